This is an optimization exercise on Yosys and OpenROAD, whose aim is small area, a short achievable clock period and few clock cycles per item, not a production implementation. RTL that was checked went through simulation tests only; none was proved equivalent to the original. The runs stand in the order in which they began. Some may have run side by side, so a run need not build on the results above it, and the first need not be the original design. The series may have gaps, and a smaller design here may also do less where the tests do not look. No functional check of the RTL was part of runs 10 to 17, 24, 28 to 30 and 37 to 39. No activity file was given, so power comes from the tool's default toggle rates.

## flow/constraint.sdc

```tcl
create_clock -name core_clock -period 12.0 [get_ports {clk}]
set_input_delay 2.4000 -clock core_clock [delete_from_list [all_inputs] [get_ports {clk}]]
set_output_delay 2.4000 -clock core_clock [all_outputs]
set_load 0.01 [all_outputs]
```

## flow/run.sh

```bash
#!/bin/bash
# synth_recipe.tcl (not shown) runs the flow's synth.tcl, then flattens the netlist and writes it again
# the make line also repeats each setting of config.mk as NAME=value (left out here)
make -C /OpenROAD-flow-scripts/flow DESIGN_CONFIG=/design/flow/config.mk WORK_HOME=/design/flow/orfs CLKGATE_MAP_FILE= SYNTH_SCRIPT=/design/flow/synth_recipe.tcl finish
```

## flow/design.v

```verilog
module Accumulator
#(
	parameter NBits=16
)
(
	input clk,
	input reset,
	input sys_reset,
	input [NBits-1:0]in,
	input ready,	
	output [NBits-1:0]acc,
	output readBit
);
logic [NBits-1:0]acc_logic;	 
bit readyLogic;					 
always @ (posedge clk, negedge reset) begin
	if(reset == 1'b0) begin
		acc_logic = 16'b0000000000000000;
		readyLogic <= 1'b0;
	end
	else if(sys_reset == 1'b1)
		acc_logic = 16'b0000000000000000;
	else
	begin
		if(!ready)
			acc_logic = acc_logic + in;
		readyLogic <= ready;
	end
end
assign acc = acc_logic;
assign readBit = readyLogic;
endmodule
module BCD_16Bit
(
	input [15:0]bits_in,
	output [3:0]uni,
	output [3:0]dec,
	output [3:0]cen,
	output [3:0]thou,
	output [3:0]thou2
);
genvar i;			 
genvar j;			 
genvar k;			 
genvar l;			 
wire [56:0]For0_wire;		 
wire [56:0]For1_wire;		 
wire [56:0]For2_wire;		 
wire [56:0]For3_wire;		 
wire [19:0]bits_out;
Binary_shift_three_adder
C1
(
	.In_Bits({1'b0,bits_in[15:13]}),
	.Out_Bits({For0_wire[3:0]})
);
Binary_shift_three_adder
C14
(
	.In_Bits({1'b0,For0_wire[3],For0_wire[7],For0_wire[11]}),
	.Out_Bits({For1_wire[3:0]})
);
Binary_shift_three_adder
C24
(
	.In_Bits({1'b0,For1_wire[3],For1_wire[7],For1_wire[11]}),
	.Out_Bits({For2_wire[3:0]})
);
Binary_shift_three_adder
C31
(
	.In_Bits({1'b0,For2_wire[3],For2_wire[7],For2_wire[11]}),
	.Out_Bits({bits_out[19],For3_wire[2:0]})
);
generate
	for(i = 0; i < 48; i = i + 4) begin:Binaries
	if(i == 44) begin
		Binary_shift_three_adder
		C_Stage1
		(
			.In_Bits({For0_wire[i+2:i+0],bits_in[12-(i/4)]}),
			.Out_Bits({bits_out[4:1]})
		);
	end
	else
	begin
		Binary_shift_three_adder
		C_Stage1
		(
			.In_Bits({For0_wire[i+2:i+0],bits_in[12-(i/4)]}),
			.Out_Bits({For0_wire[i+7:i+4]})
		);
	end
	end:Binaries
	for(j = 0; j < 36; j = j + 4) begin:Binaries_2
	if(j == 32) begin
		Binary_shift_three_adder
		C_Stage2
		(
			.In_Bits({For1_wire[j+2:j+0],For0_wire[15+j]}),
			.Out_Bits({bits_out[8:5]})
		);
	end
	else
	begin
		Binary_shift_three_adder
		C_Stage2
		(
			.In_Bits({For1_wire[j+2:j+0],For0_wire[15+j]}),
			.Out_Bits({For1_wire[j+7:j+4]})
		);
	end
	end:Binaries_2
	for(k = 0; k < 24; k = k + 4) begin:Binaries_3
	if(k == 20) begin
		Binary_shift_three_adder
		C_Stage3
		(
			.In_Bits({For2_wire[k+2:k+0],For1_wire[15+k]}),
			.Out_Bits({bits_out[12:9]})
		);
	end
	else
	begin
		Binary_shift_three_adder
		C_Stage3
		(
			.In_Bits({For2_wire[k+2:k+0],For1_wire[15+k]}),
			.Out_Bits({For2_wire[k+7:k+4]})
		);
	end
	end:Binaries_3
	for(l = 0; l < 12; l = l + 4) begin:Binaries_4
	if(l == 0)
	begin
		Binary_shift_three_adder
		C_Stage4
		(
			.In_Bits({For3_wire[l+2:l+0],For2_wire[15+l]}),
			.Out_Bits({bits_out[18-l],For3_wire[l+6:l+4]})
		);
	end
	if(l == 4)
	begin
	Binary_shift_three_adder
	C_Stage4
	(
		.In_Bits({For3_wire[l+2:l+0],For2_wire[15+l]}),
		.Out_Bits({bits_out[17],For3_wire[l+6:l+4]})
	);
	end
	if(l == 8) begin
		Binary_shift_three_adder
		C_Stage4
		(
			.In_Bits({For3_wire[l+2:l+0],For2_wire[15+l]}),
			.Out_Bits({bits_out[16:13]})
		);
	end
	end:Binaries_4
endgenerate
assign bits_out[0] = bits_in[0];
assign uni = bits_out[3:0];
assign dec = bits_out[7:4];
assign cen = bits_out[11:8];
assign thou = bits_out[15:12];
assign thou2 = bits_out[19:16];
endmodule
module Binary_a2_complement_converter
(
	input [7:0] In_Bits,
	output [7:0] Out_Bits,
	output Sign
);
	logic [7:0] Out_Bits_Logic;
	logic Sign_Logic;
	always_comb
	begin	
		if((In_Bits[7]))
		begin
			Out_Bits_Logic = ~In_Bits+8'b00000001;
			Sign_Logic = 1'b1;
		end
		else
		begin
			Out_Bits_Logic = In_Bits;
			Sign_Logic = 1'b0;
		end
	end
	assign Out_Bits = Out_Bits_Logic;
	assign Sign = Sign_Logic;
endmodule
module Binary_shift_three_adder
(
	input [3:0] In_Bits,
	output [3:0] Out_Bits
);
	logic [3:0] Out_Bits_Logic;
always_comb
	begin	
		if(~(In_Bits[3])&~(In_Bits[2])&~(In_Bits[1])&~(In_Bits[0]))
			Out_Bits_Logic = 4'b0000;
		else if(~(In_Bits[3])&~(In_Bits[2])&~(In_Bits[1])&(In_Bits[0]))    
			Out_Bits_Logic = 4'b0001;
		else if(~(In_Bits[3])&~(In_Bits[2])&(In_Bits[1])&~(In_Bits[0]))
			Out_Bits_Logic = 4'b0010;
		else if(~(In_Bits[3])&~(In_Bits[2])&(In_Bits[1])&(In_Bits[0]))
			Out_Bits_Logic = 4'b0011;
		else if(~(In_Bits[3])&(In_Bits[2])&~(In_Bits[1])&~(In_Bits[0]))
			Out_Bits_Logic = 4'b0100;
		else if(~(In_Bits[3])&(In_Bits[2])&~(In_Bits[1])&(In_Bits[0]))
			Out_Bits_Logic = 4'b1000;
		else if(~(In_Bits[3])&(In_Bits[2])&(In_Bits[1])&~(In_Bits[0]))
			Out_Bits_Logic = 4'b1001;
		else if(~(In_Bits[3])&(In_Bits[2])&(In_Bits[1])&(In_Bits[0]))
			Out_Bits_Logic = 4'b1010;
		else if((In_Bits[3])&~(In_Bits[2])&~(In_Bits[1])&~(In_Bits[0]))
			Out_Bits_Logic = 4'b1011;
		else if((In_Bits[3])&~(In_Bits[2])&~(In_Bits[1])&(In_Bits[0]))
			Out_Bits_Logic = 4'b1100;
		else
			Out_Bits_Logic = 4'b0000;
	 end
	 assign Out_Bits = Out_Bits_Logic;
endmodule
module Ctl_Unit
(
	input start,
	input reset,
	input clk,
	output one_shot,
	output first,
	output ready
);
enum logic [3:0] {IDLE, ONE_SHOT, FIRST, SECOND, THIRD, FOURTH, FIFTH, SIXTH, SEVENTH, EIGHTH, READY} state; 
bit one_shot_bit;		 
bit first_bit;			 
bit ready_bit;			 
always_ff@(posedge clk, negedge reset) begin
	if(reset == 1'b0)
		state <= IDLE;
	else
	begin
		case(state)
			IDLE:				if(start == 1'b1) 	state <= ONE_SHOT;
			ONE_SHOT:									state <= FIRST;
			FIRST:									 	state <= SECOND;
			SECOND:										state <= THIRD;
			THIRD:										state <= FOURTH;
			FOURTH:										state <= FIFTH;
			FIFTH:										state <= SIXTH;
			SIXTH:										state <= SEVENTH;
			SEVENTH:									 	state <= EIGHTH;
			EIGHTH:										state <= READY;
			READY:			if(start == 1'b0) 	state <= IDLE;
			default:		state <= IDLE;
		endcase
	end
end
always_comb begin
	one_shot_bit = 1'b0;
	first_bit = 	1'b0;
	ready_bit =	   1'b0;
	case(state) 		
			ONE_SHOT:	one_shot_bit = 1'b1;									
			FIRST:		first_bit = 	1'b1;							 									
			READY:		ready_bit =	   1'b1;	
			default:	;
	endcase
end
assign one_shot = one_shot_bit;
assign first = first_bit;
assign ready = ready_bit;
endmodule
module Multiplexer2to1
#(
	parameter NBits=32
)
(
	input Selector,
	input [NBits-1:0] MUX_Data0,
	input [NBits-1:0] MUX_Data1,
	output [NBits-1:0] MUX_Output
);
	logic [NBits-1:0] Mux_Output_Logic;
	always_comb
	begin
		if(Selector)
			Mux_Output_Logic = MUX_Data1;
		else
			Mux_Output_Logic = MUX_Data0;
	end
	assign MUX_Output = Mux_Output_Logic;
endmodule
module Nor_M
(
	input A,
	input B,
	output C
);
assign C = ~(A|B);
endmodule
module Xor_M
(
	input A,
	input B,
	output C
);
assign C = A^B;
endmodule
module SegmentDisplay
(
	input [3:0]value,
	output [6:0]Seg_Result
);
logic Seg0_log;
logic Seg1_log;
logic Seg2_log;
logic Seg3_log;
logic Seg4_log;
logic Seg5_log;
logic Seg6_log;
always_comb begin: SegDis
	if (value == 4'b0000)
		begin
			Seg0_log = 1'b0;
			Seg1_log = 1'b0;
			Seg2_log = 1'b0;
			Seg3_log = 1'b0;
			Seg4_log = 1'b0;
			Seg5_log = 1'b0;
			Seg6_log = 1'b1;
		end
	else
	if (value == 4'b0001)
		begin
			Seg0_log = 1'b1;
			Seg1_log = 1'b0;
			Seg2_log = 1'b0;
			Seg3_log = 1'b1;
			Seg4_log = 1'b1;
			Seg5_log = 1'b1;
			Seg6_log = 1'b1;
		end
	else
	if (value == 4'b0010)
		begin
			Seg0_log = 1'b0;
			Seg1_log = 1'b0;
			Seg2_log = 1'b1;
			Seg3_log = 1'b0;
			Seg4_log = 1'b0;
			Seg5_log = 1'b1;
			Seg6_log = 1'b0;
		end
	else
	if (value == 4'b0011)
		begin
			Seg0_log = 1'b0;
			Seg1_log = 1'b0;
			Seg2_log = 1'b0;
			Seg3_log = 1'b0;
			Seg4_log = 1'b1;
			Seg5_log = 1'b1;
			Seg6_log = 1'b0;
		end
	else	
	if (value == 4'b0100)
		begin
			Seg0_log = 1'b1;
			Seg1_log = 1'b0;
			Seg2_log = 1'b0;
			Seg3_log = 1'b1;
			Seg4_log = 1'b1;
			Seg5_log = 1'b0;
			Seg6_log = 1'b0;
		end
	else
	if (value == 4'b0101)
		begin
			Seg0_log = 1'b0;
			Seg1_log = 1'b1;
			Seg2_log = 1'b0;
			Seg3_log = 1'b0;
			Seg4_log = 1'b1;
			Seg5_log = 1'b0;
			Seg6_log = 1'b0;
		end
	else
	if (value == 4'b0110)
		begin
			Seg0_log = 1'b0;
			Seg1_log = 1'b1;
			Seg2_log = 1'b0;
			Seg3_log = 1'b0;
			Seg4_log = 1'b0;
			Seg5_log = 1'b0;
			Seg6_log = 1'b0;
		end
	else
	if (value == 4'b0111)
		begin
			Seg0_log = 1'b0;
			Seg1_log = 1'b0;
			Seg2_log = 1'b0;
			Seg3_log = 1'b1;
			Seg4_log = 1'b1;
			Seg5_log = 1'b1;
			Seg6_log = 1'b1;
		end
	else
	if (value == 4'b1000)
		begin
			Seg0_log = 1'b0;
			Seg1_log = 1'b0;
			Seg2_log = 1'b0;
			Seg3_log = 1'b0;
			Seg4_log = 1'b0;
			Seg5_log = 1'b0;
			Seg6_log = 1'b0;
		end
	else	
	if (value == 4'b1001)
		begin
			Seg0_log = 1'b0;
			Seg1_log = 1'b0;
			Seg2_log = 1'b0;
			Seg3_log = 1'b0;
			Seg4_log = 1'b1;
			Seg5_log = 1'b0;
			Seg6_log = 1'b0;
		end
	else
		begin
			Seg0_log = 1'b1;
			Seg1_log = 1'b1;
			Seg2_log = 1'b1;
			Seg3_log = 1'b1;
			Seg4_log = 1'b1;
			Seg5_log = 1'b1;
			Seg6_log = 1'b1;
		end
end
assign Seg_Result = {Seg6_log, Seg5_log, Seg4_log, Seg3_log, Seg2_log, Seg1_log, Seg0_log};
endmodule 
module SegmentSign
(
	input SignValue,
	input [15:0] Value,
	output [6:0]Seg_Result
);
logic Seg0_log;
logic Seg1_log;
logic Seg2_log;
logic Seg3_log;
logic Seg4_log;
logic Seg5_log;
logic Seg6_log;
always_comb begin: SegDis
	if (Value==16'b0)
		begin
			Seg0_log = 1'b1;
			Seg1_log = 1'b1;
			Seg2_log = 1'b1;
			Seg3_log = 1'b1;
			Seg4_log = 1'b1;
			Seg5_log = 1'b1;
			Seg6_log = 1'b1;
		end
	else 
		begin
		if (SignValue == 1'b1)
			begin
				Seg0_log = 1'b1;
				Seg1_log = 1'b1;
				Seg2_log = 1'b1;
				Seg3_log = 1'b1;
				Seg4_log = 1'b1;
				Seg5_log = 1'b1;
				Seg6_log = 1'b0;
			end
		else
			begin
				Seg0_log = 1'b1;
				Seg1_log = 1'b1;
				Seg2_log = 1'b1;
				Seg3_log = 1'b1;
				Seg4_log = 1'b1;
				Seg5_log = 1'b1;
				Seg6_log = 1'b1;
			end
		end
end
assign Seg_Result = {Seg6_log, Seg5_log, Seg4_log, Seg3_log, Seg2_log, Seg1_log, Seg0_log};
endmodule 
module ShiftRegisterLoR
#(
	parameter WORD_LENGTH = 8
)
(
	input clk,
	input reset,
	input load,
	input shift,
	input [WORD_LENGTH - 1 : 0] parallelInput,
	input LoR,
	input ready,
	output serialOutput,
	output [WORD_LENGTH - 1 : 0] parallelOutput,
	output readyFlag
);
logic [WORD_LENGTH - 1 : 0] shiftRegister_logic;	 
bit LoR_bit;		 
bit readyBit;		 
always @ (posedge clk, negedge reset) begin
	if(reset == 1'b0) begin
		shiftRegister_logic <= {WORD_LENGTH{1'b0}};
		LoR_bit = 1'b0;
		readyBit <= 1'b0;
	end
	else
	begin
		case ({load, shift})
			2'b01:
				if(LoR == 1'b0)
					begin
						LoR_bit = shiftRegister_logic[WORD_LENGTH - 1]; 
						shiftRegister_logic <= {shiftRegister_logic[WORD_LENGTH - 2 : 0], 1'b0};
					end
				else
					begin
						LoR_bit = shiftRegister_logic[0]; 
						shiftRegister_logic <= {1'b0, shiftRegister_logic[WORD_LENGTH - 1 : 1]};
					end
			2'b10:
				shiftRegister_logic <= parallelInput;
			default:
				shiftRegister_logic <= shiftRegister_logic;
		endcase
		readyBit <= ready;
	end
end
assign serialOutput = LoR_bit;
assign parallelOutput = shiftRegister_logic;
assign readyFlag = readyBit;
endmodule
 module Seq_Multiplier
#(
	parameter NBits = 8 , 
	parameter N2Bits = 2*NBits
)
(
	input clk,
	input reset,
	input start,
	input [NBits-1:0] multiplier,
	input [NBits-1:0] multiplicand,
	output [N2Bits-1:0] product,
	output readyBit,
	output signBit
);
wire one_shot;
wire first;
wire ready;
wire shift_ctl;
wire [NBits-1:0] parallel_output_multiplier;
wire serial_output_multiplier;
wire shift_ctl_multiplicand;
wire [N2Bits-1:0] parallel_output_multiplicand;
wire serial_output_multiplicand;
wire [N2Bits-1:0] acc_input;
wire [N2Bits-1:0] acc_output;
wire [NBits-1:0] multiplier_a2;
wire [NBits-1:0] multiplicand_a2;
wire sign_multiplier;
wire sign_multiplicand;
wire out_sign;
wire readyBitmultiplier;
wire readyBitmultiplicand;
wire readyBitAcc;
Ctl_Unit CU1 (
	.start(start),
	.reset(reset),
	.clk(clk),
	.one_shot(one_shot),
	.first(first),
	.ready(ready)
);
Nor_M NG1(
	.A(one_shot),
	.B(ready),
	.C(shift_ctl)
);
ShiftRegisterLoR #(NBits) Multiplier
(
	.clk(clk),
	.reset(reset),
	.load(one_shot),
	.shift(shift_ctl),
	.parallelInput(multiplier_a2),
	.LoR(1'b1),	
	.ready(ready),
	.serialOutput(serial_output_multiplier),
	.parallelOutput(parallel_output_multiplier),
	.readyFlag(readyBitmultiplier)
);
Multiplexer2to1 #(1) MUX_Nor
(
	.Selector(first),
	.MUX_Data0(shift_ctl),
	.MUX_Data1(1'b0),
	.MUX_Output(shift_ctl_multiplicand)
);
ShiftRegisterLoR #(N2Bits) Multiplicand
(
	.clk(clk),
	.reset(reset),
	.load(one_shot),
	.shift(shift_ctl_multiplicand),
	.parallelInput({8'b0, multiplicand_a2}),
	.LoR(1'b0),	
	.ready(ready),
	.serialOutput(serial_output_multiplicand),
	.parallelOutput(parallel_output_multiplicand),
	.readyFlag(readyBitmultiplicand)
);
Multiplexer2to1 #(N2Bits) MUX_Multiplier
(
	.Selector(serial_output_multiplier),
	.MUX_Data0(16'b0),
	.MUX_Data1(parallel_output_multiplicand),
	.MUX_Output(acc_input)
);
Accumulator #(N2Bits) acc1
(
	.clk(clk),
	.reset(reset),
	.sys_reset(one_shot),
	.in(acc_input),
	.ready(readyBitmultiplier),
	.acc(acc_output),
	.readBit(readyBitAcc)
);
Binary_a2_complement_converter A2C1
(
	.In_Bits(multiplier),
   .Out_Bits(multiplier_a2),
	.Sign(sign_multiplier)
);
Binary_a2_complement_converter A2C2
(
	.In_Bits(multiplicand),
   .Out_Bits(multiplicand_a2),
	.Sign(sign_multiplicand)
);
Xor_M XG1(
	.A(sign_multiplier),
	.B(sign_multiplicand),
	.C(out_sign)
);
assign product = acc_output;
assign readyBit = readyBitAcc;
assign signBit = out_sign;
endmodule
module Practica_1
#(
	parameter NBits = 8,
	parameter N2Bits = NBits*2
)
(
	input clk,
	input reset,
	input start,
	input [NBits-1:0] multiplier,
	input [NBits-1:0] multiplicand,
	output [6:0]uni_Seg_out,
	output [6:0]dec_Seg_out,
	output [6:0]cen_Seg_out,
	output [6:0]thou_Seg_out,
	output [6:0]thou2_Seg_out,
	output [6:0]sign_Seg_out,
	output ready
);
wire [15:0] product;
wire [15:0] product_mux;
wire readyBit;
wire signBit;
wire  [3:0] uni;
wire  [3:0] dec;
wire  [3:0] cen;
wire  [3:0] thou;
wire  [3:0] thou2;
wire [19:0] seg_In;
wire [34:0] seg_Out;
wire [6:0] sign_Seg;
assign seg_In = {thou2, thou, cen, dec, uni};
genvar i;	
 Seq_Multiplier SM1
(
	.clk(clk),
	.reset(reset),
	.start(start),
	.multiplier(multiplier),
	.multiplicand(multiplicand),
	.product(product),
	.readyBit(readyBit),
	.signBit(signBit)
);
Multiplexer2to1 #(N2Bits) MUX_Seq_Out
(
	.Selector(readyBit),
	.MUX_Data0(16'b0),
	.MUX_Data1(product),
	.MUX_Output(product_mux)
);
 BCD_16Bit BCD1
(
	.bits_in(product_mux),
	.uni(uni),
	.dec(dec),
	.cen(cen),
	.thou(thou),
	.thou2(thou2)
);
 SegmentSign SS1
(
	.SignValue(signBit),
	.Value(product_mux),
	.Seg_Result(sign_Seg)
);
generate
	for(i = 4; i < 21; i = i + 4) begin :Seg7
			SegmentDisplay SD
			(
				.value(seg_In[(i-1):(i-4)]),
				.Seg_Result(seg_Out[((7*(i/4))-1):((7*(i/4))-7)])
			);
	end: Seg7
endgenerate
assign uni_Seg_out = seg_Out[6:0];
assign dec_Seg_out = seg_Out[13:7];
assign cen_Seg_out = seg_Out[20:14];
assign thou_Seg_out = seg_Out[27:21];
assign thou2_Seg_out = seg_Out[34:28];
assign sign_Seg_out = sign_Seg;
assign ready = readyBit;
endmodule
```

## flow/config.mk

```make
export PLATFORM = sky130hd
export DESIGN_NAME = Practica_1
export DESIGN_NICKNAME = Practica_1
export VERILOG_FILES = /design/flow/design.v
export SDC_FILE = /design/flow/constraint.sdc
export NUM_CORES = 4
export LEC_CHECK = 0
export CAP_MARGIN = 20
export CORE_MARGIN = 2
export CORE_UTILIZATION = 40
export SLEW_MARGIN = 20
```

==> PnR_summary.wiki, run 1 <==
{| class="wikitable"
! Metric !! Value
|-
| Fill count || 2267
|-
| Transition time of the tightest slew-check pin || around 1.2 ns
|-
| Number of synthesized flops with an enable pin || 0
|-
| Fmax || 94.04 MHz
|-
| Via count of the first global-routing pass || 8487
|-
| Final Total Pwr || about 0.0022 W
|-
| Reported leakage power || 3.438 nW
|-
| Dominant synthesized flop cell || dfrtp_1
|-
| CTS hold repair buffers || 0
|-
| Port bufs || 55
|-
| Endpoint required time on the critical path || 9.60 ns
|-
| Iter 0 DRT Violations || 1062
|-
| Fin Clk Skew || 0.005451 ns
|-
| Number of inserted diodes || 0
|-
| DPL Wire Length || 18530 um
|-
| Congestion Overflow GR || 0
|-
| Hold Crit Class || reg2reg
|-
| I/O pin cnt || 62
|-
| Final setup TNS || 0 ns
|-
| Unrepaired setup endpoints after global routing || false
|-
| Kind of capture point of the worst setup path || output port
|-
| Total standard cell area after synthesis || 8884 um2
|-
| Router iterations before antenna repair || 5
|-
| Count of pins over their slew limit || 0
|-
| Worst setup slack after layout || 1.366 ns
|-
| Worst Path Class, Setup || reg2out
|-
| Most common cell after layout, fill and taps aside || nor2_1
|-
| Minimum period implied by the final worst setup slack || 10.63 ns
|-
| H-tree Lvls || 2
|-
| Number of distinct standard cells referenced by the synthesized netlist || 116
|-
| Die height || between 150 and 200 um
|-
| Most frequent cells in the layout || nor2_1 (140), nand2_1 (135), a21oi_1 (100)
|-
| Average footprint of a synthesized cell || 6.833 um2
|-
| Hold Violations, Final || 0
|-
| Category of the worst setup path launch point || register
|-
| Sequential cell area fraction in the yosys report || 0.1324
|-
| Cell chosen for the clock root || clkbuf_16
|-
| Layout overhead on the synthesized area || 5.127%
|-
| Worst IR drop on VDD || 0.1087 mV
|-
| Wire length per cell after detailed routing || ~17 um
|-
| Die width || between 150 and 200 um
|-
| Insertion delay to the later sink of the worst-skew pair || around 0.29 ns
|-
| Max capacitance violation total || 0
|-
| Slew headroom || 0.2166
|-
| Clock Path Buffers || 2
|-
| DRC violation count after routing || 0
|-
| Maximum number of pins on one net before global-route repair || 48
|-
| Core utilization of the finished layout || 0.4279
|-
| Outcome || timing/DRC/antenna clean
|-
| Tightest hold margin || roughly 0.48 ns
|-
| Post-placement setup slack || approximately 1.9 ns
|-
| Critical path peak fanout || 34
|-
| Fin crit share || 0.8862
|-
| Total global routing track utilization || 0.2098
|-
| YS warnings || 10
|-
| Number of clock sinks || 47
|-
| Number of instances resized during post-cts repair || 0
|-
| Post-CTS Repair Setup Buffers || 0
|-
| Initial cell density of the core || 0.4071
|-
| WL final || 25620 um
|-
| Via count of the routed design || roughly 9500
|-
| Number of antenna-violating nets in the routed design || 0
|-
| Share of layout cells above drive strength 1 || 0.06275
|-
| Final setup violating endpoints || 0
|-
| Clock tree from TritonCTS || done
|-
| Antenna violations before repair || 0
|-
| Number of synthesized register bits || 47
|-
| Full die area || 23420 um2
|-
| Clock edge transition at the registers on the reported setup and hold paths || ~0.060 ns
|-
| Post-synthesis cell count || 1300
|-
| Pwr dens || 235.7 nW/um2
|-
| Mean number of vias per cell || roughly 6.3
|-
| Final Net Count || 1279
|-
| Number of buffers added by the clock tree synthesis step || 5
|-
| Final weighted congestion in routability-driven placement || 0.9353
|-
| First-pass GRT wire length || 42590 um
|-
| Floorplan core area || roughly 22000 um2
|-
| Fraction of registers with async set/reset || 1.000
|-
| Crit path arrival time || 8.23 ns
|-
| Number of rows created at floorplan || 54
|}
-- state kept, by name (all words and copies together) (netlist names) --
register / cells
SM1.Multiplier.readyBit: 1
SM1.Multiplicand.shiftRegister_logic: 16
SM1.acc1.acc_logic: 16
SM1.Multiplier.LoR_bit: 1
SM1.acc1.readyLogic: 1
SM1.CU1.state: 4
SM1.Multiplier.shiftRegister_logic: 8
-- path summary, 6_finish.rpt --
check                      cells past startpoint                                         startpoint  slack, ns                                                end
min in group asynchronous                      1                                              reset       2.10  SM1.Multiplier.shiftRegister_logic[3]$_DFFE_PN0P_
hold reg to reg                                2  SM1.Multiplier.shiftRegister_logic[3]$_DFFE_PN0P_       0.48  SM1.Multiplier.shiftRegister_logic[3]$_DFFE_PN0P_
hold / removal                                 2  SM1.Multiplier.shiftRegister_logic[3]$_DFFE_PN0P_       0.48  SM1.Multiplier.shiftRegister_logic[3]$_DFFE_PN0P_
setup reg to reg                              19                 SM1.Multiplier.LoR_bit$_DFFE_PN0N_       7.83                 SM1.acc1.acc_logic[15]$_DFFE_PN0P_
setup / recovery                              21                 SM1.acc1.acc_logic[11]$_DFFE_PN0P_       1.37                                    thou_Seg_out[5]
max in group asynchronous                      1                                              reset       9.45                 SM1.acc1.acc_logic[13]$_DFFE_PN0P_
-- critical path: stages (launching register included) --
cell	delay, ns
dfrtp_1	1.00
nor2b_1	0.46
mux2i_1	0.41
o221ai_2	0.28
xnor2_1	0.49
nand2_1	0.32
nand3_1	0.26
and3b_1	0.20
a2111oi_1	0.51
or3_1	0.21
o211a_1	0.57
o21a_4	0.34
nor3_1	0.09
o211a_1	0.30
o31ai_4	0.35
nor3b_1	0.40
nor4_4	0.11
o21ai_4	0.38
a21oi_1	0.06
or3_1	0.35
o311ai_1	0.22
clkdlybuf4s50_1	0.58
-- metrics by stage --
step           instances  area, um2
6_report            1523       9339
5_1_grt             1523       9339
4_1_cts             1523       9330
3_5_place_dp        1515       9185
3_3_place_gp        1515       9185
2_1_floorplan       1305       8902
-- layout make-up --
| class | instances | area, um2 | share of cell area |
|---|---|---|---|
| well taps | 280 | 350.3 | 0.03751 |
| clock inverters | 2 | 16.27 | 0.001742 |
| repair buffers | 70 | 660.6 | 0.07074 |
| multi-input cells | 1083 | 6874 | 0.7361 |
| clock buffers | 6 | 128.9 | 0.01380 |
| inverters | 35 | 131.4 | 0.01407 |
| flip-flops and latches | 47 | 1177 | 0.1261 |
-- Yosys cell counts, types with 12 or more instances --
| cell type | n | area, um2 |
|---|---|---|
| mux2i_1 | 23 | 230.2 |
| clkbuf_1 | 67 | 251.5 |
| a21o_1 | 12 | 90.09 |
| nor4_1 | 12 | 75.07 |
| nor3_1 | 29 | 145.1 |
| and3_1 | 15 | 93.84 |
| nand3_1 | 48 | 240.2 |
| o21bai_1 | 14 | 105.1 |
| nand4_1 | 17 | 106.4 |
| o21ai_0 | 84 | 420.4 |
| dfrtp_1 | 47 | 1176 |
| nor2_1 | 140 | 525.5 |
| nand2b_1 | 13 | 81.33 |
| o22ai_1 | 20 | 125.1 |
| o211ai_1 | 27 | 202.7 |
| a21oi_1 | 100 | 500.5 |
| inv_1 | 33 | 123.9 |
| buf_2 | 19 | 95.09 |
| and2_1 | 29 | 181.4 |
| a211oi_1 | 17 | 127.6 |
| buf_4 | 48 | 360.4 |
| ha_1 | 17 | 212.7 |
| o31ai_1 | 15 | 112.6 |
| nand2_1 | 135 | 506.7 |
| xnor2_1 | 29 | 254.0 |
| xor2_1 | 18 | 157.7 |
-- logic make-up after synthesis --
group	Yosys count	share of synthesized area
AO/OA/AOI/OAI	469	0.3711
adder cells (fa/ha/maj)	21	0.02972
AND/OR/NAND/NOR	508	0.2849
other	1	0.0004221
flip-flops	47	0.1324
buffers and inverters	175	0.09775
multiplexers	32	0.03732
XOR/XNOR	47	0.04634
-- per-layer routing --
| layer | vias to the layer above | part of all wire | track usage |
|---|---|---|---|
| met4 | 0 | 0.011 | 0.03924 |
| met2 | 396 | 0.43 | 0.3155 |
| met5 | - | 0 | 0 |
| li1 | 4707 | - | - |
| met1 | 4406 | 0.48 | 0.3132 |
| met3 | 27 | 0.080 | 0.03941 |
-- where the power goes --
group	total, W	internal [W]	switching [W]
Sequential	0.000363	0.000218	0.000144
Combinational	0.00170	0.000750	0.000951
Clock	0.000138	0.0000780	0.0000602
Total	0.00220	0.00105	0.00116
Testbench counts, summed over its fixed seeds: cycles 120,000, items 8,000.
==> run 2: changes to the inputs <==
==> flow/design.v (replaced) <==
module BCD_16Bit
(
	input [15:0]bits_in,
	output [3:0]uni,
	output [3:0]dec,
	output [3:0]cen,
	output [3:0]thou,
	output [3:0]thou2
);
genvar i;			 
genvar j;			 
genvar k;			 
genvar l;			 
wire [56:0]For0_wire;		 
wire [56:0]For1_wire;		 
wire [56:0]For2_wire;		 
wire [56:0]For3_wire;		 
wire [19:0]bits_out;
Binary_shift_three_adder
C1
(
	.In_Bits({1'b0,bits_in[15:13]}),
	.Out_Bits({For0_wire[3:0]})
);
Binary_shift_three_adder
C14
(
	.In_Bits({1'b0,For0_wire[3],For0_wire[7],For0_wire[11]}),
	.Out_Bits({For1_wire[3:0]})
);
Binary_shift_three_adder
C24
(
	.In_Bits({1'b0,For1_wire[3],For1_wire[7],For1_wire[11]}),
	.Out_Bits({For2_wire[3:0]})
);
Binary_shift_three_adder
C31
(
	.In_Bits({1'b0,For2_wire[3],For2_wire[7],For2_wire[11]}),
	.Out_Bits({bits_out[19],For3_wire[2:0]})
);
generate
	for(i = 0; i < 48; i = i + 4) begin:Binaries
	if(i == 44) begin
		Binary_shift_three_adder
		C_Stage1
		(
			.In_Bits({For0_wire[i+2:i+0],bits_in[12-(i/4)]}),
			.Out_Bits({bits_out[4:1]})
		);
	end
	else
	begin
		Binary_shift_three_adder
		C_Stage1
		(
			.In_Bits({For0_wire[i+2:i+0],bits_in[12-(i/4)]}),
			.Out_Bits({For0_wire[i+7:i+4]})
		);
	end
	end:Binaries
	for(j = 0; j < 36; j = j + 4) begin:Binaries_2
	if(j == 32) begin
		Binary_shift_three_adder
		C_Stage2
		(
			.In_Bits({For1_wire[j+2:j+0],For0_wire[15+j]}),
			.Out_Bits({bits_out[8:5]})
		);
	end
	else
	begin
		Binary_shift_three_adder
		C_Stage2
		(
			.In_Bits({For1_wire[j+2:j+0],For0_wire[15+j]}),
			.Out_Bits({For1_wire[j+7:j+4]})
		);
	end
	end:Binaries_2
	for(k = 0; k < 24; k = k + 4) begin:Binaries_3
	if(k == 20) begin
		Binary_shift_three_adder
		C_Stage3
		(
			.In_Bits({For2_wire[k+2:k+0],For1_wire[15+k]}),
			.Out_Bits({bits_out[12:9]})
		);
	end
	else
	begin
		Binary_shift_three_adder
		C_Stage3
		(
			.In_Bits({For2_wire[k+2:k+0],For1_wire[15+k]}),
			.Out_Bits({For2_wire[k+7:k+4]})
		);
	end
	end:Binaries_3
	for(l = 0; l < 12; l = l + 4) begin:Binaries_4
	if(l == 0)
	begin
		Binary_shift_three_adder
		C_Stage4
		(
			.In_Bits({For3_wire[l+2:l+0],For2_wire[15+l]}),
			.Out_Bits({bits_out[18-l],For3_wire[l+6:l+4]})
		);
	end
	if(l == 4)
	begin
	Binary_shift_three_adder
	C_Stage4
	(
		.In_Bits({For3_wire[l+2:l+0],For2_wire[15+l]}),
		.Out_Bits({bits_out[17],For3_wire[l+6:l+4]})
	);
	end
	if(l == 8) begin
		Binary_shift_three_adder
		C_Stage4
		(
			.In_Bits({For3_wire[l+2:l+0],For2_wire[15+l]}),
			.Out_Bits({bits_out[16:13]})
		);
	end
	end:Binaries_4
endgenerate
assign bits_out[0] = bits_in[0];
assign uni = bits_out[3:0];
assign dec = bits_out[7:4];
assign cen = bits_out[11:8];
assign thou = bits_out[15:12];
assign thou2 = bits_out[19:16];
endmodule
module Binary_shift_three_adder
(
	input [3:0] In_Bits,
	output [3:0] Out_Bits
);
	logic [3:0] Out_Bits_Logic;
always_comb
	begin	
		if(~(In_Bits[3])&~(In_Bits[2])&~(In_Bits[1])&~(In_Bits[0]))
			Out_Bits_Logic = 4'b0000;
		else if(~(In_Bits[3])&~(In_Bits[2])&~(In_Bits[1])&(In_Bits[0]))    
			Out_Bits_Logic = 4'b0001;
		else if(~(In_Bits[3])&~(In_Bits[2])&(In_Bits[1])&~(In_Bits[0]))
			Out_Bits_Logic = 4'b0010;
		else if(~(In_Bits[3])&~(In_Bits[2])&(In_Bits[1])&(In_Bits[0]))
			Out_Bits_Logic = 4'b0011;
		else if(~(In_Bits[3])&(In_Bits[2])&~(In_Bits[1])&~(In_Bits[0]))
			Out_Bits_Logic = 4'b0100;
		else if(~(In_Bits[3])&(In_Bits[2])&~(In_Bits[1])&(In_Bits[0]))
			Out_Bits_Logic = 4'b1000;
		else if(~(In_Bits[3])&(In_Bits[2])&(In_Bits[1])&~(In_Bits[0]))
			Out_Bits_Logic = 4'b1001;
		else if(~(In_Bits[3])&(In_Bits[2])&(In_Bits[1])&(In_Bits[0]))
			Out_Bits_Logic = 4'b1010;
		else if((In_Bits[3])&~(In_Bits[2])&~(In_Bits[1])&~(In_Bits[0]))
			Out_Bits_Logic = 4'b1011;
		else if((In_Bits[3])&~(In_Bits[2])&~(In_Bits[1])&(In_Bits[0]))
			Out_Bits_Logic = 4'b1100;
		else
			Out_Bits_Logic = 4'b0000;
	 end
	 assign Out_Bits = Out_Bits_Logic;
endmodule
module SegmentDisplay
(
	input [3:0]value,
	output [6:0]Seg_Result
);
logic Seg0_log;
logic Seg1_log;
logic Seg2_log;
logic Seg3_log;
logic Seg4_log;
logic Seg5_log;
logic Seg6_log;
always_comb begin: SegDis
	if (value == 4'b0000)
		begin
			Seg0_log = 1'b0;
			Seg1_log = 1'b0;
			Seg2_log = 1'b0;
			Seg3_log = 1'b0;
			Seg4_log = 1'b0;
			Seg5_log = 1'b0;
			Seg6_log = 1'b1;
		end
	else
	if (value == 4'b0001)
		begin
			Seg0_log = 1'b1;
			Seg1_log = 1'b0;
			Seg2_log = 1'b0;
			Seg3_log = 1'b1;
			Seg4_log = 1'b1;
			Seg5_log = 1'b1;
			Seg6_log = 1'b1;
		end
	else
	if (value == 4'b0010)
		begin
			Seg0_log = 1'b0;
			Seg1_log = 1'b0;
			Seg2_log = 1'b1;
			Seg3_log = 1'b0;
			Seg4_log = 1'b0;
			Seg5_log = 1'b1;
			Seg6_log = 1'b0;
		end
	else
	if (value == 4'b0011)
		begin
			Seg0_log = 1'b0;
			Seg1_log = 1'b0;
			Seg2_log = 1'b0;
			Seg3_log = 1'b0;
			Seg4_log = 1'b1;
			Seg5_log = 1'b1;
			Seg6_log = 1'b0;
		end
	else	
	if (value == 4'b0100)
		begin
			Seg0_log = 1'b1;
			Seg1_log = 1'b0;
			Seg2_log = 1'b0;
			Seg3_log = 1'b1;
			Seg4_log = 1'b1;
			Seg5_log = 1'b0;
			Seg6_log = 1'b0;
		end
	else
	if (value == 4'b0101)
		begin
			Seg0_log = 1'b0;
			Seg1_log = 1'b1;
			Seg2_log = 1'b0;
			Seg3_log = 1'b0;
			Seg4_log = 1'b1;
			Seg5_log = 1'b0;
			Seg6_log = 1'b0;
		end
	else
	if (value == 4'b0110)
		begin
			Seg0_log = 1'b0;
			Seg1_log = 1'b1;
			Seg2_log = 1'b0;
			Seg3_log = 1'b0;
			Seg4_log = 1'b0;
			Seg5_log = 1'b0;
			Seg6_log = 1'b0;
		end
	else
	if (value == 4'b0111)
		begin
			Seg0_log = 1'b0;
			Seg1_log = 1'b0;
			Seg2_log = 1'b0;
			Seg3_log = 1'b1;
			Seg4_log = 1'b1;
			Seg5_log = 1'b1;
			Seg6_log = 1'b1;
		end
	else
	if (value == 4'b1000)
		begin
			Seg0_log = 1'b0;
			Seg1_log = 1'b0;
			Seg2_log = 1'b0;
			Seg3_log = 1'b0;
			Seg4_log = 1'b0;
			Seg5_log = 1'b0;
			Seg6_log = 1'b0;
		end
	else	
	if (value == 4'b1001)
		begin
			Seg0_log = 1'b0;
			Seg1_log = 1'b0;
			Seg2_log = 1'b0;
			Seg3_log = 1'b0;
			Seg4_log = 1'b1;
			Seg5_log = 1'b0;
			Seg6_log = 1'b0;
		end
	else
		begin
			Seg0_log = 1'b1;
			Seg1_log = 1'b1;
			Seg2_log = 1'b1;
			Seg3_log = 1'b1;
			Seg4_log = 1'b1;
			Seg5_log = 1'b1;
			Seg6_log = 1'b1;
		end
end
assign Seg_Result = {Seg6_log, Seg5_log, Seg4_log, Seg3_log, Seg2_log, Seg1_log, Seg0_log};
endmodule 
module Practica_1
#(
	parameter NBits = 8,
	parameter N2Bits = NBits*2
)
(
	input clk,
	input reset,
	input start,
	input [NBits-1:0] multiplier,
	input [NBits-1:0] multiplicand,
	output [6:0]uni_Seg_out,
	output [6:0]dec_Seg_out,
	output [6:0]cen_Seg_out,
	output [6:0]thou_Seg_out,
	output [6:0]thou2_Seg_out,
	output [6:0]sign_Seg_out,
	output ready
);
wire [7:0] mag_a = multiplier[7] ? -multiplier : multiplier;
wire [7:0] mag_b = multiplicand[7] ? -multiplicand : multiplicand;
wire [14:0] prod = mag_a * mag_b;
wire minus = (multiplier[7] & ~multiplicand[7] & |multiplicand) |
             (multiplicand[7] & ~multiplier[7] & |multiplier);
logic [14:0] prod_q;
logic minus_q;
logic ready_q;
always_ff @(posedge clk) begin
	prod_q <= prod;
	minus_q <= minus;
end
always_ff @(posedge clk, negedge reset) begin
	if (!reset) ready_q <= 1'b0;
	else ready_q <= start;
end
wire [3:0] uni, dec, cen, thou, thou2;
BCD_16Bit BCD1 (.bits_in({1'b0, prod_q}), .uni(uni), .dec(dec), .cen(cen), .thou(thou), .thou2(thou2));
SegmentDisplay SD0 (.value(uni),   .Seg_Result(uni_Seg_out));
SegmentDisplay SD1 (.value(dec),   .Seg_Result(dec_Seg_out));
SegmentDisplay SD2 (.value(cen),   .Seg_Result(cen_Seg_out));
SegmentDisplay SD3 (.value(thou),  .Seg_Result(thou_Seg_out));
SegmentDisplay SD4 (.value(thou2), .Seg_Result(thou2_Seg_out));
assign sign_Seg_out = minus_q ? 7'h3F : 7'h7F;
assign ready = ready_q;
endmodule
==> PnR_summary.wiki, run 2 <==
{| class="wikitable"
! Metric !! Value
|-
| Buf/Inv on CP || 1 (unchanged)
|-
| Worst Path Class, Setup || reg2out (unchanged)
|-
| Count leader, synth || nor2_1 (unchanged)
|-
| Crit-path slowest cell || dfxtp_1 (was dfrtp_1)
|-
| Flip-flop count of the largest register after layout || 15
|-
| GR peak layer || met2 (unchanged)
|-
| I/O pin cnt || 62 (unchanged)
|-
| Kind of capture point of the worst setup path || output port (unchanged)
|-
| Layout overhead on the synthesized area || 4.408% (was 5.127%)
|-
| Congestion Overflow GR || 0 (unchanged)
|-
| Post-synthesis compound-gate area fraction || 0.2963 (was 0.3711)
|-
| Die width || 139.3 um (was 153.0 um)
|-
| Critical path peak fanout || 32 (was 34)
|-
| Port bufs || 54 (was 55)
|-
| Cell chosen for the clock root || clkbuf_16 (unchanged)
|-
| First-pass GRT wire length || 30430 um (was 42590 um)
|-
| Average footprint of a synthesized cell || 7.180 um2 (was 6.833 um2)
|-
| Post-CTS Repair Setup Buffers || 0 (unchanged)
|-
| DRC violation count after routing || 0 (unchanged)
|-
| DPL Wire Length || 13390 um (was 18530 um)
|-
| Met2 track demand over resource || 0.2933 (was 0.3155)
|-
| Top post-synthesis cells by count || nor2_1 (96), nand2_1 (95), inv_1 (66) (was nor2_1 (140), nand2_1 (135), a21oi_1 (100))
|-
| CTS hold repair buffers || 0 (unchanged)
|-
| Number of inserted diodes || 0 (unchanged)
|-
| Transition time of the tightest slew-check pin || 1.072 ns (was 1.163 ns)
|-
| Number of antenna-violating nets in the routed design || 0 (unchanged)
|-
| Hold Violations, Final || 0 (unchanged)
|-
| Mean number of vias per cell || 5.989 (was 6.261)
|-
| Number of instances resized during post-cts repair || 0 (unchanged)
|-
| WL final || 17500 um (was 25620 um)
|-
| Share of cell area taken by muxes after synthesis || 0.03144 (was 0.03732)
|-
| Number of clock sinks || 17 (was 47)
|-
| Adder and majority cell fraction of the synthesized area || 0.1654 (was 0.02972)
|-
| Category of the worst setup path launch point || register (unchanged)
|-
| Total standard cell area after synthesis || 7323 um2 (was 8884 um2)
|-
| Antenna violations before repair || 0 (unchanged)
|-
| Router iterations before antenna repair || 5 (unchanged)
|-
| Share of Yosys cell area claimed by the top area cell type || 0.09568 (was 0.1324)
|-
| Die height || 139.3 um (was 153.0 um)
|-
| Dominant synthesized flop cell || dfxtp_1 (was dfrtp_1)
|-
| Xor/xnor share of the synthesized area || 0.05501 (was 0.04634)
|-
| Hold Crit Class || in2async (was reg2reg)
|-
| Post-synth top area cell || fa_1 (was dfrtp_1)
|-
| Slowest stage delay, CP || 0.96 ns (was 1.00 ns)
|-
| Post-synthesis cell count || 1020 (was 1300)
|-
| Maximum number of pins on one net before global-route repair || 33 (was 48)
|-
| Worst setup path start || prod_q[11]$_DFF_P_ (was SM1.acc1.acc_logic[11]$_DFFE_PN0P_)
|-
| Final Net Count || 1074 (was 1279)
|-
| Top area cells in the synthesized netlist || fa_1 (9.6%), ha_1 (6.2%), nor2_1 (4.9%) (was dfrtp_1 (13%), nor2_1 (5.9%), nand2_1 (5.7%))
|-
| Via count of the first global-routing pass || 6530 (was 8487)
|-
| Largest Register || prod_q
|-
| Count of pins over their slew limit || 0 (unchanged)
|-
| Number of synthesized flops with an enable pin || 0 (unchanged)
|-
| Share of layout cells above drive strength 1 || 0.06205 (was 0.06275)
|-
| Floorplan core area || 17960 um2 (was 21820 um2)
|-
| Number of distinct standard cells referenced by the synthesized netlist || 104 (was 116)
|-
| Iter 0 DRT Violations || 504 (was 1062)
|-
| Outcome || timing/DRC/antenna clean (unchanged)
|-
| Final setup violating endpoints || 0 (unchanged)
|-
| WP depth || 17 (was 21)
|-
| M1 GR Usage || 0.2435 (was 0.3132)
|-
| Most common cell after layout, fill and taps aside || nor2_1 (unchanged)
|-
| Most frequent cells in the layout || nor2_1 (96), nand2_1 (95), inv_1 (66) (was nor2_1 (140), nand2_1 (135), a21oi_1 (100))
|-
| Full die area || 19410 um2 (was 23420 um2)
|-
| Clock Path Buffers || 2 (unchanged)
|-
| H-tree Lvls || 1 (was 2)
|-
| Sequential cell area fraction in the yosys report || 0.04716 (was 0.1324)
|-
| Number of synthesized register bits || 17 (was 47)
|-
| Simple logic cell fraction of the synthesized area || 0.2775 (was 0.2849)
|-
| Met3 track demand over resource || 0.01617 (was 0.03941)
|-
| Final setup TNS || 0 ns (unchanged)
|-
| Initial cell density of the core || 0.4077 (was 0.4071)
|-
| Clock edge transition at the registers on the reported setup and hold paths || 0.05 ns (was 0.06 ns)
|-
| YS warnings || 3 (was 10)
|-
| Unrepaired setup endpoints after global routing || false (unchanged)
|-
| Endpoint required time on the critical path || 9.60 ns (about the same)
|-
| Minimum period implied by the final worst setup slack || 9.705 ns (was 10.63 ns)
|-
| Fraction of registers with async set/reset || 0.05882 (was 1.000)
|-
| Slew headroom || 0.2845 (was 0.2166)
|-
| Number of buffers added by the clock tree synthesis step || 3 (was 5)
|-
| Final weighted congestion in routability-driven placement || 0.8719 (was 0.9353)
|-
| Main combinational cell family by area after synthesis || compound AO/OA/AOI/OAI gates (unchanged)
|-
| Crit path arrival time || 7.31 ns (was 8.23 ns)
|-
| Family with the most delay on the worst path || compound AO/OA/AOI/OAI gates (unchanged)
|-
| Via count of the routed design || 7259 (was 9536)
|-
| Wire length per cell after detailed routing || 14.44 um (was 16.82 um)
|-
| Fin crit share || 0.8088 (was 0.8862)
|-
| Cell Chain, Critical Path || nor4bb_1 > a211oi_1 > a31oi_2 > a211o_4 > a32oi_1 > o2111ai_2 > o211ai_1 > a22oi_2 > o221ai_1 > a21o_1 > mux2_2 > o21ai_1 > nor3_1 > nor4b_2 > nor4_1 > or3_1 > clkdlybuf4s50_1 (was nor2b_1 > mux2i_1 > o221ai_2 > xnor2_1 > nand2_1 > nand3_1 > and3b_1 > a2111oi_1 > or3_1 > o211a_1 > o21a_4 > nor3_1 > o211a_1 > o31ai_4 > nor3b_1 > nor4_4 > o21ai_4 > a21oi_1 > or3_1 > o311ai_1 > clkdlybuf4s50_1)
|-
| Number of rows created at floorplan || 49 (was 54)
|-
| Total global routing track utilization || 0.1759 (was 0.2098)
|-
| Clock tree from TritonCTS || done (unchanged)
|-
| Max capacitance violation total || 0 (unchanged)
|-
| Fmax || 103.0 MHz (was 94.04 MHz)
|}
==> run 2: cell count changes after synthesis, moves of 19 or more <==
| cell | previous run | this run |
|---|---|---|
| o21ai_0 | 84 | 45 |
| inv_1 | 33 | 66 |
| nand2_1 | 135 | 95 |
| fa_1 | 1 | 35 |
| nor2_1 | 140 | 96 |
| ha_1 | 17 | 36 |
| a21oi_1 | 100 | 53 |
| nand3_1 | 48 | 23 |
| clkbuf_1 | 67 | 34 |
| dfrtp_1 | 47 | 1 |
==> run 2: area by class of cell <==
class / count / area (um2)
clock buffer: 4 / 78.83
tap: 229 / 286.5
fill: 1881 / 10320
inverter: 70 / 262.8
sequential: 17 / 345.3
multi-input combinational: 831 / 6080
timing repair buffer: 61 / 593.1
==> run 2: worst max-delay path by stage <==
stage                            endpoint
after floorplan           thou_Seg_out[1]
after global placement    thou_Seg_out[6]
after detailed placement  thou_Seg_out[6]
after CTS                 thou_Seg_out[6]
after global routing      thou_Seg_out[6]
final                     thou_Seg_out[6]
==> run 2: layer usage <==
layer / part of all wire / routed length [um]
met2: 0.47 / 8252
met5: 0 / 0
met1: 0.47 / 8263
met3: 0.040 / 692
met4: 0.017 / 295
==> run 2: cells by family (layout without fill, tap and decap cells) <==
kind of cell	Yosys count	after routing
buf+inv	177	135
compound gates	289	289
simple gates	391	391
xor+xnor	46	46
mux	21	21
other cells	2	7
flops	17	17
fa+ha+maj	77	77
==> run 2: through the flow <==
stage	worst slack, ns	std cells	util	area, um2	hold WS, ns
finish	2.295	1212	0.4256	7646	2.284
global route	1.722	1212	0.4256	7646	2.283
CTS	2.355	1212	0.4252	7639	2.280
detailed placement	2.656	1208	0.4208	7560	2.553
global placement	2.717	1208	0.4208	7560	2.549
floorplan	4.654	1025	-	7342	2.104
Testbench counts for the RTL of run 2, summed over its fixed seeds: cycles 16,000, items 8,000.
Power of run 2 is left out: the tool's default activity adds up to more than one toggle a clock period on the data nets, which glitch-free logic cannot reach.
==> run 3: changes to the inputs <==
==> flow/design.v (replaced) <==
module BCD_16Bit
(
	input [15:0]bits_in,
	output [3:0]uni,
	output [3:0]dec,
	output [3:0]cen,
	output [3:0]thou,
	output [3:0]thou2
);
	function automatic [3:0] add3(input [3:0] i);
		add3[3] = i[3] | (i[2] & (i[1] | i[0]));
		add3[2] = (i[3] & i[0]) | (i[2] & ~i[1] & ~i[0]);
		add3[1] = (i[3] & ~i[0]) | (~i[2] & i[1]) | (i[1] & i[0]);
		add3[0] = (i[3] & ~i[0]) | (~i[3] & ~i[2] & i[0]) | (i[2] & i[1] & ~i[0]);
	endfunction
	logic [19:0] s;
	integer k;
	always_comb begin
		s = 20'd0;
		for (k = 14; k >= 0; k = k - 1) begin
			if (s[3:0]   >= 0) s[3:0]   = add3(s[3:0]);
			if (s[7:4]   >= 0) s[7:4]   = add3(s[7:4]);
			if (s[11:8]  >= 0) s[11:8]  = add3(s[11:8]);
			if (s[15:12] >= 0) s[15:12] = add3(s[15:12]);
			s = {s[18:0], bits_in[k]};
		end
	end
	assign uni = s[3:0];
	assign dec = s[7:4];
	assign cen = s[11:8];
	assign thou = s[15:12];
	assign thou2 = s[19:16];
endmodule
module SegmentDisplay
(
	input [3:0]value,
	output [6:0]Seg_Result
);
	logic [6:0] seg;
	always_comb begin
		case (value)
			4'd0: seg = 7'h40;
			4'd1: seg = 7'h79;
			4'd2: seg = 7'h24;
			4'd3: seg = 7'h30;
			4'd4: seg = 7'h19;
			4'd5: seg = 7'h12;
			4'd6: seg = 7'h02;
			4'd7: seg = 7'h78;
			4'd8: seg = 7'h00;
			default: seg = 7'h10;
		endcase
	end
	assign Seg_Result = seg;
endmodule
module Seq_Multiplier
(
	input [7:0] multiplier,
	input [7:0] multiplicand,
	output [14:0] product,
	output signBit
);
	wire sa = multiplier[7];
	wire sb = multiplicand[7];
	wire [6:0] a1 = multiplier[6:0] ^ {7{sa}};
	wire [6:0] b1 = multiplicand[6:0] ^ {7{sb}};
	wire pp_0_0 = a1[0] & b1[0];
	wire pp_0_1 = a1[0] & b1[1];
	wire pp_0_2 = a1[0] & b1[2];
	wire pp_0_3 = a1[0] & b1[3];
	wire pp_0_4 = a1[0] & b1[4];
	wire pp_0_5 = a1[0] & b1[5];
	wire pp_0_6 = a1[0] & b1[6];
	wire pp_1_0 = a1[1] & b1[0];
	wire pp_1_1 = a1[1] & b1[1];
	wire pp_1_2 = a1[1] & b1[2];
	wire pp_1_3 = a1[1] & b1[3];
	wire pp_1_4 = a1[1] & b1[4];
	wire pp_1_5 = a1[1] & b1[5];
	wire pp_1_6 = a1[1] & b1[6];
	wire pp_2_0 = a1[2] & b1[0];
	wire pp_2_1 = a1[2] & b1[1];
	wire pp_2_2 = a1[2] & b1[2];
	wire pp_2_3 = a1[2] & b1[3];
	wire pp_2_4 = a1[2] & b1[4];
	wire pp_2_5 = a1[2] & b1[5];
	wire pp_2_6 = a1[2] & b1[6];
	wire pp_3_0 = a1[3] & b1[0];
	wire pp_3_1 = a1[3] & b1[1];
	wire pp_3_2 = a1[3] & b1[2];
	wire pp_3_3 = a1[3] & b1[3];
	wire pp_3_4 = a1[3] & b1[4];
	wire pp_3_5 = a1[3] & b1[5];
	wire pp_3_6 = a1[3] & b1[6];
	wire pp_4_0 = a1[4] & b1[0];
	wire pp_4_1 = a1[4] & b1[1];
	wire pp_4_2 = a1[4] & b1[2];
	wire pp_4_3 = a1[4] & b1[3];
	wire pp_4_4 = a1[4] & b1[4];
	wire pp_4_5 = a1[4] & b1[5];
	wire pp_4_6 = a1[4] & b1[6];
	wire pp_5_0 = a1[5] & b1[0];
	wire pp_5_1 = a1[5] & b1[1];
	wire pp_5_2 = a1[5] & b1[2];
	wire pp_5_3 = a1[5] & b1[3];
	wire pp_5_4 = a1[5] & b1[4];
	wire pp_5_5 = a1[5] & b1[5];
	wire pp_5_6 = a1[5] & b1[6];
	wire pp_6_0 = a1[6] & b1[0];
	wire pp_6_1 = a1[6] & b1[1];
	wire pp_6_2 = a1[6] & b1[2];
	wire pp_6_3 = a1[6] & b1[3];
	wire pp_6_4 = a1[6] & b1[4];
	wire pp_6_5 = a1[6] & b1[5];
	wire pp_6_6 = a1[6] & b1[6];
	wire sb1_0 = sa & b1[0];
	wire sa1_0 = sb & a1[0];
	wire sb1_1 = sa & b1[1];
	wire sa1_1 = sb & a1[1];
	wire sb1_2 = sa & b1[2];
	wire sa1_2 = sb & a1[2];
	wire sb1_3 = sa & b1[3];
	wire sa1_3 = sb & a1[3];
	wire sb1_4 = sa & b1[4];
	wire sa1_4 = sb & a1[4];
	wire sb1_5 = sa & b1[5];
	wire sa1_5 = sb & a1[5];
	wire sb1_6 = sa & b1[6];
	wire sa1_6 = sb & a1[6];
	wire ss = sa & sb;
	wire hs0 = pp_0_4 ^ pp_1_3;
	wire hc0 = pp_0_4 & pp_1_3;
	wire fs1 = pp_0_5 ^ pp_1_4 ^ pp_2_3;
	wire fc1 = (pp_0_5 & pp_1_4) | (pp_0_5 & pp_2_3) | (pp_1_4 & pp_2_3);
	wire hs2 = pp_3_2 ^ pp_4_1;
	wire hc2 = pp_3_2 & pp_4_1;
	wire fs3 = pp_0_6 ^ pp_1_5 ^ pp_2_4;
	wire fc3 = (pp_0_6 & pp_1_5) | (pp_0_6 & pp_2_4) | (pp_1_5 & pp_2_4);
	wire fs4 = pp_3_3 ^ pp_4_2 ^ pp_5_1;
	wire fc4 = (pp_3_3 & pp_4_2) | (pp_3_3 & pp_5_1) | (pp_4_2 & pp_5_1);
	wire hs5 = pp_6_0 ^ sb1_6;
	wire hc5 = pp_6_0 & sb1_6;
	wire fs6 = pp_1_6 ^ pp_2_5 ^ pp_3_4;
	wire fc6 = (pp_1_6 & pp_2_5) | (pp_1_6 & pp_3_4) | (pp_2_5 & pp_3_4);
	wire hs7 = pp_4_3 ^ pp_5_2;
	wire hc7 = pp_4_3 & pp_5_2;
	wire hs8 = pp_2_6 ^ pp_3_5;
	wire hc8 = pp_2_6 & pp_3_5;
	wire hs9 = pp_0_2 ^ pp_1_1;
	wire hc9 = pp_0_2 & pp_1_1;
	wire fs10 = pp_0_3 ^ pp_1_2 ^ pp_2_1;
	wire fc10 = (pp_0_3 & pp_1_2) | (pp_0_3 & pp_2_1) | (pp_1_2 & pp_2_1);
	wire hs11 = pp_3_0 ^ sb1_3;
	wire hc11 = pp_3_0 & sb1_3;
	wire fs12 = hs0 ^ pp_2_2 ^ pp_3_1;
	wire fc12 = (hs0 & pp_2_2) | (hs0 & pp_3_1) | (pp_2_2 & pp_3_1);
	wire fs13 = pp_4_0 ^ sb1_4 ^ sa1_4;
	wire fc13 = (pp_4_0 & sb1_4) | (pp_4_0 & sa1_4) | (sb1_4 & sa1_4);
	wire fs14 = hc0 ^ fs1 ^ hs2;
	wire fc14 = (hc0 & fs1) | (hc0 & hs2) | (fs1 & hs2);
	wire fs15 = pp_5_0 ^ sb1_5 ^ sa1_5;
	wire fc15 = (pp_5_0 & sb1_5) | (pp_5_0 & sa1_5) | (sb1_5 & sa1_5);
	wire fs16 = fc1 ^ hc2 ^ fs3;
	wire fc16 = (fc1 & hc2) | (fc1 & fs3) | (hc2 & fs3);
	wire fs17 = fs4 ^ hs5 ^ sa1_6;
	wire fc17 = (fs4 & hs5) | (fs4 & sa1_6) | (hs5 & sa1_6);
	wire fs18 = fc3 ^ fc4 ^ hc5;
	wire fc18 = (fc3 & fc4) | (fc3 & hc5) | (fc4 & hc5);
	wire fs19 = fs6 ^ hs7 ^ pp_6_1;
	wire fc19 = (fs6 & hs7) | (fs6 & pp_6_1) | (hs7 & pp_6_1);
	wire fs20 = fc6 ^ hc7 ^ hs8;
	wire fc20 = (fc6 & hc7) | (fc6 & hs8) | (hc7 & hs8);
	wire fs21 = pp_4_4 ^ pp_5_3 ^ pp_6_2;
	wire fc21 = (pp_4_4 & pp_5_3) | (pp_4_4 & pp_6_2) | (pp_5_3 & pp_6_2);
	wire fs22 = hc8 ^ pp_3_6 ^ pp_4_5;
	wire fc22 = (hc8 & pp_3_6) | (hc8 & pp_4_5) | (pp_3_6 & pp_4_5);
	wire hs23 = pp_5_4 ^ pp_6_3;
	wire hc23 = pp_5_4 & pp_6_3;
	wire hs24 = pp_4_6 ^ pp_5_5;
	wire hc24 = pp_4_6 & pp_5_5;
	wire hs25 = pp_0_0 ^ sb1_0;
	wire hc25 = pp_0_0 & sb1_0;
	wire fs26 = pp_0_1 ^ pp_1_0 ^ sb1_1;
	wire fc26 = (pp_0_1 & pp_1_0) | (pp_0_1 & sb1_1) | (pp_1_0 & sb1_1);
	wire fs27 = hs9 ^ pp_2_0 ^ sb1_2;
	wire fc27 = (hs9 & pp_2_0) | (hs9 & sb1_2) | (pp_2_0 & sb1_2);
	wire fs28 = hc9 ^ fs10 ^ hs11;
	wire fc28 = (hc9 & fs10) | (hc9 & hs11) | (fs10 & hs11);
	wire fs29 = fc10 ^ hc11 ^ fs12;
	wire fc29 = (fc10 & hc11) | (fc10 & fs12) | (hc11 & fs12);
	wire fs30 = fc12 ^ fc13 ^ fs14;
	wire fc30 = (fc12 & fc13) | (fc12 & fs14) | (fc13 & fs14);
	wire fs31 = fc14 ^ fc15 ^ fs16;
	wire fc31 = (fc14 & fc15) | (fc14 & fs16) | (fc15 & fs16);
	wire fs32 = fc16 ^ fc17 ^ fs18;
	wire fc32 = (fc16 & fc17) | (fc16 & fs18) | (fc17 & fs18);
	wire fs33 = fc18 ^ fc19 ^ fs20;
	wire fc33 = (fc18 & fc19) | (fc18 & fs20) | (fc19 & fs20);
	wire fs34 = fc20 ^ fc21 ^ fs22;
	wire fc34 = (fc20 & fc21) | (fc20 & fs22) | (fc21 & fs22);
	wire fs35 = fc22 ^ hc23 ^ hs24;
	wire fc35 = (fc22 & hc23) | (fc22 & hs24) | (hc23 & hs24);
	wire hs36 = hc24 ^ pp_5_6;
	wire hc36 = hc24 & pp_5_6;
	wire hs37 = hs25 ^ sa1_0;
	wire hc37 = hs25 & sa1_0;
	wire fs38 = hc25 ^ fs26 ^ sa1_1;
	wire fc38 = (hc25 & fs26) | (hc25 & sa1_1) | (fs26 & sa1_1);
	wire fs39 = fc26 ^ fs27 ^ sa1_2;
	wire fc39 = (fc26 & fs27) | (fc26 & sa1_2) | (fs27 & sa1_2);
	wire fs40 = fc27 ^ fs28 ^ sa1_3;
	wire fc40 = (fc27 & fs28) | (fc27 & sa1_3) | (fs28 & sa1_3);
	wire fs41 = fc28 ^ fs29 ^ fs13;
	wire fc41 = (fc28 & fs29) | (fc28 & fs13) | (fs29 & fs13);
	wire fs42 = fc29 ^ fs30 ^ fs15;
	wire fc42 = (fc29 & fs30) | (fc29 & fs15) | (fs30 & fs15);
	wire fs43 = fc30 ^ fs31 ^ fs17;
	wire fc43 = (fc30 & fs31) | (fc30 & fs17) | (fs31 & fs17);
	wire fs44 = fc31 ^ fs32 ^ fs19;
	wire fc44 = (fc31 & fs32) | (fc31 & fs19) | (fs32 & fs19);
	wire fs45 = fc32 ^ fs33 ^ fs21;
	wire fc45 = (fc32 & fs33) | (fc32 & fs21) | (fs33 & fs21);
	wire fs46 = fc33 ^ fs34 ^ hs23;
	wire fc46 = (fc33 & fs34) | (fc33 & hs23) | (fs34 & hs23);
	wire fs47 = fc34 ^ fs35 ^ pp_6_4;
	wire fc47 = (fc34 & fs35) | (fc34 & pp_6_4) | (fs35 & pp_6_4);
	wire fs48 = fc35 ^ hs36 ^ pp_6_5;
	wire fc48 = (fc35 & hs36) | (fc35 & pp_6_5) | (hs36 & pp_6_5);
	wire hs49 = hc36 ^ pp_6_6;
	wire hc49 = hc36 & pp_6_6;
	wire [14:0] rx = {1'b0, hc49, fc48, fc47, fc46, fc45, fc44, fc43, fc42, fc41, fc40, fc39, fc38, hc37, hs37};
	wire [14:0] ry = {1'b0, 1'b0, hs49, fs48, fs47, fs46, fs45, fs44, fs43, fs42, fs41, fs40, fs39, fs38, ss};
	assign product = rx + ry;
	assign signBit = (sa & ~sb & |multiplicand) | (sb & ~sa & |multiplier);
endmodule
module Practica_1
#(
	parameter NBits = 8,
	parameter N2Bits = NBits*2
)
(
	input clk,
	input reset,
	input start,
	input [NBits-1:0] multiplier,
	input [NBits-1:0] multiplicand,
	output [6:0]uni_Seg_out,
	output [6:0]dec_Seg_out,
	output [6:0]cen_Seg_out,
	output [6:0]thou_Seg_out,
	output [6:0]thou2_Seg_out,
	output [6:0]sign_Seg_out,
	output ready
);
wire [14:0] prod;
wire minus;
Seq_Multiplier SM1 (.multiplier(multiplier), .multiplicand(multiplicand), .product(prod), .signBit(minus));
logic [14:0] prod_q;
logic minus_q;
logic ready_q;
always_ff @(posedge clk) begin
	prod_q <= prod;
	minus_q <= minus;
end
always_ff @(posedge clk, negedge reset) begin
	if (!reset) ready_q <= 1'b0;
	else ready_q <= start;
end
wire [3:0] uni, dec, cen, thou, thou2;
BCD_16Bit BCD1 (.bits_in({1'b0, prod_q}), .uni(uni), .dec(dec), .cen(cen), .thou(thou), .thou2(thou2));
SegmentDisplay SD0 (.value(uni),   .Seg_Result(uni_Seg_out));
SegmentDisplay SD1 (.value(dec),   .Seg_Result(dec_Seg_out));
SegmentDisplay SD2 (.value(cen),   .Seg_Result(cen_Seg_out));
SegmentDisplay SD3 (.value(thou),  .Seg_Result(thou_Seg_out));
SegmentDisplay SD4 (.value(thou2), .Seg_Result(thou2_Seg_out));
assign sign_Seg_out = minus_q ? 7'h3F : 7'h7F;
assign ready = ready_q;
endmodule
--- a/flow/config.mk
+++ b/flow/config.mk
@@ -6,6 +6,8 @@
 export NUM_CORES = 4
 export LEC_CHECK = 0
+export ABC_AREA = 1
 export CAP_MARGIN = 20
 export CORE_MARGIN = 2
 export CORE_UTILIZATION = 40
+export SETUP_SLACK_MARGIN = 5
 export SLEW_MARGIN = 20
==> PnR_summary.wiki, run 3 <==
{| class="wikitable"
! Metric !! Value
|-
| Wire length per cell after detailed routing || 9.845 um (was 14.44 um)
|-
| DPL Wire Length || 9703 um (was 13390 um)
|-
| Slowest stage delay, CP || 0.37 ns (was 0.96 ns)
|-
| Number of rows created at floorplan || 43 (was 49)
|-
| Cell chosen for the clock root || clkbuf_16 (unchanged)
|-
| Share of layout cells above drive strength 1 || 0.3286 (was 0.06205)
|-
| Layout overhead on the synthesized area || 29.14% (was 4.408%)
|-
| Number of synthesized flops with an enable pin || 0 (unchanged)
|-
| Total global routing track utilization || 0.1543 (was 0.1759)
|-
| Count leader, synth || nand2_1 (was nor2_1)
|-
| Via count of the first global-routing pass || 5110 (was 6530)
|-
| WL final || 12200 um (was 17500 um)
|-
| Full die area || 15390 um2 (was 19410 um2)
|-
| Top area cells in the synthesized netlist || nand2_1 (20%), fa_1 (13%), ha_1 (11%) (was fa_1 (9.6%), ha_1 (6.2%), nor2_1 (4.9%))
|-
| Post-synthesis cell count || 983 (was 1020)
|-
| Filler-free cell count of the finished design || 1239 (was 1212)
|-
| Number of synthesized register bits || 17 (unchanged)
|-
| Floorplan core area || 13990 um2 (was 17960 um2)
|-
| Max capacitance violation total || 0 (unchanged)
|-
| Minimum period implied by the final worst setup slack || 6.775 ns (was 9.705 ns)
|-
| Flip-flop count of the largest register after layout || 15 (unchanged)
|-
| Slew headroom || 0.5453 (was 0.2845)
|-
| Final Net Count || 1168 (was 1074)
|-
| Hold Crit Class || in2async (unchanged)
|-
| YS warnings || 3 (unchanged)
|-
| Category of the worst setup path launch point || register (unchanged)
|-
| Via count of the routed design || 5754 (was 7259)
|-
| Final weighted congestion in routability-driven placement || 0.8210 (was 0.8719)
|-
| Clock tree from TritonCTS || done (unchanged)
|-
| Die height || 124.1 um (was 139.3 um)
|-
| Number of clock sinks || 17 (unchanged)
|-
| Transition time of the tightest slew-check pin || 0.6771 ns (was 1.072 ns)
|-
| Number of distinct standard cells referenced by the synthesized netlist || 35 (was 104)
|-
| Worst Path Class, Setup || reg2out (unchanged)
|-
| Crit-path slowest cell || dfxtp_4 (was dfxtp_1)
|-
| Endpoint required time on the critical path || 9.60 ns (about the same)
|-
| Maximum number of pins on one net before global-route repair || 12 (was 33)
|-
| Most prevalent standard cell on the critical path || nand2_2
|-
| Fin crit share || 0.5646 (was 0.8088)
|-
| Mean number of vias per cell || 4.644 (was 5.989)
|-
| Most frequent cells in the layout || nand2_1 (229), inv_1 (125), nand2_2 (123) (was nor2_1 (96), nand2_1 (95), inv_1 (66))
|-
| Crit path arrival time || 4.38 ns (was 7.31 ns)
|-
| Hold Violations, Final || 0 (unchanged)
|-
| Top post-synthesis cells by count || nand2_1 (313), inv_1 (132), nor2_1 (123) (was nor2_1 (96), nand2_1 (95), inv_1 (66))
|-
| Largest Register || prod_q (unchanged)
|-
| Post-synth top area cell || nand2_1 (was fa_1)
|-
| CTS hold repair buffers || 0 (unchanged)
|-
| Number of buffers added by the clock tree synthesis step || 3 (unchanged)
|-
| First-pass GRT wire length || 20400 um (was 30430 um)
|-
| Clock edge transition at the registers on the reported setup and hold paths || 0.06 ns (was 0.05 ns)
|-
| Initial cell density of the core || 0.4122 (was 0.4077)
|-
| Area used by multi-input combinational logic || 5446 um2 (was 6080 um2)
|-
| Register area || 360.3 um2 (was 345.3 um2)
|-
| H-tree Lvls || 1 (unchanged)
|-
| Congestion Overflow GR || 0 (unchanged)
|-
| Unrepaired setup endpoints after global routing || true (was false)
|-
| Count of pins over their slew limit || 0 (unchanged)
|-
| Die width || 124.1 um (was 139.3 um)
|-
| Share of Yosys cell area claimed by the top area cell type || 0.2038 (was 0.09568)
|-
| Port bufs || 54 (unchanged)
|-
| I/O pin cnt || 62 (unchanged)
|-
| Number of inserted diodes || 0 (unchanged)
|-
| Clock Path Buffers || 2 (unchanged)
|-
| Final setup TNS || 0 ns (unchanged)
|-
| Iter 0 DRT Violations || 145 (was 504)
|-
| Average footprint of a synthesized cell || 5.865 um2 (was 7.180 um2)
|-
| Kind of capture point of the worst setup path || output port (unchanged)
|-
| Outcome || timing/DRC/antenna clean (unchanged)
|-
| DRC violation count after routing || 0 (unchanged)
|-
| Placed Cells incl. Taps || 1210 (was 1208)
|-
| Critical path peak fanout || 5 (was 32)
|-
| Antenna violations before repair || 0 (unchanged)
|-
| Fmax || 147.6 MHz (was 103.0 MHz)
|-
| Router iterations before antenna repair || 4 (was 5)
|-
| Number of antenna-violating nets in the routed design || 0 (unchanged)
|-
| Most common cell after layout, fill and taps aside || nand2_1 (was nor2_1)
|-
| Final setup violating endpoints || 0 (unchanged)
|-
| Fraction of registers with async set/reset || 0.05882 (unchanged)
|-
| Total standard cell area after synthesis || 5766 um2 (was 7323 um2)
|-
| Sequential cell area fraction in the yosys report || 0.05990 (was 0.04716)
|-
| Fill count || 1477 (was 1881)
|-
| Dominant synthesized flop cell || dfxtp_1 (unchanged)
|}
==> run 3: layout make-up <==
class	instances	share of cell area
flip-flops and latches	17	0.04840
clock buffers	3	0.01008
well taps	180	0.03025
repair buffers	79	0.08973
multi-input cells	786	0.7315
clock inverters	1	0.0006722
inverters	173	0.08940
==> run 3: what timing repair did <==
action,4_1_cts,5_1_grt
buffers inserted,1,24
resized for setup,46,233
hold endpoints to repair,0,0
endpoints found under the setup margin,34,38
pin swaps,4,66
==> run 3: cells by family (layout without fill, tap and decap cells) <==
group,Yosys count,in the layout,synth area share
AO/OA/AOI/OAI,59,59,0.06011
XOR/XNOR,23,23,0.03494
adder cells (fa/ha/maj),89,89,0.2426
buffers and inverters,185,256,0.1254
flip-flops,17,17,0.05990
other,2,7,0.001303
AND/OR/NAND/NOR,608,608,0.4757
==> run 3: metrics by stage <==
step | cell area, um2 | utilization | hold WS (ns) | setup slack [ns]
6_report | 7446 | 0.5323 | 2.281 | 5.225
5_1_grt | 7446 | 0.5323 | 2.280 | 4.798
4_1_cts | 6629 | 0.4739 | 2.277 | 4.773
3_5_place_dp | 6479 | 0.4631 | 2.551 | 4.115
3_3_place_gp | 6479 | 0.4631 | 2.549 | 4.251
2_1_floorplan | 5786 | - | 2.104 | 5.064
==> run 3: worst paths after layout <==
path                               startpoint                end
worst max-delay path       prod_q[12]$_DFF_P_     dec_Seg_out[0]
worst min-delay path                    reset  ready_q$_DFF_PN0_
max in group asynchronous               reset  ready_q$_DFF_PN0_
min in group core_clock                 start  ready_q$_DFF_PN0_
==> run 3: layer usage <==
metal | wire length (um) | track usage | up-vias
li1 | - | - | 3122
met1 | 5664 | 0.2011 | 2554
met2 | 6136 | 0.2824 | 68
met3 | 265 | 0.008242 | 10
met4 | 131 | 0.02949 | 0
met5 | 0 | 0 | -
==> run 3: worst max-delay path: cells and delay by family (launching register included) <==
kind            cells  cell delay, ns
fa+ha+maj           1            0.20
flops               1            0.37
compound gates      2            0.20
simple gates       28            2.50
buf+inv             8            0.84
Testbench counts for the RTL of run 3, summed over its fixed seeds: cycles 16,000, items 8,000.
Power of run 3 is left out for the same reason.
==> run 4: changes to the inputs <==
--- a/flow/config.mk
+++ b/flow/config.mk
@@ -6,5 +6,6 @@
 export NUM_CORES = 4
 export LEC_CHECK = 0
-export ABC_AREA = 1
+export ABC_AREA = 0
+export ABC_CLOCK_PERIOD_IN_PS = 5000
 export CAP_MARGIN = 20
 export CORE_MARGIN = 2
==> PnR_summary.wiki, run 4 <==
{| class="wikitable"
! Metric !! Value
|-
| Outcome || timing/DRC/antenna clean (unchanged)
|-
| Minimum period implied by the final worst setup slack || 7.953 ns (was 6.775 ns)
|-
| Unrepaired setup endpoints after global routing || true (unchanged)
|-
| Share of Yosys cell area claimed by the top area cell type || 0.1005 (was 0.2038)
|-
| Average footprint of a synthesized cell || 7.316 um2 (was 5.865 um2)
|-
| Wire length per cell after detailed routing || 17.16 um (was 9.845 um)
|-
| Endpoint required time on the critical path || 9.60 ns (about the same)
|-
| Top post-synthesis cells by count || nor2_1 (126), nand2_1 (75), inv_1 (74) (was nand2_1 (313), inv_1 (132), nor2_1 (123))
|-
| Mean number of vias per cell || 6.072 (was 4.644)
|-
| YS warnings || 3 (unchanged)
|-
| Fmax || 125.7 MHz (was 147.6 MHz)
|-
| Flip-flop count of the largest register after layout || 15 (unchanged)
|-
| Number of distinct standard cells referenced by the synthesized netlist || 123 (was 35)
|-
| DRC violation count after routing || 0 (unchanged)
|-
| Core utilization of the finished layout || 0.5903 (was 0.5323)
|-
| First-pass GRT wire length || 39610 um (was 20400 um)
|-
| Clock tree from TritonCTS || done (unchanged)
|-
| Total standard cell area after synthesis || 7572 um2 (was 5766 um2)
|-
| Number of synthesized flops with an enable pin || 0 (unchanged)
|-
| Tightest hold margin || 2.295 ns (was 2.281 ns)
|-
| Post-synthesis compound-gate area fraction || 0.3457 (was 0.06011)
|-
| Worst Path Class, Setup || reg2out (unchanged)
|-
| Number of buffers added by the clock tree synthesis step || 3 (unchanged)
|-
| Slowest stage delay, CP || 0.54 ns (was 0.37 ns)
|-
| WL final || 24630 um (was 12200 um)
|-
| Kind of capture point of the worst setup path || output port (unchanged)
|-
| Share of cell area taken by muxes after synthesis || 0.02594 (was 0)
|-
| Top area cells in the synthesized netlist || fa_1 (10%), ha_1 (8.4%), nor2_1 (6.2%) (was nand2_1 (20%), fa_1 (13%), ha_1 (11%))
|-
| Total global routing track utilization || 0.2297 (was 0.1543)
|-
| Via count of the first global-routing pass || 8318 (was 5110)
|-
| Port bufs || 54 (unchanged)
|-
| Crit-path slowest cell || or4b_4 (was dfxtp_4)
|-
| Count leader, synth || nor2_1 (was nand2_1)
|-
| Initial cell density of the core || 0.4062 (was 0.4122)
|-
| Full die area || 20050 um2 (was 15390 um2)
|-
| Fill count || 1590 (was 1477)
|-
| Number of rows created at floorplan || 50 (was 43)
|-
| Number of inserted diodes || 0 (unchanged)
|-
| DPL Wire Length || 14570 um (was 9703 um)
|-
| Router iterations before antenna repair || 5 (was 4)
|-
| Main combinational cell family by area after synthesis || compound AO/OA/AOI/OAI gates (was simple AND/OR/NAND/NOR gates)
|-
| Most common cell after layout, fill and taps aside || buf_4 (was nand2_1)
|-
| Number of synthesized register bits || 17 (unchanged)
|-
| Slew headroom || 0.4514 (was 0.5453)
|-
| Sequential cell area fraction in the yosys report || 0.04560 (was 0.05990)
|-
| Cell chosen for the clock root || clkbuf_16 (unchanged)
|-
| Largest Register || prod_q (unchanged)
|-
| I/O pin cnt || 62 (unchanged)
|-
| Floorplan core area || 18640 um2 (was 13990 um2)
|-
| Maximum number of pins on one net before global-route repair || 39 (was 12)
|-
| Adder and majority cell fraction of the synthesized area || 0.1900 (was 0.2426)
|-
| Category of the worst setup path launch point || register (unchanged)
|-
| Most prevalent standard cell on the critical path || and2_4 (was nand2_2)
|-
| Fraction of registers with async set/reset || 0.05882 (unchanged)
|-
| Die height || 141.6 um (was 124.1 um)
|-
| Layout overhead on the synthesized area || 45.34% (was 29.14%)
|-
| Clock Path Buffers || 2 (unchanged)
|-
| Xor/xnor share of the synthesized area || 0.04280 (was 0.03494)
|-
| Transition time of the tightest slew-check pin || 0.8229 ns (was 0.6771 ns)
|-
| Most frequent cells in the layout || buf_4 (132), nor2_1 (108), nand2_1 (67) (was nand2_1 (229), inv_1 (125), nand2_2 (123))
|-
| Simple logic cell fraction of the synthesized area || 0.2601 (was 0.4757)
|-
| Congestion Overflow GR || 0 (unchanged)
|-
| Final Net Count || 1310 (was 1168)
|-
| Hold Violations, Final || 0 (unchanged)
|-
| Antenna violations before repair || 0 (unchanged)
|-
| Iter 0 DRT Violations || 754 (was 145)
|-
| Critical path peak fanout || 11 (was 5)
|-
| Hold Crit Class || in2async (unchanged)
|-
| Fin crit share || 0.6627 (was 0.5646)
|-
| Post-synthesis cell count || 1035 (was 983)
|-
| H-tree Lvls || 1 (unchanged)
|-
| Cell Chain, Critical Path || buf_12 > buf_16 > and4bb_2 > a211oi_4 > and2_4 > o211ai_1 > buf_4 > buf_4 > o21a_1 > o211a_1 > and2_4 > a211o_4 > a41oi_2 > nor2_1 > or4b_4 > and2_4 > nand2_4 > and4_1 > a21oi_2 > o21a_1 > ha_1 > or4_4 > a21oi_2 > buf_2
|-
| Dominant synthesized flop cell || dfxtp_1 (unchanged)
|-
| Final weighted congestion in routability-driven placement || 0.8984 (was 0.8210)
|-
| Via count of the routed design || 8714 (was 5754)
|-
| Final setup TNS || 0 ns (unchanged)
|-
| Buf/Inv on CP || 5 (was 8)
|-
| Number of antenna-violating nets in the routed design || 0 (unchanged)
|-
| Family with the most delay on the worst path || simple AND/OR/NAND/NOR gates (unchanged)
|-
| Post-synth top area cell || fa_1 (was nand2_1)
|-
| Clock edge transition at the registers on the reported setup and hold paths || 0.05 ns (was 0.06 ns)
|-
| CTS hold repair buffers || 0 (unchanged)
|-
| Max capacitance violation total || 0 (unchanged)
|-
| Die width || 141.6 um (was 124.1 um)
|-
| Share of layout cells above drive strength 1 || 0.3963 (was 0.3286)
|-
| Count of pins over their slew limit || 0 (unchanged)
|-
| Number of clock sinks || 17 (unchanged)
|-
| Crit path arrival time || 5.55 ns (was 4.38 ns)
|-
| Final setup violating endpoints || 0 (unchanged)
|}
==> run 4: final cells by class <==
type	instances	area [um2]	area share
Multi-Input combinational cell	878	7976	0.7248
Clock buffer	4	78.83	0.007162
Inverter	76	296.5	0.02694
Timing Repair Buffer	226	1992	0.1810
Sequential cell	17	369.1	0.03354
Tap cell	234	292.8	0.02660
==> run 4: worst paths after layout <==
| kind | startpoint | to | cells after the start | slack (ns) |
|---|---|---|---|---|
| max in group asynchronous | reset | ready_q$_DFF_PN0_ | 1 | 9.61 |
| setup / recovery | prod_q[14]$_DFF_P_ | cen_Seg_out[3] | 24 | 4.05 |
| min in group core_clock | multiplicand[7] | minus_q$_DFF_P_ | 3 | 2.51 |
| hold / removal | reset | ready_q$_DFF_PN0_ | 1 | 2.29 |
==> run 4: logic make-up after synthesis <==
kind of cell	count (synthesis)
multiplexers	19
buffers and inverters	148
AND/OR/NAND/NOR	376
other	2
flip-flops	17
XOR/XNOR	37
AO/OA/AOI/OAI	343
adder cells (fa/ha/maj)	93
==> run 4: stage by stage <==
stage / instance area [um2] / setup WS [ns] / std cells
5_1_grt: 11010 / 3.875 / 1435
3_5_place_dp: 8127 / 2.875 / 1262
3_3_place_gp: 8127 / 2.941 / 1262
2_1_floorplan: 7642 / 4.646 / 1040
6_report: 11010 / 4.047 / 1435
4_1_cts: 10100 / 4.181 / 1387
==> run 4: timing repair <==
action,4_1_cts,5_1_grt
resized for setup,327,141
pin swaps,93,50
endpoints found under the setup margin,40,37
setup buffers,115,47
gates cloned,6,1
==> run 4: metal layers <==
metal	GRT usage	up-vias	part of all wire	wire length, um
met1	0.2968	4159	0.42	10410
met3	0.01384	69	0.043	1054
met4	0.07737	0	0.028	692
met2	0.4083	362	0.51	12470
li1	-	4124	-	-
met5	0	-	0	0
Power of run 4 is left out for the same reason.
==> run 5: changes to the inputs <==
==> flow/flow/run.sh (new file) <==
#!/bin/bash
set -euo pipefail
bash standard.sh SETUP_SLACK_MARGIN=6.0 finish > flow_make.log 2>&1
==> flow/standard.sh (new file) <==
#!/bin/bash
# synth_recipe.tcl (not shown) runs the flow's synth.tcl, then flattens the netlist and writes it again
# the make line also repeats each setting of config.mk as NAME=value (left out here)
make -C /OpenROAD-flow-scripts/flow DESIGN_CONFIG=/design/flow/config.mk WORK_HOME=/design/flow/orfs CLKGATE_MAP_FILE= SYNTH_SCRIPT=/design/flow/synth_recipe.tcl "${@:-finish}"
--- a/flow/config.mk
+++ b/flow/config.mk
@@ -6,6 +6,5 @@
 export NUM_CORES = 4
 export LEC_CHECK = 0
-export ABC_AREA = 0
-export ABC_CLOCK_PERIOD_IN_PS = 5000
+export ABC_AREA = 1
 export CAP_MARGIN = 20
 export CORE_MARGIN = 2
removed: flow/run.sh
==> PnR_summary.wiki, run 5 <==
{| class="wikitable"
! Metric !! Value
|-
| Outcome || timing/DRC/antenna clean (unchanged)
|-
| Fmax || 146.3 MHz (was 125.7 MHz)
|-
| Die height || 124.1 um (was 141.6 um)
|-
| Max capacitance violation total || 0 (unchanged)
|-
| Die width || 124.1 um (was 141.6 um)
|-
| Maximum number of pins on one net before global-route repair || 10 (was 39)
|-
| Via count of the routed design || 6398 (was 8714)
|-
| Average footprint of a synthesized cell || 5.865 um2 (was 7.316 um2)
|-
| Most common cell after layout, fill and taps aside || nand2_1 (was buf_4)
|-
| Clock edge transition at the registers on the reported setup and hold paths || 0.05 ns (about the same)
|-
| Layout overhead on the synthesized area || 65.28% (was 45.34%)
|-
| Most frequent cells in the layout || nand2_1 (156), nand2_2 (132), inv_1 (102) (was buf_4 (132), nor2_1 (108), nand2_1 (67))
|-
| Unrepaired setup endpoints after global routing || true (unchanged)
|-
| CTS hold repair buffers || 0 (unchanged)
|-
| Worst Path Class, Setup || reg2out (unchanged)
|-
| Fin crit share || 0.5698 (was 0.6627)
|-
| Worst setup slack after layout || 5.163 ns (was 4.047 ns)
|-
| Most prevalent standard cell on the critical path || nand2_4 (was and2_4)
|-
| Share of layout cells above drive strength 1 || 0.5567 (was 0.3963)
|-
| Endpoint required time on the critical path || 9.60 ns (about the same)
|-
| Full die area || 15390 um2 (was 20050 um2)
|-
| Critical path peak fanout || 8 (was 11)
|-
| Slowest stage delay, CP || 0.39 ns (was 0.54 ns)
|-
| Sequential cell area fraction in the yosys report || 0.05990 (was 0.04560)
|-
| Number of clock sinks || 17 (unchanged)
|-
| Count of pins over their slew limit || 0 (unchanged)
|-
| Kind of capture point of the worst setup path || output port (unchanged)
|-
| Dominant synthesized flop cell || dfxtp_1 (unchanged)
|-
| YS warnings || 3 (unchanged)
|-
| Port bufs || 54 (unchanged)
|-
| Router iterations before antenna repair || 6 (was 5)
|-
| Number of synthesized register bits || 17 (unchanged)
|-
| Total global routing track utilization || 0.1781 (was 0.2297)
|-
| Share of Yosys cell area claimed by the top area cell type || 0.2038 (was 0.1005)
|-
| H-tree Lvls || 1 (unchanged)
|-
| Fraction of registers with async set/reset || 0.05882 (unchanged)
|-
| Minimum period implied by the final worst setup slack || 6.837 ns (was 7.953 ns)
|-
| Congestion Overflow GR || 0 (unchanged)
|-
| Iter 0 DRT Violations || 182 (was 754)
|-
| Number of synthesized flops with an enable pin || 0 (unchanged)
|-
| Post-synth top area cell || nand2_1 (was fa_1)
|-
| Crit path arrival time || 4.44 ns (was 5.55 ns)
|-
| Number of inserted diodes || 0 (unchanged)
|-
| Number of buffers added by the clock tree synthesis step || 3 (unchanged)
|-
| Post-synthesis cell count || 983 (was 1035)
|-
| Post-placement setup slack || 4.035 ns (was 2.875 ns)
|-
| Antenna violations before repair || 0 (unchanged)
|-
| Final weighted congestion in routability-driven placement || 0.8098 (was 0.8984)
|-
| Wire length per cell after detailed routing || 11.68 um (was 17.16 um)
|-
| First-pass GRT wire length || 23340 um (was 39610 um)
|-
| Count leader, synth || nand2_1 (was nor2_1)
|-
| Number of distinct standard cells referenced by the synthesized netlist || 35 (was 123)
|-
| Final setup TNS || 0 ns (unchanged)
|-
| Hold Violations, Final || 0 (unchanged)
|-
| Via count of the first global-routing pass || 5717 (was 8318)
|-
| Total standard cell area after synthesis || 5766 um2 (was 7572 um2)
|-
| Flip-flop count of the largest register after layout || 15 (unchanged)
|-
| Clock Path Buffers || 2 (unchanged)
|-
| Number of antenna-violating nets in the routed design || 0 (unchanged)
|-
| Cell chosen for the clock root || clkbuf_16 (unchanged)
|-
| Top post-synthesis cells by count || nand2_1 (313), inv_1 (132), nor2_1 (123) (was nor2_1 (126), nand2_1 (75), inv_1 (74))
|-
| Crit-path slowest cell || dfxtp_4 (was or4b_4)
|-
| Fill count || 1161 (was 1590)
|-
| Final setup violating endpoints || 0 (unchanged)
|-
| Mean number of vias per cell || 4.825 (was 6.072)
|-
| Initial cell density of the core || 0.4122 (was 0.4062)
|-
| DRC violation count after routing || 0 (unchanged)
|-
| Post-route cell area || 9529 um2 (was 11010 um2)
|-
| I/O pin cnt || 62 (unchanged)
|-
| Clock tree from TritonCTS || done (unchanged)
|-
| Category of the worst setup path launch point || register (unchanged)
|-
| DPL Wire Length || 9881 um (was 14570 um)
|-
| Hold Crit Class || in2async (unchanged)
|-
| Final Net Count || 1255 (was 1310)
|-
| Area post-placement || 6638 um2 (was 8127 um2)
|-
| Floorplan core area || 13990 um2 (was 18640 um2)
|-
| Largest Register || prod_q (unchanged)
|-
| Number of rows created at floorplan || 43 (was 50)
|-
| WL final || 15490 um (was 24630 um)
|-
| Top area cells in the synthesized netlist || nand2_1 (20%), fa_1 (13%), ha_1 (11%) (was fa_1 (10%), ha_1 (8.4%), nor2_1 (6.2%))
|}
==> run 5: area by class of cell <==
class	instances	area, um2	area share
Clock buffer	4	78.83	0.008272
Sequential cell	17	360.3	0.03782
Timing Repair Buffer	166	1439	0.1510
Multi-Input combinational cell	786	6719	0.7051
Tap cell	180	225.2	0.02363
Inverter	173	706.9	0.07419
==> run 5: layer usage <==
metal | up-vias | global-route usage | routed length, um
met5 | - | 0 | 0
li1 | 3297 | - | -
met2 | 95 | 0.3381 | 8580
met4 | 0 | 0.03652 | 166
met3 | 15 | 0.01053 | 338
met1 | 2991 | 0.2205 | 6399
==> run 5: worst paths after layout <==
check,from,to,slack [ns]
setup / recovery,prod_q[14]$_DFF_P_,thou_Seg_out[6],5.16
hold / removal,reset,ready_q$_DFF_PN0_,2.28
min in group core_clock,multiplier[1],minus_q$_DFF_P_,2.57
max in group asynchronous,reset,ready_q$_DFF_PN0_,9.62
==> run 5: worst max-delay path, delay by kind of cell (launching register included) <==
kind | cells | cell delay, ns
simple gates | 28 | 2.54
buf+inv | 11 | 1.03
flops | 1 | 0.39
compound gates | 1 | 0.24
==> run 5: logic make-up after synthesis <==
kind of cell,share of synthesized area
simple gates,0.4757
xor+xnor,0.03494
fa+ha+maj,0.2426
buf+inv,0.1254
flops,0.05990
other cells,0.001303
compound gates,0.06011
==> run 5: timing repair <==
action                     CTS  global route
resized for setup          397           325
pin swaps                  141           198
setup endpoints to repair   46            39
setup buffers               70            42
==> run 5: metrics by stage <==
step | utilization | cells | hold WS [ns]
after floorplan | - | 988 | 2.104
after global placement | 0.4745 | 1210 | 2.549
after detailed placement | 0.4745 | 1210 | 2.551
after CTS | 0.5721 | 1284 | 2.282
after global routing | 0.6812 | 1326 | 2.291
final | 0.6812 | 1326 | 2.285
Power of run 5 is left out for the same reason.
==> run 6: changes to the inputs <==
==> flow/flow/run.sh (replaced) <==
#!/bin/bash
set -euo pipefail
bash standard.sh SETUP_SLACK_MARGIN=6.5 finish > flow_make.log 2>&1
==> PnR_summary.wiki, run 6 <==
{| class="wikitable"
! Metric !! Value
|-
| Outcome || timing/DRC/antenna clean (unchanged)
|-
| Clock edge transition at the registers on the reported setup and hold paths || 0.05 ns (about the same)
|-
| Share of Yosys cell area claimed by the top area cell type || 0.2038 (unchanged)
|-
| Number of rows created at floorplan || 43 (unchanged)
|-
| Number of synthesized flops with an enable pin || 0 (unchanged)
|-
| Fill count || 1185 (was 1161)
|-
| Count leader, synth || nand2_1 (unchanged)
|-
| Via count of the first global-routing pass || 5704 (was 5717)
|-
| Number of distinct standard cells referenced by the synthesized netlist || 35 (unchanged)
|-
| Die width || 124.1 um (unchanged)
|-
| Buf/Inv on CP || 10 (was 11)
|-
| Most frequent cells in the layout || nand2_1 (158), nand2_2 (135), inv_1 (110) (was nand2_1 (156), nand2_2 (132), inv_1 (102))
|-
| Initial cell density of the core || 0.4122 (unchanged)
|-
| Hold Violations, Final || 0 (unchanged)
|-
| WL final || 15090 um (was 15490 um)
|-
| Kind of capture point of the worst setup path || output port (unchanged)
|-
| Iter 0 DRT Violations || 214 (was 182)
|-
| H-tree Lvls || 1 (unchanged)
|-
| Most prevalent standard cell on the critical path || nand2_4 (unchanged)
|-
| Total global routing track utilization || 0.1762 (was 0.1781)
|-
| Clock Path Buffers || 2 (unchanged)
|-
| Crit-path slowest cell || dfxtp_4 (unchanged)
|-
| Fmax || 146.0 MHz (was 146.3 MHz)
|-
| Endpoint required time on the critical path || 9.60 ns (about the same)
|-
| Via count of the routed design || 6237 (was 6398)
|-
| Sequential cell area fraction in the yosys report || 0.05990 (unchanged)
|-
| Total standard cell area after synthesis || 5766 um2 (unchanged)
|-
| Final setup violating endpoints || 0 (unchanged)
|-
| Area post-placement || 6675 um2 (was 6638 um2)
|-
| Area used by multi-input combinational logic || 6564 um2 (was 6719 um2)
|-
| Number of antenna-violating nets in the routed design || 0 (unchanged)
|-
| Fin crit share || 0.5708 (was 0.5698)
|-
| Top area cells in the synthesized netlist || nand2_1 (20%), fa_1 (13%), ha_1 (11%) (unchanged)
|-
| Post-synth top area cell || nand2_1 (unchanged)
|-
| DPL Wire Length || 9791 um (was 9881 um)
|-
| Unrepaired setup endpoints after global routing || true (unchanged)
|-
| Full die area || 15390 um2 (unchanged)
|-
| Die height || 124.1 um (unchanged)
|-
| Fraction of registers with async set/reset || 0.05882 (unchanged)
|-
| Flip-flop count of the largest register after layout || 15 (unchanged)
|-
| Maximum number of pins on one net before global-route repair || 12 (was 10)
|-
| Worst Path Class, Setup || reg2out (unchanged)
|-
| Average footprint of a synthesized cell || 5.865 um2 (unchanged)
|-
| Router iterations before antenna repair || 4 (was 6)
|-
| Register area || 360.3 um2 (unchanged)
|-
| Crit path arrival time || 4.45 ns (was 4.44 ns)
|-
| Final weighted congestion in routability-driven placement || 0.8110 (was 0.8098)
|-
| Most common cell after layout, fill and taps aside || nand2_1 (unchanged)
|-
| Category of the worst setup path launch point || register (unchanged)
|-
| Minimum period implied by the final worst setup slack || 6.849 ns (was 6.837 ns)
|-
| I/O pin cnt || 62 (unchanged)
|-
| Clock tree from TritonCTS || done (unchanged)
|-
| Final Net Count || 1238 (was 1255)
|-
| Number of synthesized register bits || 17 (unchanged)
|-
| Number of inserted diodes || 0 (unchanged)
|-
| Port bufs || 54 (unchanged)
|-
| YS warnings || 3 (unchanged)
|-
| Wire length per cell after detailed routing || 11.53 um (was 11.68 um)
|-
| CTS hold repair buffers || 0 (unchanged)
|-
| Number of clock sinks || 17 (unchanged)
|-
| Final setup TNS || 0 ns (unchanged)
|-
| Post-route cell area || 9186 um2 (was 9529 um2)
|-
| Family with the most delay on the worst path || simple AND/OR/NAND/NOR gates (unchanged)
|-
| Share of layout cells above drive strength 1 || 0.5376 (was 0.5567)
|-
| Floorplan core area || 13990 um2 (unchanged)
|-
| Max capacitance violation total || 0 (unchanged)
|-
| Antenna violations before repair || 0 (unchanged)
|-
| Post-synthesis cell count || 983 (unchanged)
|-
| Largest Register || prod_q (unchanged)
|-
| Cell chosen for the clock root || clkbuf_16 (unchanged)
|-
| First-pass GRT wire length || 23180 um (was 23340 um)
|-
| Top post-synthesis cells by count || nand2_1 (313), inv_1 (132), nor2_1 (123) (unchanged)
|-
| Hold Crit Class || in2async (unchanged)
|-
| Layout overhead on the synthesized area || 59.33% (was 65.28%)
|-
| Number of buffers added by the clock tree synthesis step || 3 (unchanged)
|-
| DRC violation count after routing || 0 (unchanged)
|-
| Slowest stage delay, CP || 0.40 ns (was 0.39 ns)
|-
| Dominant synthesized flop cell || dfxtp_1 (unchanged)
|-
| Count of pins over their slew limit || 0 (unchanged)
|-
| Congestion Overflow GR || 0 (unchanged)
|-
| Critical path peak fanout || 8 (unchanged)
|-
| Mean number of vias per cell || 4.765 (was 4.825)
|}
-- run 6: cell count changes in the layout (fill, tap and decap cells not counted), moves of 3 or more --
| cell | change |
|---|---|
| nand2_2 | +3 |
| ha_4 | -5 |
| buf_6 | -10 |
| ha_1 | +6 |
| inv_2 | -7 |
| nand3_4 | -5 |
| nand2_8 | -3 |
| inv_1 | +8 |
| clkbuf_2 | +7 |
| nand3_2 | +4 |
| buf_4 | -11 |
| inv_4 | -3 |
-- run 6: cells by family after synthesis --
kind of cell    synth area share
compound gates           0.06011
other cells             0.001303
fa+ha+maj                 0.2426
xor+xnor                 0.03494
simple gates              0.4757
buf+inv                   0.1254
flops                    0.05990
-- run 6: metrics by stage --
step,std cells,setup WS [ns],utilization,hold WS [ns]
floorplan,988,5.512,-,2.104
global route,1309,4.851,0.6567,2.283
CTS,1274,5.257,0.5516,2.281
finish,1309,5.151,0.6567,2.285
global placement,1210,4.192,0.4772,2.549
detailed placement,1210,4.145,0.4772,2.550
-- run 6: path summary, 6_finish.rpt --
kind,slack [ns],from,end,depth (start not counted)
worst min-delay path,2.29,reset,ready_q$_DFF_PN0_,1
min in group core_clock,2.50,multiplier[7],minus_q$_DFF_P_,3
worst max-delay path,5.15,prod_q[12]$_DFF_P_,thou_Seg_out[6],41
max in group asynchronous,9.62,reset,ready_q$_DFF_PN0_,1
-- run 6: final cells by class --
class | instances | area share
multi-input combinational | 786 | 0.7145
timing repair buffer | 149 | 0.1354
inverter | 173 | 0.07777
sequential | 17 | 0.03923
tap | 180 | 0.02452
clock buffer | 4 | 0.008581
-- run 6: metal layers --
layer  track usage  up-vias  wire [um]  share of wire
met5             0        -          0              0
met4       0.03933        0        156          0.010
met3      0.008242       12        293          0.019
met2        0.3408       85       8380           0.56
met1        0.2128     2876       6263           0.41
li1              -     3264          -              -
-- run 6: timing repair --
| action | CTS | global route |
|---|---|---|
| setup endpoints to repair | 48 | 45 |
| cloned | 0 | 1 |
| hold endpoints to repair | 0 | 0 |
| setup buffers | 60 | 34 |
| gates resized for setup | 281 | 377 |
| pin swaps | 124 | 168 |
Power of run 6 is left out for the same reason.
==> run 7: changes to the inputs <==
==> flow/flow/run.sh (replaced) <==
#!/bin/bash
# The standard layout (standard.sh), with two changes:
#  - synthesis maps logic with flow/abc_custom.script (see flow/my_synth.tcl);
#  - port buffers are sky130_fd_sc_hd__buf_2 cells.
# make's output goes to flow_make.log here; each tool's full log is under orfs/logs.
set -euo pipefail
bash standard.sh "SYNTH_SCRIPT=$PWD/flow/my_synth.tcl" \
  "BUFFER_PORTS_ARGS=-buffer_cell sky130_fd_sc_hd__buf_2" finish > flow_make.log 2>&1
==> flow/flow/abc_custom.script (new file) <==
strash
dch
map -a
topo
stime -c
buffer -c
upsize -c
dnsize -c
==> flow/flow/my_synth.tcl (new file) <==
# The standard synthesis (synth_recipe.tcl), with one change: the ABC
# technology-mapping call uses the script named by abc_custom.script next to
# this file instead of ORFS's abc_area/abc_speed script.  Registers, their
# names and cell types come from the same steps as the standard synthesis.
set ::custom_abc_script [file join [file dirname [file normalize [info script]]] abc_custom.script]
proc abc {args} {
  set i [lsearch -exact $args -script]
  if {$i >= 0} { lset args [expr {$i + 1}] $::custom_abc_script }
  puts "custom abc: $args"
  yosys abc {*}$args
}
proc synth {args} { yosys synth -nofsm -noshare {*}$args }
source $::env(SCRIPTS_DIR)/synth.tcl
# left out here: clear keep_hierarchy, flatten, clean up, hide names made inside functions, write 1_2_yosys.v
==> PnR_summary.wiki, run 7 <==
{| class="wikitable"
! Metric !! Value
|-
| Number of antenna-violating nets in the routed design || 0 (unchanged)
|-
| I/O pin cnt || 62 (unchanged)
|-
| Count leader, synth || nor2_1 (was nand2_1)
|-
| Flip-flop count of the largest register after layout || 15 (unchanged)
|-
| Top post-synthesis cells by count || nor2_1 (143), inv_1 (119), nand2_1 (72) (was nand2_1 (313), inv_1 (132), nor2_1 (123))
|-
| Category of the worst setup path launch point || register (unchanged)
|-
| Fin crit share || 0.6339 (was 0.5708)
|-
| CTS hold repair buffers || 0 (unchanged)
|-
| Top area cells in the synthesized netlist || fa_1 (15%), ha_1 (13%), nor2_1 (11%) (was nand2_1 (20%), fa_1 (13%), ha_1 (11%))
|-
| Fraction of registers with async set/reset || 0.05882 (unchanged)
|-
| Worst setup slack after layout || 4.393 ns (was 5.151 ns)
|-
| Minimum period implied by the final worst setup slack || 7.607 ns (was 6.849 ns)
|-
| Cell chosen for the clock root || clkbuf_16 (unchanged)
|-
| Maximum number of pins on one net before global-route repair || 11 (was 12)
|-
| Iter 0 DRT Violations || 137 (was 214)
|-
| Slew headroom || 0.4908
|-
| H-tree Lvls || 1 (unchanged)
|-
| Unrepaired setup endpoints after global routing || true (unchanged)
|-
| Number of distinct standard cells referenced by the synthesized netlist || 47 (was 35)
|-
| Critical path peak fanout || 5 (was 8)
|-
| Port bufs || 54 (unchanged)
|-
| Slowest stage delay, CP || 0.33 ns (was 0.40 ns)
|-
| Total global routing track utilization || 0.1674 (was 0.1762)
|-
| DRC violation count after routing || 0 (unchanged)
|-
| Most prevalent standard cell on the critical path || inv_2 (was nand2_4)
|-
| Number of synthesized register bits || 17 (unchanged)
|-
| DPL Wire Length || 7796 um (was 9791 um)
|-
| Via count of the first global-routing pass || 4597 (was 5704)
|-
| Final setup TNS || 0 ns (unchanged)
|-
| Endpoint required time on the critical path || 9.60 ns (about the same)
|-
| Initial cell density of the core || 0.4134 (was 0.4122)
|-
| Share of Yosys cell area claimed by the top area cell type || 0.1519 (was 0.2038)
|-
| Largest Register || prod_q (unchanged)
|-
| Count of pins over their slew limit || 0 (unchanged)
|-
| Post-synth top area cell || fa_1 (was nand2_1)
|-
| Clock edge transition at the registers on the reported setup and hold paths || 0.05 ns (about the same)
|-
| Post-synthesis cell count || 753 (was 983)
|-
| Die height || 115.9 um (was 124.1 um)
|-
| Average footprint of a synthesized cell || 6.650 um2 (was 5.865 um2)
|-
| Crit path arrival time || 5.21 ns (was 4.45 ns)
|-
| Post-placement setup slack || 4.542 ns (was 4.145 ns)
|-
| Final Net Count || 970 (was 1238)
|-
| First-pass GRT wire length || 19110 um (was 23180 um)
|-
| Clock Path Buffers || 2 (unchanged)
|-
| Share of layout cells above drive strength 1 || 0.4774 (was 0.5376)
|-
| Mean number of vias per cell || 4.717 (was 4.765)
|-
| Hold Violations, Final || 0 (unchanged)
|-
| Family with the most delay on the worst path || compound AO/OA/AOI/OAI gates (was simple AND/OR/NAND/NOR gates)
|-
| Congestion Overflow GR || 0 (unchanged)
|-
| Wire length per cell after detailed routing || 11.20 um (was 11.53 um)
|-
| Most frequent cells in the layout || nor2_1 (104), inv_1 (101), inv_2 (78) (was nand2_1 (158), nand2_2 (135), inv_1 (110))
|-
| Number of buffers added by the clock tree synthesis step || 3 (unchanged)
|-
| Via count of the routed design || 4854 (was 6237)
|-
| Max capacitance violation total || 0 (unchanged)
|-
| Outcome || timing/DRC/antenna clean (unchanged)
|-
| WL final || 11520 um (was 15090 um)
|-
| Full die area || 13430 um2 (was 15390 um2)
|-
| Kind of capture point of the worst setup path || output port (unchanged)
|-
| Crit-path slowest cell || dfxtp_2 (was dfxtp_4)
|-
| Fmax || 131.5 MHz (was 146.0 MHz)
|-
| Layout overhead on the synthesized area || 41.48% (was 59.33%)
|-
| Number of synthesized flops with an enable pin || 0 (unchanged)
|-
| Clock tree from TritonCTS || done (unchanged)
|-
| Number of clock sinks || 17 (unchanged)
|-
| Sequential cell area fraction in the yosys report || 0.06897 (was 0.05990)
|-
| Final weighted congestion in routability-driven placement || 0.7658 (was 0.8110)
|-
| Buf/Inv on CP || 15 (was 10)
|-
| Router iterations before antenna repair || 4 (unchanged)
|-
| Floorplan core area || 12110 um2 (was 13990 um2)
|-
| Number of inserted diodes || 0 (unchanged)
|-
| Fill count || 1064 (was 1185)
|-
| Die width || 115.9 um (was 124.1 um)
|-
| Antenna violations before repair || 0 (unchanged)
|-
| Hold Crit Class || in2async (unchanged)
|-
| YS warnings || 3 (unchanged)
|-
| Total standard cell area after synthesis || 5007 um2 (was 5766 um2)
|-
| Final setup violating endpoints || 0 (unchanged)
|-
| Dominant synthesized flop cell || dfxtp_1 (unchanged)
|-
| Most common cell after layout, fill and taps aside || nor2_1 (was nand2_1)
|-
| Worst Path Class, Setup || reg2out (unchanged)
|-
| Transition time of the tightest slew-check pin || 0.7584 ns
|-
| Number of rows created at floorplan || 40 (was 43)
|}
==> run 7: changes by cell type in the layout (fill, tap and decap cells not counted), sizes merged, moves of 8 or more <==
cell	delta
a21oi	+20
a22oi	+8
buf	-11
clkbuf	-8
inv	+8
nand2	-295
nand3	-46
nor2	+10
o21ai	+22
o22ai	+21
==> run 7: metal layers <==
metal  vias up  share of wire  global-route usage
met1      2234           0.44              0.2019
li1       2556              -                   -
met5         -              0                   0
met4         0          0.011             0.04444
met2        58           0.53              0.3240
met3         6          0.016            0.005753
==> run 7: kinds of logic after synthesis <==
kind of cell,count (synthesis),synth area share
other,2,0.001500
buffers and inverters,204,0.1582
xor gates and xnor gates,21,0.03673
and+or+nand+nor,271,0.2309
AOI/OAI and AO/OA,149,0.2244
adders and majority gates,89,0.2794
DFF,17,0.06897
==> run 7: layout make-up <==
class / count / area [um2] / area share
clock buffer: 4 / 78.83 / 0.01113
inverter: 184 / 704.4 / 0.09943
multi-input combinational: 538 / 4930 / 0.6959
sequential: 17 / 347.8 / 0.04910
tap: 168 / 210.2 / 0.02967
timing repair buffer: 118 / 813.3 / 0.1148
==> run 7: repair_timing <==
action                     in CTS  in global routing
resized for setup             163                 81
setup endpoints to repair      35                 38
pin swaps                      46                 42
cloned                          1                  0
buffers inserted               46                 18
==> run 7: path summary, 6_finish.rpt <==
kind | from | to | slack [ns] | depth (start not counted)
worst max-delay path | prod_q[14]$_DFF_P_ | dec_Seg_out[4] | 4.39 | 40
worst min-delay path | reset | ready_q$_DFF_PN0_ | 1.91 | 1
max in group asynchronous | reset | ready_q$_DFF_PN0_ | 10.00 | 1
min in group core_clock | start | ready_q$_DFF_PN0_ | 2.25 | 1
==> run 7: through the flow <==
stage | util | hold WS, ns | instances | instance area [um2]
global placement | 0.4464 | 2.174 | 960 | 5406
finish | 0.5849 | 1.914 | 1029 | 7084
floorplan | - | 2.104 | 758 | 5029
CTS | 0.5405 | 1.908 | 1011 | 6546
global route | 0.5849 | 1.905 | 1029 | 7084
detailed placement | 0.4464 | 2.176 | 960 | 5406
Power of run 7 is left out for the same reason.
==> run 8: changes to the inputs <==
--- a/flow/config.mk
+++ b/flow/config.mk
@@ -10,4 +10,3 @@
 export CORE_MARGIN = 2
 export CORE_UTILIZATION = 40
-export SETUP_SLACK_MARGIN = 5
 export SLEW_MARGIN = 20
==> PnR_summary.wiki, run 8 <==
{| class="wikitable"
! Metric !! Value
|-
| Most prevalent standard cell on the critical path || nor2_1 (was inv_2)
|-
| Via count of the routed design || 4401 (was 4854)
|-
| Core utilization of the finished layout || 0.4528 (was 0.5849)
|-
| Die height || 115.9 um (unchanged)
|-
| Fin crit share || 0.6411 (was 0.6339)
|-
| Hold Violations, Final || 0 (unchanged)
|-
| Transition time of the tightest slew-check pin || 0.7894 ns (was 0.7584 ns)
|-
| Slowest stage delay, CP || 0.35 ns (was 0.33 ns)
|-
| Layout overhead on the synthesized area || 9.520% (was 41.48%)
|-
| Number of instances resized during post-cts repair || 0 (was 163)
|-
| Minimum period implied by the final worst setup slack || 7.693 ns (was 7.607 ns)
|-
| DRC violation count after routing || 0 (unchanged)
|-
| WL final || 8678 um (was 11520 um)
|-
| Final setup violating endpoints || 0 (unchanged)
|-
| Share of layout cells above drive strength 1 || 0.2399 (was 0.4774)
|-
| Post-synthesis cell count || 753 (unchanged)
|-
| Kind of capture point of the worst setup path || output port (unchanged)
|-
| YS warnings || 3 (unchanged)
|-
| Full die area || 13430 um2 (unchanged)
|-
| Maximum number of pins on one net before global-route repair || 11 (unchanged)
|-
| Via count of the first global-routing pass || 4101 (was 4597)
|-
| Unrepaired setup endpoints after global routing || false (was true)
|-
| Number of inserted diodes || 0 (unchanged)
|-
| Top post-synthesis cells by count || nor2_1 (143), inv_1 (119), nand2_1 (72) (unchanged)
|-
| Category of the worst setup path launch point || register (unchanged)
|-
| Number of distinct standard cells referenced by the synthesized netlist || 47 (unchanged)
|-
| Tightest hold margin || 1.918 ns (was 1.914 ns)
|-
| Die width || 115.9 um (unchanged)
|-
| Cell chosen for the clock root || clkbuf_16 (unchanged)
|-
| Clock edge transition at the registers on the reported setup and hold paths || 0.05 ns (about the same)
|-
| DPL Wire Length || 7692 um (was 7796 um)
|-
| Endpoint required time on the critical path || 9.60 ns (about the same)
|-
| Largest Register || prod_q (unchanged)
|-
| Share of Yosys cell area claimed by the top area cell type || 0.1519 (unchanged)
|-
| Slew headroom || 0.4700 (was 0.4908)
|-
| Congestion Overflow GR || 0 (unchanged)
|-
| Hold Crit Class || in2async (unchanged)
|-
| Total global routing track utilization || 0.1366 (was 0.1674)
|-
| Average footprint of a synthesized cell || 6.650 um2 (unchanged)
|-
| Critical path peak fanout || 5 (unchanged)
|-
| Clock Path Buffers || 2 (unchanged)
|-
| Post-CTS Repair Setup Buffers || 0 (was 46)
|-
| Count of pins over their slew limit || 0 (unchanged)
|-
| Number of buffers added by the clock tree synthesis step || 3 (unchanged)
|-
| Total standard cell area after synthesis || 5007 um2 (unchanged)
|-
| Number of antenna-violating nets in the routed design || 0 (unchanged)
|-
| Antenna violations before repair || 0 (unchanged)
|-
| Final weighted congestion in routability-driven placement || 0.7847 (was 0.7658)
|-
| Initial cell density of the core || 0.4134 (unchanged)
|-
| Worst Path Class, Setup || reg2out (unchanged)
|-
| Number of synthesized register bits || 17 (unchanged)
|-
| Most common cell after layout, fill and taps aside || nor2_1 (unchanged)
|-
| First-pass GRT wire length || 15990 um (was 19110 um)
|-
| Fraction of registers with async set/reset || 0.05882 (unchanged)
|-
| Final Net Count || 905 (was 970)
|-
| Iter 0 DRT Violations || 112 (was 137)
|-
| Clock tree from TritonCTS || done (unchanged)
|-
| Most frequent cells in the layout || nor2_1 (143), inv_1 (119), nand2_1 (72) (was nor2_1 (104), inv_1 (101), inv_2 (78))
|-
| I/O pin cnt || 62 (unchanged)
|-
| Number of rows created at floorplan || 40 (unchanged)
|-
| Floorplan core area || 12110 um2 (unchanged)
|-
| Number of clock sinks || 17 (unchanged)
|-
| Number of synthesized flops with an enable pin || 0 (unchanged)
|-
| Router iterations before antenna repair || 4 (unchanged)
|-
| Final setup TNS || 0 ns (unchanged)
|-
| Count leader, synth || nor2_1 (unchanged)
|-
| Outcome || timing/DRC/antenna clean (unchanged)
|-
| Max capacitance violation total || 0 (unchanged)
|-
| Post-synth top area cell || fa_1 (unchanged)
|-
| Crit-path slowest cell || dfxtp_1 (was dfxtp_2)
|-
| Port bufs || 54 (unchanged)
|-
| Mean number of vias per cell || 4.565 (was 4.717)
|-
| CTS hold repair buffers || 0 (unchanged)
|-
| Dominant synthesized flop cell || dfxtp_1 (unchanged)
|-
| Crit path arrival time || 5.29 ns (was 5.21 ns)
|-
| H-tree Lvls || 1 (unchanged)
|-
| Sequential cell area fraction in the yosys report || 0.06897 (unchanged)
|-
| Flip-flop count of the largest register after layout || 15 (unchanged)
|-
| Fmax || 130.0 MHz (was 131.5 MHz)
|-
| Top area cells in the synthesized netlist || fa_1 (15%), ha_1 (13%), nor2_1 (11%) (unchanged)
|-
| Wire length per cell after detailed routing || 9.002 um (was 11.20 um)
|}
==> run 8: cell counts after synthesis <==
Identical to the previous run, type by type.
==> run 8: worst max-delay path, delay by kind of cell, from the launching register on <==
family                     cells  cell delay (ns)
buffers and inverters          9             0.74
AOI/OAI and AO/OA             12             1.87
adders and majority gates      1             0.20
DFF                            1             0.35
and+or+nand+nor               15             1.88
==> run 8: cell type report <==
type                            count  area (um2)
Multi-Input combinational cell    537        3889
Tap cell                          168       210.2
Sequential cell                    17       345.3
Inverter                          184       690.7
Clock buffer                        4       78.83
Fill cell                        1286        6628
Timing Repair Buffer               54       270.3
==> run 8: layer usage <==
metal | global-route usage | vias to the layer above | wire length (um)
met2 | 0.2491 | 51 | 4016
met1 | 0.1795 | 1919 | 4419
met5 | 0 | - | 0
met4 | 0.03016 | 0 | 70
met3 | 0.005230 | 4 | 172
li1 | - | 2427 | -
==> run 8: cells by family (layout without fill, tap and decap cells) <==
family                     Yosys count  in the layout  synth area share
DFF                                 17             17           0.06897
adders and majority gates           89             89            0.2794
xor gates and xnor gates            21             21           0.03673
buffers and inverters              204            242            0.1582
other                                2              7          0.001500
AOI/OAI and AO/OA                  149            149            0.2244
and+or+nand+nor                    271            271            0.2309
==> run 8: how the worst max path moves through the flow <==
stage,from,to,slack (ns),depth (start not counted)
CTS,prod_q[14]$_DFF_P_,cen_Seg_out[4],4.27,39
detailed placement,multiplicand[7],prod_q[13]$_DFF_P_,4.51,24
global placement,multiplicand[7],prod_q[13]$_DFF_P_,4.54,24
finish,prod_q[14]$_DFF_P_,cen_Seg_out[6],4.31,37
global route,prod_q[14]$_DFF_P_,cen_Seg_out[4],3.49,38
floorplan,multiplicand[7],prod_q[13]$_DFF_P_,4.76,24
==> run 8: through the flow <==
stage / std cells / instance area (um2) / worst slack [ns]
2_1_floorplan: 758 / 5026 / 4.760
3_3_place_gp: 960 / 5405 / 4.543
3_5_place_dp: 960 / 5405 / 4.510
4_1_cts: 964 / 5484 / 4.269
5_1_grt: 964 / 5484 / 3.487
6_report: 964 / 5484 / 4.307
Power of run 8 is left out for the same reason.
==> run 9: changes to the inputs <==
--- a/flow/config.mk
+++ b/flow/config.mk
@@ -9,4 +9,6 @@
 export CAP_MARGIN = 20
 export CORE_MARGIN = 2
-export CORE_UTILIZATION = 40
+export CORE_UTILIZATION = 70
+export CTS_BUF_LIST = sky130_fd_sc_hd__clkbuf_4
+export PLACE_DENSITY = 0.8
 export SLEW_MARGIN = 20
==> PnR_summary.wiki, run 9 <==
{| class="wikitable"
! Metric !! Value
|-
| Fin crit share || 0.6573 (was 0.6411)
|-
| Number of synthesized register bits || 17 (unchanged)
|-
| Area used by multi-input combinational logic || 3889 um2 (unchanged)
|-
| H-tree Lvls || 1 (unchanged)
|-
| Iter 0 DRT Violations || 127 (was 112)
|-
| DPL Wire Length || 8526 um (was 7692 um)
|-
| Register area || 345.3 um2 (unchanged)
|-
| Share of cell area taken by muxes after synthesis || 0 (unchanged)
|-
| Fraction of registers with async set/reset || 0.05882 (unchanged)
|-
| Share of Yosys cell area claimed by the top area cell type || 0.1519 (unchanged)
|-
| Fmax || 126.8 MHz (was 130.0 MHz)
|-
| Clock Path Buffers || 2 (unchanged)
|-
| Cell chosen for the clock root || clkbuf_4 (was clkbuf_16)
|-
| Total global routing track utilization || 0.2590 (was 0.1366)
|-
| Crit-path slowest cell || dfxtp_1 (unchanged)
|-
| Unrepaired setup endpoints after global routing || false (unchanged)
|-
| Simple logic cell fraction of the synthesized area || 0.2309 (unchanged)
|-
| YS warnings || 3 (unchanged)
|-
| Outcome || timing/DRC/antenna clean (unchanged)
|-
| Transition time of the tightest slew-check pin || 0.7919 ns (was 0.7894 ns)
|-
| Total standard cell area after synthesis || 5007 um2 (unchanged)
|-
| Final setup TNS || 0 ns (unchanged)
|-
| Slew headroom || 0.4683 (was 0.4700)
|-
| Max capacitance violation total || 0 (unchanged)
|-
| Via count of the routed design || 4687 (was 4401)
|-
| Layout overhead on the synthesized area || 6.747% (was 9.520%)
|-
| Via count of the first global-routing pass || 4325 (was 4101)
|-
| Die height || 88.58 um (was 115.9 um)
|-
| Fill count || 544 (was 1286)
|-
| Clock edge transition at the registers on the reported setup and hold paths || 0.09 ns (was 0.05 ns)
|-
| Final Net Count || 905 (unchanged)
|-
| Average footprint of a synthesized cell || 6.650 um2 (unchanged)
|-
| Main combinational cell family by area after synthesis || adder cells (unchanged)
|-
| Largest Register || prod_q (unchanged)
|-
| Category of the worst setup path launch point || register (unchanged)
|-
| Congestion Overflow GR || 0 (unchanged)
|-
| Worst Path Class, Setup || reg2out (unchanged)
|-
| Worst setup slack after layout || 4.112 ns (was 4.307 ns)
|-
| Post-synthesis cell count || 753 (unchanged)
|-
| Family with the most delay on the worst path || simple AND/OR/NAND/NOR gates (unchanged)
|-
| Initial cell density of the core || 0.7290 (was 0.4134)
|-
| Number of buffers added by the clock tree synthesis step || 3 (unchanged)
|-
| Buf/Inv on CP || 9 (unchanged)
|-
| Hold Violations, Final || 0 (unchanged)
|-
| DRC violation count after routing || 0 (unchanged)
|-
| Most frequent cells in the layout || nor2_1 (143), inv_1 (119), nand2_1 (72) (unchanged)
|-
| I/O pin cnt || 62 (unchanged)
|-
| Share of layout cells above drive strength 1 || 0.2412 (was 0.2399)
|-
| Post-synth top area cell || fa_1 (unchanged)
|-
| Most common cell after layout, fill and taps aside || nor2_1 (unchanged)
|-
| Final weighted congestion in routability-driven placement || 0.9196 (was 0.7847)
|-
| Floorplan core area || 6869 um2 (was 12110 um2)
|-
| Hold Crit Class || in2async (unchanged)
|-
| Top post-synthesis cells by count || nor2_1 (143), inv_1 (119), nand2_1 (72) (unchanged)
|-
| Port bufs || 54 (unchanged)
|-
| Post-synthesis compound-gate area fraction || 0.2244 (unchanged)
|-
| Xor/xnor share of the synthesized area || 0.03673 (unchanged)
|-
| Number of instances resized during post-cts repair || 0 (unchanged)
|-
| Maximum number of pins on one net before global-route repair || 11 (unchanged)
|-
| Kind of capture point of the worst setup path || output port (unchanged)
|-
| Number of clock sinks || 17 (unchanged)
|-
| Number of inserted diodes || 0 (unchanged)
|-
| Count of pins over their slew limit || 0 (unchanged)
|-
| Wire length per cell after detailed routing || 11.02 um (was 9.002 um)
|-
| Router iterations before antenna repair || 4 (unchanged)
|-
| Critical path peak fanout || 5 (unchanged)
|-
| Number of synthesized flops with an enable pin || 0 (unchanged)
|-
| Slowest stage delay, CP || 0.36 ns (was 0.35 ns)
|-
| Adder and majority cell fraction of the synthesized area || 0.2794 (unchanged)
|-
| Full die area || 7846 um2 (was 13430 um2)
|-
| Clock tree from TritonCTS || done (unchanged)
|-
| Number of distinct standard cells referenced by the synthesized netlist || 47 (unchanged)
|-
| Count leader, synth || nor2_1 (unchanged)
|-
| Final setup violating endpoints || 0 (unchanged)
|-
| Minimum period implied by the final worst setup slack || 7.888 ns (was 7.693 ns)
|-
| Number of rows created at floorplan || 30 (was 40)
|-
| Antenna violations before repair || 0 (unchanged)
|-
| Post-CTS Repair Setup Buffers || 0 (unchanged)
|-
| Post-placement setup slack || 4.432 ns (was 4.510 ns)
|-
| Top area cells in the synthesized netlist || fa_1 (15%), ha_1 (13%), nor2_1 (11%) (unchanged)
|-
| Crit path arrival time || 5.49 ns (was 5.29 ns)
|-
| Dominant synthesized flop cell || dfxtp_1 (unchanged)
|-
| CTS hold repair buffers || 0 (unchanged)
|-
| Core utilization of the finished layout || 0.7781 (was 0.4528)
|-
| Endpoint required time on the critical path || 9.60 ns (about the same)
|-
| Number of antenna-violating nets in the routed design || 0 (unchanged)
|-
| First-pass GRT wire length || 16790 um (was 15990 um)
|-
| Mean number of vias per cell || 5.254 (was 4.565)
|-
| WL final || 9828 um (was 8678 um)
|-
| Most prevalent standard cell on the critical path || nor2_1 (unchanged)
|-
| Die width || 88.58 um (was 115.9 um)
|-
| Sequential cell area fraction in the yosys report || 0.06897 (unchanged)
|-
| Flip-flop count of the largest register after layout || 15 (unchanged)
|}
## run 9: per-layer routing
metal	up-vias	routed length [um]	track usage	share of wire
li1	2417	-	-	-
met1	2161	4107	0.2774	0.42
met2	99	5317	0.5400	0.54
met3	10	289	0.01493	0.029
met4	0	113	0.06474	0.011
met5	-	0	0	0
## run 9: cell families after synthesis
family                   Yosys count
other                              2
AO/OA/AOI/OAI                    149
XOR/XNOR                          21
adder cells (fa/ha/maj)           89
AND/OR/NAND/NOR                  271
flip-flops                        17
buffers and inverters            204
## run 9: how the worst max path moves through the flow
stage | startpoint | to | cells past startpoint
after floorplan | multiplicand[7] | prod_q[13]$_DFF_P_ | 24
after global placement | multiplicand[7] | prod_q[13]$_DFF_P_ | 24
after detailed placement | multiplicand[7] | prod_q[14]$_DFF_P_ | 20
after CTS | prod_q[14]$_DFF_P_ | cen_Seg_out[6] | 38
after global routing | prod_q[14]$_DFF_P_ | cen_Seg_out[5] | 38
final | prod_q[14]$_DFF_P_ | cen_Seg_out[5] | 37
## run 9: layout make-up
type	count	share of cell area
Multi-Input combinational cell	537	0.7275
Timing Repair Buffer	54	0.05056
Sequential cell	17	0.06461
Tap cell	96	0.02247
Inverter	184	0.1292
Clock buffer	4	0.005618
## run 9: per-stage QoR
stage	instance area (um2)	cells	hold slack, ns
CTS	5345	892	1.847
global placement	5315	888	2.174
global route	5345	892	1.845
detailed placement	5315	888	2.176
finish	5345	892	1.856
floorplan	5026	758	2.104
Power of run 9 is left out for the same reason.
==> run 10: changes to the inputs <==
--- a/flow/design.v
+++ b/flow/design.v
@@ -1,16 +1,15 @@
-module BCD_16Bit
-(
-	input [15:0]bits_in,
-	output [3:0]uni,
-	output [3:0]dec,
-	output [3:0]cen,
-	output [3:0]thou,
-	output [3:0]thou2
-);
-	function automatic [3:0] add3(input [3:0] i);
-		add3[3] = i[3] | (i[2] & (i[1] | i[0]));
-		add3[2] = (i[3] & i[0]) | (i[2] & ~i[1] & ~i[0]);
-		add3[1] = (i[3] & ~i[0]) | (~i[2] & i[1]) | (i[1] & i[0]);
-		add3[0] = (i[3] & ~i[0]) | (~i[3] & ~i[2] & i[0]) | (i[2] & i[1] & ~i[0]);
+module BCD_Head
+#(
+	parameter K = 7
+)
+(
+	input [14:0] bits_in,
+	output [14:0] state
+);
+	function automatic [3:0] bcd_add3(input [3:0] i);
+		bcd_add3[3] = i[3] | (i[2] & (i[1] | i[0]));
+		bcd_add3[2] = (i[3] & i[0]) | (i[2] & ~i[1] & ~i[0]);
+		bcd_add3[1] = (i[3] & ~i[0]) | (~i[2] & i[1]) | (i[1] & i[0]);
+		bcd_add3[0] = (i[3] & ~i[0]) | (~i[3] & ~i[2] & i[0]) | (i[2] & i[1] & ~i[0]);
 	endfunction
 	logic [19:0] s;
@@ -18,10 +17,47 @@
 	always_comb begin
 		s = 20'd0;
-		for (k = 14; k >= 0; k = k - 1) begin
-			if (s[3:0]   >= 0) s[3:0]   = add3(s[3:0]);
-			if (s[7:4]   >= 0) s[7:4]   = add3(s[7:4]);
-			if (s[11:8]  >= 0) s[11:8]  = add3(s[11:8]);
-			if (s[15:12] >= 0) s[15:12] = add3(s[15:12]);
+		for (k = 14; k > 14 - K; k = k - 1) begin
+			s[3:0]   = bcd_add3(s[3:0]);
+			s[7:4]   = bcd_add3(s[7:4]);
 			s = {s[18:0], bits_in[k]};
+		end
+	end
+	generate
+		if (K < 15) begin : rest
+			assign state = {s[K-1:0], bits_in[14-K:0]};
+		end else begin : all
+			assign state = s[14:0];
+		end
+	endgenerate
+endmodule
+module BCD_16Bit
+#(
+	parameter K = 7
+)
+(
+	input [14:0] state,
+	output [3:0] uni,
+	output [3:0] dec,
+	output [3:0] cen,
+	output [3:0] thou,
+	output [3:0] thou2
+);
+	function automatic [3:0] bcd_add3(input [3:0] i);
+		bcd_add3[3] = i[3] | (i[2] & (i[1] | i[0]));
+		bcd_add3[2] = (i[3] & i[0]) | (i[2] & ~i[1] & ~i[0]);
+		bcd_add3[1] = (i[3] & ~i[0]) | (~i[2] & i[1]) | (i[1] & i[0]);
+		bcd_add3[0] = (i[3] & ~i[0]) | (~i[3] & ~i[2] & i[0]) | (i[2] & i[1] & ~i[0]);
+	endfunction
+	logic [19:0] s;
+	integer k;
+	always_comb begin
+		s = 20'd0;
+		s[K-1:0] = state[14:15-K];
+		for (k = 14 - K; k >= 0; k = k - 1) begin
+			s[3:0]   = bcd_add3(s[3:0]);
+			s[7:4]   = bcd_add3(s[7:4]);
+			s[11:8]  = bcd_add3(s[11:8]);
+			s[15:12] = bcd_add3(s[15:12]);
+			s = {s[18:0], state[k]};
 		end
 	end
@@ -237,5 +273,6 @@
 #(
 	parameter NBits = 8,
-	parameter N2Bits = NBits*2
+	parameter N2Bits = NBits*2,
+	parameter K = 5		 
 )
 (
@@ -254,11 +291,13 @@
 );
 wire [14:0] prod;
+wire [14:0] bcd_state;
 wire minus;
 Seq_Multiplier SM1 (.multiplier(multiplier), .multiplicand(multiplicand), .product(prod), .signBit(minus));
-logic [14:0] prod_q;
+BCD_Head #(K) BH1 (.bits_in(prod), .state(bcd_state));
+logic [14:0] state_q;
 logic minus_q;
 logic ready_q;
 always_ff @(posedge clk) begin
-	prod_q <= prod;
+	state_q <= bcd_state;
 	minus_q <= minus;
 end
@@ -268,5 +307,5 @@
 end
 wire [3:0] uni, dec, cen, thou, thou2;
-BCD_16Bit BCD1 (.bits_in({1'b0, prod_q}), .uni(uni), .dec(dec), .cen(cen), .thou(thou), .thou2(thou2));
+BCD_16Bit #(K) BCD1 (.state(state_q), .uni(uni), .dec(dec), .cen(cen), .thou(thou), .thou2(thou2));
 SegmentDisplay SD0 (.value(uni),   .Seg_Result(uni_Seg_out));
 SegmentDisplay SD1 (.value(dec),   .Seg_Result(dec_Seg_out));
==> flow/flow/abc_custom.script (replaced) <==
strash
dch
map -D 3500
topo
stime -c
buffer -c
upsize -c
dnsize -c
==> flow/flow/my_synth.tcl (replaced) <==
# The standard synthesis (synth_recipe.tcl) with two changes to how the
# combinational logic is mapped; registers, their names and cell types come
# from the same steps as the standard synthesis:
#  - the ABC call uses abc_custom.script (next to this file) instead of ORFS's
#    abc_area/abc_speed script;
#  - extract_fa only extracts full adders (no half adders), so that XOR/AND
#    pairs are left to ABC.
set ::custom_dir [file dirname [file normalize [info script]]]
set ::custom_abc_script [file join $::custom_dir abc_custom.script]
set ::custom_fa_mode -fa
if {[file exists [file join $::custom_dir fa_mode]]} {
  set f [open [file join $::custom_dir fa_mode]]; set ::custom_fa_mode [string trim [read $f]]; close $f
}
proc abc {args} {
  set i [lsearch -exact $args -script]
  if {$i >= 0} { lset args [expr {$i + 1}] $::custom_abc_script }
  puts "custom abc: $args"
  yosys abc {*}$args
}
proc extract_fa {args} {
  puts "custom extract_fa: $::custom_fa_mode $args"
  if {$::custom_fa_mode ne "none"} { yosys extract_fa {*}$::custom_fa_mode {*}$args }
}
proc synth {args} { yosys synth -nofsm -noshare {*}$args }
source $::env(SCRIPTS_DIR)/synth.tcl
# left out here: clear keep_hierarchy, flatten, clean up, hide names made inside functions, write 1_2_yosys.v
--- a/flow/config.mk
+++ b/flow/config.mk
@@ -9,6 +9,4 @@
 export CAP_MARGIN = 20
 export CORE_MARGIN = 2
-export CORE_UTILIZATION = 70
-export CTS_BUF_LIST = sky130_fd_sc_hd__clkbuf_4
-export PLACE_DENSITY = 0.8
+export CORE_UTILIZATION = 40
 export SLEW_MARGIN = 20
==> PnR_summary.wiki, run 10 <==
{| class="wikitable"
! Metric !! Value
|-
| Core utilization of the finished layout || 0.4499 (was 0.7781)
|-
| Critical path peak fanout || 16 (was 5)
|-
| Maximum number of pins on one net before global-route repair || 20 (was 11)
|-
| Wire length per cell after detailed routing || 11.14 um (was 11.02 um)
|-
| Total standard cell area after synthesis || 4474 um2 (was 5007 um2)
|-
| Clock edge transition at the registers on the reported setup and hold paths || 0.07 ns (was 0.09 ns)
|-
| Iter 0 DRT Violations || 216 (was 127)
|-
| GR peak layer || met2 (unchanged)
|-
| Die height || 109.8 um (was 88.58 um)
|-
| Dominant synthesized flop cell || dfxtp_1 (unchanged)
|-
| Number of inserted diodes || 0 (unchanged)
|-
| Minimum period implied by the final worst setup slack || 7.510 ns (was 7.888 ns)
|-
| Post-synth top area cell || fa_1 (unchanged)
|-
| Hold Violations, Final || 0 (unchanged)
|-
| YS warnings || 4 (was 3)
|-
| Endpoint required time on the critical path || 12.19 ns (was 9.60 ns)
|-
| Kind of capture point of the worst setup path || register (was output port)
|-
| CTS hold repair buffers || 0 (unchanged)
|-
| Sequential cell area fraction in the yosys report || 0.07718 (was 0.06897)
|-
| Count of pins over their slew limit || 0 (unchanged)
|-
| Top post-synthesis cells by count || inv_1 (149), nor2_1 (142), nand2_1 (139) (was nor2_1 (143), inv_1 (119), nand2_1 (72))
|-
| Congestion Overflow GR || 0 (unchanged)
|-
| Floorplan core area || 10890 um2 (was 6869 um2)
|-
| Full die area || 12050 um2 (was 7846 um2)
|-
| Slew headroom || 0.4924 (was 0.4683)
|-
| Average footprint of a synthesized cell || 6.006 um2 (was 6.650 um2)
|-
| First-pass GRT wire length || 18310 um (was 16790 um)
|-
| Filler-free cell count of the finished design || 935 (was 892)
|-
| Most frequent cells in the layout || inv_1 (149), nor2_1 (142), nand2_1 (139) (was nor2_1 (143), inv_1 (119), nand2_1 (72))
|-
| Placed Cells incl. Taps || 931 (was 888)
|-
| DPL Wire Length || 9236 um (was 8526 um)
|-
| Die width || 109.8 um (was 88.58 um)
|-
| Number of distinct standard cells referenced by the synthesized netlist || 53 (was 47)
|-
| I/O pin cnt || 62 (unchanged)
|-
| H-tree Lvls || 1 (unchanged)
|-
| Mean number of vias per cell || 4.863 (was 5.254)
|-
| Via count of the routed design || 4547 (was 4687)
|-
| Number of synthesized flops with an enable pin || 0 (unchanged)
|-
| Share of layout cells above drive strength 1 || 0.1761 (was 0.2412)
|-
| Clock Path Buffers || 2 (unchanged)
|-
| Router iterations before antenna repair || 4 (unchanged)
|-
| Crit path arrival time || 7.70 ns (was 5.49 ns)
|-
| Unrepaired setup endpoints after global routing || false (unchanged)
|-
| Count leader, synth || inv_1 (was nor2_1)
|-
| Flip-flop count of the largest register after layout || 15 (unchanged)
|-
| DRC violation count after routing || 0 (unchanged)
|-
| Number of buffers added by the clock tree synthesis step || 3 (unchanged)
|-
| Port bufs || 54 (unchanged)
|-
| Number of instances resized during post-cts repair || 0 (unchanged)
|-
| Antenna violations before repair || 0 (unchanged)
|-
| Met2 track demand over resource || 0.3563 (was 0.5400)
|-
| Hold Crit Class || in2async (unchanged)
|-
| Final setup violating endpoints || 0 (unchanged)
|-
| Met3 track demand over resource || 0.01600 (was 0.01493)
|-
| Outcome || timing/DRC/antenna clean (unchanged)
|-
| Largest Register || state_q (was prod_q)
|-
| Fraction of registers with async set/reset || 0.05882 (unchanged)
|-
| Top area cells in the synthesized netlist || fa_1 (17%), inv_1 (13%), nor2_1 (12%) (was fa_1 (15%), ha_1 (13%), nor2_1 (11%))
|-
| Initial cell density of the core || 0.4109 (was 0.7290)
|-
| Final Net Count || 853 (was 905)
|-
| Category of the worst setup path launch point || input pin (was register)
|-
| Transition time of the tightest slew-check pin || 0.7559 ns (was 0.7919 ns)
|-
| Share of Yosys cell area claimed by the top area cell type || 0.1700 (was 0.1519)
|-
| Layout overhead on the synthesized area || 9.480% (was 6.747%)
|-
| Crit-path slowest cell || fa_1 (was dfxtp_1)
|-
| Number of clock sinks || 17 (unchanged)
|-
| Cell chosen for the clock root || clkbuf_8 (was clkbuf_4)
|-
| Post-synthesis cell count || 745 (was 753)
|-
| Slowest stage delay, CP || 0.51 ns (was 0.36 ns)
|-
| Most common cell after layout, fill and taps aside || inv_1 (was nor2_1)
|-
| M1 GR Usage || 0.2313 (was 0.2774)
|-
| Final setup TNS || 0 ns (unchanged)
|-
| WL final || 10420 um (was 9828 um)
|-
| Number of antenna-violating nets in the routed design || 0 (unchanged)
|-
| Number of synthesized register bits || 17 (unchanged)
|-
| Worst Path Class, Setup || in2reg (was reg2out)
|-
| Post-CTS Repair Setup Buffers || 0 (unchanged)
|-
| Final weighted congestion in routability-driven placement || 0.8494 (was 0.9196)
|-
| Fmax || 133.2 MHz (was 126.8 MHz)
|-
| Max capacitance violation total || 0 (unchanged)
|-
| Most prevalent standard cell on the critical path || nand2_1 (was nor2_1)
|-
| Fin crit share || 0.6258 (was 0.6573)
|-
| Clock tree from TritonCTS || done (unchanged)
|-
| Total global routing track utilization || 0.1842 (was 0.2590)
|-
| Number of rows created at floorplan || 38 (was 30)
|-
| Via count of the first global-routing pass || 4373 (was 4325)
|}
[run 10: cell types whose count changed after synthesis, sizes merged, moves of 5 or more]
cell,previous run,this run
a21oi,50,24
a22oi,8,13
a31oi,4,9
clkbuf,13,3
ha,51,0
inv,181,169
nand2,77,145
nand3,23,34
nand4,0,5
nor3,2,14
o22ai,21,12
[run 10: worst max-delay path, delay by kind of cell]
kind / cells / cell delay (ns)
AOI/OAI and AO/OA: 5 / 0.88
buffers and inverters: 5 / 0.83
adders and majority gates: 4 / 1.94
and+or+nand+nor: 12 / 1.61
[run 10: stage by stage]
step	setup WS [ns]	hold slack [ns]	cell area, um2
5_1_grt	4.034	1.886	4898
6_report	4.490	1.902	4898
3_5_place_dp	4.260	2.177	4852
2_1_floorplan	4.885	2.104	4493
3_3_place_gp	4.363	2.176	4852
4_1_cts	4.520	1.893	4898
[run 10: metal layers]
metal	wire, um	vias to the layer above	share of wire
li1	-	2393	-
met1	4890	2092	0.47
met2	5237	58	0.50
met3	252	4	0.024
met4	37	0	0.0036
met5	0	-	0
[run 10: cell families (layout without fill, tap and decap cells)]
family                     count (synthesis)  in the layout  synth area share
AOI/OAI and AO/OA                        117            117            0.1980
xor gates and xnor gates                  20             20           0.03915
adders and majority gates                 38             38            0.1700
buffers and inverters                    183            228            0.1619
DFF                                       17             17           0.07718
other                                      2              7          0.001678
and+or+nand+nor                          368            368            0.3521
[run 10: layout make-up]
| cell class | instances | area, um2 |
|---|---|---|
| Multi-Input combinational cell | 550 | 3423 |
| Clock buffer | 3 | 41.29 |
| Sequential cell | 17 | 345.3 |
| Timing Repair Buffer | 54 | 270.3 |
| Inverter | 170 | 638.1 |
| Tap cell | 140 | 175.2 |
| Clock inverter | 1 | 5.005 |
| Fill cell | 1175 | 5989 |
[run 10: worst paths after layout]
path | slack [ns] | to | from | cells after the start
max in group asynchronous | 10.02 | ready_q$_DFF_PN0_ | reset | 1
setup / recovery | 4.49 | state_q[13]$_DFF_P_ | multiplicand[7] | 26
hold / removal | 1.90 | ready_q$_DFF_PN0_ | reset | 1
min in group core_clock | 2.25 | ready_q$_DFF_PN0_ | start | 1
Power of run 10 is left out for the same reason.
==> run 11: changes to the inputs <==
--- a/flow/design.v
+++ b/flow/design.v
@@ -274,5 +274,5 @@
 	parameter NBits = 8,
 	parameter N2Bits = NBits*2,
-	parameter K = 5		 
+	parameter K = 7		 
 )
 (
==> PnR_summary.wiki, run 11 <==
{| class="wikitable"
! Metric !! Value
|-
| Number of clock sinks || 17 (unchanged)
|-
| Worst setup path start || multiplier[7] (was multiplicand[7])
|-
| Share of Yosys cell area claimed by the top area cell type || 0.1639 (was 0.1700)
|-
| Final setup violating endpoints || 0 (unchanged)
|-
| Number of synthesized flops with an enable pin || 0 (unchanged)
|-
| Die width || 111.7 um (was 109.8 um)
|-
| Worst Path Class, Setup || in2reg (unchanged)
|-
| Final setup TNS || 0 ns (unchanged)
|-
| Crit-path slowest cell || fa_1 (unchanged)
|-
| I/O pin cnt || 62 (unchanged)
|-
| Average footprint of a synthesized cell || 5.897 um2 (was 6.006 um2)
|-
| Count of pins over their slew limit || 0 (unchanged)
|-
| GR peak layer || met2 (unchanged)
|-
| Full die area || 12480 um2 (was 12050 um2)
|-
| Family with the most delay on the worst path || simple AND/OR/NAND/NOR gates (was adder cells)
|-
| Maximum number of pins on one net before global-route repair || 21 (was 20)
|-
| Final Net Count || 895 (was 853)
|-
| Critical path peak fanout || 20 (was 16)
|-
| Post-synthesis compound-gate area fraction || 0.1874 (was 0.1980)
|-
| Most prevalent standard cell on the critical path || inv_1 (was nand2_1)
|-
| Most common cell after layout, fill and taps aside || inv_1 (unchanged)
|-
| Post-synthesis cell count || 787 (was 745)
|-
| Tightest hold margin || 1.912 ns (was 1.902 ns)
|-
| Antenna violations before repair || 0 (unchanged)
|-
| Layout overhead on the synthesized area || 9.841% (was 9.480%)
|-
| Met3 track demand over resource || 0.008710 (was 0.01600)
|-
| Congestion Overflow GR || 0 (unchanged)
|-
| First-pass GRT wire length || 16660 um (was 18310 um)
|-
| Flip-flop count of the largest register after layout || 15 (unchanged)
|-
| Area post-placement || 5019 um2 (was 4852 um2)
|-
| Number of synthesized register bits || 17 (unchanged)
|-
| Transition time of the tightest slew-check pin || 0.4998 ns (was 0.7559 ns)
|-
| Share of cell area taken by muxes after synthesis || 0 (unchanged)
|-
| Wire length per cell after detailed routing || 9.187 um (was 11.14 um)
|-
| DRC violation count after routing || 0 (unchanged)
|-
| Via count of the first global-routing pass || 4024 (was 4373)
|-
| Crit path arrival time || 8.23 ns (was 7.70 ns)
|-
| M1 GR Usage || 0.2175 (was 0.2313)
|-
| Unrepaired setup endpoints after global routing || false (unchanged)
|-
| Sequential cell area fraction in the yosys report || 0.07441 (was 0.07718)
|-
| Largest Register || state_q (unchanged)
|-
| WP depth || 33 (was 26)
|-
| Final weighted congestion in routability-driven placement || 0.8926 (was 0.8494)
|-
| Initial cell density of the core || 0.4082 (was 0.4109)
|-
| Buf/Inv on CP || 10 (was 5)
|-
| Number of inserted diodes || 0 (unchanged)
|-
| Number of rows created at floorplan || 39 (was 38)
|-
| Floorplan core area || 11370 um2 (was 10890 um2)
|-
| Critical Path Sink || state_q[9]$_DFF_P_ (was state_q[13]$_DFF_P_)
|-
| Fin crit share || 0.6729 (was 0.6258)
|-
| Number of instances resized during post-cts repair || 0 (unchanged)
|-
| Clock tree from TritonCTS || done (unchanged)
|-
| Main combinational cell family by area after synthesis || simple AND/OR/NAND/NOR gates (unchanged)
|-
| Xor/xnor share of the synthesized area || 0.03020 (was 0.03915)
|-
| DPL Wire Length || 7966 um (was 9236 um)
|-
| Hold Violations, Final || 0 (unchanged)
|-
| Number of buffers added by the clock tree synthesis step || 3 (unchanged)
|-
| Simple logic cell fraction of the synthesized area || 0.3629 (was 0.3521)
|-
| Clock edge transition at the registers on the reported setup and hold paths || 0.05 ns (was 0.07 ns)
|-
| CTS hold repair buffers || 0 (unchanged)
|-
| Slowest stage delay, CP || 0.54 ns (was 0.51 ns)
|-
| Hold Crit Class || in2async (unchanged)
|-
| Adder and majority cell fraction of the synthesized area || 0.1639 (was 0.1700)
|-
| Met2 track demand over resource || 0.2574 (was 0.3563)
|-
| Number of antenna-violating nets in the routed design || 0 (unchanged)
|-
| Minimum period implied by the final worst setup slack || 8.075 ns (was 7.510 ns)
|-
| Via count of the routed design || 4535 (was 4547)
|-
| Post-synth top area cell || fa_1 (unchanged)
|-
| Total global routing track utilization || 0.1524 (was 0.1842)
|-
| Top area cells in the synthesized netlist || fa_1 (16%), inv_1 (13%), nor2_1 (13%) (was fa_1 (17%), inv_1 (13%), nor2_1 (12%))
|-
| Outcome || timing/DRC/antenna clean (unchanged)
|-
| Category of the worst setup path launch point || input pin (unchanged)
|-
| Max capacitance violation total || 0 (unchanged)
|-
| H-tree Lvls || 1 (unchanged)
|-
| YS warnings || 4 (unchanged)
|-
| Worst setup slack after layout || 3.925 ns (was 4.490 ns)
|-
| Port bufs || 54 (unchanged)
|-
| Most frequent cells in the layout || inv_1 (159), nor2_1 (155), nand2_1 (138) (was inv_1 (149), nor2_1 (142), nand2_1 (139))
|-
| Top post-synthesis cells by count || inv_1 (159), nor2_1 (155), nand2_1 (138) (was inv_1 (149), nor2_1 (142), nand2_1 (139))
|-
| Kind of capture point of the worst setup path || register (unchanged)
|-
| Number of distinct standard cells referenced by the synthesized netlist || 45 (was 53)
|-
| Endpoint required time on the critical path || 12.15 ns (was 12.19 ns)
|-
| Clock Path Buffers || 2 (unchanged)
|-
| Share of layout cells above drive strength 1 || 0.2043 (was 0.1761)
|-
| Cell chosen for the clock root || clkbuf_16 (was clkbuf_8)
|-
| Die height || 111.7 um (was 109.8 um)
|-
| Dominant synthesized flop cell || dfxtp_1 (unchanged)
|-
| Slew headroom || 0.6656 (was 0.4924)
|-
| WL final || 9003 um (was 10420 um)
|-
| Total standard cell area after synthesis || 4641 um2 (was 4474 um2)
|-
| Fmax || 123.8 MHz (was 133.2 MHz)
|-
| Post-CTS Repair Setup Buffers || 0 (unchanged)
|-
| Count leader, synth || inv_1 (unchanged)
|-
| Iter 0 DRT Violations || 175 (was 216)
|-
| Router iterations before antenna repair || 4 (unchanged)
|-
| Mean number of vias per cell || 4.628 (was 4.863)
|-
| Fraction of registers with async set/reset || 0.05882 (unchanged)
|-
| Post-route cell area || 5097 um2 (was 4898 um2)
|-
| Post-placement setup slack || 3.701 ns (was 4.260 ns)
|}
## run 11: worst min-delay path by stage
| stage | end | cells after the start |
|---|---|---|
| floorplan | ready_q$_DFF_PN0_ | 0 |
| global placement | ready_q$_DFF_PN0_ | 1 |
| detailed placement | ready_q$_DFF_PN0_ | 1 |
| CTS | ready_q$_DFF_PN0_ | 1 |
| global route | ready_q$_DFF_PN0_ | 1 |
| finish | ready_q$_DFF_PN0_ | 1 |
## run 11: routing by layer
| metal | share of wire | routed length [um] |
|---|---|---|
| met5 | 0 | 0 |
| met4 | 0.0086 | 77 |
| met3 | 0.036 | 321 |
| met2 | 0.44 | 3994 |
| met1 | 0.51 | 4610 |
## run 11: kinds of logic (layout without fill, tap and decap cells)
kind of cell | after synthesis | count (layout)
other | 2 | 7
adders and majority gates | 38 | 38
and+or+nand+nor | 384 | 384
xor gates and xnor gates | 16 | 16
buffers and inverters | 211 | 256
AOI/OAI and AO/OA | 119 | 119
DFF | 17 | 17
## run 11: through the flow
| step | instances | util |
|---|---|---|
| 2_1_floorplan | 792 | - |
| 3_3_place_gp | 976 | 0.4414 |
| 3_5_place_dp | 976 | 0.4414 |
| 4_1_cts | 980 | 0.4483 |
| 5_1_grt | 980 | 0.4483 |
| 6_report | 980 | 0.4483 |
## run 11: layout make-up
cell class,count,area [um2]
Clock buffer,4,78.83
Fill cell,1239,6272
Inverter,198,743.2
Multi-Input combinational cell,564,3481
Sequential cell,17,345.3
Tap cell,143,178.9
Timing Repair Buffer,54,270.3
Power of run 11 is left out for the same reason.
==> run 12: changes to the inputs <==
--- a/flow/design.v
+++ b/flow/design.v
@@ -18,6 +18,6 @@
 		s = 20'd0;
 		for (k = 14; k > 14 - K; k = k - 1) begin
-			s[3:0]   = bcd_add3(s[3:0]);
-			s[7:4]   = bcd_add3(s[7:4]);
+			if (k <= 10) s[3:0] = bcd_add3(s[3:0]);
+			if (k <= 7)  s[7:4] = bcd_add3(s[7:4]);
 			s = {s[18:0], bits_in[k]};
 		end
@@ -55,8 +55,8 @@
 		s[K-1:0] = state[14:15-K];
 		for (k = 14 - K; k >= 0; k = k - 1) begin
-			s[3:0]   = bcd_add3(s[3:0]);
-			s[7:4]   = bcd_add3(s[7:4]);
-			s[11:8]  = bcd_add3(s[11:8]);
-			s[15:12] = bcd_add3(s[15:12]);
+			if (k <= 10) s[3:0]   = bcd_add3(s[3:0]);
+			if (k <= 7)  s[7:4]   = bcd_add3(s[7:4]);
+			if (k <= 4)  s[11:8]  = bcd_add3(s[11:8]);
+			if (k <= 0)  s[15:12] = bcd_add3(s[15:12]);
 			s = {s[18:0], state[k]};
 		end
@@ -274,5 +274,5 @@
 	parameter NBits = 8,
 	parameter N2Bits = NBits*2,
-	parameter K = 7		 
+	parameter K = 5		 
 )
 (
==> flow/flow/fa_mode (new file) <==
none
==> PnR_summary.wiki, run 12 <==
{| class="wikitable"
! Metric !! Value
|-
| Endpoint required time on the critical path || 9.60 ns (was 12.15 ns)
|-
| Post-synth top area cell || nand2_1 (was fa_1)
|-
| Layout overhead on the synthesized area || 8.790% (was 9.841%)
|-
| Top post-synthesis cells by count || nand2_1 (218), nor2_1 (141), inv_1 (115) (was inv_1 (159), nor2_1 (155), nand2_1 (138))
|-
| Share of Yosys cell area claimed by the top area cell type || 0.1706 (was 0.1639)
|-
| Area post-placement || 5140 um2 (was 5019 um2)
|-
| Clock Path Buffers || 2 (unchanged)
|-
| Dominant synthesized flop cell || dfxtp_1 (unchanged)
|-
| Fraction of registers with async set/reset || 0.05882 (unchanged)
|-
| Fin crit share || 0.5807 (was 0.6729)
|-
| Critical path peak fanout || 7 (was 20)
|-
| Core utilization of the finished layout || 0.4513 (was 0.4483)
|-
| Floorplan core area || 11560 um2 (was 11370 um2)
|-
| I/O pin cnt || 62 (unchanged)
|-
| Most common cell after layout, fill and taps aside || nand2_1 (was inv_1)
|-
| Antenna violations before repair || 0 (unchanged)
|-
| Number of distinct standard cells referenced by the synthesized netlist || 60 (was 45)
|-
| YS warnings || 4 (unchanged)
|-
| Congestion Overflow GR || 0 (unchanged)
|-
| Transition time of the tightest slew-check pin || 0.5336 ns (was 0.4998 ns)
|-
| Post-synthesis cell count || 875 (was 787)
|-
| Count of pins over their slew limit || 0 (unchanged)
|-
| Outcome || timing/DRC/antenna clean (unchanged)
|-
| Via count of the routed design || 5051 (was 4535)
|-
| Hold Violations, Final || 0 (unchanged)
|-
| Initial cell density of the core || 0.4148 (was 0.4082)
|-
| Kind of capture point of the worst setup path || output port (was register)
|-
| Via count of the first global-routing pass || 4576 (was 4024)
|-
| Final setup TNS || 0 ns (unchanged)
|-
| Number of synthesized register bits || 17 (unchanged)
|-
| Post-CTS Repair Setup Buffers || 0 (unchanged)
|-
| Most prevalent standard cell on the critical path || nor2_1 (was inv_1)
|-
| Unrepaired setup endpoints after global routing || false (unchanged)
|-
| Sequential cell area fraction in the yosys report || 0.07199 (was 0.07441)
|-
| Worst setup slack after layout || 5.032 ns (was 3.925 ns)
|-
| Count leader, synth || nand2_1 (was inv_1)
|-
| Die height || 113.5 um (was 111.7 um)
|-
| Fmax || 143.5 MHz (was 123.8 MHz)
|-
| H-tree Lvls || 1 (unchanged)
|-
| Wire length per cell after detailed routing || 9.384 um (was 9.187 um)
|-
| Hold Crit Class || in2async (unchanged)
|-
| Final weighted congestion in routability-driven placement || 0.8300 (was 0.8926)
|-
| Die width || 113.5 um (was 111.7 um)
|-
| Max capacitance violation total || 0 (unchanged)
|-
| Cell chosen for the clock root || clkbuf_16 (unchanged)
|-
| Final setup violating endpoints || 0 (unchanged)
|-
| DPL Wire Length || 8545 um (was 7966 um)
|-
| Category of the worst setup path launch point || register (was input pin)
|-
| Port bufs || 52 (was 54)
|-
| Final Net Count || 941 (was 895)
|-
| Full die area || 12880 um2 (was 12480 um2)
|-
| Maximum number of pins on one net before global-route repair || 16 (was 21)
|-
| Clock tree from TritonCTS || done (unchanged)
|-
| Number of antenna-violating nets in the routed design || 0 (unchanged)
|-
| Crit path arrival time || 4.57 ns (was 8.23 ns)
|-
| Minimum period implied by the final worst setup slack || 6.968 ns (was 8.075 ns)
|-
| First-pass GRT wire length || 18700 um (was 16660 um)
|-
| Post-placement setup slack || 5.298 ns (was 3.701 ns)
|-
| Router iterations before antenna repair || 5 (was 4)
|-
| Worst Path Class, Setup || reg2out (was in2reg)
|-
| CTS hold repair buffers || 0 (unchanged)
|-
| Mean number of vias per cell || 4.747 (was 4.628)
|-
| Number of inserted diodes || 0 (unchanged)
|-
| Post-route cell area || 5219 um2 (was 5097 um2)
|-
| Clock edge transition at the registers on the reported setup and hold paths || 0.05 ns (about the same)
|-
| Flip-flop count of the largest register after layout || 15 (unchanged)
|-
| Crit-path slowest cell || nor3_1 (was fa_1)
|-
| Total standard cell area after synthesis || 4797 um2 (was 4641 um2)
|-
| Largest Register || state_q (unchanged)
|-
| Share of layout cells above drive strength 1 || 0.1954 (was 0.2043)
|-
| Number of clock sinks || 17 (unchanged)
|-
| Number of instances resized during post-cts repair || 0 (unchanged)
|-
| Slowest stage delay, CP || 0.43 ns (was 0.54 ns)
|-
| Slew headroom || 0.6415 (was 0.6656)
|-
| Average footprint of a synthesized cell || 5.482 um2 (was 5.897 um2)
|-
| Number of synthesized flops with an enable pin || 0 (unchanged)
|-
| DRC violation count after routing || 0 (unchanged)
|-
| Top area cells in the synthesized netlist || nand2_1 (17%), nor2_1 (11%), inv_1 (9.0%) (was fa_1 (16%), inv_1 (13%), nor2_1 (13%))
|-
| Number of rows created at floorplan || 39 (unchanged)
|-
| WL final || 9985 um (was 9003 um)
|-
| Total global routing track utilization || 0.1650 (was 0.1524)
|-
| Most frequent cells in the layout || nand2_1 (218), nor2_1 (141), inv_1 (115) (was inv_1 (159), nor2_1 (155), nand2_1 (138))
|-
| Iter 0 DRT Violations || 150 (was 175)
|-
| Number of buffers added by the clock tree synthesis step || 3 (unchanged)
|}
run 12: changes by cell type in the layout (fill, tap and decap cells not counted), sizes merged, moves of 5 or more:
cell,before,now
inv,195,145
o22ai,12,20
xnor2,6,19
a21oi,46,32
nand3,29,38
or2,9,24
a21o,0,5
nand2,141,228
xor2,10,35
nor2,173,162
fa,38,0
o21ai,40,58
run 12: worst paths after layout:
check	startpoint	end	slack, ns	depth (start not counted)
hold / removal	reset	ready_q$_DFF_PN0_	1.91	1
max in group asynchronous	reset	ready_q$_DFF_PN0_	10.00	1
min in group core_clock	start	ready_q$_DFF_PN0_	2.25	1
setup / recovery	state_q[10]$_DFF_P_	uni_Seg_out[3]	5.03	29
run 12: per-stage QoR:
stage | instances | hold WS, ns
floorplan | 882 | 2.104
global placement | 1060 | 2.176
detailed placement | 1060 | 2.178
CTS | 1064 | 1.911
global route | 1064 | 1.904
finish | 1064 | 1.912
run 12: logic make-up (layout without fill, tap and decap cells):
kind of cell | after synthesis | count (layout) | synth area share
compound gates | 146 | 146 | 0.2327
xor+xnor | 54 | 54 | 0.1017
buf+inv | 168 | 207 | 0.1437
flops | 17 | 17 | 0.07199
other cells | 2 | 9 | 0.001566
simple gates | 488 | 488 | 0.4484
run 12: final cells by class:
cell class	count	area [um2]
clock buffers	4	78.83
fillers	1265	6346
inverters	151	566.8
multi-input cells	697	3789
flip-flops and latches	17	345.3
well taps	143	178.9
repair buffers	52	260.3
run 12: worst max-delay path: cells and delay by family, from the launching register on:
kind,cells,cell delay (ns)
buffers and inverters,6,0.52
AOI/OAI and AO/OA,11,1.80
DFF,1,0.42
and+or+nand+nor,12,1.57
run 12: routing by layer:
layer  global-route usage  part of all wire  vias up
met3              0.01435             0.025        6
met2               0.2954              0.45       57
met4              0.02764            0.0065        0
met5                    0                 0        -
met1               0.2193              0.52     2136
li1                     -                 -     2852
Power of run 12 is left out for the same reason.
==> run 13: changes to the inputs <==
--- a/flow/design.v
+++ b/flow/design.v
@@ -274,5 +274,5 @@
 	parameter NBits = 8,
 	parameter N2Bits = NBits*2,
-	parameter K = 5		 
+	parameter K = 7		 
 )
 (
==> PnR_summary.wiki, run 13 <==
{| class="wikitable"
! Metric !! Value
|-
| DPL Wire Length || 9553 um (was 8545 um)
|-
| I/O pin cnt || 62 (unchanged)
|-
| Crit path arrival time || 4.54 ns (was 4.57 ns)
|-
| Layout overhead on the synthesized area || 8.407% (was 8.790%)
|-
| Kind of capture point of the worst setup path || output port (unchanged)
|-
| Via count of the routed design || 5366 (was 5051)
|-
| First-pass GRT wire length || 19750 um (was 18700 um)
|-
| Total standard cell area after synthesis || 4941 um2 (was 4797 um2)
|-
| Transition time of the tightest slew-check pin || 0.6973 ns (was 0.5336 ns)
|-
| Clock Path Buffers || 2 (unchanged)
|-
| Maximum number of pins on one net before global-route repair || 15 (was 16)
|-
| Die width || 115.1 um (was 113.5 um)
|-
| Fill count || 1318 (was 1265)
|-
| Fraction of registers with async set/reset || 0.05882 (unchanged)
|-
| WL final || 11230 um (was 9985 um)
|-
| Number of rows created at floorplan || 40 (was 39)
|-
| Share of Yosys cell area claimed by the top area cell type || 0.1421 (was 0.1706)
|-
| Number of antenna-violating nets in the routed design || 0 (unchanged)
|-
| Die height || 115.1 um (was 113.5 um)
|-
| Flip-flop count of the largest register after layout || 15 (unchanged)
|-
| Congestion Overflow GR || 0 (unchanged)
|-
| Post-synth top area cell || nand2_1 (unchanged)
|-
| Initial cell density of the core || 0.4114 (was 0.4148)
|-
| Number of instances resized during post-cts repair || 0 (unchanged)
|-
| Hold Violations, Final || 0 (unchanged)
|-
| Category of the worst setup path launch point || register (unchanged)
|-
| Post-CTS Repair Setup Buffers || 0 (unchanged)
|-
| Number of inserted diodes || 0 (unchanged)
|-
| Family with the most delay on the worst path || compound AO/OA/AOI/OAI gates (unchanged)
|-
| Unrepaired setup endpoints after global routing || false (unchanged)
|-
| Final setup violating endpoints || 0 (unchanged)
|-
| Minimum period implied by the final worst setup slack || 6.936 ns (was 6.968 ns)
|-
| Top area cells in the synthesized netlist || nand2_1 (14%), inv_1 (13%), nor2_1 (12%) (was nand2_1 (17%), nor2_1 (11%), inv_1 (9.0%))
|-
| Iter 0 DRT Violations || 158 (was 150)
|-
| CTS hold repair buffers || 0 (unchanged)
|-
| M1 GR Usage || 0.2201 (was 0.2193)
|-
| Port bufs || 52 (unchanged)
|-
| Buf/Inv on CP || 9 (was 6)
|-
| Crit-path slowest cell || o21ai_0 (was nor3_1)
|-
| Met3 track demand over resource || 0.008434 (was 0.01435)
|-
| Wire length per cell after detailed routing || 10.08 um (was 9.384 um)
|-
| Total global routing track utilization || 0.1753 (was 0.1650)
|-
| Number of synthesized flops with an enable pin || 0 (unchanged)
|-
| Full die area || 13260 um2 (was 12880 um2)
|-
| Number of buffers added by the clock tree synthesis step || 3 (unchanged)
|-
| Dominant synthesized flop cell || dfxtp_1 (unchanged)
|-
| H-tree Lvls || 1 (unchanged)
|-
| Fmax || 144.2 MHz (was 143.5 MHz)
|-
| GR peak layer || met2 (unchanged)
|-
| Slew headroom || 0.5309 (was 0.6415)
|-
| Worst setup path start || state_q[8]$_DFF_P_ (was state_q[10]$_DFF_P_)
|-
| Share of layout cells above drive strength 1 || 0.1406 (was 0.1954)
|-
| Largest Register || state_q (unchanged)
|-
| Outcome || timing/DRC/antenna clean (unchanged)
|-
| Router iterations before antenna repair || 5 (unchanged)
|-
| Mean number of vias per cell || 4.817 (was 4.747)
|-
| YS warnings || 4 (unchanged)
|-
| Number of distinct standard cells referenced by the synthesized netlist || 62 (was 60)
|-
| Fin crit share || 0.5780 (was 0.5807)
|-
| Final weighted congestion in routability-driven placement || 0.8994 (was 0.8300)
|-
| Antenna violations before repair || 0 (unchanged)
|-
| Number of clock sinks || 17 (unchanged)
|-
| Hold Crit Class || in2async (unchanged)
|-
| Most common cell after layout, fill and taps aside || nand2_1 (unchanged)
|-
| Final setup TNS || 0 ns (unchanged)
|-
| DRC violation count after routing || 0 (unchanged)
|-
| Final Net Count || 987 (was 941)
|-
| Number of synthesized register bits || 17 (unchanged)
|-
| Average footprint of a synthesized cell || 5.365 um2 (was 5.482 um2)
|-
| Post-synthesis cell count || 921 (was 875)
|-
| Max capacitance violation total || 0 (unchanged)
|-
| Top post-synthesis cells by count || nand2_1 (187), inv_1 (168), nor2_1 (161) (was nand2_1 (218), nor2_1 (141), inv_1 (115))
|-
| Endpoint required time on the critical path || 9.60 ns (about the same)
|-
| Cell chosen for the clock root || clkbuf_16 (unchanged)
|-
| Most frequent cells in the layout || nand2_1 (187), inv_1 (168), nor2_1 (161) (was nand2_1 (218), nor2_1 (141), inv_1 (115))
|-
| Floorplan core area || 12010 um2 (was 11560 um2)
|-
| Via count of the first global-routing pass || 4813 (was 4576)
|-
| Sequential cell area fraction in the yosys report || 0.06989 (was 0.07199)
|-
| Clock tree from TritonCTS || done (unchanged)
|-
| Worst Path Class, Setup || reg2out (unchanged)
|-
| Critical path peak fanout || 5 (was 7)
|-
| Count leader, synth || nand2_1 (unchanged)
|-
| Count of pins over their slew limit || 0 (unchanged)
|-
| Met2 track demand over resource || 0.3255 (was 0.2954)
|-
| Clock edge transition at the registers on the reported setup and hold paths || 0.05 ns (about the same)
|-
| Slowest stage delay, CP || 0.41 ns (was 0.43 ns)
|}
==> run 13: cell count changes after synthesis, sizes merged, moves of 6 or more <==
cell and delta:
inv +36, xnor2 +6, nor3 -7, nand2 -20, nor2 +11, nand3 -6, a21oi +36, o21ai -6
==> run 13: worst max path at each step <==
stage,endpoint,slack [ns],depth (start not counted)
6_report,thou_Seg_out[6],5.06,30
2_1_floorplan,thou_Seg_out[3],5.89,30
3_5_place_dp,state_q[11]$_DFF_P_,5.27,30
4_1_cts,dec_Seg_out[0],5.11,23
3_3_place_gp,state_q[11]$_DFF_P_,5.25,30
5_1_grt,thou_Seg_out[6],4.40,32
==> run 13: cells by family (layout without fill, tap and decap cells) <==
logic type / Yosys count / after routing / share of synthesized area
AO/OA/AOI/OAI: 180 / 180 / 0.2259
XOR/XNOR: 64 / 64 / 0.1302
adder cells (fa/ha/maj): 1 / 1 / 0.002026
buffers and inverters: 199 / 238 / 0.1661
flip-flops: 17 / 17 / 0.06989
other: 2 / 9 / 0.001520
AND/OR/NAND/NOR: 458 / 458 / 0.4044
==> run 13: area by class of cell <==
class / instances / area [um2] / area share
sequential: 17 / 345.3 / 0.06447
timing repair buffer: 52 / 260.3 / 0.04859
tap: 147 / 183.9 / 0.03434
clock buffer: 3 / 75.07 / 0.01402
clock inverter: 1 / 5.005 / 0.0009344
inverter: 182 / 685.7 / 0.1280
multi-input combinational: 712 / 3801 / 0.7096
==> run 13: per-stage QoR <==
step	cell area [um2]	worst slack (ns)	hold WS (ns)	cells	util
after floorplan	4967	5.885	2.104	928	-
after global placement	5276	5.247	2.174	1110	0.4393
after detailed placement	5276	5.275	2.177	1110	0.4393
after CTS	5356	5.106	1.904	1114	0.4459
after global routing	5356	4.402	1.904	1114	0.4459
final	5356	5.064	1.909	1114	0.4459
==> run 13: per-layer routing <==
layer,vias to the layer above,part of all wire
met2,78,0.47
met4,0,0.019
met3,17,0.022
li1,2966,-
met1,2305,0.48
met5,-,0
Power of run 13 is left out for the same reason.
==> run 14: changes to the inputs <==
--- a/flow/flow/run.sh
+++ b/flow/flow/run.sh
@@ -5,4 +5,4 @@
 # make's output goes to flow_make.log here; each tool's full log is under orfs/logs.
 set -euo pipefail
-bash standard.sh "SYNTH_SCRIPT=$PWD/flow/my_synth.tcl" \
+bash standard.sh SETUP_SLACK_MARGIN=6.0 TNS_END_PERCENT=0 "SYNTH_SCRIPT=$PWD/flow/my_synth.tcl" \
   "BUFFER_PORTS_ARGS=-buffer_cell sky130_fd_sc_hd__buf_2" finish > flow_make.log 2>&1
==> PnR_summary.wiki, run 14 <==
{| class="wikitable"
! Metric !! Value
|-
| Dominant synthesized flop cell || dfxtp_1 (unchanged)
|-
| Hold Violations, Final || 0 (unchanged)
|-
| Slew headroom || 0.5204 (was 0.5309)
|-
| Kind of capture point of the worst setup path || output port (unchanged)
|-
| YS warnings || 4 (unchanged)
|-
| Router iterations before antenna repair || 4 (was 5)
|-
| Clock edge transition at the registers on the reported setup and hold paths || 0.05 ns (about the same)
|-
| Fin crit share || 0.5443 (was 0.5780)
|-
| Number of buffers added by the clock tree synthesis step || 3 (unchanged)
|-
| Final setup violating endpoints || 0 (unchanged)
|-
| Fraction of registers with async set/reset || 0.05882 (unchanged)
|-
| Share of layout cells above drive strength 1 || 0.3396 (was 0.1406)
|-
| Category of the worst setup path launch point || register (unchanged)
|-
| Via count of the routed design || 5588 (was 5366)
|-
| Full die area || 13260 um2 (unchanged)
|-
| Antenna violations before repair || 0 (unchanged)
|-
| Minimum period implied by the final worst setup slack || 6.531 ns (was 6.936 ns)
|-
| Number of distinct standard cells referenced by the synthesized netlist || 62 (unchanged)
|-
| First-pass GRT wire length || 20640 um (was 19750 um)
|-
| Clock tree from TritonCTS || done (unchanged)
|-
| Final Net Count || 1024 (was 987)
|-
| Crit-path slowest cell || a221o_1 (was o21ai_0)
|-
| Via count of the first global-routing pass || 4998 (was 4813)
|-
| Core utilization of the finished layout || 0.5368 (was 0.4459)
|-
| Worst Path Class, Setup || reg2out (unchanged)
|-
| Tightest hold margin || 1.911 ns (was 1.909 ns)
|-
| Floorplan core area || 12010 um2 (unchanged)
|-
| Endpoint required time on the critical path || 9.60 ns (about the same)
|-
| Die width || 115.1 um (unchanged)
|-
| Share of Yosys cell area claimed by the top area cell type || 0.1421 (unchanged)
|-
| Number of clock sinks || 17 (unchanged)
|-
| Outcome || timing/DRC/antenna clean (unchanged)
|-
| Layout overhead on the synthesized area || 30.49% (was 8.407%)
|-
| WL final || 12900 um (was 11230 um)
|-
| Number of rows created at floorplan || 40 (unchanged)
|-
| Clock Path Buffers || 2 (unchanged)
|-
| Number of inserted diodes || 0 (unchanged)
|-
| Fmax || 153.1 MHz (was 144.2 MHz)
|-
| Die height || 115.1 um (unchanged)
|-
| Hold Crit Class || in2async (unchanged)
|-
| Cell chosen for the clock root || clkbuf_16 (unchanged)
|-
| H-tree Lvls || 1 (unchanged)
|-
| Largest Register || state_q (unchanged)
|-
| Wire length per cell after detailed routing || 11.20 um (was 10.08 um)
|-
| Iter 0 DRT Violations || 171 (was 158)
|-
| Maximum number of pins on one net before global-route repair || 15 (unchanged)
|-
| Number of synthesized flops with an enable pin || 0 (unchanged)
|-
| Most frequent cells in the layout || nand2_1 (177), inv_1 (135), nor2_1 (118) (was nand2_1 (187), inv_1 (168), nor2_1 (161))
|-
| Top post-synthesis cells by count || nand2_1 (187), inv_1 (168), nor2_1 (161) (unchanged)
|-
| Fill count || 1219 (was 1318)
|-
| DRC violation count after routing || 0 (unchanged)
|-
| Register area || 355.3 um2 (was 345.3 um2)
|-
| Most common cell after layout, fill and taps aside || nand2_1 (unchanged)
|-
| Area used by multi-input combinational logic || 4596 um2 (was 3801 um2)
|-
| DPL Wire Length || 9584 um (was 9553 um)
|-
| Mean number of vias per cell || 4.855 (was 4.817)
|-
| Initial cell density of the core || 0.4114 (unchanged)
|-
| Transition time of the tightest slew-check pin || 0.7128 ns (was 0.6973 ns)
|-
| Post-synth top area cell || nand2_1 (unchanged)
|-
| Total global routing track utilization || 0.1818 (was 0.1753)
|-
| Count leader, synth || nand2_1 (unchanged)
|-
| Critical path peak fanout || 4 (was 5)
|-
| Count of pins over their slew limit || 0 (unchanged)
|-
| Flip-flop count of the largest register after layout || 15 (unchanged)
|-
| Sequential cell area fraction in the yosys report || 0.06989 (unchanged)
|-
| Top area cells in the synthesized netlist || nand2_1 (14%), inv_1 (13%), nor2_1 (12%) (unchanged)
|-
| Unrepaired setup endpoints after global routing || true (was false)
|-
| Slowest stage delay, CP || 0.37 ns (was 0.41 ns)
|-
| Number of antenna-violating nets in the routed design || 0 (unchanged)
|-
| Final setup TNS || 0 ns (unchanged)
|-
| Number of synthesized register bits || 17 (unchanged)
|-
| Average footprint of a synthesized cell || 5.365 um2 (unchanged)
|-
| Final weighted congestion in routability-driven placement || 0.9432 (was 0.8994)
|-
| Most prevalent standard cell on the critical path || inv_2
|-
| Post-synthesis cell count || 921 (unchanged)
|-
| Crit path arrival time || 4.13 ns (was 4.54 ns)
|-
| I/O pin cnt || 62 (unchanged)
|-
| Total standard cell area after synthesis || 4941 um2 (unchanged)
|-
| Port bufs || 52 (unchanged)
|-
| Max capacitance violation total || 0 (unchanged)
|-
| Congestion Overflow GR || 0 (unchanged)
|}
-- run 14: layout make-up --
| cell class | count | share of cell area |
|---|---|---|
| Timing Repair Buffer | 89 | 0.08422 |
| Sequential cell | 17 | 0.05511 |
| Clock buffer | 4 | 0.01223 |
| Inverter | 182 | 0.1071 |
| Multi-Input combinational cell | 712 | 0.7128 |
| Tap cell | 147 | 0.02853 |
-- run 14: kinds of logic (layout without fill, tap and decap cells) --
logic type / Yosys count / count (layout) / synth area share
other: 2 / 9 / 0.001520
buffers and inverters: 199 / 275 / 0.1661
flip-flops: 17 / 17 / 0.06989
XOR/XNOR: 64 / 64 / 0.1302
AND/OR/NAND/NOR: 458 / 458 / 0.4044
adder cells (fa/ha/maj): 1 / 1 / 0.002026
AO/OA/AOI/OAI: 180 / 180 / 0.2259
-- run 14: timing repair --
item	4_1_cts	5_1_grt
hold buffers	0	0
endpoints found under the setup margin	37	38
buffers inserted	12	25
pin swaps	18	54
resized for setup	72	162
-- run 14: worst max path at each step --
stage / from / to / depth (start not counted)
floorplan: state_q[10]$_DFF_P_ / dec_Seg_out[3] / 26
detailed placement: state_q[8]$_DFF_P_ / thou_Seg_out[0] / 29
finish: state_q[8]$_DFF_P_ / thou_Seg_out[6] / 28
CTS: state_q[9]$_DFF_P_ / cen_Seg_out[0] / 33
global route: state_q[8]$_DFF_P_ / cen_Seg_out[6] / 26
global placement: state_q[8]$_DFF_P_ / thou_Seg_out[0] / 29
-- run 14: routing by layer --
layer  share of wire  vias up  track usage
met5               0        -            0
met4           0.013        0      0.04498
met3           0.021       12     0.006326
met2            0.52       92       0.3424
met1            0.44     2441       0.2275
li1                -     3043            -
-- run 14: through the flow --
stage	instance area, um2	instances	setup WS, ns
after floorplan	4972	928	5.963
after CTS	5705	1126	5.545
after global placement	5281	1110	5.209
after global routing	6447	1151	5.156
final	6447	1151	5.469
after detailed placement	5281	1110	5.262
-- run 14: worst max-delay path: cells and delay by family, from the launching register on --
kind / cells / cell delay [ns]
AOI/OAI and AO/OA: 8 / 1.42
and+or+nand+nor: 11 / 1.10
buffers and inverters: 9 / 1.01
DFF: 1 / 0.33
Power of run 14 is left out for the same reason.
==> run 15: changes to the inputs <==
--- a/flow/flow/run.sh
+++ b/flow/flow/run.sh
@@ -5,4 +5,4 @@
 # make's output goes to flow_make.log here; each tool's full log is under orfs/logs.
 set -euo pipefail
-bash standard.sh SETUP_SLACK_MARGIN=6.0 TNS_END_PERCENT=0 "SYNTH_SCRIPT=$PWD/flow/my_synth.tcl" \
+bash standard.sh SETUP_SLACK_MARGIN=6.5 TNS_END_PERCENT=0 "SYNTH_SCRIPT=$PWD/flow/my_synth.tcl" \
   "BUFFER_PORTS_ARGS=-buffer_cell sky130_fd_sc_hd__buf_2" finish > flow_make.log 2>&1
==> PnR_summary.wiki, run 15 <==
{| class="wikitable"
! Metric !! Value
|-
| Fraction of registers with async set/reset || 0.05882 (unchanged)
|-
| Share of layout cells above drive strength 1 || 0.2910 (was 0.3396)
|-
| Initial cell density of the core || 0.4114 (unchanged)
|-
| DRC violation count after routing || 0 (unchanged)
|-
| Count of pins over their slew limit || 0 (unchanged)
|-
| Post-synthesis cell count || 921 (unchanged)
|-
| Dominant synthesized flop cell || dfxtp_1 (unchanged)
|-
| Clock edge transition at the registers on the reported setup and hold paths || 0.06 ns (was 0.05 ns)
|-
| Post-synth top area cell || nand2_1 (unchanged)
|-
| DPL Wire Length || 9751 um (was 9584 um)
|-
| Outcome || timing/DRC/antenna clean (unchanged)
|-
| First-pass GRT wire length || 20090 um (was 20640 um)
|-
| Most common cell after layout, fill and taps aside || nand2_1 (unchanged)
|-
| Fmax || 154.1 MHz (was 153.1 MHz)
|-
| Cell chosen for the clock root || clkbuf_16 (unchanged)
|-
| Layout overhead on the synthesized area || 23.73% (was 30.49%)
|-
| Iter 0 DRT Violations || 226 (was 171)
|-
| Transition time of the tightest slew-check pin || 0.6534 ns (was 0.7128 ns)
|-
| Hold Violations, Final || 0 (unchanged)
|-
| Number of buffers added by the clock tree synthesis step || 3 (unchanged)
|-
| Kind of capture point of the worst setup path || output port (unchanged)
|-
| Final setup violating endpoints || 0 (unchanged)
|-
| Number of distinct standard cells referenced by the synthesized netlist || 62 (unchanged)
|-
| Full die area || 13260 um2 (unchanged)
|-
| Largest Register || state_q (unchanged)
|-
| Critical path peak fanout || 6 (was 4)
|-
| Endpoint required time on the critical path || 9.60 ns (about the same)
|-
| Area used by multi-input combinational logic || 4352 um2 (was 4596 um2)
|-
| Most frequent cells in the layout || nand2_1 (181), inv_1 (151), nor2_1 (132) (was nand2_1 (177), inv_1 (135), nor2_1 (118))
|-
| Crit-path slowest cell || dfxtp_2 (was a221o_1)
|-
| Worst setup slack after layout || 5.510 ns (was 5.469 ns)
|-
| Final weighted congestion in routability-driven placement || 0.8788 (was 0.9432)
|-
| Fill count || 1251 (was 1219)
|-
| Total standard cell area after synthesis || 4941 um2 (unchanged)
|-
| Hold Crit Class || in2async (unchanged)
|-
| Unrepaired setup endpoints after global routing || true (unchanged)
|-
| Flip-flop count of the largest register after layout || 15 (unchanged)
|-
| Average footprint of a synthesized cell || 5.365 um2 (unchanged)
|-
| Number of inserted diodes || 0 (unchanged)
|-
| Via count of the first global-routing pass || 4900 (was 4998)
|-
| Via count of the routed design || 5554 (was 5588)
|-
| Die width || 115.1 um (unchanged)
|-
| Slew headroom || 0.5598 (was 0.5204)
|-
| I/O pin cnt || 62 (unchanged)
|-
| Number of synthesized flops with an enable pin || 0 (unchanged)
|-
| Port bufs || 52 (unchanged)
|-
| WL final || 12100 um (was 12900 um)
|-
| Wire length per cell after detailed routing || 10.62 um (was 11.20 um)
|-
| Worst Path Class, Setup || reg2out (unchanged)
|-
| Sequential cell area fraction in the yosys report || 0.06989 (unchanged)
|-
| Share of Yosys cell area claimed by the top area cell type || 0.1421 (unchanged)
|-
| Slowest stage delay, CP || 0.33 ns (was 0.37 ns)
|-
| Number of antenna-violating nets in the routed design || 0 (unchanged)
|-
| Final setup TNS || 0 ns (unchanged)
|-
| Top area cells in the synthesized netlist || nand2_1 (14%), inv_1 (13%), nor2_1 (12%) (unchanged)
|-
| Count leader, synth || nand2_1 (unchanged)
|-
| Number of synthesized register bits || 17 (unchanged)
|-
| Total global routing track utilization || 0.1791 (was 0.1818)
|-
| Antenna violations before repair || 0 (unchanged)
|-
| Max capacitance violation total || 0 (unchanged)
|-
| CTS hold repair buffers || 0 (unchanged)
|-
| Router iterations before antenna repair || 4 (unchanged)
|-
| Maximum number of pins on one net before global-route repair || 15 (unchanged)
|-
| YS warnings || 4 (unchanged)
|-
| Register area || 351.6 um2 (was 355.3 um2)
|-
| Mean number of vias per cell || 4.872 (was 4.855)
|-
| H-tree Lvls || 1 (unchanged)
|-
| Clock Path Buffers || 2 (unchanged)
|-
| Minimum period implied by the final worst setup slack || 6.490 ns (was 6.531 ns)
|-
| Final Net Count || 1013 (was 1024)
|-
| Post-placement setup slack || 5.419 ns (was 5.262 ns)
|-
| Number of clock sinks || 17 (unchanged)
|-
| Die height || 115.1 um (unchanged)
|-
| Congestion Overflow GR || 0 (unchanged)
|-
| Category of the worst setup path launch point || register (unchanged)
|-
| Fin crit share || 0.5408 (was 0.5443)
|-
| Clock tree from TritonCTS || done (unchanged)
|-
| Crit path arrival time || 4.09 ns (was 4.13 ns)
|-
| Floorplan core area || 12010 um2 (unchanged)
|-
| Top post-synthesis cells by count || nand2_1 (187), inv_1 (168), nor2_1 (161) (unchanged)
|-
| Number of rows created at floorplan || 40 (unchanged)
|}
## run 15: critical path, delay by kind of cell (launching register included)
| family | cells | cell delay (ns) |
|---|---|---|
| AO/OA/AOI/OAI | 9 | 1.40 |
| buffers and inverters | 11 | 0.85 |
| flip-flops | 1 | 0.33 |
| AND/OR/NAND/NOR | 13 | 1.24 |
## run 15: final timing paths
kind | startpoint | endpoint | slack, ns | depth (start not counted)
min in group core_clock | start | ready_q$_DFF_PN0_ | 2.24 | 1
setup / recovery | state_q[8]$_DFF_P_ | cen_Seg_out[0] | 5.51 | 33
max in group asynchronous | reset | ready_q$_DFF_PN0_ | 10.02 | 1
hold / removal | reset | ready_q$_DFF_PN0_ | 1.90 | 1
## run 15: final cells by class
type | instances | share of cell area
Clock buffer | 3 | 0.01228
Clock inverter | 1 | 0.0008187
Inverter | 182 | 0.1126
Multi-Input combinational cell | 712 | 0.7118
Sequential cell | 17 | 0.05751
Tap cell | 147 | 0.03009
Timing Repair Buffer | 78 | 0.07491
## run 15: cells by family (layout without fill, tap and decap cells)
| family | Yosys count | count (layout) | synth area share |
|---|---|---|---|
| adders and majority gates | 1 | 1 | 0.002026 |
| DFF | 17 | 17 | 0.06989 |
| other | 2 | 9 | 0.001520 |
| and+or+nand+nor | 458 | 458 | 0.4044 |
| xor gates and xnor gates | 64 | 64 | 0.1302 |
| buffers and inverters | 199 | 264 | 0.1661 |
| AOI/OAI and AO/OA | 180 | 180 | 0.2259 |
## run 15: through the flow
stage / cell area (um2) / std cells / util / hold slack (ns)
floorplan: 5080 / 928 / - / 2.104
global placement: 5389 / 1110 / 0.4486 / 2.174
detailed placement: 5389 / 1110 / 0.4486 / 2.175
CTS: 5705 / 1127 / 0.4750 / 1.900
global route: 6113 / 1140 / 0.5090 / 1.897
finish: 6113 / 1140 / 0.5090 / 1.900
## run 15: routing by layer
metal | global-route usage | up-vias | routed length [um]
met1 | 0.2114 | 2446 | 5427
met3 | 0.01845 | 12 | 301
met2 | 0.3455 | 67 | 6149
li1 | - | 3029 | -
met4 | 0.04016 | 0 | 223
met5 | 0 | - | 0
## run 15: what timing repair did
action | CTS | global route
buffers inserted | 13 | 13
resized for setup | 42 | 95
setup endpoints to repair | 38 | 41
pin swaps | 15 | 32
Power of run 15 is left out for the same reason.
==> run 16: changes to the inputs <==
--- a/flow/design.v
+++ b/flow/design.v
@@ -1,9 +1,10 @@
 module BCD_Head
 #(
-	parameter K = 7
+	parameter K = 7,
+	parameter SW = (K <= 7) ? 15 : 16
 )
 (
 	input [14:0] bits_in,
-	output [14:0] state
+	output [SW-1:0] state
 );
 	function automatic [3:0] bcd_add3(input [3:0] i);
@@ -23,18 +24,13 @@
 		end
 	end
-	generate
-		if (K < 15) begin : rest
-			assign state = {s[K-1:0], bits_in[14-K:0]};
-		end else begin : all
-			assign state = s[14:0];
-		end
-	endgenerate
+	assign state = {s[SW-16+K:0], bits_in[14-K:0]};
 endmodule
 module BCD_16Bit
 #(
-	parameter K = 7
+	parameter K = 7,
+	parameter SW = (K <= 7) ? 15 : 16
 )
 (
-	input [14:0] state,
+	input [SW-1:0] state,
 	output [3:0] uni,
 	output [3:0] dec,
@@ -53,5 +49,5 @@
 	always_comb begin
 		s = 20'd0;
-		s[K-1:0] = state[14:15-K];
+		s[SW-16+K:0] = state[SW-1:15-K];
 		for (k = 14 - K; k >= 0; k = k - 1) begin
 			if (k <= 10) s[3:0]   = bcd_add3(s[3:0]);
@@ -274,5 +270,6 @@
 	parameter NBits = 8,
 	parameter N2Bits = NBits*2,
-	parameter K = 7		 
+	parameter K = 9,	 
+	parameter SW = (K <= 7) ? 15 : 16	 
 )
 (
@@ -291,9 +288,9 @@
 );
 wire [14:0] prod;
-wire [14:0] bcd_state;
+wire [SW-1:0] bcd_state;
 wire minus;
 Seq_Multiplier SM1 (.multiplier(multiplier), .multiplicand(multiplicand), .product(prod), .signBit(minus));
 BCD_Head #(K) BH1 (.bits_in(prod), .state(bcd_state));
-logic [14:0] state_q;
+logic [SW-1:0] state_q;
 logic minus_q;
 logic ready_q;
--- a/flow/flow/run.sh
+++ b/flow/flow/run.sh
@@ -5,4 +5,4 @@
 # make's output goes to flow_make.log here; each tool's full log is under orfs/logs.
 set -euo pipefail
-bash standard.sh SETUP_SLACK_MARGIN=6.5 TNS_END_PERCENT=0 "SYNTH_SCRIPT=$PWD/flow/my_synth.tcl" \
+bash standard.sh "SYNTH_SCRIPT=$PWD/flow/my_synth.tcl" \
   "BUFFER_PORTS_ARGS=-buffer_cell sky130_fd_sc_hd__buf_2" finish > flow_make.log 2>&1
==> PnR_summary.wiki, run 16 <==
{| class="wikitable"
! Metric !! Value
|-
| Outcome || timing/DRC/antenna clean (unchanged)
|-
| Worst Path Class, Setup || in2reg (was reg2out)
|-
| Clock edge transition at the registers on the reported setup and hold paths || 0.05 ns (was 0.06 ns)
|-
| Hold Crit Class || in2async (unchanged)
|-
| Hold Violations, Final || 0 (unchanged)
|-
| Slew headroom || 0.5647 (was 0.5598)
|-
| YS warnings || 4 (unchanged)
|-
| Adder and majority cell fraction of the synthesized area || 0.001969 (was 0.002026)
|-
| Slowest stage delay, CP || 0.38 ns (was 0.33 ns)
|-
| I/O pin cnt || 62 (unchanged)
|-
| Congestion Overflow GR || 0 (unchanged)
|-
| Number of synthesized register bits || 18 (was 17)
|-
| Family with the most delay on the worst path || simple AND/OR/NAND/NOR gates (was compound AO/OA/AOI/OAI gates)
|-
| CTS hold repair buffers || 0 (unchanged)
|-
| Clock tree from TritonCTS || done (unchanged)
|-
| Via count of the first global-routing pass || 5030 (was 4900)
|-
| Crit-path slowest cell || xor2_1 (was dfxtp_2)
|-
| Number of rows created at floorplan || 41 (was 40)
|-
| Number of antenna-violating nets in the routed design || 0 (unchanged)
|-
| Critical Path Sink || state_q[7]$_DFF_P_ (was cen_Seg_out[0])
|-
| Tightest hold margin || 1.905 ns (was 1.900 ns)
|-
| Max capacitance violation total || 0 (unchanged)
|-
| Placed Cells incl. Taps || 1165 (was 1110)
|-
| Floorplan core area || 12520 um2 (was 12010 um2)
|-
| Simple logic cell fraction of the synthesized area || 0.4381 (was 0.4044)
|-
| Unrepaired setup endpoints after global routing || false (was true)
|-
| Post-synth top area cell || nand2_1 (unchanged)
|-
| Buf/Inv on CP || 5 (was 11)
|-
| WL final || 11400 um (was 12100 um)
|-
| Share of cell area taken by muxes after synthesis || 0 (unchanged)
|-
| Via count of the routed design || 5690 (was 5554)
|-
| Worst setup slack after layout || 4.829 ns (was 5.510 ns)
|-
| Maximum number of pins on one net before global-route repair || 16 (was 15)
|-
| Post-synthesis compound-gate area fraction || 0.2171 (was 0.2259)
|-
| DRC violation count after routing || 0 (unchanged)
|-
| Antenna violations before repair || 0 (unchanged)
|-
| Dominant synthesized flop cell || dfxtp_1 (unchanged)
|-
| Port bufs || 52 (unchanged)
|-
| Fill count || 1405 (was 1251)
|-
| Count leader, synth || nand2_1 (unchanged)
|-
| Number of instances resized during post-cts repair || 0 (was 42)
|-
| Crit path arrival time || 7.30 ns (was 4.09 ns)
|-
| Average footprint of a synthesized cell || 5.346 um2 (was 5.365 um2)
|-
| Layout overhead on the synthesized area || 9.082% (was 23.73%)
|-
| WP depth || 32 (was 33)
|-
| Share of Yosys cell area claimed by the top area cell type || 0.1528 (was 0.1421)
|-
| Count of pins over their slew limit || 0 (unchanged)
|-
| Initial cell density of the core || 0.4061 (was 0.4114)
|-
| Sequential cell area fraction in the yosys report || 0.07187 (was 0.06989)
|-
| Fraction of registers with async set/reset || 0.05556 (was 0.05882)
|-
| Final setup violating endpoints || 0 (unchanged)
|-
| Share of layout cells above drive strength 1 || 0.1174 (was 0.2910)
|-
| Number of clock sinks || 18 (was 17)
|-
| Number of inserted diodes || 0 (unchanged)
|-
| Most frequent cells in the layout || nand2_1 (207), nor2_1 (163), inv_1 (159) (was nand2_1 (181), inv_1 (151), nor2_1 (132))
|-
| Flip-flop count of the largest register after layout || 16 (was 15)
|-
| Transition time of the tightest slew-check pin || 0.6470 ns (was 0.6534 ns)
|-
| Post-placement setup slack || 4.619 ns (was 5.419 ns)
|-
| Main combinational cell family by area after synthesis || simple AND/OR/NAND/NOR gates (unchanged)
|-
| Die height || 116.7 um (was 115.1 um)
|-
| Top post-synthesis cells by count || nand2_1 (207), nor2_1 (163), inv_1 (159) (was nand2_1 (187), inv_1 (168), nor2_1 (161))
|-
| Worst setup path start || multiplicand[7] (was state_q[8]$_DFF_P_)
|-
| Post-synthesis cell count || 951 (was 921)
|-
| Die width || 116.7 um (was 115.1 um)
|-
| Full die area || 13630 um2 (was 13260 um2)
|-
| Number of distinct standard cells referenced by the synthesized netlist || 55 (was 62)
|-
| Top area cells in the synthesized netlist || nand2_1 (15%), nor2_1 (12%), inv_1 (12%) (was nand2_1 (14%), inv_1 (13%), nor2_1 (12%))
|-
| Xor/xnor share of the synthesized area || 0.1245 (was 0.1302)
|-
| Router iterations before antenna repair || 7 (was 4)
|-
| Final setup TNS || 0 ns (unchanged)
|-
| Kind of capture point of the worst setup path || register (was output port)
|-
| Total standard cell area after synthesis || 5084 um2 (was 4941 um2)
|-
| First-pass GRT wire length || 20670 um (was 20090 um)
|-
| Post-CTS Repair Setup Buffers || 0 (was 13)
|-
| Mean number of vias per cell || 4.867 (was 4.872)
|-
| Iter 0 DRT Violations || 298 (was 226)
|-
| Fmax || 139.5 MHz (was 154.1 MHz)
|-
| Clock Path Buffers || 2 (unchanged)
|-
| Critical path peak fanout || 14 (was 6)
|-
| Final weighted congestion in routability-driven placement || 0.8536 (was 0.8788)
|-
| Final Net Count || 1017 (was 1013)
|-
| Minimum period implied by the final worst setup slack || 7.171 ns (was 6.490 ns)
|-
| DPL Wire Length || 9648 um (was 9751 um)
|-
| Wire length per cell after detailed routing || 9.752 um (was 10.62 um)
|-
| Endpoint required time on the critical path || 12.13 ns (was 9.60 ns)
|-
| Largest Register || state_q (unchanged)
|-
| Fin crit share || 0.5976 (was 0.5408)
|-
| Cell chosen for the clock root || clkbuf_16 (unchanged)
|-
| Total global routing track utilization || 0.1769 (was 0.1791)
|-
| Most prevalent standard cell on the critical path || nand2_1
|-
| Category of the worst setup path launch point || input pin (was register)
|-
| Most common cell after layout, fill and taps aside || nand2_1 (unchanged)
|-
| H-tree Lvls || 1 (unchanged)
|-
| Number of buffers added by the clock tree synthesis step || 3 (unchanged)
|-
| Filler-free cell count of the finished design || 1169 (was 1140)
|-
| Number of synthesized flops with an enable pin || 0 (unchanged)
|}
[run 16: cell types whose count changed after synthesis, moves of 9 or more]
cell     change
inv_2        -9
nand3_1     +26
inv_1        -9
nand2_1     +20
xnor2_1      -9
nand4_1     +10
a21oi_1     -11
[run 16: worst min path at each step]
stage / from / endpoint / slack [ns] / cells past startpoint
3_5_place_dp: reset / ready_q$_DFF_PN0_ / 2.18 / 1
3_3_place_gp: reset / ready_q$_DFF_PN0_ / 2.17 / 1
2_1_floorplan: reset / ready_q$_DFF_PN0_ / 2.10 / 0
6_report: reset / ready_q$_DFF_PN0_ / 1.91 / 1
5_1_grt: reset / ready_q$_DFF_PN0_ / 1.90 / 1
4_1_cts: reset / ready_q$_DFF_PN0_ / 1.90 / 1
[run 16: stage by stage]
stage / utilization / cell area [um2]
floorplan: - / 5110
global placement: 0.4359 / 5456
detailed placement: 0.4359 / 5456
CTS: 0.4430 / 5545
global route: 0.4430 / 5545
finish: 0.4430 / 5545
[run 16: per-layer routing]
| metal | share of wire | wire length, um | track usage | up-vias |
|---|---|---|---|---|
| met2 | 0.45 | 5172 | 0.3133 | 84 |
| met3 | 0.028 | 314 | 0.007265 | 7 |
| met1 | 0.51 | 5799 | 0.2359 | 2474 |
| met4 | 0.010 | 114 | 0.04549 | 0 |
| li1 | - | - | - | 3125 |
| met5 | 0 | 0 | 0 | - |
[run 16: final cells by class]
class / count / area, um2 / share of cell area
clock buffer: 4 / 88.84 / 0.01602
inverter: 162 / 608.1 / 0.1097
multi-input combinational: 761 / 4008 / 0.7227
sequential: 18 / 365.4 / 0.06588
tap: 172 / 215.2 / 0.03881
timing repair buffer: 52 / 260.3 / 0.04693
[run 16: cells by family (layout without fill, tap and decap cells)]
logic type | count (synthesis) | count (layout)
other | 2 | 9
xor gates and xnor gates | 62 | 62
buffers and inverters | 179 | 218
AOI/OAI and AO/OA | 173 | 173
DFF | 18 | 18
adders and majority gates | 1 | 1
and+or+nand+nor | 516 | 516
Power of run 16 is left out for the same reason.
==> run 17: changes to the inputs <==
==> flow/flow/abc_custom.script (replaced) <==
strash
&get -n
&dch -f
&nf -D 3500 -R 1000
&put
topo
stime -c
buffer -c
upsize -c
dnsize -c
==> PnR_summary.wiki, run 17 <==
{| class="wikitable"
! Metric !! Value
|-
| Outcome || timing/DRC/antenna clean (unchanged)
|-
| Antenna violations before repair || 0 (unchanged)
|-
| Clock tree from TritonCTS || done (unchanged)
|-
| Sequential cell area fraction in the yosys report || 0.08095 (was 0.07187)
|-
| Initial cell density of the core || 0.4127 (was 0.4061)
|-
| Mean number of vias per cell || 5.184 (was 4.867)
|-
| Via count of the routed design || 4738 (was 5690)
|-
| Cell chosen for the clock root || clkbuf_16 (unchanged)
|-
| Number of rows created at floorplan || 38 (was 41)
|-
| Unrepaired setup endpoints after global routing || false (unchanged)
|-
| Area post-placement || 4832 um2 (was 5456 um2)
|-
| Fraction of registers with async set/reset || 0.05556 (unchanged)
|-
| Number of synthesized register bits || 18 (unchanged)
|-
| Transition time of the tightest slew-check pin || 0.7347 ns (was 0.6470 ns)
|-
| Most frequent cells in the layout || nor2_1 (136), nand2_1 (123), buf_2 (52) (was nand2_1 (207), nor2_1 (163), inv_1 (159))
|-
| Maximum number of pins on one net before global-route repair || 21 (was 16)
|-
| H-tree Lvls || 1 (unchanged)
|-
| Router iterations before antenna repair || 4 (was 7)
|-
| Post-synthesis cell count || 730 (was 951)
|-
| WL final || 9865 um (was 11400 um)
|-
| Core utilization of the finished layout || 0.4500 (was 0.4430)
|-
| Top post-synthesis cells by count || nor2_1 (136), nand2_1 (123), xnor2_1 (51) (was nand2_1 (207), nor2_1 (163), inv_1 (159))
|-
| YS warnings || 4 (unchanged)
|-
| Via count of the first global-routing pass || 4343 (was 5030)
|-
| Final Net Count || 794 (was 1017)
|-
| Hold Crit Class || in2async (unchanged)
|-
| Post-synth top area cell || nor2_1 (was nand2_1)
|-
| Worst setup slack after layout || 3.608 ns (was 4.829 ns)
|-
| DPL Wire Length || 8270 um (was 9648 um)
|-
| Floorplan core area || 10940 um2 (was 12520 um2)
|-
| Clock Path Buffers || 2 (unchanged)
|-
| Most common cell after layout, fill and taps aside || nor2_1 (was nand2_1)
|-
| Iter 0 DRT Violations || 205 (was 298)
|-
| Most prevalent standard cell on the critical path || nand2_1 (unchanged)
|-
| Layout overhead on the synthesized area || 9.038% (was 9.082%)
|-
| Post-CTS Repair Setup Buffers || 0 (unchanged)
|-
| Post-route cell area || 4921 um2 (was 5545 um2)
|-
| Number of synthesized flops with an enable pin || 0 (unchanged)
|-
| Crit path arrival time || 8.53 ns (was 7.30 ns)
|-
| Category of the worst setup path launch point || input pin (unchanged)
|-
| Crit-path slowest cell || xor2_1 (unchanged)
|-
| Slowest stage delay, CP || 0.66 ns (was 0.38 ns)
|-
| Number of clock sinks || 18 (unchanged)
|-
| Fin crit share || 0.6993 (was 0.5976)
|-
| Number of distinct standard cells referenced by the synthesized netlist || 59 (was 55)
|-
| Number of antenna-violating nets in the routed design || 0 (unchanged)
|-
| I/O pin cnt || 62 (unchanged)
|-
| Slew headroom || 0.5086 (was 0.5647)
|-
| Final setup violating endpoints || 0 (unchanged)
|-
| Fmax || 119.2 MHz (was 139.5 MHz)
|-
| Endpoint required time on the critical path || 12.14 ns (was 12.13 ns)
|-
| Wire length per cell after detailed routing || 10.79 um (was 9.752 um)
|-
| Minimum period implied by the final worst setup slack || 8.392 ns (was 7.171 ns)
|-
| Largest Register || state_q (unchanged)
|-
| Flip-flop count of the largest register after layout || 16 (unchanged)
|-
| Post-placement setup slack || 3.417 ns (was 4.619 ns)
|-
| DRC violation count after routing || 0 (unchanged)
|-
| Total global routing track utilization || 0.1683 (was 0.1769)
|-
| Final weighted congestion in routability-driven placement || 0.8468 (was 0.8536)
|-
| Share of layout cells above drive strength 1 || 0.1176 (was 0.1174)
|-
| Full die area || 12150 um2 (was 13630 um2)
|-
| Number of inserted diodes || 0 (unchanged)
|-
| Final setup TNS || 0 ns (unchanged)
|-
| Average footprint of a synthesized cell || 6.182 um2 (was 5.346 um2)
|-
| Congestion Overflow GR || 0 (unchanged)
|-
| Top area cells in the synthesized netlist || nor2_1 (11%), nand2_1 (10%), xnor2_1 (9.9%) (was nand2_1 (15%), nor2_1 (12%), inv_1 (12%))
|-
| Worst Path Class, Setup || in2reg (unchanged)
|-
| Die width || 110.2 um (was 116.7 um)
|-
| Share of Yosys cell area claimed by the top area cell type || 0.1131 (was 0.1528)
|-
| Max capacitance violation total || 0 (unchanged)
|-
| Hold Violations, Final || 0 (unchanged)
|-
| Count leader, synth || nor2_1 (was nand2_1)
|-
| Count of pins over their slew limit || 0 (unchanged)
|-
| Number of buffers added by the clock tree synthesis step || 3 (unchanged)
|-
| Number of instances resized during post-cts repair || 0 (unchanged)
|-
| Die height || 110.2 um (was 116.7 um)
|-
| CTS hold repair buffers || 0 (unchanged)
|-
| Kind of capture point of the worst setup path || register (unchanged)
|-
| Dominant synthesized flop cell || dfxtp_1 (unchanged)
|-
| Clock edge transition at the registers on the reported setup and hold paths || 0.05 ns (about the same)
|-
| Port bufs || 52 (unchanged)
|-
| First-pass GRT wire length || 17370 um (was 20670 um)
|-
| Critical path peak fanout || 20 (was 14)
|-
| Total standard cell area after synthesis || 4513 um2 (was 5084 um2)
|}
[run 17: cell types whose count changed in the layout (fill, tap and decap cells not counted), moves of 14 or more]
cell	before	now
nand2b_1	0	19
nand3_1	57	14
nand2_1	207	123
xor2_1	40	18
nor2_1	163	136
xnor2_1	10	51
and2_1	7	23
o22ai_1	24	10
inv_1	159	32
[run 17: kinds of logic (layout without fill, tap and decap cells)]
kind of cell               after synthesis  in the layout  share of synthesized area
AOI/OAI and AO/OA                      176            176                     0.2429
xor gates and xnor gates                86             86                     0.2068
adders and majority gates               10             10                    0.02301
buffers and inverters                   51             88                    0.05822
DFF                                     18             18                    0.08095
muxes                                    1              1                   0.002218
other                                    2              9                   0.001664
and+or+nand+nor                        386            386                     0.3843
[run 17: area by class of cell]
class	count	area, um2
tap	140	175.2
clock buffer	4	88.84
inverter	32	120.1
timing repair buffer	52	260.3
multi-input combinational	668	3911
fill	1169	6015
sequential	18	365.4
[run 17: worst max-delay path: cells and delay by family]
| kind | cells | cell delay [ns] |
|---|---|---|
| fa+ha+maj | 1 | 0.39 |
| compound gates | 7 | 1.19 |
| simple gates | 19 | 2.21 |
| buf+inv | 2 | 0.61 |
| xor+xnor | 5 | 1.72 |
[run 17: layer usage]
metal | wire length, um | vias to the layer above | track usage
met1 | 4796 | 2132 | 0.2066
met2 | 4699 | 62 | 0.3216
met3 | 303 | 5 | 0.01235
met4 | 65 | 0 | 0.03036
li1 | - | 2539 | -
met5 | 0 | - | 0
[run 17: path summary, 6_finish.rpt]
kind	cells after the start	from	slack, ns	to
worst max-delay path	34	multiplicand[7]	3.61	state_q[7]$_DFF_P_
worst min-delay path	1	reset	1.91	ready_q$_DFF_PN0_
max in group asynchronous	1	reset	10.00	ready_q$_DFF_PN0_
min in group core_clock	1	start	2.25	ready_q$_DFF_PN0_
[run 17: stage by stage]
stage	std cells	hold WS, ns
finish	914	1.911
global route	914	1.912
CTS	914	1.906
detailed placement	910	2.176
global placement	910	2.174
floorplan	737	2.104
Power of run 17 is left out for the same reason.
==> run 18: changes to the inputs <==
--- a/flow/design.v
+++ b/flow/design.v
@@ -270,5 +270,5 @@
 	parameter NBits = 8,
 	parameter N2Bits = NBits*2,
-	parameter K = 9,	 
+	parameter K = 8,	 
 	parameter SW = (K <= 7) ? 15 : 16	 
 )
==> flow/flow/abc_custom.script (replaced) <==
strash
dch
map -D 3500
topo
stime -c
buffer -c
upsize -c
dnsize -c
--- a/flow/config.mk
+++ b/flow/config.mk
@@ -9,4 +9,6 @@
 export CAP_MARGIN = 20
 export CORE_MARGIN = 2
-export CORE_UTILIZATION = 40
+export CORE_UTILIZATION = 65
+export CTS_BUF_LIST = sky130_fd_sc_hd__clkbuf_8
+export PLACE_DENSITY = 0.75
 export SLEW_MARGIN = 20
==> PnR_summary.wiki, run 18 <==
{| class="wikitable"
! Metric !! Value
|-
| Number of clock sinks || 18 (unchanged)
|-
| Number of instances resized during post-cts repair || 0 (unchanged)
|-
| Post-route cell area || 5231 um2 (was 4921 um2)
|-
| Number of synthesized register bits || 18 (unchanged)
|-
| Sequential cell area fraction in the yosys report || 0.07447 (was 0.08095)
|-
| Flip-flop count of the largest register after layout || 16 (unchanged)
|-
| Clock edge transition at the registers on the reported setup and hold paths || 0.07 ns (was 0.05 ns)
|-
| Iter 0 DRT Violations || 285 (was 205)
|-
| Full die area || 8258 um2 (was 12150 um2)
|-
| Cell chosen for the clock root || clkbuf_8 (was clkbuf_16)
|-
| Number of buffers added by the clock tree synthesis step || 3 (unchanged)
|-
| Floorplan core area || 7292 um2 (was 10940 um2)
|-
| Port bufs || 52 (unchanged)
|-
| Largest Register || state_q (unchanged)
|-
| WL final || 12850 um (was 9865 um)
|-
| Total standard cell area after synthesis || 4906 um2 (was 4513 um2)
|-
| Die width || 90.88 um (was 110.2 um)
|-
| DRC violation count after routing || 0 (unchanged)
|-
| Count of pins over their slew limit || 0 (unchanged)
|-
| Post-synth top area cell || nand2_1 (was nor2_1)
|-
| Number of antenna-violating nets in the routed design || 0 (unchanged)
|-
| Fmax || 144.3 MHz (was 119.2 MHz)
|-
| Crit path arrival time || 7.07 ns (was 8.53 ns)
|-
| Number of synthesized flops with an enable pin || 0 (unchanged)
|-
| Clock Path Buffers || 2 (unchanged)
|-
| Final setup TNS || 0 ns (unchanged)
|-
| Hold Crit Class || in2async (unchanged)
|-
| Router iterations before antenna repair || 7 (was 4)
|-
| Endpoint required time on the critical path || 12.14 ns (about the same)
|-
| Share of layout cells above drive strength 1 || 0.1160 (was 0.1176)
|-
| Most common cell after layout, fill and taps aside || nand2_1 (was nor2_1)
|-
| Minimum period implied by the final worst setup slack || 6.928 ns (was 8.392 ns)
|-
| Clock tree from TritonCTS || done (unchanged)
|-
| Post-CTS Repair Setup Buffers || 0 (unchanged)
|-
| Transition time of the tightest slew-check pin || 0.5727 ns (was 0.7347 ns)
|-
| Wire length per cell after detailed routing || 11.88 um (was 10.79 um)
|-
| Layout overhead on the synthesized area || 6.631% (was 9.038%)
|-
| Slew headroom || 0.6142 (was 0.5086)
|-
| Via count of the first global-routing pass || 5600 (was 4343)
|-
| CTS hold repair buffers || 0 (unchanged)
|-
| Fin crit share || 0.5773 (was 0.6993)
|-
| Number of distinct standard cells referenced by the synthesized netlist || 57 (was 59)
|-
| Fraction of registers with async set/reset || 0.05556 (unchanged)
|-
| Number of rows created at floorplan || 31 (was 38)
|-
| Final weighted congestion in routability-driven placement || 0.9698 (was 0.8468)
|-
| Worst Path Class, Setup || in2reg (unchanged)
|-
| Dominant synthesized flop cell || dfxtp_1 (unchanged)
|-
| Maximum number of pins on one net before global-route repair || 18 (was 21)
|-
| YS warnings || 4 (unchanged)
|-
| Final Net Count || 1003 (was 794)
|-
| I/O pin cnt || 62 (unchanged)
|-
| DPL Wire Length || 10770 um (was 8270 um)
|-
| Kind of capture point of the worst setup path || register (unchanged)
|-
| Congestion Overflow GR || 0 (unchanged)
|-
| Outcome || timing/DRC/antenna clean (unchanged)
|-
| Critical path peak fanout || 17 (was 20)
|-
| Max capacitance violation total || 0 (unchanged)
|-
| Tightest hold margin || 1.905 ns (was 1.911 ns)
|-
| Post-placement setup slack || 4.903 ns (was 3.417 ns)
|-
| Mean number of vias per cell || 5.416 (was 5.184)
|-
| Most frequent cells in the layout || nand2_1 (211), nor2_1 (174), inv_1 (157) (was nor2_1 (136), nand2_1 (123), buf_2 (52))
|-
| Fill count || 694 (was 1169)
|-
| First-pass GRT wire length || 22710 um (was 17370 um)
|-
| Unrepaired setup endpoints after global routing || false (unchanged)
|-
| Category of the worst setup path launch point || input pin (unchanged)
|-
| Top area cells in the synthesized netlist || nand2_1 (16%), nor2_1 (13%), inv_1 (12%) (was nor2_1 (11%), nand2_1 (10%), xnor2_1 (9.9%))
|-
| Count leader, synth || nand2_1 (was nor2_1)
|-
| H-tree Lvls || 1 (unchanged)
|-
| Post-synthesis cell count || 938 (was 730)
|-
| Number of inserted diodes || 0 (unchanged)
|-
| Hold Violations, Final || 0 (unchanged)
|-
| Final setup violating endpoints || 0 (unchanged)
|-
| Worst setup slack after layout || 5.072 ns (was 3.608 ns)
|-
| Share of Yosys cell area claimed by the top area cell type || 0.1614 (was 0.1131)
|-
| Initial cell density of the core || 0.6728 (was 0.4127)
|-
| Total global routing track utilization || 0.3165 (was 0.1683)
|-
| Top post-synthesis cells by count || nand2_1 (211), nor2_1 (174), inv_1 (157) (was nor2_1 (136), nand2_1 (123), xnor2_1 (51))
|-
| Antenna violations before repair || 0 (unchanged)
|-
| Average footprint of a synthesized cell || 5.230 um2 (was 6.182 um2)
|-
| Via count of the routed design || 5860 (was 4738)
|-
| Area post-placement || 5176 um2 (was 4832 um2)
|-
| Die height || 90.88 um (was 110.2 um)
|}
-- run 18: cell count changes in the layout (fill, tap and decap cells not counted), moves of 11 or more --
| cell | previous run | this run |
|---|---|---|
| a21oi_1 | 42 | 53 |
| a22oi_1 | 17 | 5 |
| and2_1 | 23 | 5 |
| inv_1 | 32 | 157 |
| nand2_1 | 123 | 211 |
| nand2_2 | 1 | 12 |
| nand2b_1 | 19 | 0 |
| nand3_1 | 14 | 42 |
| nor2_1 | 136 | 174 |
| nor2b_1 | 13 | 0 |
| xnor2_1 | 51 | 19 |
| xor2_1 | 18 | 40 |
-- run 18: how the worst max path moves through the flow --
stage                          end           from  slack (ns)  cells past startpoint
2_1_floorplan  state_q[11]$_DFF_P_  multiplier[7]        5.75                     32
3_3_place_gp   state_q[11]$_DFF_P_  multiplier[7]        5.10                     30
3_5_place_dp   state_q[11]$_DFF_P_  multiplier[7]        4.90                     29
4_1_cts        state_q[11]$_DFF_P_  multiplier[7]        5.17                     27
5_1_grt         state_q[8]$_DFF_P_  multiplier[7]        4.53                     29
6_report       state_q[11]$_DFF_P_  multiplier[7]        5.07                     27
-- run 18: through the flow --
stage / cells / util
2_1_floorplan: 945 / -
3_3_place_gp: 1078 / 0.7098
3_5_place_dp: 1078 / 0.7098
4_1_cts: 1082 / 0.7174
5_1_grt: 1082 / 0.7174
6_report: 1082 / 0.7174
-- run 18: layer usage --
| layer | up-vias | GRT usage | routed length (um) |
|---|---|---|---|
| met5 | - | 0 | 0 |
| met4 | 0 | 0.1376 | 541 |
| met3 | 41 | 0.01669 | 535 |
| met2 | 189 | 0.6455 | 6722 |
| met1 | 2599 | 0.3271 | 5050 |
| li1 | 3031 | - | - |
-- run 18: cell type report --
class,instances,area [um2],share of cell area
multi-input cells,744,3805,0.7273
inverters,165,621.8,0.1189
flip-flops and latches,18,365.4,0.06984
repair buffers,52,260.3,0.04975
well taps,99,123.9,0.02368
clock buffers,4,55.05,0.01052
-- run 18: cells by family (layout without fill, tap and decap cells) --
logic type               count (synthesis)  after routing  share of synthesized area
AND/OR/NAND/NOR                        508            508                     0.4430
adder cells (fa/ha/maj)                  1              1                   0.002040
other                                    2              9                   0.001531
XOR/XNOR                                65             65                     0.1252
flip-flops                              18             18                    0.07447
buffers and inverters                  183            221                     0.1553
AO/OA/AOI/OAI                          161            161                     0.1984
-- run 18: critical path: stages --
cell and delay [ns]:
buf_2 0.35, nor2_1 0.14, nor2_2 0.32, inv_2 0.11, nor2_1 0.16, inv_1 0.08, nor2_1 0.12, xor2_1 0.31
inv_1 0.07, nand2_1 0.06, nand2_1 0.08, xor2_1 0.20, xor2_1 0.16, inv_1 0.06, or2_2 0.29, nand2_1 0.15
o21ai_1 0.16, a221oi_1 0.39, o21ai_2 0.16, xnor2_1 0.28, nand2_1 0.11, nand2_2 0.13, nand2_2 0.08, a21oi_2 0.22
nand3_1 0.16, a31oi_1 0.21, o21bai_1 0.07
Testbench counts for the RTL of run 18, summed over its fixed seeds: cycles 16,000, items 8,000.
Power of run 18 is left out for the same reason.
==> run 19: changes to the inputs <==
--- a/flow/config.mk
+++ b/flow/config.mk
@@ -9,6 +9,4 @@
 export CAP_MARGIN = 20
 export CORE_MARGIN = 2
-export CORE_UTILIZATION = 65
-export CTS_BUF_LIST = sky130_fd_sc_hd__clkbuf_8
-export PLACE_DENSITY = 0.75
+export CORE_UTILIZATION = 40
 export SLEW_MARGIN = 20
==> PnR_summary.wiki, run 19 <==
{| class="wikitable"
! Metric !! Value
|-
| Number of distinct standard cells referenced by the synthesized netlist || 57 (unchanged)
|-
| First-pass GRT wire length || 20140 um (was 22710 um)
|-
| I/O pin cnt || 62 (unchanged)
|-
| Dominant synthesized flop cell || dfxtp_1 (unchanged)
|-
| Top area cells in the synthesized netlist || nand2_1 (16%), nor2_1 (13%), inv_1 (12%) (unchanged)
|-
| Most prevalent standard cell on the critical path || nand2_1 (unchanged)
|-
| Count leader, synth || nand2_1 (unchanged)
|-
| Number of inserted diodes || 0 (unchanged)
|-
| Average footprint of a synthesized cell || 5.230 um2 (unchanged)
|-
| Number of rows created at floorplan || 40 (was 31)
|-
| Hold Crit Class || in2async (unchanged)
|-
| Total global routing track utilization || 0.1811 (was 0.3165)
|-
| Worst setup path start || multiplier[7] (unchanged)
|-
| Max capacitance violation total || 0 (unchanged)
|-
| CTS hold repair buffers || 0 (unchanged)
|-
| Final Net Count || 1003 (unchanged)
|-
| Largest Register || state_q (unchanged)
|-
| Share of Yosys cell area claimed by the top area cell type || 0.1614 (unchanged)
|-
| Most frequent cells in the layout || nand2_1 (211), nor2_1 (174), inv_1 (157) (unchanged)
|-
| Slew headroom || 0.6334 (was 0.6142)
|-
| Transition time of the tightest slew-check pin || 0.5442 ns (was 0.5727 ns)
|-
| Maximum number of pins on one net before global-route repair || 18 (unchanged)
|-
| Number of antenna-violating nets in the routed design || 0 (unchanged)
|-
| Kind of capture point of the worst setup path || register (unchanged)
|-
| DPL Wire Length || 9990 um (was 10770 um)
|-
| Final setup violating endpoints || 0 (unchanged)
|-
| Post-CTS Repair Setup Buffers || 0 (unchanged)
|-
| Hold Violations, Final || 0 (unchanged)
|-
| Total standard cell area after synthesis || 4906 um2 (unchanged)
|-
| Number of clock sinks || 18 (unchanged)
|-
| Crit path arrival time || 6.97 ns (was 7.07 ns)
|-
| Clock edge transition at the registers on the reported setup and hold paths || 0.05 ns (was 0.07 ns)
|-
| Number of synthesized register bits || 18 (unchanged)
|-
| Met3 track demand over resource || 0.02109 (was 0.01669)
|-
| WL final || 11500 um (was 12850 um)
|-
| Post-synth top area cell || nand2_1 (unchanged)
|-
| Via count of the routed design || 5425 (was 5860)
|-
| YS warnings || 4 (unchanged)
|-
| Slowest stage delay, CP || 0.34 ns (was 0.39 ns)
|-
| GR peak layer || met2 (unchanged)
|-
| Crit-path slowest cell || buf_2 (was a221oi_1)
|-
| Full die area || 13170 um2 (was 8258 um2)
|-
| Unrepaired setup endpoints after global routing || false (unchanged)
|-
| Mean number of vias per cell || 4.801 (was 5.416)
|-
| Clock Path Buffers || 2 (unchanged)
|-
| Post-synthesis cell count || 938 (unchanged)
|-
| Final setup TNS || 0 ns (unchanged)
|-
| M1 GR Usage || 0.2518 (was 0.3271)
|-
| Endpoint required time on the critical path || 12.20 ns (was 12.14 ns)
|-
| Die height || 114.7 um (was 90.88 um)
|-
| Most common cell after layout, fill and taps aside || nand2_1 (unchanged)
|-
| Fraction of registers with async set/reset || 0.05556 (unchanged)
|-
| Initial cell density of the core || 0.4084 (was 0.6728)
|-
| Cell chosen for the clock root || clkbuf_16 (was clkbuf_8)
|-
| Clock tree from TritonCTS || done (unchanged)
|-
| Wire length per cell after detailed routing || 10.18 um (was 11.88 um)
|-
| Fmax || 147.6 MHz (was 144.3 MHz)
|-
| Layout overhead on the synthesized area || 8.544% (was 6.631%)
|-
| Die width || 114.7 um (was 90.88 um)
|-
| Flip-flop count of the largest register after layout || 16 (unchanged)
|-
| Count of pins over their slew limit || 0 (unchanged)
|-
| Router iterations before antenna repair || 5 (was 7)
|-
| Iter 0 DRT Violations || 244 (was 285)
|-
| Fin crit share || 0.5647 (was 0.5773)
|-
| Worst Path Class, Setup || in2reg (unchanged)
|-
| Floorplan core area || 12010 um2 (was 7292 um2)
|-
| Category of the worst setup path launch point || input pin (unchanged)
|-
| Number of synthesized flops with an enable pin || 0 (unchanged)
|-
| DRC violation count after routing || 0 (unchanged)
|-
| Congestion Overflow GR || 0 (unchanged)
|-
| Critical path peak fanout || 17 (unchanged)
|-
| Via count of the first global-routing pass || 4734 (was 5600)
|-
| Met2 track demand over resource || 0.3077 (was 0.6455)
|-
| Antenna violations before repair || 0 (unchanged)
|-
| Minimum period implied by the final worst setup slack || 6.776 ns (was 6.928 ns)
|-
| Final weighted congestion in routability-driven placement || 0.8852 (was 0.9698)
|-
| H-tree Lvls || 1 (unchanged)
|-
| Number of buffers added by the clock tree synthesis step || 3 (unchanged)
|-
| Number of instances resized during post-cts repair || 0 (unchanged)
|-
| Port bufs || 52 (unchanged)
|-
| Outcome || timing/DRC/antenna clean (unchanged)
|-
| Sequential cell area fraction in the yosys report || 0.07447 (unchanged)
|-
| Top post-synthesis cells by count || nand2_1 (211), nor2_1 (174), inv_1 (157) (unchanged)
|-
| Share of layout cells above drive strength 1 || 0.1160 (unchanged)
|}
-- run 19: cell types whose count changed in the layout (fill, tap and decap cells not counted) --
cell / change
clkbuf_8: -3
clkbuf_16: +3
-- run 19: area by class of cell --
| class | instances | area [um2] |
|---|---|---|
| Fill cell | 1369 | 6686 |
| Multi-Input combinational cell | 744 | 3805 |
| Inverter | 165 | 621.8 |
| Sequential cell | 18 | 365.4 |
| Timing Repair Buffer | 52 | 260.3 |
| Tap cell | 147 | 183.9 |
| Clock buffer | 4 | 88.84 |
-- run 19: logic make-up (layout without fill, tap and decap cells) --
logic type,count (synthesis),count (layout),synth area share
AND/OR/NAND/NOR,508,508,0.4430
adder cells (fa/ha/maj),1,1,0.002040
XOR/XNOR,65,65,0.1252
AO/OA/AOI/OAI,161,161,0.1984
other,2,9,0.001531
flip-flops,18,18,0.07447
buffers and inverters,183,221,0.1553
-- run 19: worst max-delay path, delay by kind of cell --
| family | cells | cell delay, ns |
|---|---|---|
| XOR/XNOR | 4 | 0.88 |
| AND/OR/NAND/NOR | 17 | 2.22 |
| buffers and inverters | 3 | 0.53 |
| AO/OA/AOI/OAI | 6 | 0.93 |
-- run 19: layer usage --
metal / routed length (um) / vias to the layer above
met3: 559 / 8
li1: - / 3016
met2: 4891 / 110
met5: 0 / -
met4: 122 / 0
met1: 5928 / 2291
-- run 19: worst max path at each step --
| stage | end | slack, ns |
|---|---|---|
| 2_1_floorplan | state_q[11]$_DFF_P_ | 5.75 |
| 3_3_place_gp | state_q[11]$_DFF_P_ | 5.02 |
| 3_5_place_dp | state_q[8]$_DFF_P_ | 5.03 |
| 4_1_cts | state_q[8]$_DFF_P_ | 5.28 |
| 5_1_grt | state_q[8]$_DFF_P_ | 4.61 |
| 6_report | state_q[8]$_DFF_P_ | 5.22 |
-- run 19: stage by stage --
step | instance area, um2 | worst slack [ns] | hold WS, ns | std cells | utilization
finish | 5325 | 5.224 | 1.907 | 1130 | 0.4433
global route | 5325 | 4.612 | 1.902 | 1130 | 0.4433
CTS | 5325 | 5.275 | 1.900 | 1130 | 0.4433
detailed placement | 5236 | 5.029 | 2.176 | 1126 | 0.4359
global placement | 5236 | 5.022 | 2.176 | 1126 | 0.4359
floorplan | 4932 | 5.745 | 2.104 | 945 | -
Power of run 19 is left out for the same reason.
==> run 20: changes to the inputs <==
==> flow/flow/run.sh (replaced) <==
#!/bin/bash
# The standard layout (standard.sh) with two changes:
#  - synthesis runs flow/my_synth.tcl: the standard flow's synthesis script, except that
#    ABC maps the logic with flow/abc_custom.script and extract_fa is set by
#    flow/fa_mode ("none": adders are left to ABC as plain logic);
#  - port buffers are sky130_fd_sc_hd__buf_2 cells.
# make's output goes to flow_make.log here; each tool's full log is in orfs/logs.
set -euo pipefail
bash standard.sh "SYNTH_SCRIPT=$PWD/flow/my_synth.tcl" \
  "BUFFER_PORTS_ARGS=-buffer_cell sky130_fd_sc_hd__buf_2" finish > flow_make.log 2>&1
--- a/flow/flow/my_synth.tcl
+++ b/flow/flow/my_synth.tcl
@@ -4,6 +4,6 @@
 #  - the ABC call uses abc_custom.script (next to this file) instead of ORFS's
 #    abc_area/abc_speed script;
-#  - extract_fa only extracts full adders (no half adders), so that XOR/AND
-#    pairs are left to ABC.
+#  - extract_fa runs with the options in fa_mode next to this file (default
+#    -fa, full adders only); "none" skips it, leaving adders to ABC.
 set ::custom_dir [file dirname [file normalize [info script]]]
 set ::custom_abc_script [file join $::custom_dir abc_custom.script]
==> PnR_summary.wiki, run 20 <==
{| class="wikitable"
! Metric !! Value
|-
| Die width || 114.7 um (unchanged)
|-
| DRC violation count after routing || 0 (unchanged)
|-
| Worst Path Class, Setup || in2reg (unchanged)
|-
| Share of layout cells above drive strength 1 || 0.1160 (unchanged)
|-
| Category of the worst setup path launch point || input pin (unchanged)
|-
| Final Net Count || 1003 (unchanged)
|-
| Via count of the routed design || 5425 (unchanged)
|-
| Number of synthesized flops with an enable pin || 0 (unchanged)
|-
| Crit-path slowest cell || buf_2 (unchanged)
|-
| Post-synthesis cell count || 938 (unchanged)
|-
| Number of synthesized register bits || 18 (unchanged)
|-
| H-tree Lvls || 1 (unchanged)
|-
| Layout overhead on the synthesized area || 8.544% (unchanged)
|-
| Most prevalent standard cell on the critical path || nand2_1 (unchanged)
|-
| Hold Violations, Final || 0 (unchanged)
|-
| Share of Yosys cell area claimed by the top area cell type || 0.1614 (unchanged)
|-
| Crit path arrival time || 6.97 ns (about the same)
|-
| Total global routing track utilization || 0.1811 (unchanged)
|-
| Clock edge transition at the registers on the reported setup and hold paths || 0.05 ns (about the same)
|-
| Minimum period implied by the final worst setup slack || 6.776 ns (unchanged)
|-
| Count of pins over their slew limit || 0 (unchanged)
|-
| Clock tree from TritonCTS || done (unchanged)
|-
| Router iterations before antenna repair || 5 (unchanged)
|-
| Top area cells in the synthesized netlist || nand2_1 (16%), nor2_1 (13%), inv_1 (12%) (unchanged)
|-
| Final setup TNS || 0 ns (unchanged)
|-
| Antenna violations before repair || 0 (unchanged)
|-
| Endpoint required time on the critical path || 12.20 ns (about the same)
|-
| DPL Wire Length || 9990 um (unchanged)
|-
| First-pass GRT wire length || 20140 um (unchanged)
|-
| Top post-synthesis cells by count || nand2_1 (211), nor2_1 (174), inv_1 (157) (unchanged)
|-
| Iter 0 DRT Violations || 244 (unchanged)
|-
| Via count of the first global-routing pass || 4734 (unchanged)
|-
| I/O pin cnt || 62 (unchanged)
|-
| Number of buffers added by the clock tree synthesis step || 3 (unchanged)
|-
| Total standard cell area after synthesis || 4906 um2 (unchanged)
|-
| Dominant synthesized flop cell || dfxtp_1 (unchanged)
|-
| Largest Register || state_q (unchanged)
|-
| Outcome || timing/DRC/antenna clean (unchanged)
|-
| Congestion Overflow GR || 0 (unchanged)
|-
| Cell chosen for the clock root || clkbuf_16 (unchanged)
|-
| Average footprint of a synthesized cell || 5.230 um2 (unchanged)
|-
| Clock Path Buffers || 2 (unchanged)
|-
| Final setup violating endpoints || 0 (unchanged)
|-
| Fmax || 147.6 MHz (unchanged)
|-
| Number of antenna-violating nets in the routed design || 0 (unchanged)
|-
| Number of distinct standard cells referenced by the synthesized netlist || 57 (unchanged)
|-
| CTS hold repair buffers || 0 (unchanged)
|-
| Post-CTS Repair Setup Buffers || 0 (unchanged)
|-
| Unrepaired setup endpoints after global routing || false (unchanged)
|-
| Port bufs || 52 (unchanged)
|-
| Post-synth top area cell || nand2_1 (unchanged)
|-
| YS warnings || 4 (unchanged)
|-
| Flip-flop count of the largest register after layout || 16 (unchanged)
|-
| WL final || 11500 um (unchanged)
|-
| Die height || 114.7 um (unchanged)
|-
| Wire length per cell after detailed routing || 10.18 um (unchanged)
|-
| Maximum number of pins on one net before global-route repair || 18 (unchanged)
|-
| Final weighted congestion in routability-driven placement || 0.8852 (unchanged)
|-
| Max capacitance violation total || 0 (unchanged)
|-
| Hold Crit Class || in2async (unchanged)
|-
| Number of clock sinks || 18 (unchanged)
|-
| Transition time of the tightest slew-check pin || 0.5442 ns (unchanged)
|-
| Mean number of vias per cell || 4.801 (unchanged)
|-
| Fin crit share || 0.5647 (unchanged)
|-
| Slowest stage delay, CP || 0.34 ns (about the same)
|-
| Slew headroom || 0.6334 (unchanged)
|-
| Most frequent cells in the layout || nand2_1 (211), nor2_1 (174), inv_1 (157) (unchanged)
|-
| Floorplan core area || 12010 um2 (unchanged)
|-
| Number of rows created at floorplan || 40 (unchanged)
|-
| Count leader, synth || nand2_1 (unchanged)
|-
| Most common cell after layout, fill and taps aside || nand2_1 (unchanged)
|-
| Sequential cell area fraction in the yosys report || 0.07447 (unchanged)
|-
| Full die area || 13170 um2 (unchanged)
|-
| Kind of capture point of the worst setup path || register (unchanged)
|-
| Number of inserted diodes || 0 (unchanged)
|-
| Critical path peak fanout || 17 (unchanged)
|-
| Number of instances resized during post-cts repair || 0 (unchanged)
|-
| Fraction of registers with async set/reset || 0.05556 (unchanged)
|-
| Initial cell density of the core || 0.4084 (unchanged)
|}
## run 20: cell counts in the layout (fill, tap and decap cells not counted)
No cell type changed its count.
## run 20: per-layer routing
layer	wire (um)	global-route usage	vias to the layer above	share of wire
li1	-	-	3016	-
met3	559	0.02109	8	0.049
met1	5928	0.2518	2291	0.52
met2	4891	0.3077	110	0.43
met4	122	0.02892	0	0.011
met5	0	0	-	0
## run 20: final cells by class
class	count	area, um2
Multi-Input combinational cell	744	3805
Sequential cell	18	365.4
Clock buffer	4	88.84
Inverter	165	621.8
Tap cell	147	183.9
Timing Repair Buffer	52	260.3
Fill cell	1369	6686
## run 20: how the worst max path moves through the flow
stage                    startpoint                  end  slack (ns)  cells past startpoint
finish                multiplier[7]   state_q[8]$_DFF_P_        5.22                     30
global route          multiplier[7]   state_q[8]$_DFF_P_        4.61                     29
CTS                   multiplier[7]   state_q[8]$_DFF_P_        5.28                     30
detailed placement  multiplicand[7]   state_q[8]$_DFF_P_        5.03                     32
global placement      multiplier[7]  state_q[11]$_DFF_P_        5.02                     32
floorplan             multiplier[7]  state_q[11]$_DFF_P_        5.75                     32
## run 20: kinds of logic after synthesis
group           count (synthesis)  share of synthesized area
simple gates                  508                     0.4430
buf+inv                       183                     0.1553
compound gates                161                     0.1984
xor+xnor                       65                     0.1252
flops                          18                    0.07447
other cells                     2                   0.001531
fa+ha+maj                       1                   0.002040
## run 20: per-stage QoR
step	hold slack [ns]	setup slack, ns	cell area, um2	util	instances
after global placement	2.176	5.022	5236	0.4359	1126
final	1.907	5.224	5325	0.4433	1130
after detailed placement	2.176	5.029	5236	0.4359	1126
after CTS	1.900	5.275	5325	0.4433	1130
after floorplan	2.104	5.745	4932	-	945
after global routing	1.902	4.612	5325	0.4433	1130
## run 20: worst max-delay path: cells and delay by family
family | cells | cell delay, ns
buffers and inverters | 3 | 0.53
xor gates and xnor gates | 4 | 0.88
AOI/OAI and AO/OA | 6 | 0.93
and+or+nand+nor | 17 | 2.22
Power of run 20 is left out for the same reason.
==> run 21: changes to the inputs <==
==> flow/flow/run.sh (replaced) <==
#!/bin/bash
# The standard layout (standard.sh) with two changes:
#  - synthesis runs flow/my_synth.tcl: the standard flow's synthesis script, except that
#    ABC maps the logic with flow/abc_custom.script and extract_fa is set by
#    flow/fa_mode ("none": adders are left to ABC as plain logic);
#  - port buffers are sky130_fd_sc_hd__buf_1 cells.
# make's output goes to flow_make.log here; each tool's full log is in orfs/logs.
set -euo pipefail
bash standard.sh "SYNTH_SCRIPT=$PWD/flow/my_synth.tcl" \
  "BUFFER_PORTS_ARGS=-buffer_cell sky130_fd_sc_hd__buf_1" finish > flow_make.log 2>&1
==> PnR_summary.wiki, run 21 <==
{| class="wikitable"
! Metric !! Value
|-
| Number of inserted diodes || 0 (unchanged)
|-
| Iter 0 DRT Violations || 323 (was 244)
|-
| Average footprint of a synthesized cell || 5.230 um2 (unchanged)
|-
| Crit-path slowest cell || buf_1 (was buf_2)
|-
| Outcome || timing/DRC/antenna clean (unchanged)
|-
| Final setup TNS || 0 ns (unchanged)
|-
| I/O pin cnt || 62 (unchanged)
|-
| Antenna violations before repair || 0 (unchanged)
|-
| Congestion Overflow GR || 0 (unchanged)
|-
| Number of synthesized register bits || 18 (unchanged)
|-
| Max capacitance violation total || 0 (unchanged)
|-
| Minimum period implied by the final worst setup slack || 7.141 ns (was 6.776 ns)
|-
| Count of pins over their slew limit || 0 (unchanged)
|-
| Unrepaired setup endpoints after global routing || false (unchanged)
|-
| Core utilization of the finished layout || 0.4379 (was 0.4433)
|-
| Clock Path Buffers || 2 (unchanged)
|-
| Full die area || 13170 um2 (unchanged)
|-
| Largest Register || state_q (unchanged)
|-
| Sequential cell area fraction in the yosys report || 0.07447 (unchanged)
|-
| Count leader, synth || nand2_1 (unchanged)
|-
| Crit path arrival time || 7.28 ns (was 6.97 ns)
|-
| Initial cell density of the core || 0.4084 (unchanged)
|-
| Clock edge transition at the registers on the reported setup and hold paths || 0.05 ns (about the same)
|-
| Fraction of registers with async set/reset || 0.05556 (unchanged)
|-
| Worst Path Class, Setup || in2reg (unchanged)
|-
| Number of distinct standard cells referenced by the synthesized netlist || 57 (unchanged)
|-
| First-pass GRT wire length || 20210 um (was 20140 um)
|-
| YS warnings || 4 (unchanged)
|-
| Floorplan core area || 12010 um2 (unchanged)
|-
| Endpoint required time on the critical path || 12.14 ns (was 12.20 ns)
|-
| Slowest stage delay, CP || 0.66 ns (was 0.34 ns)
|-
| Total global routing track utilization || 0.1795 (was 0.1811)
|-
| Wire length per cell after detailed routing || 10.09 um (was 10.18 um)
|-
| Hold Violations, Final || 0 (unchanged)
|-
| Share of Yosys cell area claimed by the top area cell type || 0.1614 (unchanged)
|-
| Number of instances resized during post-cts repair || 0 (unchanged)
|-
| CTS hold repair buffers || 0 (unchanged)
|-
| Fin crit share || 0.5951 (was 0.5647)
|-
| Maximum number of pins on one net before global-route repair || 18 (unchanged)
|-
| Number of synthesized flops with an enable pin || 0 (unchanged)
|-
| Number of rows created at floorplan || 40 (unchanged)
|-
| Number of antenna-violating nets in the routed design || 0 (unchanged)
|-
| Clock tree from TritonCTS || done (unchanged)
|-
| Via count of the first global-routing pass || 4815 (was 4734)
|-
| Post-synth top area cell || nand2_1 (unchanged)
|-
| Number of clock sinks || 18 (unchanged)
|-
| Total standard cell area after synthesis || 4906 um2 (unchanged)
|-
| Critical path peak fanout || 17 (unchanged)
|-
| Slew headroom || 0.3932 (was 0.6334)
|-
| Router iterations before antenna repair || 5 (unchanged)
|-
| Category of the worst setup path launch point || input pin (unchanged)
|-
| Top post-synthesis cells by count || nand2_1 (211), nor2_1 (174), inv_1 (157) (unchanged)
|-
| Via count of the routed design || 5425 (unchanged)
|-
| Most frequent cells in the layout || nand2_1 (211), nor2_1 (174), inv_1 (157) (unchanged)
|-
| Final weighted congestion in routability-driven placement || 0.9293 (was 0.8852)
|-
| Dominant synthesized flop cell || dfxtp_1 (unchanged)
|-
| Post-synthesis cell count || 938 (unchanged)
|-
| Layout overhead on the synthesized area || 7.217% (was 8.544%)
|-
| Flip-flop count of the largest register after layout || 16 (unchanged)
|-
| WL final || 11400 um (was 11500 um)
|-
| Die width || 114.7 um (unchanged)
|-
| Share of layout cells above drive strength 1 || 0.06307 (was 0.1160)
|-
| Post-CTS Repair Setup Buffers || 0 (unchanged)
|-
| Port bufs || 52 (unchanged)
|-
| Final Net Count || 1003 (unchanged)
|-
| Top area cells in the synthesized netlist || nand2_1 (16%), nor2_1 (13%), inv_1 (12%) (unchanged)
|-
| Cell chosen for the clock root || clkbuf_16 (unchanged)
|-
| Kind of capture point of the worst setup path || register (unchanged)
|-
| Final setup violating endpoints || 0 (unchanged)
|-
| Transition time of the tightest slew-check pin || 0.9102 ns (was 0.5442 ns)
|-
| Hold Crit Class || in2async (unchanged)
|-
| Mean number of vias per cell || 4.801 (unchanged)
|-
| DPL Wire Length || 9812 um (was 9990 um)
|-
| Number of buffers added by the clock tree synthesis step || 3 (unchanged)
|-
| Most common cell after layout, fill and taps aside || nand2_1 (unchanged)
|-
| H-tree Lvls || 1 (unchanged)
|-
| Most prevalent standard cell on the critical path || nand2_1 (unchanged)
|-
| Die height || 114.7 um (unchanged)
|-
| Fmax || 140.0 MHz (was 147.6 MHz)
|-
| DRC violation count after routing || 0 (unchanged)
|}
[run 21: kinds of logic (layout without fill, tap and decap cells)]
logic type / after synthesis / in the layout / share of synthesized area
compound gates: 161 / 161 / 0.1984
xor+xnor: 65 / 65 / 0.1252
fa+ha+maj: 1 / 1 / 0.002040
buf+inv: 183 / 221 / 0.1553
flops: 18 / 18 / 0.07447
other cells: 2 / 9 / 0.001531
simple gates: 508 / 508 / 0.4430
[run 21: layout make-up]
cell class | count | area (um2)
timing repair buffer | 52 | 195.2
tap | 147 | 183.9
fill | 1346 | 6751
clock buffer | 4 | 88.84
multi-input combinational | 744 | 3805
inverter | 165 | 621.8
sequential | 18 | 365.4
[run 21: metal layers]
metal / global-route usage / vias up / share of wire / wire length [um]
met5: 0 / - / 0 / 0
met2: 0.3030 / 105 / 0.43 / 4857
met3: 0.02109 / 6 / 0.050 / 565
met4: 0.02892 / 0 / 0.0096 / 110
li1: - / 3017 / - / -
met1: 0.2510 / 2297 / 0.51 / 5867
[run 21: worst max-delay path, delay by kind of cell]
| family | cells | cell delay, ns |
|---|---|---|
| buffers and inverters | 4 | 0.91 |
| XOR/XNOR | 2 | 0.38 |
| AO/OA/AOI/OAI | 4 | 0.49 |
| AND/OR/NAND/NOR | 23 | 3.10 |
[run 21: worst paths after layout]
check,endpoint,startpoint
max,state_q[8]$_DFF_P_,multiplier[7]
max in group asynchronous,ready_q$_DFF_PN0_,reset
min in group core_clock,ready_q$_DFF_PN0_,start
min,ready_q$_DFF_PN0_,reset
[run 21: metrics by stage]
step           cells  hold slack, ns  setup WS (ns)  cell area (um2)
6_report        1130           1.899          4.859             5260
5_1_grt         1130           1.898          4.099             5260
4_1_cts         1130           1.899          4.894             5260
3_5_place_dp    1126           2.165          4.641             5171
3_3_place_gp    1126           2.166          4.654             5171
2_1_floorplan    945           2.104          5.745             4932
Power of run 21 is left out for the same reason.
==> run 22: changes to the inputs <==
==> flow/flow/run.sh (replaced) <==
#!/bin/bash
# The standard layout (standard.sh) with two changes:
#  - synthesis runs flow/my_synth.tcl: the standard flow's synthesis script, except that
#    ABC maps the logic with flow/abc_custom.script and extract_fa is set by
#    flow/fa_mode ("none": adders are left to ABC as plain logic);
#  - port buffers are sky130_fd_sc_hd__buf_2 cells.
# make's output goes to flow_make.log here; each tool's full log is in orfs/logs.
set -euo pipefail
bash standard.sh "SYNTH_SCRIPT=$PWD/flow/my_synth.tcl" \
  "BUFFER_PORTS_ARGS=-buffer_cell sky130_fd_sc_hd__buf_2" finish > flow_make.log 2>&1
==> flow/flow/abc_custom.script (replaced) <==
strash
dch
map -D 4000
topo
stime -c
buffer -c
upsize -c
dnsize -c
==> PnR_summary.wiki, run 22 <==
{| class="wikitable"
! Metric !! Value
|-
| Router iterations before antenna repair || 5 (unchanged)
|-
| Most common cell after layout, fill and taps aside || nand2_1 (unchanged)
|-
| Final Net Count || 1002 (was 1003)
|-
| Sequential cell area fraction in the yosys report || 0.07557 (was 0.07447)
|-
| Total standard cell area after synthesis || 4835 um2 (was 4906 um2)
|-
| Initial cell density of the core || 0.4059 (was 0.4084)
|-
| Tightest hold margin || 1.909 ns (was 1.899 ns)
|-
| Hold Violations, Final || 0 (unchanged)
|-
| Post-synth top area cell || nand2_1 (unchanged)
|-
| DRC violation count after routing || 0 (unchanged)
|-
| Layout overhead on the synthesized area || 8.696% (was 7.217%)
|-
| Slowest stage delay, CP || 0.29 ns (was 0.66 ns)
|-
| Number of antenna-violating nets in the routed design || 0 (unchanged)
|-
| Crit path arrival time || 6.97 ns (was 7.28 ns)
|-
| Fin crit share || 0.5707 (was 0.5951)
|-
| Flip-flop count of the largest register after layout || 16 (unchanged)
|-
| Clock edge transition at the registers on the reported setup and hold paths || 0.06 ns (was 0.05 ns)
|-
| Minimum period implied by the final worst setup slack || 6.849 ns (was 7.141 ns)
|-
| Outcome || timing/DRC/antenna clean (unchanged)
|-
| Worst Path Class, Setup || in2reg (unchanged)
|-
| Endpoint required time on the critical path || 12.13 ns (was 12.14 ns)
|-
| H-tree Lvls || 1 (unchanged)
|-
| Number of buffers added by the clock tree synthesis step || 3 (unchanged)
|-
| Maximum number of pins on one net before global-route repair || 18 (unchanged)
|-
| Share of layout cells above drive strength 1 || 0.1253 (was 0.06307)
|-
| Full die area || 12980 um2 (was 13170 um2)
|-
| Family with the most delay on the worst path || simple AND/OR/NAND/NOR gates (unchanged)
|-
| Count leader, synth || nand2_1 (unchanged)
|-
| Wire length per cell after detailed routing || 10.20 um (was 10.09 um)
|-
| Via count of the routed design || 5318 (was 5425)
|-
| Number of distinct standard cells referenced by the synthesized netlist || 54 (was 57)
|-
| Max capacitance violation total || 0 (unchanged)
|-
| Core utilization of the finished layout || 0.4412 (was 0.4379)
|-
| Largest Register || state_q (unchanged)
|-
| Most prevalent standard cell on the critical path || nand2_1 (unchanged)
|-
| Die width || 113.9 um (was 114.7 um)
|-
| Unrepaired setup endpoints after global routing || false (unchanged)
|-
| Clock Path Buffers || 2 (unchanged)
|-
| Antenna violations before repair || 0 (unchanged)
|-
| Category of the worst setup path launch point || input pin (unchanged)
|-
| Transition time of the tightest slew-check pin || 0.7336 ns (was 0.9102 ns)
|-
| Via count of the first global-routing pass || 4728 (was 4815)
|-
| Number of clock sinks || 18 (unchanged)
|-
| Post-CTS Repair Setup Buffers || 0 (unchanged)
|-
| Cell chosen for the clock root || clkbuf_16 (unchanged)
|-
| Buf/Inv on CP || 5 (was 4)
|-
| DPL Wire Length || 10140 um (was 9812 um)
|-
| I/O pin cnt || 62 (unchanged)
|-
| Final setup TNS || 0 ns (unchanged)
|-
| YS warnings || 4 (unchanged)
|-
| Port bufs || 52 (unchanged)
|-
| Floorplan core area || 11910 um2 (was 12010 um2)
|-
| Number of rows created at floorplan || 40 (unchanged)
|-
| Crit-path slowest cell || buf_2 (was buf_1)
|-
| Mean number of vias per cell || 4.710 (was 4.801)
|-
| Final weighted congestion in routability-driven placement || 0.8801 (was 0.9293)
|-
| CTS hold repair buffers || 0 (unchanged)
|-
| Number of inserted diodes || 0 (unchanged)
|-
| Count of pins over their slew limit || 0 (unchanged)
|-
| Final setup violating endpoints || 0 (unchanged)
|-
| Share of Yosys cell area claimed by the top area cell type || 0.1514 (was 0.1614)
|-
| Kind of capture point of the worst setup path || register (unchanged)
|-
| Critical path peak fanout || 17 (unchanged)
|-
| Fmax || 146.0 MHz (was 140.0 MHz)
|-
| Congestion Overflow GR || 0 (unchanged)
|-
| Total global routing track utilization || 0.1838 (was 0.1795)
|-
| Most frequent cells in the layout || nand2_1 (195), nor2_1 (182), inv_1 (176) (was nand2_1 (211), nor2_1 (174), inv_1 (157))
|-
| Fraction of registers with async set/reset || 0.05556 (unchanged)
|-
| Die height || 113.9 um (was 114.7 um)
|-
| WL final || 11510 um (was 11400 um)
|-
| Iter 0 DRT Violations || 237 (was 323)
|-
| Top post-synthesis cells by count || nand2_1 (195), nor2_1 (182), inv_1 (176) (was nand2_1 (211), nor2_1 (174), inv_1 (157))
|-
| Top area cells in the synthesized netlist || nand2_1 (15%), nor2_1 (14%), inv_1 (14%) (was nand2_1 (16%), nor2_1 (13%), inv_1 (12%))
|-
| Dominant synthesized flop cell || dfxtp_1 (unchanged)
|-
| Number of synthesized flops with an enable pin || 0 (unchanged)
|-
| Post-synthesis cell count || 936 (was 938)
|-
| Number of instances resized during post-cts repair || 0 (unchanged)
|-
| Hold Crit Class || in2async (unchanged)
|-
| Clock tree from TritonCTS || done (unchanged)
|-
| Average footprint of a synthesized cell || 5.165 um2 (was 5.230 um2)
|-
| Slew headroom || 0.5065 (was 0.3932)
|-
| Number of synthesized register bits || 18 (unchanged)
|-
| First-pass GRT wire length || 20240 um (was 20210 um)
|}
run 22: cell types whose count changed in the layout (fill, tap and decap cells not counted), moves of 4 or more:
cell and delta:
o21ai_1 -4, nand4_1 -4, a21oi_1 +9, nand2_1 -16, buf_1 -52, inv_1 +19
buf_2 +52, inv_2 +9, nand3_1 -11, nor2_1 +8, a21boi_1 -4, xnor2_1 -8
run 22: layer usage:
| layer | GRT usage | wire [um] |
|---|---|---|
| met4 | 0.03252 | 124 |
| met1 | 0.2417 | 5644 |
| met2 | 0.3357 | 5441 |
| met5 | 0 | 0 |
| met3 | 0.009033 | 303 |
run 22: path summary, 6_finish.rpt:
| kind | cells past startpoint | end | startpoint | slack [ns] |
|---|---|---|---|---|
| setup / recovery | 35 | state_q[8]$_DFF_P_ | multiplier[7] | 5.15 |
| hold / removal | 1 | ready_q$_DFF_PN0_ | reset | 1.91 |
| max in group asynchronous | 1 | ready_q$_DFF_PN0_ | reset | 10.01 |
| min in group core_clock | 1 | ready_q$_DFF_PN0_ | start | 2.26 |
run 22: metrics by stage:
stage	instances	area [um2]	setup WS [ns]
2_1_floorplan	943	4861	5.623
3_3_place_gp	1125	5166	4.930
3_5_place_dp	1125	5166	4.900
4_1_cts	1129	5255	5.159
5_1_grt	1129	5255	4.480
6_report	1129	5255	5.151
run 22: cell type report:
class / instances / area, um2
Clock buffer: 4 / 88.84
Fill cell: 1350 / 6656
Inverter: 193 / 724.4
Multi-Input combinational cell: 715 / 3632
Sequential cell: 18 / 365.4
Tap cell: 147 / 183.9
Timing Repair Buffer: 52 / 260.3
run 22: cells by family after synthesis:
logic type / Yosys count / synth area share
xor+xnor: 59 / 0.1146
buf+inv: 210 / 0.1786
compound gates: 158 / 0.1957
other cells: 2 / 0.001553
simple gates: 488 / 0.4319
flops: 18 / 0.07557
fa+ha+maj: 1 / 0.002070
Power of run 22 is left out for the same reason.
==> run 23: changes to the inputs <==
==> flow/flow/abc_custom.script (replaced) <==
strash
dch
map -D 3500
topo
stime -c
buffer -c
upsize -c
dnsize -c
--- a/flow/config.mk
+++ b/flow/config.mk
@@ -9,4 +9,4 @@
 export CAP_MARGIN = 20
 export CORE_MARGIN = 2
-export CORE_UTILIZATION = 40
+export CORE_UTILIZATION = 55
 export SLEW_MARGIN = 20
==> PnR_summary.wiki, run 23 <==
{| class="wikitable"
! Metric !! Value
|-
| Crit-path slowest cell || a21oi_1 (was buf_2)
|-
| Clock edge transition at the registers on the reported setup and hold paths || 0.08 ns (was 0.06 ns)
|-
| Congestion Overflow GR || 0 (unchanged)
|-
| Top area cells in the synthesized netlist || nand2_1 (16%), nor2_1 (13%), inv_1 (12%) (was nand2_1 (15%), nor2_1 (14%), inv_1 (14%))
|-
| Hold Crit Class || in2async (unchanged)
|-
| Fmax || 146.8 MHz (was 146.0 MHz)
|-
| Die width || 98.45 um (was 113.9 um)
|-
| Kind of capture point of the worst setup path || output port (was register)
|-
| Layout overhead on the synthesized area || 6.861% (was 8.696%)
|-
| Count of pins over their slew limit || 0 (unchanged)
|-
| Post-CTS Repair Setup Buffers || 0 (unchanged)
|-
| YS warnings || 4 (unchanged)
|-
| Number of synthesized flops with an enable pin || 0 (unchanged)
|-
| Number of instances resized during post-cts repair || 0 (unchanged)
|-
| Port bufs || 52 (unchanged)
|-
| Unrepaired setup endpoints after global routing || false (unchanged)
|-
| Transition time of the tightest slew-check pin || 0.5840 ns (was 0.7336 ns)
|-
| Largest Register || state_q (unchanged)
|-
| Post-synth top area cell || nand2_1 (unchanged)
|-
| Critical path peak fanout || 6 (was 17)
|-
| Fin crit share || 0.5675 (was 0.5707)
|-
| Count leader, synth || nand2_1 (unchanged)
|-
| Endpoint required time on the critical path || 9.60 ns (was 12.13 ns)
|-
| DRC violation count after routing || 0 (unchanged)
|-
| Final setup TNS || 0 ns (unchanged)
|-
| Slowest stage delay, CP || 0.40 ns (was 0.29 ns)
|-
| Antenna violations before repair || 0 (unchanged)
|-
| First-pass GRT wire length || 21570 um (was 20240 um)
|-
| Number of synthesized register bits || 18 (unchanged)
|-
| Via count of the routed design || 5619 (was 5318)
|-
| Worst Path Class, Setup || reg2out (was in2reg)
|-
| Number of antenna-violating nets in the routed design || 0 (unchanged)
|-
| Sequential cell area fraction in the yosys report || 0.07447 (was 0.07557)
|-
| Mean number of vias per cell || 5.150 (was 4.710)
|-
| Flip-flop count of the largest register after layout || 16 (unchanged)
|-
| Average footprint of a synthesized cell || 5.230 um2 (was 5.165 um2)
|-
| Top post-synthesis cells by count || nand2_1 (211), nor2_1 (174), inv_1 (157) (was nand2_1 (195), nor2_1 (182), inv_1 (176))
|-
| Initial cell density of the core || 0.5653 (was 0.4059)
|-
| Fill count || 884 (was 1350)
|-
| Xor/xnor share of the synthesized area || 0.1252 (was 0.1146)
|-
| Post-synthesis compound-gate area fraction || 0.1984 (was 0.1957)
|-
| Simple logic cell fraction of the synthesized area || 0.4430 (was 0.4319)
|-
| Die height || 98.45 um (was 113.9 um)
|-
| Worst setup slack after layout || 5.189 ns (was 5.151 ns)
|-
| Tightest hold margin || 1.885 ns (was 1.909 ns)
|-
| Share of cell area taken by muxes after synthesis || 0 (unchanged)
|-
| Crit path arrival time || 4.41 ns (was 6.97 ns)
|-
| Final Net Count || 1003 (was 1002)
|-
| Register area || 365.4 um2 (unchanged)
|-
| Minimum period implied by the final worst setup slack || 6.811 ns (was 6.849 ns)
|-
| Most frequent cells in the layout || nand2_1 (211), nor2_1 (174), inv_1 (157) (was nand2_1 (195), nor2_1 (182), inv_1 (176))
|-
| Cell chosen for the clock root || clkbuf_8 (was clkbuf_16)
|-
| Clock tree from TritonCTS || done (unchanged)
|-
| Outcome || timing/DRC/antenna clean (unchanged)
|-
| Iter 0 DRT Violations || 195 (was 237)
|-
| Number of inserted diodes || 0 (unchanged)
|-
| Adder and majority cell fraction of the synthesized area || 0.002040 (was 0.002070)
|-
| Maximum number of pins on one net before global-route repair || 18 (unchanged)
|-
| Number of distinct standard cells referenced by the synthesized netlist || 57 (was 54)
|-
| Share of layout cells above drive strength 1 || 0.1160 (was 0.1253)
|-
| Full die area || 9691 um2 (was 12980 um2)
|-
| Fraction of registers with async set/reset || 0.05556 (unchanged)
|-
| I/O pin cnt || 62 (unchanged)
|-
| Hold Violations, Final || 0 (unchanged)
|-
| H-tree Lvls || 1 (unchanged)
|-
| Total standard cell area after synthesis || 4906 um2 (was 4835 um2)
|-
| Clock Path Buffers || 2 (unchanged)
|-
| Router iterations before antenna repair || 7 (was 5)
|-
| Most prevalent standard cell on the critical path || inv_1 (was nand2_1)
|-
| Dominant synthesized flop cell || dfxtp_1 (unchanged)
|-
| Core utilization of the finished layout || 0.6041 (was 0.4412)
|-
| Final weighted congestion in routability-driven placement || 0.9138 (was 0.8801)
|-
| Floorplan core area || 8678 um2 (was 11910 um2)
|-
| Number of clock sinks || 18 (unchanged)
|-
| Post-placement setup slack || 4.887 ns (was 4.900 ns)
|-
| WL final || 12120 um (was 11510 um)
|-
| DPL Wire Length || 10440 um (was 10140 um)
|-
| CTS hold repair buffers || 0 (unchanged)
|-
| Via count of the first global-routing pass || 5280 (was 4728)
|-
| Post-synthesis cell count || 938 (was 936)
|-
| Share of Yosys cell area claimed by the top area cell type || 0.1614 (was 0.1514)
|-
| Total global routing track utilization || 0.2582 (was 0.1838)
|-
| Number of buffers added by the clock tree synthesis step || 3 (unchanged)
|-
| Wire length per cell after detailed routing || 11.11 um (was 10.20 um)
|-
| Category of the worst setup path launch point || register (was input pin)
|-
| Area used by multi-input combinational logic || 3805 um2 (was 3632 um2)
|-
| Number of rows created at floorplan || 34 (was 40)
|-
| Max capacitance violation total || 0 (unchanged)
|-
| Final setup violating endpoints || 0 (unchanged)
|-
| Main combinational cell family by area after synthesis || simple AND/OR/NAND/NOR gates (unchanged)
|-
| Slew headroom || 0.6087 (was 0.5065)
|-
| Most common cell after layout, fill and taps aside || nand2_1 (unchanged)
|}
==> run 23: cell count changes after synthesis, sizes merged, moves of 3 or more <==
cell	before	now
nand3	34	43
a21boi	3	9
nand2	209	224
xnor2	14	24
nand4	3	7
nor2	191	183
a21oi	65	55
xor2	45	41
inv	190	163
o21a	1	5
or2	25	22
==> run 23: metrics by stage <==
step | instance area (um2) | cells
6_report | 5243 | 1091
5_1_grt | 5243 | 1091
4_1_cts | 5243 | 1091
3_5_place_dp | 5187 | 1087
3_3_place_gp | 5187 | 1087
2_1_floorplan | 4932 | 945
==> run 23: per-layer routing <==
metal,vias to the layer above,global-route usage,share of wire
met4,0,0.05585,0.013
li1,3026,-,-
met5,-,0,0
met2,91,0.5306,0.53
met3,13,0.01348,0.029
met1,2489,0.2871,0.43
==> run 23: final timing paths <==
kind	start	endpoint	slack (ns)
min in group core_clock	start	ready_q$_DFF_PN0_	2.23
max in group asynchronous	reset	ready_q$_DFF_PN0_	10.03
hold / removal	reset	ready_q$_DFF_PN0_	1.89
setup / recovery	state_q[7]$_DFF_P_	thou_Seg_out[3]	5.19
==> run 23: final cells by class <==
class | instances | share of cell area
flip-flops and latches | 18 | 0.06969
inverters | 165 | 0.1186
multi-input cells | 744 | 0.7258
well taps | 108 | 0.02578
repair buffers | 52 | 0.04964
clock buffers | 4 | 0.01050
==> run 23: cell families after synthesis <==
group | Yosys count
simple gates | 508
xor+xnor | 65
compound gates | 161
buf+inv | 183
flops | 18
fa+ha+maj | 1
other cells | 2
==> run 23: critical path, delay by kind of cell (launching register included) <==
family	cells	cell delay, ns
simple gates	11	1.23
flops	1	0.34
compound gates	7	1.76
buf+inv	8	0.81
Power of run 23 is left out for the same reason.
==> run 24: changes to the inputs <==
--- a/flow/design.v
+++ b/flow/design.v
@@ -293,9 +293,7 @@
 BCD_Head #(K) BH1 (.bits_in(prod), .state(bcd_state));
 logic [SW-1:0] state_q;
-logic minus_q;
 logic ready_q;
 always_ff @(posedge clk) begin
 	state_q <= bcd_state;
-	minus_q <= minus;
 end
 always_ff @(posedge clk, negedge reset) begin
@@ -310,5 +308,5 @@
 SegmentDisplay SD3 (.value(thou),  .Seg_Result(thou_Seg_out));
 SegmentDisplay SD4 (.value(thou2), .Seg_Result(thou2_Seg_out));
-assign sign_Seg_out = minus_q ? 7'h3F : 7'h7F;
+assign sign_Seg_out = minus ? 7'h3F : 7'h7F;
 assign ready = ready_q;
 endmodule
--- a/flow/config.mk
+++ b/flow/config.mk
@@ -9,4 +9,4 @@
 export CAP_MARGIN = 20
 export CORE_MARGIN = 2
-export CORE_UTILIZATION = 55
+export CORE_UTILIZATION = 40
 export SLEW_MARGIN = 20
==> PnR_summary.wiki, run 24 <==
{| class="wikitable"
! Metric !! Value
|-
| Top post-synthesis cells by count || nand2_1 (193), nor2_1 (170), inv_1 (149) (was nand2_1 (211), nor2_1 (174), inv_1 (157))
|-
| Worst Path Class, Setup || in2reg (was reg2out)
|-
| H-tree Lvls || 1 (unchanged)
|-
| Category of the worst setup path launch point || input pin (was register)
|-
| Cell chosen for the clock root || clkbuf_16 (was clkbuf_8)
|-
| Full die area || 13150 um2 (was 9691 um2)
|-
| Mean number of vias per cell || 4.844 (was 5.150)
|-
| Final weighted congestion in routability-driven placement || 0.8300 (was 0.9138)
|-
| Maximum number of pins on one net before global-route repair || 18 (unchanged)
|-
| GR peak layer || met2 (unchanged)
|-
| Count of pins over their slew limit || 0 (unchanged)
|-
| Final Net Count || 987 (was 1003)
|-
| Outcome || timing/DRC/antenna clean (unchanged)
|-
| YS warnings || 4 (unchanged)
|-
| Family with the most delay on the worst path || simple AND/OR/NAND/NOR gates (was compound AO/OA/AOI/OAI gates)
|-
| Crit path arrival time || 6.96 ns (was 4.41 ns)
|-
| Transition time of the tightest slew-check pin || 0.7346 ns (was 0.5840 ns)
|-
| Fmax || 146.3 MHz (was 146.8 MHz)
|-
| Flip-flop count of the largest register after layout || 16 (unchanged)
|-
| I/O pin cnt || 62 (unchanged)
|-
| Minimum period implied by the final worst setup slack || 6.837 ns (was 6.811 ns)
|-
| Fraction of registers with async set/reset || 0.05882 (was 0.05556)
|-
| Dominant synthesized flop cell || dfxtp_1 (unchanged)
|-
| Clock tree from TritonCTS || done (unchanged)
|-
| Share of layout cells above drive strength 1 || 0.1324 (was 0.1160)
|-
| Congestion Overflow GR || 0 (unchanged)
|-
| Top area cells in the synthesized netlist || nand2_1 (15%), nor2_1 (13%), inv_1 (11%) (was nand2_1 (16%), nor2_1 (13%), inv_1 (12%))
|-
| Met2 track demand over resource || 0.2935 (was 0.5306)
|-
| Placed Cells incl. Taps || 1110 (was 1087)
|-
| CTS hold repair buffers || 0 (unchanged)
|-
| Slowest stage delay, CP || 0.43 ns (was 0.40 ns)
|-
| Hold Crit Class || in2async (unchanged)
|-
| Number of inserted diodes || 0 (unchanged)
|-
| DRC violation count after routing || 0 (unchanged)
|-
| Number of clock sinks || 17 (was 18)
|-
| Number of buffers added by the clock tree synthesis step || 3 (unchanged)
|-
| Initial cell density of the core || 0.4095 (was 0.5653)
|-
| Count leader, synth || nand2_1 (unchanged)
|-
| Kind of capture point of the worst setup path || register (was output port)
|-
| Wire length per cell after detailed routing || 9.505 um (was 11.11 um)
|-
| Die width || 114.7 um (was 98.45 um)
|-
| Final setup TNS || 0 ns (unchanged)
|-
| Number of distinct standard cells referenced by the synthesized netlist || 56 (was 57)
|-
| Via count of the first global-routing pass || 4609 (was 5280)
|-
| Final setup violating endpoints || 0 (unchanged)
|-
| Buf/Inv on CP || 4 (was 8)
|-
| Number of synthesized register bits || 17 (was 18)
|-
| Post-synthesis cell count || 921 (was 938)
|-
| Iter 0 DRT Violations || 239 (was 195)
|-
| Number of antenna-violating nets in the routed design || 0 (unchanged)
|-
| Fin crit share || 0.5697 (was 0.5675)
|-
| Port bufs || 52 (unchanged)
|-
| Post-synth top area cell || nand2_1 (unchanged)
|-
| Critical path peak fanout || 17 (was 6)
|-
| Max capacitance violation total || 0 (unchanged)
|-
| Floorplan core area || 11960 um2 (was 8678 um2)
|-
| Number of instances resized during post-cts repair || 0 (unchanged)
|-
| Share of Yosys cell area claimed by the top area cell type || 0.1479 (was 0.1614)
|-
| Most frequent cells in the layout || nand2_1 (193), nor2_1 (170), inv_1 (149) (was nand2_1 (211), nor2_1 (174), inv_1 (157))
|-
| M1 GR Usage || 0.2168 (was 0.2871)
|-
| Most prevalent standard cell on the critical path || nor2_1 (was inv_1)
|-
| Most common cell after layout, fill and taps aside || nand2_1 (unchanged)
|-
| Clock edge transition at the registers on the reported setup and hold paths || 0.05 ns (was 0.08 ns)
|-
| Via count of the routed design || 5396 (was 5619)
|-
| WP depth || 31 (was 26)
|-
| Clock Path Buffers || 2 (unchanged)
|-
| Post-CTS Repair Setup Buffers || 0 (unchanged)
|-
| Total global routing track utilization || 0.1636 (was 0.2582)
|-
| Sequential cell area fraction in the yosys report || 0.07050 (was 0.07447)
|-
| Total standard cell area after synthesis || 4898 um2 (was 4906 um2)
|-
| Antenna violations before repair || 0 (unchanged)
|-
| Layout overhead on the synthesized area || 8.557% (was 6.861%)
|-
| Endpoint required time on the critical path || 12.12 ns (was 9.60 ns)
|-
| Crit-path slowest cell || a221oi_1 (was a21oi_1)
|-
| Largest Register || state_q (unchanged)
|-
| First-pass GRT wire length || 18690 um (was 21570 um)
|-
| Hold Violations, Final || 0 (unchanged)
|-
| Unrepaired setup endpoints after global routing || false (unchanged)
|-
| Die height || 114.7 um (was 98.45 um)
|-
| Met3 track demand over resource || 0.004764 (was 0.01348)
|-
| Router iterations before antenna repair || 5 (was 7)
|-
| Number of synthesized flops with an enable pin || 0 (unchanged)
|-
| DPL Wire Length || 9064 um (was 10440 um)
|-
| Filler-free cell count of the finished design || 1114 (was 1091)
|-
| Average footprint of a synthesized cell || 5.319 um2 (was 5.230 um2)
|-
| WL final || 10590 um (was 12120 um)
|-
| Slew headroom || 0.5079 (was 0.6087)
|-
| Number of rows created at floorplan || 40 (was 34)
|}
run 24: cell types whose count changed in the layout (fill, tap and decap cells not counted), moves of 4 or more:
| cell | change |
|---|---|
| nand2_2 | +9 |
| a31oi_1 | +5 |
| xor2_1 | -4 |
| nor2_1 | -4 |
| nand2_1 | -18 |
| inv_2 | +5 |
| clkbuf_8 | -4 |
| inv_1 | -8 |
| or2_1 | +4 |
run 24: worst paths after layout:
check	from	to	slack [ns]
max in group asynchronous	reset	ready_q$_DFF_PN0_	10.00
setup / recovery	multiplier[7]	state_q[11]$_DFF_P_	5.16
min in group core_clock	start	ready_q$_DFF_PN0_	2.26
hold / removal	reset	ready_q$_DFF_PN0_	1.92
run 24: cell families after synthesis:
kind of cell / count (synthesis) / share of synthesized area
compound gates: 171 / 0.2179
xor+xnor: 59 / 0.1155
flops: 17 / 0.07050
simple gates: 496 / 0.4444
buf+inv: 176 / 0.1502
other cells: 2 / 0.001533
run 24: stage by stage:
| stage | setup slack, ns | area, um2 | hold slack [ns] | util |
|---|---|---|---|---|
| finish | 5.163 | 5318 | 1.917 | 0.4446 |
| detailed placement | 4.781 | 5230 | 2.175 | 0.4372 |
| CTS | 5.028 | 5310 | 1.913 | 0.4439 |
| global route | 4.481 | 5318 | 1.916 | 0.4446 |
| floorplan | 5.803 | 4925 | 2.104 | - |
| global placement | 4.883 | 5230 | 2.174 | 0.4372 |
run 24: layer usage:
metal	share of wire	vias to the layer above
met5	0	-
met4	0.012	0
met3	0.032	12
met2	0.46	86
met1	0.50	2288
li1	-	3010
run 24: area by class of cell:
| type | count | area [um2] |
|---|---|---|
| fillers | 1355 | 6644 |
| multi-input cells | 735 | 3851 |
| inverters | 159 | 596.8 |
| flip-flops and latches | 17 | 345.3 |
| repair buffers | 52 | 260.3 |
| well taps | 147 | 183.9 |
| clock buffers | 3 | 75.07 |
| clock inverters | 1 | 5.005 |
Power of run 24 is left out for the same reason.
==> run 25: changes to the inputs <==
==> flow/design.v (replaced) <==
module BCD_Head
#(
	parameter K = 7,
	parameter SW = (K <= 7) ? 15 : 16
)
(
	input [14:0] bits_in,
	output [SW-1:0] state
);
	function automatic [3:0] bcd_add3(input [3:0] i);
		bcd_add3[3] = i[3] | (i[2] & (i[1] | i[0]));
		bcd_add3[2] = (i[3] & i[0]) | (i[2] & ~i[1] & ~i[0]);
		bcd_add3[1] = (i[3] & ~i[0]) | (~i[2] & i[1]) | (i[1] & i[0]);
		bcd_add3[0] = (i[3] & ~i[0]) | (~i[3] & ~i[2] & i[0]) | (i[2] & i[1] & ~i[0]);
	endfunction
	logic [19:0] s;
	integer k;
	always_comb begin
		s = 20'd0;
		for (k = 14; k > 14 - K; k = k - 1) begin
			if (k <= 10) s[3:0] = bcd_add3(s[3:0]);
			if (k <= 7)  s[7:4] = bcd_add3(s[7:4]);
			s = {s[18:0], bits_in[k]};
		end
	end
	assign state = {s[SW-16+K:0], bits_in[14-K:0]};
endmodule
module BCD_16Bit
#(
	parameter K = 7,
	parameter SW = (K <= 7) ? 15 : 16
)
(
	input [SW-1:0] state,
	output [3:0] uni,
	output [3:0] dec,
	output [3:0] cen,
	output [3:0] thou,
	output [3:0] thou2
);
	function automatic [3:0] bcd_add3(input [3:0] i);
		bcd_add3[3] = i[3] | (i[2] & (i[1] | i[0]));
		bcd_add3[2] = (i[3] & i[0]) | (i[2] & ~i[1] & ~i[0]);
		bcd_add3[1] = (i[3] & ~i[0]) | (~i[2] & i[1]) | (i[1] & i[0]);
		bcd_add3[0] = (i[3] & ~i[0]) | (~i[3] & ~i[2] & i[0]) | (i[2] & i[1] & ~i[0]);
	endfunction
	logic [19:0] s;
	integer k;
	always_comb begin
		s = 20'd0;
		s[SW-16+K:0] = state[SW-1:15-K];
		for (k = 14 - K; k >= 0; k = k - 1) begin
			if (k <= 10) s[3:0]   = bcd_add3(s[3:0]);
			if (k <= 7)  s[7:4]   = bcd_add3(s[7:4]);
			if (k <= 4)  s[11:8]  = bcd_add3(s[11:8]);
			if (k <= 0)  s[15:12] = bcd_add3(s[15:12]);
			s = {s[18:0], state[k]};
		end
	end
	assign uni = s[3:0];
	assign dec = s[7:4];
	assign cen = s[11:8];
	assign thou = s[15:12];
	assign thou2 = s[19:16];
endmodule
module SegmentDisplay
(
	input [3:0]value,
	output [6:0]Seg_Result
);
	logic [6:0] seg;
	always_comb begin
		case (value)
			4'd0: seg = 7'h40;
			4'd1: seg = 7'h79;
			4'd2: seg = 7'h24;
			4'd3: seg = 7'h30;
			4'd4: seg = 7'h19;
			4'd5: seg = 7'h12;
			4'd6: seg = 7'h02;
			4'd7: seg = 7'h78;
			4'd8: seg = 7'h00;
			default: seg = 7'h10;
		endcase
	end
	assign Seg_Result = seg;
endmodule
module Seq_Multiplier
(
	input [7:0] multiplier,
	input [7:0] multiplicand,
	output [14:0] product,
	output signBit
);
	wire sa = multiplier[7];
	wire sb = multiplicand[7];
	function automatic [7:0] magnitude(input [7:0] x);
		integer i;
		magnitude[0] = x[0];
		for (i = 1; i < 8; i = i + 1)
			magnitude[i] = x[i] ^ (x[7] & |(x & ((8'd1 << i) - 8'd1)));
	endfunction
	wire [7:0] ma = magnitude(multiplier);
	wire [7:0] mb = magnitude(multiplicand);
	wire pp_0_0 = (ma[0] & mb[0]);
	wire pp_0_1 = (ma[0] & mb[1]);
	wire pp_0_2 = (ma[0] & mb[2]);
	wire pp_0_3 = (ma[0] & mb[3]);
	wire pp_0_4 = (ma[0] & mb[4]);
	wire pp_0_5 = (ma[0] & mb[5]);
	wire pp_0_6 = (ma[0] & mb[6]);
	wire pp_1_0 = (ma[1] & mb[0]);
	wire pp_1_1 = (ma[1] & mb[1]);
	wire pp_1_2 = (ma[1] & mb[2]);
	wire pp_1_3 = (ma[1] & mb[3]);
	wire pp_1_4 = (ma[1] & mb[4]);
	wire pp_1_5 = (ma[1] & mb[5]);
	wire pp_1_6 = (ma[1] & mb[6]);
	wire pp_2_0 = (ma[2] & mb[0]);
	wire pp_2_1 = (ma[2] & mb[1]);
	wire pp_2_2 = (ma[2] & mb[2]);
	wire pp_2_3 = (ma[2] & mb[3]);
	wire pp_2_4 = (ma[2] & mb[4]);
	wire pp_2_5 = (ma[2] & mb[5]);
	wire pp_2_6 = (ma[2] & mb[6]);
	wire pp_3_0 = (ma[3] & mb[0]);
	wire pp_3_1 = (ma[3] & mb[1]);
	wire pp_3_2 = (ma[3] & mb[2]);
	wire pp_3_3 = (ma[3] & mb[3]);
	wire pp_3_4 = (ma[3] & mb[4]);
	wire pp_3_5 = (ma[3] & mb[5]);
	wire pp_3_6 = (ma[3] & mb[6]);
	wire pp_4_0 = (ma[4] & mb[0]);
	wire pp_4_1 = (ma[4] & mb[1]);
	wire pp_4_2 = (ma[4] & mb[2]);
	wire pp_4_3 = (ma[4] & mb[3]);
	wire pp_4_4 = (ma[4] & mb[4]);
	wire pp_4_5 = (ma[4] & mb[5]);
	wire pp_4_6 = (ma[4] & mb[6]);
	wire pp_5_0 = (ma[5] & mb[0]);
	wire pp_5_1 = (ma[5] & mb[1]);
	wire pp_5_2 = (ma[5] & mb[2]);
	wire pp_5_3 = (ma[5] & mb[3]);
	wire pp_5_4 = (ma[5] & mb[4]);
	wire pp_5_5 = (ma[5] & mb[5]);
	wire pp_5_6 = (ma[5] & mb[6]);
	wire pp_6_0 = (ma[6] & mb[0]);
	wire pp_6_1 = (ma[6] & mb[1]) | (ma[7] & mb[0]) | (mb[7] & ma[0]);
	wire pp_6_2 = (ma[6] & mb[2]) | (ma[7] & mb[1]) | (mb[7] & ma[1]);
	wire pp_6_3 = (ma[6] & mb[3]) | (ma[7] & mb[2]) | (mb[7] & ma[2]);
	wire pp_6_4 = (ma[6] & mb[4]) | (ma[7] & mb[3]) | (mb[7] & ma[3]);
	wire pp_6_5 = (ma[6] & mb[5]) | (ma[7] & mb[4]) | (mb[7] & ma[4]);
	wire pp_6_6 = (ma[6] & mb[6]) | (ma[7] & mb[5]) | (mb[7] & ma[5]);
	wire px_13 = (ma[7] & mb[6]) | (mb[7] & ma[6]);
	wire px_14 = (ma[7] & mb[7]);
	wire hs0 = pp_0_6 ^ pp_1_5;
	wire hc0 = pp_0_6 & pp_1_5;
	wire hs1 = pp_1_6 ^ pp_2_5;
	wire hc1 = pp_1_6 & pp_2_5;
	wire hs2 = pp_0_4 ^ pp_1_3;
	wire hc2 = pp_0_4 & pp_1_3;
	wire fs3 = pp_0_5 ^ pp_1_4 ^ pp_2_3;
	wire fc3 = (pp_0_5 & pp_1_4) | (pp_0_5 & pp_2_3) | (pp_1_4 & pp_2_3);
	wire hs4 = pp_3_2 ^ pp_4_1;
	wire hc4 = pp_3_2 & pp_4_1;
	wire fs5 = hs0 ^ pp_2_4 ^ pp_3_3;
	wire fc5 = (hs0 & pp_2_4) | (hs0 & pp_3_3) | (pp_2_4 & pp_3_3);
	wire fs6 = pp_4_2 ^ pp_5_1 ^ pp_6_0;
	wire fc6 = (pp_4_2 & pp_5_1) | (pp_4_2 & pp_6_0) | (pp_5_1 & pp_6_0);
	wire fs7 = hc0 ^ hs1 ^ pp_3_4;
	wire fc7 = (hc0 & hs1) | (hc0 & pp_3_4) | (hs1 & pp_3_4);
	wire fs8 = pp_4_3 ^ pp_5_2 ^ pp_6_1;
	wire fc8 = (pp_4_3 & pp_5_2) | (pp_4_3 & pp_6_1) | (pp_5_2 & pp_6_1);
	wire fs9 = hc1 ^ pp_2_6 ^ pp_3_5;
	wire fc9 = (hc1 & pp_2_6) | (hc1 & pp_3_5) | (pp_2_6 & pp_3_5);
	wire fs10 = pp_4_4 ^ pp_5_3 ^ pp_6_2;
	wire fc10 = (pp_4_4 & pp_5_3) | (pp_4_4 & pp_6_2) | (pp_5_3 & pp_6_2);
	wire fs11 = pp_3_6 ^ pp_4_5 ^ pp_5_4;
	wire fc11 = (pp_3_6 & pp_4_5) | (pp_3_6 & pp_5_4) | (pp_4_5 & pp_5_4);
	wire hs12 = pp_0_3 ^ pp_1_2;
	wire hc12 = pp_0_3 & pp_1_2;
	wire fs13 = hs2 ^ pp_2_2 ^ pp_3_1;
	wire fc13 = (hs2 & pp_2_2) | (hs2 & pp_3_1) | (pp_2_2 & pp_3_1);
	wire fs14 = hc2 ^ fs3 ^ hs4;
	wire fc14 = (hc2 & fs3) | (hc2 & hs4) | (fs3 & hs4);
	wire fs15 = fc3 ^ hc4 ^ fs5;
	wire fc15 = (fc3 & hc4) | (fc3 & fs5) | (hc4 & fs5);
	wire fs16 = fc5 ^ fc6 ^ fs7;
	wire fc16 = (fc5 & fc6) | (fc5 & fs7) | (fc6 & fs7);
	wire fs17 = fc7 ^ fc8 ^ fs9;
	wire fc17 = (fc7 & fc8) | (fc7 & fs9) | (fc8 & fs9);
	wire fs18 = fc9 ^ fc10 ^ fs11;
	wire fc18 = (fc9 & fc10) | (fc9 & fs11) | (fc10 & fs11);
	wire fs19 = fc11 ^ pp_4_6 ^ pp_5_5;
	wire fc19 = (fc11 & pp_4_6) | (fc11 & pp_5_5) | (pp_4_6 & pp_5_5);
	wire hs20 = pp_0_2 ^ pp_1_1;
	wire hc20 = pp_0_2 & pp_1_1;
	wire fs21 = hs12 ^ pp_2_1 ^ pp_3_0;
	wire fc21 = (hs12 & pp_2_1) | (hs12 & pp_3_0) | (pp_2_1 & pp_3_0);
	wire fs22 = hc12 ^ fs13 ^ pp_4_0;
	wire fc22 = (hc12 & fs13) | (hc12 & pp_4_0) | (fs13 & pp_4_0);
	wire fs23 = fc13 ^ fs14 ^ pp_5_0;
	wire fc23 = (fc13 & fs14) | (fc13 & pp_5_0) | (fs14 & pp_5_0);
	wire fs24 = fc14 ^ fs15 ^ fs6;
	wire fc24 = (fc14 & fs15) | (fc14 & fs6) | (fs15 & fs6);
	wire fs25 = fc15 ^ fs16 ^ fs8;
	wire fc25 = (fc15 & fs16) | (fc15 & fs8) | (fs16 & fs8);
	wire fs26 = fc16 ^ fs17 ^ fs10;
	wire fc26 = (fc16 & fs17) | (fc16 & fs10) | (fs17 & fs10);
	wire fs27 = fc17 ^ fs18 ^ pp_6_3;
	wire fc27 = (fc17 & fs18) | (fc17 & pp_6_3) | (fs18 & pp_6_3);
	wire fs28 = fc18 ^ fs19 ^ pp_6_4;
	wire fc28 = (fc18 & fs19) | (fc18 & pp_6_4) | (fs19 & pp_6_4);
	wire fs29 = fc19 ^ pp_5_6 ^ pp_6_5;
	wire fc29 = (fc19 & pp_5_6) | (fc19 & pp_6_5) | (pp_5_6 & pp_6_5);
	wire [14:0] rx = {px_14, px_13, fc29, fc28, fc27, fc26, fc25, fc24, fc23, fc22, fc21, hc20, hs20, pp_0_1, pp_0_0};
	wire [14:0] ry = {1'b0, 1'b0, pp_6_6, fs29, fs28, fs27, fs26, fs25, fs24, fs23, fs22, fs21, pp_2_0, pp_1_0, 1'b0};
	assign product = rx + ry;
	assign signBit = (sa & ~sb & |multiplicand) | (sb & ~sa & |multiplier);
endmodule
module Practica_1
#(
	parameter NBits = 8,
	parameter N2Bits = NBits*2,
	parameter K = 8,	 
	parameter SW = (K <= 7) ? 15 : 16	 
)
(
	input clk,
	input reset,
	input start,
	input [NBits-1:0] multiplier,
	input [NBits-1:0] multiplicand,
	output [6:0]uni_Seg_out,
	output [6:0]dec_Seg_out,
	output [6:0]cen_Seg_out,
	output [6:0]thou_Seg_out,
	output [6:0]thou2_Seg_out,
	output [6:0]sign_Seg_out,
	output ready
);
wire [14:0] prod;
wire [SW-1:0] bcd_state;
wire minus;
Seq_Multiplier SM1 (.multiplier(multiplier), .multiplicand(multiplicand), .product(prod), .signBit(minus));
BCD_Head #(K) BH1 (.bits_in(prod), .state(bcd_state));
logic [SW-1:0] state_q;
logic minus_q;
logic ready_q;
always_ff @(posedge clk) begin
	state_q <= bcd_state;
	minus_q <= minus;
end
always_ff @(posedge clk, negedge reset) begin
	if (!reset) ready_q <= 1'b0;
	else ready_q <= start;
end
wire [3:0] uni, dec, cen, thou, thou2;
BCD_16Bit #(K) BCD1 (.state(state_q), .uni(uni), .dec(dec), .cen(cen), .thou(thou), .thou2(thou2));
SegmentDisplay SD0 (.value(uni),   .Seg_Result(uni_Seg_out));
SegmentDisplay SD1 (.value(dec),   .Seg_Result(dec_Seg_out));
SegmentDisplay SD2 (.value(cen),   .Seg_Result(cen_Seg_out));
SegmentDisplay SD3 (.value(thou),  .Seg_Result(thou_Seg_out));
SegmentDisplay SD4 (.value(thou2), .Seg_Result(thou2_Seg_out));
assign sign_Seg_out = minus_q ? 7'h3F : 7'h7F;
assign ready = ready_q;
endmodule
==> PnR_summary.wiki, run 25 <==
{| class="wikitable"
! Metric !! Value
|-
| Largest Register || state_q (unchanged)
|-
| Mean number of vias per cell || 4.845 (was 4.844)
|-
| Number of inserted diodes || 0 (unchanged)
|-
| Sequential cell area fraction in the yosys report || 0.08265 (was 0.07050)
|-
| Hold Crit Class || in2async (unchanged)
|-
| Fmax || 150.5 MHz (was 146.3 MHz)
|-
| Slew headroom || 0.6634 (was 0.5079)
|-
| Clock Path Buffers || 2 (unchanged)
|-
| Top area cells in the synthesized netlist || nand2_1 (15%), inv_1 (12%), nor2_1 (12%) (was nand2_1 (15%), nor2_1 (13%), inv_1 (11%))
|-
| Max capacitance violation total || 0 (unchanged)
|-
| DRC violation count after routing || 0 (unchanged)
|-
| Via count of the first global-routing pass || 4115 (was 4609)
|-
| Total standard cell area after synthesis || 4420 um2 (was 4898 um2)
|-
| Final Net Count || 894 (was 987)
|-
| Post-synthesis cell count || 826 (was 921)
|-
| Full die area || 11910 um2 (was 13150 um2)
|-
| Number of antenna-violating nets in the routed design || 0 (unchanged)
|-
| Final setup TNS || 0 ns (unchanged)
|-
| Number of clock sinks || 18 (was 17)
|-
| Via count of the routed design || 4913 (was 5396)
|-
| Wire length per cell after detailed routing || 9.179 um (was 9.505 um)
|-
| DPL Wire Length || 8022 um (was 9064 um)
|-
| Floorplan core area || 10790 um2 (was 11960 um2)
|-
| Number of instances resized during post-cts repair || 0 (unchanged)
|-
| Most frequent cells in the layout || nand2_1 (171), inv_1 (145), nor2_1 (144) (was nand2_1 (193), nor2_1 (170), inv_1 (149))
|-
| Router iterations before antenna repair || 5 (unchanged)
|-
| Transition time of the tightest slew-check pin || 0.4997 ns (was 0.7346 ns)
|-
| Final weighted congestion in routability-driven placement || 0.8667 (was 0.8300)
|-
| Post-route cell area || 4827 um2 (was 5318 um2)
|-
| Clock tree from TritonCTS || done (unchanged)
|-
| Unrepaired setup endpoints after global routing || false (unchanged)
|-
| Number of distinct standard cells referenced by the synthesized netlist || 56 (unchanged)
|-
| Number of buffers added by the clock tree synthesis step || 3 (unchanged)
|-
| Initial cell density of the core || 0.4096 (was 0.4095)
|-
| Die height || 109.1 um (was 114.7 um)
|-
| Kind of capture point of the worst setup path || output port (was register)
|-
| WL final || 9307 um (was 10590 um)
|-
| Crit path arrival time || 4.24 ns (was 6.96 ns)
|-
| Fin crit share || 0.5535 (was 0.5697)
|-
| Fill count || 1192 (was 1355)
|-
| Critical path peak fanout || 5 (was 17)
|-
| Number of synthesized flops with an enable pin || 0 (unchanged)
|-
| Category of the worst setup path launch point || register (was input pin)
|-
| Count leader, synth || nand2_1 (unchanged)
|-
| Total global routing track utilization || 0.1585 (was 0.1636)
|-
| Area post-placement || 4772 um2 (was 5230 um2)
|-
| Number of synthesized register bits || 18 (was 17)
|-
| Post-CTS Repair Setup Buffers || 0 (unchanged)
|-
| Clock edge transition at the registers on the reported setup and hold paths || 0.07 ns (was 0.05 ns)
|-
| Count of pins over their slew limit || 0 (unchanged)
|-
| Number of rows created at floorplan || 38 (was 40)
|-
| YS warnings || 5 (was 4)
|-
| Most common cell after layout, fill and taps aside || nand2_1 (unchanged)
|-
| Top post-synthesis cells by count || nand2_1 (171), inv_1 (145), nor2_1 (144) (was nand2_1 (193), nor2_1 (170), inv_1 (149))
|-
| Maximum number of pins on one net before global-route repair || 11 (was 18)
|-
| Flip-flop count of the largest register after layout || 16 (unchanged)
|-
| H-tree Lvls || 1 (unchanged)
|-
| Average footprint of a synthesized cell || 5.352 um2 (was 5.319 um2)
|-
| Antenna violations before repair || 0 (unchanged)
|-
| Minimum period implied by the final worst setup slack || 6.642 ns (was 6.837 ns)
|-
| I/O pin cnt || 62 (unchanged)
|-
| Endpoint required time on the critical path || 9.60 ns (was 12.12 ns)
|-
| Share of layout cells above drive strength 1 || 0.1430 (was 0.1324)
|-
| Hold Violations, Final || 0 (unchanged)
|-
| Worst Path Class, Setup || reg2out (was in2reg)
|-
| Congestion Overflow GR || 0 (unchanged)
|-
| Share of Yosys cell area claimed by the top area cell type || 0.1452 (was 0.1479)
|-
| First-pass GRT wire length || 16330 um (was 18690 um)
|-
| Dominant synthesized flop cell || dfxtp_1 (unchanged)
|-
| Fraction of registers with async set/reset || 0.05556 (was 0.05882)
|-
| Die width || 109.1 um (was 114.7 um)
|-
| Port bufs || 52 (unchanged)
|-
| Post-synth top area cell || nand2_1 (unchanged)
|-
| Outcome || timing/DRC/antenna clean (unchanged)
|-
| Final setup violating endpoints || 0 (unchanged)
|-
| Cell chosen for the clock root || clkbuf_8 (was clkbuf_16)
|-
| CTS hold repair buffers || 0 (unchanged)
|-
| Layout overhead on the synthesized area || 9.199% (was 8.557%)
|-
| Iter 0 DRT Violations || 273 (was 239)
|}
## run 25: cell count changes in the layout (fill, tap and decap cells not counted), sizes merged, moves of 5 or more
cell	delta
nor2	-27
nand4	-6
or2	-9
nand2	-29
xnor2	-7
a31oi	-5
nand3	+6
xor2	-9
## run 25: cell families after synthesis
| logic type | count (synthesis) | synth area share |
|---|---|---|
| xor gates and xnor gates | 43 | 0.1056 |
| DFF | 18 | 0.08265 |
| other | 2 | 0.001699 |
| AOI/OAI and AO/OA | 161 | 0.2281 |
| buffers and inverters | 176 | 0.1622 |
| and+or+nand+nor | 426 | 0.4198 |
## run 25: worst max path at each step
stage | start | end | slack, ns | cells past startpoint
floorplan | multiplicand[7] | state_q[8]$_DFF_P_ | 5.90 | 31
global placement | multiplicand[1] | state_q[8]$_DFF_P_ | 5.33 | 32
detailed placement | multiplicand[1] | state_q[8]$_DFF_P_ | 5.35 | 32
CTS | state_q[7]$_DFF_P_ | thou_Seg_out[1] | 5.32 | 24
global route | state_q[7]$_DFF_P_ | cen_Seg_out[0] | 4.61 | 27
finish | state_q[7]$_DFF_P_ | thou_Seg_out[1] | 5.36 | 24
## run 25: layout make-up
| cell class | instances | area, um2 | area share |
|---|---|---|---|
| Multi-Input combinational cell | 639 | 3364 | 0.6970 |
| Inverter | 161 | 606.8 | 0.1257 |
| Sequential cell | 18 | 365.4 | 0.07569 |
| Timing Repair Buffer | 52 | 260.3 | 0.05391 |
| Tap cell | 140 | 175.2 | 0.03629 |
| Clock buffer | 4 | 55.05 | 0.01140 |
## run 25: per-layer routing
layer,share of wire,vias to the layer above,global-route usage
met5,0,-,0
met4,0.010,0,0.02930
met3,0.031,6,0.005380
met2,0.46,74,0.2941
met1,0.50,2125,0.2043
li1,-,2708,-
## run 25: through the flow
step | hold WS [ns] | worst slack [ns] | utilization | std cells
after floorplan | 2.104 | 5.902 | - | 833
after global placement | 2.176 | 5.327 | 0.4422 | 1010
after detailed placement | 2.175 | 5.345 | 0.4422 | 1010
after CTS | 1.901 | 5.318 | 0.4473 | 1014
after global routing | 1.895 | 4.609 | 0.4473 | 1014
final | 1.907 | 5.358 | 0.4473 | 1014
## run 25: worst max-delay path, stage by stage (launching register included)
cell	delay, ns
dfxtp_1	0.32
inv_1	0.09
nand2_1	0.07
a21oi_1	0.26
inv_1	0.10
nor2_1	0.16
inv_1	0.07
a21oi_1	0.26
inv_1	0.09
a21oi_1	0.24
inv_1	0.10
nor2_1	0.10
inv_1	0.05
a21oi_1	0.25
nor2_1	0.08
o21ai_0	0.21
inv_1	0.10
nor2_1	0.12
nand2_1	0.06
nand3_1	0.12
nor2_1	0.07
o21ai_0	0.41
nor2_1	0.18
nor4_1	0.29
buf_2	0.17
Testbench counts for the RTL of run 25, summed over its fixed seeds: cycles 16,000, items 8,000.
Power of run 25 is left out for the same reason.
==> run 26: changes to the inputs <==
==> flow/flow/abc_custom.script (replaced) <==
strash
dch
map -D 3000
topo
stime -c
buffer -c
upsize -c
dnsize -c
==> PnR_summary.wiki, run 26 <==
{| class="wikitable"
! Metric !! Value
|-
| Wire length per cell after detailed routing || 9.701 um (was 9.179 um)
|-
| DRC violation count after routing || 0 (unchanged)
|-
| Crit path arrival time || 4.16 ns (was 4.24 ns)
|-
| Number of synthesized flops with an enable pin || 0 (unchanged)
|-
| Slowest stage delay, CP || 0.35 ns (was 0.41 ns)
|-
| Fraction of registers with async set/reset || 0.05556 (unchanged)
|-
| Number of clock sinks || 18 (unchanged)
|-
| Most common cell after layout, fill and taps aside || nand2_1 (unchanged)
|-
| Critical path peak fanout || 4 (was 5)
|-
| First-pass GRT wire length || 18830 um (was 16330 um)
|-
| Die height || 111.8 um (was 109.1 um)
|-
| Mean number of vias per cell || 4.946 (was 4.845)
|-
| Iter 0 DRT Violations || 251 (was 273)
|-
| Number of antenna-violating nets in the routed design || 0 (unchanged)
|-
| Count of pins over their slew limit || 0 (unchanged)
|-
| Minimum period implied by the final worst setup slack || 6.558 ns (was 6.642 ns)
|-
| H-tree Lvls || 1 (unchanged)
|-
| Full die area || 12500 um2 (was 11910 um2)
|-
| Outcome || timing/DRC/antenna clean (unchanged)
|-
| Most frequent cells in the layout || nand2_1 (216), inv_1 (146), nor2_1 (139) (was nand2_1 (171), inv_1 (145), nor2_1 (144))
|-
| Hold Crit Class || in2async (unchanged)
|-
| WL final || 10430 um (was 9307 um)
|-
| Final setup violating endpoints || 0 (unchanged)
|-
| Number of inserted diodes || 0 (unchanged)
|-
| Total standard cell area after synthesis || 4648 um2 (was 4420 um2)
|-
| Share of layout cells above drive strength 1 || 0.1094 (was 0.1430)
|-
| Sequential cell area fraction in the yosys report || 0.07860 (was 0.08265)
|-
| DPL Wire Length || 8896 um (was 8022 um)
|-
| Share of Yosys cell area claimed by the top area cell type || 0.1744 (was 0.1452)
|-
| Die width || 111.8 um (was 109.1 um)
|-
| Maximum number of pins on one net before global-route repair || 12 (was 11)
|-
| CTS hold repair buffers || 0 (unchanged)
|-
| Top post-synthesis cells by count || nand2_1 (216), inv_1 (146), nor2_1 (139) (was nand2_1 (171), inv_1 (145), nor2_1 (144))
|-
| Total global routing track utilization || 0.1686 (was 0.1585)
|-
| Post-CTS Repair Setup Buffers || 0 (unchanged)
|-
| Congestion Overflow GR || 0 (unchanged)
|-
| Dominant synthesized flop cell || dfxtp_1 (unchanged)
|-
| Hold Violations, Final || 0 (unchanged)
|-
| Post-synth top area cell || nand2_1 (unchanged)
|-
| Number of buffers added by the clock tree synthesis step || 3 (unchanged)
|-
| Largest Register || state_q (unchanged)
|-
| Antenna violations before repair || 0 (unchanged)
|-
| Via count of the routed design || 5317 (was 4913)
|-
| Fin crit share || 0.5465 (was 0.5535)
|-
| Endpoint required time on the critical path || 9.60 ns (about the same)
|-
| Final Net Count || 952 (was 894)
|-
| Average footprint of a synthesized cell || 5.246 um2 (was 5.352 um2)
|-
| Worst Path Class, Setup || reg2out (unchanged)
|-
| Router iterations before antenna repair || 5 (unchanged)
|-
| Layout overhead on the synthesized area || 9.233% (was 9.199%)
|-
| Category of the worst setup path launch point || register (unchanged)
|-
| Final weighted congestion in routability-driven placement || 0.8339 (was 0.8667)
|-
| Number of synthesized register bits || 18 (unchanged)
|-
| Clock tree from TritonCTS || done (unchanged)
|-
| Count leader, synth || nand2_1 (unchanged)
|-
| YS warnings || 5 (unchanged)
|-
| Clock edge transition at the registers on the reported setup and hold paths || 0.06 ns (was 0.07 ns)
|-
| Clock Path Buffers || 2 (unchanged)
|-
| Via count of the first global-routing pass || 4614 (was 4115)
|-
| Cell chosen for the clock root || clkbuf_16 (was clkbuf_8)
|-
| Number of rows created at floorplan || 39 (was 38)
|-
| Most prevalent standard cell on the critical path || inv_1 (unchanged)
|-
| Buf/Inv on CP || 10 (was 8)
|-
| Family with the most delay on the worst path || compound AO/OA/AOI/OAI gates (unchanged)
|-
| Port bufs || 52 (unchanged)
|-
| Flip-flop count of the largest register after layout || 16 (unchanged)
|-
| Initial cell density of the core || 0.4088 (was 0.4096)
|-
| Crit-path slowest cell || o21ai_0 (unchanged)
|-
| Unrepaired setup endpoints after global routing || false (unchanged)
|-
| Top area cells in the synthesized netlist || nand2_1 (17%), inv_1 (12%), nor2_1 (11%) (was nand2_1 (15%), inv_1 (12%), nor2_1 (12%))
|-
| Max capacitance violation total || 0 (unchanged)
|-
| Floorplan core area || 11370 um2 (was 10790 um2)
|-
| Cell Chain, Critical Path || inv_1 > nand2_1 > a21oi_1 > inv_1 > nor2_1 > inv_1 > a21oi_1 > inv_1 > a21oi_1 > inv_1 > nor2_1 > inv_1 > a21oi_1 > nor2_1 > o21ai_0 > inv_1 > o22ai_1 > inv_1 > o21ai_0 > inv_1 > nor3_1 > nor2_1 > buf_2 (was inv_1 > nand2_1 > a21oi_1 > inv_1 > nor2_1 > inv_1 > a21oi_1 > inv_1 > a21oi_1 > inv_1 > nor2_1 > inv_1 > a21oi_1 > nor2_1 > o21ai_0 > inv_1 > nor2_1 > nand2_1 > nand3_1 > nor2_1 > o21ai_0 > nor2_1 > nor4_1 > buf_2)
|-
| Transition time of the tightest slew-check pin || 0.7393 ns (was 0.4997 ns)
|-
| Kind of capture point of the worst setup path || output port (unchanged)
|-
| Slew headroom || 0.5055 (was 0.6634)
|-
| Number of distinct standard cells referenced by the synthesized netlist || 56 (unchanged)
|-
| Fmax || 152.5 MHz (was 150.5 MHz)
|-
| Number of instances resized during post-cts repair || 0 (unchanged)
|-
| Post-synthesis cell count || 886 (was 826)
|-
| I/O pin cnt || 62 (unchanged)
|-
| Final setup TNS || 0 ns (unchanged)
|}
run 26: cell types whose count changed in the layout (fill, tap and decap cells not counted), sizes merged, moves of 4 or more:
cell,delta
nand2,+39
or2,-7
nor4,-4
nand4,+12
o21ai,+6
xor2,-5
nand3,+14
inv,-9
run 26: per-stage QoR:
stage | std cells | hold slack [ns] | cell area (um2) | utilization | worst slack (ns)
after floorplan | 893 | 2.104 | 4674 | - | 6.131
final | 1075 | 1.907 | 5077 | 0.4466 | 5.442
after global routing | 1075 | 1.901 | 5077 | 0.4466 | 4.757
after CTS | 1075 | 1.903 | 5077 | 0.4466 | 5.421
after detailed placement | 1071 | 2.175 | 4989 | 0.4388 | 5.427
after global placement | 1071 | 2.174 | 4989 | 0.4388 | 5.462
run 26: cells by family (layout without fill, tap and decap cells):
logic type / count (synthesis) / in the layout / synth area share
buffers and inverters: 170 / 209 / 0.1505
AO/OA/AOI/OAI: 177 / 177 / 0.2393
other: 2 / 9 / 0.001616
flip-flops: 18 / 18 / 0.07860
XOR/XNOR: 39 / 39 / 0.08479
AND/OR/NAND/NOR: 480 / 480 / 0.4452
run 26: layer usage:
layer	part of all wire	up-vias	GRT usage
met5	0	-	0
met4	0.014	0	0.03868
met3	0.032	11	0.008165
met2	0.46	86	0.2966
met1	0.50	2283	0.2277
li1	-	2937	-
run 26: worst paths after layout:
path                                      to  cells after the start               start  slack [ns]
max                           cen_Seg_out[3]                     23  state_q[7]$_DFF_P_        5.44
min                        ready_q$_DFF_PN0_                      1               reset        1.91
max in group asynchronous  ready_q$_DFF_PN0_                      1               reset       10.01
min in group core_clock    ready_q$_DFF_PN0_                      1               start        2.25
run 26: area by class of cell:
type	instances	area, um2
Sequential cell	18	365.4
Multi-Input combinational cell	705	3610
Timing Repair Buffer	52	260.3
Inverter	153	574.3
Tap cell	143	178.9
Clock buffer	4	88.84
Fill cell	1285	6292
Power of run 26 is left out for the same reason.
==> run 27: changes to the inputs <==
--- a/flow/design.v
+++ b/flow/design.v
@@ -69,20 +69,13 @@
 	output [6:0]Seg_Result
 );
-	logic [6:0] seg;
-	always_comb begin
-		case (value)
-			4'd0: seg = 7'h40;
-			4'd1: seg = 7'h79;
-			4'd2: seg = 7'h24;
-			4'd3: seg = 7'h30;
-			4'd4: seg = 7'h19;
-			4'd5: seg = 7'h12;
-			4'd6: seg = 7'h02;
-			4'd7: seg = 7'h78;
-			4'd8: seg = 7'h00;
-			default: seg = 7'h10;
-		endcase
-	end
-	assign Seg_Result = seg;
+	wire d3 = value[3], d2 = value[2], d1 = value[1], d0 = value[0];
+	wire a = d3 | d1 | ~(d2 ^ d0);
+	wire b = ~d2 | ~(d1 ^ d0);
+	wire c = d2 | ~d1 | d0;
+	wire d = d3 | (~d2 & ~d0) | (~d2 & d1) | (d1 & ~d0) | (d2 & ~d1 & d0);
+	wire e = ~d0 & (~d2 | d1);
+	wire f = d3 | (~d1 & ~d0) | (d2 & ~d1) | (d2 & ~d0);
+	wire g = d3 | (d2 ^ d1) | (d1 & ~d0);
+	assign Seg_Result = ~{g, f, e, d, c, b, a};
 endmodule
 module Seq_Multiplier
==> flow/flow/abc_custom.script (replaced) <==
strash
dch
map -D 3500
topo
stime -c
buffer -c
upsize -c
dnsize -c
--- a/flow/config.mk
+++ b/flow/config.mk
@@ -9,4 +9,5 @@
 export CAP_MARGIN = 20
 export CORE_MARGIN = 2
-export CORE_UTILIZATION = 40
+export CORE_UTILIZATION = 55
+export PLACE_DENSITY = 0.75
 export SLEW_MARGIN = 20
==> PnR_summary.wiki, run 27 <==
{| class="wikitable"
! Metric !! Value
|-
| Fraction of registers with async set/reset || 0.05556 (unchanged)
|-
| Clock edge transition at the registers on the reported setup and hold paths || 0.08 ns (was 0.06 ns)
|-
| Iter 0 DRT Violations || 175 (was 251)
|-
| Unrepaired setup endpoints after global routing || false (unchanged)
|-
| Top post-synthesis cells by count || nand2_1 (195), inv_1 (146), nor2_1 (128) (was nand2_1 (216), inv_1 (146), nor2_1 (139))
|-
| DPL Wire Length || 8776 um (was 8896 um)
|-
| Dominant synthesized flop cell || dfxtp_1 (unchanged)
|-
| Critical path peak fanout || 5 (was 4)
|-
| Final weighted congestion in routability-driven placement || 0.8988 (was 0.8339)
|-
| WL final || 10290 um (was 10430 um)
|-
| Full die area || 8737 um2 (was 12500 um2)
|-
| Flip-flop count of the largest register after layout || 16 (unchanged)
|-
| Most frequent cells in the layout || nand2_1 (195), inv_1 (146), nor2_1 (128) (was nand2_1 (216), inv_1 (146), nor2_1 (139))
|-
| Number of buffers added by the clock tree synthesis step || 3 (unchanged)
|-
| Number of inserted diodes || 0 (unchanged)
|-
| Via count of the routed design || 4994 (was 5317)
|-
| Sequential cell area fraction in the yosys report || 0.08298 (was 0.07860)
|-
| Max capacitance violation total || 0 (unchanged)
|-
| Number of synthesized flops with an enable pin || 0 (unchanged)
|-
| Router iterations before antenna repair || 5 (unchanged)
|-
| Congestion Overflow GR || 0 (unchanged)
|-
| Via count of the first global-routing pass || 4772 (was 4614)
|-
| Final setup violating endpoints || 0 (unchanged)
|-
| Number of antenna-violating nets in the routed design || 0 (unchanged)
|-
| Number of instances resized during post-cts repair || 0 (unchanged)
|-
| Mean number of vias per cell || 5.127 (was 4.946)
|-
| Total standard cell area after synthesis || 4403 um2 (was 4648 um2)
|-
| YS warnings || 4 (was 5)
|-
| Category of the worst setup path launch point || register (unchanged)
|-
| Cell chosen for the clock root || clkbuf_8 (was clkbuf_16)
|-
| Post-CTS Repair Setup Buffers || 0 (unchanged)
|-
| Antenna violations before repair || 0 (unchanged)
|-
| Clock Path Buffers || 2 (unchanged)
|-
| Average footprint of a synthesized cell || 5.343 um2 (was 5.246 um2)
|-
| Die width || 93.47 um (was 111.8 um)
|-
| I/O pin cnt || 62 (unchanged)
|-
| H-tree Lvls || 1 (unchanged)
|-
| Clock tree from TritonCTS || done (unchanged)
|-
| Die height || 93.47 um (was 111.8 um)
|-
| Layout overhead on the synthesized area || 8.156% (was 9.233%)
|-
| Slew headroom || 0.6646 (was 0.5055)
|-
| Floorplan core area || 7727 um2 (was 11370 um2)
|-
| Number of clock sinks || 18 (unchanged)
|-
| Total global routing track utilization || 0.2470 (was 0.1686)
|-
| Final Net Count || 892 (was 952)
|-
| Fin crit share || 0.5720 (was 0.5465)
|-
| Transition time of the tightest slew-check pin || 0.4978 ns (was 0.7393 ns)
|-
| Endpoint required time on the critical path || 9.60 ns (about the same)
|-
| Minimum period implied by the final worst setup slack || 6.864 ns (was 6.558 ns)
|-
| Fmax || 145.7 MHz (was 152.5 MHz)
|-
| Initial cell density of the core || 0.5698 (was 0.4088)
|-
| Number of distinct standard cells referenced by the synthesized netlist || 58 (was 56)
|-
| Hold Violations, Final || 0 (unchanged)
|-
| Hold Crit Class || in2async (unchanged)
|-
| First-pass GRT wire length || 18710 um (was 18830 um)
|-
| Wire length per cell after detailed routing || 10.56 um (was 9.701 um)
|-
| Port bufs || 52 (unchanged)
|-
| Crit path arrival time || 4.46 ns (was 4.16 ns)
|-
| Count of pins over their slew limit || 0 (unchanged)
|-
| DRC violation count after routing || 0 (unchanged)
|-
| CTS hold repair buffers || 0 (unchanged)
|-
| Top area cells in the synthesized netlist || nand2_1 (17%), inv_1 (12%), nor2_1 (11%) (unchanged)
|-
| Maximum number of pins on one net before global-route repair || 11 (was 12)
|-
| Count leader, synth || nand2_1 (unchanged)
|-
| Largest Register || state_q (unchanged)
|-
| Worst Path Class, Setup || reg2out (unchanged)
|-
| Number of synthesized register bits || 18 (unchanged)
|-
| Most common cell after layout, fill and taps aside || nand2_1 (unchanged)
|-
| Post-synthesis cell count || 824 (was 886)
|-
| Number of rows created at floorplan || 32 (was 39)
|-
| Share of Yosys cell area claimed by the top area cell type || 0.1662 (was 0.1744)
|-
| Final setup TNS || 0 ns (unchanged)
|-
| Share of layout cells above drive strength 1 || 0.1365 (was 0.1094)
|-
| Post-synth top area cell || nand2_1 (unchanged)
|-
| Placed Cells incl. Taps || 970 (was 1071)
|-
| Kind of capture point of the worst setup path || output port (unchanged)
|-
| Outcome || timing/DRC/antenna clean (unchanged)
|-
| Filler-free cell count of the finished design || 974 (was 1075)
|}
run 27: cell type report:
| type | count | area, um2 |
|---|---|---|
| inverters | 154 | 578.1 |
| flip-flops and latches | 18 | 365.4 |
| well taps | 102 | 127.6 |
| fillers | 776 | 2965 |
| repair buffers | 52 | 260.3 |
| clock buffers | 4 | 55.05 |
| multi-input cells | 644 | 3376 |
run 27: per-stage QoR:
| stage | cell area (um2) | hold WS, ns | setup WS, ns | utilization |
|---|---|---|---|---|
| final | 4762 | 1.902 | 5.137 | 0.6163 |
| after global routing | 4762 | 1.887 | 4.396 | 0.6163 |
| after CTS | 4762 | 1.897 | 5.161 | 0.6163 |
| after detailed placement | 4707 | 2.176 | 5.175 | 0.6091 |
| after global placement | 4707 | 2.175 | 5.347 | 0.6091 |
| after floorplan | 4429 | 2.104 | 5.926 | - |
run 27: final timing paths:
| path | end | slack (ns) | startpoint |
|---|---|---|---|
| worst max-delay path | cen_Seg_out[3] | 5.14 | state_q[9]$_DFF_P_ |
| max in group asynchronous | ready_q$_DFF_PN0_ | 10.02 | reset |
| worst min-delay path | ready_q$_DFF_PN0_ | 1.90 | reset |
| min in group core_clock | ready_q$_DFF_PN0_ | 2.25 | start |
run 27: kinds of logic (layout without fill, tap and decap cells):
| kind of cell | after synthesis | count (layout) | share of synthesized area |
|---|---|---|---|
| AOI/OAI and AO/OA | 165 | 165 | 0.2324 |
| xor gates and xnor gates | 44 | 44 | 0.1037 |
| buffers and inverters | 169 | 210 | 0.1563 |
| DFF | 18 | 18 | 0.08298 |
| other | 2 | 9 | 0.001706 |
| and+or+nand+nor | 426 | 426 | 0.4228 |
run 27: worst max-delay path: stages (launching register included):
cell and delay, ns:
dfxtp_1 0.31, inv_1 0.09, nor2_1 0.06, o21ai_0 0.25, inv_1 0.09, nor2_1 0.14
inv_1 0.07, o21ai_0 0.38, nor2_1 0.10, o21ai_0 0.14, nand2_1 0.14, a21oi_1 0.34
nor2_1 0.08, o21ai_0 0.42, nor2_1 0.12, inv_1 0.09, o21ai_0 0.10, inv_1 0.12
nor2_1 0.06, a21oi_1 0.15, o21ai_0 0.22, nor4_1 0.47, a21o_1 0.13, buf_2 0.12
run 27: routing by layer:
metal / vias up / track usage / routed length (um)
met3: 10 / 0.02659 / 360
met5: - / 0 / 0
li1: 2694 / - / -
met2: 101 / 0.4688 / 5090
met4: 0 / 0.04657 / 68
met1: 2189 / 0.2988 / 4768
Testbench counts for the RTL of run 27, summed over its fixed seeds: cycles 16,000, items 8,000.
Power of run 27 is left out for the same reason.
==> run 28: changes to the inputs <==
--- a/flow/design.v
+++ b/flow/design.v
@@ -216,5 +216,5 @@
 	parameter NBits = 8,
 	parameter N2Bits = NBits*2,
-	parameter K = 8,	 
+	parameter K = 7,	 
 	parameter SW = (K <= 7) ? 15 : 16	 
 )
--- a/flow/config.mk
+++ b/flow/config.mk
@@ -9,5 +9,4 @@
 export CAP_MARGIN = 20
 export CORE_MARGIN = 2
-export CORE_UTILIZATION = 55
-export PLACE_DENSITY = 0.75
+export CORE_UTILIZATION = 40
 export SLEW_MARGIN = 20
==> PnR_summary.wiki, run 28 <==
{| class="wikitable"
! Metric !! Value
|-
| Outcome || timing/DRC/antenna clean (unchanged)
|-
| Total standard cell area after synthesis || 4333 um2 (was 4403 um2)
|-
| Clock Path Buffers || 2 (unchanged)
|-
| Iter 0 DRT Violations || 250 (was 175)
|-
| Number of clock sinks || 17 (was 18)
|-
| Initial cell density of the core || 0.4050 (was 0.5698)
|-
| YS warnings || 4 (unchanged)
|-
| Transition time of the tightest slew-check pin || 0.6594 ns (was 0.4978 ns)
|-
| Number of synthesized flops with an enable pin || 0 (unchanged)
|-
| WL final || 8907 um (was 10290 um)
|-
| Hold Violations, Final || 0 (unchanged)
|-
| DRC violation count after routing || 0 (unchanged)
|-
| Top area cells in the synthesized netlist || nand2_1 (15%), inv_1 (14%), nor2_1 (13%) (was nand2_1 (17%), inv_1 (12%), nor2_1 (11%))
|-
| Largest Register || state_q (unchanged)
|-
| Fmax || 138.9 MHz (was 145.7 MHz)
|-
| Post-synthesis cell count || 825 (was 824)
|-
| Share of Yosys cell area claimed by the top area cell type || 0.1533 (was 0.1662)
|-
| Most common cell after layout, fill and taps aside || nand2_1 (unchanged)
|-
| Final weighted congestion in routability-driven placement || 0.8115 (was 0.8988)
|-
| WP depth || 26 (was 23)
|-
| Port bufs || 52 (unchanged)
|-
| Unrepaired setup endpoints after global routing || false (unchanged)
|-
| Wire length per cell after detailed routing || 8.784 um (was 10.56 um)
|-
| Critical path peak fanout || 5 (unchanged)
|-
| Final setup violating endpoints || 0 (unchanged)
|-
| Maximum number of pins on one net before global-route repair || 11 (unchanged)
|-
| Number of inserted diodes || 0 (unchanged)
|-
| Sequential cell area fraction in the yosys report || 0.07970 (was 0.08298)
|-
| Number of synthesized register bits || 17 (was 18)
|-
| Floorplan core area || 10700 um2 (was 7727 um2)
|-
| Mean number of vias per cell || 4.617 (was 5.127)
|-
| Total global routing track utilization || 0.1557 (was 0.2470)
|-
| Layout overhead on the synthesized area || 9.356% (was 8.156%)
|-
| Full die area || 11680 um2 (was 8737 um2)
|-
| Slew headroom || 0.5589 (was 0.6646)
|-
| Family with the most delay on the worst path || compound AO/OA/AOI/OAI gates (unchanged)
|-
| Number of instances resized during post-cts repair || 0 (unchanged)
|-
| Count leader, synth || nand2_1 (unchanged)
|-
| Number of rows created at floorplan || 38 (was 32)
|-
| Flip-flop count of the largest register after layout || 15 (was 16)
|-
| DPL Wire Length || 7623 um (was 8776 um)
|-
| Worst Path Class, Setup || reg2out (unchanged)
|-
| Die width || 108.1 um (was 93.47 um)
|-
| Via count of the first global-routing pass || 3918 (was 4772)
|-
| Via count of the routed design || 4682 (was 4994)
|-
| Minimum period implied by the final worst setup slack || 7.201 ns (was 6.864 ns)
|-
| Clock tree from TritonCTS || done (unchanged)
|-
| Count of pins over their slew limit || 0 (unchanged)
|-
| Crit path arrival time || 4.80 ns (was 4.46 ns)
|-
| CTS hold repair buffers || 0 (unchanged)
|-
| Post-CTS Repair Setup Buffers || 0 (unchanged)
|-
| Buf/Inv on CP || 9 (was 6)
|-
| Congestion Overflow GR || 0 (unchanged)
|-
| Worst setup path start || state_q[10]$_DFF_P_ (was state_q[9]$_DFF_P_)
|-
| Top post-synthesis cells by count || nand2_1 (177), inv_1 (156), nor2_1 (154) (was nand2_1 (195), inv_1 (146), nor2_1 (128))
|-
| Final setup TNS || 0 ns (unchanged)
|-
| Cell chosen for the clock root || clkbuf_8 (unchanged)
|-
| Number of buffers added by the clock tree synthesis step || 3 (unchanged)
|-
| Fraction of registers with async set/reset || 0.05882 (was 0.05556)
|-
| Max capacitance violation total || 0 (unchanged)
|-
| Post-synth top area cell || nand2_1 (unchanged)
|-
| H-tree Lvls || 1 (unchanged)
|-
| Critical Path Sink || dec_Seg_out[3] (was cen_Seg_out[3])
|-
| First-pass GRT wire length || 15860 um (was 18710 um)
|-
| Kind of capture point of the worst setup path || output port (unchanged)
|-
| Antenna violations before repair || 0 (unchanged)
|-
| Slowest stage delay, CP || 0.40 ns (was 0.47 ns)
|-
| Most frequent cells in the layout || nand2_1 (177), inv_1 (156), nor2_1 (154) (was nand2_1 (195), inv_1 (146), nor2_1 (128))
|-
| Hold Crit Class || in2async (unchanged)
|-
| Crit-path slowest cell || o21ai_0 (was nor4_1)
|-
| Die height || 108.1 um (was 93.47 um)
|-
| Fin crit share || 0.6000 (was 0.5720)
|-
| Tightest hold margin || 1.909 ns (was 1.902 ns)
|-
| Dominant synthesized flop cell || dfxtp_1 (unchanged)
|-
| Share of layout cells above drive strength 1 || 0.1293 (was 0.1365)
|-
| Average footprint of a synthesized cell || 5.252 um2 (was 5.343 um2)
|-
| Final Net Count || 894 (was 892)
|-
| Number of antenna-violating nets in the routed design || 0 (unchanged)
|-
| Category of the worst setup path launch point || register (unchanged)
|-
| Most prevalent standard cell on the critical path || inv_1
|-
| Clock edge transition at the registers on the reported setup and hold paths || 0.07 ns (was 0.08 ns)
|-
| Fill count || 1213 (was 776)
|-
| I/O pin cnt || 62 (unchanged)
|-
| Router iterations before antenna repair || 4 (was 5)
|-
| Endpoint required time on the critical path || 9.60 ns (about the same)
|-
| Number of distinct standard cells referenced by the synthesized netlist || 61 (was 58)
|}
run 28: area by class of cell:
type | instances | area (um2) | share of cell area
Tap cell | 140 | 175.2 | 0.03697
Clock buffer | 3 | 41.29 | 0.008714
Clock inverter | 1 | 5.005 | 0.001056
Sequential cell | 17 | 345.3 | 0.07288
Multi-Input combinational cell | 633 | 3281 | 0.6924
Inverter | 168 | 630.6 | 0.1331
Timing Repair Buffer | 52 | 260.3 | 0.05492
run 28: per-layer routing:
layer  global-route usage  vias to the layer above  wire length, um
li1                     -                     2669                -
met1               0.2145                     1958             4677
met2               0.2713                       53             3974
met3              0.01748                        2              238
met4              0.01282                        0               16
met5                    0                        -                0
run 28: per-stage QoR:
stage,cell area [um2],util,std cells,setup slack (ns)
2_1_floorplan,4359,-,832,5.815
3_3_place_gp,4692,0.4386,1010,5.164
3_5_place_dp,4692,0.4386,1010,5.143
4_1_cts,4738,0.4429,1014,4.840
5_1_grt,4738,0.4429,1014,4.101
6_report,4738,0.4429,1014,4.799
run 28: worst min path at each step:
stage | from | cells after the start | to
2_1_floorplan | reset | 0 | ready_q$_DFF_PN0_
3_3_place_gp | reset | 1 | ready_q$_DFF_PN0_
3_5_place_dp | reset | 1 | ready_q$_DFF_PN0_
4_1_cts | reset | 1 | ready_q$_DFF_PN0_
5_1_grt | reset | 1 | ready_q$_DFF_PN0_
6_report | reset | 1 | ready_q$_DFF_PN0_
run 28: logic make-up (layout without fill, tap and decap cells):
kind of cell,after synthesis,count (layout),synth area share
xor+xnor,40,40,0.09472
other cells,2,9,0.001733
fa+ha+maj,1,1,0.002310
buf+inv,182,224,0.1692
compound gates,155,155,0.2252
simple gates,428,428,0.4271
flops,17,17,0.07970
Power of run 28 is left out for the same reason.
==> run 29: changes to the inputs <==
--- a/flow/design.v
+++ b/flow/design.v
@@ -239,9 +239,7 @@
 BCD_Head #(K) BH1 (.bits_in(prod), .state(bcd_state));
 logic [SW-1:0] state_q;
-logic minus_q;
 logic ready_q;
 always_ff @(posedge clk) begin
 	state_q <= bcd_state;
-	minus_q <= minus;
 end
 always_ff @(posedge clk, negedge reset) begin
@@ -256,5 +254,5 @@
 SegmentDisplay SD3 (.value(thou),  .Seg_Result(thou_Seg_out));
 SegmentDisplay SD4 (.value(thou2), .Seg_Result(thou2_Seg_out));
-assign sign_Seg_out = minus_q ? 7'h3F : 7'h7F;
+assign sign_Seg_out = minus ? 7'h3F : 7'h7F;
 assign ready = ready_q;
 endmodule
==> PnR_summary.wiki, run 29 <==
{| class="wikitable"
! Metric !! Value
|-
| Initial cell density of the core || 0.4121 (was 0.4050)
|-
| Clock edge transition at the registers on the reported setup and hold paths || 0.06 ns (was 0.07 ns)
|-
| H-tree Lvls || 1 (unchanged)
|-
| Full die area || 11480 um2 (was 11680 um2)
|-
| Top post-synthesis cells by count || nand2_1 (172), inv_1 (148), nor2_1 (143) (was nand2_1 (177), inv_1 (156), nor2_1 (154))
|-
| Final weighted congestion in routability-driven placement || 0.7966 (was 0.8115)
|-
| Worst Path Class, Setup || reg2out (unchanged)
|-
| DRC violation count after routing || 0 (unchanged)
|-
| Average footprint of a synthesized cell || 5.291 um2 (was 5.252 um2)
|-
| Fraction of registers with async set/reset || 0.06250 (was 0.05882)
|-
| Share of Yosys cell area claimed by the top area cell type || 0.1518 (was 0.1533)
|-
| Crit-path slowest cell || o21ai_0 (unchanged)
|-
| Most frequent cells in the layout || nand2_1 (172), inv_1 (148), nor2_1 (143) (was nand2_1 (177), inv_1 (156), nor2_1 (154))
|-
| Final setup TNS || 0 ns (unchanged)
|-
| Congestion Overflow GR || 0 (unchanged)
|-
| Mean number of vias per cell || 4.675 (was 4.617)
|-
| Hold Crit Class || in2async (unchanged)
|-
| Number of synthesized flops with an enable pin || 0 (unchanged)
|-
| Wire length per cell after detailed routing || 8.995 um (was 8.784 um)
|-
| Hold Violations, Final || 0 (unchanged)
|-
| Floorplan core area || 10320 um2 (was 10700 um2)
|-
| Total standard cell area after synthesis || 4254 um2 (was 4333 um2)
|-
| Kind of capture point of the worst setup path || output port (unchanged)
|-
| Outcome || timing/DRC/antenna clean (unchanged)
|-
| Category of the worst setup path launch point || register (unchanged)
|-
| Final setup violating endpoints || 0 (unchanged)
|-
| Router iterations before antenna repair || 4 (unchanged)
|-
| Post-synthesis cell count || 804 (was 825)
|-
| DPL Wire Length || 7653 um (was 7623 um)
|-
| Post-synth top area cell || nand2_1 (unchanged)
|-
| Cell chosen for the clock root || clkbuf_8 (unchanged)
|-
| Unrepaired setup endpoints after global routing || false (unchanged)
|-
| Post-CTS Repair Setup Buffers || 0 (unchanged)
|-
| Count leader, synth || nand2_1 (unchanged)
|-
| Number of inserted diodes || 0 (unchanged)
|-
| Dominant synthesized flop cell || dfxtp_1 (unchanged)
|-
| Number of clock sinks || 16 (was 17)
|-
| Maximum number of pins on one net before global-route repair || 11 (unchanged)
|-
| Iter 0 DRT Violations || 228 (was 250)
|-
| Post-placement setup slack || 5.172 ns (was 5.143 ns)
|-
| Antenna violations before repair || 0 (unchanged)
|-
| Number of buffers added by the clock tree synthesis step || 3 (unchanged)
|-
| Port bufs || 52 (unchanged)
|-
| Buf/Inv on CP || 8 (was 9)
|-
| WL final || 8896 um (was 8907 um)
|-
| Fin crit share || 0.5930 (was 0.6000)
|-
| Final Net Count || 873 (was 894)
|-
| Slowest stage delay, CP || 0.38 ns (was 0.40 ns)
|-
| Clock tree from TritonCTS || done (unchanged)
|-
| YS warnings || 4 (unchanged)
|-
| Most common cell after layout, fill and taps aside || nand2_1 (unchanged)
|-
| First-pass GRT wire length || 16140 um (was 15860 um)
|-
| Sequential cell area fraction in the yosys report || 0.07647 (was 0.07970)
|-
| Number of rows created at floorplan || 37 (was 38)
|-
| I/O pin cnt || 62 (unchanged)
|-
| Number of antenna-violating nets in the routed design || 0 (unchanged)
|-
| Worst setup slack after layout || 4.884 ns (was 4.799 ns)
|-
| Number of synthesized register bits || 16 (was 17)
|-
| Total global routing track utilization || 0.1602 (was 0.1557)
|-
| Die width || 107.1 um (was 108.1 um)
|-
| Layout overhead on the synthesized area || 9.618% (was 9.356%)
|-
| Number of distinct standard cells referenced by the synthesized netlist || 56 (was 61)
|-
| Share of layout cells above drive strength 1 || 0.1301 (was 0.1293)
|-
| Number of instances resized during post-cts repair || 0 (unchanged)
|-
| Top area cells in the synthesized netlist || nand2_1 (15%), inv_1 (13%), nor2_1 (13%) (was nand2_1 (15%), inv_1 (14%), nor2_1 (13%))
|-
| Endpoint required time on the critical path || 9.60 ns (about the same)
|-
| Crit path arrival time || 4.72 ns (was 4.80 ns)
|-
| Critical path peak fanout || 5 (unchanged)
|-
| CTS hold repair buffers || 0 (unchanged)
|-
| Largest Register || state_q (unchanged)
|-
| Clock Path Buffers || 2 (unchanged)
|-
| Fmax || 140.5 MHz (was 138.9 MHz)
|-
| Max capacitance violation total || 0 (unchanged)
|-
| Flip-flop count of the largest register after layout || 15 (unchanged)
|-
| Die height || 107.1 um (was 108.1 um)
|-
| Count of pins over their slew limit || 0 (unchanged)
|-
| Family with the most delay on the worst path || compound AO/OA/AOI/OAI gates (unchanged)
|-
| Via count of the first global-routing pass || 4043 (was 3918)
|-
| Tightest hold margin || 1.906 ns (was 1.909 ns)
|-
| Via count of the routed design || 4624 (was 4682)
|-
| Minimum period implied by the final worst setup slack || 7.116 ns (was 7.201 ns)
|-
| Core utilization of the finished layout || 0.4517 (was 0.4429)
|-
| Most prevalent standard cell on the critical path || inv_1 (unchanged)
|}
[run 29: cell type report]
class | instances | area (um2)
Multi-Input combinational cell | 626 | 3271
Inverter | 155 | 581.8
Sequential cell | 16 | 325.3
Timing Repair Buffer | 52 | 260.3
Fill cell | 1144 | 5660
Clock buffer | 4 | 55.05
Tap cell | 136 | 170.2
[run 29: worst max-delay path by stage]
| stage | startpoint | endpoint | depth (start not counted) |
|---|---|---|---|
| 2_1_floorplan | state_q[8]$_DFF_P_ | dec_Seg_out[3] | 24 |
| 3_3_place_gp | state_q[8]$_DFF_P_ | dec_Seg_out[3] | 25 |
| 3_5_place_dp | state_q[8]$_DFF_P_ | dec_Seg_out[3] | 25 |
| 4_1_cts | state_q[8]$_DFF_P_ | dec_Seg_out[3] | 25 |
| 5_1_grt | state_q[10]$_DFF_P_ | dec_Seg_out[3] | 27 |
| 6_report | state_q[8]$_DFF_P_ | dec_Seg_out[3] | 25 |
[run 29: per-layer routing]
layer,routed length [um],global-route usage,vias to the layer above
met2,4000,0.2880,51
li1,-,-,2641
met3,203,0.01277,5
met4,44,0.02226,0
met1,4647,0.2125,1927
met5,0,0,-
[run 29: cells by family (layout without fill, tap and decap cells)]
family          after synthesis  after routing  share of synthesized area
simple gates                415            415                     0.4215
buf+inv                     169            211                     0.1609
compound gates              160            160                     0.2397
xor+xnor                     42             42                    0.09971
flops                        16             16                    0.07647
other cells                   2              9                   0.001765
[run 29: stage by stage]
| step | area (um2) | std cells |
|---|---|---|
| after floorplan | 4280 | 811 |
| after global placement | 4608 | 985 |
| after detailed placement | 4608 | 985 |
| after CTS | 4663 | 989 |
| after global routing | 4663 | 989 |
| final | 4663 | 989 |
Power of run 29 is left out for the same reason.
==> run 30: changes to the inputs <==
--- a/flow/design.v
+++ b/flow/design.v
@@ -216,5 +216,5 @@
 	parameter NBits = 8,
 	parameter N2Bits = NBits*2,
-	parameter K = 7,	 
+	parameter K = 8,	 
 	parameter SW = (K <= 7) ? 15 : 16	 
 )
==> PnR_summary.wiki, run 30 <==
{| class="wikitable"
! Metric !! Value
|-
| Outcome || timing/DRC/antenna clean (unchanged)
|-
| Post-CTS Repair Setup Buffers || 0 (unchanged)
|-
| Clock Path Buffers || 2 (unchanged)
|-
| Count of pins over their slew limit || 0 (unchanged)
|-
| Number of synthesized flops with an enable pin || 0 (unchanged)
|-
| Initial cell density of the core || 0.4058 (was 0.4121)
|-
| Critical path peak fanout || 5 (unchanged)
|-
| Max capacitance violation total || 0 (unchanged)
|-
| Dominant synthesized flop cell || dfxtp_1 (unchanged)
|-
| Hold Crit Class || in2async (unchanged)
|-
| Crit path arrival time || 4.52 ns (was 4.72 ns)
|-
| WL final || 8880 um (was 8896 um)
|-
| YS warnings || 4 (unchanged)
|-
| Wire length per cell after detailed routing || 8.916 um (was 8.995 um)
|-
| Via count of the routed design || 4740 (was 4624)
|-
| Number of rows created at floorplan || 38 (was 37)
|-
| Number of antenna-violating nets in the routed design || 0 (unchanged)
|-
| Total standard cell area after synthesis || 4360 um2 (was 4254 um2)
|-
| Kind of capture point of the worst setup path || output port (unchanged)
|-
| Via count of the first global-routing pass || 4077 (was 4043)
|-
| Fin crit share || 0.5767 (was 0.5930)
|-
| Number of distinct standard cells referenced by the synthesized netlist || 54 (was 56)
|-
| Core utilization of the finished layout || 0.4421 (was 0.4517)
|-
| Minimum period implied by the final worst setup slack || 6.921 ns (was 7.116 ns)
|-
| Placed Cells incl. Taps || 992 (was 985)
|-
| Share of Yosys cell area claimed by the top area cell type || 0.1773 (was 0.1518)
|-
| CTS hold repair buffers || 0 (unchanged)
|-
| M1 GR Usage || 0.2058 (was 0.2125)
|-
| Met3 track demand over resource || 0.007836 (was 0.01277)
|-
| Fmax || 144.5 MHz (was 140.5 MHz)
|-
| Maximum number of pins on one net before global-route repair || 12 (was 11)
|-
| I/O pin cnt || 62 (unchanged)
|-
| Worst Path Class, Setup || reg2out (unchanged)
|-
| Category of the worst setup path launch point || register (unchanged)
|-
| Layout overhead on the synthesized area || 8.953% (was 9.618%)
|-
| Worst setup path start || state_q[9]$_DFF_P_ (was state_q[8]$_DFF_P_)
|-
| DPL Wire Length || 7618 um (was 7653 um)
|-
| Share of layout cells above drive strength 1 || 0.1495 (was 0.1301)
|-
| Average footprint of a synthesized cell || 5.390 um2 (was 5.291 um2)
|-
| Transition time of the tightest slew-check pin || 0.4973 ns
|-
| Unrepaired setup endpoints after global routing || false (unchanged)
|-
| Final setup violating endpoints || 0 (unchanged)
|-
| Area post-placement || 4705 um2 (was 4608 um2)
|-
| Mean number of vias per cell || 4.759 (was 4.675)
|-
| Largest Register || state_q (unchanged)
|-
| Final weighted congestion in routability-driven placement || 0.8199 (was 0.7966)
|-
| First-pass GRT wire length || 16260 um (was 16140 um)
|-
| DRC violation count after routing || 0 (unchanged)
|-
| Final setup TNS || 0 ns (unchanged)
|-
| Number of clock sinks || 17 (was 16)
|-
| Port bufs || 52 (unchanged)
|-
| Number of buffers added by the clock tree synthesis step || 3 (unchanged)
|-
| Fraction of registers with async set/reset || 0.05882 (was 0.06250)
|-
| Cell chosen for the clock root || clkbuf_8 (unchanged)
|-
| Router iterations before antenna repair || 5 (was 4)
|-
| Sequential cell area fraction in the yosys report || 0.07920 (was 0.07647)
|-
| Number of synthesized register bits || 17 (was 16)
|-
| GR peak layer || met2 (unchanged)
|-
| Number of instances resized during post-cts repair || 0 (unchanged)
|-
| Die height || 108.4 um (was 107.1 um)
|-
| Iter 0 DRT Violations || 226 (was 228)
|-
| Die width || 108.4 um (was 107.1 um)
|-
| Filler-free cell count of the finished design || 996 (was 989)
|-
| Flip-flop count of the largest register after layout || 16 (was 15)
|-
| Final Net Count || 876 (was 873)
|-
| Floorplan core area || 10750 um2 (was 10320 um2)
|-
| Hold Violations, Final || 0 (unchanged)
|-
| Most frequent cells in the layout || nand2_1 (206), inv_1 (127), nor2_1 (125) (was nand2_1 (172), inv_1 (148), nor2_1 (143))
|-
| Endpoint required time on the critical path || 9.60 ns (about the same)
|-
| Congestion Overflow GR || 0 (unchanged)
|-
| Slew headroom || 0.6649
|-
| Total global routing track utilization || 0.1585 (was 0.1602)
|-
| Clock tree from TritonCTS || done (unchanged)
|-
| Antenna violations before repair || 0 (unchanged)
|-
| Most common cell after layout, fill and taps aside || nand2_1 (unchanged)
|-
| Count leader, synth || nand2_1 (unchanged)
|-
| Post-synth top area cell || nand2_1 (unchanged)
|-
| Post-synthesis cell count || 809 (was 804)
|-
| Met2 track demand over resource || 0.2929 (was 0.2880)
|-
| Full die area || 11750 um2 (was 11480 um2)
|-
| H-tree Lvls || 1 (unchanged)
|-
| Post-route cell area || 4751 um2 (was 4663 um2)
|-
| Top post-synthesis cells by count || nand2_1 (206), inv_1 (127), nor2_1 (125) (was nand2_1 (172), inv_1 (148), nor2_1 (143))
|-
| Clock edge transition at the registers on the reported setup and hold paths || 0.07 ns (was 0.06 ns)
|-
| Number of inserted diodes || 0 (unchanged)
|-
| Top area cells in the synthesized netlist || nand2_1 (18%), inv_1 (11%), nor2_1 (11%) (was nand2_1 (15%), inv_1 (13%), nor2_1 (13%))
|}
-- run 30: kinds of logic (layout without fill, tap and decap cells) --
logic type / count (synthesis) / in the layout / share of synthesized area
AOI/OAI and AO/OA: 164 / 164 / 0.2485
xor gates and xnor gates: 39 / 39 / 0.09555
buffers and inverters: 151 / 191 / 0.1432
DFF: 17 / 17 / 0.07920
other: 2 / 9 / 0.001722
and+or+nand+nor: 436 / 436 / 0.4318
-- run 30: final timing paths --
path                                endpoint  slack (ns)
max in group asynchronous  ready_q$_DFF_PN0_       10.01
hold / removal             ready_q$_DFF_PN0_        1.91
setup / recovery              dec_Seg_out[3]        5.08
min in group core_clock    ready_q$_DFF_PN0_        2.25
-- run 30: final cells by class --
| class | instances | area (um2) |
|---|---|---|
| Fill cell | 1233 | 5995 |
| Sequential cell | 17 | 345.3 |
| Clock inverter | 1 | 5.005 |
| Inverter | 135 | 506.7 |
| Timing Repair Buffer | 52 | 260.3 |
| Clock buffer | 3 | 41.29 |
| Multi-Input combinational cell | 648 | 3417 |
| Tap cell | 140 | 175.2 |
-- run 30: metal layers --
metal  routed length (um)  vias up
li1                     -     2668
met1                 4458     2006
met2                 4146       64
met3                  232        2
met4                   42        0
met5                    0        -
-- run 30: worst max-delay path, cell delays in order (launching register included) --
cell     delay (ns)
dfxtp_1        0.32
inv_1          0.06
nor2_1         0.09
inv_1          0.06
a22oi_1        0.22
nor2_1         0.07
inv_1          0.10
o22ai_1        0.07
or2_2          0.31
nand2_1        0.07
nand2_1        0.04
or2_2          0.29
or2_2          0.27
a21oi_1        0.25
inv_1          0.09
o21ai_0        0.42
nor2_1         0.11
a21oi_1        0.23
nor2_1         0.10
o21ai_0        0.35
inv_1          0.10
nor2_1         0.16
inv_1          0.07
nand2_1        0.06
nor2_1         0.04
a31o_2         0.20
buf_2          0.13
-- run 30: metrics by stage --
step	hold slack, ns	setup WS, ns
finish	1.911	5.079
global route	1.897	4.446
CTS	1.906	5.091
detailed placement	2.176	5.359
global placement	2.174	5.353
floorplan	2.104	5.862
Power of run 30 is left out for the same reason.
==> run 31: changes to the inputs <==
--- a/flow/design.v
+++ b/flow/design.v
@@ -239,7 +239,9 @@
 BCD_Head #(K) BH1 (.bits_in(prod), .state(bcd_state));
 logic [SW-1:0] state_q;
+logic minus_q;
 logic ready_q;
 always_ff @(posedge clk) begin
 	state_q <= bcd_state;
+	minus_q <= minus;
 end
 always_ff @(posedge clk, negedge reset) begin
@@ -254,5 +256,5 @@
 SegmentDisplay SD3 (.value(thou),  .Seg_Result(thou_Seg_out));
 SegmentDisplay SD4 (.value(thou2), .Seg_Result(thou2_Seg_out));
-assign sign_Seg_out = minus ? 7'h3F : 7'h7F;
+assign sign_Seg_out = minus_q ? 7'h3F : 7'h7F;
 assign ready = ready_q;
 endmodule
--- a/flow/config.mk
+++ b/flow/config.mk
@@ -10,3 +10,4 @@
 export CORE_MARGIN = 2
 export CORE_UTILIZATION = 40
+export CTS_BUF_LIST = sky130_fd_sc_hd__clkbuf_4 sky130_fd_sc_hd__clkbuf_8
 export SLEW_MARGIN = 20
==> PnR_summary.wiki, run 31 <==
{| class="wikitable"
! Metric !! Value
|-
| Final weighted congestion in routability-driven placement || 0.8430 (was 0.8199)
|-
| Number of distinct standard cells referenced by the synthesized netlist || 58 (was 54)
|-
| Clock Path Buffers || 2 (unchanged)
|-
| Number of antenna-violating nets in the routed design || 0 (unchanged)
|-
| Sequential cell area fraction in the yosys report || 0.08298 (was 0.07920)
|-
| Port bufs || 52 (unchanged)
|-
| Most common cell after layout, fill and taps aside || nand2_1 (unchanged)
|-
| Most frequent cells in the layout || nand2_1 (195), inv_1 (146), nor2_1 (128) (was nand2_1 (206), inv_1 (127), nor2_1 (125))
|-
| Total standard cell area after synthesis || 4403 um2 (was 4360 um2)
|-
| Total global routing track utilization || 0.1629 (was 0.1585)
|-
| Post-CTS Repair Setup Buffers || 0 (unchanged)
|-
| Iter 0 DRT Violations || 192 (was 226)
|-
| Post-synth top area cell || nand2_1 (unchanged)
|-
| H-tree Lvls || 1 (unchanged)
|-
| Number of synthesized flops with an enable pin || 0 (unchanged)
|-
| Register area || 365.4 um2 (was 345.3 um2)
|-
| I/O pin cnt || 62 (unchanged)
|-
| Fmax || 150.5 MHz (was 144.5 MHz)
|-
| CTS hold repair buffers || 0 (unchanged)
|-
| Fraction of registers with async set/reset || 0.05556 (was 0.05882)
|-
| Number of synthesized register bits || 18 (was 17)
|-
| Final Net Count || 892 (was 876)
|-
| Count of pins over their slew limit || 0 (unchanged)
|-
| Most prevalent standard cell on the critical path || nor2_1
|-
| Worst Path Class, Setup || reg2out (unchanged)
|-
| Final setup TNS || 0 ns (unchanged)
|-
| YS warnings || 4 (unchanged)
|-
| Critical Path Sink || cen_Seg_out[3] (was dec_Seg_out[3])
|-
| Wire length per cell after detailed routing || 9.088 um (was 8.916 um)
|-
| Final setup violating endpoints || 0 (unchanged)
|-
| Router iterations before antenna repair || 5 (unchanged)
|-
| Post-synthesis cell count || 824 (was 809)
|-
| Top post-synthesis cells by count || nand2_1 (195), inv_1 (146), nor2_1 (128) (was nand2_1 (206), inv_1 (127), nor2_1 (125))
|-
| Clock edge transition at the registers on the reported setup and hold paths || 0.06 ns (was 0.07 ns)
|-
| Max capacitance violation total || 0 (unchanged)
|-
| Number of clock sinks || 18 (was 17)
|-
| Category of the worst setup path launch point || register (unchanged)
|-
| Maximum number of pins on one net before global-route repair || 11 (was 12)
|-
| WL final || 9197 um (was 8880 um)
|-
| Fin crit share || 0.5538 (was 0.5767)
|-
| Slew headroom || 0.6631 (was 0.6649)
|-
| Unrepaired setup endpoints after global routing || false (unchanged)
|-
| Floorplan core area || 10790 um2 (was 10750 um2)
|-
| Clock tree from TritonCTS || done (unchanged)
|-
| Fill count || 1194 (was 1233)
|-
| Top area cells in the synthesized netlist || nand2_1 (17%), inv_1 (12%), nor2_1 (11%) (was nand2_1 (18%), inv_1 (11%), nor2_1 (11%))
|-
| Share of layout cells above drive strength 1 || 0.1365 (was 0.1495)
|-
| Kind of capture point of the worst setup path || output port (unchanged)
|-
| Die height || 108.9 um (was 108.4 um)
|-
| Cell chosen for the clock root || clkbuf_8 (unchanged)
|-
| Dominant synthesized flop cell || dfxtp_1 (unchanged)
|-
| Endpoint required time on the critical path || 9.60 ns (about the same)
|-
| Layout overhead on the synthesized area || 9.236% (was 8.953%)
|-
| Post-placement setup slack || 5.262 ns (was 5.359 ns)
|-
| DRC violation count after routing || 0 (unchanged)
|-
| Number of buffers added by the clock tree synthesis step || 3 (unchanged)
|-
| Transition time of the tightest slew-check pin || 0.5001 ns (was 0.4973 ns)
|-
| Flip-flop count of the largest register after layout || 16 (unchanged)
|-
| Number of rows created at floorplan || 38 (unchanged)
|-
| Share of Yosys cell area claimed by the top area cell type || 0.1662 (was 0.1773)
|-
| Full die area || 11860 um2 (was 11750 um2)
|-
| Slowest stage delay, CP || 0.41 ns (was 0.42 ns)
|-
| Initial cell density of the core || 0.4080 (was 0.4058)
|-
| Average footprint of a synthesized cell || 5.343 um2 (was 5.390 um2)
|-
| Largest Register || state_q (unchanged)
|-
| Via count of the first global-routing pass || 4082 (was 4077)
|-
| DPL Wire Length || 7941 um (was 7618 um)
|-
| Worst setup path start || state_q[9]$_DFF_P_ (unchanged)
|-
| Hold Crit Class || in2async (unchanged)
|-
| Minimum period implied by the final worst setup slack || 6.646 ns (was 6.921 ns)
|-
| Congestion Overflow GR || 0 (unchanged)
|-
| Mean number of vias per cell || 4.728 (was 4.759)
|-
| Hold Violations, Final || 0 (unchanged)
|-
| Crit-path slowest cell || o21ai_0 (unchanged)
|-
| Worst setup slack after layout || 5.354 ns (was 5.079 ns)
|-
| Number of inserted diodes || 0 (unchanged)
|-
| Via count of the routed design || 4785 (was 4740)
|-
| Crit path arrival time || 4.25 ns (was 4.52 ns)
|-
| Critical path peak fanout || 5 (unchanged)
|-
| Area used by multi-input combinational logic || 3376 um2 (was 3417 um2)
|-
| Cell Chain, Critical Path || inv_1 > nor2_1 > o21ai_0 > inv_1 > nor2_1 > inv_1 > o21ai_0 > nor2_1 > a21oi_1 > nor2_1 > a21oi_1 > o21ai_0 > nor2_1 > o21ai_0 > nor2_1 > inv_1 > o21ai_0 > nor2_1 > a21oi_1 > o21ai_0 > nor4_1 > a21o_1 > buf_2
|-
| Number of instances resized during post-cts repair || 0 (unchanged)
|-
| Count leader, synth || nand2_1 (unchanged)
|-
| Die width || 108.9 um (was 108.4 um)
|-
| First-pass GRT wire length || 16600 um (was 16260 um)
|-
| Antenna violations before repair || 0 (unchanged)
|-
| Outcome || timing/DRC/antenna clean (unchanged)
|}
## run 31: how the worst min path moves through the flow
| stage | cells after the start | from | slack (ns) | to |
|---|---|---|---|---|
| after floorplan | 0 | reset | 2.10 | ready_q$_DFF_PN0_ |
| after detailed placement | 1 | reset | 2.18 | ready_q$_DFF_PN0_ |
| after global routing | 1 | reset | 1.89 | ready_q$_DFF_PN0_ |
| final | 1 | reset | 1.91 | ready_q$_DFF_PN0_ |
| after global placement | 1 | reset | 2.17 | ready_q$_DFF_PN0_ |
| after CTS | 1 | reset | 1.91 | ready_q$_DFF_PN0_ |
## run 31: area by class of cell
class / count / share of cell area
multi-input cells: 644 / 0.7019
inverters: 154 / 0.1202
flip-flops and latches: 18 / 0.07596
clock buffers: 4 / 0.01145
well taps: 140 / 0.03642
repair buffers: 52 / 0.05411
## run 31: kinds of logic (layout without fill, tap and decap cells)
kind of cell | count (synthesis) | in the layout | synth area share
compound gates | 165 | 165 | 0.2324
xor+xnor | 44 | 44 | 0.1037
buf+inv | 169 | 210 | 0.1563
flops | 18 | 18 | 0.08298
other cells | 2 | 9 | 0.001706
simple gates | 426 | 426 | 0.4228
## run 31: through the flow
| step | instance area, um2 | util | hold slack [ns] | cells |
|---|---|---|---|---|
| after CTS | 4810 | 0.4456 | 1.905 | 1012 |
| after global routing | 4810 | 0.4456 | 1.893 | 1012 |
| after global placement | 4755 | 0.4405 | 2.175 | 1008 |
| after floorplan | 4429 | - | 2.104 | 831 |
| final | 4810 | 0.4456 | 1.910 | 1012 |
| after detailed placement | 4755 | 0.4405 | 2.175 | 1008 |
## run 31: metal layers
metal | vias to the layer above | share of wire | track usage
met2 | 104 | 0.43 | 0.2733
li1 | 2695 | - | -
met3 | 8 | 0.044 | 0.01913
met5 | - | 0 | 0
met4 | 0 | 0.010 | 0.02839
met1 | 1978 | 0.52 | 0.2260
## run 31: critical path, delay by kind of cell (launching register included)
kind	cells	cell delay, ns
compound gates	10	2.10
buf+inv	5	0.40
flops	1	0.31
simple gates	8	1.17
Testbench counts for the RTL of run 31, summed over its fixed seeds: cycles 16,000, items 8,000.
Power of run 31 is left out for the same reason.
==> run 32: changes to the inputs <==
--- a/flow/config.mk
+++ b/flow/config.mk
@@ -10,4 +10,3 @@
 export CORE_MARGIN = 2
 export CORE_UTILIZATION = 40
-export CTS_BUF_LIST = sky130_fd_sc_hd__clkbuf_4 sky130_fd_sc_hd__clkbuf_8
 export SLEW_MARGIN = 20
==> PnR_summary.wiki, run 32 <==
{| class="wikitable"
! Metric !! Value
|-
| Outcome || timing/DRC/antenna clean (unchanged)
|-
| Clock edge transition at the registers on the reported setup and hold paths || 0.06 ns (about the same)
|-
| Unrepaired setup endpoints after global routing || false (unchanged)
|-
| Clock tree from TritonCTS || done (unchanged)
|-
| Most prevalent standard cell on the critical path || nor2_1 (unchanged)
|-
| Initial cell density of the core || 0.4080 (unchanged)
|-
| Antenna violations before repair || 0 (unchanged)
|-
| Final weighted congestion in routability-driven placement || 0.8430 (unchanged)
|-
| Endpoint required time on the critical path || 9.60 ns (about the same)
|-
| DRC violation count after routing || 0 (unchanged)
|-
| GR peak layer || met2 (unchanged)
|-
| Transition time of the tightest slew-check pin || 0.5001 ns (unchanged)
|-
| Worst setup slack after layout || 5.354 ns (unchanged)
|-
| Most frequent cells in the layout || nand2_1 (195), inv_1 (146), nor2_1 (128) (unchanged)
|-
| Full die area || 11860 um2 (unchanged)
|-
| Hold Violations, Final || 0 (unchanged)
|-
| Die width || 108.9 um (unchanged)
|-
| Share of layout cells above drive strength 1 || 0.1365 (unchanged)
|-
| Critical path peak fanout || 5 (unchanged)
|-
| Top area cells in the synthesized netlist || nand2_1 (17%), inv_1 (12%), nor2_1 (11%) (unchanged)
|-
| Floorplan core area || 10790 um2 (unchanged)
|-
| Number of rows created at floorplan || 38 (unchanged)
|-
| Count of pins over their slew limit || 0 (unchanged)
|-
| Number of clock sinks || 18 (unchanged)
|-
| Hold Crit Class || in2async (unchanged)
|-
| Crit path arrival time || 4.25 ns (about the same)
|-
| Post-synth top area cell || nand2_1 (unchanged)
|-
| Fmax || 150.5 MHz (unchanged)
|-
| Maximum number of pins on one net before global-route repair || 11 (unchanged)
|-
| Congestion Overflow GR || 0 (unchanged)
|-
| WL final || 9197 um (unchanged)
|-
| Post-synthesis cell count || 824 (unchanged)
|-
| Clock Path Buffers || 2 (unchanged)
|-
| Slowest stage delay, CP || 0.41 ns (about the same)
|-
| Cell Chain, Critical Path || inv_1 > nor2_1 > o21ai_0 > inv_1 > nor2_1 > inv_1 > o21ai_0 > nor2_1 > a21oi_1 > nor2_1 > a21oi_1 > o21ai_0 > nor2_1 > o21ai_0 > nor2_1 > inv_1 > o21ai_0 > nor2_1 > a21oi_1 > o21ai_0 > nor4_1 > a21o_1 > buf_2 (unchanged)
|-
| Port bufs || 52 (unchanged)
|-
| Number of inserted diodes || 0 (unchanged)
|-
| Crit-path slowest cell || o21ai_0 (unchanged)
|-
| DPL Wire Length || 7941 um (unchanged)
|-
| Sequential cell area fraction in the yosys report || 0.08298 (unchanged)
|-
| YS warnings || 4 (unchanged)
|-
| Mean number of vias per cell || 4.728 (unchanged)
|-
| Die height || 108.9 um (unchanged)
|-
| Max capacitance violation total || 0 (unchanged)
|-
| Category of the worst setup path launch point || register (unchanged)
|-
| CTS hold repair buffers || 0 (unchanged)
|-
| Met3 track demand over resource || 0.01913 (unchanged)
|-
| Number of distinct standard cells referenced by the synthesized netlist || 58 (unchanged)
|-
| Number of instances resized during post-cts repair || 0 (unchanged)
|-
| Post-placement setup slack || 5.262 ns (unchanged)
|-
| Number of buffers added by the clock tree synthesis step || 3 (unchanged)
|-
| Average footprint of a synthesized cell || 5.343 um2 (unchanged)
|-
| Final Net Count || 892 (unchanged)
|-
| Router iterations before antenna repair || 5 (unchanged)
|-
| Fill count || 1194 (unchanged)
|-
| Kind of capture point of the worst setup path || output port (unchanged)
|-
| Number of synthesized register bits || 18 (unchanged)
|-
| Fraction of registers with async set/reset || 0.05556 (unchanged)
|-
| Worst Path Class, Setup || reg2out (unchanged)
|-
| I/O pin cnt || 62 (unchanged)
|-
| Fin crit share || 0.5538 (unchanged)
|-
| Via count of the first global-routing pass || 4082 (unchanged)
|-
| H-tree Lvls || 1 (unchanged)
|-
| M1 GR Usage || 0.2260 (unchanged)
|-
| Number of synthesized flops with an enable pin || 0 (unchanged)
|-
| Most common cell after layout, fill and taps aside || nand2_1 (unchanged)
|-
| Iter 0 DRT Violations || 192 (unchanged)
|-
| Cell chosen for the clock root || clkbuf_8 (unchanged)
|-
| Share of Yosys cell area claimed by the top area cell type || 0.1662 (unchanged)
|-
| Post-CTS Repair Setup Buffers || 0 (unchanged)
|-
| First-pass GRT wire length || 16600 um (unchanged)
|-
| Slew headroom || 0.6631 (unchanged)
|-
| Top post-synthesis cells by count || nand2_1 (195), inv_1 (146), nor2_1 (128) (unchanged)
|-
| Final setup TNS || 0 ns (unchanged)
|-
| Final setup violating endpoints || 0 (unchanged)
|-
| Count leader, synth || nand2_1 (unchanged)
|-
| Largest Register || state_q (unchanged)
|-
| Dominant synthesized flop cell || dfxtp_1 (unchanged)
|-
| Wire length per cell after detailed routing || 9.088 um (unchanged)
|-
| Via count of the routed design || 4785 (unchanged)
|-
| Met2 track demand over resource || 0.2733 (unchanged)
|-
| Layout overhead on the synthesized area || 9.236% (unchanged)
|-
| Number of antenna-violating nets in the routed design || 0 (unchanged)
|-
| Minimum period implied by the final worst setup slack || 6.646 ns (unchanged)
|-
| Total global routing track utilization || 0.1629 (unchanged)
|-
| Flip-flop count of the largest register after layout || 16 (unchanged)
|-
| Total standard cell area after synthesis || 4403 um2 (unchanged)
|}
-- run 32: area by class of cell --
class | count | area [um2] | share of cell area
timing repair buffer | 52 | 260.3 | 0.05411
clock buffer | 4 | 55.05 | 0.01145
multi-input combinational | 644 | 3376 | 0.7019
tap | 140 | 175.2 | 0.03642
sequential | 18 | 365.4 | 0.07596
inverter | 154 | 578.1 | 0.1202
-- run 32: worst max-delay path by stage --
stage,startpoint,to,cells after the start
after global placement,multiplicand[0],state_q[8]$_DFF_P_,29
after global routing,state_q[9]$_DFF_P_,cen_Seg_out[3],23
after CTS,state_q[9]$_DFF_P_,cen_Seg_out[3],23
after detailed placement,multiplicand[0],state_q[8]$_DFF_P_,30
after floorplan,multiplicand[7],state_q[8]$_DFF_P_,29
final,state_q[9]$_DFF_P_,cen_Seg_out[3],23
-- run 32: logic make-up (layout without fill, tap and decap cells) --
| group | count (synthesis) | after routing | synth area share |
|---|---|---|---|
| xor+xnor | 44 | 44 | 0.1037 |
| flops | 18 | 18 | 0.08298 |
| other cells | 2 | 9 | 0.001706 |
| compound gates | 165 | 165 | 0.2324 |
| buf+inv | 169 | 210 | 0.1563 |
| simple gates | 426 | 426 | 0.4228 |
-- run 32: metrics by stage --
step                      cells    util  hold WS, ns  area, um2
final                      1012  0.4456        1.910       4810
after global routing       1012  0.4456        1.893       4810
after CTS                  1012  0.4456        1.905       4810
after floorplan             831       -        2.104       4429
after detailed placement   1008  0.4405        2.175       4755
after global placement     1008  0.4405        2.175       4755
-- run 32: metal layers --
metal,wire (um),part of all wire,vias to the layer above
li1,-,-,2695
met1,4739,0.52,1978
met2,3957,0.43,104
met3,405,0.044,8
met4,94,0.010,0
met5,0,0,-
-- run 32: worst max-delay path, delay by kind of cell (launching register included) --
family,cells,cell delay (ns)
buffers and inverters,5,0.40
AO/OA/AOI/OAI,10,2.10
AND/OR/NAND/NOR,8,1.17
flip-flops,1,0.31
Power of run 32 is left out for the same reason.
==> run 33: changes to the inputs <==
==> flow/run.sh (new file) <==
#!/bin/bash
# synth_recipe.tcl (not shown) runs the flow's synth.tcl, then flattens the netlist and writes it again
# the make line also repeats each setting of config.mk as NAME=value (left out here)
make -C /OpenROAD-flow-scripts/flow DESIGN_CONFIG=/design/flow/config.mk WORK_HOME=/design/flow/orfs CLKGATE_MAP_FILE= SYNTH_SCRIPT=/design/flow/synth_recipe.tcl finish
removed: flow/flow/run.sh
removed: flow/flow/abc_custom.script
removed: flow/flow/fa_mode
removed: flow/flow/my_synth.tcl
removed: flow/standard.sh
==> PnR_summary.wiki, run 33 <==
{| class="wikitable"
! Metric !! Value
|-
| Outcome || timing/DRC/antenna clean (unchanged)
|-
| Via count of the first global-routing pass || 4373 (was 4082)
|-
| Count leader, synth || nand2_1 (unchanged)
|-
| Xor/xnor share of the synthesized area || 0.03658 (was 0.1037)
|-
| Endpoint required time on the critical path || 12.14 ns (was 9.60 ns)
|-
| Worst setup slack after layout || 3.688 ns (was 5.354 ns)
|-
| Minimum period implied by the final worst setup slack || 8.312 ns (was 6.646 ns)
|-
| Hold Violations, Final || 0 (unchanged)
|-
| Iter 0 DRT Violations || 173 (was 192)
|-
| Most prevalent standard cell on the critical path || nand2_1 (was nor2_1)
|-
| Fill count || 1249 (was 1194)
|-
| Worst setup path start || multiplicand[0] (was state_q[9]$_DFF_P_)
|-
| Sequential cell area fraction in the yosys report || 0.07630 (was 0.08298)
|-
| Final Net Count || 959 (was 892)
|-
| Clock tree from TritonCTS || done (unchanged)
|-
| Main combinational cell family by area after synthesis || simple AND/OR/NAND/NOR gates (unchanged)
|-
| Full die area || 12860 um2 (was 11860 um2)
|-
| Crit path arrival time || 8.45 ns (was 4.25 ns)
|-
| Final weighted congestion in routability-driven placement || 0.8462 (was 0.8430)
|-
| DRC violation count after routing || 0 (unchanged)
|-
| Critical path peak fanout || 7 (was 5)
|-
| Dominant synthesized flop cell || dfxtp_1 (unchanged)
|-
| Clock Path Buffers || 2 (unchanged)
|-
| Post-synthesis cell count || 822 (was 824)
|-
| Total standard cell area after synthesis || 4788 um2 (was 4403 um2)
|-
| Fmax || 120.3 MHz (was 150.5 MHz)
|-
| Number of instances resized during post-cts repair || 0 (unchanged)
|-
| Hold Crit Class || in2async (unchanged)
|-
| Number of distinct standard cells referenced by the synthesized netlist || 43 (was 58)
|-
| Fraction of registers with async set/reset || 0.05556 (unchanged)
|-
| CTS hold repair buffers || 0 (unchanged)
|-
| Post-synthesis compound-gate area fraction || 0.09041 (was 0.2325)
|-
| Top area cells in the synthesized netlist || nand2_1 (18%), ha_1 (11%), inv_1 (11%) (was nand2_1 (17%), inv_1 (12%), nor2_1 (11%))
|-
| Via count of the routed design || 4888 (was 4785)
|-
| Antenna violations before repair || 0 (unchanged)
|-
| Floorplan core area || 11560 um2 (was 10790 um2)
|-
| Transition time of the tightest slew-check pin || 0.6722 ns (was 0.5001 ns)
|-
| Router iterations before antenna repair || 4 (was 5)
|-
| Die height || 113.4 um (was 108.9 um)
|-
| Post-CTS Repair Setup Buffers || 0 (unchanged)
|-
| Slew headroom || 0.5503 (was 0.6631)
|-
| Wire length per cell after detailed routing || 9.934 um (was 9.088 um)
|-
| Number of inserted diodes || 0 (unchanged)
|-
| Final setup TNS || 0 ns (unchanged)
|-
| YS warnings || 4 (unchanged)
|-
| Maximum number of pins on one net before global-route repair || 11 (unchanged)
|-
| Category of the worst setup path launch point || input pin (was register)
|-
| Most common cell after layout, fill and taps aside || nand2_1 (unchanged)
|-
| First-pass GRT wire length || 18060 um (was 16600 um)
|-
| Post-placement setup slack || 3.498 ns (was 5.262 ns)
|-
| Number of antenna-violating nets in the routed design || 0 (unchanged)
|-
| Number of rows created at floorplan || 39 (was 38)
|-
| Top post-synthesis cells by count || nand2_1 (234), inv_1 (134), nor2_1 (102) (was nand2_1 (195), inv_1 (146), nor2_1 (128))
|-
| Most frequent cells in the layout || nand2_1 (234), inv_1 (134), nor2_1 (102) (was nand2_1 (195), inv_1 (146), nor2_1 (128))
|-
| Flip-flop count of the largest register after layout || 16 (unchanged)
|-
| Average footprint of a synthesized cell || 5.825 um2 (was 5.343 um2)
|-
| H-tree Lvls || 1 (unchanged)
|-
| Cell chosen for the clock root || clkbuf_16 (was clkbuf_8)
|-
| DPL Wire Length || 8946 um (was 7941 um)
|-
| Layout overhead on the synthesized area || 14.97% (was 9.236%)
|-
| Family with the most delay on the worst path || adder cells (was compound AO/OA/AOI/OAI gates)
|-
| Worst Path Class, Setup || in2reg (was reg2out)
|-
| Filler-free cell count of the finished design || 1015 (was 1012)
|-
| Placed Cells incl. Taps || 1011 (was 1008)
|-
| Largest Register || state_q (unchanged)
|-
| Number of synthesized register bits || 18 (unchanged)
|-
| WL final || 10080 um (was 9197 um)
|-
| Mean number of vias per cell || 4.816 (was 4.728)
|-
| Crit-path slowest cell || fa_1 (was o21ai_0)
|-
| Port bufs || 52 (unchanged)
|-
| Unrepaired setup endpoints after global routing || false (unchanged)
|-
| Initial cell density of the core || 0.4140 (was 0.4080)
|-
| Clock edge transition at the registers on the reported setup and hold paths || 0.05 ns (was 0.06 ns)
|-
| Die width || 113.4 um (was 108.9 um)
|-
| Share of layout cells above drive strength 1 || 0.08945 (was 0.1365)
|-
| Max capacitance violation total || 0 (unchanged)
|-
| Simple logic cell fraction of the synthesized area || 0.4421 (was 0.4228)
|-
| Kind of capture point of the worst setup path || register (was output port)
|-
| Final setup violating endpoints || 0 (unchanged)
|-
| Share of cell area taken by muxes after synthesis || 0 (unchanged)
|-
| Fin crit share || 0.6927 (was 0.5538)
|-
| Share of Yosys cell area claimed by the top area cell type || 0.1834 (was 0.1662)
|-
| Count of pins over their slew limit || 0 (unchanged)
|-
| Number of buffers added by the clock tree synthesis step || 3 (unchanged)
|-
| Buf/Inv on CP || 5 (unchanged)
|-
| Number of synthesized flops with an enable pin || 0 (unchanged)
|-
| Adder and majority cell fraction of the synthesized area || 0.2143 (was 0)
|-
| Total global routing track utilization || 0.1585 (was 0.1629)
|-
| I/O pin cnt || 62 (unchanged)
|-
| Congestion Overflow GR || 0 (unchanged)
|-
| Post-synth top area cell || nand2_1 (unchanged)
|-
| Slowest stage delay, CP || 0.54 ns (was 0.41 ns)
|-
| Number of clock sinks || 18 (unchanged)
|}
[run 33: stage by stage]
stage,utilization,hold WS [ns],instance area [um2]
floorplan,-,2.104,4815
global placement,0.4684,2.549,5416
detailed placement,0.4684,2.554,5416
CTS,0.4760,2.287,5505
global route,0.4760,2.293,5505
finish,0.4760,2.293,5505
[run 33: routing by layer]
metal / part of all wire / track usage
met1: 0.47 / 0.2106
met2: 0.50 / 0.2950
met3: 0.024 / 0.004782
met4: 0.0044 / 0.01951
met5: 0 / 0
[run 33: worst paths after layout]
| path | cells after the start | slack, ns | to |
|---|---|---|---|
| setup / recovery | 31 | 3.69 | state_q[9]$_DFF_P_ |
| hold / removal | 1 | 2.29 | ready_q$_DFF_PN0_ |
| max in group asynchronous | 1 | 9.61 | ready_q$_DFF_PN0_ |
| min in group core_clock | 1 | 2.59 | ready_q$_DFF_PN0_ |
[run 33: area by class of cell]
type | count | area, um2 | area share
multi-input combinational | 647 | 3785 | 0.6875
inverter | 151 | 566.8 | 0.1030
timing repair buffer | 52 | 520.5 | 0.09455
sequential | 18 | 365.4 | 0.06636
tap | 143 | 178.9 | 0.03250
clock buffer | 4 | 88.84 | 0.01614
[run 33: logic make-up (layout without fill, tap and decap cells)]
logic type,after synthesis,count (layout)
compound gates,72,72
xor+xnor,20,20
fa+ha+maj,67,67
buf+inv,164,207
flops,18,18
other cells,2,9
simple gates,479,479
Power of run 33 is left out for the same reason.
==> run 34: changes to the inputs <==
==> flow/flow/run.sh (new file) <==
#!/bin/bash
# The standard layout (standard.sh) with two changes:
#  - synthesis runs flow/my_synth.tcl: the standard flow's synthesis script, except that
#    ABC maps the logic with flow/abc_custom.script and extract_fa is set by
#    flow/fa_mode ("none": adders are left to ABC as plain logic);
#  - port buffers are sky130_fd_sc_hd__buf_2 cells.
# make's output goes to flow_make.log here; each tool's full log is in orfs/logs.
set -euo pipefail
bash standard.sh "SYNTH_SCRIPT=$PWD/flow/my_synth.tcl" \
  "BUFFER_PORTS_ARGS=-buffer_cell sky130_fd_sc_hd__buf_2" finish > flow_make.log 2>&1
==> flow/flow/abc_custom.script (new file) <==
strash
dch
map -D 3500
topo
stime -c
buffer -c
upsize -c
dnsize -c
==> flow/flow/fa_mode (new file) <==
none
==> flow/flow/my_synth.tcl (new file) <==
# The standard synthesis (synth_recipe.tcl) with two changes to how the
# combinational logic is mapped; registers, their names and cell types come
# from the same steps as the standard synthesis:
#  - the ABC call uses abc_custom.script (next to this file) instead of ORFS's
#    abc_area/abc_speed script;
#  - extract_fa runs with the options in fa_mode next to this file (default
#    -fa, full adders only); "none" skips it, leaving adders to ABC.
set ::custom_dir [file dirname [file normalize [info script]]]
set ::custom_abc_script [file join $::custom_dir abc_custom.script]
set ::custom_fa_mode -fa
if {[file exists [file join $::custom_dir fa_mode]]} {
  set f [open [file join $::custom_dir fa_mode]]; set ::custom_fa_mode [string trim [read $f]]; close $f
}
proc abc {args} {
  set i [lsearch -exact $args -script]
  if {$i >= 0} { lset args [expr {$i + 1}] $::custom_abc_script }
  puts "custom abc: $args"
  yosys abc {*}$args
}
proc extract_fa {args} {
  puts "custom extract_fa: $::custom_fa_mode $args"
  if {$::custom_fa_mode ne "none"} { yosys extract_fa {*}$::custom_fa_mode {*}$args }
}
proc synth {args} { yosys synth -nofsm -noshare {*}$args }
source $::env(SCRIPTS_DIR)/synth.tcl
# left out here: clear keep_hierarchy, flatten, clean up, hide names made inside functions, write 1_2_yosys.v
==> flow/standard.sh (new file) <==
#!/bin/bash
# synth_recipe.tcl (not shown) runs the flow's synth.tcl, then flattens the netlist and writes it again
# the make line also repeats each setting of config.mk as NAME=value (left out here)
make -C /OpenROAD-flow-scripts/flow DESIGN_CONFIG=/design/flow/config.mk WORK_HOME=/design/flow/orfs CLKGATE_MAP_FILE= SYNTH_SCRIPT=/design/flow/synth_recipe.tcl "${@:-finish}"
--- a/flow/config.mk
+++ b/flow/config.mk
@@ -10,3 +10,5 @@
 export CORE_MARGIN = 2
 export CORE_UTILIZATION = 40
+export CTS_CLUSTER_DIAMETER = 200
+export CTS_CLUSTER_SIZE = 40
 export SLEW_MARGIN = 20
removed: flow/run.sh
==> PnR_summary.wiki, run 34 <==
{| class="wikitable"
! Metric !! Value
|-
| Outcome || timing/DRC/antenna clean (unchanged)
|-
| Number of synthesized flops with an enable pin || 0 (unchanged)
|-
| Final setup violating endpoints || 0 (unchanged)
|-
| Top area cells in the synthesized netlist || nand2_1 (17%), inv_1 (12%), nor2_1 (11%) (was nand2_1 (18%), ha_1 (11%), inv_1 (11%))
|-
| Port bufs || 52 (unchanged)
|-
| Top post-synthesis cells by count || nand2_1 (195), inv_1 (146), nor2_1 (128) (was nand2_1 (234), inv_1 (134), nor2_1 (102))
|-
| Post-placement setup slack || 5.262 ns (was 3.498 ns)
|-
| Count of pins over their slew limit || 0 (unchanged)
|-
| Met3 track demand over resource || 0.01913 (was 0.004782)
|-
| Post-CTS Repair Setup Buffers || 0 (unchanged)
|-
| Crit path arrival time || 4.25 ns (was 8.45 ns)
|-
| Kind of capture point of the worst setup path || output port (was register)
|-
| Clock edge transition at the registers on the reported setup and hold paths || 0.06 ns (was 0.05 ns)
|-
| Most frequent cells in the layout || nand2_1 (195), inv_1 (146), nor2_1 (128) (was nand2_1 (234), inv_1 (134), nor2_1 (102))
|-
| Fmax || 150.5 MHz (was 120.3 MHz)
|-
| Final setup TNS || 0 ns (unchanged)
|-
| Layout overhead on the synthesized area || 9.236% (was 14.97%)
|-
| Fill count || 1194 (was 1249)
|-
| Total standard cell area after synthesis || 4403 um2 (was 4788 um2)
|-
| Via count of the routed design || 4785 (was 4888)
|-
| Full die area || 11860 um2 (was 12860 um2)
|-
| I/O pin cnt || 62 (unchanged)
|-
| Post-synth top area cell || nand2_1 (unchanged)
|-
| DRC violation count after routing || 0 (unchanged)
|-
| Share of Yosys cell area claimed by the top area cell type || 0.1662 (was 0.1834)
|-
| Max capacitance violation total || 0 (unchanged)
|-
| Number of buffers added by the clock tree synthesis step || 3 (unchanged)
|-
| Number of distinct standard cells referenced by the synthesized netlist || 58 (was 43)
|-
| Mean number of vias per cell || 4.728 (was 4.816)
|-
| Slew headroom || 0.6631 (was 0.5503)
|-
| Final weighted congestion in routability-driven placement || 0.8430 (was 0.8462)
|-
| Worst Path Class, Setup || reg2out (was in2reg)
|-
| Wire length per cell after detailed routing || 9.088 um (was 9.934 um)
|-
| Number of rows created at floorplan || 38 (was 39)
|-
| Flip-flop count of the largest register after layout || 16 (unchanged)
|-
| Unrepaired setup endpoints after global routing || false (unchanged)
|-
| Met2 track demand over resource || 0.2733 (was 0.2950)
|-
| Hold Crit Class || in2async (unchanged)
|-
| Iter 0 DRT Violations || 192 (was 173)
|-
| Floorplan core area || 10790 um2 (was 11560 um2)
|-
| Most common cell after layout, fill and taps aside || nand2_1 (unchanged)
|-
| Share of layout cells above drive strength 1 || 0.1365 (was 0.08945)
|-
| Antenna violations before repair || 0 (unchanged)
|-
| Average footprint of a synthesized cell || 5.343 um2 (was 5.825 um2)
|-
| Sequential cell area fraction in the yosys report || 0.08298 (was 0.07630)
|-
| Count leader, synth || nand2_1 (unchanged)
|-
| Category of the worst setup path launch point || register (was input pin)
|-
| Endpoint required time on the critical path || 9.60 ns (was 12.14 ns)
|-
| WL final || 9197 um (was 10080 um)
|-
| Number of instances resized during post-cts repair || 0 (unchanged)
|-
| Cell chosen for the clock root || clkbuf_8 (was clkbuf_16)
|-
| Die height || 108.9 um (was 113.4 um)
|-
| M1 GR Usage || 0.2260 (was 0.2106)
|-
| Worst setup path start || state_q[9]$_DFF_P_ (was multiplicand[0])
|-
| Hold Violations, Final || 0 (unchanged)
|-
| Maximum number of pins on one net before global-route repair || 11 (unchanged)
|-
| Number of antenna-violating nets in the routed design || 0 (unchanged)
|-
| Placed Cells incl. Taps || 1008 (was 1011)
|-
| Fin crit share || 0.5538 (was 0.6927)
|-
| Number of clock sinks || 18 (unchanged)
|-
| Clock tree from TritonCTS || done (unchanged)
|-
| Post-synthesis cell count || 824 (was 822)
|-
| Critical path peak fanout || 5 (was 7)
|-
| Number of synthesized register bits || 18 (unchanged)
|-
| Die width || 108.9 um (was 113.4 um)
|-
| Tightest hold margin || 1.910 ns (was 2.293 ns)
|-
| Initial cell density of the core || 0.4080 (was 0.4140)
|-
| GR peak layer || met2 (unchanged)
|-
| Transition time of the tightest slew-check pin || 0.5001 ns (was 0.6722 ns)
|-
| Worst setup slack after layout || 5.354 ns (was 3.688 ns)
|-
| Clock Path Buffers || 2 (unchanged)
|-
| H-tree Lvls || 1 (unchanged)
|-
| Via count of the first global-routing pass || 4082 (was 4373)
|-
| Minimum period implied by the final worst setup slack || 6.646 ns (was 8.312 ns)
|-
| Final Net Count || 892 (was 959)
|-
| Congestion Overflow GR || 0 (unchanged)
|-
| Fraction of registers with async set/reset || 0.05556 (unchanged)
|-
| Total global routing track utilization || 0.1629 (was 0.1585)
|-
| Router iterations before antenna repair || 5 (was 4)
|-
| First-pass GRT wire length || 16600 um (was 18060 um)
|-
| Filler-free cell count of the finished design || 1012 (was 1015)
|-
| CTS hold repair buffers || 0 (unchanged)
|-
| Largest Register || state_q (unchanged)
|-
| YS warnings || 4 (unchanged)
|-
| Number of inserted diodes || 0 (unchanged)
|-
| DPL Wire Length || 7941 um (was 8946 um)
|-
| Dominant synthesized flop cell || dfxtp_1 (unchanged)
|}
-- run 34: cell types whose count changed after synthesis, sizes merged, moves of 11 or more --
cell and change:
nand2 -49, ha -42, nand3 -31, fa -25, nor2 +24, a21oi +23, o21ai +21, xnor2 +12
xor2 +12, o22ai +11
-- run 34: per-layer routing --
layer  part of all wire  routed length, um
met5                  0                  0
met1               0.52               4739
met3              0.044                405
met4              0.010                 94
met2               0.43               3957
-- run 34: how the worst max path moves through the flow --
stage / to / slack [ns] / cells after the start
2_1_floorplan: state_q[8]$_DFF_P_ / 5.93 / 29
6_report: cen_Seg_out[3] / 5.35 / 23
4_1_cts: cen_Seg_out[3] / 5.34 / 23
3_3_place_gp: state_q[8]$_DFF_P_ / 5.27 / 29
5_1_grt: cen_Seg_out[3] / 4.65 / 23
3_5_place_dp: state_q[8]$_DFF_P_ / 5.26 / 30
-- run 34: final cells by class --
type	instances	area (um2)	area share
sequential	18	365.4	0.07596
clock buffer	4	55.05	0.01145
timing repair buffer	52	260.3	0.05411
tap	140	175.2	0.03642
multi-input combinational	644	3376	0.7019
inverter	154	578.1	0.1202
-- run 34: cell families after synthesis --
| group | Yosys count | share of synthesized area |
|---|---|---|
| and+or+nand+nor | 426 | 0.4228 |
| buffers and inverters | 169 | 0.1563 |
| AOI/OAI and AO/OA | 165 | 0.2324 |
| DFF | 18 | 0.08298 |
| other | 2 | 0.001706 |
| xor gates and xnor gates | 44 | 0.1037 |
-- run 34: through the flow --
stage / utilization / area [um2]
final: 0.4456 / 4810
after global placement: 0.4405 / 4755
after floorplan: - / 4429
after CTS: 0.4456 / 4810
after global routing: 0.4456 / 4810
after detailed placement: 0.4405 / 4755
-- run 34: critical path, stage by stage (launching register included) --
cell and delay [ns]:
dfxtp_1 0.31, inv_1 0.08, nor2_1 0.06, o21ai_0 0.19, inv_1 0.08, nor2_1 0.12, inv_1 0.06, o21ai_0 0.41
nor2_1 0.10, a21oi_1 0.34, nor2_1 0.11, a21oi_1 0.11, o21ai_0 0.18, nor2_1 0.12, o21ai_0 0.17, nor2_1 0.18
inv_1 0.06, o21ai_0 0.21, nor2_1 0.10, a21oi_1 0.15, o21ai_0 0.22, nor4_1 0.38, a21o_1 0.12, buf_2 0.12
Power of run 34 is left out for the same reason.
==> run 35: changes to the inputs <==
==> flow/flow/abc_custom.script (replaced) <==
strash
dch
map -D 3250
topo
stime -c
buffer -c
upsize -c
dnsize -c
--- a/flow/config.mk
+++ b/flow/config.mk
@@ -10,5 +10,3 @@
 export CORE_MARGIN = 2
 export CORE_UTILIZATION = 40
-export CTS_CLUSTER_DIAMETER = 200
-export CTS_CLUSTER_SIZE = 40
 export SLEW_MARGIN = 20
==> PnR_summary.wiki, run 35 <==
{| class="wikitable"
! Metric !! Value
|-
| Count of pins over their slew limit || 0 (unchanged)
|-
| Transition time of the tightest slew-check pin || 0.5121 ns (was 0.5001 ns)
|-
| Area post-placement || 4842 um2 (was 4755 um2)
|-
| Full die area || 12080 um2 (was 11860 um2)
|-
| Cell Chain, Critical Path || nor2_1 > o21ai_0 > inv_1 > nor2_1 > inv_1 > o21ai_0 > nor2_1 > a21oi_1 > nor2_1 > a21oi_1 > o21ai_0 > nor2_1 > o21ai_0 > nor2_1 > inv_1 > o21ai_0 > nor2_1 > a21oi_1 > o21ai_0 > nor4_1 > a21o_1 > buf_2 (was inv_1 > nor2_1 > o21ai_0 > inv_1 > nor2_1 > inv_1 > o21ai_0 > nor2_1 > a21oi_1 > nor2_1 > a21oi_1 > o21ai_0 > nor2_1 > o21ai_0 > nor2_1 > inv_1 > o21ai_0 > nor2_1 > a21oi_1 > o21ai_0 > nor4_1 > a21o_1 > buf_2)
|-
| Number of rows created at floorplan || 38 (unchanged)
|-
| Post-synth top area cell || nand2_1 (unchanged)
|-
| Number of instances resized during post-cts repair || 0 (unchanged)
|-
| Number of inserted diodes || 0 (unchanged)
|-
| Family with the most delay on the worst path || compound AO/OA/AOI/OAI gates (unchanged)
|-
| Final weighted congestion in routability-driven placement || 0.8866 (was 0.8430)
|-
| Category of the worst setup path launch point || register (unchanged)
|-
| Number of buffers added by the clock tree synthesis step || 3 (unchanged)
|-
| Die width || 109.9 um (was 108.9 um)
|-
| Top area cells in the synthesized netlist || nand2_1 (17%), inv_1 (11%), nor2_1 (10%) (was nand2_1 (17%), inv_1 (12%), nor2_1 (11%))
|-
| H-tree Lvls || 1 (unchanged)
|-
| Wire length per cell after detailed routing || 9.502 um (was 9.088 um)
|-
| Fmax || 150.2 MHz (was 150.5 MHz)
|-
| Post-route cell area || 4897 um2 (was 4810 um2)
|-
| Share of layout cells above drive strength 1 || 0.1440 (was 0.1365)
|-
| Cell chosen for the clock root || clkbuf_8 (unchanged)
|-
| Final Net Count || 902 (was 892)
|-
| Slew headroom || 0.6550 (was 0.6631)
|-
| Floorplan core area || 10890 um2 (was 10790 um2)
|-
| Critical path peak fanout || 5 (unchanged)
|-
| Tightest hold margin || 1.911 ns (was 1.910 ns)
|-
| Most common cell after layout, fill and taps aside || nand2_1 (unchanged)
|-
| Via count of the first global-routing pass || 4240 (was 4082)
|-
| Final setup violating endpoints || 0 (unchanged)
|-
| Clock edge transition at the registers on the reported setup and hold paths || 0.06 ns (about the same)
|-
| Post-synthesis cell count || 833 (was 824)
|-
| YS warnings || 4 (unchanged)
|-
| Crit path arrival time || 4.26 ns (was 4.25 ns)
|-
| First-pass GRT wire length || 17570 um (was 16600 um)
|-
| Post-placement setup slack || 5.462 ns (was 5.262 ns)
|-
| Clock tree from TritonCTS || done (unchanged)
|-
| Number of clock sinks || 18 (unchanged)
|-
| Endpoint required time on the critical path || 9.60 ns (about the same)
|-
| Sequential cell area fraction in the yosys report || 0.08145 (was 0.08298)
|-
| Hold Crit Class || in2async (unchanged)
|-
| Mean number of vias per cell || 4.789 (was 4.728)
|-
| I/O pin cnt || 62 (unchanged)
|-
| CTS hold repair buffers || 0 (unchanged)
|-
| Buf/Inv on CP || 4 (was 5)
|-
| Share of Yosys cell area claimed by the top area cell type || 0.1674 (was 0.1662)
|-
| DRC violation count after routing || 0 (unchanged)
|-
| Most prevalent standard cell on the critical path || nor2_1 (unchanged)
|-
| Most frequent cells in the layout || nand2_1 (200), inv_1 (131), nor2_1 (119) (was nand2_1 (195), inv_1 (146), nor2_1 (128))
|-
| Iter 0 DRT Violations || 228 (was 192)
|-
| Count leader, synth || nand2_1 (unchanged)
|-
| Post-CTS Repair Setup Buffers || 0 (unchanged)
|-
| Dominant synthesized flop cell || dfxtp_1 (unchanged)
|-
| Congestion Overflow GR || 0 (unchanged)
|-
| Number of synthesized register bits || 18 (unchanged)
|-
| Top post-synthesis cells by count || nand2_1 (200), inv_1 (131), nor2_1 (119) (was nand2_1 (195), inv_1 (146), nor2_1 (128))
|-
| Final setup TNS || 0 ns (unchanged)
|-
| Die height || 109.9 um (was 108.9 um)
|-
| Router iterations before antenna repair || 4 (was 5)
|-
| Worst setup slack after layout || 5.341 ns (was 5.354 ns)
|-
| Average footprint of a synthesized cell || 5.385 um2 (was 5.343 um2)
|-
| Flip-flop count of the largest register after layout || 16 (unchanged)
|-
| Fraction of registers with async set/reset || 0.05556 (unchanged)
|-
| Fill count || 1195 (was 1194)
|-
| DPL Wire Length || 8393 um (was 7941 um)
|-
| Number of distinct standard cells referenced by the synthesized netlist || 58 (unchanged)
|-
| Layout overhead on the synthesized area || 9.177% (was 9.236%)
|-
| Max capacitance violation total || 0 (unchanged)
|-
| Number of synthesized flops with an enable pin || 0 (unchanged)
|-
| Via count of the routed design || 4894 (was 4785)
|-
| Total global routing track utilization || 0.1700 (was 0.1629)
|-
| Number of antenna-violating nets in the routed design || 0 (unchanged)
|-
| Fin crit share || 0.5549 (was 0.5538)
|-
| Maximum number of pins on one net before global-route repair || 11 (unchanged)
|-
| Crit-path slowest cell || o21ai_0 (unchanged)
|-
| WL final || 9711 um (was 9197 um)
|-
| Clock Path Buffers || 2 (unchanged)
|-
| Largest Register || state_q (unchanged)
|-
| Initial cell density of the core || 0.4120 (was 0.4080)
|-
| Hold Violations, Final || 0 (unchanged)
|-
| Minimum period implied by the final worst setup slack || 6.659 ns (was 6.646 ns)
|-
| Slowest stage delay, CP || 0.39 ns (was 0.41 ns)
|-
| Kind of capture point of the worst setup path || output port (unchanged)
|-
| Antenna violations before repair || 0 (unchanged)
|-
| Unrepaired setup endpoints after global routing || false (unchanged)
|-
| Worst Path Class, Setup || reg2out (unchanged)
|-
| Outcome || timing/DRC/antenna clean (unchanged)
|-
| Port bufs || 52 (unchanged)
|-
| Total standard cell area after synthesis || 4486 um2 (was 4403 um2)
|}
## run 35: changes by cell type after synthesis, moves of 4 or more
| cell | delta |
|---|---|
| xor2_1 | -6 |
| o211ai_1 | +4 |
| nand2_1 | +5 |
| inv_2 | +7 |
| inv_1 | -15 |
| o21ai_1 | +4 |
| nor2_1 | -9 |
## run 35: cell families (layout without fill, tap and decap cells)
family	count (synthesis)	in the layout	share of synthesized area
AND/OR/NAND/NOR	426	426	0.4139
AO/OA/AOI/OAI	185	185	0.2636
buffers and inverters	163	205	0.1481
XOR/XNOR	39	39	0.09121
flip-flops	18	18	0.08145
other	2	9	0.001674
## run 35: metal layers
metal | vias up | share of wire | GRT usage
met1 | 2054 | 0.52 | 0.2343
li1 | 2772 | - | -
met2 | 61 | 0.45 | 0.2940
met3 | 7 | 0.027 | 0.01838
met4 | 0 | 0.0072 | 0.01627
met5 | - | 0 | 0
## run 35: stage by stage
stage,utilization,cells
after floorplan,-,840
after global placement,0.4447,1018
after detailed placement,0.4447,1018
after CTS,0.4498,1022
after global routing,0.4498,1022
final,0.4498,1022
## run 35: area by class of cell
| type | count | area [um2] | area share |
|---|---|---|---|
| flip-flops and latches | 18 | 365.4 | 0.07460 |
| multi-input cells | 659 | 3482 | 0.7110 |
| well taps | 140 | 175.2 | 0.03577 |
| clock buffers | 4 | 55.05 | 0.01124 |
| inverters | 149 | 559.3 | 0.1142 |
| repair buffers | 52 | 260.3 | 0.05314 |
## run 35: path summary, 6_finish.rpt
path	startpoint	end	slack [ns]	cells past startpoint
setup / recovery	state_q[7]$_DFF_P_	cen_Seg_out[3]	5.34	22
hold / removal	reset	ready_q$_DFF_PN0_	1.91	1
min in group core_clock	start	ready_q$_DFF_PN0_	2.25	1
max in group asynchronous	reset	ready_q$_DFF_PN0_	10.01	1
Power of run 35 is left out for the same reason.
==> run 36: changes to the inputs <==
==> flow/flow/abc_custom.script (replaced) <==
strash
dch -f
map -D 3500
topo
stime -c
buffer -c
upsize -c
dnsize -c
==> PnR_summary.wiki, run 36 <==
{| class="wikitable"
! Metric !! Value
|-
| Average footprint of a synthesized cell || 5.191 um2 (was 5.385 um2)
|-
| Sequential cell area fraction in the yosys report || 0.08398 (was 0.08145)
|-
| Post-route cell area || 4757 um2 (was 4897 um2)
|-
| Die width || 108.3 um (was 109.9 um)
|-
| Port bufs || 52 (unchanged)
|-
| Share of layout cells above drive strength 1 || 0.1208 (was 0.1440)
|-
| Fmax || 154.2 MHz (was 150.2 MHz)
|-
| Final Net Count || 906 (was 902)
|-
| Post-synth top area cell || nand2_1 (unchanged)
|-
| Floorplan core area || 10750 um2 (was 10890 um2)
|-
| Dominant synthesized flop cell || dfxtp_1 (unchanged)
|-
| Crit path arrival time || 4.09 ns (was 4.26 ns)
|-
| Most common cell after layout, fill and taps aside || nand2_1 (unchanged)
|-
| Final weighted congestion in routability-driven placement || 0.9909 (was 0.8866)
|-
| Layout overhead on the synthesized area || 9.347% (was 9.177%)
|-
| Cell chosen for the clock root || clkbuf_8 (unchanged)
|-
| Number of clock sinks || 18 (unchanged)
|-
| Clock tree from TritonCTS || done (unchanged)
|-
| Slew headroom || 0.6427 (was 0.6550)
|-
| Clock edge transition at the registers on the reported setup and hold paths || 0.06 ns (about the same)
|-
| YS warnings || 4 (unchanged)
|-
| Total standard cell area after synthesis || 4350 um2 (was 4486 um2)
|-
| DRC violation count after routing || 0 (unchanged)
|-
| Number of synthesized register bits || 18 (unchanged)
|-
| Via count of the first global-routing pass || 4119 (was 4240)
|-
| Wire length per cell after detailed routing || 8.999 um (was 9.502 um)
|-
| Most frequent cells in the layout || nand2_1 (207), inv_1 (159), nor2_1 (134) (was nand2_1 (200), inv_1 (131), nor2_1 (119))
|-
| Category of the worst setup path launch point || register (unchanged)
|-
| Number of buffers added by the clock tree synthesis step || 3 (unchanged)
|-
| Hold Violations, Final || 0 (unchanged)
|-
| Count leader, synth || nand2_1 (unchanged)
|-
| Total global routing track utilization || 0.1633 (was 0.1700)
|-
| Top area cells in the synthesized netlist || nand2_1 (18%), inv_1 (14%), nor2_1 (12%) (was nand2_1 (17%), inv_1 (11%), nor2_1 (10%))
|-
| Number of distinct standard cells referenced by the synthesized netlist || 61 (was 58)
|-
| Endpoint required time on the critical path || 9.60 ns (about the same)
|-
| Share of Yosys cell area claimed by the top area cell type || 0.1786 (was 0.1674)
|-
| Router iterations before antenna repair || 5 (was 4)
|-
| Count of pins over their slew limit || 0 (unchanged)
|-
| Number of rows created at floorplan || 38 (unchanged)
|-
| H-tree Lvls || 1 (unchanged)
|-
| I/O pin cnt || 62 (unchanged)
|-
| Outcome || timing/DRC/antenna clean (unchanged)
|-
| Minimum period implied by the final worst setup slack || 6.485 ns (was 6.659 ns)
|-
| Final setup TNS || 0 ns (unchanged)
|-
| Fraction of registers with async set/reset || 0.05556 (unchanged)
|-
| DPL Wire Length || 7916 um (was 8393 um)
|-
| Max capacitance violation total || 0 (unchanged)
|-
| Number of inserted diodes || 0 (unchanged)
|-
| Number of synthesized flops with an enable pin || 0 (unchanged)
|-
| Antenna violations before repair || 0 (unchanged)
|-
| Unrepaired setup endpoints after global routing || false (unchanged)
|-
| CTS hold repair buffers || 0 (unchanged)
|-
| Mean number of vias per cell || 4.663 (was 4.789)
|-
| Hold Crit Class || in2async (unchanged)
|-
| Top post-synthesis cells by count || nand2_1 (207), inv_1 (159), nor2_1 (134) (was nand2_1 (200), inv_1 (131), nor2_1 (119))
|-
| Area post-placement || 4702 um2 (was 4842 um2)
|-
| Congestion Overflow GR || 0 (unchanged)
|-
| Critical path peak fanout || 5 (unchanged)
|-
| Kind of capture point of the worst setup path || output port (unchanged)
|-
| Die height || 108.3 um (was 109.9 um)
|-
| Clock Path Buffers || 2 (unchanged)
|-
| Transition time of the tightest slew-check pin || 0.5304 ns (was 0.5121 ns)
|-
| Via count of the routed design || 4784 (was 4894)
|-
| Post-CTS Repair Setup Buffers || 0 (unchanged)
|-
| Final setup violating endpoints || 0 (unchanged)
|-
| Post-synthesis cell count || 838 (was 833)
|-
| Number of antenna-violating nets in the routed design || 0 (unchanged)
|-
| Worst Path Class, Setup || reg2out (unchanged)
|-
| Flip-flop count of the largest register after layout || 16 (unchanged)
|-
| Number of instances resized during post-cts repair || 0 (unchanged)
|-
| Largest Register || state_q (unchanged)
|-
| WL final || 9233 um (was 9711 um)
|-
| First-pass GRT wire length || 16560 um (was 17570 um)
|-
| Initial cell density of the core || 0.4049 (was 0.4120)
|-
| Full die area || 11730 um2 (was 12080 um2)
|-
| Maximum number of pins on one net before global-route repair || 11 (unchanged)
|-
| Iter 0 DRT Violations || 219 (was 228)
|-
| Fin crit share || 0.5404 (was 0.5549)
|}
[run 36: changes by cell type after synthesis, moves of 4 or more]
cell / change
inv_1: +28
nand3_1: -16
nor2_1: +15
a21boi_1: -7
inv_2: -7
nand2_1: +7
a21oi_1: +5
o211ai_1: -5
o22ai_1: +5
a22oi_1: +4
nor2_2: -4
xnor2_1: +4
[run 36: area by class of cell]
class | count | area, um2
sequential | 18 | 365.4
multi-input combinational | 643 | 3267
fill | 1222 | 5988
inverter | 169 | 634.4
timing repair buffer | 52 | 260.3
clock buffer | 4 | 55.05
tap | 140 | 175.2
[run 36: metrics by stage]
stage / std cells / hold WS [ns] / utilization / setup slack (ns)
2_1_floorplan: 845 / 2.104 / - / 5.888
3_3_place_gp: 1022 / 2.175 / 0.4376 / 5.328
3_5_place_dp: 1022 / 2.175 / 0.4376 / 5.326
4_1_cts: 1026 / 1.901 / 0.4427 / 5.519
5_1_grt: 1026 / 1.896 / 0.4427 / 4.804
6_report: 1026 / 1.907 / 0.4427 / 5.515
[run 36: routing by layer]
layer | wire length, um | track usage | part of all wire
met3 | 306 | 0.01869 | 0.033
met5 | 0 | 0 | 0
met4 | 89 | 0.03205 | 0.0096
met2 | 4015 | 0.2839 | 0.43
met1 | 4822 | 0.2183 | 0.52
[run 36: worst paths after layout]
kind	cells after the start	slack [ns]	start	endpoint
hold / removal	1	1.91	reset	ready_q$_DFF_PN0_
max in group asynchronous	1	10.01	reset	ready_q$_DFF_PN0_
min in group core_clock	1	2.25	start	ready_q$_DFF_PN0_
setup / recovery	26	5.51	state_q[9]$_DFF_P_	dec_Seg_out[3]
[run 36: worst max-delay path, cell delays in order, from the launching register on]
cell and delay, ns:
dfxtp_1 0.33, inv_1 0.08, nor3_1 0.13, a21oi_1 0.11
inv_1 0.08, nor2_1 0.05, nand2_1 0.06, o21ai_0 0.06
or2_2 0.31, o22ai_1 0.28, inv_1 0.07, o21ai_0 0.28
inv_1 0.10, o21ai_0 0.31, inv_1 0.10, o21ai_0 0.42
nor2_1 0.08, nand2_1 0.10, inv_1 0.04, nor2_1 0.11
inv_1 0.10, nor2_1 0.15, inv_1 0.07, nand2_1 0.05
nor2_1 0.04, a31o_2 0.20, buf_2 0.13
[run 36: logic make-up after synthesis]
logic type / count (synthesis) / share of synthesized area
AO/OA/AOI/OAI: 176 / 0.2496
XOR/XNOR: 36 / 0.08110
buffers and inverters: 184 / 0.1711
flip-flops: 18 / 0.08398
other: 2 / 0.001726
AND/OR/NAND/NOR: 422 / 0.4124
Power of run 36 is left out for the same reason.
==> run 37: changes to the inputs <==
--- a/flow/design.v
+++ b/flow/design.v
@@ -239,9 +239,7 @@
 BCD_Head #(K) BH1 (.bits_in(prod), .state(bcd_state));
 logic [SW-1:0] state_q;
-logic minus_q;
 logic ready_q;
 always_ff @(posedge clk) begin
 	state_q <= bcd_state;
-	minus_q <= minus;
 end
 always_ff @(posedge clk, negedge reset) begin
@@ -256,5 +254,5 @@
 SegmentDisplay SD3 (.value(thou),  .Seg_Result(thou_Seg_out));
 SegmentDisplay SD4 (.value(thou2), .Seg_Result(thou2_Seg_out));
-assign sign_Seg_out = minus_q ? 7'h3F : 7'h7F;
+assign sign_Seg_out = minus ? 7'h3F : 7'h7F;
 assign ready = ready_q;
 endmodule
==> PnR_summary.wiki, run 37 <==
{| class="wikitable"
! Metric !! Value
|-
| Via count of the first global-routing pass || 4228 (was 4119)
|-
| Final setup violating endpoints || 0 (unchanged)
|-
| Crit-path slowest cell || o21ai_0 (unchanged)
|-
| Count of pins over their slew limit || 0 (unchanged)
|-
| Hold Violations, Final || 0 (unchanged)
|-
| Number of distinct standard cells referenced by the synthesized netlist || 59 (was 61)
|-
| Share of layout cells above drive strength 1 || 0.1557 (was 0.1208)
|-
| H-tree Lvls || 1 (unchanged)
|-
| Top area cells in the synthesized netlist || nand2_1 (16%), inv_1 (13%), nor2_1 (11%) (was nand2_1 (18%), inv_1 (14%), nor2_1 (12%))
|-
| Dominant synthesized flop cell || dfxtp_1 (unchanged)
|-
| Total standard cell area after synthesis || 4548 um2 (was 4350 um2)
|-
| Hold Crit Class || in2async (unchanged)
|-
| Most common cell after layout, fill and taps aside || nand2_1 (unchanged)
|-
| Kind of capture point of the worst setup path || output port (unchanged)
|-
| Number of antenna-violating nets in the routed design || 0 (unchanged)
|-
| Initial cell density of the core || 0.4141 (was 0.4049)
|-
| WL final || 9435 um (was 9233 um)
|-
| Final Net Count || 913 (was 906)
|-
| Total global routing track utilization || 0.1504 (was 0.1633)
|-
| First-pass GRT wire length || 16720 um (was 16560 um)
|-
| Fin crit share || 0.5597 (was 0.5404)
|-
| Number of rows created at floorplan || 38 (unchanged)
|-
| Number of buffers added by the clock tree synthesis step || 3 (unchanged)
|-
| Fraction of registers with async set/reset || 0.05882 (was 0.05556)
|-
| Maximum number of pins on one net before global-route repair || 11 (unchanged)
|-
| Final setup TNS || 0 ns (unchanged)
|-
| Port bufs || 52 (unchanged)
|-
| Cell chosen for the clock root || clkbuf_16 (was clkbuf_8)
|-
| Number of inserted diodes || 0 (unchanged)
|-
| Number of clock sinks || 17 (was 18)
|-
| Sequential cell area fraction in the yosys report || 0.07593 (was 0.08398)
|-
| Flip-flop count of the largest register after layout || 16 (unchanged)
|-
| Largest Register || state_q (unchanged)
|-
| Fmax || 148.9 MHz (was 154.2 MHz)
|-
| Max capacitance violation total || 0 (unchanged)
|-
| Wire length per cell after detailed routing || 9.134 um (was 8.999 um)
|-
| Mean number of vias per cell || 4.731 (was 4.663)
|-
| Endpoint required time on the critical path || 9.60 ns (about the same)
|-
| Die height || 110.6 um (was 108.3 um)
|-
| CTS hold repair buffers || 0 (unchanged)
|-
| Category of the worst setup path launch point || register (unchanged)
|-
| Post-synthesis cell count || 844 (was 838)
|-
| Critical path peak fanout || 6 (was 5)
|-
| Number of synthesized register bits || 17 (was 18)
|-
| DRC violation count after routing || 0 (unchanged)
|-
| Worst setup path start || state_q[7]$_DFF_P_ (was state_q[9]$_DFF_P_)
|-
| Congestion Overflow GR || 0 (unchanged)
|-
| Post-CTS Repair Setup Buffers || 0 (unchanged)
|-
| Slowest stage delay, CP || 0.43 ns (was 0.42 ns)
|-
| Crit path arrival time || 4.32 ns (was 4.09 ns)
|-
| Layout overhead on the synthesized area || 9.601% (was 9.347%)
|-
| Count leader, synth || nand2_1 (unchanged)
|-
| Router iterations before antenna repair || 4 (was 5)
|-
| Most prevalent standard cell on the critical path || nor2_1 (was inv_1)
|-
| Number of instances resized during post-cts repair || 0 (unchanged)
|-
| Outcome || timing/DRC/antenna clean (unchanged)
|-
| Transition time of the tightest slew-check pin || 0.5017 ns (was 0.5304 ns)
|-
| Worst Path Class, Setup || reg2out (unchanged)
|-
| Cell Chain, Critical Path || nor2_1 > o21ai_0 > nor2_1 > nand2_1 > o21ai_0 > or2_2 > o21ai_0 > nor2_1 > a21oi_1 > inv_1 > o21ai_0 > nor2_1 > a21oi_1 > nor2_1 > o21ai_0 > inv_1 > nor2_1 > inv_1 > nand2_1 > nor2_1 > a31o_2 > buf_2
|-
| Family with the most delay on the worst path || compound AO/OA/AOI/OAI gates (unchanged)
|-
| I/O pin cnt || 62 (unchanged)
|-
| Fill count || 1216 (was 1222)
|-
| Most frequent cells in the layout || nand2_1 (198), inv_1 (154), nor2_1 (139) (was nand2_1 (207), inv_1 (159), nor2_1 (134))
|-
| Top post-synthesis cells by count || nand2_1 (198), inv_1 (154), nor2_1 (139) (was nand2_1 (207), inv_1 (159), nor2_1 (134))
|-
| Die width || 110.6 um (was 108.3 um)
|-
| Number of synthesized flops with an enable pin || 0 (unchanged)
|-
| Antenna violations before repair || 0 (unchanged)
|-
| Via count of the routed design || 4887 (was 4784)
|-
| Clock Path Buffers || 2 (unchanged)
|-
| Share of Yosys cell area claimed by the top area cell type || 0.1634 (was 0.1786)
|-
| Minimum period implied by the final worst setup slack || 6.716 ns (was 6.485 ns)
|-
| Buf/Inv on CP || 4 (was 9)
|-
| Final weighted congestion in routability-driven placement || 0.8321 (was 0.9909)
|-
| Iter 0 DRT Violations || 150 (was 219)
|-
| Clock edge transition at the registers on the reported setup and hold paths || 0.05 ns (was 0.06 ns)
|-
| YS warnings || 4 (unchanged)
|-
| Unrepaired setup endpoints after global routing || false (unchanged)
|-
| Slew headroom || 0.6627 (was 0.6427)
|-
| Clock tree from TritonCTS || done (unchanged)
|-
| Floorplan core area || 10980 um2 (was 10750 um2)
|-
| Full die area || 12240 um2 (was 11730 um2)
|-
| DPL Wire Length || 8154 um (was 7916 um)
|-
| Post-synth top area cell || nand2_1 (unchanged)
|-
| Average footprint of a synthesized cell || 5.389 um2 (was 5.191 um2)
|}
## run 37: metal layers
metal	share of wire	global-route usage	up-vias
met2	0.47	0.2765	62
met4	0.0089	0.03000	0
met5	0	0	-
li1	-	-	2742
met3	0.026	0.007135	5
met1	0.50	0.1947	2078
## run 37: worst max-delay path by stage
stage | cells past startpoint | slack, ns | endpoint
2_1_floorplan | 29 | 6.02 | state_q[10]$_DFF_P_
3_3_place_gp | 29 | 5.39 | state_q[8]$_DFF_P_
3_5_place_dp | 28 | 5.42 | state_q[8]$_DFF_P_
4_1_cts | 22 | 5.27 | dec_Seg_out[3]
5_1_grt | 22 | 4.75 | dec_Seg_out[3]
6_report | 22 | 5.28 | dec_Seg_out[3]
## run 37: metrics by stage
stage               cell area (um2)  hold WS (ns)  setup WS (ns)  std cells    util
detailed placement             4905         2.177          5.423       1029  0.4466
finish                         4985         1.917          5.284       1033  0.4539
floorplan                      4574         2.104          6.018        851       -
CTS                            4985         1.916          5.266       1033  0.4539
global placement               4905         2.174          5.386       1029  0.4466
global route                   4985         1.910          4.748       1033  0.4539
## run 37: kinds of logic (layout without fill, tap and decap cells)
group | Yosys count | in the layout | synth area share
other | 2 | 9 | 0.001651
flip-flops | 17 | 17 | 0.07593
AND/OR/NAND/NOR | 441 | 441 | 0.4231
AO/OA/AOI/OAI | 160 | 160 | 0.2226
buffers and inverters | 178 | 220 | 0.1585
XOR/XNOR | 46 | 46 | 0.1183
## run 37: final cells by class
type / count / area, um2 / share of cell area
Sequential cell: 17 / 345.3 / 0.06928
Timing Repair Buffer: 52 / 260.3 / 0.05221
Clock buffer: 3 / 75.07 / 0.01506
Multi-Input combinational cell: 656 / 3508 / 0.7038
Tap cell: 140 / 175.2 / 0.03514
Clock inverter: 1 / 5.005 / 0.001004
Inverter: 164 / 615.6 / 0.1235
Power of run 37 is left out for the same reason.
==> run 38: changes to the inputs <==
--- a/flow/design.v
+++ b/flow/design.v
@@ -216,5 +216,5 @@
 	parameter NBits = 8,
 	parameter N2Bits = NBits*2,
-	parameter K = 8,	 
+	parameter K = 7,	 
 	parameter SW = (K <= 7) ? 15 : 16	 
 )
@@ -239,7 +239,9 @@
 BCD_Head #(K) BH1 (.bits_in(prod), .state(bcd_state));
 logic [SW-1:0] state_q;
+logic minus_q;
 logic ready_q;
 always_ff @(posedge clk) begin
 	state_q <= bcd_state;
+	minus_q <= minus;
 end
 always_ff @(posedge clk, negedge reset) begin
@@ -254,5 +256,5 @@
 SegmentDisplay SD3 (.value(thou),  .Seg_Result(thou_Seg_out));
 SegmentDisplay SD4 (.value(thou2), .Seg_Result(thou2_Seg_out));
-assign sign_Seg_out = minus ? 7'h3F : 7'h7F;
+assign sign_Seg_out = minus_q ? 7'h3F : 7'h7F;
 assign ready = ready_q;
 endmodule
==> PnR_summary.wiki, run 38 <==
{| class="wikitable"
! Metric !! Value
|-
| Outcome || timing/DRC/antenna clean (unchanged)
|-
| Transition time of the tightest slew-check pin || 0.5275 ns (was 0.5017 ns)
|-
| I/O pin cnt || 62 (unchanged)
|-
| Hold Crit Class || in2async (unchanged)
|-
| Number of inserted diodes || 0 (unchanged)
|-
| DPL Wire Length || 7924 um (was 8154 um)
|-
| Final weighted congestion in routability-driven placement || 0.8470 (was 0.8321)
|-
| Minimum period implied by the final worst setup slack || 7.043 ns (was 6.716 ns)
|-
| Count of pins over their slew limit || 0 (unchanged)
|-
| H-tree Lvls || 1 (unchanged)
|-
| Slowest stage delay, CP || 0.44 ns (was 0.43 ns)
|-
| DRC violation count after routing || 0 (unchanged)
|-
| Die height || 107.7 um (was 110.6 um)
|-
| Sum of routed wire segments on met1 || 4857 um (was 4715 um)
|-
| Number of clock sinks || 17 (unchanged)
|-
| Topmost layer with routed signal wires || met4 (unchanged)
|-
| Final Net Count || 897 (was 913)
|-
| Maximum number of pins on one net before global-route repair || 11 (unchanged)
|-
| Category of the worst setup path launch point || register (unchanged)
|-
| Most common cell after layout, fill and taps aside || nand2_1 (unchanged)
|-
| Buf/Inv on CP || 8 (was 4)
|-
| WL final || 9169 um (was 9435 um)
|-
| Max capacitance violation total || 0 (unchanged)
|-
| Kind of capture point of the worst setup path || output port (unchanged)
|-
| Post-CTS Repair Setup Buffers || 0 (unchanged)
|-
| Share of layout cells above drive strength 1 || 0.1357 (was 0.1557)
|-
| Unrepaired setup endpoints after global routing || false (unchanged)
|-
| Via count of the first global-routing pass || 4003 (was 4228)
|-
| Dominant synthesized flop cell || dfxtp_1 (unchanged)
|-
| Port bufs || 52 (unchanged)
|-
| Congestion Overflow GR || 0 (unchanged)
|-
| Wire length per cell after detailed routing || 9.051 um (was 9.134 um)
|-
| Critical path peak fanout || 6 (unchanged)
|-
| Largest Register || state_q (unchanged)
|-
| Top post-synthesis cells by count || nand2_1 (190), nor2_1 (152), inv_1 (143) (was nand2_1 (198), inv_1 (154), nor2_1 (139))
|-
| Floorplan core area || 10370 um2 (was 10980 um2)
|-
| Clock tree from TritonCTS || done (unchanged)
|-
| First-pass GRT wire length || 16280 um (was 16720 um)
|-
| Number of distinct standard cells referenced by the synthesized netlist || 51 (was 59)
|-
| Number of rows created at floorplan || 37 (was 38)
|-
| Final setup violating endpoints || 0 (unchanged)
|-
| Worst Path Class, Setup || reg2out (unchanged)
|-
| Clock edge transition at the registers on the reported setup and hold paths || 0.07 ns (was 0.05 ns)
|-
| Crit path arrival time || 4.64 ns (was 4.32 ns)
|-
| Count leader, synth || nand2_1 (unchanged)
|-
| Clock Path Buffers || 2 (unchanged)
|-
| Number of buffers added by the clock tree synthesis step || 3 (unchanged)
|-
| Antenna violations before repair || 0 (unchanged)
|-
| Flip-flop count of the largest register after layout || 15 (was 16)
|-
| Layout overhead on the synthesized area || 9.308% (was 9.601%)
|-
| Number of antenna-violating nets in the routed design || 0 (unchanged)
|-
| Total global routing track utilization || 0.1620 (was 0.1504)
|-
| Router iterations before antenna repair || 4 (unchanged)
|-
| Slew headroom || 0.6447 (was 0.6627)
|-
| Sequential cell area fraction in the yosys report || 0.08028 (was 0.07593)
|-
| Fraction of registers with async set/reset || 0.05882 (unchanged)
|-
| Initial cell density of the core || 0.4148 (was 0.4141)
|-
| CTS hold repair buffers || 0 (unchanged)
|-
| Mean number of vias per cell || 4.660 (was 4.731)
|-
| Average footprint of a synthesized cell || 5.195 um2 (was 5.389 um2)
|-
| Fill count || 1214 (was 1216)
|-
| Cell chosen for the clock root || clkbuf_8 (was clkbuf_16)
|-
| Post-synth top area cell || nand2_1 (unchanged)
|-
| Post-synthesis cell count || 828 (was 844)
|-
| Number of synthesized flops with an enable pin || 0 (unchanged)
|-
| Fmax || 142.0 MHz (was 148.9 MHz)
|-
| Detailed route wirelength on metal2 || 4017 um (was 4393 um)
|-
| Top area cells in the synthesized netlist || nand2_1 (17%), nor2_1 (13%), inv_1 (12%) (was nand2_1 (16%), inv_1 (13%), nor2_1 (11%))
|-
| Final setup TNS || 0 ns (unchanged)
|-
| Number of synthesized register bits || 17 (unchanged)
|-
| Most prevalent standard cell on the critical path || nor2_1 (unchanged)
|-
| Via count of the routed design || 4721 (was 4887)
|-
| Number of instances resized during post-cts repair || 0 (unchanged)
|-
| Family with the most delay on the worst path || compound AO/OA/AOI/OAI gates (unchanged)
|-
| Share of Yosys cell area claimed by the top area cell type || 0.1658 (was 0.1634)
|-
| Crit-path slowest cell || o21ai_0 (unchanged)
|-
| Met3 WL post-DR || 241 um (was 242 um)
|-
| Most frequent cells in the layout || nand2_1 (190), nor2_1 (152), inv_1 (143) (was nand2_1 (198), inv_1 (154), nor2_1 (139))
|-
| Total standard cell area after synthesis || 4302 um2 (was 4548 um2)
|-
| YS warnings || 4 (unchanged)
|-
| Endpoint required time on the critical path || 9.60 ns (about the same)
|-
| Full die area || 11600 um2 (was 12240 um2)
|-
| Hold Violations, Final || 0 (unchanged)
|-
| Fin crit share || 0.5869 (was 0.5597)
|-
| Die width || 107.7 um (was 110.6 um)
|-
| Iter 0 DRT Violations || 178 (was 150)
|}
run 38: cell types whose count changed after synthesis, moves of 4 or more:
cell,before,now
inv_1,154,143
xor2_2,6,2
nor2_1,139,152
nand2_1,198,190
o21ai_2,6,2
or2_1,11,20
nand2_2,23,7
xor2_1,22,18
inv_2,9,17
nand4_1,6,2
nor2_2,4,11
run 38: kinds of logic after synthesis:
kind of cell,Yosys count,share of synthesized area
buffers and inverters,177,0.1661
other,2,0.001746
and+or+nand+nor,438,0.4343
xor gates and xnor gates,38,0.08930
AOI/OAI and AO/OA,156,0.2283
DFF,17,0.08028
run 38: layout make-up:
type                    count  area (um2)  area share
clock buffers               3       41.29    0.008781
clock inverters             1       5.005    0.001064
inverters                 163       611.8      0.1301
multi-input cells         641        3268      0.6950
flip-flops and latches     17       345.3     0.07344
well taps                 136       170.2     0.03619
repair buffers             52       260.3     0.05535
run 38: stage by stage:
step | setup slack [ns] | util | instances | hold slack [ns] | cell area [um2]
2_1_floorplan | 6.013 | - | 835 | 2.104 | 4328
3_3_place_gp | 5.326 | 0.4490 | 1009 | 2.176 | 4656
4_1_cts | 5.006 | 0.4534 | 1013 | 1.901 | 4702
3_5_place_dp | 5.319 | 0.4490 | 1009 | 2.176 | 4656
5_1_grt | 4.254 | 0.4534 | 1013 | 1.891 | 4702
6_report | 4.957 | 0.4534 | 1013 | 1.904 | 4702
run 38: worst paths after layout:
check	from	to	slack (ns)	cells after the start
max	state_q[8]$_DFF_P_	cen_Seg_out[3]	4.96	27
max in group asynchronous	reset	ready_q$_DFF_PN0_	10.01	1
min	reset	ready_q$_DFF_PN0_	1.90	1
min in group core_clock	start	ready_q$_DFF_PN0_	2.25	1
run 38: metal layers:
layer  vias up  GRT usage
met5         -          0
li1       2684          -
met2        61     0.2781
met4         0    0.01832
met3         7    0.01634
met1      1969     0.2249
Power of run 38 is left out for the same reason.
==> run 39: changes to the inputs <==
--- a/flow/design.v
+++ b/flow/design.v
@@ -216,5 +216,5 @@
 	parameter NBits = 8,
 	parameter N2Bits = NBits*2,
-	parameter K = 7,	 
+	parameter K = 9,	 
 	parameter SW = (K <= 7) ? 15 : 16	 
 )
==> PnR_summary.wiki, run 39 <==
{| class="wikitable"
! Metric !! Value
|-
| Outcome || timing/DRC/antenna clean (unchanged)
|-
| Largest Register || state_q (unchanged)
|-
| Average footprint of a synthesized cell || 5.342 um2 (was 5.195 um2)
|-
| WL final || 9805 um (was 9169 um)
|-
| Final weighted congestion in routability-driven placement || 0.8693 (was 0.8470)
|-
| Number of buffers added by the clock tree synthesis step || 3 (unchanged)
|-
| Filler-free cell count of the finished design || 1015 (was 1013)
|-
| Share of Yosys cell area claimed by the top area cell type || 0.1835 (was 0.1658)
|-
| Placed Cells incl. Taps || 1011 (was 1009)
|-
| Top post-synthesis cells by count || nand2_1 (216), inv_1 (125), nor2_1 (121) (was nand2_1 (190), nor2_1 (152), inv_1 (143))
|-
| Initial cell density of the core || 0.4093 (was 0.4148)
|-
| Post-synth top area cell || nand2_1 (unchanged)
|-
| Tightest hold margin || 1.908 ns (was 1.904 ns)
|-
| Number of clock sinks || 18 (was 17)
|-
| Minimum period implied by the final worst setup slack || 6.809 ns (was 7.043 ns)
|-
| Number of distinct standard cells referenced by the synthesized netlist || 62 (was 51)
|-
| Endpoint required time on the critical path || 12.12 ns (was 9.60 ns)
|-
| Count of pins over their slew limit || 0 (unchanged)
|-
| Number of instances resized during post-cts repair || 0 (unchanged)
|-
| Post-CTS Repair Setup Buffers || 0 (unchanged)
|-
| Area used by multi-input combinational logic || 3465 um2 (was 3268 um2)
|-
| Post-synthesis cell count || 827 (was 828)
|-
| Antenna violations before repair || 0 (unchanged)
|-
| Congestion Overflow GR || 0 (unchanged)
|-
| DPL Wire Length || 8419 um (was 7924 um)
|-
| Fmax || 146.9 MHz (was 142.0 MHz)
|-
| Simple logic cell fraction of the synthesized area || 0.4381 (was 0.4343)
|-
| Via count of the first global-routing pass || 4263 (was 4003)
|-
| H-tree Lvls || 1 (unchanged)
|-
| Adder and majority cell fraction of the synthesized area || 0 (unchanged)
|-
| Worst Path Class, Setup || in2reg (was reg2out)
|-
| Register area || 365.4 um2 (was 345.3 um2)
|-
| Hold Crit Class || in2async (unchanged)
|-
| Xor/xnor share of the synthesized area || 0.08213 (was 0.08930)
|-
| Iter 0 DRT Violations || 210 (was 178)
|-
| First-pass GRT wire length || 17060 um (was 16280 um)
|-
| CTS hold repair buffers || 0 (unchanged)
|-
| Crit path arrival time || 6.93 ns (was 4.64 ns)
|-
| Via count of the routed design || 5013 (was 4721)
|-
| Number of antenna-violating nets in the routed design || 0 (unchanged)
|-
| Max capacitance violation total || 0 (unchanged)
|-
| Transition time of the tightest slew-check pin || 0.5641 ns (was 0.5275 ns)
|-
| Final setup TNS || 0 ns (unchanged)
|-
| Critical path peak fanout || 7 (was 6)
|-
| Number of rows created at floorplan || 38 (was 37)
|-
| Fin crit share || 0.5674 (was 0.5869)
|-
| Top area cells in the synthesized netlist || nand2_1 (18%), inv_1 (11%), nor2_1 (10%) (was nand2_1 (17%), nor2_1 (13%), inv_1 (12%))
|-
| Core utilization of the finished layout || 0.4473 (was 0.4534)
|-
| Fraction of registers with async set/reset || 0.05556 (was 0.05882)
|-
| Most frequent cells in the layout || nand2_1 (216), inv_1 (125), nor2_1 (121) (was nand2_1 (190), nor2_1 (152), inv_1 (143))
|-
| Clock Path Buffers || 2 (unchanged)
|-
| Final setup violating endpoints || 0 (unchanged)
|-
| Main combinational cell family by area after synthesis || simple AND/OR/NAND/NOR gates (unchanged)
|-
| Die height || 109.1 um (was 107.7 um)
|-
| Number of synthesized register bits || 18 (was 17)
|-
| Slowest stage delay, CP || 0.37 ns (was 0.44 ns)
|-
| Layout overhead on the synthesized area || 9.261% (was 9.308%)
|-
| Wire length per cell after detailed routing || 9.660 um (was 9.051 um)
|-
| Total global routing track utilization || 0.1667 (was 0.1620)
|-
| Sequential cell area fraction in the yosys report || 0.08270 (was 0.08028)
|-
| Full die area || 11900 um2 (was 11600 um2)
|-
| Cell chosen for the clock root || clkbuf_8 (unchanged)
|-
| Mean number of vias per cell || 4.939 (was 4.660)
|-
| Clock edge transition at the registers on the reported setup and hold paths || 0.07 ns (about the same)
|-
| Hold Violations, Final || 0 (unchanged)
|-
| Final Net Count || 895 (was 897)
|-
| Fill count || 1207 (was 1214)
|-
| Post-synthesis compound-gate area fraction || 0.2563 (was 0.2283)
|-
| Most common cell after layout, fill and taps aside || nand2_1 (unchanged)
|-
| Share of cell area taken by muxes after synthesis || 0 (unchanged)
|-
| Unrepaired setup endpoints after global routing || false (unchanged)
|-
| Router iterations before antenna repair || 5 (was 4)
|-
| Most prevalent standard cell on the critical path || nand2_1 (was nor2_1)
|-
| Count leader, synth || nand2_1 (unchanged)
|-
| Dominant synthesized flop cell || dfxtp_1 (unchanged)
|-
| Crit-path slowest cell || nor4_4 (was o21ai_0)
|-
| Clock tree from TritonCTS || done (unchanged)
|-
| Kind of capture point of the worst setup path || register (was output port)
|-
| Die width || 109.1 um (was 107.7 um)
|-
| Total standard cell area after synthesis || 4418 um2 (was 4302 um2)
|-
| Slew headroom || 0.6221 (was 0.6447)
|-
| I/O pin cnt || 62 (unchanged)
|-
| Number of synthesized flops with an enable pin || 0 (unchanged)
|-
| Floorplan core area || 10790 um2 (was 10370 um2)
|-
| Number of inserted diodes || 0 (unchanged)
|-
| YS warnings || 4 (unchanged)
|-
| Flip-flop count of the largest register after layout || 16 (was 15)
|-
| Maximum number of pins on one net before global-route repair || 11 (unchanged)
|-
| Share of layout cells above drive strength 1 || 0.1280 (was 0.1357)
|-
| DRC violation count after routing || 0 (unchanged)
|-
| Category of the worst setup path launch point || input pin (was register)
|-
| Port bufs || 52 (unchanged)
|}
## run 39: cell types whose count changed after synthesis, sizes merged, moves of 4 or more
cell and delta:
nor3 -4, nor2 -40, nand2 +31, a21oi -5
a31oi +5, inv -26, or2 -7, xnor2 -4
o22ai +6, xor2 +5, nand4 +9, nand3 +14
## run 39: layer usage
metal / up-vias / track usage / part of all wire
met5: - / 0 / 0
met4: 0 / 0.03022 / 0.010
met3: 8 / 0.007173 / 0.030
met2: 72 / 0.3017 / 0.45
met1: 2148 / 0.2202 / 0.51
li1: 2785 / - / -
## run 39: cell families after synthesis
kind of cell	after synthesis
XOR/XNOR	38
buffers and inverters	150
flip-flops	18
other	2
AND/OR/NAND/NOR	443
AO/OA/AOI/OAI	176
## run 39: critical path, delay by kind of cell
family | cells | cell delay [ns]
and+or+nand+nor | 16 | 2.22
AOI/OAI and AO/OA | 11 | 1.70
xor gates and xnor gates | 2 | 0.33
buffers and inverters | 2 | 0.27
## run 39: path summary, 6_finish.rpt
check                                endpoint             from  depth (start not counted)
worst max-delay path       state_q[9]$_DFF_P_  multiplicand[1]                         31
min in group core_clock     ready_q$_DFF_PN0_            start                          1
max in group asynchronous   ready_q$_DFF_PN0_            reset                          1
worst min-delay path        ready_q$_DFF_PN0_            reset                          1
## run 39: per-stage QoR
stage | area [um2] | worst slack [ns]
after detailed placement | 4772 | 4.933
after global routing | 4827 | 4.530
after floorplan | 4444 | 5.637
after CTS | 4827 | 5.172
after global placement | 4772 | 4.965
final | 4827 | 5.191
## run 39: final cells by class
cell class	count	share of cell area
Multi-Input combinational cell	666	0.7177
Timing Repair Buffer	52	0.05391
Inverter	135	0.1050
Sequential cell	18	0.07569
Clock buffer	4	0.01140
Tap cell	140	0.03629
Power of run 39 is left out for the same reason.

## what the ideal ports hide
In the flow no input, the clock included, has a driving cell. The finished layouts below were timed again as built, in two steps. Step 1 sets driving cells, clkbuf_16 on the clock port and buf_2 on the other inputs (assumed; they add their load-dependent delay and slew). Step 2 adds t to the input delays and takes it off the output delays; t is the mean of the earliest and latest rising clock arrival at the registers after step 1. Input paths then give back, and output paths get back, about the clock's delay inside the block. a / b / c = ideal / step 1 / step 2; a / b = the first two.
| run | shift t [ns] | setup slack, ns | slew at the worst register clock pin (ns) | worst slew at a driven data input, ns | pins driven straight from the clock port |
|---|---|---|---|---|---|
| run 1 | 0.324 | 1.366 / 1.329 / 1.653 | 0.06 / 0.06 | 0.03 | 1 |
| run 2 | 0.285 | 2.295 / 2.264 / 2.549 | 0.05 / 0.05 | 0.03 | 1 |
| run 3 | 0.289 | 5.225 / 5.191 / 4.971 | 0.06 / 0.06 | 0.04 | 1 |
| run 4 | 0.286 | 4.047 / 4.011 / 4.297 | 0.06 / 0.06 | 0.04 | 1 |
| run 5 | 0.288 | 5.163 / 5.128 / 5.344 | 0.06 / 0.06 | 0.08 | 1 |
| run 6 | 0.283 | 5.151 / 5.118 / 5.369 | 0.05 / 0.05 | 0.12 | 1 |
| run 7 | 0.284 | 4.393 / 4.357 / 4.641 | 0.05 / 0.05 | 0.05 | 1 |
| run 8 | 0.279 | 4.307 / 4.274 / 4.517 | 0.05 / 0.05 | 0.03 | 1 |
| run 9 | 0.324 | 4.112 / 4.087 / 4.411 | 0.11 / 0.11 | 0.03 | 1 |
| run 10 | 0.278 | 4.490 / 4.494 / 4.216 | 0.07 / 0.07 | 0.03 | 1 |
| run 11 | 0.282 | 3.925 / 3.940 / 3.657 | 0.05 / 0.05 | 0.04 | 1 |
| run 12 | 0.282 | 5.032 / 4.999 / 5.281 | 0.05 / 0.05 | 0.03 | 1 |
| run 13 | 0.280 | 5.064 / 5.033 / 5.244 | 0.05 / 0.05 | 0.03 | 1 |
| run 14 | 0.278 | 5.469 / 5.436 / 5.475 | 0.05 / 0.05 | 0.03 | 1 |
| run 15 | 0.287 | 5.510 / 5.476 / 5.411 | 0.06 / 0.06 | 0.03 | 1 |
| run 16 | 0.285 | 4.829 / 4.842 / 4.557 | 0.05 / 0.05 | 0.03 | 1 |
| run 17 | 0.280 | 3.608 / 3.617 / 3.337 | 0.05 / 0.05 | 0.03 | 1 |
| run 18 | 0.275 | 5.072 / 5.072 / 4.797 | 0.07 / 0.07 | 0.03 | 1 |
| run 19 | 0.287 | 5.224 / 5.233 / 4.946 | 0.06 / 0.06 | 0.03 | 1 |
| run 20 | 0.287 | 5.224 / 5.233 / 4.946 | 0.06 / 0.06 | 0.03 | 1 |
| run 21 | 0.284 | 4.859 / 4.866 / 4.581 | 0.05 / 0.05 | 0.03 | 1 |
| run 22 | 0.280 | 5.151 / 5.158 / 4.878 | 0.06 / 0.06 | 0.04 | 1 |
| run 23 | 0.290 | 5.189 / 5.161 / 4.918 | 0.08 / 0.08 | 0.03 | 1 |
| run 24 | 0.277 | 5.163 / 5.173 / 4.897 | 0.05 / 0.05 | 0.03 | 1 |
| run 25 | 0.274 | 5.358 / 5.331 / 5.333 | 0.07 / 0.07 | 0.03 | 1 |
| run 26 | 0.282 | 5.442 / 5.409 / 5.364 | 0.06 / 0.06 | 0.03 | 1 |
| run 27 | 0.279 | 5.136 / 5.110 / 5.126 | 0.08 / 0.08 | 0.03 | 1 |
| run 28 | 0.274 | 4.799 / 4.773 / 5.047 | 0.07 / 0.07 | 0.03 | 1 |
| run 29 | 0.276 | 4.884 / 4.857 / 5.133 | 0.06 / 0.06 | 0.03 | 1 |
| run 30 | 0.271 | 5.079 / 5.052 / 5.323 | 0.07 / 0.07 | 0.03 | 1 |
| run 31 | 0.279 | 5.354 / 5.325 / 5.219 | 0.07 / 0.07 | 0.03 | 1 |
| run 32 | 0.279 | 5.354 / 5.325 / 5.219 | 0.07 / 0.07 | 0.03 | 1 |
| run 33 | 0.276 | 3.688 / 3.693 / 3.418 | 0.05 / 0.05 | 0.03 | 1 |
| run 34 | 0.279 | 5.354 / 5.325 / 5.219 | 0.07 / 0.07 | 0.03 | 1 |
| run 35 | 0.278 | 5.341 / 5.313 / 5.431 | 0.07 / 0.07 | 0.03 | 1 |
| run 36 | 0.286 | 5.515 / 5.485 / 5.298 | 0.08 / 0.08 | 0.03 | 1 |
| run 37 | 0.274 | 5.284 / 5.253 / 5.384 | 0.05 / 0.05 | 0.03 | 1 |
| run 38 | 0.282 | 4.957 / 4.929 / 5.211 | 0.07 / 0.07 | 0.03 | 1 |
| run 39 | 0.274 | 5.191 / 5.200 / 4.926 | 0.07 / 0.07 | 0.03 | 1 |
After both steps setup and hold are still met in every run listed.
